Background: an optimization exercise with open tools, aiming at small area. Do not read the settings as production practice. In this exercise RTL edits were held to simulation tests only and were not proved equivalent to the original. Order is by start time. A run may have started before the one above it ended, and the first run may already hold edits. Not every run is shown, and edits may drop behaviour that the tests do not exercise. Power is estimated from default activity; no workload was simulated.

### design/flow/design.v
`timescale 1ns/100ps 
module I2cExpAndMuxMaster 
#(  parameter g_SclHalfPeriod = 10'd256)      
(   
    input             Clk_ik,
    input             Rst_irq,
    input             IoExpWrReq_i,    
    output reg        IoExpWrOn_oq,
    input             IoExpRdReq_i,     
    output reg        IoExpRdOn_oq,    
    input       [2:0] IoExpAddr_ib3,
    input       [1:0] IoExpRegAddr_ib2, 
    input       [7:0] IoExpData_ib8,  
    input             I2cSlaveWrReq_i,
    output reg        I2cSlaveWrOn_o,
    input             I2cSlaveRdReq_i,
    output reg        I2cSlaveRdOn_o,    
    input             I2cMuxAddress_i,
    input       [1:0] I2cMuxChannel_ib2, 
    input       [6:0] I2cSlaveAddr_ib7,
    input       [7:0] I2cSlaveRegAddr_ib8,
    input       [7:0] I2cSlaveByte_ib8,   
    output reg        Busy_o,
    output reg        NewByteRead_op,
    output reg  [7:0] ByteOut_ob8,
    output reg        AckError_op,    
    input             Scl_ioz,
    input             Sda_ioz,
    output            SclOe_o,
    output            SdaOe_o
);     
localparam  s_Idle              = 4'h0,
            s_FetchCommand      = 4'h1,
            s_StartExecution    = 4'h2,
            s_StartSda1         = 4'h3,
            s_StartScl1         = 4'h4,
            s_StartSda0         = 4'h5,
            s_StartScl0         = 4'h6,
            s_SendScl0          = 4'h7,
            s_SendScl1          = 4'h8,
            s_GetScl0           = 4'h9,
            s_GetScl1           = 4'ha,
            s_StopSda0          = 4'hb,
            s_StopScl1          = 4'hc,
            s_StopSda1          = 4'hd;
localparam  c_IoExpWriteSeq     = 3'd0,
            c_IoExpReadSeq      = 3'd1,
            c_I2cSlaveRead      = 3'd2,  
            c_I2cSlaveWrite     = 3'd3;
localparam  c_SendStartBit  = 3'd1, 
            c_SendStopBit   = 3'd2,
            c_SendByte      = 3'd3,
            c_GetByte       = 3'd4,
            c_GoToIdle      = 3'b0;           
reg [3:0] State_qb4, NextState_ab4;    
reg [2:0] Command_b3;
reg [9:0] SclCounter_c10; 
reg [3:0] BitCounter_c4;
reg       SclOe_e, SdaOe_e;        
reg       I2CAck;  
reg [7:0] ShReg_b8;   
reg [2:0] ActiveSequence_b3;  
reg  [3:0] CommandPointer_c4;          
reg [10:0] IoExpWriteSeq_b11, IoExpReadSeq_b11;
reg  [2:0] IoExpAddr_qb3;
reg  [1:0] IoExpRegAddr_qb2;
reg  [7:0] IoExpData_qb8; 
reg [10:0] I2cMuxRdSlaveRegSeq_b11, I2cMuxWrSlaveRegSeq_b11;
reg        I2cMuxAddress_q;
reg  [1:0] I2cMuxChannel_qb2; 
reg  [6:0] I2cSlaveAddr_qb7;
reg  [7:0] I2cSlaveRegAddr_qb8;
reg  [7:0] I2cSlaveByte_qb8;   
always @(posedge Clk_ik) case(CommandPointer_c4) 
    4'd0: IoExpWriteSeq_b11    <= {c_SendStartBit, 8'h0};
    4'd1: IoExpWriteSeq_b11    <= {c_SendByte, 4'b0100, IoExpAddr_qb3, 1'b0};  
    4'd2: IoExpWriteSeq_b11    <= {c_SendByte, 6'b0, IoExpRegAddr_qb2};        
    4'd3: IoExpWriteSeq_b11    <= {c_SendByte, IoExpData_qb8};                 
    4'd4: IoExpWriteSeq_b11    <= {c_SendStopBit, 8'h0};
    default: IoExpWriteSeq_b11 <= {c_GoToIdle, 8'h0};
endcase
always @(posedge Clk_ik) case(CommandPointer_c4) 
    4'd0: IoExpReadSeq_b11    <= {c_SendStartBit, 8'h0};
    4'd1: IoExpReadSeq_b11    <= {c_SendByte, 4'b0100, IoExpAddr_qb3, 1'b0};  
    4'd2: IoExpReadSeq_b11    <= {c_SendByte, 6'b0, IoExpRegAddr_qb2};        
    4'd3: IoExpReadSeq_b11    <= {c_SendStartBit, 8'h0};                      
    4'd4: IoExpReadSeq_b11    <= {c_SendByte, 4'b0100, IoExpAddr_qb3, 1'b1};  
    4'd5: IoExpReadSeq_b11    <= {c_GetByte, 8'h1};                            
    4'd6: IoExpReadSeq_b11    <= {c_SendStopBit, 8'h0};
    default: IoExpReadSeq_b11 <= {c_GoToIdle, 8'h0};  
endcase
always @(posedge Clk_ik) case(CommandPointer_c4) 
    4'h0: I2cMuxRdSlaveRegSeq_b11 <= {c_SendStartBit, 8'h0};
    4'h1: I2cMuxRdSlaveRegSeq_b11 <= {c_SendByte, 6'h38, I2cMuxAddress_q, 1'b0};   
    4'h2: I2cMuxRdSlaveRegSeq_b11 <= {c_SendByte, 5'b0, 1'b1, I2cMuxChannel_qb2};  
    4'h3: I2cMuxRdSlaveRegSeq_b11 <= {c_SendStopBit, 8'h0};
    4'h4: I2cMuxRdSlaveRegSeq_b11 <= {c_SendStartBit, 8'h0};
    4'h5: I2cMuxRdSlaveRegSeq_b11 <= {c_SendByte, I2cSlaveAddr_qb7, 1'b0};          
    4'h6: I2cMuxRdSlaveRegSeq_b11 <= {c_SendByte, I2cSlaveRegAddr_qb8};             
    4'h7: I2cMuxRdSlaveRegSeq_b11 <= {c_SendStartBit, 8'h0};                       
    4'h8: I2cMuxRdSlaveRegSeq_b11 <= {c_SendByte, I2cSlaveAddr_qb7, 1'b1};          
    4'h9: I2cMuxRdSlaveRegSeq_b11 <= {c_GetByte, 8'h1};                            
    4'ha: I2cMuxRdSlaveRegSeq_b11 <= {c_SendStopBit, 8'h0};
    4'hb: I2cMuxRdSlaveRegSeq_b11 <= {c_SendStartBit, 8'h0};
    4'hc: I2cMuxRdSlaveRegSeq_b11 <= {c_SendByte, 6'h38, I2cMuxAddress_q, 1'b0};  
    4'hd: I2cMuxRdSlaveRegSeq_b11 <= {c_SendByte, 5'b0, 3'b0};                    
    4'he: I2cMuxRdSlaveRegSeq_b11 <= {c_SendStopBit, 8'h0};        
    default: I2cMuxRdSlaveRegSeq_b11 <= {c_GoToIdle, 8'h0};
endcase
always @(posedge Clk_ik) case(CommandPointer_c4) 
    4'h0: I2cMuxWrSlaveRegSeq_b11 <= {c_SendStartBit, 8'h0};
    4'h1: I2cMuxWrSlaveRegSeq_b11 <= {c_SendByte, 6'h38, I2cMuxAddress_q, 1'b0};   
    4'h2: I2cMuxWrSlaveRegSeq_b11 <= {c_SendByte, 5'b0, 1'b1, I2cMuxChannel_qb2};  
    4'h3: I2cMuxWrSlaveRegSeq_b11 <= {c_SendStopBit, 8'h0};
    4'h4: I2cMuxWrSlaveRegSeq_b11 <= {c_SendStartBit, 8'h0};
    4'h5: I2cMuxWrSlaveRegSeq_b11 <= {c_SendByte, I2cSlaveAddr_qb7, 1'b0};          
    4'h6: I2cMuxWrSlaveRegSeq_b11 <= {c_SendByte, I2cSlaveRegAddr_qb8};             
    4'h7: I2cMuxWrSlaveRegSeq_b11 <= {c_SendByte, I2cSlaveByte_qb8};                
    4'h8: I2cMuxWrSlaveRegSeq_b11 <= {c_SendStopBit, 8'h0};
    4'h9: I2cMuxWrSlaveRegSeq_b11 <= {c_SendStartBit, 8'h0};
    4'ha: I2cMuxWrSlaveRegSeq_b11 <= {c_SendByte, 6'h38, I2cMuxAddress_q, 1'b0};  
    4'hb: I2cMuxWrSlaveRegSeq_b11 <= {c_SendByte, 5'b0, 3'b0};                    
    4'hc: I2cMuxWrSlaveRegSeq_b11 <= {c_SendStopBit, 8'h0};        
    default: I2cMuxWrSlaveRegSeq_b11 <= {c_GoToIdle, 8'h0};
endcase
always @(posedge Clk_ik) State_qb4 <= Rst_irq ?  s_Idle :  NextState_ab4;
always @* begin
    NextState_ab4 =  State_qb4;
    case(State_qb4)
    s_Idle: if (~Busy_o&&(IoExpWrReq_i || IoExpRdReq_i || I2cSlaveWrReq_i || I2cSlaveRdReq_i)) NextState_ab4 = s_FetchCommand;
    s_FetchCommand: NextState_ab4 =  s_StartExecution;
    s_StartExecution: if (Command_b3 == c_SendStartBit) NextState_ab4 = s_StartSda1;
                 else if (Command_b3 == c_SendByte)     NextState_ab4 = s_SendScl0;
                 else if (Command_b3 == c_GetByte)      NextState_ab4 = s_GetScl0;
                 else if (Command_b3 == c_SendStopBit)  NextState_ab4 = s_StopSda0;
                 else if (Command_b3 == c_GoToIdle)     NextState_ab4 = s_Idle; 
    s_StartSda1: if (SclCounter_c10 == g_SclHalfPeriod) NextState_ab4 = s_StartScl1;
    s_StartScl1: if (SclCounter_c10 == g_SclHalfPeriod) NextState_ab4 = s_StartSda0;
    s_StartSda0: if (SclCounter_c10 == g_SclHalfPeriod) NextState_ab4 = s_StartScl0;
    s_StartScl0: if (SclCounter_c10 == g_SclHalfPeriod) NextState_ab4 = s_FetchCommand;
    s_SendScl0: if (SclCounter_c10 == g_SclHalfPeriod) NextState_ab4 = (BitCounter_c4==4'd9) ? s_FetchCommand : s_SendScl1;
    s_SendScl1: if (SclCounter_c10 == g_SclHalfPeriod) NextState_ab4 = s_SendScl0;
    s_GetScl0 : if (SclCounter_c10 == g_SclHalfPeriod) NextState_ab4 = (BitCounter_c4==4'd9) ? s_FetchCommand : s_GetScl1;
    s_GetScl1 : if (SclCounter_c10 == g_SclHalfPeriod) NextState_ab4 = s_GetScl0;
    s_StopSda0: if (SclCounter_c10 == g_SclHalfPeriod) NextState_ab4 = s_StopScl1;
    s_StopScl1: if (SclCounter_c10 == g_SclHalfPeriod) NextState_ab4 = s_StopSda1;
    s_StopSda1: if (SclCounter_c10 == g_SclHalfPeriod) NextState_ab4 = s_FetchCommand;
    default: NextState_ab4 = s_Idle;
    endcase 
end 
always @(posedge Clk_ik) begin
    if  (Rst_irq) begin
        BitCounter_c4       <= 4'b0;
        SclCounter_c10      <= 10'b0;
        I2CAck              <= 1'b0;  
        ShReg_b8            <= 8'b0; 
        Command_b3          <= 3'b0;      
        CommandPointer_c4   <= 4'h0;
        ActiveSequence_b3   <= 3'b0;
        ByteOut_ob8         <= 8'b0;
        SclOe_e             <= 1'b0;
        SdaOe_e             <= 1'b0;   
        Busy_o              <= 1'b0;
        IoExpWrOn_oq        <= 1'b0;
        IoExpRdOn_oq        <= 1'b0;
        I2cSlaveWrOn_o      <= 1'b0;
        I2cSlaveRdOn_o      <= 1'b0;   
        NewByteRead_op      <= 1'b0;
    end else case(State_qb4)
        s_Idle : begin
            SclOe_e             <= 1'b0;
            SdaOe_e             <= 1'b0;         
            CommandPointer_c4   <= 4'h0; 
            IoExpWrOn_oq        <= 1'b0;
            IoExpRdOn_oq        <= 1'b0;
            I2cSlaveWrOn_o      <= 1'b0;
            I2cSlaveRdOn_o      <= 1'b0; 
            Busy_o              <= 1'b0;
            NewByteRead_op      <= 1'b0;
            if (NextState_ab4 != s_Idle) begin
                AckError_op <= 1'b0;  
                Busy_o      <= 1'b1;                
                if (IoExpWrReq_i) begin    
                    ActiveSequence_b3   <= c_IoExpWriteSeq;
                    IoExpWrOn_oq        <= 1'b1;
                    IoExpAddr_qb3       <= IoExpAddr_ib3;
                    IoExpRegAddr_qb2    <= IoExpRegAddr_ib2;
                    IoExpData_qb8       <= IoExpData_ib8;                        
                end else if (IoExpRdReq_i) begin
                    ActiveSequence_b3   <= c_IoExpReadSeq;   
                    IoExpRdOn_oq        <= 1'b1;
                    IoExpAddr_qb3       <= IoExpAddr_ib3;
                    IoExpRegAddr_qb2    <= IoExpRegAddr_ib2;
                end else if (I2cSlaveWrReq_i) begin
                    ActiveSequence_b3   <= c_I2cSlaveWrite;   
                    I2cSlaveWrOn_o      <= 1'b1; 
                    I2cMuxAddress_q     <= I2cMuxAddress_i;
                    I2cMuxChannel_qb2   <= I2cMuxChannel_ib2;
                    I2cSlaveAddr_qb7    <= I2cSlaveAddr_ib7;    
                    I2cSlaveRegAddr_qb8 <= I2cSlaveRegAddr_ib8;  
                    I2cSlaveByte_qb8    <= I2cSlaveByte_ib8;                         
                end else if (I2cSlaveRdReq_i) begin
                    ActiveSequence_b3   <= c_I2cSlaveRead;   
                    I2cSlaveRdOn_o      <= 1'b1;
                    I2cMuxAddress_q     <= I2cMuxAddress_i;
                    I2cMuxChannel_qb2   <= I2cMuxChannel_ib2;
                    I2cSlaveAddr_qb7    <= I2cSlaveAddr_ib7;    
                    I2cSlaveRegAddr_qb8 <= I2cSlaveRegAddr_ib8;  
                end 
            end
        end
        s_FetchCommand: begin
            NewByteRead_op    <= Command_b3 == c_GetByte;
            ByteOut_ob8       <= ShReg_b8;   
            AckError_op       <= Command_b3 == c_SendByte &&  I2CAck;   
            CommandPointer_c4 <= CommandPointer_c4 + 1'b1;
            case (ActiveSequence_b3) 
                c_IoExpWriteSeq:     {Command_b3, ShReg_b8} <= IoExpWriteSeq_b11;         
                c_IoExpReadSeq:      {Command_b3, ShReg_b8} <= IoExpReadSeq_b11;   
                c_I2cSlaveRead:      {Command_b3, ShReg_b8} <= I2cMuxRdSlaveRegSeq_b11; 
                c_I2cSlaveWrite:     {Command_b3, ShReg_b8} <= I2cMuxWrSlaveRegSeq_b11;  
                default:             {Command_b3, ShReg_b8} <= {c_GoToIdle, 8'h0};  
            endcase
        end
        s_StartExecution : begin
            NewByteRead_op    <= 1'b0;
            BitCounter_c4     <= 4'h0;
            SclCounter_c10    <= 10'h0;
            if (NextState_ab4==s_GetScl0)   I2CAck      <= ShReg_b8[0]; 
        end     
        s_StartSda1 : begin
            SdaOe_e <= 1'b0;
            if (NextState_ab4 !=  State_qb4) SclCounter_c10    <= 'h0;
            else if (Sda_ioz) SclCounter_c10 <= SclCounter_c10 + 1'b1;
            else SclCounter_c10    <= 'h0;
        end             
        s_StartScl1 : begin
            SclOe_e <= 1'b0;
            if (NextState_ab4 !=  State_qb4) SclCounter_c10    <= 'h0;
            else if (Scl_ioz) SclCounter_c10 <= SclCounter_c10 + 1'b1;
            else SclCounter_c10    <= 'h0;        
        end          
        s_StartSda0 : begin
            SdaOe_e <= 1'b1;
            if (NextState_ab4 !=  State_qb4) SclCounter_c10    <= 'h0;
            else if (!Sda_ioz) SclCounter_c10 <= SclCounter_c10 + 1'b1;
            else SclCounter_c10    <= 'h0;        
        end             
        s_StartScl0 : begin
            SclOe_e <= 1'b1;
            if (NextState_ab4 !=  State_qb4) SclCounter_c10    <= 'h0;
            else if (!Scl_ioz) SclCounter_c10 <= SclCounter_c10 + 1'b1;
            else SclCounter_c10    <= 'h0;        
        end   
        s_SendScl0 : begin
            SclOe_e             <= 1'b1;
            if (NextState_ab4 !=  State_qb4) SclCounter_c10    <= 'h0;
            else if (!Scl_ioz) SclCounter_c10 <= SclCounter_c10 + 1'b1;
            else SclCounter_c10    <= 'h0; 
            if (SclCounter_c10[8:0]==g_SclHalfPeriod[9:1])  SdaOe_e <= BitCounter_c4[3] ? 1'b0 : !ShReg_b8[7];   
        end
        s_SendScl1 : begin
            SclOe_e             <= 1'b0;
            if (NextState_ab4 !=  State_qb4) begin
                BitCounter_c4       <= BitCounter_c4 + 1'b1;
                SclCounter_c10    <= 'h0;
                ShReg_b8[7:1]       <= ShReg_b8[6:0];
                I2CAck              <= Sda_ioz; 
            end else if (Scl_ioz) SclCounter_c10 <= SclCounter_c10 + 1'b1;
            else SclCounter_c10    <= 'h0;                          
        end             
        s_GetScl0 : begin
            SclOe_e             <= 1'b1;
            SdaOe_e             <= (BitCounter_c4==4'd8) ? !I2CAck : 1'b0;        
            if (NextState_ab4 !=  State_qb4) SclCounter_c10    <= 'h0;
            else if (!Scl_ioz) SclCounter_c10 <= SclCounter_c10 + 1'b1;
            else SclCounter_c10    <= 'h0;         
        end                              
        s_GetScl1 : begin
            SclOe_e             <= 1'b0;
            if (NextState_ab4 !=  State_qb4) begin
                BitCounter_c4       <= BitCounter_c4 + 1'b1;
                SclCounter_c10    <= 'h0;
                ShReg_b8            <= (BitCounter_c4==4'd8) ? ShReg_b8 : {ShReg_b8[6:0], Sda_ioz};         
            end else if (Scl_ioz) SclCounter_c10 <= SclCounter_c10 + 1'b1;
            else SclCounter_c10    <= 'h0;               
        end  
        s_StopSda0 : begin
            SdaOe_e <= 1'b1;
            if (NextState_ab4 !=  State_qb4) SclCounter_c10    <= 'h0;
            else if (!Sda_ioz) SclCounter_c10 <= SclCounter_c10 + 1'b1;
            else SclCounter_c10    <= 'h0;  
        end              
        s_StopScl1 : begin
            SclOe_e <= 1'b0;
            if (NextState_ab4 !=  State_qb4) SclCounter_c10    <= 'h0;
            else if (Scl_ioz) SclCounter_c10 <= SclCounter_c10 + 1'b1;
            else SclCounter_c10    <= 'h0;        
        end              
        s_StopSda1 : begin
            SdaOe_e <= 1'b0;
            if (NextState_ab4 !=  State_qb4) SclCounter_c10    <= 'h0;
            else if (Sda_ioz) SclCounter_c10 <= SclCounter_c10 + 1'b1;
            else SclCounter_c10    <= 'h0;        
        end  
        default: begin
            SclOe_e             <= 1'b0;
            SdaOe_e             <= 1'b0;         
        end
    endcase
 end
assign SclOe_o = SclOe_e;
assign SdaOe_o = SdaOe_e;
endmodule
`timescale 1ns/100ps 
module I2cExpAndMuxReqArbiter 
#(  parameter g_SclHalfPeriod = 10'd256,
    parameter g_IdWaitWidth   = 24)      
(   
    input             Clk_ik,
    input             Rst_irq,
    output reg        IoExpWrReq_oq,    
    input             IoExpWrOn_i,
    output reg        IoExpRdReq_oq,     
    input             IoExpRdOn_i,    
    output reg  [2:0] IoExpAddr_oqb3,
    output reg  [1:0] IoExpRegAddr_oqb2, 
    output reg  [7:0] IoExpData_oqb8,  
    output reg        I2cSlaveWrReq_oq,
    input             I2cSlaveWrOn_i,
    output reg        I2cSlaveRdReq_oq,
    input             I2cSlaveRdOn_i,    
    output reg        I2cMuxAddress_oq,
    output reg  [1:0] I2cMuxChannel_oqb2, 
    output reg  [6:0] I2cSlaveAddr_oqb7,
    output reg  [7:0] I2cSlaveRegAddr_oqb8,
    output reg  [7:0] I2cSlaveByte_oqb8,   
    input             MasterBusy_i,
    input             MasterNewByteRead_ip,
    input       [7:0] MasterByteOut_ib8,
    input             MasterAckError_i,
    input             IoExpApp12Int_ian,
    input             IoExpApp34Int_ian,
    input             IoExpBstEthInt_ian,
    input             IoExpLosInt_ian,
    input             IoExpBlmInInt_ian,   
    output reg        InitDone_oq,
    output reg  [4:0] VmeGa_onqb5,
    output reg        VmeGaP_onq,
    input       [7:0] Led_ib8,
    output reg  [7:0] StatusLed_ob8,
    input             GpIo1A2B_i,
    input             EnGpIo1Term_i,
    input             GpIo2A2B_i,
    input             EnGpIo2Term_i,    
    input             GpIo34A2B_i,
    input             EnGpIo3Term_i,    
    input             EnGpIo4Term_i,    
    output reg        StatusGpIo1A2B_oq,
    output reg        StatusEnGpIo1Term_oq,
    output reg        StatusGpIo2A2B_oq,
    output reg        StatusEnGpIo2Term_oq,    
    output reg        StatusGpIo34A2B_oq,
    output reg        StatusEnGpIo3Term_oq,    
    output reg        StatusEnGpIo4Term_oq, 
    output reg  [7:0] BlmIn_oqb8,
    output reg        AppSfp1Present_oq,
    output reg [15:0] AppSfp1Id_oq16,
    output reg        AppSfp1TxFault_oq,
    output reg        AppSfp1Los_oq,
    input             AppSfp1TxDisable_i,
    input             AppSfp1RateSelect_i,
    output reg        StatusAppSfp1TxDisable_oq,
    output reg        StatusAppSfp1RateSelect_oq,    
    output reg        AppSfp2Present_oq,
    output reg [15:0] AppSfp2Id_oq16,
    output reg        AppSfp2TxFault_oq,
    output reg        AppSfp2Los_oq,
    input             AppSfp2TxDisable_i,
    input             AppSfp2RateSelect_i, 
    output reg        StatusAppSfp2TxDisable_oq,
    output reg        StatusAppSfp2RateSelect_oq,    
    output reg        AppSfp3Present_oq,
    output reg [15:0] AppSfp3Id_oq16,
    output reg        AppSfp3TxFault_oq,
    output reg        AppSfp3Los_oq,
    input             AppSfp3TxDisable_i,
    input             AppSfp3RateSelect_i,  
    output reg        StatusAppSfp3TxDisable_oq,
    output reg        StatusAppSfp3RateSelect_oq,
    output reg        AppSfp4Present_oq,
    output reg [15:0] AppSfp4Id_oq16,
    output reg        AppSfp4TxFault_oq,
    output reg        AppSfp4Los_oq,
    input             AppSfp4TxDisable_i,
    input             AppSfp4RateSelect_i,  
    output reg        StatusAppSfp4TxDisable_oq,
    output reg        StatusAppSfp4RateSelect_oq,
    output reg        BstSfpPresent_oq,
    output reg [15:0] BstSfpId_oq16,
    output reg        BstSfpTxFault_oq,
    output reg        BstSfpLos_oq,
    input             BstSfpTxDisable_i,
    input             BstSfpRateSelect_i,  
    output reg        StatusBstSfpTxDisable_oq,
    output reg        StatusBstSfpRateSelect_oq,    
    output reg        EthSfpPresent_oq,
    output reg [15:0] EthSfpId_oq16,
    output reg        EthSfpTxFault_oq,
    output reg        EthSfpLos_oq,
    input             EthSfpTxDisable_i,
    input             EthSfpRateSelect_i, 
    output reg        StatusEthSfpTxDisable_oq,
    output reg        StatusEthSfpRateSelect_oq,     
    output reg        CdrLos_oq,
    output reg        CdrLol_oq,
    input              I2cWbCyc_i,
    input              I2cWbStb_i,
    input              I2cWbWe_i,
    input       [11:0] I2cWbAdr_ib12,
    input        [7:0] I2cWbDat_ib8,
    output  reg  [7:0] I2cWbDat_ob8,
    output  reg        I2cWbAck_o,    
    input              WbCyc_i,
    input              WbStb_i,
    input              WbWe_i,
    input       [31:0] WbDat_ib32,
    output  reg [31:0] WbDat_oqb32,
    output  reg        WbAck_oa    
);     
localparam  s_Idle            = 6'd00,
            s_GaRead          = 6'd01,
            s_BlmInRead       = 6'd02,
            s_LosRead         = 6'd03,
            s_GpioWrite       = 6'd04, 
            s_GpioSetMode     = 6'd05, 
            s_LedWrite        = 6'd06, 
            s_LedSetMode      = 6'd07,     
            s_BstEthWrite     = 6'd08, 
            s_BstEthSetMode   = 6'd09, 
            s_App1App2Write   = 6'd10, 
            s_App1App2SetMode = 6'd11, 
            s_App3App4Write   = 6'd12, 
            s_App3App4SetMode = 6'd13, 
            s_BstEthRead      = 6'd14, 
            s_BstReadId1      = 6'd15, 
            s_BstReadId2      = 6'd16,      
            s_BstI2cRead      = 6'd17, 
            s_BstI2cWrite     = 6'd18,       
            s_EthReadId1      = 6'd19, 
            s_EthReadId2      = 6'd20, 
            s_EthI2cRead      = 6'd21, 
            s_EthI2cWrite     = 6'd22, 
            s_App1App2Read    = 6'd23, 
            s_App1ReadId1     = 6'd24, 
            s_App1ReadId2     = 6'd25, 
            s_App1I2cRead     = 6'd26, 
            s_App1I2cWrite    = 6'd27,       
            s_App2ReadId1     = 6'd28, 
            s_App2ReadId2     = 6'd29, 
            s_App2I2cRead     = 6'd30, 
            s_App2I2cWrite    = 6'd31, 
            s_App3App4Read    = 6'd32, 
            s_App3ReadId1     = 6'd33, 
            s_App3ReadId2     = 6'd34, 
            s_App3I2cRead     = 6'd35, 
            s_App3I2cWrite    = 6'd36, 
            s_App4ReadId1     = 6'd37, 
            s_App4ReadId2     = 6'd38,       
            s_App4I2cRead     = 6'd39, 
            s_App4I2cWrite    = 6'd40, 
            s_CdrI2cRead      = 6'd41, 
            s_CdrI2cWrite     = 6'd42,        
            s_Si57xI2cRead    = 6'd43, 
            s_Si57xI2cWrite   = 6'd44; 
reg [31:0] GlobalConfigReg_q32;
reg [31:0] BlmInConfigReg_q32;
reg [5:0] State_q, NextState_a, State_d;
reg AppSfp12ExpWrReqMask, AppSfp34ExpWrReqMask, BstEthSfpExpWrReqMask, GpioExpWrReqMask, LedExpWrReqMask, AppSfp12ExpRdReqMask, AppSfp34ExpRdReqMask, BstEthSfpExpRdReqMask, LosExRdReqMask;       
reg BlmInRdReqMask, AppSfp1I2cAccReqMask, AppSfp2I2cAccReqMask, AppSfp3I2cAccReqMask, AppSfp4I2cAccReqMask, BstSfpI2cAccReqMask, EthSfpI2cAccReqMask, CdrI2cAccReqMask, Si57xI2cAccReqMask; 
reg [23:0] BlmInMuteOthersCnt_c24;
reg PreAppSfp1Present_q, 
    PreAppSfp2Present_q, 
    PreAppSfp3Present_q, 
    PreAppSfp4Present_q, 
    PreEthSfpPresent_q, 
    PreBstSfpPresent_q; 
reg MasterBusy_d,
    MasterTrnDone_p;
reg [2:0] IoExpApp12Int_x3, IoExpApp34Int_x3, IoExpBstEthInt_x3, IoExpLosInt_x3, IoExpBlmInInt_x3;
reg [g_IdWaitWidth-1:0] WaitCounter_c24;
always @(posedge Clk_ik) 
    if (Rst_irq) begin
        GlobalConfigReg_q32 <= {3'b0, 1'b0, 1'b0, 1'b0, 1'b0, 1'b0, 24'd250_000};  
        WbAck_oa            <= 1'b0;
    end else begin  
        if (WbCyc_i && WbWe_i && WbStb_i) GlobalConfigReg_q32 <= WbDat_ib32;
        WbDat_oqb32    <= WbWe_i ? WbDat_ib32 : GlobalConfigReg_q32;
        WbAck_oa       <= WbStb_i&&WbCyc_i;
    end
wire        a_BlmInI2cIntDisable         = GlobalConfigReg_q32[28]; 
wire        a_LosI2cIntDisable           = GlobalConfigReg_q32[27]; 
wire        a_BstEthSfpI2cIntDisable     = GlobalConfigReg_q32[26];
wire        a_AppSfp34I2cIntDisable      = GlobalConfigReg_q32[25];
wire        a_AppSfp12I2cIntDisable      = GlobalConfigReg_q32[24];
wire [23:0] a_BlmInMuteOthersTime_b24    = GlobalConfigReg_q32[23:0];   
wire        a_BlmInI2cIntTimeOutEnable   = |a_BlmInMuteOthersTime_b24;    
reg [3:0] SelectedInterface_b4 ;
localparam  c_SelNothing    = 4'd0,
            c_SelAppSfp1    = 4'd1,
            c_SelAppSfp2    = 4'd2,
            c_SelAppSfp3    = 4'd3,
            c_SelAppSfp4    = 4'd4,
            c_SelBstSfp     = 4'd5,
            c_SelEthSfp     = 4'd6,
            c_SelCdr        = 4'd7,
            c_SelSi57x      = 4'd8;
always @* 
    if (I2cWbCyc_i && I2cWbStb_i && ~I2cWbAck_o) casez(I2cWbAdr_ib12)
        12'b000?_????????: SelectedInterface_b4 = c_SelAppSfp1 ;
        12'b001?_????????: SelectedInterface_b4 = c_SelAppSfp2 ;
        12'b010?_????????: SelectedInterface_b4 = c_SelAppSfp3 ;
        12'b011?_????????: SelectedInterface_b4 = c_SelAppSfp4 ;
        12'b100?_????????: SelectedInterface_b4 = c_SelBstSfp  ;
        12'b101?_????????: SelectedInterface_b4 = c_SelEthSfp  ;
        12'b1100_????????: SelectedInterface_b4 = c_SelCdr     ;
        12'b1110_????????: SelectedInterface_b4 = c_SelSi57x   ;
        default:           SelectedInterface_b4 = c_SelNothing ;
        endcase 
    else SelectedInterface_b4 = c_SelNothing;
always @(posedge Clk_ik) begin
    IoExpApp12Int_x3  <= {IoExpApp12Int_x3 [1:0], IoExpApp12Int_ian};
    IoExpApp34Int_x3  <= {IoExpApp34Int_x3 [1:0], IoExpApp34Int_ian};
    IoExpBstEthInt_x3 <= {IoExpBstEthInt_x3[1:0], IoExpBstEthInt_ian};
    IoExpLosInt_x3    <= {IoExpLosInt_x3   [1:0], IoExpLosInt_ian};
    IoExpBlmInInt_x3  <= {IoExpBlmInInt_x3 [1:0], IoExpBlmInInt_ian};
end 
wire BlmInRdReq        = ~BlmInRdReqMask        && ~(IoExpBlmInInt_x3[2] || a_BlmInI2cIntDisable);
wire AppSfp12ExpRdReq  = ~AppSfp12ExpRdReqMask  && ~(IoExpApp12Int_x3[2] || a_AppSfp12I2cIntDisable);
wire AppSfp34ExpRdReq  = ~AppSfp34ExpRdReqMask  && ~(IoExpApp34Int_x3[2] || a_AppSfp34I2cIntDisable);
wire BstEthSfpExpRdReq = ~BstEthSfpExpRdReqMask && ~(IoExpBstEthInt_x3[2] || a_BstEthSfpI2cIntDisable);
wire LosExRdReq        = ~LosExRdReqMask        && ~(IoExpLosInt_x3[2] || a_LosI2cIntDisable);
wire AppSfp12ExpWrReq  = ~AppSfp12ExpWrReqMask  && (AppSfp1TxDisable_i^StatusAppSfp1TxDisable_oq) || (AppSfp1RateSelect_i^StatusAppSfp1RateSelect_oq) || (AppSfp2TxDisable_i^StatusAppSfp2TxDisable_oq) || (AppSfp2RateSelect_i^StatusAppSfp2RateSelect_oq);
wire AppSfp34ExpWrReq  = ~AppSfp34ExpWrReqMask  && (AppSfp3TxDisable_i^StatusAppSfp3TxDisable_oq) || (AppSfp3RateSelect_i^StatusAppSfp3RateSelect_oq) || (AppSfp4TxDisable_i^StatusAppSfp4TxDisable_oq) || (AppSfp4RateSelect_i^StatusAppSfp4RateSelect_oq);
wire BstEthSfpExpWrReq = ~BstEthSfpExpWrReqMask && (BstSfpTxDisable_i^StatusBstSfpTxDisable_oq) || (BstSfpRateSelect_i^StatusBstSfpRateSelect_oq) || (EthSfpTxDisable_i^StatusEthSfpTxDisable_oq) || (EthSfpRateSelect_i^StatusEthSfpRateSelect_oq);
wire GpioExpWrReq      = ~GpioExpWrReqMask      && (GpIo1A2B_i^StatusGpIo1A2B_oq || EnGpIo1Term_i^StatusEnGpIo1Term_oq || GpIo2A2B_i^StatusGpIo2A2B_oq || EnGpIo2Term_i^StatusEnGpIo2Term_oq || GpIo34A2B_i^StatusGpIo34A2B_oq || EnGpIo3Term_i^StatusEnGpIo3Term_oq || EnGpIo4Term_i^StatusEnGpIo4Term_oq);    
wire LedExpWrReq       = ~LedExpWrReqMask       && (Led_ib8!=StatusLed_ob8);
wire AppSfp1I2cAccReq  = ~AppSfp1I2cAccReqMask  && SelectedInterface_b4 == c_SelAppSfp1;
wire AppSfp2I2cAccReq  = ~AppSfp2I2cAccReqMask  && SelectedInterface_b4 == c_SelAppSfp2;
wire AppSfp3I2cAccReq  = ~AppSfp3I2cAccReqMask  && SelectedInterface_b4 == c_SelAppSfp3;
wire AppSfp4I2cAccReq  = ~AppSfp4I2cAccReqMask  && SelectedInterface_b4 == c_SelAppSfp4;
wire BstSfpI2cAccReq   = ~BstSfpI2cAccReqMask   && SelectedInterface_b4 == c_SelBstSfp;
wire EthSfpI2cAccReq   = ~EthSfpI2cAccReqMask   && SelectedInterface_b4 == c_SelEthSfp;
wire CdrI2cAccReq      = ~CdrI2cAccReqMask      && SelectedInterface_b4 == c_SelCdr;
wire Si57xI2cAccReq    = ~Si57xI2cAccReqMask    && SelectedInterface_b4 == c_SelSi57x;
always @(posedge Clk_ik) MasterBusy_d    <= MasterBusy_i;
always @(posedge Clk_ik) MasterTrnDone_p <= MasterBusy_d && ~MasterBusy_i;
always @(posedge Clk_ik) State_d <= State_q;
always @(posedge Clk_ik) State_q <= Rst_irq ?  s_Idle :  NextState_a;
always @* begin
    NextState_a = State_q;
    case (State_q)
    s_Idle            : if (~MasterBusy_i) begin
                            if (~InitDone_oq) NextState_a = s_GaRead;
                            else if (|BlmInMuteOthersCnt_c24) begin   
                                if ((BlmInMuteOthersCnt_c24 == a_BlmInMuteOthersTime_b24) && BlmInRdReq ) NextState_a = s_BlmInRead;
                            end else begin
                                if (BlmInRdReq && ~|a_BlmInMuteOthersTime_b24) NextState_a = s_BlmInRead;  
                                else if (AppSfp12ExpRdReq )                    NextState_a = s_App1App2Read;
                                else if (AppSfp34ExpRdReq )                    NextState_a = s_App3App4Read;
                                else if (BstEthSfpExpRdReq)                    NextState_a = s_BstEthRead;
                                else if (LosExRdReq       )                    NextState_a = s_LosRead;
                                else if (AppSfp12ExpWrReq )                    NextState_a = s_App1App2Write;
                                else if (AppSfp34ExpWrReq )                    NextState_a = s_App3App4Write;
                                else if (BstEthSfpExpWrReq)                    NextState_a = s_BstEthWrite;
                                else if (GpioExpWrReq     )                    NextState_a = s_GpioWrite;
                                else if (LedExpWrReq      )                    NextState_a = s_LedWrite;
                                else if (AppSfp1I2cAccReq )                    NextState_a = I2cWbWe_i ? s_App1I2cWrite  : s_App1I2cRead; 
                                else if (AppSfp2I2cAccReq )                    NextState_a = I2cWbWe_i ? s_App2I2cWrite  : s_App2I2cRead; 
                                else if (AppSfp3I2cAccReq )                    NextState_a = I2cWbWe_i ? s_App3I2cWrite  : s_App3I2cRead; 
                                else if (AppSfp4I2cAccReq )                    NextState_a = I2cWbWe_i ? s_App4I2cWrite  : s_App4I2cRead; 
                                else if (BstSfpI2cAccReq  )                    NextState_a = I2cWbWe_i ? s_BstI2cWrite   : s_BstI2cRead; 
                                else if (EthSfpI2cAccReq  )                    NextState_a = I2cWbWe_i ? s_EthI2cWrite   : s_EthI2cRead;
                                else if (CdrI2cAccReq     )                    NextState_a = I2cWbWe_i ? s_CdrI2cWrite   : s_CdrI2cRead;
                                else if (Si57xI2cAccReq   )                    NextState_a = I2cWbWe_i ? s_Si57xI2cWrite : s_Si57xI2cRead;
                            end   
                        end
    s_GaRead          : if (MasterTrnDone_p) NextState_a = s_BlmInRead;  
    s_BlmInRead       : if (MasterTrnDone_p) NextState_a = InitDone_oq ? s_Idle : s_LosRead        ;
    s_LosRead         : if (MasterTrnDone_p) NextState_a = InitDone_oq ? s_Idle : s_GpioWrite      ;
    s_GpioWrite       : if (MasterTrnDone_p) NextState_a = InitDone_oq ? s_Idle : s_GpioSetMode    ;
    s_GpioSetMode     : if (MasterTrnDone_p) NextState_a = InitDone_oq ? s_Idle : s_LedWrite       ;
    s_LedWrite        : if (MasterTrnDone_p) NextState_a = InitDone_oq ? s_Idle : s_LedSetMode     ;
    s_LedSetMode      : if (MasterTrnDone_p) NextState_a = InitDone_oq ? s_Idle : s_BstEthWrite    ;
    s_BstEthWrite     : if (MasterTrnDone_p) NextState_a = InitDone_oq ? s_Idle : s_BstEthSetMode  ;   
    s_BstEthSetMode   : if (MasterTrnDone_p) NextState_a = InitDone_oq ? s_Idle : s_App1App2Write  ;
    s_App1App2Write   : if (MasterTrnDone_p) NextState_a = InitDone_oq ? s_Idle : s_App1App2SetMode;
    s_App1App2SetMode : if (MasterTrnDone_p) NextState_a = InitDone_oq ? s_Idle : s_App3App4Write  ;
    s_App3App4Write   : if (MasterTrnDone_p) NextState_a = InitDone_oq ? s_Idle : s_App3App4SetMode;
    s_App3App4SetMode : if (MasterTrnDone_p) NextState_a = InitDone_oq ? s_Idle : s_BstEthRead     ;
    s_BstEthRead      : if (MasterTrnDone_p) begin
                            if      (PreBstSfpPresent_q && ~BstSfpPresent_oq) NextState_a = s_BstReadId1;
                            else if (PreEthSfpPresent_q && ~EthSfpPresent_oq) NextState_a = s_EthReadId1;
                            else                                              NextState_a = InitDone_oq ? s_Idle : s_App1App2Read;
                        end
    s_BstReadId1      : if (MasterTrnDone_p) NextState_a = s_BstReadId2;
    s_BstReadId2      : if (MasterTrnDone_p) begin
                            if (PreEthSfpPresent_q && ~EthSfpPresent_oq) NextState_a = s_EthReadId1;
                            else                                         NextState_a = InitDone_oq ? s_Idle : s_App1App2Read;
                        end
    s_EthReadId1      : if (MasterTrnDone_p) NextState_a = s_EthReadId2;
    s_EthReadId2      : if (MasterTrnDone_p) NextState_a = InitDone_oq ? s_Idle : s_App1App2Read;
    s_App1App2Read    : if (MasterTrnDone_p) begin
                            if      (PreAppSfp1Present_q && ~AppSfp1Present_oq) NextState_a = s_App1ReadId1;
                            else if (PreAppSfp2Present_q && ~AppSfp2Present_oq) NextState_a = s_App2ReadId1;
                            else                                               NextState_a = InitDone_oq ? s_Idle : s_App3App4Read;
                        end
    s_App1ReadId1     : if (MasterTrnDone_p) NextState_a = s_App1ReadId2;
    s_App1ReadId2     : if (MasterTrnDone_p) begin
                            if (PreAppSfp2Present_q && ~AppSfp2Present_oq) NextState_a = s_App2ReadId1;
                            else                                          NextState_a = InitDone_oq ? s_Idle : s_App3App4Read;
                        end   
    s_App2ReadId1     : if (MasterTrnDone_p) NextState_a = s_App2ReadId2;
    s_App2ReadId2     : if (MasterTrnDone_p) NextState_a = InitDone_oq ? s_Idle : s_App3App4Read;  
    s_App3App4Read    : if (MasterTrnDone_p) begin
                            if      (PreAppSfp3Present_q && ~AppSfp3Present_oq) NextState_a = s_App3ReadId1;
                            else if (PreAppSfp4Present_q && ~AppSfp4Present_oq) NextState_a = s_App4ReadId1;
                            else                                               NextState_a = s_Idle;
                        end
    s_App3ReadId1     : if (MasterTrnDone_p) NextState_a = s_App3ReadId2;
    s_App3ReadId2     : if (MasterTrnDone_p) begin
                            if (PreAppSfp4Present_q && ~AppSfp4Present_oq) NextState_a = s_App4ReadId1;
                            else                                          NextState_a = s_Idle;
                        end   
    s_App4ReadId1     : if (MasterTrnDone_p) NextState_a = s_App4ReadId2;
    s_App4ReadId2     : if (MasterTrnDone_p) NextState_a = s_Idle; 
    s_BstI2cRead      : if (~(I2cWbCyc_i && I2cWbStb_i)) NextState_a = s_Idle;
    s_BstI2cWrite     : if (~(I2cWbCyc_i && I2cWbStb_i)) NextState_a = s_Idle;
    s_EthI2cRead      : if (~(I2cWbCyc_i && I2cWbStb_i)) NextState_a = s_Idle;
    s_EthI2cWrite     : if (~(I2cWbCyc_i && I2cWbStb_i)) NextState_a = s_Idle;
    s_App1I2cRead     : if (~(I2cWbCyc_i && I2cWbStb_i)) NextState_a = s_Idle;
    s_App1I2cWrite    : if (~(I2cWbCyc_i && I2cWbStb_i)) NextState_a = s_Idle;
    s_App2I2cRead     : if (~(I2cWbCyc_i && I2cWbStb_i)) NextState_a = s_Idle;
    s_App2I2cWrite    : if (~(I2cWbCyc_i && I2cWbStb_i)) NextState_a = s_Idle;
    s_App3I2cRead     : if (~(I2cWbCyc_i && I2cWbStb_i)) NextState_a = s_Idle;
    s_App3I2cWrite    : if (~(I2cWbCyc_i && I2cWbStb_i)) NextState_a = s_Idle;
    s_App4I2cRead     : if (~(I2cWbCyc_i && I2cWbStb_i)) NextState_a = s_Idle;
    s_App4I2cWrite    : if (~(I2cWbCyc_i && I2cWbStb_i)) NextState_a = s_Idle; 
    s_CdrI2cRead      : if (~(I2cWbCyc_i && I2cWbStb_i)) NextState_a = s_Idle;
    s_CdrI2cWrite     : if (~(I2cWbCyc_i && I2cWbStb_i)) NextState_a = s_Idle;
    s_Si57xI2cRead    : if (~(I2cWbCyc_i && I2cWbStb_i)) NextState_a = s_Idle;
    s_Si57xI2cWrite   : if (~(I2cWbCyc_i && I2cWbStb_i)) NextState_a = s_Idle;
    endcase
end
always @(posedge Clk_ik) begin
    if (Rst_irq) begin
        InitDone_oq                <= 1'b0;
        IoExpWrReq_oq              <= 1'b0;    
        IoExpRdReq_oq              <= 1'b0;     
        IoExpAddr_oqb3             <= 3'b0;
        IoExpRegAddr_oqb2          <= 2'b0; 
        IoExpData_oqb8             <= 8'b0;  
        I2cSlaveWrReq_oq           <= 1'b0;
        I2cSlaveRdReq_oq           <= 1'b0;
        I2cMuxAddress_oq           <= 1'b0;
        I2cMuxChannel_oqb2         <= 2'b0; 
        I2cSlaveAddr_oqb7          <= 7'b0;
        I2cSlaveRegAddr_oqb8       <= 8'b0;
        I2cSlaveByte_oqb8          <= 8'b0;      
        VmeGa_onqb5                <= 5'b0;
        VmeGaP_onq                 <= 1'b0;
        StatusLed_ob8              <= 8'b0;
        StatusGpIo1A2B_oq          <= 1'b0;
        StatusEnGpIo1Term_oq       <= 1'b0;
        StatusGpIo2A2B_oq          <= 1'b0;
        StatusEnGpIo2Term_oq       <= 1'b0;    
        StatusGpIo34A2B_oq         <= 1'b0;
        StatusEnGpIo3Term_oq       <= 1'b0;    
        StatusEnGpIo4Term_oq       <= 1'b0; 
        BlmIn_oqb8                 <= 8'b0;
        AppSfp1Present_oq          <= 1'b0;
        AppSfp1Id_oq16             <= 16'b0;
        AppSfp1TxFault_oq          <= 1'b0;
        AppSfp1Los_oq              <= 1'b0;
        StatusAppSfp1TxDisable_oq  <= 1'b0;
        StatusAppSfp1RateSelect_oq <= 1'b0;    
        AppSfp2Present_oq          <= 1'b0;
        AppSfp2Id_oq16             <= 16'b0;
        AppSfp2TxFault_oq          <= 1'b0;
        AppSfp2Los_oq              <= 1'b0;
        StatusAppSfp2TxDisable_oq  <= 1'b0;
        StatusAppSfp2RateSelect_oq <= 1'b0;    
        AppSfp3Present_oq          <= 1'b0;
        AppSfp3Id_oq16             <= 16'b0;
        AppSfp3TxFault_oq          <= 1'b0;
        AppSfp3Los_oq              <= 1'b0;
        StatusAppSfp3TxDisable_oq  <= 1'b0;
        StatusAppSfp3RateSelect_oq <= 1'b0; 
        AppSfp4Present_oq          <= 1'b0;
        AppSfp4Id_oq16             <= 16'b0;
        AppSfp4TxFault_oq          <= 1'b0;
        AppSfp4Los_oq              <= 1'b0;
        StatusAppSfp4TxDisable_oq  <= 1'b0;
        StatusAppSfp4RateSelect_oq <= 1'b0; 
        BstSfpPresent_oq           <= 1'b0;
        BstSfpId_oq16              <= 16'b0;
        BstSfpTxFault_oq           <= 1'b0;
        BstSfpLos_oq               <= 1'b0;
        StatusBstSfpTxDisable_oq   <= 1'b0;
        StatusBstSfpRateSelect_oq  <= 1'b0;    
        EthSfpPresent_oq           <= 1'b0;
        EthSfpId_oq16              <= 16'b0;
        EthSfpTxFault_oq           <= 1'b0;
        EthSfpLos_oq               <= 1'b0;
        StatusEthSfpTxDisable_oq   <= 1'b0;
        StatusEthSfpRateSelect_oq  <= 1'b0;     
        CdrLos_oq                  <= 1'b0;
        CdrLol_oq                  <= 1'b1;
        BlmInRdReqMask             <= 1'b0;
        AppSfp12ExpRdReqMask       <= 1'b0;
        AppSfp34ExpRdReqMask       <= 1'b0;
        BstEthSfpExpRdReqMask      <= 1'b0;
        LosExRdReqMask             <= 1'b0;
        AppSfp12ExpWrReqMask       <= 1'b0;
        AppSfp34ExpWrReqMask       <= 1'b0;
        BstEthSfpExpWrReqMask      <= 1'b0;
        GpioExpWrReqMask           <= 1'b0;
        LedExpWrReqMask            <= 1'b0;
        AppSfp1I2cAccReqMask       <= 1'b0;
        AppSfp2I2cAccReqMask       <= 1'b0;
        AppSfp3I2cAccReqMask       <= 1'b0;
        AppSfp4I2cAccReqMask       <= 1'b0;
        BstSfpI2cAccReqMask        <= 1'b0;
        EthSfpI2cAccReqMask        <= 1'b0;
        CdrI2cAccReqMask           <= 1'b0;
        Si57xI2cAccReqMask         <= 1'b0;
        BlmInMuteOthersCnt_c24     <= 24'h0;
        PreAppSfp1Present_q        <= 1'b0; 
        PreAppSfp2Present_q        <= 1'b0; 
        PreAppSfp3Present_q        <= 1'b0; 
        PreAppSfp4Present_q        <= 1'b0; 
        PreEthSfpPresent_q         <= 1'b0; 
        PreBstSfpPresent_q         <= 1'b0;  
        I2cWbAck_o                 <= 1'b0;
        WaitCounter_c24            <= {g_IdWaitWidth{1'b0}};
    end else begin
        if (~InitDone_oq || ~a_BlmInI2cIntTimeOutEnable) BlmInMuteOthersCnt_c24 <= 24'h0;
        else if (|BlmInMuteOthersCnt_c24 || (BlmInRdReq && |a_BlmInMuteOthersTime_b24)) BlmInMuteOthersCnt_c24 <= BlmInMuteOthersCnt_c24 + 1'b1;      
        case(State_q)
        s_Idle            : begin 
            I2cWbAck_o                 <= 1'b0;
            WaitCounter_c24            <= {g_IdWaitWidth{1'b0}};
            if (~(BlmInRdReq||AppSfp12ExpRdReq||AppSfp34ExpRdReq||BstEthSfpExpRdReq||LosExRdReq||AppSfp12ExpWrReq||AppSfp34ExpWrReq||BstEthSfpExpWrReq||GpioExpWrReq||LedExpWrReq||AppSfp1I2cAccReq||AppSfp2I2cAccReq||AppSfp3I2cAccReq ||AppSfp4I2cAccReq||BstSfpI2cAccReq||EthSfpI2cAccReq||CdrI2cAccReq||Si57xI2cAccReq)) begin
                BlmInRdReqMask             <= 1'b0;
                AppSfp12ExpRdReqMask       <= 1'b0;
                AppSfp34ExpRdReqMask       <= 1'b0;
                BstEthSfpExpRdReqMask      <= 1'b0;
                LosExRdReqMask             <= 1'b0;
                AppSfp12ExpWrReqMask       <= 1'b0;
                AppSfp34ExpWrReqMask       <= 1'b0;
                BstEthSfpExpWrReqMask      <= 1'b0;
                GpioExpWrReqMask           <= 1'b0;
                LedExpWrReqMask            <= 1'b0;
                AppSfp1I2cAccReqMask       <= 1'b0;
                AppSfp2I2cAccReqMask       <= 1'b0;
                AppSfp3I2cAccReqMask       <= 1'b0;
                AppSfp4I2cAccReqMask       <= 1'b0;
                BstSfpI2cAccReqMask        <= 1'b0;
                EthSfpI2cAccReqMask        <= 1'b0;
                CdrI2cAccReqMask           <= 1'b0;
                Si57xI2cAccReqMask         <= 1'b0;           
            end
        end             
        s_GaRead          : begin
            if (State_q!=State_d) IoExpRdReq_oq <= 1'b1; 
            else if (IoExpRdOn_i) IoExpRdReq_oq <= 1'b0; 
            IoExpAddr_oqb3            <= 3'b011;
            IoExpRegAddr_oqb2         <= 2'b00; 
            if (MasterNewByteRead_ip) {VmeGaP_onq, VmeGa_onqb5} <= MasterByteOut_ib8[5:0];
        end
        s_BlmInRead       : begin
            if (State_q!=State_d) IoExpRdReq_oq <= 1'b1; 
            else if (IoExpRdOn_i) IoExpRdReq_oq <= 1'b0; 
            IoExpAddr_oqb3            <= 3'b110;
            IoExpRegAddr_oqb2         <= 2'b00; 
            if (MasterNewByteRead_ip) BlmIn_oqb8 <= MasterByteOut_ib8;
            BlmInRdReqMask         <= ~a_BlmInI2cIntTimeOutEnable;
            BlmInMuteOthersCnt_c24 <= 24'b0;
        end
        s_LosRead         : begin
            if (State_q!=State_d) IoExpRdReq_oq <= 1'b1; 
            else if (IoExpRdOn_i) IoExpRdReq_oq <= 1'b0; 
            IoExpAddr_oqb3            <= 3'b111;
            IoExpRegAddr_oqb2         <= 2'b00; 
            if (MasterNewByteRead_ip) {CdrLol_oq, CdrLos_oq, EthSfpLos_oq, BstSfpLos_oq, AppSfp4Los_oq, AppSfp3Los_oq, AppSfp2Los_oq, AppSfp1Los_oq} <= MasterByteOut_ib8;
            LosExRdReqMask         <= 1'b1;
        end
        s_GpioWrite       : begin
            if (State_q!=State_d) begin 
                IoExpWrReq_oq  <= 1'b1; 
                IoExpData_oqb8 <= {1'b0, EnGpIo4Term_i, EnGpIo3Term_i, EnGpIo2Term_i, EnGpIo1Term_i, GpIo34A2B_i, GpIo2A2B_i, GpIo1A2B_i};
            end else if (IoExpWrOn_i) IoExpWrReq_oq <= 1'b0; 
            IoExpAddr_oqb3            <= 3'b100;
            IoExpRegAddr_oqb2         <= 2'b01;             
            if (NextState_a != s_GpioWrite) {StatusEnGpIo4Term_oq, StatusEnGpIo3Term_oq, StatusEnGpIo2Term_oq, StatusEnGpIo1Term_oq, StatusGpIo34A2B_oq, StatusGpIo2A2B_oq, StatusGpIo1A2B_oq} <= IoExpData_oqb8[6:0];
            GpioExpWrReqMask         <= 1'b1;
        end
        s_GpioSetMode     : begin
            if (State_q!=State_d) begin 
                IoExpWrReq_oq  <= 1'b1; 
                IoExpData_oqb8 <= 8'b0;
            end else if (IoExpWrOn_i) IoExpWrReq_oq <= 1'b0; 
            IoExpAddr_oqb3            <= 3'b100;
            IoExpRegAddr_oqb2         <= 2'b11;             
        end
        s_LedWrite        : begin
            if (State_q!=State_d) begin 
                IoExpWrReq_oq  <= 1'b1; 
                IoExpData_oqb8 <= ~Led_ib8;
            end else if (IoExpWrOn_i) IoExpWrReq_oq <= 1'b0; 
            IoExpAddr_oqb3            <= 3'b101;
            IoExpRegAddr_oqb2         <= 2'b01;             
            if (NextState_a != s_LedWrite) StatusLed_ob8 <= ~IoExpData_oqb8;
            LedExpWrReqMask         <= 1'b1;
        end
        s_LedSetMode      : begin
            if (State_q!=State_d) begin 
                IoExpWrReq_oq  <= 1'b1; 
                IoExpData_oqb8 <= 8'b0;
            end else if (IoExpWrOn_i) IoExpWrReq_oq <= 1'b0; 
            IoExpAddr_oqb3            <= 3'b101;
            IoExpRegAddr_oqb2         <= 2'b11;             
        end        
        s_BstEthWrite     : begin
            if (State_q!=State_d) begin 
                IoExpWrReq_oq  <= 1'b1; 
                IoExpData_oqb8 <= {1'b0, EthSfpRateSelect_i, EthSfpTxDisable_i, 1'b0, 1'b0, BstSfpRateSelect_i, BstSfpTxDisable_i, 1'b0};
            end else if (IoExpWrOn_i) IoExpWrReq_oq <= 1'b0; 
            IoExpAddr_oqb3            <= 3'b010;
            IoExpRegAddr_oqb2         <= 2'b01;             
            if (NextState_a != s_BstEthWrite) begin
                StatusEthSfpRateSelect_oq <= IoExpData_oqb8[6];
                StatusEthSfpTxDisable_oq  <= IoExpData_oqb8[5];
                StatusBstSfpRateSelect_oq <= IoExpData_oqb8[2];
                StatusBstSfpTxDisable_oq  <= IoExpData_oqb8[1];
            end    
            BstEthSfpExpWrReqMask         <= 1'b1;
        end
        s_BstEthSetMode   : begin
            if (State_q!=State_d) begin 
                IoExpWrReq_oq  <= 1'b1; 
            end else if (IoExpWrOn_i) IoExpWrReq_oq <= 1'b0; 
            IoExpAddr_oqb3            <= 3'b010;
            IoExpRegAddr_oqb2         <= 2'b11; 
            IoExpData_oqb8            <= 8'b10011001;            
        end
        s_BstEthRead      : begin
            if (State_q!=State_d) IoExpRdReq_oq <= 1'b1; 
            else if (IoExpRdOn_i) IoExpRdReq_oq <= 1'b0; 
            IoExpAddr_oqb3            <= 3'b010;
            IoExpRegAddr_oqb2         <= 2'b00; 
            if (MasterNewByteRead_ip) begin
                if (MasterByteOut_ib8[7]) begin
                    EthSfpPresent_oq <= 1'b0;
                    EthSfpId_oq16    <= 16'h0;
                end  
                PreEthSfpPresent_q <= ~MasterByteOut_ib8[7]; 
                EthSfpTxFault_oq   <= MasterByteOut_ib8[4];
                if (MasterByteOut_ib8[3]) begin
                    BstSfpPresent_oq <= 1'b0;
                    BstSfpId_oq16    <= 16'h0;
                end  
                PreBstSfpPresent_q  <= ~MasterByteOut_ib8[3];
                BstSfpTxFault_oq    <= MasterByteOut_ib8[0];
            end       
            BstEthSfpExpRdReqMask  <= 1'b1;
        end
        s_BstReadId1      : begin
            if ((State_q!=State_d) || |WaitCounter_c24)   WaitCounter_c24  <= WaitCounter_c24 + 1'b1;
            if (&WaitCounter_c24)    I2cSlaveRdReq_oq <= 1'b1; 
            else if (I2cSlaveRdOn_i) I2cSlaveRdReq_oq <= 1'b0;         
            I2cMuxAddress_oq          <= 1'b1;
            I2cMuxChannel_oqb2        <= 2'b00; 
            I2cSlaveAddr_oqb7         <= 7'h50;
            I2cSlaveRegAddr_oqb8      <= 8'b0;
            if (MasterNewByteRead_ip) BstSfpId_oq16[7:0] <= MasterByteOut_ib8; 
        end
        s_BstReadId2      : begin
            if (State_q!=State_d)    I2cSlaveRdReq_oq <= 1'b1; 
            else if (I2cSlaveRdOn_i) I2cSlaveRdReq_oq <= 1'b0;       
            I2cMuxAddress_oq          <= 1'b1;
            I2cMuxChannel_oqb2        <= 2'b00; 
            I2cSlaveAddr_oqb7         <= 7'h50;
            I2cSlaveRegAddr_oqb8      <= 8'b1;
            if (MasterNewByteRead_ip) begin 
                BstSfpId_oq16[15:8] <= MasterByteOut_ib8;
                BstSfpPresent_oq    <= 1'b1;
            end
        end   
        s_EthReadId1      : begin
            if ((State_q!=State_d) || |WaitCounter_c24)   WaitCounter_c24  <= WaitCounter_c24 + 1'b1;
            if (&WaitCounter_c24)    I2cSlaveRdReq_oq <= 1'b1;            
            else if (I2cSlaveRdOn_i) I2cSlaveRdReq_oq <= 1'b0;         
            I2cMuxAddress_oq          <= 1'b1;
            I2cMuxChannel_oqb2        <= 2'b01; 
            I2cSlaveAddr_oqb7         <= 7'h50;
            I2cSlaveRegAddr_oqb8      <= 8'b0;
            if (MasterNewByteRead_ip) EthSfpId_oq16[7:0] <= MasterByteOut_ib8; 
        end
        s_EthReadId2      : begin
            if (State_q!=State_d)    I2cSlaveRdReq_oq <= 1'b1; 
            else if (I2cSlaveRdOn_i) I2cSlaveRdReq_oq <= 1'b0;         
            I2cMuxAddress_oq          <= 1'b1;
            I2cMuxChannel_oqb2        <= 2'b01; 
            I2cSlaveAddr_oqb7         <= 7'h50;
            I2cSlaveRegAddr_oqb8      <= 8'b1;
            if (MasterNewByteRead_ip) begin 
                EthSfpId_oq16[15:8] <= MasterByteOut_ib8;
                EthSfpPresent_oq    <= 1'b1;
            end
        end 
        s_App1App2Write     : begin
            if (State_q!=State_d) begin 
                IoExpWrReq_oq  <= 1'b1; 
                IoExpData_oqb8 <= {1'b0, AppSfp2RateSelect_i, AppSfp2TxDisable_i, 1'b0, 1'b0, AppSfp1RateSelect_i, AppSfp1TxDisable_i, 1'b0};
            end else if (IoExpWrOn_i) IoExpWrReq_oq <= 1'b0; 
            IoExpAddr_oqb3            <= 3'b000;
            IoExpRegAddr_oqb2         <= 2'b01;             
            if (NextState_a != s_App1App2Write) begin
                StatusAppSfp2RateSelect_oq <= IoExpData_oqb8[6];
                StatusAppSfp2TxDisable_oq  <= IoExpData_oqb8[5];
                StatusAppSfp1RateSelect_oq <= IoExpData_oqb8[2];
                StatusAppSfp1TxDisable_oq  <= IoExpData_oqb8[1];
            end    
            AppSfp12ExpWrReqMask         <= 1'b1;
        end
        s_App1App2SetMode   : begin
            if (State_q!=State_d) begin 
                IoExpWrReq_oq  <= 1'b1; 
            end else if (IoExpWrOn_i) IoExpWrReq_oq <= 1'b0; 
            IoExpAddr_oqb3            <= 3'b000;
            IoExpRegAddr_oqb2         <= 2'b11;
            IoExpData_oqb8            <= 8'b10011001;            
        end
        s_App1App2Read      : begin
            if (State_q!=State_d) IoExpRdReq_oq <= 1'b1; 
            else if (IoExpRdOn_i) IoExpRdReq_oq <= 1'b0; 
            IoExpAddr_oqb3          <= 3'b000;
            IoExpRegAddr_oqb2       <= 2'b00; 
            if (MasterNewByteRead_ip) begin
                if (MasterByteOut_ib8[7]) begin
                    AppSfp2Present_oq <= 1'b0;
                    AppSfp2Id_oq16    <= 16'h0;
                end 
                PreAppSfp2Present_q <= ~MasterByteOut_ib8[7]; 
                AppSfp2TxFault_oq   <= MasterByteOut_ib8[4];
                if (MasterByteOut_ib8[3]) begin
                    AppSfp1Present_oq <= 1'b0;
                    AppSfp1Id_oq16    <= 16'h0;
                end 
                PreAppSfp1Present_q <= ~MasterByteOut_ib8[3];
                AppSfp1TxFault_oq   <= MasterByteOut_ib8[0];
            end    
            AppSfp12ExpRdReqMask    <= 1'b1;
        end
        s_App1ReadId1      : begin
            if ((State_q!=State_d) || |WaitCounter_c24)   WaitCounter_c24  <= WaitCounter_c24 + 1'b1;
            if (&WaitCounter_c24)    I2cSlaveRdReq_oq <= 1'b1;             
            else if (I2cSlaveRdOn_i) I2cSlaveRdReq_oq <= 1'b0;         
            I2cMuxAddress_oq          <= 1'b0;
            I2cMuxChannel_oqb2        <= 2'b00; 
            I2cSlaveAddr_oqb7         <= 7'h50;
            I2cSlaveRegAddr_oqb8      <= 8'b0;
            if (MasterNewByteRead_ip) AppSfp1Id_oq16[7:0] <= MasterByteOut_ib8; 
        end        
        s_App1ReadId2      : begin
            if (State_q!=State_d)    I2cSlaveRdReq_oq <= 1'b1; 
            else if (I2cSlaveRdOn_i) I2cSlaveRdReq_oq <= 1'b0;     
            I2cMuxAddress_oq          <= 1'b0;
            I2cMuxChannel_oqb2        <= 2'b00; 
            I2cSlaveAddr_oqb7         <= 7'h50;
            I2cSlaveRegAddr_oqb8      <= 8'b1;
            if (MasterNewByteRead_ip) begin 
                AppSfp1Id_oq16[15:8]  <= MasterByteOut_ib8;
                AppSfp1Present_oq     <= 1'b1;
            end
        end  
        s_App2ReadId1      : begin
            if ((State_q!=State_d) || |WaitCounter_c24)   WaitCounter_c24  <= WaitCounter_c24 + 1'b1;
            if (&WaitCounter_c24)    I2cSlaveRdReq_oq <= 1'b1;             
            else if (I2cSlaveRdOn_i) I2cSlaveRdReq_oq <= 1'b0;        
            I2cMuxAddress_oq          <= 1'b0;
            I2cMuxChannel_oqb2        <= 2'b01; 
            I2cSlaveAddr_oqb7         <= 7'h50;
            I2cSlaveRegAddr_oqb8      <= 8'b0;
            if (MasterNewByteRead_ip) AppSfp2Id_oq16[7:0] <= MasterByteOut_ib8; 
        end        
        s_App2ReadId2      : begin
            if (State_q!=State_d)    I2cSlaveRdReq_oq <= 1'b1; 
            else if (I2cSlaveRdOn_i) I2cSlaveRdReq_oq <= 1'b0;
            I2cMuxAddress_oq          <= 1'b0;
            I2cMuxChannel_oqb2        <= 2'b01; 
            I2cSlaveAddr_oqb7         <= 7'h50;
            I2cSlaveRegAddr_oqb8      <= 8'b1;
            if (MasterNewByteRead_ip) begin 
                AppSfp2Id_oq16[15:8] <= MasterByteOut_ib8;
                AppSfp2Present_oq    <= 1'b1;
            end
        end 
        s_App3App4Write     : begin
            if (State_q!=State_d) begin 
                IoExpWrReq_oq  <= 1'b1; 
                IoExpData_oqb8 <= {1'b0, AppSfp4RateSelect_i, AppSfp4TxDisable_i, 1'b0, 1'b0, AppSfp3RateSelect_i, AppSfp3TxDisable_i, 1'b0};
            end else if (IoExpWrOn_i) IoExpWrReq_oq <= 1'b0; 
            IoExpAddr_oqb3            <= 3'b001;
            IoExpRegAddr_oqb2         <= 2'b01;             
            if (NextState_a != s_App1App2Write) begin
                StatusAppSfp4RateSelect_oq <= IoExpData_oqb8[6];
                StatusAppSfp4TxDisable_oq  <= IoExpData_oqb8[5];
                StatusAppSfp3RateSelect_oq <= IoExpData_oqb8[2];
                StatusAppSfp3TxDisable_oq  <= IoExpData_oqb8[1];
            end    
            AppSfp34ExpWrReqMask     <= 1'b1;
        end
        s_App3App4SetMode   : begin
            if (State_q!=State_d) begin 
                IoExpWrReq_oq  <= 1'b1; 
            end else if (IoExpWrOn_i) IoExpWrReq_oq <= 1'b0; 
            IoExpAddr_oqb3            <= 3'b001;
            IoExpRegAddr_oqb2         <= 2'b11; 
            IoExpData_oqb8            <= 8'b10011001;            
        end       
        s_App3App4Read      : begin
            if (State_q!=State_d) IoExpRdReq_oq <= 1'b1; 
            else if (IoExpRdOn_i) IoExpRdReq_oq <= 1'b0; 
            IoExpAddr_oqb3            <= 3'b001;
            IoExpRegAddr_oqb2         <= 2'b00; 
            if (MasterNewByteRead_ip) begin
                if (MasterByteOut_ib8[7]) begin
                    AppSfp4Present_oq <= 1'b0;
                    AppSfp4Id_oq16    <= 16'h0;
                end 
                PreAppSfp4Present_q <= ~MasterByteOut_ib8[7]; 
                AppSfp4TxFault_oq   <= MasterByteOut_ib8[4];
                if (MasterByteOut_ib8[3]) begin
                    AppSfp3Present_oq <= 1'b0;
                    AppSfp3Id_oq16    <= 16'h0;
                end 
                PreAppSfp3Present_q <= ~MasterByteOut_ib8[3];
                AppSfp3TxFault_oq   <= MasterByteOut_ib8[0];
            end    
            AppSfp34ExpRdReqMask  <= 1'b1;
            if (NextState_a==s_Idle) InitDone_oq           <= 1'b1;
        end
        s_App3ReadId1      : begin
            if ((State_q!=State_d) || |WaitCounter_c24)   WaitCounter_c24  <= WaitCounter_c24 + 1'b1;
            if (&WaitCounter_c24)    I2cSlaveRdReq_oq <= 1'b1;             
            else if (I2cSlaveRdOn_i) I2cSlaveRdReq_oq <= 1'b0; 
            I2cMuxAddress_oq          <= 1'b0;
            I2cMuxChannel_oqb2        <= 2'b10; 
            I2cSlaveAddr_oqb7         <= 7'h50;
            I2cSlaveRegAddr_oqb8      <= 8'b0;
            if (MasterNewByteRead_ip) AppSfp3Id_oq16[7:0] <= MasterByteOut_ib8; 
        end        
        s_App3ReadId2      : begin
            if (State_q!=State_d)    I2cSlaveRdReq_oq <= 1'b1; 
            else if (I2cSlaveRdOn_i) I2cSlaveRdReq_oq <= 1'b0; 
            I2cMuxAddress_oq          <= 1'b0;
            I2cMuxChannel_oqb2        <= 2'b10; 
            I2cSlaveAddr_oqb7         <= 7'h50;
            I2cSlaveRegAddr_oqb8      <= 8'b1;
            if (MasterNewByteRead_ip) begin 
                AppSfp3Id_oq16[15:8] <= MasterByteOut_ib8;
                AppSfp3Present_oq    <= 1'b1;
            end
            if (NextState_a==s_Idle) InitDone_oq           <= 1'b1;            
        end  
        s_App4ReadId1      : begin
            if ((State_q!=State_d) || |WaitCounter_c24)   WaitCounter_c24  <= WaitCounter_c24 + 1'b1;
            if (&WaitCounter_c24)    I2cSlaveRdReq_oq <= 1'b1;             
            else if (I2cSlaveRdOn_i) I2cSlaveRdReq_oq <= 1'b0; 
            I2cMuxAddress_oq          <= 1'b0;
            I2cMuxChannel_oqb2        <= 2'b11; 
            I2cSlaveAddr_oqb7         <= 7'h50;
            I2cSlaveRegAddr_oqb8      <= 8'b0;
            if (MasterNewByteRead_ip) AppSfp4Id_oq16[7:0] <= MasterByteOut_ib8; 
        end        
        s_App4ReadId2      : begin
            if (State_q!=State_d)    I2cSlaveRdReq_oq <= 1'b1;
            else if (I2cSlaveRdOn_i) I2cSlaveRdReq_oq <= 1'b0;
            I2cMuxAddress_oq          <= 1'b0;
            I2cMuxChannel_oqb2        <= 2'b11; 
            I2cSlaveAddr_oqb7         <= 7'h50;
            I2cSlaveRegAddr_oqb8      <= 8'b1;
            if (MasterNewByteRead_ip) begin 
                AppSfp4Id_oq16[15:8] <= MasterByteOut_ib8;
                AppSfp4Present_oq    <= 1'b1;
            end
            if (NextState_a==s_Idle) InitDone_oq <= 1'b1;
        end     
        s_BstI2cRead      : begin
            if (State_q!=State_d)    I2cSlaveRdReq_oq <= 1'b1; 
            else if (I2cSlaveRdOn_i) I2cSlaveRdReq_oq <= 1'b0; 
            I2cMuxAddress_oq          <= 1'b1;
            I2cMuxChannel_oqb2        <= 2'b00; 
            I2cSlaveAddr_oqb7         <= {6'b101000, I2cWbAdr_ib12[8]};
            I2cSlaveRegAddr_oqb8      <= I2cWbAdr_ib12[7:0];
            if (MasterNewByteRead_ip) I2cWbDat_ob8 <= MasterByteOut_ib8;
            BstSfpI2cAccReqMask        <= 1'b1;
            if (MasterTrnDone_p)      I2cWbAck_o   <= 1'b1;
        end 
        s_BstI2cWrite     : begin
            if (State_q!=State_d)    I2cSlaveWrReq_oq <= 1'b1; 
            else if (I2cSlaveWrOn_i) I2cSlaveWrReq_oq <= 1'b0; 
            I2cSlaveByte_oqb8         <= I2cWbDat_ib8;
            I2cMuxAddress_oq          <= 1'b1;
            I2cMuxChannel_oqb2        <= 2'b00; 
            I2cSlaveAddr_oqb7         <= {6'b101000, I2cWbAdr_ib12[8]};
            I2cSlaveRegAddr_oqb8      <= I2cWbAdr_ib12[7:0];
            BstSfpI2cAccReqMask       <= 1'b1;
            if (MasterTrnDone_p)      I2cWbAck_o   <= 1'b1;
        end 
        s_EthI2cRead      : begin
            if (State_q!=State_d)    I2cSlaveRdReq_oq <= 1'b1; 
            else if (I2cSlaveRdOn_i) I2cSlaveRdReq_oq <= 1'b0; 
            I2cMuxAddress_oq          <= 1'b1;
            I2cMuxChannel_oqb2        <= 2'b01; 
            I2cSlaveAddr_oqb7         <= {6'b101000, I2cWbAdr_ib12[8]};
            I2cSlaveRegAddr_oqb8      <= I2cWbAdr_ib12[7:0];
            if (MasterNewByteRead_ip) I2cWbDat_ob8 <= MasterByteOut_ib8;
            EthSfpI2cAccReqMask        <= 1'b1;
            if (MasterTrnDone_p)      I2cWbAck_o   <= 1'b1;
        end 
        s_EthI2cWrite     : begin
            if (State_q!=State_d)    I2cSlaveWrReq_oq <= 1'b1; 
            else if (I2cSlaveWrOn_i) I2cSlaveWrReq_oq <= 1'b0; 
            I2cSlaveByte_oqb8         <= I2cWbDat_ib8;
            I2cMuxAddress_oq          <= 1'b1;
            I2cMuxChannel_oqb2        <= 2'b01; 
            I2cSlaveAddr_oqb7         <= {6'b101000, I2cWbAdr_ib12[8]};
            I2cSlaveRegAddr_oqb8      <= I2cWbAdr_ib12[7:0];
            EthSfpI2cAccReqMask       <= 1'b1;
            if (MasterTrnDone_p)      I2cWbAck_o   <= 1'b1;
        end        
        s_Si57xI2cRead      : begin
            if (State_q!=State_d)    I2cSlaveRdReq_oq <= 1'b1; 
            else if (I2cSlaveRdOn_i) I2cSlaveRdReq_oq <= 1'b0; 
            I2cMuxAddress_oq          <= 1'b1;
            I2cMuxChannel_oqb2        <= 2'b10; 
            I2cSlaveAddr_oqb7         <= 7'h55;
            I2cSlaveRegAddr_oqb8      <= I2cWbAdr_ib12[7:0];
            if (MasterNewByteRead_ip) I2cWbDat_ob8 <= MasterByteOut_ib8;
            Si57xI2cAccReqMask        <= 1'b1;
            if (MasterTrnDone_p)      I2cWbAck_o   <= 1'b1;
        end 
        s_Si57xI2cWrite     : begin
            if (State_q!=State_d)    I2cSlaveWrReq_oq <= 1'b1; 
            else if (I2cSlaveWrOn_i) I2cSlaveWrReq_oq <= 1'b0; 
            I2cSlaveByte_oqb8         <= I2cWbDat_ib8;            
            I2cMuxAddress_oq          <= 1'b1;
            I2cMuxChannel_oqb2        <= 2'b10; 
            I2cSlaveAddr_oqb7         <= 7'h55;
            I2cSlaveRegAddr_oqb8      <= I2cWbAdr_ib12[7:0];
            Si57xI2cAccReqMask        <= 1'b1;
            if (MasterTrnDone_p)      I2cWbAck_o   <= 1'b1;
        end 
        s_CdrI2cRead      : begin
            if (State_q!=State_d)    I2cSlaveRdReq_oq <= 1'b1; 
            else if (I2cSlaveRdOn_i) I2cSlaveRdReq_oq <= 1'b0; 
            I2cMuxAddress_oq          <= 1'b1;
            I2cMuxChannel_oqb2        <= 2'b11; 
            I2cSlaveAddr_oqb7         <= 7'h40;
            I2cSlaveRegAddr_oqb8      <= I2cWbAdr_ib12[7:0];
            if (MasterNewByteRead_ip) I2cWbDat_ob8     <= MasterByteOut_ib8;
            CdrI2cAccReqMask          <= 1'b1;
            if (MasterTrnDone_p)      I2cWbAck_o   <= 1'b1;
        end 
        s_CdrI2cWrite     : begin
            if (State_q!=State_d)    I2cSlaveWrReq_oq <= 1'b1; 
            else if (I2cSlaveWrOn_i) I2cSlaveWrReq_oq <= 1'b0; 
            I2cSlaveByte_oqb8         <= I2cWbDat_ib8;            
            I2cMuxAddress_oq          <= 1'b1;
            I2cMuxChannel_oqb2        <= 2'b11; 
            I2cSlaveAddr_oqb7         <= 7'h40;
            I2cSlaveRegAddr_oqb8      <= I2cWbAdr_ib12[7:0];
            CdrI2cAccReqMask          <= 1'b1;
            if (MasterTrnDone_p)      I2cWbAck_o   <= 1'b1;
        end
        s_App1I2cRead      : begin
            if (State_q!=State_d)    I2cSlaveRdReq_oq <= 1'b1; 
            else if (I2cSlaveRdOn_i) I2cSlaveRdReq_oq <= 1'b0; 
            I2cMuxAddress_oq          <= 1'b0;
            I2cMuxChannel_oqb2        <= 2'b00; 
            I2cSlaveAddr_oqb7         <= {6'b101000, I2cWbAdr_ib12[8]};
            I2cSlaveRegAddr_oqb8      <= I2cWbAdr_ib12[7:0];
            if (MasterNewByteRead_ip) I2cWbDat_ob8 <= MasterByteOut_ib8;
            AppSfp1I2cAccReqMask      <= 1'b1;
            if (MasterTrnDone_p)      I2cWbAck_o   <= 1'b1;
        end 
        s_App1I2cWrite     : begin
            if (State_q!=State_d)    I2cSlaveWrReq_oq <= 1'b1; 
            else if (I2cSlaveWrOn_i) I2cSlaveWrReq_oq <= 1'b0; 
            I2cSlaveByte_oqb8         <= I2cWbDat_ib8;            
            I2cMuxAddress_oq          <= 1'b0;
            I2cMuxChannel_oqb2        <= 2'b00; 
            I2cSlaveAddr_oqb7         <= {6'b101000, I2cWbAdr_ib12[8]};
            I2cSlaveRegAddr_oqb8      <= I2cWbAdr_ib12[7:0];
            AppSfp1I2cAccReqMask      <= 1'b1;
            if (MasterTrnDone_p)      I2cWbAck_o   <= 1'b1;
        end 
        s_App2I2cRead      : begin
            if (State_q!=State_d)    I2cSlaveRdReq_oq <= 1'b1; 
            else if (I2cSlaveRdOn_i) I2cSlaveRdReq_oq <= 1'b0; 
            I2cMuxAddress_oq          <= 1'b0;
            I2cMuxChannel_oqb2        <= 2'b01; 
            I2cSlaveAddr_oqb7         <= {6'b101000, I2cWbAdr_ib12[8]};
            I2cSlaveRegAddr_oqb8      <= I2cWbAdr_ib12[7:0];
            if (MasterNewByteRead_ip) I2cWbDat_ob8 <= MasterByteOut_ib8;
            AppSfp2I2cAccReqMask      <= 1'b1;
            if (MasterTrnDone_p)      I2cWbAck_o   <= 1'b1;
        end 
        s_App2I2cWrite     : begin
            if (State_q!=State_d)    I2cSlaveWrReq_oq <= 1'b1; 
            else if (I2cSlaveWrOn_i) I2cSlaveWrReq_oq <= 1'b0; 
            I2cSlaveByte_oqb8         <= I2cWbDat_ib8;            
            I2cMuxAddress_oq          <= 1'b0;
            I2cMuxChannel_oqb2        <= 2'b01; 
            I2cSlaveAddr_oqb7         <= {6'b101000, I2cWbAdr_ib12[8]};
            I2cSlaveRegAddr_oqb8      <= I2cWbAdr_ib12[7:0];
            AppSfp2I2cAccReqMask      <= 1'b1;
            if (MasterTrnDone_p)      I2cWbAck_o   <= 1'b1;
        end  
        s_App3I2cRead      : begin
            if (State_q!=State_d)    I2cSlaveRdReq_oq <= 1'b1; 
            else if (I2cSlaveRdOn_i) I2cSlaveRdReq_oq <= 1'b0; 
            I2cMuxAddress_oq          <= 1'b0;
            I2cMuxChannel_oqb2        <= 2'b10; 
            I2cSlaveAddr_oqb7         <= {6'b101000, I2cWbAdr_ib12[8]};
            I2cSlaveRegAddr_oqb8      <= I2cWbAdr_ib12[7:0];
            if (MasterNewByteRead_ip) I2cWbDat_ob8 <= MasterByteOut_ib8; 
            AppSfp3I2cAccReqMask      <= 1'b1;
            if (MasterTrnDone_p)      I2cWbAck_o   <= 1'b1;
        end 
        s_App3I2cWrite     : begin
            if (State_q!=State_d)    I2cSlaveWrReq_oq <= 1'b1; 
            else if (I2cSlaveWrOn_i) I2cSlaveWrReq_oq <= 1'b0; 
            I2cSlaveByte_oqb8         <= I2cWbDat_ib8;            
            I2cMuxAddress_oq          <= 1'b0;
            I2cMuxChannel_oqb2        <= 2'b10; 
            I2cSlaveAddr_oqb7         <= {6'b101000, I2cWbAdr_ib12[8]};
            I2cSlaveRegAddr_oqb8      <= I2cWbAdr_ib12[7:0];
            AppSfp3I2cAccReqMask      <= 1'b1;
            if (MasterTrnDone_p)      I2cWbAck_o   <= 1'b1;
        end  
         s_App4I2cRead      : begin
            if (State_q!=State_d)    I2cSlaveRdReq_oq <= 1'b1; 
            else if (I2cSlaveRdOn_i) I2cSlaveRdReq_oq <= 1'b0; 
            I2cMuxAddress_oq          <= 1'b0;
            I2cMuxChannel_oqb2        <= 2'b11; 
            I2cSlaveAddr_oqb7         <= {6'b101000, I2cWbAdr_ib12[8]};
            I2cSlaveRegAddr_oqb8      <= I2cWbAdr_ib12[7:0];
            if (MasterNewByteRead_ip)  I2cWbDat_ob8 <= MasterByteOut_ib8;
            AppSfp4I2cAccReqMask      <= 1'b1;
            if (MasterTrnDone_p)      I2cWbAck_o   <= 1'b1;
        end 
        s_App4I2cWrite     : begin
            if (State_q!=State_d)    I2cSlaveWrReq_oq <= 1'b1; 
            else if (I2cSlaveWrOn_i) I2cSlaveWrReq_oq <= 1'b0; 
            I2cSlaveByte_oqb8         <= I2cWbDat_ib8;            
            I2cMuxAddress_oq          <= 1'b0;
            I2cMuxChannel_oqb2        <= 2'b11; 
            I2cSlaveAddr_oqb7         <= {6'b101000, I2cWbAdr_ib12[8]};
            I2cSlaveRegAddr_oqb8      <= I2cWbAdr_ib12[7:0];
            AppSfp4I2cAccReqMask      <= 1'b1;
            if (MasterTrnDone_p)      I2cWbAck_o   <= 1'b1;
        end 
        default           : begin
            InitDone_oq                <= 1'b0;
            IoExpWrReq_oq              <= 1'b0;    
            IoExpRdReq_oq              <= 1'b0;     
            IoExpAddr_oqb3             <= 3'b0;
            IoExpRegAddr_oqb2          <= 2'b0; 
            IoExpData_oqb8             <= 8'b0;  
            I2cSlaveWrReq_oq           <= 1'b0;
            I2cSlaveRdReq_oq           <= 1'b0;
            I2cMuxAddress_oq           <= 1'b0;
            I2cMuxChannel_oqb2         <= 2'b0; 
            I2cSlaveAddr_oqb7          <= 7'b0;
            I2cSlaveRegAddr_oqb8       <= 8'b0;
            I2cSlaveByte_oqb8          <= 8'b0;      
            VmeGa_onqb5                <= 5'b0;
            VmeGaP_onq                 <= 1'b0;
            StatusLed_ob8              <= 8'b0;
            StatusGpIo1A2B_oq          <= 1'b0;
            StatusEnGpIo1Term_oq       <= 1'b0;
            StatusGpIo2A2B_oq          <= 1'b0;
            StatusEnGpIo2Term_oq       <= 1'b0;    
            StatusGpIo34A2B_oq         <= 1'b0;
            StatusEnGpIo3Term_oq       <= 1'b0;    
            StatusEnGpIo4Term_oq       <= 1'b0; 
            BlmIn_oqb8                 <= 8'b0;
            AppSfp1Present_oq          <= 1'b0;
            AppSfp1Id_oq16             <= 16'b0;
            AppSfp1TxFault_oq          <= 1'b0;
            AppSfp1Los_oq              <= 1'b0;
            StatusAppSfp1TxDisable_oq  <= 1'b0;
            StatusAppSfp1RateSelect_oq <= 1'b0;    
            AppSfp2Present_oq          <= 1'b0;
            AppSfp2Id_oq16             <= 16'b0;
            AppSfp2TxFault_oq          <= 1'b0;
            AppSfp2Los_oq              <= 1'b0;
            StatusAppSfp2TxDisable_oq  <= 1'b0;
            StatusAppSfp2RateSelect_oq <= 1'b0;    
            AppSfp3Present_oq          <= 1'b0;
            AppSfp3Id_oq16             <= 16'b0;
            AppSfp3TxFault_oq          <= 1'b0;
            AppSfp3Los_oq              <= 1'b0;
            StatusAppSfp3TxDisable_oq  <= 1'b0;
            StatusAppSfp3RateSelect_oq <= 1'b0; 
            AppSfp4Present_oq          <= 1'b0;
            AppSfp4Id_oq16             <= 16'b0;
            AppSfp4TxFault_oq          <= 1'b0;
            AppSfp4Los_oq              <= 1'b0;
            StatusAppSfp4TxDisable_oq  <= 1'b0;
            StatusAppSfp4RateSelect_oq <= 1'b0; 
            BstSfpPresent_oq           <= 1'b0;
            BstSfpId_oq16              <= 16'b0;
            BstSfpTxFault_oq           <= 1'b0;
            BstSfpLos_oq               <= 1'b0;
            StatusBstSfpTxDisable_oq   <= 1'b0;
            StatusBstSfpRateSelect_oq  <= 1'b0;    
            EthSfpPresent_oq           <= 1'b0;
            EthSfpId_oq16              <= 16'b0;
            EthSfpTxFault_oq           <= 1'b0;
            EthSfpLos_oq               <= 1'b0;
            StatusEthSfpTxDisable_oq   <= 1'b0;
            StatusEthSfpRateSelect_oq  <= 1'b0;     
            CdrLos_oq                  <= 1'b0;
            CdrLol_oq                  <= 1'b1;
            BlmInRdReqMask             <= 1'b0;
            AppSfp12ExpRdReqMask       <= 1'b0;
            AppSfp34ExpRdReqMask       <= 1'b0;
            BstEthSfpExpRdReqMask      <= 1'b0;
            LosExRdReqMask             <= 1'b0;
            AppSfp12ExpWrReqMask       <= 1'b0;
            AppSfp34ExpWrReqMask       <= 1'b0;
            BstEthSfpExpWrReqMask      <= 1'b0;
            GpioExpWrReqMask           <= 1'b0;
            LedExpWrReqMask            <= 1'b0;
            AppSfp1I2cAccReqMask       <= 1'b0;
            AppSfp2I2cAccReqMask       <= 1'b0;
            AppSfp3I2cAccReqMask       <= 1'b0;
            AppSfp4I2cAccReqMask       <= 1'b0;
            BstSfpI2cAccReqMask        <= 1'b0;
            EthSfpI2cAccReqMask        <= 1'b0;
            CdrI2cAccReqMask           <= 1'b0;
            Si57xI2cAccReqMask         <= 1'b0;
            BlmInMuteOthersCnt_c24     <= 24'h0;
            PreAppSfp1Present_q        <= 1'b0; 
            PreAppSfp2Present_q        <= 1'b0; 
            PreAppSfp3Present_q        <= 1'b0; 
            PreAppSfp4Present_q        <= 1'b0; 
            PreEthSfpPresent_q         <= 1'b0; 
            PreBstSfpPresent_q         <= 1'b0;  
            I2cWbAck_o                 <= 1'b0;
        end
        endcase
    end
end
endmodule
`timescale 1ns/100ps
module vfchd_i2cmux (
    input           Clk_ik,
    input           Rst_irq,
    input           IoExpApp12Int_ian,
    input           IoExpApp34Int_ian,
    input           IoExpBstEthInt_ian,
    input           IoExpLosInt_ian,
    input           IoExpBlmInInt_ian,
    output          InitDone_oq,
    output [4:0]    VmeGa_onqb5,
    output          VmeGaP_onq,
    input  [7:0]    Led_ib8,
    output [7:0]    StatusLed_ob8,
    input           GpIo1A2B_i,
    input           EnGpIo1Term_i,
    input           GpIo2A2B_i,
    input           EnGpIo2Term_i,
    input           GpIo34A2B_i,
    input           EnGpIo3Term_i,
    input           EnGpIo4Term_i,
    output          StatusGpIo1A2B_oq,
    output          StatusEnGpIo1Term_oq,
    output          StatusGpIo2A2B_oq,
    output          StatusEnGpIo2Term_oq,
    output          StatusGpIo34A2B_oq,
    output          StatusEnGpIo3Term_oq,
    output          StatusEnGpIo4Term_oq,
    output [7:0]    BlmIn_oqb8,
    output          AppSfp1Present_oq,
    output [15:0]   AppSfp1Id_oq16,
    output          AppSfp1TxFault_oq,
    output          AppSfp1Los_oq,
    input           AppSfp1TxDisable_i,
    input           AppSfp1RateSelect_i,
    output          StatusAppSfp1TxDisable_oq,
    output          StatusAppSfp1RateSelect_oq,
    output          AppSfp2Present_oq,
    output [15:0]   AppSfp2Id_oq16,
    output          AppSfp2TxFault_oq,
    output          AppSfp2Los_oq,
    input           AppSfp2TxDisable_i,
    input           AppSfp2RateSelect_i,
    output          StatusAppSfp2TxDisable_oq,
    output          StatusAppSfp2RateSelect_oq,
    output          AppSfp3Present_oq,
    output [15:0]   AppSfp3Id_oq16,
    output          AppSfp3TxFault_oq,
    output          AppSfp3Los_oq,
    input           AppSfp3TxDisable_i,
    input           AppSfp3RateSelect_i,
    output          StatusAppSfp3TxDisable_oq,
    output          StatusAppSfp3RateSelect_oq,
    output          AppSfp4Present_oq,
    output [15:0]   AppSfp4Id_oq16,
    output          AppSfp4TxFault_oq,
    output          AppSfp4Los_oq,
    input           AppSfp4TxDisable_i,
    input           AppSfp4RateSelect_i,
    output          StatusAppSfp4TxDisable_oq,
    output          StatusAppSfp4RateSelect_oq,
    output          BstSfpPresent_oq,
    output [15:0]   BstSfpId_oq16,
    output          BstSfpTxFault_oq,
    output          BstSfpLos_oq,
    input           BstSfpTxDisable_i,
    input           BstSfpRateSelect_i,
    output          StatusBstSfpTxDisable_oq,
    output          StatusBstSfpRateSelect_oq,
    output          EthSfpPresent_oq,
    output [15:0]   EthSfpId_oq16,
    output          EthSfpTxFault_oq,
    output          EthSfpLos_oq,
    input           EthSfpTxDisable_i,
    input           EthSfpRateSelect_i,
    output          StatusEthSfpTxDisable_oq,
    output          StatusEthSfpRateSelect_oq,
    output          CdrLos_oq,
    output          CdrLol_oq,
    input           I2cWbCyc_i,
    input           I2cWbStb_i,
    input           I2cWbWe_i,
    input  [11:0]   I2cWbAdr_ib12,
    input  [7:0]    I2cWbDat_ib8,
    output [7:0]    I2cWbDat_ob8,
    output          I2cWbAck_o,
    input           WbCyc_i,
    input           WbStb_i,
    input           WbWe_i,
    input  [31:0]   WbDat_ib32,
    output [31:0]   WbDat_oqb32,
    output          WbAck_oa,
    input           Scl_i,
    input           Sda_i,
    output          SclOe_o,
    output          SdaOe_o
);
wire       IoExpWrReq, IoExpWrOn, IoExpRdReq, IoExpRdOn;
wire [2:0] IoExpAddr;
wire [1:0] IoExpRegAddr;
wire [7:0] IoExpData;
wire       I2cSlaveWrReq, I2cSlaveWrOn, I2cSlaveRdReq, I2cSlaveRdOn;
wire       I2cMuxAddress;
wire [1:0] I2cMuxChannel;
wire [6:0] I2cSlaveAddr;
wire [7:0] I2cSlaveRegAddr, I2cSlaveByte;
wire       MasterBusy, MasterNewByteRead, MasterAckError;
wire [7:0] MasterByteOut;
I2cExpAndMuxReqArbiter #(.g_IdWaitWidth(12)) i_Arbiter (
    .Clk_ik                      (Clk_ik),
    .Rst_irq                     (Rst_irq),
    .IoExpWrReq_oq               (IoExpWrReq),
    .IoExpWrOn_i                 (IoExpWrOn),
    .IoExpRdReq_oq               (IoExpRdReq),
    .IoExpRdOn_i                 (IoExpRdOn),
    .IoExpAddr_oqb3              (IoExpAddr),
    .IoExpRegAddr_oqb2           (IoExpRegAddr),
    .IoExpData_oqb8              (IoExpData),
    .I2cSlaveWrReq_oq            (I2cSlaveWrReq),
    .I2cSlaveWrOn_i              (I2cSlaveWrOn),
    .I2cSlaveRdReq_oq            (I2cSlaveRdReq),
    .I2cSlaveRdOn_i              (I2cSlaveRdOn),
    .I2cMuxAddress_oq            (I2cMuxAddress),
    .I2cMuxChannel_oqb2          (I2cMuxChannel),
    .I2cSlaveAddr_oqb7           (I2cSlaveAddr),
    .I2cSlaveRegAddr_oqb8        (I2cSlaveRegAddr),
    .I2cSlaveByte_oqb8           (I2cSlaveByte),
    .MasterBusy_i                (MasterBusy),
    .MasterNewByteRead_ip        (MasterNewByteRead),
    .MasterByteOut_ib8           (MasterByteOut),
    .MasterAckError_i            (MasterAckError),
    .IoExpApp12Int_ian           (IoExpApp12Int_ian),
    .IoExpApp34Int_ian           (IoExpApp34Int_ian),
    .IoExpBstEthInt_ian          (IoExpBstEthInt_ian),
    .IoExpLosInt_ian             (IoExpLosInt_ian),
    .IoExpBlmInInt_ian           (IoExpBlmInInt_ian),
    .InitDone_oq                 (InitDone_oq),
    .VmeGa_onqb5                 (VmeGa_onqb5),
    .VmeGaP_onq                  (VmeGaP_onq),
    .Led_ib8                     (Led_ib8),
    .StatusLed_ob8               (StatusLed_ob8),
    .GpIo1A2B_i                  (GpIo1A2B_i),
    .EnGpIo1Term_i               (EnGpIo1Term_i),
    .GpIo2A2B_i                  (GpIo2A2B_i),
    .EnGpIo2Term_i               (EnGpIo2Term_i),
    .GpIo34A2B_i                 (GpIo34A2B_i),
    .EnGpIo3Term_i               (EnGpIo3Term_i),
    .EnGpIo4Term_i               (EnGpIo4Term_i),
    .StatusGpIo1A2B_oq           (StatusGpIo1A2B_oq),
    .StatusEnGpIo1Term_oq        (StatusEnGpIo1Term_oq),
    .StatusGpIo2A2B_oq           (StatusGpIo2A2B_oq),
    .StatusEnGpIo2Term_oq        (StatusEnGpIo2Term_oq),
    .StatusGpIo34A2B_oq          (StatusGpIo34A2B_oq),
    .StatusEnGpIo3Term_oq        (StatusEnGpIo3Term_oq),
    .StatusEnGpIo4Term_oq        (StatusEnGpIo4Term_oq),
    .BlmIn_oqb8                  (BlmIn_oqb8),
    .AppSfp1Present_oq           (AppSfp1Present_oq),
    .AppSfp1Id_oq16              (AppSfp1Id_oq16),
    .AppSfp1TxFault_oq           (AppSfp1TxFault_oq),
    .AppSfp1Los_oq               (AppSfp1Los_oq),
    .AppSfp1TxDisable_i          (AppSfp1TxDisable_i),
    .AppSfp1RateSelect_i         (AppSfp1RateSelect_i),
    .StatusAppSfp1TxDisable_oq   (StatusAppSfp1TxDisable_oq),
    .StatusAppSfp1RateSelect_oq  (StatusAppSfp1RateSelect_oq),
    .AppSfp2Present_oq           (AppSfp2Present_oq),
    .AppSfp2Id_oq16              (AppSfp2Id_oq16),
    .AppSfp2TxFault_oq           (AppSfp2TxFault_oq),
    .AppSfp2Los_oq               (AppSfp2Los_oq),
    .AppSfp2TxDisable_i          (AppSfp2TxDisable_i),
    .AppSfp2RateSelect_i         (AppSfp2RateSelect_i),
    .StatusAppSfp2TxDisable_oq   (StatusAppSfp2TxDisable_oq),
    .StatusAppSfp2RateSelect_oq  (StatusAppSfp2RateSelect_oq),
    .AppSfp3Present_oq           (AppSfp3Present_oq),
    .AppSfp3Id_oq16              (AppSfp3Id_oq16),
    .AppSfp3TxFault_oq           (AppSfp3TxFault_oq),
    .AppSfp3Los_oq               (AppSfp3Los_oq),
    .AppSfp3TxDisable_i          (AppSfp3TxDisable_i),
    .AppSfp3RateSelect_i         (AppSfp3RateSelect_i),
    .StatusAppSfp3TxDisable_oq   (StatusAppSfp3TxDisable_oq),
    .StatusAppSfp3RateSelect_oq  (StatusAppSfp3RateSelect_oq),
    .AppSfp4Present_oq           (AppSfp4Present_oq),
    .AppSfp4Id_oq16              (AppSfp4Id_oq16),
    .AppSfp4TxFault_oq           (AppSfp4TxFault_oq),
    .AppSfp4Los_oq               (AppSfp4Los_oq),
    .AppSfp4TxDisable_i          (AppSfp4TxDisable_i),
    .AppSfp4RateSelect_i         (AppSfp4RateSelect_i),
    .StatusAppSfp4TxDisable_oq   (StatusAppSfp4TxDisable_oq),
    .StatusAppSfp4RateSelect_oq  (StatusAppSfp4RateSelect_oq),
    .BstSfpPresent_oq            (BstSfpPresent_oq),
    .BstSfpId_oq16               (BstSfpId_oq16),
    .BstSfpTxFault_oq            (BstSfpTxFault_oq),
    .BstSfpLos_oq                (BstSfpLos_oq),
    .BstSfpTxDisable_i           (BstSfpTxDisable_i),
    .BstSfpRateSelect_i          (BstSfpRateSelect_i),
    .StatusBstSfpTxDisable_oq    (StatusBstSfpTxDisable_oq),
    .StatusBstSfpRateSelect_oq   (StatusBstSfpRateSelect_oq),
    .EthSfpPresent_oq            (EthSfpPresent_oq),
    .EthSfpId_oq16               (EthSfpId_oq16),
    .EthSfpTxFault_oq            (EthSfpTxFault_oq),
    .EthSfpLos_oq                (EthSfpLos_oq),
    .EthSfpTxDisable_i           (EthSfpTxDisable_i),
    .EthSfpRateSelect_i          (EthSfpRateSelect_i),
    .StatusEthSfpTxDisable_oq    (StatusEthSfpTxDisable_oq),
    .StatusEthSfpRateSelect_oq   (StatusEthSfpRateSelect_oq),
    .CdrLos_oq                   (CdrLos_oq),
    .CdrLol_oq                   (CdrLol_oq),
    .I2cWbCyc_i                  (I2cWbCyc_i),
    .I2cWbStb_i                  (I2cWbStb_i),
    .I2cWbWe_i                   (I2cWbWe_i),
    .I2cWbAdr_ib12               (I2cWbAdr_ib12),
    .I2cWbDat_ib8                (I2cWbDat_ib8),
    .I2cWbDat_ob8                (I2cWbDat_ob8),
    .I2cWbAck_o                  (I2cWbAck_o),
    .WbCyc_i                     (WbCyc_i),
    .WbStb_i                     (WbStb_i),
    .WbWe_i                      (WbWe_i),
    .WbDat_ib32                  (WbDat_ib32),
    .WbDat_oqb32                 (WbDat_oqb32),
    .WbAck_oa                    (WbAck_oa)
);
I2cExpAndMuxMaster #(.g_SclHalfPeriod(10'd160)) i_Master (
    .Clk_ik             (Clk_ik),
    .Rst_irq            (Rst_irq),
    .IoExpWrReq_i       (IoExpWrReq),
    .IoExpWrOn_oq       (IoExpWrOn),
    .IoExpRdReq_i       (IoExpRdReq),
    .IoExpRdOn_oq       (IoExpRdOn),
    .IoExpAddr_ib3      (IoExpAddr),
    .IoExpRegAddr_ib2   (IoExpRegAddr),
    .IoExpData_ib8      (IoExpData),
    .I2cSlaveWrReq_i    (I2cSlaveWrReq),
    .I2cSlaveWrOn_o     (I2cSlaveWrOn),
    .I2cSlaveRdReq_i    (I2cSlaveRdReq),
    .I2cSlaveRdOn_o     (I2cSlaveRdOn),
    .I2cMuxAddress_i    (I2cMuxAddress),
    .I2cMuxChannel_ib2  (I2cMuxChannel),
    .I2cSlaveAddr_ib7   (I2cSlaveAddr),
    .I2cSlaveRegAddr_ib8(I2cSlaveRegAddr),
    .I2cSlaveByte_ib8   (I2cSlaveByte),
    .Busy_o             (MasterBusy),
    .NewByteRead_op     (MasterNewByteRead),
    .ByteOut_ob8        (MasterByteOut),
    .AckError_op        (MasterAckError),
    .Scl_ioz            (Scl_i),
    .Sda_ioz            (Sda_i),
    .SclOe_o            (SclOe_o),
    .SdaOe_o            (SdaOe_o));
endmodule
### design/flow/constraint.sdc
create_clock -name core_clock -period 10.0 [get_ports {Clk_ik}]
set_input_delay 2.0000 -clock core_clock [delete_from_list [all_inputs] [get_ports {Clk_ik}]]
set_output_delay 2.0000 -clock core_clock [all_outputs]
set_load 0.01 [all_outputs]
### design/flow/run.sh
#!/bin/bash
# synth_recipe.tcl (not shown) runs the flow's synth.tcl, then flattens the netlist and writes it again
# the make line also repeats each setting of config.mk as NAME=value (left out here)
make -C /OpenROAD-flow-scripts/flow DESIGN_CONFIG=/design/flow/config.mk WORK_HOME=/design/flow/orfs CLKGATE_MAP_FILE= SYNTH_SCRIPT=/design/flow/synth_recipe.tcl finish
### design/flow/config.mk
export PLATFORM = sky130hd
export DESIGN_NAME = vfchd_i2cmux
export DESIGN_NICKNAME = vfchd_i2cmux
export VERILOG_FILES = /design/flow/design.v
export SDC_FILE = /design/flow/constraint.sdc
export NUM_CORES = 4
export LEC_CHECK = 0
export CAP_MARGIN = 20
export CORE_MARGIN = 2
export CORE_UTILIZATION = 40
export SLEW_MARGIN = 20
==> results by group, run 1 <==
Timing
  • Period utilization: 48.92%
  • Tmin final: 4.892 ns
  • Hold WS: 0.3150 ns
  • Slew Viols, Final: 0
  • Final setup vio count: 0
  • RSZ-0062 raised after global routing: no
  • TNS Setup: 0 ns
  • Slew Limit Headroom: 27.43%
  • Fmax: 0.2044 GHz
  • Least-Margin Pin Slew: 1.089 ns
  • Skew final: 0.02491 ns
  • Final Hold Fails: 0

Setup path
  • Critical-path cell list: clkdlybuf4s50_1 -> nor4bb_1 -> a31o_1 -> mux2i_1 -> a311oi_1 -> o2111ai_1 -> a31oi_2 -> nand4_2 -> a32o_1
  • Startpoint Class: input port
  • Worst endpoint data arrival time: 5.37 ns
  • Nature of the critical path endpoint: flop
  • Slowest cell on the critical path: clkdlybuf4s50_1
  • Crit path kind: in -> reg
  • Max FO, Critical Path: 14
  • Max incr delay on CP: 0.78 ns
  • Worst endpoint required time: 10.48 ns
  • Reg2Reg Depth: 10

Place
  • Detailed Place HPWL: 62020 um
  • Placer Congestion: 1.033
  • Placed Cells: 3719
  • PortBufs: 295

Global routing
  • Gr usage total: 27.36%
  • Total gr overflow: 0
  • Initial antenna violation count: 0
  • First-pass GRT wire length: 130900 um
  • Largest net degree at the start of global routing: 167
  • Vias in the first global route: 21630

Logic synthesis
  • Yosys warnings: 2
  • Post-synth EDFFs: 76
  • Main synth FF type: dfxtp_1
  • Mapped Area: 0.02378 mm^2
  • Cell variety after synth: 117
  • Mean Syn Cell Area: 8.475 um^2
  • Synth area leader: dfxtp_1
  • Ys async rst share: 0%
  • Synth Register Bits: 488
  • Syn Inst Count: 2806
  • Synth area leaders: dfxtp_1 (35%), edfxtp_1 (9.6%), a21oi_1 (6.3%), nand2_1 (5.5%), nor2_1 (5.0%)
  • Syn Nets: 2913
  • Share of the synthesized area in the top cell type: 34.68%
  • Sequential cell area fraction in the yosys report: 44.28%

Power
  • Pwr Total: 5.212 mW
  • Internal power: 3.617 mW
  • Sw Pwr: 1.595 mW
  • Peak VDD IR: 0.1359 mV
  • Pwr per Cell Area: 179.1 mW/mm^2
  • Reg power frac: 42.0%
  • Sw frac: 30.60%
  • Clock share of power: 39.4%
  • Combinational Power Share: 18.6%
  • P_leak: 10.24 nW

Clock network
  • Clock transition at the registers of the reported paths: 0.06 ns
  • TritonCTS Buffers: 52
  • Number of hold buffers added after CTS: 0
  • Post-CTS sizing: 0
  • Max clock buf depth: 3
  • CTS Root Cell: clkbuf_16
  • CTS H-tree depth: 2
  • Clock Latency Late Sink: 0.61 ns
  • CTS tree: yes
  • Clock Sinks: 488
  • Setup Buffers After CTS: 0

Detailed routing
  • WL final: 87430 um
  • Iteration-0 DRC Markers: 2217
  • Via count: 22750
  • Final ANT Viol Nets: 0
  • DRC viols: 0
  • Vias/cell: 5.960
  • DRT Pass-1 Iters: 7
  • Wire per inst: 22.91 um

Floorplanning
  • Die area: 0.06142 mm^2
  • Die Wd: 247.8 um
  • Die Ht: 247.8 um
  • Rows: 89
  • Core Region: 0.05891 mm^2
  • Ports: 296
  • Starting Density: 40.37%

Final layout
  • Synthesis-to-finish area growth: 22.35%
  • Most frequent cells in the layout: dfxtp_1 (406), nand2_1 (346), nor2_1 (314)
  • Layout cells sized above 1: 8.051%
  • Fin nets: 3107
  • N_diodes: 0
  • Final Non-Filler Cells: 3816
  • Most common cell after layout, fill and taps aside: dfxtp_1
  • FILL cells: 5544

Hold path
  • Min-delay worst type: reg -> reg
  • Hold path cells: 0

Run
  • # Max-Cap Violations: 0

Outcome
  • Status: timing/DRC/antenna clean
-- logic make-up after synthesis --
kind of cell             count (synthesis)  share of synthesized area (%)
adder cells (fa/ha/maj)                 14                         0.7261
buffers and inverters                  239                          4.109
flip-flops                             488                          44.28
AND/OR/NAND/NOR                       1143                          23.02
XOR/XNOR                                91                          3.351
multiplexers                            90                          4.362
AO/OA/AOI/OAI                          741                          20.16
-- area by class of cell --
cell class | count | area [um^2] | area share [%]
clock inverter | 30 | 362.8 | 1.247
clock buffer | 67 | 1461 | 5.022
sequential | 488 | 10540 | 36.21
multi-input combinational | 2079 | 12330 | 42.36
tap | 773 | 967.2 | 3.324
timing repair buffer | 337 | 3284 | 11.29
inverter | 42 | 157.7 | 0.5418
-- per-layer routing --
layer  track usage [%]  wire (um)  vias up
met5                 0          0        -
met3             4.304       6215      251
met2             44.60      40960     1023
met1             35.94      36520    10970
li1                  -          -    10500
met4             11.64       3732        0
-- power groups by stage --
stage | combinational (mW) | clock (mW) | sequential [mW]
after floorplan | 0.623 | 0 | 2.18
after global placement | 0.915 | 0 | 2.23
after detailed placement | 0.928 | 0 | 2.23
after CTS | 0.935 | 2.09 | 2.19
after global routing | 1.03 | 2.17 | 2.20
final | 0.968 | 2.05 | 2.19
-- registers in the layout (all words and copies together) (netlist names), 10 cells and up --
register                          count
i_Arbiter.AppSfp1Id_oq16             16
i_Arbiter.AppSfp2Id_oq16             16
i_Arbiter.AppSfp3Id_oq16             16
i_Arbiter.AppSfp4Id_oq16             16
i_Arbiter.BlmInMuteOthersCnt_c24     24
i_Arbiter.BstSfpId_oq16              16
i_Arbiter.EthSfpId_oq16              16
i_Arbiter.GlobalConfigReg_q32        32
i_Arbiter.WaitCounter_c24            12
i_Arbiter.WbDat_oqb32                32
i_Master.I2cMuxRdSlaveRegSeq_b11     11
i_Master.I2cMuxWrSlaveRegSeq_b11     10
i_Master.IoExpWriteSeq_b11           10
i_Master.SclCounter_c10              10
-- worst max-delay path: cells and delay by family --
kind            cells  cell delay, ns
compound gates      5            1.64
mux                 1            0.08
buf+inv             1            0.78
simple gates        2            0.87
-- through the flow --
| stage | area [um^2] | utilization (%) | setup slack (ns) |
|---|---|---|---|
| finish | 29100 | 49.40 | 5.108 |
| global route | 29100 | 49.40 | 4.946 |
| CTS | 29070 | 49.36 | 5.230 |
| detailed placement | 27250 | 46.26 | 4.626 |
| global placement | 27240 | 46.24 | 4.794 |
| floorplan | 23780 | - | 5.466 |
-- worst paths after layout --
kind                                               startpoint  slack (ns)                             end
worst max-delay path                        I2cWbAdr_ib12[11]        5.11  i_Arbiter.StatusEnGpIo2Term_oq
worst min register to register  i_Arbiter.IoExpBlmInInt_x3[1]        0.32   i_Arbiter.IoExpBlmInInt_x3[2]
worst max register to register           i_Arbiter.State_q[5]        5.28  i_Arbiter.StatusEnGpIo2Term_oq
worst min-delay path            i_Arbiter.IoExpBlmInInt_x3[1]        0.32   i_Arbiter.IoExpBlmInInt_x3[2]
-- cells in the mapped netlist, types with 23 or more instances --
cell        n
dfxtp_1   412
nand2_1   346
nor2_1    315
a21oi_1   298
clkbuf_1  133
nand3_1   128
o21ai_0   113
edfxtp_1   76
nor3_1     69
xnor2_1    47
a22oi_1    45
mux2i_1    44
xor2_1     44
mux2_2     38
buf_2      36
inv_1      32
nor4_1     32
nand2b_1   29
nor2b_1    29
and3_1     27
nand4_1    27
and2_1     25
or3_1      25
a31oi_1    23
==> run 2, diff against run 1 <==
==> design/flow/flow/run.sh (new file) <==
#!/bin/bash
# Standard ORFS flow (standard.sh, unchanged synthesis) with smaller port buffers
# and smaller clock-tree buffers.
set -euo pipefail
bash standard.sh \
  BUFFER_PORTS_ARGS="-buffer_cell sky130_fd_sc_hd__buf_1" \
  CTS_ARGS="-sink_clustering_enable -repair_clock_nets -buf_list sky130_fd_sc_hd__clkbuf_4 -dont_use_dummy_load" \
  finish > standard_flow.log 2>&1
==> design/flow/standard.sh (new file) <==
#!/bin/bash
# synth_recipe.tcl (not shown) runs the flow's synth.tcl, then flattens the netlist and writes it again
# the make line also repeats each setting of config.mk as NAME=value (left out here)
make -C /OpenROAD-flow-scripts/flow DESIGN_CONFIG=/design/flow/config.mk WORK_HOME=/design/flow/orfs CLKGATE_MAP_FILE= SYNTH_SCRIPT=/design/flow/synth_recipe.tcl "${@:-finish}"
removed: design/flow/run.sh
==> run 2 against run 1 <==
Against the previous run:
- area after synthesis stayed put
- routed wire length is 0.75% lower
- flip-flop and latch count stayed put
- die area stayed put
- count of clock-buffer cells in the layout is 67 higher
- register-to-register slack better by 0.19 ns
- fmax is 8.0% higher
- global-route usage is 0.22 points higher
- hold slack worse by 0.019 ns
- critical path depth is 1 higher
- critical endpoint is now i_Arbiter.StatusEnGpIo4Term_oq
- largest cell class unchanged
==> results by group, run 2 <==
Clock network
  • Max clock buf depth: 3
  • CTS H-tree depth: 4
  • Setup Buffers After CTS: 0
  • Post-CTS sizing: 0
  • Clock Latency Late Sink: 1.05 ns
  • TritonCTS Buffers: 134
  • CTS tree: yes
  • CTS Root Cell: clkbuf_4
  • Clock transition at the registers of the reported paths: 0.06 ns
  • Clock Sinks: 488
  • Number of hold buffers added after CTS: 0

Run
  • # Max-Cap Violations: 0

Timing
  • Tmin final: 4.528 ns
  • Final Hold Fails: 0
  • Skew final: 0.1277 ns
  • Slew Viols, Final: 0
  • Period utilization: 45.28%
  • RSZ-0062 raised after global routing: no
  • Final WS setup: 5.472 ns
  • Least-Margin Pin Slew: 1.089 ns
  • Final setup vio count: 0
  • Fmax: 0.2208 GHz
  • Slew Limit Headroom: 27.12%
  • TNS Setup: 0 ns

Global routing
  • First-pass GRT wire length: 130500 um
  • Gr usage total: 27.58%
  • Total gr overflow: 0
  • Largest net degree at the start of global routing: 113
  • Vias in the first global route: 21930
  • Initial antenna violation count: 2

Logic synthesis
  • Top-count cell post-synth: dfxtp_1
  • Commonest cells post-synth: dfxtp_1 (412), nand2_1 (346), nor2_1 (315), a21oi_1 (298), clkbuf_1 (133)
  • Synth area leaders: dfxtp_1 (35%), edfxtp_1 (9.6%), a21oi_1 (6.3%), nand2_1 (5.5%), nor2_1 (5.0%)
  • Mapped Area: 0.02378 mm^2
  • Mean Syn Cell Area: 8.475 um^2
  • Main synth FF type: dfxtp_1
  • Synth area leader: dfxtp_1
  • Post-synth EDFFs: 76
  • Syn Nets: 2913
  • Syn Inst Count: 2806
  • Synth Register Bits: 488
  • Cell variety after synth: 117
  • Share of the synthesized area in the top cell type: 34.68%
  • Yosys warnings: 2
  • Ys async rst share: 0%
  • Sequential cell area fraction in the yosys report: 44.28%

Final layout
  • Most common cell after layout, fill and taps aside: dfxtp_1
  • Leading registers by flop count: i_Arbiter.GlobalConfigReg_q32 x32, i_Arbiter.WbDat_oqb32 x32, i_Arbiter.BlmInMuteOthersCnt_c24 x24
  • Final Non-Filler Cells: 3862
  • Fin nets: 3193
  • Layout cells sized above 1: 9.695%
  • Synthesis-to-finish area growth: 11.29%
  • Storage cell area: 0.01054 mm^2
  • Multi-input logic area: 0.01233 mm^2
  • FILL cells: 5877
  • Most frequent cells in the layout: dfxtp_1 (406), nand2_1 (346), nor2_1 (315)

Detailed routing
  • Vias/cell: 5.974
  • DRT Pass-1 Iters: 6
  • WL final: 86770 um
  • Wire per inst: 22.47 um
  • Final ANT Viol Nets: 0
  • Via count: 23070
  • DRC viols: 0
  • Iteration-0 DRC Markers: 2511

Setup path
  • Max FO, Critical Path: 44
  • Crit path kind: reg -> reg
  • Worst endpoint data arrival time: 5.35 ns
  • Crit-path most repeated cell: a32o_1
  • Critical-path cell list: buf_4 -> nor2b_1 -> nand2_1 -> a2111oi_0 -> o22ai_1 -> a41oi_1 -> a211oi_2 -> and3_1 -> a32o_1 -> a32o_1
  • Nature of the critical path endpoint: flop
  • Startpoint Class: flop
  • Worst r2r src: i_Arbiter.State_q[5]
  • Max incr delay on CP: 0.66 ns
  • Reg2Reg Depth: 10
  • Slowest cell on the critical path: a41oi_1
  • R2R Setup Slk: 5.47 ns
  • Worst endpoint required time: 10.82 ns
  • Reg2Reg Capture Point: i_Arbiter.StatusEnGpIo4Term_oq

Place
  • Placer Congestion: 1.028
  • Placed Cells: 3722
  • Place WS: 4.981 ns
  • PortBufs: 295
  • Detailed Place HPWL: 61210 um

Floorplanning
  • Rows: 89
  • Die Ht: 247.8 um
  • Starting Density: 40.37%
  • Ports: 296
  • Core Region: 0.05891 mm^2
  • Die area: 0.06142 mm^2
  • Die Wd: 247.8 um

Power
  • P_leak: 9.260 nW
  • Pwr per Cell Area: 168.5 mW/mm^2
  • Pwr Total: 4.460 mW
  • Peak VDD IR: 0.1040 mV

Hold path
  • Hold path cells: 0
  • Hold_sp: i_Arbiter.IoExpBstEthInt_x3[0]
  • Hold Path Sink: i_Arbiter.IoExpBstEthInt_x3[1]
  • Min-delay worst type: reg -> reg

Outcome
  • Status: timing/DRC/antenna clean
==> run 2: metal layers <==
metal	up-vias	track usage, %	routed length, um
li1	10660	-	-
met1	11080	34.83	35420
met2	1071	43.84	40440
met3	258	6.120	6695
met4	0	14.88	4216
met5	-	0	0
==> run 2: kinds of logic after synthesis <==
family / count (synthesis) / share of synthesized area, %
and+or+nand+nor: 1143 / 23.02
xor gates and xnor gates: 91 / 3.351
AOI/OAI and AO/OA: 741 / 20.16
buffers and inverters: 239 / 4.109
adders and majority gates: 14 / 0.7261
DFF: 488 / 44.28
muxes: 90 / 4.362
==> run 2: how the worst max path moves through the flow <==
stage | slack [ns] | to | cells after the start | startpoint
final | 5.47 | i_Arbiter.StatusEnGpIo4Term_oq | 10 | i_Arbiter.State_q[5]
after global routing | 5.25 | i_Arbiter.StatusAppSfp1RateSelect_oq | 9 | i_Arbiter.State_q[5]
after CTS | 5.58 | i_Arbiter.StatusEnGpIo4Term_oq | 10 | i_Arbiter.State_q[5]
after detailed placement | 4.98 | i_Arbiter.LedExpWrReqMask | 10 | EthSfpRateSelect_i
after global placement | 5.08 | i_Arbiter.StatusGpIo2A2B_oq | 10 | I2cWbAdr_ib12[9]
after floorplan | 5.47 | i_Master.I2cSlaveByte_qb8[0] | 3 | Rst_irq
==> run 2: power by group <==
part | switching, mW | total, mW | leakage, nW | internal (mW)
Clock | 0.740 | 1.35 | 0.617 | 0.606
Combinational | 0.653 | 0.926 | 4.57 | 0.273
Sequential | 0.0990 | 2.19 | 4.07 | 2.09
Total | 1.49 | 4.46 | 9.26 | 2.97
==> run 2: critical path, delay by kind of cell (launching register included) <==
family / cells / cell delay, ns
DFF: 1 / 0.64
buffers and inverters: 1 / 0.54
and+or+nand+nor: 3 / 1.07
AOI/OAI and AO/OA: 6 / 2.10
==> run 2: cell type report <==
type                       instances  share of cell area (%)
sequential                       488                   39.81
multi-input combinational       2079                   46.57
tap                              773                   3.654
inverter                          42                  0.5957
timing repair buffer             341                   5.512
antenna                            5                 0.04727
clock buffer                     134                   3.801
==> run 2: per-stage QoR <==
stage / hold slack (ns) / instance area (um^2) / util, %
after floorplan: 0.3096 / 23780 / -
after global placement: 0.3119 / 25400 / 43.12
after detailed placement: 0.3121 / 25420 / 43.15
after CTS: 0.2921 / 26420 / 44.86
after global routing: 0.3104 / 26470 / 44.93
final: 0.2963 / 26470 / 44.93
==> run 3, diff against run 2 <==
==> design/flow/design.v (replaced) <==
`timescale 1ns/100ps
module I2cExpAndMuxMaster
#(  parameter g_SclHalfPeriod = 10'd256)
(
    input             Clk_ik,
    input             Rst_irq,
    input             IoExpWrReq_i,
    output            IoExpWrOn_oq,
    input             IoExpRdReq_i,
    output            IoExpRdOn_oq,
    input       [2:0] IoExpAddr_ib3,
    input       [1:0] IoExpRegAddr_ib2,
    input       [7:0] IoExpData_ib8,
    input             I2cSlaveWrReq_i,
    output            I2cSlaveWrOn_o,
    input             I2cSlaveRdReq_i,
    output            I2cSlaveRdOn_o,
    input       [3:0] I2cTarget_ib4,
    input       [7:0] I2cSlaveRegAddr_ib8,
    input       [7:0] I2cSlaveByte_ib8,
    output            Busy_o,
    output            NewByteRead_op,
    output      [7:0] ByteOut_ob8,
    input             Scl_ioz,
    input             Sda_ioz,
    output reg        SclOe_o,
    output reg        SdaOe_o
);
localparam CW = (g_SclHalfPeriod >= 512) ? 10 : (g_SclHalfPeriod >= 256) ? 9 : (g_SclHalfPeriod >= 128) ? 8 :
                (g_SclHalfPeriod >= 64) ? 7 : (g_SclHalfPeriod >= 32) ? 6 : (g_SclHalfPeriod >= 16) ? 5 :
                (g_SclHalfPeriod >= 8) ? 4 : (g_SclHalfPeriod >= 4) ? 3 : 2;
localparam  s_Idle           = 4'h0,
            s_IdleFirst      = 4'h1,
            s_FetchCommand   = 4'h2,
            s_StartExecution = 4'h3,
            s_StartSda1      = 4'h4,
            s_StartScl1      = 4'h5,
            s_StartSda0      = 4'h6,
            s_StartScl0      = 4'h7,
            s_SendScl0       = 4'h8,
            s_SendScl1       = 4'h9,
            s_GetScl0        = 4'ha,
            s_GetScl1        = 4'hb,
            s_StopSda0       = 4'hc,
            s_StopScl1       = 4'hd,
            s_StopSda1       = 4'he;
localparam  c_IoExpWriteSeq = 2'd0,
            c_IoExpReadSeq  = 2'd1,
            c_I2cSlaveRead  = 2'd2,
            c_I2cSlaveWrite = 2'd3;
localparam  c_GoToIdle     = 3'd0,
            c_SendStartBit = 3'd1,
            c_SendStopBit  = 3'd2,
            c_SendByte     = 3'd3,
            c_GetByte      = 3'd4;
reg  [3:0]    State_qb4, NextState_ab4;
reg  [CW-1:0] SclCounter_c;
reg  [3:0]    BitCounter_c4;
reg  [7:0]    ShReg_b8;
reg  [1:0]    ActiveSequence_b2;
reg  [3:0]    CommandPointer_c4;      
reg  [3:0]    Target_qb4;             
reg  [7:0]    RegAddr_qb8;
reg  [7:0]    Data_qb8;
wire       Accept = (State_qb4 == s_Idle) && (IoExpWrReq_i || IoExpRdReq_i || I2cSlaveWrReq_i || I2cSlaveRdReq_i);
wire       SlaveAcc = ~IoExpWrReq_i && ~IoExpRdReq_i;
wire       CntDone = SclCounter_c == g_SclHalfPeriod;
assign Busy_o         = State_qb4 != s_Idle;
assign IoExpWrOn_oq   = Busy_o && ActiveSequence_b2 == c_IoExpWriteSeq;
assign IoExpRdOn_oq   = Busy_o && ActiveSequence_b2 == c_IoExpReadSeq;
assign I2cSlaveRdOn_o = Busy_o && ActiveSequence_b2 == c_I2cSlaveRead;
assign I2cSlaveWrOn_o = Busy_o && ActiveSequence_b2 == c_I2cSlaveWrite;
assign ByteOut_ob8    = ShReg_b8;
assign NewByteRead_op = State_qb4 == s_StartExecution &&
                        ((ActiveSequence_b2 == c_IoExpReadSeq && CommandPointer_c4 == 4'd6) ||
                         (ActiveSequence_b2 == c_I2cSlaveRead && CommandPointer_c4 == 4'ha));
wire [6:0] SlaveAddr_b7 = (Target_qb4[3] && Target_qb4[2:1] == 2'b10) ? 7'h55 :
                          (Target_qb4[3] && Target_qb4[2:1] == 2'b11) ? 7'h40 :
                                                                        {6'b101000, Target_qb4[0]};
wire [7:0] MuxAddrByte = {6'h38, Target_qb4[3], 1'b0};
wire [7:0] IoExpAddrByte = {4'b0100, Target_qb4[2:0], 1'b0};
reg  [2:0] Command_b3;
reg  [7:0] Byte_b8;
always @* begin
    Byte_b8 = 8'h00;
    case (ActiveSequence_b2)
    c_IoExpWriteSeq: case (CommandPointer_c4)
        4'd0: Command_b3 = c_SendStartBit;
        4'd1: begin Command_b3 = c_SendByte; Byte_b8 = IoExpAddrByte; end
        4'd2: begin Command_b3 = c_SendByte; Byte_b8 = RegAddr_qb8; end
        4'd3: begin Command_b3 = c_SendByte; Byte_b8 = Data_qb8; end
        4'd4: Command_b3 = c_SendStopBit;
        default: Command_b3 = c_GoToIdle;
        endcase
    c_IoExpReadSeq: case (CommandPointer_c4)
        4'd0: Command_b3 = c_SendStartBit;
        4'd1: begin Command_b3 = c_SendByte; Byte_b8 = IoExpAddrByte; end
        4'd2: begin Command_b3 = c_SendByte; Byte_b8 = RegAddr_qb8; end
        4'd3: Command_b3 = c_SendStartBit;
        4'd4: begin Command_b3 = c_SendByte; Byte_b8 = IoExpAddrByte | 8'h01; end
        4'd5: Command_b3 = c_GetByte;
        4'd6: Command_b3 = c_SendStopBit;
        default: Command_b3 = c_GoToIdle;
        endcase
    c_I2cSlaveRead: case (CommandPointer_c4)
        4'h0: Command_b3 = c_SendStartBit;
        4'h1: begin Command_b3 = c_SendByte; Byte_b8 = MuxAddrByte; end
        4'h2: begin Command_b3 = c_SendByte; Byte_b8 = {5'b0, 1'b1, Target_qb4[2:1]}; end
        4'h3: Command_b3 = c_SendStopBit;
        4'h4: Command_b3 = c_SendStartBit;
        4'h5: begin Command_b3 = c_SendByte; Byte_b8 = {SlaveAddr_b7, 1'b0}; end
        4'h6: begin Command_b3 = c_SendByte; Byte_b8 = RegAddr_qb8; end
        4'h7: Command_b3 = c_SendStartBit;
        4'h8: begin Command_b3 = c_SendByte; Byte_b8 = {SlaveAddr_b7, 1'b1}; end
        4'h9: Command_b3 = c_GetByte;
        4'ha: Command_b3 = c_SendStopBit;
        4'hb: Command_b3 = c_SendStartBit;
        4'hc: begin Command_b3 = c_SendByte; Byte_b8 = MuxAddrByte; end
        4'hd: Command_b3 = c_SendByte;
        4'he: Command_b3 = c_SendStopBit;
        default: Command_b3 = c_GoToIdle;
        endcase
    default: case (CommandPointer_c4)
        4'h0: Command_b3 = c_SendStartBit;
        4'h1: begin Command_b3 = c_SendByte; Byte_b8 = MuxAddrByte; end
        4'h2: begin Command_b3 = c_SendByte; Byte_b8 = {5'b0, 1'b1, Target_qb4[2:1]}; end
        4'h3: Command_b3 = c_SendStopBit;
        4'h4: Command_b3 = c_SendStartBit;
        4'h5: begin Command_b3 = c_SendByte; Byte_b8 = {SlaveAddr_b7, 1'b0}; end
        4'h6: begin Command_b3 = c_SendByte; Byte_b8 = RegAddr_qb8; end
        4'h7: begin Command_b3 = c_SendByte; Byte_b8 = Data_qb8; end
        4'h8: Command_b3 = c_SendStopBit;
        4'h9: Command_b3 = c_SendStartBit;
        4'ha: begin Command_b3 = c_SendByte; Byte_b8 = MuxAddrByte; end
        4'hb: Command_b3 = c_SendByte;
        4'hc: Command_b3 = c_SendStopBit;
        default: Command_b3 = c_GoToIdle;
        endcase
    endcase
end
always @* begin
    NextState_ab4 = State_qb4;
    case (State_qb4)
    s_Idle:           if (Accept) NextState_ab4 = s_FetchCommand;
    s_IdleFirst:      NextState_ab4 = s_Idle;
    s_FetchCommand:   NextState_ab4 = s_StartExecution;
    s_StartExecution: case (Command_b3)
                      c_SendStartBit: NextState_ab4 = s_StartSda1;
                      c_SendByte:     NextState_ab4 = s_SendScl0;
                      c_GetByte:      NextState_ab4 = s_GetScl0;
                      c_SendStopBit:  NextState_ab4 = s_StopSda0;
                      default:        NextState_ab4 = s_IdleFirst;
                      endcase
    s_StartSda1: if (CntDone) NextState_ab4 = s_StartScl1;
    s_StartScl1: if (CntDone) NextState_ab4 = s_StartSda0;
    s_StartSda0: if (CntDone) NextState_ab4 = s_StartScl0;
    s_StartScl0: if (CntDone) NextState_ab4 = s_FetchCommand;
    s_SendScl0:  if (CntDone) NextState_ab4 = (BitCounter_c4 == 4'd9) ? s_FetchCommand : s_SendScl1;
    s_SendScl1:  if (CntDone) NextState_ab4 = s_SendScl0;
    s_GetScl0:   if (CntDone) NextState_ab4 = (BitCounter_c4 == 4'd9) ? s_FetchCommand : s_GetScl1;
    s_GetScl1:   if (CntDone) NextState_ab4 = s_GetScl0;
    s_StopSda0:  if (CntDone) NextState_ab4 = s_StopScl1;
    s_StopScl1:  if (CntDone) NextState_ab4 = s_StopSda1;
    s_StopSda1:  if (CntDone) NextState_ab4 = s_FetchCommand;
    default:     NextState_ab4 = s_Idle;
    endcase
end
always @(posedge Clk_ik) State_qb4 <= Rst_irq ? s_Idle : NextState_ab4;
reg LineOk;
always @* case (State_qb4)
    s_StartSda1, s_StopSda1:                                  LineOk =  Sda_ioz;
    s_StartSda0, s_StopSda0:                                  LineOk = ~Sda_ioz;
    s_StartScl1, s_SendScl1, s_GetScl1, s_StopScl1:           LineOk =  Scl_ioz;
    default:                                                  LineOk = ~Scl_ioz;
endcase
always @(posedge Clk_ik) begin
    if (State_qb4 == s_StartExecution || CntDone || !LineOk) SclCounter_c <= {CW{1'b0}};
    else                                                     SclCounter_c <= SclCounter_c + 1'b1;
    if (State_qb4 == s_StartExecution) BitCounter_c4 <= 4'h0;
    else if ((State_qb4 == s_SendScl1 || State_qb4 == s_GetScl1) && CntDone) BitCounter_c4 <= BitCounter_c4 + 1'b1;
    if (State_qb4 == s_Idle || State_qb4 == s_IdleFirst) CommandPointer_c4 <= 4'hf;
    else if (State_qb4 == s_FetchCommand)                CommandPointer_c4 <= CommandPointer_c4 + 1'b1;
    if (State_qb4 == s_StartExecution && Command_b3 == c_SendByte) ShReg_b8 <= Byte_b8;
    else if (State_qb4 == s_SendScl1 && CntDone) ShReg_b8[7:1] <= ShReg_b8[6:0];
    else if (State_qb4 == s_GetScl1 && CntDone && BitCounter_c4 != 4'd8) ShReg_b8 <= {ShReg_b8[6:0], Sda_ioz};
    if (Accept) begin
        ActiveSequence_b2 <= IoExpWrReq_i ? c_IoExpWriteSeq :
                             IoExpRdReq_i ? c_IoExpReadSeq  :
                             I2cSlaveWrReq_i ? c_I2cSlaveWrite : c_I2cSlaveRead;
        Target_qb4  <= SlaveAcc ? I2cTarget_ib4 : {1'b0, IoExpAddr_ib3};
        RegAddr_qb8 <= SlaveAcc ? I2cSlaveRegAddr_ib8 : {6'b0, IoExpRegAddr_ib2};
        if (IoExpWrReq_i)                      Data_qb8 <= IoExpData_ib8;
        else if (~IoExpRdReq_i && I2cSlaveWrReq_i) Data_qb8 <= I2cSlaveByte_ib8;
    end
end
always @(posedge Clk_ik) begin
    if (Rst_irq) begin
        SclOe_o <= 1'b0;
        SdaOe_o <= 1'b0;
    end else case (State_qb4)
        s_Idle, s_IdleFirst: begin SclOe_o <= 1'b0; SdaOe_o <= 1'b0; end
        s_StartSda1, s_StopSda1: SdaOe_o <= 1'b0;
        s_StartSda0, s_StopSda0: SdaOe_o <= 1'b1;
        s_StartScl1, s_SendScl1, s_GetScl1, s_StopScl1: SclOe_o <= 1'b0;
        s_StartScl0: SclOe_o <= 1'b1;
        s_SendScl0: begin
            SclOe_o <= 1'b1;
            if (SclCounter_c == g_SclHalfPeriod[9:1]) SdaOe_o <= BitCounter_c4[3] ? 1'b0 : !ShReg_b8[7];
        end
        s_GetScl0: begin SclOe_o <= 1'b1; SdaOe_o <= 1'b0; end
        default: ;
    endcase
end
endmodule
`timescale 1ns/100ps
module I2cExpAndMuxReqArbiter
#(  parameter g_IdWaitWidth   = 24)
(
    input             Clk_ik,
    input             Rst_irq,
    output reg        IoExpWrReq_oq,
    input             IoExpWrOn_i,
    output reg        IoExpRdReq_oq,
    input             IoExpRdOn_i,
    output reg  [2:0] IoExpAddr_oqb3,
    output reg  [1:0] IoExpRegAddr_oqb2,
    output reg  [7:0] IoExpData_oqb8,
    output reg        I2cSlaveWrReq_oq,
    input             I2cSlaveWrOn_i,
    output reg        I2cSlaveRdReq_oq,
    input             I2cSlaveRdOn_i,
    output reg  [3:0] I2cTarget_oqb4,        
    output reg  [7:0] I2cSlaveRegAddr_oqb8,
    output reg  [7:0] I2cSlaveByte_oqb8,
    input             MasterBusy_i,
    input             MasterNewByteRead_ip,
    input       [7:0] MasterByteOut_ib8,
    input             IoExpApp12Int_ian,
    input             IoExpApp34Int_ian,
    input             IoExpBstEthInt_ian,
    input             IoExpLosInt_ian,
    input             IoExpBlmInInt_ian,
    output reg        InitDone_oq,
    output reg  [4:0] VmeGa_onqb5,
    output reg        VmeGaP_onq,
    input       [7:0] Led_ib8,
    output reg  [7:0] StatusLed_ob8,
    input             GpIo1A2B_i,
    input             EnGpIo1Term_i,
    input             GpIo2A2B_i,
    input             EnGpIo2Term_i,
    input             GpIo34A2B_i,
    input             EnGpIo3Term_i,
    input             EnGpIo4Term_i,
    output reg        StatusGpIo1A2B_oq,
    output reg        StatusEnGpIo1Term_oq,
    output reg        StatusGpIo2A2B_oq,
    output reg        StatusEnGpIo2Term_oq,
    output reg        StatusGpIo34A2B_oq,
    output reg        StatusEnGpIo3Term_oq,
    output reg        StatusEnGpIo4Term_oq,
    output reg  [7:0] BlmIn_oqb8,
    output reg        AppSfp1Present_oq,
    output reg [15:0] AppSfp1Id_oq16,
    output reg        AppSfp1TxFault_oq,
    output reg        AppSfp1Los_oq,
    input             AppSfp1TxDisable_i,
    input             AppSfp1RateSelect_i,
    output reg        StatusAppSfp1TxDisable_oq,
    output reg        StatusAppSfp1RateSelect_oq,
    output reg        AppSfp2Present_oq,
    output reg [15:0] AppSfp2Id_oq16,
    output reg        AppSfp2TxFault_oq,
    output reg        AppSfp2Los_oq,
    input             AppSfp2TxDisable_i,
    input             AppSfp2RateSelect_i,
    output reg        StatusAppSfp2TxDisable_oq,
    output reg        StatusAppSfp2RateSelect_oq,
    output reg        AppSfp3Present_oq,
    output reg [15:0] AppSfp3Id_oq16,
    output reg        AppSfp3TxFault_oq,
    output reg        AppSfp3Los_oq,
    input             AppSfp3TxDisable_i,
    input             AppSfp3RateSelect_i,
    output reg        StatusAppSfp3TxDisable_oq,
    output reg        StatusAppSfp3RateSelect_oq,
    output reg        AppSfp4Present_oq,
    output reg [15:0] AppSfp4Id_oq16,
    output reg        AppSfp4TxFault_oq,
    output reg        AppSfp4Los_oq,
    input             AppSfp4TxDisable_i,
    input             AppSfp4RateSelect_i,
    output reg        StatusAppSfp4TxDisable_oq,
    output reg        StatusAppSfp4RateSelect_oq,
    output reg        BstSfpPresent_oq,
    output reg [15:0] BstSfpId_oq16,
    output reg        BstSfpTxFault_oq,
    output reg        BstSfpLos_oq,
    input             BstSfpTxDisable_i,
    input             BstSfpRateSelect_i,
    output reg        StatusBstSfpTxDisable_oq,
    output reg        StatusBstSfpRateSelect_oq,
    output reg        EthSfpPresent_oq,
    output reg [15:0] EthSfpId_oq16,
    output reg        EthSfpTxFault_oq,
    output reg        EthSfpLos_oq,
    input             EthSfpTxDisable_i,
    input             EthSfpRateSelect_i,
    output reg        StatusEthSfpTxDisable_oq,
    output reg        StatusEthSfpRateSelect_oq,
    output reg        CdrLos_oq,
    output reg        CdrLol_oq,
    input              I2cWbCyc_i,
    input              I2cWbStb_i,
    input              I2cWbWe_i,
    input       [11:0] I2cWbAdr_ib12,
    input        [7:0] I2cWbDat_ib8,
    output  reg  [7:0] I2cWbDat_ob8,
    output  reg        I2cWbAck_o,
    input              WbCyc_i,
    input              WbStb_i,
    input              WbWe_i,
    input       [31:0] WbDat_ib32,
    output      [31:0] WbDat_oqb32,
    output  reg        WbAck_oa
);
localparam  s_Idle            = 6'b010000,
            s_GaRead          = 6'b000011,
            s_BlmInRead       = 6'b000110,
            s_LosRead         = 6'b000111,
            s_GpioWrite       = 6'b001100,
            s_GpioSetMode     = 6'b011100,
            s_LedWrite        = 6'b001101,
            s_LedSetMode      = 6'b011101,
            s_BstEthWrite     = 6'b001010,
            s_BstEthSetMode   = 6'b011010,
            s_App1App2Write   = 6'b001000,
            s_App1App2SetMode = 6'b011000,
            s_App3App4Write   = 6'b001001,
            s_App3App4SetMode = 6'b011001,
            s_BstEthRead      = 6'b000010,
            s_App1App2Read    = 6'b000000,
            s_App3App4Read    = 6'b000001,
            s_App1ReadId1     = 6'b100000,
            s_App2ReadId1     = 6'b100001,
            s_App3ReadId1     = 6'b100010,
            s_App4ReadId1     = 6'b100011,
            s_BstReadId1      = 6'b100100,
            s_EthReadId1      = 6'b100101,
            s_App1ReadId2     = 6'b101000,
            s_App2ReadId2     = 6'b101001,
            s_App3ReadId2     = 6'b101010,
            s_App4ReadId2     = 6'b101011,
            s_BstReadId2      = 6'b101100,
            s_EthReadId2      = 6'b101101;
reg [31:0] GlobalConfigReg_q32;
always @(posedge Clk_ik)
    if (Rst_irq) begin
        GlobalConfigReg_q32 <= 32'h0003_D090;
        WbAck_oa            <= 1'b0;
    end else begin
        if (WbCyc_i && WbWe_i && WbStb_i) GlobalConfigReg_q32 <= WbDat_ib32;
        WbAck_oa <= WbStb_i && WbCyc_i;
    end
assign WbDat_oqb32 = GlobalConfigReg_q32;
wire        a_BlmInI2cIntDisable       = GlobalConfigReg_q32[28];
wire        a_LosI2cIntDisable         = GlobalConfigReg_q32[27];
wire        a_BstEthSfpI2cIntDisable   = GlobalConfigReg_q32[26];
wire        a_AppSfp34I2cIntDisable    = GlobalConfigReg_q32[25];
wire        a_AppSfp12I2cIntDisable    = GlobalConfigReg_q32[24];
wire [23:0] a_BlmInMuteOthersTime_b24  = GlobalConfigReg_q32[23:0];
wire        a_BlmInI2cIntTimeOutEnable = |a_BlmInMuteOthersTime_b24;
reg [5:0] State_q, NextState_a;
reg       Enter_q;       
reg AppSfp12ExpWrReqMask, AppSfp34ExpWrReqMask, BstEthSfpExpWrReqMask, GpioExpWrReqMask, LedExpWrReqMask,
    AppSfp12ExpRdReqMask, AppSfp34ExpRdReqMask, BstEthSfpExpRdReqMask, LosExRdReqMask, BlmInRdReqMask;
reg [7:0] I2cAccReqMask_b8;
reg [23:0] BlmInMuteOthersCnt_c24;
reg PreAppSfp1Present_q, PreAppSfp2Present_q, PreAppSfp3Present_q, PreAppSfp4Present_q,
    PreEthSfpPresent_q, PreBstSfpPresent_q;
reg MasterBusy_d, MasterTrnDone_p;
reg [2:0] IoExpApp12Int_x3, IoExpApp34Int_x3, IoExpBstEthInt_x3, IoExpLosInt_x3, IoExpBlmInInt_x3;
reg [g_IdWaitWidth-1:0] WaitCounter_c;
always @(posedge Clk_ik) begin
    IoExpApp12Int_x3  <= {IoExpApp12Int_x3 [1:0], IoExpApp12Int_ian};
    IoExpApp34Int_x3  <= {IoExpApp34Int_x3 [1:0], IoExpApp34Int_ian};
    IoExpBstEthInt_x3 <= {IoExpBstEthInt_x3[1:0], IoExpBstEthInt_ian};
    IoExpLosInt_x3    <= {IoExpLosInt_x3   [1:0], IoExpLosInt_ian};
    IoExpBlmInInt_x3  <= {IoExpBlmInInt_x3 [1:0], IoExpBlmInInt_ian};
end
wire BlmInRdReq        = ~BlmInRdReqMask        && ~(IoExpBlmInInt_x3[2]  || a_BlmInI2cIntDisable);
wire AppSfp12ExpRdReq  = ~AppSfp12ExpRdReqMask  && ~(IoExpApp12Int_x3[2]  || a_AppSfp12I2cIntDisable);
wire AppSfp34ExpRdReq  = ~AppSfp34ExpRdReqMask  && ~(IoExpApp34Int_x3[2]  || a_AppSfp34I2cIntDisable);
wire BstEthSfpExpRdReq = ~BstEthSfpExpRdReqMask && ~(IoExpBstEthInt_x3[2] || a_BstEthSfpI2cIntDisable);
wire LosExRdReq        = ~LosExRdReqMask        && ~(IoExpLosInt_x3[2]    || a_LosI2cIntDisable);
wire AppSfp12ExpWrReq  = ~AppSfp12ExpWrReqMask  && (AppSfp1TxDisable_i^StatusAppSfp1TxDisable_oq) || (AppSfp1RateSelect_i^StatusAppSfp1RateSelect_oq) || (AppSfp2TxDisable_i^StatusAppSfp2TxDisable_oq) || (AppSfp2RateSelect_i^StatusAppSfp2RateSelect_oq);
wire AppSfp34ExpWrReq  = ~AppSfp34ExpWrReqMask  && (AppSfp3TxDisable_i^StatusAppSfp3TxDisable_oq) || (AppSfp3RateSelect_i^StatusAppSfp3RateSelect_oq) || (AppSfp4TxDisable_i^StatusAppSfp4TxDisable_oq) || (AppSfp4RateSelect_i^StatusAppSfp4RateSelect_oq);
wire BstEthSfpExpWrReq = ~BstEthSfpExpWrReqMask && (BstSfpTxDisable_i^StatusBstSfpTxDisable_oq) || (BstSfpRateSelect_i^StatusBstSfpRateSelect_oq) || (EthSfpTxDisable_i^StatusEthSfpTxDisable_oq) || (EthSfpRateSelect_i^StatusEthSfpRateSelect_oq);
wire GpioExpWrReq      = ~GpioExpWrReqMask      && (GpIo1A2B_i^StatusGpIo1A2B_oq || EnGpIo1Term_i^StatusEnGpIo1Term_oq || GpIo2A2B_i^StatusGpIo2A2B_oq || EnGpIo2Term_i^StatusEnGpIo2Term_oq || GpIo34A2B_i^StatusGpIo34A2B_oq || EnGpIo3Term_i^StatusEnGpIo3Term_oq || EnGpIo4Term_i^StatusEnGpIo4Term_oq);
wire LedExpWrReq       = ~LedExpWrReqMask       && (Led_ib8 != StatusLed_ob8);
wire       WbReq = I2cWbCyc_i && I2cWbStb_i && ~I2cWbAck_o &&
                   ~(I2cWbAdr_ib12[11:10] == 2'b11 && I2cWbAdr_ib12[8]);
wire [2:0] WbIface = (I2cWbAdr_ib12[11:10] == 2'b11) ? {2'b11, ~I2cWbAdr_ib12[9]} : I2cWbAdr_ib12[11:9];
wire [7:0] I2cAccReq_b8 = {8{WbReq}} & (8'b1 << WbIface) & ~I2cAccReqMask_b8;    
wire AnyReq = BlmInRdReq || AppSfp12ExpRdReq || AppSfp34ExpRdReq || BstEthSfpExpRdReq || LosExRdReq ||
              AppSfp12ExpWrReq || AppSfp34ExpWrReq || BstEthSfpExpWrReq || GpioExpWrReq || LedExpWrReq ||
              |I2cAccReq_b8;
always @(posedge Clk_ik) MasterBusy_d    <= MasterBusy_i;
always @(posedge Clk_ik) MasterTrnDone_p <= MasterBusy_d && ~MasterBusy_i;
wire StIoExp = ~State_q[5];
wire StId    = State_q[5] & ~State_q[4];
wire StWb    = State_q[5] &  State_q[4];
wire StIdle  = State_q == s_Idle;
wire [2:0] Iface = State_q[2:0];
always @* begin
    NextState_a = State_q;
    if (StWb) begin
        if (~(I2cWbCyc_i && I2cWbStb_i)) NextState_a = s_Idle;
    end else if (StIdle) begin
        if (~MasterBusy_i) begin
            if (~InitDone_oq) NextState_a = s_GaRead;
            else if (|BlmInMuteOthersCnt_c24) begin
                if ((BlmInMuteOthersCnt_c24 == a_BlmInMuteOthersTime_b24) && BlmInRdReq) NextState_a = s_BlmInRead;
            end else begin
                if (BlmInRdReq && ~a_BlmInI2cIntTimeOutEnable) NextState_a = s_BlmInRead;
                else if (AppSfp12ExpRdReq ) NextState_a = s_App1App2Read;
                else if (AppSfp34ExpRdReq ) NextState_a = s_App3App4Read;
                else if (BstEthSfpExpRdReq) NextState_a = s_BstEthRead;
                else if (LosExRdReq       ) NextState_a = s_LosRead;
                else if (AppSfp12ExpWrReq ) NextState_a = s_App1App2Write;
                else if (AppSfp34ExpWrReq ) NextState_a = s_App3App4Write;
                else if (BstEthSfpExpWrReq) NextState_a = s_BstEthWrite;
                else if (GpioExpWrReq     ) NextState_a = s_GpioWrite;
                else if (LedExpWrReq      ) NextState_a = s_LedWrite;
                else if (|I2cAccReq_b8    ) NextState_a = {2'b11, I2cWbWe_i, WbIface};
            end
        end
    end else if (MasterTrnDone_p) case (State_q)
        s_GaRead          : NextState_a = s_BlmInRead;
        s_BlmInRead       : NextState_a = InitDone_oq ? s_Idle : s_LosRead;
        s_LosRead         : NextState_a = InitDone_oq ? s_Idle : s_GpioWrite;
        s_GpioWrite       : NextState_a = InitDone_oq ? s_Idle : s_GpioSetMode;
        s_GpioSetMode     : NextState_a = InitDone_oq ? s_Idle : s_LedWrite;
        s_LedWrite        : NextState_a = InitDone_oq ? s_Idle : s_LedSetMode;
        s_LedSetMode      : NextState_a = InitDone_oq ? s_Idle : s_BstEthWrite;
        s_BstEthWrite     : NextState_a = InitDone_oq ? s_Idle : s_BstEthSetMode;
        s_BstEthSetMode   : NextState_a = InitDone_oq ? s_Idle : s_App1App2Write;
        s_App1App2Write   : NextState_a = InitDone_oq ? s_Idle : s_App1App2SetMode;
        s_App1App2SetMode : NextState_a = InitDone_oq ? s_Idle : s_App3App4Write;
        s_App3App4Write   : NextState_a = InitDone_oq ? s_Idle : s_App3App4SetMode;
        s_App3App4SetMode : NextState_a = InitDone_oq ? s_Idle : s_BstEthRead;
        s_BstEthRead      : if      (PreBstSfpPresent_q && ~BstSfpPresent_oq) NextState_a = s_BstReadId1;
                            else if (PreEthSfpPresent_q && ~EthSfpPresent_oq) NextState_a = s_EthReadId1;
                            else NextState_a = InitDone_oq ? s_Idle : s_App1App2Read;
        s_BstReadId1      : NextState_a = s_BstReadId2;
        s_BstReadId2      : if (PreEthSfpPresent_q && ~EthSfpPresent_oq) NextState_a = s_EthReadId1;
                            else NextState_a = InitDone_oq ? s_Idle : s_App1App2Read;
        s_EthReadId1      : NextState_a = s_EthReadId2;
        s_EthReadId2      : NextState_a = InitDone_oq ? s_Idle : s_App1App2Read;
        s_App1App2Read    : if      (PreAppSfp1Present_q && ~AppSfp1Present_oq) NextState_a = s_App1ReadId1;
                            else if (PreAppSfp2Present_q && ~AppSfp2Present_oq) NextState_a = s_App2ReadId1;
                            else NextState_a = InitDone_oq ? s_Idle : s_App3App4Read;
        s_App1ReadId1     : NextState_a = s_App1ReadId2;
        s_App1ReadId2     : if (PreAppSfp2Present_q && ~AppSfp2Present_oq) NextState_a = s_App2ReadId1;
                            else NextState_a = InitDone_oq ? s_Idle : s_App3App4Read;
        s_App2ReadId1     : NextState_a = s_App2ReadId2;
        s_App2ReadId2     : NextState_a = InitDone_oq ? s_Idle : s_App3App4Read;
        s_App3App4Read    : if      (PreAppSfp3Present_q && ~AppSfp3Present_oq) NextState_a = s_App3ReadId1;
                            else if (PreAppSfp4Present_q && ~AppSfp4Present_oq) NextState_a = s_App4ReadId1;
                            else NextState_a = s_Idle;
        s_App3ReadId1     : NextState_a = s_App3ReadId2;
        s_App3ReadId2     : if (PreAppSfp4Present_q && ~AppSfp4Present_oq) NextState_a = s_App4ReadId1;
                            else NextState_a = s_Idle;
        s_App4ReadId1     : NextState_a = s_App4ReadId2;
        s_App4ReadId2     : NextState_a = s_Idle;
        default           : ;
    endcase
end
always @(posedge Clk_ik) State_q <= Rst_irq ? s_Idle : NextState_a;
always @(posedge Clk_ik) Enter_q <= NextState_a != State_q;
wire NBR = MasterNewByteRead_ip;
wire [7:0] B = MasterByteOut_ib8;
wire StIoRd   = StIoExp && State_q[4:3] == 2'b00;
wire StIoWr   = StIoExp && State_q[4:3] == 2'b01;
wire StIoSm   = StIoExp && State_q[4:3] == 2'b11;
wire StId1    = StId && ~State_q[3];
wire StId2    = StId &&  State_q[3];
wire StWbRd   = StWb && ~State_q[3];
wire StWbWr   = StWb &&  State_q[3];
wire Exit     = NextState_a != State_q;
always @(posedge Clk_ik) begin
    if (Rst_irq) begin
        InitDone_oq                <= 1'b0;
        IoExpWrReq_oq              <= 1'b0;
        IoExpRdReq_oq              <= 1'b0;
        IoExpAddr_oqb3             <= 3'b0;
        IoExpRegAddr_oqb2          <= 2'b0;
        IoExpData_oqb8             <= 8'b0;
        I2cSlaveWrReq_oq           <= 1'b0;
        I2cSlaveRdReq_oq           <= 1'b0;
        VmeGa_onqb5                <= 5'b0;
        VmeGaP_onq                 <= 1'b0;
        StatusLed_ob8              <= 8'b0;
        StatusGpIo1A2B_oq          <= 1'b0;
        StatusEnGpIo1Term_oq       <= 1'b0;
        StatusGpIo2A2B_oq          <= 1'b0;
        StatusEnGpIo2Term_oq       <= 1'b0;
        StatusGpIo34A2B_oq         <= 1'b0;
        StatusEnGpIo3Term_oq       <= 1'b0;
        StatusEnGpIo4Term_oq       <= 1'b0;
        BlmIn_oqb8                 <= 8'b0;
        AppSfp1Present_oq          <= 1'b0;
        AppSfp1Id_oq16             <= 16'b0;
        AppSfp1TxFault_oq          <= 1'b0;
        AppSfp1Los_oq              <= 1'b0;
        StatusAppSfp1TxDisable_oq  <= 1'b0;
        StatusAppSfp1RateSelect_oq <= 1'b0;
        AppSfp2Present_oq          <= 1'b0;
        AppSfp2Id_oq16             <= 16'b0;
        AppSfp2TxFault_oq          <= 1'b0;
        AppSfp2Los_oq              <= 1'b0;
        StatusAppSfp2TxDisable_oq  <= 1'b0;
        StatusAppSfp2RateSelect_oq <= 1'b0;
        AppSfp3Present_oq          <= 1'b0;
        AppSfp3Id_oq16             <= 16'b0;
        AppSfp3TxFault_oq          <= 1'b0;
        AppSfp3Los_oq              <= 1'b0;
        StatusAppSfp3TxDisable_oq  <= 1'b0;
        StatusAppSfp3RateSelect_oq <= 1'b0;
        AppSfp4Present_oq          <= 1'b0;
        AppSfp4Id_oq16             <= 16'b0;
        AppSfp4TxFault_oq          <= 1'b0;
        AppSfp4Los_oq              <= 1'b0;
        StatusAppSfp4TxDisable_oq  <= 1'b0;
        StatusAppSfp4RateSelect_oq <= 1'b0;
        BstSfpPresent_oq           <= 1'b0;
        BstSfpId_oq16              <= 16'b0;
        BstSfpTxFault_oq           <= 1'b0;
        BstSfpLos_oq               <= 1'b0;
        StatusBstSfpTxDisable_oq   <= 1'b0;
        StatusBstSfpRateSelect_oq  <= 1'b0;
        EthSfpPresent_oq           <= 1'b0;
        EthSfpId_oq16              <= 16'b0;
        EthSfpTxFault_oq           <= 1'b0;
        EthSfpLos_oq               <= 1'b0;
        StatusEthSfpTxDisable_oq   <= 1'b0;
        StatusEthSfpRateSelect_oq  <= 1'b0;
        CdrLos_oq                  <= 1'b0;
        CdrLol_oq                  <= 1'b1;
        BlmInRdReqMask             <= 1'b0;
        AppSfp12ExpRdReqMask       <= 1'b0;
        AppSfp34ExpRdReqMask       <= 1'b0;
        BstEthSfpExpRdReqMask      <= 1'b0;
        LosExRdReqMask             <= 1'b0;
        AppSfp12ExpWrReqMask       <= 1'b0;
        AppSfp34ExpWrReqMask       <= 1'b0;
        BstEthSfpExpWrReqMask      <= 1'b0;
        GpioExpWrReqMask           <= 1'b0;
        LedExpWrReqMask            <= 1'b0;
        I2cAccReqMask_b8           <= 8'b0;
        BlmInMuteOthersCnt_c24     <= 24'h0;
        PreAppSfp1Present_q        <= 1'b0;
        PreAppSfp2Present_q        <= 1'b0;
        PreAppSfp3Present_q        <= 1'b0;
        PreAppSfp4Present_q        <= 1'b0;
        PreEthSfpPresent_q         <= 1'b0;
        PreBstSfpPresent_q         <= 1'b0;
        I2cWbAck_o                 <= 1'b0;
        WaitCounter_c              <= {g_IdWaitWidth{1'b0}};
    end else begin
        if (State_q == s_BlmInRead || ~InitDone_oq || ~a_BlmInI2cIntTimeOutEnable) BlmInMuteOthersCnt_c24 <= 24'h0;
        else if (|BlmInMuteOthersCnt_c24 || BlmInRdReq) BlmInMuteOthersCnt_c24 <= BlmInMuteOthersCnt_c24 + 1'b1;
        if (StIdle) begin
            I2cWbAck_o    <= 1'b0;
            WaitCounter_c <= {g_IdWaitWidth{1'b0}};
            if (~AnyReq) begin
                BlmInRdReqMask        <= 1'b0;
                AppSfp12ExpRdReqMask  <= 1'b0;
                AppSfp34ExpRdReqMask  <= 1'b0;
                BstEthSfpExpRdReqMask <= 1'b0;
                LosExRdReqMask        <= 1'b0;
                AppSfp12ExpWrReqMask  <= 1'b0;
                AppSfp34ExpWrReqMask  <= 1'b0;
                BstEthSfpExpWrReqMask <= 1'b0;
                GpioExpWrReqMask      <= 1'b0;
                LedExpWrReqMask       <= 1'b0;
                I2cAccReqMask_b8      <= 8'b0;
            end
        end
        if (StIoExp && ~StIdle) begin
            IoExpAddr_oqb3    <= State_q[2:0];
            IoExpRegAddr_oqb2 <= State_q[4:3];
        end
        if (StIoRd) begin
            if (Enter_q) IoExpRdReq_oq <= 1'b1;
            else if (IoExpRdOn_i) IoExpRdReq_oq <= 1'b0;
        end
        if (StIoWr || StIoSm) begin
            if (Enter_q) IoExpWrReq_oq <= 1'b1;
            else if (IoExpWrOn_i) IoExpWrReq_oq <= 1'b0;
        end
        if (StIoSm && State_q[2:1] != 2'b10) IoExpData_oqb8 <= 8'b10011001;    
        if (Enter_q) case (State_q)
            s_GpioWrite:     IoExpData_oqb8 <= {1'b0, EnGpIo4Term_i, EnGpIo3Term_i, EnGpIo2Term_i, EnGpIo1Term_i, GpIo34A2B_i, GpIo2A2B_i, GpIo1A2B_i};
            s_GpioSetMode,
            s_LedSetMode:    IoExpData_oqb8 <= 8'b0;
            s_LedWrite:      IoExpData_oqb8 <= ~Led_ib8;
            s_BstEthWrite:   IoExpData_oqb8 <= {1'b0, EthSfpRateSelect_i, EthSfpTxDisable_i, 2'b0, BstSfpRateSelect_i, BstSfpTxDisable_i, 1'b0};
            s_App1App2Write: IoExpData_oqb8 <= {1'b0, AppSfp2RateSelect_i, AppSfp2TxDisable_i, 2'b0, AppSfp1RateSelect_i, AppSfp1TxDisable_i, 1'b0};
            s_App3App4Write: IoExpData_oqb8 <= {1'b0, AppSfp4RateSelect_i, AppSfp4TxDisable_i, 2'b0, AppSfp3RateSelect_i, AppSfp3TxDisable_i, 1'b0};
            default: ;
        endcase
        case (State_q)
        s_GaRead: if (NBR) {VmeGaP_onq, VmeGa_onqb5} <= B[5:0];
        s_BlmInRead: begin
            if (NBR) BlmIn_oqb8 <= B;
            BlmInRdReqMask <= ~a_BlmInI2cIntTimeOutEnable;
        end
        s_LosRead: begin
            if (NBR) {CdrLol_oq, CdrLos_oq, EthSfpLos_oq, BstSfpLos_oq, AppSfp4Los_oq, AppSfp3Los_oq, AppSfp2Los_oq, AppSfp1Los_oq} <= B;
            LosExRdReqMask <= 1'b1;
        end
        s_GpioWrite: begin
            if (Exit) {StatusEnGpIo4Term_oq, StatusEnGpIo3Term_oq, StatusEnGpIo2Term_oq, StatusEnGpIo1Term_oq, StatusGpIo34A2B_oq, StatusGpIo2A2B_oq, StatusGpIo1A2B_oq} <= IoExpData_oqb8[6:0];
            GpioExpWrReqMask <= 1'b1;
        end
        s_LedWrite: begin
            if (Exit) StatusLed_ob8 <= ~IoExpData_oqb8;
            LedExpWrReqMask <= 1'b1;
        end
        s_BstEthWrite: begin
            if (Exit) {StatusEthSfpRateSelect_oq, StatusEthSfpTxDisable_oq, StatusBstSfpRateSelect_oq, StatusBstSfpTxDisable_oq} <= {IoExpData_oqb8[6:5], IoExpData_oqb8[2:1]};
            BstEthSfpExpWrReqMask <= 1'b1;
        end
        s_App1App2Write: begin
            if (Exit) {StatusAppSfp2RateSelect_oq, StatusAppSfp2TxDisable_oq, StatusAppSfp1RateSelect_oq, StatusAppSfp1TxDisable_oq} <= {IoExpData_oqb8[6:5], IoExpData_oqb8[2:1]};
            AppSfp12ExpWrReqMask <= 1'b1;
        end
        s_App3App4Write: begin
            {StatusAppSfp4RateSelect_oq, StatusAppSfp4TxDisable_oq, StatusAppSfp3RateSelect_oq, StatusAppSfp3TxDisable_oq} <= {IoExpData_oqb8[6:5], IoExpData_oqb8[2:1]};
            AppSfp34ExpWrReqMask <= 1'b1;
        end
        s_BstEthRead: begin
            if (NBR) begin
                if (B[7]) begin EthSfpPresent_oq <= 1'b0; EthSfpId_oq16 <= 16'h0; end
                PreEthSfpPresent_q <= ~B[7];
                EthSfpTxFault_oq   <= B[4];
                if (B[3]) begin BstSfpPresent_oq <= 1'b0; BstSfpId_oq16 <= 16'h0; end
                PreBstSfpPresent_q <= ~B[3];
                BstSfpTxFault_oq   <= B[0];
            end
            BstEthSfpExpRdReqMask <= 1'b1;
        end
        s_App1App2Read: begin
            if (NBR) begin
                if (B[7]) begin AppSfp2Present_oq <= 1'b0; AppSfp2Id_oq16 <= 16'h0; end
                PreAppSfp2Present_q <= ~B[7];
                AppSfp2TxFault_oq   <= B[4];
                if (B[3]) begin AppSfp1Present_oq <= 1'b0; AppSfp1Id_oq16 <= 16'h0; end
                PreAppSfp1Present_q <= ~B[3];
                AppSfp1TxFault_oq   <= B[0];
            end
            AppSfp12ExpRdReqMask <= 1'b1;
        end
        s_App3App4Read: begin
            if (NBR) begin
                if (B[7]) begin AppSfp4Present_oq <= 1'b0; AppSfp4Id_oq16 <= 16'h0; end
                PreAppSfp4Present_q <= ~B[7];
                AppSfp4TxFault_oq   <= B[4];
                if (B[3]) begin AppSfp3Present_oq <= 1'b0; AppSfp3Id_oq16 <= 16'h0; end
                PreAppSfp3Present_q <= ~B[3];
                AppSfp3TxFault_oq   <= B[0];
            end
            AppSfp34ExpRdReqMask <= 1'b1;
            if (NextState_a == s_Idle) InitDone_oq <= 1'b1;
        end
        s_App1ReadId1: if (NBR) AppSfp1Id_oq16[7:0]  <= B;
        s_App2ReadId1: if (NBR) AppSfp2Id_oq16[7:0]  <= B;
        s_App3ReadId1: if (NBR) AppSfp3Id_oq16[7:0]  <= B;
        s_App4ReadId1: if (NBR) AppSfp4Id_oq16[7:0]  <= B;
        s_BstReadId1:  if (NBR) BstSfpId_oq16[7:0]   <= B;
        s_EthReadId1:  if (NBR) EthSfpId_oq16[7:0]   <= B;
        s_App1ReadId2: if (NBR) begin AppSfp1Id_oq16[15:8] <= B; AppSfp1Present_oq <= 1'b1; end
        s_App2ReadId2: if (NBR) begin AppSfp2Id_oq16[15:8] <= B; AppSfp2Present_oq <= 1'b1; end
        s_App3ReadId2: begin
            if (NBR) begin AppSfp3Id_oq16[15:8] <= B; AppSfp3Present_oq <= 1'b1; end
            if (NextState_a == s_Idle) InitDone_oq <= 1'b1;
        end
        s_App4ReadId2: begin
            if (NBR) begin AppSfp4Id_oq16[15:8] <= B; AppSfp4Present_oq <= 1'b1; end
            if (NextState_a == s_Idle) InitDone_oq <= 1'b1;
        end
        s_BstReadId2:  if (NBR) begin BstSfpId_oq16[15:8] <= B; BstSfpPresent_oq <= 1'b1; end
        s_EthReadId2:  if (NBR) begin EthSfpId_oq16[15:8] <= B; EthSfpPresent_oq <= 1'b1; end
        default: ;
        endcase
        if (StId1 && (Enter_q || |WaitCounter_c)) WaitCounter_c <= WaitCounter_c + 1'b1;
        if (StId) begin
            I2cTarget_oqb4       <= {Iface[2], Iface[2] ? {1'b0, Iface[0]} : Iface[1:0], 1'b0};
            I2cSlaveRegAddr_oqb8 <= {7'b0, State_q[3]};
        end
        if (StId1) begin
            if (&WaitCounter_c) I2cSlaveRdReq_oq <= 1'b1;
            else if (I2cSlaveRdOn_i) I2cSlaveRdReq_oq <= 1'b0;
        end
        if (StWb) begin
            I2cTarget_oqb4       <= {Iface, I2cWbAdr_ib12[8]};
            I2cSlaveRegAddr_oqb8 <= I2cWbAdr_ib12[7:0];
            I2cAccReqMask_b8[Iface] <= 1'b1;
            if (MasterTrnDone_p) I2cWbAck_o <= 1'b1;
        end
        if (StWbRd && NBR) I2cWbDat_ob8 <= B;
        if (StWbWr) begin
            I2cSlaveByte_oqb8 <= I2cWbDat_ib8;
            if (Enter_q) I2cSlaveWrReq_oq <= 1'b1;
            else if (I2cSlaveWrOn_i) I2cSlaveWrReq_oq <= 1'b0;
        end
        if (StId2 || StWbRd) begin
            if (Enter_q) I2cSlaveRdReq_oq <= 1'b1;
            else if (I2cSlaveRdOn_i) I2cSlaveRdReq_oq <= 1'b0;
        end
    end
end
endmodule
`timescale 1ns/100ps
module vfchd_i2cmux (
    input           Clk_ik,
    input           Rst_irq,
    input           IoExpApp12Int_ian,
    input           IoExpApp34Int_ian,
    input           IoExpBstEthInt_ian,
    input           IoExpLosInt_ian,
    input           IoExpBlmInInt_ian,
    output          InitDone_oq,
    output [4:0]    VmeGa_onqb5,
    output          VmeGaP_onq,
    input  [7:0]    Led_ib8,
    output [7:0]    StatusLed_ob8,
    input           GpIo1A2B_i,
    input           EnGpIo1Term_i,
    input           GpIo2A2B_i,
    input           EnGpIo2Term_i,
    input           GpIo34A2B_i,
    input           EnGpIo3Term_i,
    input           EnGpIo4Term_i,
    output          StatusGpIo1A2B_oq,
    output          StatusEnGpIo1Term_oq,
    output          StatusGpIo2A2B_oq,
    output          StatusEnGpIo2Term_oq,
    output          StatusGpIo34A2B_oq,
    output          StatusEnGpIo3Term_oq,
    output          StatusEnGpIo4Term_oq,
    output [7:0]    BlmIn_oqb8,
    output          AppSfp1Present_oq,
    output [15:0]   AppSfp1Id_oq16,
    output          AppSfp1TxFault_oq,
    output          AppSfp1Los_oq,
    input           AppSfp1TxDisable_i,
    input           AppSfp1RateSelect_i,
    output          StatusAppSfp1TxDisable_oq,
    output          StatusAppSfp1RateSelect_oq,
    output          AppSfp2Present_oq,
    output [15:0]   AppSfp2Id_oq16,
    output          AppSfp2TxFault_oq,
    output          AppSfp2Los_oq,
    input           AppSfp2TxDisable_i,
    input           AppSfp2RateSelect_i,
    output          StatusAppSfp2TxDisable_oq,
    output          StatusAppSfp2RateSelect_oq,
    output          AppSfp3Present_oq,
    output [15:0]   AppSfp3Id_oq16,
    output          AppSfp3TxFault_oq,
    output          AppSfp3Los_oq,
    input           AppSfp3TxDisable_i,
    input           AppSfp3RateSelect_i,
    output          StatusAppSfp3TxDisable_oq,
    output          StatusAppSfp3RateSelect_oq,
    output          AppSfp4Present_oq,
    output [15:0]   AppSfp4Id_oq16,
    output          AppSfp4TxFault_oq,
    output          AppSfp4Los_oq,
    input           AppSfp4TxDisable_i,
    input           AppSfp4RateSelect_i,
    output          StatusAppSfp4TxDisable_oq,
    output          StatusAppSfp4RateSelect_oq,
    output          BstSfpPresent_oq,
    output [15:0]   BstSfpId_oq16,
    output          BstSfpTxFault_oq,
    output          BstSfpLos_oq,
    input           BstSfpTxDisable_i,
    input           BstSfpRateSelect_i,
    output          StatusBstSfpTxDisable_oq,
    output          StatusBstSfpRateSelect_oq,
    output          EthSfpPresent_oq,
    output [15:0]   EthSfpId_oq16,
    output          EthSfpTxFault_oq,
    output          EthSfpLos_oq,
    input           EthSfpTxDisable_i,
    input           EthSfpRateSelect_i,
    output          StatusEthSfpTxDisable_oq,
    output          StatusEthSfpRateSelect_oq,
    output          CdrLos_oq,
    output          CdrLol_oq,
    input           I2cWbCyc_i,
    input           I2cWbStb_i,
    input           I2cWbWe_i,
    input  [11:0]   I2cWbAdr_ib12,
    input  [7:0]    I2cWbDat_ib8,
    output [7:0]    I2cWbDat_ob8,
    output          I2cWbAck_o,
    input           WbCyc_i,
    input           WbStb_i,
    input           WbWe_i,
    input  [31:0]   WbDat_ib32,
    output [31:0]   WbDat_oqb32,
    output          WbAck_oa,
    input           Scl_i,
    input           Sda_i,
    output          SclOe_o,
    output          SdaOe_o
);
wire       IoExpWrReq, IoExpWrOn, IoExpRdReq, IoExpRdOn;
wire [2:0] IoExpAddr;
wire [1:0] IoExpRegAddr;
wire [7:0] IoExpData;
wire       I2cSlaveWrReq, I2cSlaveWrOn, I2cSlaveRdReq, I2cSlaveRdOn;
wire [3:0] I2cTarget;
wire [7:0] I2cSlaveRegAddr, I2cSlaveByte;
wire       MasterBusy, MasterNewByteRead;
wire [7:0] MasterByteOut;
I2cExpAndMuxReqArbiter #(.g_IdWaitWidth(12)) i_Arbiter (
    .Clk_ik                      (Clk_ik),
    .Rst_irq                     (Rst_irq),
    .IoExpWrReq_oq               (IoExpWrReq),
    .IoExpWrOn_i                 (IoExpWrOn),
    .IoExpRdReq_oq               (IoExpRdReq),
    .IoExpRdOn_i                 (IoExpRdOn),
    .IoExpAddr_oqb3              (IoExpAddr),
    .IoExpRegAddr_oqb2           (IoExpRegAddr),
    .IoExpData_oqb8              (IoExpData),
    .I2cSlaveWrReq_oq            (I2cSlaveWrReq),
    .I2cSlaveWrOn_i              (I2cSlaveWrOn),
    .I2cSlaveRdReq_oq            (I2cSlaveRdReq),
    .I2cSlaveRdOn_i              (I2cSlaveRdOn),
    .I2cTarget_oqb4              (I2cTarget),
    .I2cSlaveRegAddr_oqb8        (I2cSlaveRegAddr),
    .I2cSlaveByte_oqb8           (I2cSlaveByte),
    .MasterBusy_i                (MasterBusy),
    .MasterNewByteRead_ip        (MasterNewByteRead),
    .MasterByteOut_ib8           (MasterByteOut),
    .IoExpApp12Int_ian           (IoExpApp12Int_ian),
    .IoExpApp34Int_ian           (IoExpApp34Int_ian),
    .IoExpBstEthInt_ian          (IoExpBstEthInt_ian),
    .IoExpLosInt_ian             (IoExpLosInt_ian),
    .IoExpBlmInInt_ian           (IoExpBlmInInt_ian),
    .InitDone_oq                 (InitDone_oq),
    .VmeGa_onqb5                 (VmeGa_onqb5),
    .VmeGaP_onq                  (VmeGaP_onq),
    .Led_ib8                     (Led_ib8),
    .StatusLed_ob8               (StatusLed_ob8),
    .GpIo1A2B_i                  (GpIo1A2B_i),
    .EnGpIo1Term_i               (EnGpIo1Term_i),
    .GpIo2A2B_i                  (GpIo2A2B_i),
    .EnGpIo2Term_i               (EnGpIo2Term_i),
    .GpIo34A2B_i                 (GpIo34A2B_i),
    .EnGpIo3Term_i               (EnGpIo3Term_i),
    .EnGpIo4Term_i               (EnGpIo4Term_i),
    .StatusGpIo1A2B_oq           (StatusGpIo1A2B_oq),
    .StatusEnGpIo1Term_oq        (StatusEnGpIo1Term_oq),
    .StatusGpIo2A2B_oq           (StatusGpIo2A2B_oq),
    .StatusEnGpIo2Term_oq        (StatusEnGpIo2Term_oq),
    .StatusGpIo34A2B_oq          (StatusGpIo34A2B_oq),
    .StatusEnGpIo3Term_oq        (StatusEnGpIo3Term_oq),
    .StatusEnGpIo4Term_oq        (StatusEnGpIo4Term_oq),
    .BlmIn_oqb8                  (BlmIn_oqb8),
    .AppSfp1Present_oq           (AppSfp1Present_oq),
    .AppSfp1Id_oq16              (AppSfp1Id_oq16),
    .AppSfp1TxFault_oq           (AppSfp1TxFault_oq),
    .AppSfp1Los_oq               (AppSfp1Los_oq),
    .AppSfp1TxDisable_i          (AppSfp1TxDisable_i),
    .AppSfp1RateSelect_i         (AppSfp1RateSelect_i),
    .StatusAppSfp1TxDisable_oq   (StatusAppSfp1TxDisable_oq),
    .StatusAppSfp1RateSelect_oq  (StatusAppSfp1RateSelect_oq),
    .AppSfp2Present_oq           (AppSfp2Present_oq),
    .AppSfp2Id_oq16              (AppSfp2Id_oq16),
    .AppSfp2TxFault_oq           (AppSfp2TxFault_oq),
    .AppSfp2Los_oq               (AppSfp2Los_oq),
    .AppSfp2TxDisable_i          (AppSfp2TxDisable_i),
    .AppSfp2RateSelect_i         (AppSfp2RateSelect_i),
    .StatusAppSfp2TxDisable_oq   (StatusAppSfp2TxDisable_oq),
    .StatusAppSfp2RateSelect_oq  (StatusAppSfp2RateSelect_oq),
    .AppSfp3Present_oq           (AppSfp3Present_oq),
    .AppSfp3Id_oq16              (AppSfp3Id_oq16),
    .AppSfp3TxFault_oq           (AppSfp3TxFault_oq),
    .AppSfp3Los_oq               (AppSfp3Los_oq),
    .AppSfp3TxDisable_i          (AppSfp3TxDisable_i),
    .AppSfp3RateSelect_i         (AppSfp3RateSelect_i),
    .StatusAppSfp3TxDisable_oq   (StatusAppSfp3TxDisable_oq),
    .StatusAppSfp3RateSelect_oq  (StatusAppSfp3RateSelect_oq),
    .AppSfp4Present_oq           (AppSfp4Present_oq),
    .AppSfp4Id_oq16              (AppSfp4Id_oq16),
    .AppSfp4TxFault_oq           (AppSfp4TxFault_oq),
    .AppSfp4Los_oq               (AppSfp4Los_oq),
    .AppSfp4TxDisable_i          (AppSfp4TxDisable_i),
    .AppSfp4RateSelect_i         (AppSfp4RateSelect_i),
    .StatusAppSfp4TxDisable_oq   (StatusAppSfp4TxDisable_oq),
    .StatusAppSfp4RateSelect_oq  (StatusAppSfp4RateSelect_oq),
    .BstSfpPresent_oq            (BstSfpPresent_oq),
    .BstSfpId_oq16               (BstSfpId_oq16),
    .BstSfpTxFault_oq            (BstSfpTxFault_oq),
    .BstSfpLos_oq                (BstSfpLos_oq),
    .BstSfpTxDisable_i           (BstSfpTxDisable_i),
    .BstSfpRateSelect_i          (BstSfpRateSelect_i),
    .StatusBstSfpTxDisable_oq    (StatusBstSfpTxDisable_oq),
    .StatusBstSfpRateSelect_oq   (StatusBstSfpRateSelect_oq),
    .EthSfpPresent_oq            (EthSfpPresent_oq),
    .EthSfpId_oq16               (EthSfpId_oq16),
    .EthSfpTxFault_oq            (EthSfpTxFault_oq),
    .EthSfpLos_oq                (EthSfpLos_oq),
    .EthSfpTxDisable_i           (EthSfpTxDisable_i),
    .EthSfpRateSelect_i          (EthSfpRateSelect_i),
    .StatusEthSfpTxDisable_oq    (StatusEthSfpTxDisable_oq),
    .StatusEthSfpRateSelect_oq   (StatusEthSfpRateSelect_oq),
    .CdrLos_oq                   (CdrLos_oq),
    .CdrLol_oq                   (CdrLol_oq),
    .I2cWbCyc_i                  (I2cWbCyc_i),
    .I2cWbStb_i                  (I2cWbStb_i),
    .I2cWbWe_i                   (I2cWbWe_i),
    .I2cWbAdr_ib12               (I2cWbAdr_ib12),
    .I2cWbDat_ib8                (I2cWbDat_ib8),
    .I2cWbDat_ob8                (I2cWbDat_ob8),
    .I2cWbAck_o                  (I2cWbAck_o),
    .WbCyc_i                     (WbCyc_i),
    .WbStb_i                     (WbStb_i),
    .WbWe_i                      (WbWe_i),
    .WbDat_ib32                  (WbDat_ib32),
    .WbDat_oqb32                 (WbDat_oqb32),
    .WbAck_oa                    (WbAck_oa)
);
I2cExpAndMuxMaster #(.g_SclHalfPeriod(10'd160)) i_Master (
    .Clk_ik             (Clk_ik),
    .Rst_irq            (Rst_irq),
    .IoExpWrReq_i       (IoExpWrReq),
    .IoExpWrOn_oq       (IoExpWrOn),
    .IoExpRdReq_i       (IoExpRdReq),
    .IoExpRdOn_oq       (IoExpRdOn),
    .IoExpAddr_ib3      (IoExpAddr),
    .IoExpRegAddr_ib2   (IoExpRegAddr),
    .IoExpData_ib8      (IoExpData),
    .I2cSlaveWrReq_i    (I2cSlaveWrReq),
    .I2cSlaveWrOn_o     (I2cSlaveWrOn),
    .I2cSlaveRdReq_i    (I2cSlaveRdReq),
    .I2cSlaveRdOn_o     (I2cSlaveRdOn),
    .I2cTarget_ib4      (I2cTarget),
    .I2cSlaveRegAddr_ib8(I2cSlaveRegAddr),
    .I2cSlaveByte_ib8   (I2cSlaveByte),
    .Busy_o             (MasterBusy),
    .NewByteRead_op     (MasterNewByteRead),
    .ByteOut_ob8        (MasterByteOut),
    .Scl_ioz            (Scl_i),
    .Sda_ioz            (Sda_i),
    .SclOe_o            (SclOe_o),
    .SdaOe_o            (SdaOe_o));
endmodule
==> run 3 against run 2 <==
Against the previous run:
- non-clock buffer count shrank 29
- cell count fell by 25%
- global-route usage decreased by 3.8 points
- largest cell class unchanged
- critical endpoint is now i_Arbiter.StatusLed_ob8[2]
- via count shrank 29%
- register-to-register slack worse by 0.11 ns
- core utilization is 0.93 points higher
==> results by group, run 3 <==
Logic synthesis
  • Syn Inst Count: 2043
  • Synth Register Bits: 373
  • Post-synth EDFFs: 58
  • Synth area leader: dfxtp_1
  • Multiplexer area fraction after synthesis: 3.812%
  • Synthesized-area fraction occupied by adder cells: 1.211%
  • Mapped Area: 0.01756 mm^2
  • Mean Syn Cell Area: 8.595 um^2
  • Share of the synthesized area in the top cell type: 35.91%
  • Post-Synth Simple-Gate Area: 22.34%
  • Sequential cell area fraction in the yosys report: 45.83%
  • Syn Nets: 2154
  • Synth area leaders: dfxtp_1 (36%), edfxtp_1 (9.9%), nor2_1 (5.2%), a21oi_1 (5.1%), nand2_1 (4.9%)
  • Top-count cell post-synth: dfxtp_1
  • Post-Synth XOR/XNOR Area: 4.489%
  • Main combinational cell family by area after synthesis: simple AND/OR/NAND/NOR gates
  • Cell variety after synth: 90
  • Commonest cells post-synth: dfxtp_1 (315), nor2_1 (244), nand2_1 (231), a21oi_1 (179), clkbuf_1 (106)
  • Ys async rst share: 0%
  • Yosys warnings: 2
  • Post-synthesis compound-gate area fraction: 18.41%
  • Main synth FF type: dfxtp_1

Power
  • Peak VDD IR: 0.1030 mV
  • Reg power frac: 47.8%
  • P_leak: 6.810 nW
  • Pwr per Cell Area: 179.1 mW/mm^2
  • Clock share of power: 28.5%
  • Combinational Power Share: 23.7%
  • Internal power: 2.326 mW
  • Sw frac: 34.41%
  • Sw Pwr: 1.220 mW

Clock network
  • Clock Sinks: 373
  • Max clock buf depth: 3
  • Post-CTS sizing: 0
  • CTS H-tree depth: 3
  • Clock Latency Late Sink: 0.81 ns
  • CTS Root Cell: clkbuf_4
  • Clock transition at the registers of the reported paths: 0.06 ns
  • Number of hold buffers added after CTS: 0
  • TritonCTS Buffers: 100
  • CTS tree: yes
  • Setup Buffers After CTS: 0

Setup path
  • Reg2Reg Depth: 11
  • Worst endpoint required time: 10.68 ns
  • Nature of the critical path endpoint: flop
  • Crit path kind: reg -> reg
  • Startpoint Class: flop
  • Worst r2r src: i_Arbiter.State_q[0]
  • R2R Setup Slk: 5.36 ns
  • Setup crit start: i_Arbiter.State_q[0]
  • Worst endpoint data arrival time: 5.32 ns
  • Max FO, Critical Path: 13
  • Crit path to: i_Arbiter.StatusLed_ob8[2]
  • Reg2Reg Capture Point: i_Arbiter.StatusLed_ob8[2]

Place
  • Detailed Place HPWL: 39210 um
  • PortBufs: 295
  • Placed Cells: 2801
  • Placer Congestion: 0.9218

Final layout
  • Most common cell after layout, fill and taps aside: dfxtp_1
  • Most frequent cells in the layout: dfxtp_1 (315), buf_1 (294), nor2_1 (242)
  • Layout Utilization: 45.86%
  • FILL cells: 4415
  • Most flops, register: i_Arbiter.GlobalConfigReg_q32
  • Number of flip-flops in the largest register: 32
  • Fin nets: 2430
  • Layout cells sized above 1: 7.553%
  • Leading registers by flop count: i_Arbiter.GlobalConfigReg_q32 x32, i_Arbiter.BlmInMuteOthersCnt_c24 x24
  • Final Non-Filler Cells: 2905
  • Synthesis-to-finish area growth: 12.73%

Detailed routing
  • WL final: 55390 um
  • Via count: 16450
  • DRC viols: 0
  • DRT Pass-1 Iters: 7
  • Iteration-0 DRC Markers: 1482
  • Final ANT Viol Nets: 0
  • Wire per inst: 19.07 um
  • Vias/cell: 5.662

Run
  • # Max-Cap Violations: 0

Global routing
  • First-pass GRT wire length: 85220 um
  • Vias in the first global route: 15360
  • Total gr overflow: 0
  • Gr usage total: 23.75%
  • Largest net degree at the start of global routing: 99
  • Initial antenna violation count: 2

Floorplanning
  • Core Region: 0.04317 mm^2
  • Die Wd: 213.5 um
  • Rows: 76
  • Starting Density: 40.68%
  • Die Ht: 213.5 um
  • Die area: 0.04559 mm^2
  • Ports: 296

Timing
  • Slew Limit Headroom: 23.18%
  • Fmax: 0.2154 GHz
  • Tmin final: 4.643 ns
  • Least-Margin Pin Slew: 1.143 ns
  • TNS Setup: 0 ns
  • Hold WS: 0.3197 ns
  • Period utilization: 46.43%
  • Final Hold Fails: 0
  • Final setup vio count: 0
  • RSZ-0062 raised after global routing: no
  • Slew Viols, Final: 0
  • Skew final: 0.06047 ns

Hold path
  • Min-delay worst type: reg -> reg

Outcome
  • Status: timing/DRC/antenna clean
==> run 3: routing by layer <==
| metal | GRT usage (%) | routed length [um] | vias up |
|---|---|---|---|
| met4 | 8.716 | 1565 | 0 |
| met5 | 0 | 0 | - |
| met1 | 31.64 | 24510 | 7885 |
| met3 | 4.818 | 3595 | 98 |
| met2 | 38.15 | 25710 | 613 |
| li1 | - | - | 7852 |
==> run 3: cells by family (layout without fill, tap and decap cells) <==
group,after synthesis,count (layout)
and+or+nand+nor,829,829
muxes,64,64
DFF,373,373
adders and majority gates,17,17
xor gates and xnor gates,90,90
other,0,3
buffers and inverters,171,445
AOI/OAI and AO/OA,499,499
==> run 3: how the worst min path moves through the flow <==
stage	startpoint	endpoint	slack [ns]	depth (start not counted)
5_1_grt	i_Arbiter.IoExpApp34Int_x3[0]	i_Arbiter.IoExpApp34Int_x3[1]	0.30	0
4_1_cts	i_Arbiter.IoExpApp34Int_x3[0]	i_Arbiter.IoExpApp34Int_x3[1]	0.31	0
2_1_floorplan	i_Arbiter.IoExpApp12Int_x3[0]	i_Arbiter.IoExpApp12Int_x3[1]	0.31	0
3_3_place_gp	i_Arbiter.IoExpApp34Int_x3[1]	i_Arbiter.IoExpApp34Int_x3[2]	0.31	0
3_5_place_dp	i_Arbiter.IoExpLosInt_x3[0]	i_Arbiter.IoExpLosInt_x3[1]	0.31	0
6_report	i_Arbiter.IoExpApp34Int_x3[0]	i_Arbiter.IoExpApp34Int_x3[1]	0.32	0
==> run 3: worst max-delay path: stages (launching register included) <==
cell,delay (ns)
dfxtp_1,0.66
inv_1,0.20
ha_1,0.40
or3b_1,0.51
nor2_1,0.23
a311o_1,0.37
o41ai_4,0.50
mux2i_1,0.34
a311o_1,0.19
nand4_1,0.29
a31oi_4,0.45
mux2_2,0.39
==> run 3: area by class of cell <==
type	instances	area [um^2]	share of cell area [%]
timing repair buffer	312	1246	6.295
sequential	373	8048	40.65
clock buffer	100	750.7	3.792
antenna	3	7.507	0.03792
multi-input combinational	1499	8889	44.90
inverter	33	123.9	0.6257
tap	585	732.0	3.697
==> run 3: power by group through the flow <==
stage | combinational, mW | sequential, mW | clock (mW)
detailed placement | 0.826 | 1.72 | 0
global route | 0.929 | 1.70 | 1.12
finish | 0.842 | 1.69 | 1.01
CTS | 0.829 | 1.69 | 1.05
floorplan | 0.644 | 1.67 | 0
global placement | 0.822 | 1.72 | 0
==> run 3: through the flow <==
step | setup slack [ns] | area, um^2 | power (mW)
after CTS | 5.404 | 19740 | 3.572
after floorplan | 5.320 | 17560 | 2.315
after global placement | 4.900 | 18980 | 2.546
after detailed placement | 4.850 | 18990 | 2.551
final | 5.357 | 19800 | 3.546
after global routing | 5.085 | 19800 | 3.754
==> run 4, diff against run 3 <==
==> design/flow/flow/run.sh (replaced) <==
#!/bin/bash
# Standard ORFS flow (standard.sh, unchanged synthesis) with smaller port buffers
# and a clock tree of fewer, mid-size buffers.
set -euo pipefail
bash standard.sh \
  BUFFER_PORTS_ARGS="-buffer_cell sky130_fd_sc_hd__buf_1" \
  CTS_ARGS="-sink_clustering_enable -repair_clock_nets -buf_list sky130_fd_sc_hd__clkbuf_16 -sink_clustering_size 30 -sink_clustering_max_diameter 100 -dont_use_dummy_load" \
  finish > standard_flow.log 2>&1
==> run 4 against run 3 <==
Against the previous run:
- count of clock-buffer cells in the layout fell by 83
- synthesized cell count did not move
- clock power fell by 23%
- cell count fell by 3.0%
- flip-flop and latch count did not move
- via count fell by 3.5%
- largest cell class unchanged
==> results by group, run 4 <==
Outcome
  • Status: timing/DRC/antenna clean

Global routing
  • Total gr overflow: 0
  • Initial antenna violation count: 0
  • Largest net degree at the start of global routing: 99
  • Vias in the first global route: 14580
  • Gr usage total: 22.90%
  • First-pass GRT wire length: 82920 um

Final layout
  • Design area: 0.01947 mm^2
  • Most common cell after layout, fill and taps aside: dfxtp_1
  • Fin nets: 2347
  • N_diodes: 0
  • Synthesis-to-finish area growth: 10.87%
  • Most frequent cells in the layout: dfxtp_1 (315), buf_1 (294), nor2_1 (242)
  • Most flops, register: i_Arbiter.GlobalConfigReg_q32
  • Layout cells sized above 1: 4.163%
  • Number of flip-flops in the largest register: 32
  • Leading registers by flop count: i_Arbiter.GlobalConfigReg_q32 x32, i_Arbiter.BlmInMuteOthersCnt_c24 x24

Floorplanning
  • Starting Density: 40.68%
  • Die area: 0.04559 mm^2
  • Die Ht: 213.5 um
  • Ports: 296
  • Core Region: 0.04317 mm^2
  • Rows: 76
  • Die Wd: 213.5 um

Setup path
  • Startpoint Class: flop
  • Max incr delay on CP: 0.69 ns
  • Worst r2r src: i_Arbiter.State_q[0]
  • Slowest cell on the critical path: dfxtp_1
  • Worst endpoint data arrival time: 5.11 ns
  • Max FO, Critical Path: 13
  • Reg2Reg Depth: 11
  • Worst endpoint required time: 10.43 ns
  • Crit path kind: reg -> reg
  • R2R Setup Slk: 5.31 ns
  • Nature of the critical path endpoint: flop
  • Critical-path cell list: inv_1 -> ha_1 -> or3b_1 -> nor2_1 -> a311o_1 -> o41ai_4 -> mux2i_1 -> a311o_1 -> nand4_1 -> a31oi_4 -> mux2_2
  • Crit-path most repeated cell: a311o_1
  • Setup crit start: i_Arbiter.State_q[0]
  • Reg2Reg Capture Point: i_Arbiter.StatusLed_ob8[0]

Logic synthesis
  • Share of the synthesized area in the top cell type: 35.91%
  • Top-count cell post-synth: dfxtp_1
  • Synth area leaders: dfxtp_1 (36%), edfxtp_1 (9.9%), nor2_1 (5.2%), a21oi_1 (5.1%), nand2_1 (4.9%)
  • Post-synth EDFFs: 58
  • Mean Syn Cell Area: 8.595 um^2
  • Synth area leader: dfxtp_1
  • Syn Inst Count: 2043
  • Sequential cell area fraction in the yosys report: 45.83%
  • Ys async rst share: 0%
  • Main synth FF type: dfxtp_1
  • Mapped Area: 0.01756 mm^2
  • Cell variety after synth: 90
  • Syn Nets: 2154
  • Synth Register Bits: 373
  • Yosys warnings: 2
  • Commonest cells post-synth: dfxtp_1 (315), nor2_1 (244), nand2_1 (231), a21oi_1 (179), clkbuf_1 (106)

Power
  • Reg power frac: 51.2%
  • Peak VDD IR: 0.1551 mV
  • P_leak: 6.561 nW
  • Sw frac: 34.06%
  • Pwr per Cell Area: 170.0 mW/mm^2
  • Sw Pwr: 1.127 mW
  • Clock share of power: 23.5%
  • Combinational Power Share: 25.4%
  • Pwr Total: 3.309 mW
  • Internal power: 2.182 mW

Timing
  • TNS Setup: 0 ns
  • RSZ-0062 raised after global routing: no
  • Least-Margin Pin Slew: 1.118 ns
  • Final setup vio count: 0
  • Skew final: 0.05315 ns
  • Slew Limit Headroom: 25.19%
  • Tmin final: 4.685 ns
  • Slew Viols, Final: 0
  • Fmax: 0.2134 GHz
  • Period utilization: 46.85%
  • Final Hold Fails: 0

Detailed routing
  • Wire per inst: 19.24 um
  • DRT Pass-1 Iters: 7
  • Final ANT Viol Nets: 0
  • Iteration-0 DRC Markers: 1539
  • Via count: 15870
  • Vias/cell: 5.630
  • DRC viols: 0
  • WL final: 54240 um

Clock network
  • CTS Root Cell: clkbuf_16
  • Clock Sinks: 373
  • Max clock buf depth: 3
  • Post-CTS sizing: 0
  • CTS tree: yes
  • CTS H-tree depth: 1
  • Clock transition at the registers of the reported paths: 0.12 ns
  • Number of hold buffers added after CTS: 0
  • Clock Latency Late Sink: 0.55 ns
  • Setup Buffers After CTS: 0
  • TritonCTS Buffers: 17

Hold path
  • Hold_sp: i_Arbiter.IoExpBlmInInt_x3[1]
  • Hold Path Sink: i_Arbiter.IoExpBlmInInt_x3[2]
  • Hold path cells: 0
  • Min-delay worst type: reg -> reg

Run
  • # Max-Cap Violations: 0

Place
  • Placer Congestion: 0.9218
  • Placed Area: 0.01899 mm^2
  • Detailed Place HPWL: 39210 um
  • PortBufs: 295
==> run 4: how the worst max path moves through the flow <==
stage               cells after the start                          to  slack, ns
floorplan                              10  i_Arbiter.StatusLed_ob8[0]       5.32
global placement                       10  i_Arbiter.StatusLed_ob8[4]       4.90
detailed placement                     10  i_Arbiter.StatusLed_ob8[0]       4.85
CTS                                    11  i_Arbiter.StatusLed_ob8[0]       5.38
global route                           11  i_Arbiter.StatusLed_ob8[4]       5.07
finish                                 11  i_Arbiter.StatusLed_ob8[0]       5.31
==> run 4: area by class of cell <==
| cell class | instances | area (um^2) |
|---|---|---|
| clock buffers | 17 | 425.4 |
| fillers | 4415 | 23700 |
| inverters | 33 | 123.9 |
| multi-input cells | 1499 | 8894 |
| flip-flops and latches | 373 | 8048 |
| well taps | 585 | 732.0 |
| repair buffers | 312 | 1246 |
==> run 4: cells by family (layout without fill, tap and decap cells) <==
family,count (synthesis),in the layout,synth area share (%)
buffers and inverters,171,362,3.912
multiplexers,64,64,3.812
adder cells (fa/ha/maj),17,17,1.211
flip-flops,373,373,45.83
AO/OA/AOI/OAI,499,499,18.41
XOR/XNOR,90,90,4.489
AND/OR/NAND/NOR,829,829,22.34
==> run 4: routing by layer <==
| metal | global-route usage (%) | vias up | part of all wire (%) |
|---|---|---|---|
| met5 | 0 | - | 0 |
| met4 | 6.873 | 0 | 3.1 |
| met3 | 3.603 | 88 | 6.3 |
| met2 | 37.10 | 541 | 46 |
| met1 | 31.51 | 7592 | 45 |
| li1 | - | 7651 | - |
==> run 4: per-stage QoR <==
stage                     std cells  hold WS, ns  worst slack (ns)  utilization, %
after CTS                      2818       0.3298             5.376           44.98
after global routing           2819       0.3440             5.069           45.10
after detailed placement       2801       0.3121             4.850           43.99
after floorplan                2043       0.3096             5.320               -
after global placement         2801       0.3100             4.900           43.97
final                          2819       0.3296             5.315           45.10
==> run 4: worst max-delay path: cells and delay by family, from the launching register on <==
family / cells / cell delay, ns
AO/OA/AOI/OAI: 4 / 1.51
adder cells (fa/ha/maj): 1 / 0.39
buffers and inverters: 1 / 0.20
flip-flops: 1 / 0.69
multiplexers: 2 / 0.72
AND/OR/NAND/NOR: 3 / 1.04
==> run 4: power groups by stage <==
| stage | combinational, mW | clock, mW | sequential, mW |
|---|---|---|---|
| finish | 0.839 | 0.777 | 1.69 |
| global route | 0.930 | 0.850 | 1.70 |
| CTS | 0.829 | 0.802 | 1.69 |
| detailed placement | 0.826 | 0 | 1.72 |
| global placement | 0.822 | 0 | 1.72 |
| floorplan | 0.644 | 0 | 1.67 |
==> run 5, diff against run 4 <==
==> design/flow/flow/run.sh (replaced) <==
#!/bin/bash
# Standard ORFS flow (standard.sh, unchanged synthesis) with smaller port buffers
# and a clock tree of fewer, mid-size buffers.
set -euo pipefail
bash standard.sh \
  BUFFER_PORTS_ARGS="-buffer_cell sky130_fd_sc_hd__buf_1" \
  CTS_ARGS="-sink_clustering_enable -repair_clock_nets -buf_list sky130_fd_sc_hd__clkbuf_8 -sink_clustering_size 16 -sink_clustering_max_diameter 60 -dont_use_dummy_load" \
  finish > standard_flow.log 2>&1
==> run 5 against run 4 <==
Against the previous run:
- synthesized cell count unchanged
- largest power group unchanged
- flip-flop and latch count unchanged
- non-clock buffer count unchanged
- cell count up 0.71%
==> results by group, run 5 <==
Clock network
  • Clock transition at the registers of the reported paths: 0.09 ns
  • Clock Sinks: 373
  • Max clock buf depth: 3
  • Clock Latency Late Sink: 0.62 ns
  • Setup Buffers After CTS: 0
  • Number of hold buffers added after CTS: 0
  • CTS Root Cell: clkbuf_8
  • TritonCTS Buffers: 37
  • CTS tree: yes
  • CTS H-tree depth: 2
  • Post-CTS sizing: 0

Logic synthesis
  • Syn Nets: 2154
  • Yosys warnings: 2
  • Commonest cells post-synth: dfxtp_1 (315), nor2_1 (244), nand2_1 (231), a21oi_1 (179), clkbuf_1 (106)
  • Cell variety after synth: 90
  • Sequential cell area fraction in the yosys report: 45.83%
  • Synth area leaders: dfxtp_1 (36%), edfxtp_1 (9.9%), nor2_1 (5.2%), a21oi_1 (5.1%), nand2_1 (4.9%)
  • Ys async rst share: 0%
  • Synth area leader: dfxtp_1
  • Post-synth EDFFs: 58
  • Syn Inst Count: 2043
  • Main synth FF type: dfxtp_1
  • Share of the synthesized area in the top cell type: 35.91%
  • Mapped Area: 0.01756 mm^2
  • Top-count cell post-synth: dfxtp_1
  • Mean Syn Cell Area: 8.595 um^2
  • Synth Register Bits: 373

Timing
  • Period utilization: 46.99%
  • Final Hold Fails: 0
  • Slew Viols, Final: 0
  • Final setup vio count: 0
  • Least-Margin Pin Slew: 1.149 ns
  • RSZ-0062 raised after global routing: no
  • Slew Limit Headroom: 23.12%
  • Tmin final: 4.699 ns
  • Fmax: 0.2128 GHz
  • Skew final: 0.07358 ns
  • TNS Setup: 0 ns

Global routing
  • Largest net degree at the start of global routing: 99
  • Total gr overflow: 0
  • Gr usage total: 23.27%
  • Initial antenna violation count: 0
  • First-pass GRT wire length: 83770 um
  • Vias in the first global route: 14650

Setup path
  • Worst endpoint required time: 10.48 ns
  • R2R Setup Slk: 5.30 ns
  • Startpoint Class: flop
  • Crit path kind: reg -> reg
  • Worst endpoint data arrival time: 5.18 ns
  • Max FO, Critical Path: 13
  • Nature of the critical path endpoint: flop

Detailed routing
  • DRC viols: 0
  • WL final: 54750 um
  • Via count: 16060
  • Vias/cell: 5.658
  • Iteration-0 DRC Markers: 1506
  • Final ANT Viol Nets: 0
  • DRT Pass-1 Iters: 6
  • Wire per inst: 19.28 um

Final layout
  • Most flops, register: i_Arbiter.GlobalConfigReg_q32
  • Layout Utilization: 45.28%
  • N_diodes: 0
  • Most common cell after layout, fill and taps aside: dfxtp_1
  • Most frequent cells in the layout: dfxtp_1 (315), buf_1 (294), nor2_1 (242)
  • Fin nets: 2367
  • Number of flip-flops in the largest register: 32
  • Leading registers by flop count: i_Arbiter.GlobalConfigReg_q32 x32, i_Arbiter.BlmInMuteOthersCnt_c24 x24
  • Synthesis-to-finish area growth: 11.31%
  • Layout cells sized above 1: 4.969%

Power
  • Peak VDD IR: 0.09120 mV
  • P_leak: 6.616 nW
  • Pwr per Cell Area: 172.0 mW/mm^2

Floorplanning
  • Die area: 0.04559 mm^2
  • Die Ht: 213.5 um
  • Starting Density: 40.68%
  • Ports: 296
  • Core Region: 0.04317 mm^2
  • Die Wd: 213.5 um
  • Rows: 76

Hold path
  • Min-delay worst type: reg -> reg

Place
  • Detailed Place HPWL: 39210 um
  • PortBufs: 295
  • Placer Congestion: 0.9218

Outcome
  • Status: timing/DRC/antenna clean

Run
  • # Max-Cap Violations: 0
## run 5: cell count changes in the layout (fill, tap and decap cells not counted), sizes merged
cell    delta
clkbuf    +20
## run 5: cells by family after synthesis
kind of cell             Yosys count  synth area share [%]
buffers and inverters            171                 3.912
multiplexers                      64                 3.812
AND/OR/NAND/NOR                  829                 22.34
flip-flops                       373                 45.83
AO/OA/AOI/OAI                    499                 18.41
XOR/XNOR                          90                 4.489
adder cells (fa/ha/maj)           17                 1.211
## run 5: final cells by class
cell class | count | area (um^2)
Multi-Input combinational cell | 1499 | 8889
Sequential cell | 373 | 8048
Timing Repair Buffer | 312 | 1246
Tap cell | 585 | 732.0
Inverter | 33 | 123.9
Fill cell | 4413 | 23620
Clock buffer | 37 | 509.2
## run 5: where the power goes
group	switching (mW)	internal [mW]
registers	0.0975	1.59
clock network	0.498	0.331
logic	0.562	0.279
## run 5: metrics by stage
step	total power, mW	hold WS, ns	worst slack, ns	instances	instance area, um^2
2_1_floorplan	2.315	0.3096	5.320	2043	17560
3_3_place_gp	2.546	0.3100	4.900	2801	18980
3_5_place_dp	2.551	0.3121	4.850	2801	18990
4_1_cts	3.385	0.3338	5.405	2838	19500
5_1_grt	3.547	0.3421	5.077	2839	19550
6_report	3.362	0.3341	5.301	2839	19550
## run 5: final timing paths
| kind | to | startpoint | cells past startpoint |
|---|---|---|---|
| worst max-delay path | i_Arbiter.StatusLed_ob8[0] | i_Arbiter.State_q[0] | 11 |
| worst min-delay path | i_Arbiter.IoExpLosInt_x3[1] | i_Arbiter.IoExpLosInt_x3[0] | 0 |
| worst max register to register | i_Arbiter.StatusLed_ob8[0] | i_Arbiter.State_q[0] | 11 |
| worst min register to register | i_Arbiter.IoExpLosInt_x3[1] | i_Arbiter.IoExpLosInt_x3[0] | 0 |
## run 5: routing by layer
layer	track usage, %	wire length, um	up-vias
li1	-	-	7690
met5	0	0	-
met2	38.21	25590	576
met1	32.03	24480	7725
met3	3.661	3522	71
met4	5.819	1145	0
## run 5: worst max-delay path: stages (launching register included)
cell	delay, ns
dfxtp_1	0.66
inv_1	0.20
ha_1	0.40
or3b_1	0.53
nor2_1	0.25
a311o_1	0.38
o41ai_4	0.51
mux2i_1	0.32
a311o_1	0.19
nand4_1	0.29
a31oi_4	0.45
mux2_2	0.39
==> run 6, diff against run 5 <==
--- a/design/flow/design.v
+++ b/design/flow/design.v
@@ -57,5 +57,5 @@
 reg  [CW-1:0] SclCounter_c;
 reg  [3:0]    BitCounter_c4;
-reg  [7:0]    ShReg_b8;
+reg  [7:0]    ShReg_b8;               
 reg  [1:0]    ActiveSequence_b2;
 reg  [3:0]    CommandPointer_c4;      
@@ -181,7 +181,5 @@
     if (State_qb4 == s_Idle || State_qb4 == s_IdleFirst) CommandPointer_c4 <= 4'hf;
     else if (State_qb4 == s_FetchCommand)                CommandPointer_c4 <= CommandPointer_c4 + 1'b1;
-    if (State_qb4 == s_StartExecution && Command_b3 == c_SendByte) ShReg_b8 <= Byte_b8;
-    else if (State_qb4 == s_SendScl1 && CntDone) ShReg_b8[7:1] <= ShReg_b8[6:0];
-    else if (State_qb4 == s_GetScl1 && CntDone && BitCounter_c4 != 4'd8) ShReg_b8 <= {ShReg_b8[6:0], Sda_ioz};
+    if (State_qb4 == s_GetScl1 && CntDone && BitCounter_c4 != 4'd8) ShReg_b8 <= {ShReg_b8[6:0], Sda_ioz};
     if (Accept) begin
         ActiveSequence_b2 <= IoExpWrReq_i ? c_IoExpWriteSeq :
@@ -206,5 +204,5 @@
         s_SendScl0: begin
             SclOe_o <= 1'b1;
-            if (SclCounter_c == g_SclHalfPeriod[9:1]) SdaOe_o <= BitCounter_c4[3] ? 1'b0 : !ShReg_b8[7];
+            if (SclCounter_c == g_SclHalfPeriod[9:1]) SdaOe_o <= BitCounter_c4[3] ? 1'b0 : !Byte_b8[~BitCounter_c4[2:0]];
         end
         s_GetScl0: begin SclOe_o <= 1'b1; SdaOe_o <= 1'b0; end
@@ -479,6 +477,33 @@
 always @(posedge Clk_ik) State_q <= Rst_irq ? s_Idle : NextState_a;
 always @(posedge Clk_ik) Enter_q <= NextState_a != State_q;
+always @(posedge Clk_ik) begin
+        if (StIoExp && ~StIdle) begin
+            IoExpAddr_oqb3    <= State_q[2:0];
+            IoExpRegAddr_oqb2 <= State_q[4:3];
+        end
+        if (StIoSm && State_q[2:1] != 2'b10) IoExpData_oqb8 <= 8'b10011001;    
+        if (Enter_q) case (State_q)
+            s_GpioWrite:     IoExpData_oqb8 <= {1'b0, EnGpIo4Term_i, EnGpIo3Term_i, EnGpIo2Term_i, EnGpIo1Term_i, GpIo34A2B_i, GpIo2A2B_i, GpIo1A2B_i};
+            s_GpioSetMode,
+            s_LedSetMode:    IoExpData_oqb8 <= 8'b0;
+            s_LedWrite:      IoExpData_oqb8 <= ~Led_ib8;
+            s_BstEthWrite:   IoExpData_oqb8 <= {1'b0, EthSfpRateSelect_i, EthSfpTxDisable_i, 2'b0, BstSfpRateSelect_i, BstSfpTxDisable_i, 1'b0};
+            s_App1App2Write: IoExpData_oqb8 <= {1'b0, AppSfp2RateSelect_i, AppSfp2TxDisable_i, 2'b0, AppSfp1RateSelect_i, AppSfp1TxDisable_i, 1'b0};
+            s_App3App4Write: IoExpData_oqb8 <= {1'b0, AppSfp4RateSelect_i, AppSfp4TxDisable_i, 2'b0, AppSfp3RateSelect_i, AppSfp3TxDisable_i, 1'b0};
+            default: ;
+        endcase
+        if (StId) begin
+            I2cTarget_oqb4       <= {Iface[2], Iface[2] ? {1'b0, Iface[0]} : Iface[1:0], 1'b0};
+            I2cSlaveRegAddr_oqb8 <= {7'b0, State_q[3]};
+        end
+        if (StWb) begin
+            I2cTarget_oqb4       <= {Iface, I2cWbAdr_ib12[8]};
+            I2cSlaveRegAddr_oqb8 <= I2cWbAdr_ib12[7:0];
+        end
+        if (StWbWr) I2cSlaveByte_oqb8 <= I2cWbDat_ib8;
+end
 wire NBR = MasterNewByteRead_ip;
 wire [7:0] B = MasterByteOut_ib8;
+wire Done     = MasterTrnDone_p;
 wire StIoRd   = StIoExp && State_q[4:3] == 2'b00;
 wire StIoWr   = StIoExp && State_q[4:3] == 2'b01;
@@ -488,5 +513,64 @@
 wire StWbRd   = StWb && ~State_q[3];
 wire StWbWr   = StWb &&  State_q[3];
-wire Exit     = NextState_a != State_q;
+wire [7:0] Br = B & {8{~Rst_irq}};                   
+wire [7:0] Bz = B & {8{~(Rst_irq | StIoRd)}};        
+wire       Pz = ~(Rst_irq | StIoRd);                 
+wire [7:0] Dr = IoExpData_oqb8 & {8{~Rst_irq}};
+wire RdApp12  = State_q == s_App1App2Read && NBR;
+wire RdApp34  = State_q == s_App3App4Read && NBR;
+wire RdBstEth = State_q == s_BstEthRead   && NBR;
+wire ClrApp1 = RdApp12  && B[3];
+wire ClrApp2 = RdApp12  && B[7];
+wire ClrApp3 = RdApp34  && B[3];
+wire ClrApp4 = RdApp34  && B[7];
+wire ClrBst  = RdBstEth && B[3];
+wire ClrEth  = RdBstEth && B[7];
+wire [5:0] LdId1 = {6{StId1 && NBR}} & (6'b1 << Iface);    
+wire [5:0] LdId2 = {6{StId2 && NBR}} & (6'b1 << Iface);
+always @(posedge Clk_ik) begin
+    if (Rst_irq || ClrApp1 || LdId1[0]) AppSfp1Id_oq16[7:0]  <= Bz;
+    if (Rst_irq || ClrApp2 || LdId1[1]) AppSfp2Id_oq16[7:0]  <= Bz;
+    if (Rst_irq || ClrApp3 || LdId1[2]) AppSfp3Id_oq16[7:0]  <= Bz;
+    if (Rst_irq || ClrApp4 || LdId1[3]) AppSfp4Id_oq16[7:0]  <= Bz;
+    if (Rst_irq || ClrBst  || LdId1[4]) BstSfpId_oq16[7:0]   <= Bz;
+    if (Rst_irq || ClrEth  || LdId1[5]) EthSfpId_oq16[7:0]   <= Bz;
+    if (Rst_irq || ClrApp1 || LdId2[0]) begin AppSfp1Id_oq16[15:8] <= Bz; AppSfp1Present_oq <= Pz; end
+    if (Rst_irq || ClrApp2 || LdId2[1]) begin AppSfp2Id_oq16[15:8] <= Bz; AppSfp2Present_oq <= Pz; end
+    if (Rst_irq || ClrApp3 || LdId2[2]) begin AppSfp3Id_oq16[15:8] <= Bz; AppSfp3Present_oq <= Pz; end
+    if (Rst_irq || ClrApp4 || LdId2[3]) begin AppSfp4Id_oq16[15:8] <= Bz; AppSfp4Present_oq <= Pz; end
+    if (Rst_irq || ClrBst  || LdId2[4]) begin BstSfpId_oq16[15:8]  <= Bz; BstSfpPresent_oq  <= Pz; end
+    if (Rst_irq || ClrEth  || LdId2[5]) begin EthSfpId_oq16[15:8]  <= Bz; EthSfpPresent_oq  <= Pz; end
+    if (Rst_irq || RdApp12) begin
+        AppSfp1TxFault_oq <= Br[0]; PreAppSfp1Present_q <= ~B[3] & ~Rst_irq;
+        AppSfp2TxFault_oq <= Br[4]; PreAppSfp2Present_q <= ~B[7] & ~Rst_irq;
+    end
+    if (Rst_irq || RdApp34) begin
+        AppSfp3TxFault_oq <= Br[0]; PreAppSfp3Present_q <= ~B[3] & ~Rst_irq;
+        AppSfp4TxFault_oq <= Br[4]; PreAppSfp4Present_q <= ~B[7] & ~Rst_irq;
+    end
+    if (Rst_irq || RdBstEth) begin
+        BstSfpTxFault_oq <= Br[0]; PreBstSfpPresent_q <= ~B[3] & ~Rst_irq;
+        EthSfpTxFault_oq <= Br[4]; PreEthSfpPresent_q <= ~B[7] & ~Rst_irq;
+    end
+    if (Rst_irq || (State_q == s_GaRead && NBR)) {VmeGaP_onq, VmeGa_onqb5} <= Br[5:0];
+    if (Rst_irq || (State_q == s_BlmInRead && NBR)) BlmIn_oqb8 <= Br;
+    if (Rst_irq || (State_q == s_LosRead && NBR))
+        {CdrLol_oq, CdrLos_oq, EthSfpLos_oq, BstSfpLos_oq, AppSfp4Los_oq, AppSfp3Los_oq, AppSfp2Los_oq, AppSfp1Los_oq} <= {B[7] | Rst_irq, Br[6:0]};
+    if (Rst_irq || (State_q == s_GpioWrite && Done))
+        {StatusEnGpIo4Term_oq, StatusEnGpIo3Term_oq, StatusEnGpIo2Term_oq, StatusEnGpIo1Term_oq, StatusGpIo34A2B_oq, StatusGpIo2A2B_oq, StatusGpIo1A2B_oq} <= Dr[6:0];
+    if (Rst_irq || (State_q == s_LedWrite && Done)) StatusLed_ob8 <= ~IoExpData_oqb8 & {8{~Rst_irq}};
+    if (Rst_irq || (State_q == s_BstEthWrite && Done))
+        {StatusEthSfpRateSelect_oq, StatusEthSfpTxDisable_oq, StatusBstSfpRateSelect_oq, StatusBstSfpTxDisable_oq} <= {Dr[6:5], Dr[2:1]};
+    if (Rst_irq || (State_q == s_App1App2Write && Done))
+        {StatusAppSfp2RateSelect_oq, StatusAppSfp2TxDisable_oq, StatusAppSfp1RateSelect_oq, StatusAppSfp1TxDisable_oq} <= {Dr[6:5], Dr[2:1]};
+    if (Rst_irq || State_q == s_App3App4Write)
+        {StatusAppSfp4RateSelect_oq, StatusAppSfp4TxDisable_oq, StatusAppSfp3RateSelect_oq, StatusAppSfp3TxDisable_oq} <= {Dr[6:5], Dr[2:1]};
+    if (StWbRd && NBR) I2cWbDat_ob8 <= B;
+end
+wire App4IdPending = PreAppSfp4Present_q && ~AppSfp4Present_oq;
+wire App3IdPending = PreAppSfp3Present_q && ~AppSfp3Present_oq;
+wire InitEnd = Done && ((State_q == s_App3App4Read && ~App3IdPending && ~App4IdPending) ||
+                        (State_q == s_App3ReadId2  && ~App4IdPending) ||
+                         State_q == s_App4ReadId2);
 always @(posedge Clk_ik) begin
     if (Rst_irq) begin
@@ -494,58 +578,6 @@
         IoExpWrReq_oq              <= 1'b0;
         IoExpRdReq_oq              <= 1'b0;
-        IoExpAddr_oqb3             <= 3'b0;
-        IoExpRegAddr_oqb2          <= 2'b0;
-        IoExpData_oqb8             <= 8'b0;
         I2cSlaveWrReq_oq           <= 1'b0;
         I2cSlaveRdReq_oq           <= 1'b0;
-        VmeGa_onqb5                <= 5'b0;
-        VmeGaP_onq                 <= 1'b0;
-        StatusLed_ob8              <= 8'b0;
-        StatusGpIo1A2B_oq          <= 1'b0;
-        StatusEnGpIo1Term_oq       <= 1'b0;
-        StatusGpIo2A2B_oq          <= 1'b0;
-        StatusEnGpIo2Term_oq       <= 1'b0;
-        StatusGpIo34A2B_oq         <= 1'b0;
-        StatusEnGpIo3Term_oq       <= 1'b0;
-        StatusEnGpIo4Term_oq       <= 1'b0;
-        BlmIn_oqb8                 <= 8'b0;
-        AppSfp1Present_oq          <= 1'b0;
-        AppSfp1Id_oq16             <= 16'b0;
-        AppSfp1TxFault_oq          <= 1'b0;
-        AppSfp1Los_oq              <= 1'b0;
-        StatusAppSfp1TxDisable_oq  <= 1'b0;
-        StatusAppSfp1RateSelect_oq <= 1'b0;
-        AppSfp2Present_oq          <= 1'b0;
-        AppSfp2Id_oq16             <= 16'b0;
-        AppSfp2TxFault_oq          <= 1'b0;
-        AppSfp2Los_oq              <= 1'b0;
-        StatusAppSfp2TxDisable_oq  <= 1'b0;
-        StatusAppSfp2RateSelect_oq <= 1'b0;
-        AppSfp3Present_oq          <= 1'b0;
-        AppSfp3Id_oq16             <= 16'b0;
-        AppSfp3TxFault_oq          <= 1'b0;
-        AppSfp3Los_oq              <= 1'b0;
-        StatusAppSfp3TxDisable_oq  <= 1'b0;
-        StatusAppSfp3RateSelect_oq <= 1'b0;
-        AppSfp4Present_oq          <= 1'b0;
-        AppSfp4Id_oq16             <= 16'b0;
-        AppSfp4TxFault_oq          <= 1'b0;
-        AppSfp4Los_oq              <= 1'b0;
-        StatusAppSfp4TxDisable_oq  <= 1'b0;
-        StatusAppSfp4RateSelect_oq <= 1'b0;
-        BstSfpPresent_oq           <= 1'b0;
-        BstSfpId_oq16              <= 16'b0;
-        BstSfpTxFault_oq           <= 1'b0;
-        BstSfpLos_oq               <= 1'b0;
-        StatusBstSfpTxDisable_oq   <= 1'b0;
-        StatusBstSfpRateSelect_oq  <= 1'b0;
-        EthSfpPresent_oq           <= 1'b0;
-        EthSfpId_oq16              <= 16'b0;
-        EthSfpTxFault_oq           <= 1'b0;
-        EthSfpLos_oq               <= 1'b0;
-        StatusEthSfpTxDisable_oq   <= 1'b0;
-        StatusEthSfpRateSelect_oq  <= 1'b0;
-        CdrLos_oq                  <= 1'b0;
-        CdrLol_oq                  <= 1'b1;
         BlmInRdReqMask             <= 1'b0;
         AppSfp12ExpRdReqMask       <= 1'b0;
@@ -560,13 +592,8 @@
         I2cAccReqMask_b8           <= 8'b0;
         BlmInMuteOthersCnt_c24     <= 24'h0;
-        PreAppSfp1Present_q        <= 1'b0;
-        PreAppSfp2Present_q        <= 1'b0;
-        PreAppSfp3Present_q        <= 1'b0;
-        PreAppSfp4Present_q        <= 1'b0;
-        PreEthSfpPresent_q         <= 1'b0;
-        PreBstSfpPresent_q         <= 1'b0;
         I2cWbAck_o                 <= 1'b0;
         WaitCounter_c              <= {g_IdWaitWidth{1'b0}};
     end else begin
+        if (InitEnd) InitDone_oq <= 1'b1;
         if (State_q == s_BlmInRead || ~InitDone_oq || ~a_BlmInI2cIntTimeOutEnable) BlmInMuteOthersCnt_c24 <= 24'h0;
         else if (|BlmInMuteOthersCnt_c24 || BlmInRdReq) BlmInMuteOthersCnt_c24 <= BlmInMuteOthersCnt_c24 + 1'b1;
@@ -588,8 +615,17 @@
             end
         end
-        if (StIoExp && ~StIdle) begin
-            IoExpAddr_oqb3    <= State_q[2:0];
-            IoExpRegAddr_oqb2 <= State_q[4:3];
-        end
+        case (State_q)
+        s_BlmInRead:     BlmInRdReqMask        <= ~a_BlmInI2cIntTimeOutEnable;
+        s_LosRead:       LosExRdReqMask        <= 1'b1;
+        s_GpioWrite:     GpioExpWrReqMask      <= 1'b1;
+        s_LedWrite:      LedExpWrReqMask       <= 1'b1;
+        s_BstEthWrite:   BstEthSfpExpWrReqMask <= 1'b1;
+        s_App1App2Write: AppSfp12ExpWrReqMask  <= 1'b1;
+        s_App3App4Write: AppSfp34ExpWrReqMask  <= 1'b1;
+        s_BstEthRead:    BstEthSfpExpRdReqMask <= 1'b1;
+        s_App1App2Read:  AppSfp12ExpRdReqMask  <= 1'b1;
+        s_App3App4Read:  AppSfp34ExpRdReqMask  <= 1'b1;
+        default: ;
+        endcase
         if (StIoRd) begin
             if (Enter_q) IoExpRdReq_oq <= 1'b1;
@@ -600,104 +636,5 @@
             else if (IoExpWrOn_i) IoExpWrReq_oq <= 1'b0;
         end
-        if (StIoSm && State_q[2:1] != 2'b10) IoExpData_oqb8 <= 8'b10011001;    
-        if (Enter_q) case (State_q)
-            s_GpioWrite:     IoExpData_oqb8 <= {1'b0, EnGpIo4Term_i, EnGpIo3Term_i, EnGpIo2Term_i, EnGpIo1Term_i, GpIo34A2B_i, GpIo2A2B_i, GpIo1A2B_i};
-            s_GpioSetMode,
-            s_LedSetMode:    IoExpData_oqb8 <= 8'b0;
-            s_LedWrite:      IoExpData_oqb8 <= ~Led_ib8;
-            s_BstEthWrite:   IoExpData_oqb8 <= {1'b0, EthSfpRateSelect_i, EthSfpTxDisable_i, 2'b0, BstSfpRateSelect_i, BstSfpTxDisable_i, 1'b0};
-            s_App1App2Write: IoExpData_oqb8 <= {1'b0, AppSfp2RateSelect_i, AppSfp2TxDisable_i, 2'b0, AppSfp1RateSelect_i, AppSfp1TxDisable_i, 1'b0};
-            s_App3App4Write: IoExpData_oqb8 <= {1'b0, AppSfp4RateSelect_i, AppSfp4TxDisable_i, 2'b0, AppSfp3RateSelect_i, AppSfp3TxDisable_i, 1'b0};
-            default: ;
-        endcase
-        case (State_q)
-        s_GaRead: if (NBR) {VmeGaP_onq, VmeGa_onqb5} <= B[5:0];
-        s_BlmInRead: begin
-            if (NBR) BlmIn_oqb8 <= B;
-            BlmInRdReqMask <= ~a_BlmInI2cIntTimeOutEnable;
-        end
-        s_LosRead: begin
-            if (NBR) {CdrLol_oq, CdrLos_oq, EthSfpLos_oq, BstSfpLos_oq, AppSfp4Los_oq, AppSfp3Los_oq, AppSfp2Los_oq, AppSfp1Los_oq} <= B;
-            LosExRdReqMask <= 1'b1;
-        end
-        s_GpioWrite: begin
-            if (Exit) {StatusEnGpIo4Term_oq, StatusEnGpIo3Term_oq, StatusEnGpIo2Term_oq, StatusEnGpIo1Term_oq, StatusGpIo34A2B_oq, StatusGpIo2A2B_oq, StatusGpIo1A2B_oq} <= IoExpData_oqb8[6:0];
-            GpioExpWrReqMask <= 1'b1;
-        end
-        s_LedWrite: begin
-            if (Exit) StatusLed_ob8 <= ~IoExpData_oqb8;
-            LedExpWrReqMask <= 1'b1;
-        end
-        s_BstEthWrite: begin
-            if (Exit) {StatusEthSfpRateSelect_oq, StatusEthSfpTxDisable_oq, StatusBstSfpRateSelect_oq, StatusBstSfpTxDisable_oq} <= {IoExpData_oqb8[6:5], IoExpData_oqb8[2:1]};
-            BstEthSfpExpWrReqMask <= 1'b1;
-        end
-        s_App1App2Write: begin
-            if (Exit) {StatusAppSfp2RateSelect_oq, StatusAppSfp2TxDisable_oq, StatusAppSfp1RateSelect_oq, StatusAppSfp1TxDisable_oq} <= {IoExpData_oqb8[6:5], IoExpData_oqb8[2:1]};
-            AppSfp12ExpWrReqMask <= 1'b1;
-        end
-        s_App3App4Write: begin
-            {StatusAppSfp4RateSelect_oq, StatusAppSfp4TxDisable_oq, StatusAppSfp3RateSelect_oq, StatusAppSfp3TxDisable_oq} <= {IoExpData_oqb8[6:5], IoExpData_oqb8[2:1]};
-            AppSfp34ExpWrReqMask <= 1'b1;
-        end
-        s_BstEthRead: begin
-            if (NBR) begin
-                if (B[7]) begin EthSfpPresent_oq <= 1'b0; EthSfpId_oq16 <= 16'h0; end
-                PreEthSfpPresent_q <= ~B[7];
-                EthSfpTxFault_oq   <= B[4];
-                if (B[3]) begin BstSfpPresent_oq <= 1'b0; BstSfpId_oq16 <= 16'h0; end
-                PreBstSfpPresent_q <= ~B[3];
-                BstSfpTxFault_oq   <= B[0];
-            end
-            BstEthSfpExpRdReqMask <= 1'b1;
-        end
-        s_App1App2Read: begin
-            if (NBR) begin
-                if (B[7]) begin AppSfp2Present_oq <= 1'b0; AppSfp2Id_oq16 <= 16'h0; end
-                PreAppSfp2Present_q <= ~B[7];
-                AppSfp2TxFault_oq   <= B[4];
-                if (B[3]) begin AppSfp1Present_oq <= 1'b0; AppSfp1Id_oq16 <= 16'h0; end
-                PreAppSfp1Present_q <= ~B[3];
-                AppSfp1TxFault_oq   <= B[0];
-            end
-            AppSfp12ExpRdReqMask <= 1'b1;
-        end
-        s_App3App4Read: begin
-            if (NBR) begin
-                if (B[7]) begin AppSfp4Present_oq <= 1'b0; AppSfp4Id_oq16 <= 16'h0; end
-                PreAppSfp4Present_q <= ~B[7];
-                AppSfp4TxFault_oq   <= B[4];
-                if (B[3]) begin AppSfp3Present_oq <= 1'b0; AppSfp3Id_oq16 <= 16'h0; end
-                PreAppSfp3Present_q <= ~B[3];
-                AppSfp3TxFault_oq   <= B[0];
-            end
-            AppSfp34ExpRdReqMask <= 1'b1;
-            if (NextState_a == s_Idle) InitDone_oq <= 1'b1;
-        end
-        s_App1ReadId1: if (NBR) AppSfp1Id_oq16[7:0]  <= B;
-        s_App2ReadId1: if (NBR) AppSfp2Id_oq16[7:0]  <= B;
-        s_App3ReadId1: if (NBR) AppSfp3Id_oq16[7:0]  <= B;
-        s_App4ReadId1: if (NBR) AppSfp4Id_oq16[7:0]  <= B;
-        s_BstReadId1:  if (NBR) BstSfpId_oq16[7:0]   <= B;
-        s_EthReadId1:  if (NBR) EthSfpId_oq16[7:0]   <= B;
-        s_App1ReadId2: if (NBR) begin AppSfp1Id_oq16[15:8] <= B; AppSfp1Present_oq <= 1'b1; end
-        s_App2ReadId2: if (NBR) begin AppSfp2Id_oq16[15:8] <= B; AppSfp2Present_oq <= 1'b1; end
-        s_App3ReadId2: begin
-            if (NBR) begin AppSfp3Id_oq16[15:8] <= B; AppSfp3Present_oq <= 1'b1; end
-            if (NextState_a == s_Idle) InitDone_oq <= 1'b1;
-        end
-        s_App4ReadId2: begin
-            if (NBR) begin AppSfp4Id_oq16[15:8] <= B; AppSfp4Present_oq <= 1'b1; end
-            if (NextState_a == s_Idle) InitDone_oq <= 1'b1;
-        end
-        s_BstReadId2:  if (NBR) begin BstSfpId_oq16[15:8] <= B; BstSfpPresent_oq <= 1'b1; end
-        s_EthReadId2:  if (NBR) begin EthSfpId_oq16[15:8] <= B; EthSfpPresent_oq <= 1'b1; end
-        default: ;
-        endcase
         if (StId1 && (Enter_q || |WaitCounter_c)) WaitCounter_c <= WaitCounter_c + 1'b1;
-        if (StId) begin
-            I2cTarget_oqb4       <= {Iface[2], Iface[2] ? {1'b0, Iface[0]} : Iface[1:0], 1'b0};
-            I2cSlaveRegAddr_oqb8 <= {7'b0, State_q[3]};
-        end
         if (StId1) begin
             if (&WaitCounter_c) I2cSlaveRdReq_oq <= 1'b1;
@@ -705,12 +642,8 @@
         end
         if (StWb) begin
-            I2cTarget_oqb4       <= {Iface, I2cWbAdr_ib12[8]};
-            I2cSlaveRegAddr_oqb8 <= I2cWbAdr_ib12[7:0];
             I2cAccReqMask_b8[Iface] <= 1'b1;
-            if (MasterTrnDone_p) I2cWbAck_o <= 1'b1;
+            if (Done) I2cWbAck_o <= 1'b1;
         end
-        if (StWbRd && NBR) I2cWbDat_ob8 <= B;
         if (StWbWr) begin
-            I2cSlaveByte_oqb8 <= I2cWbDat_ib8;
             if (Enter_q) I2cSlaveWrReq_oq <= 1'b1;
             else if (I2cSlaveWrOn_i) I2cSlaveWrReq_oq <= 1'b0;
==> run 6 against run 5 <==
Against the previous run:
- still clean
- sequential share of layout area increased by 11 points
- count of clock-buffer cells in the layout unchanged
- design area decreased by 3.8%
- fmax increased by 12%
- core utilization decreased by 0.23 points
- clock power decreased by 0.5%
- combinational power increased by 18%
- critical path depth decreased by 3
- global-route usage decreased by 1.8 points
- critical path type is now in -> reg
- critical endpoint is now i_Arbiter.I2cAccReqMask_b8[0]
==> results by group, run 6 <==
Logic synthesis
  • Main synth FF type: edfxtp_1
  • Mapped Area: 0.01681 mm^2
  • Synth Register Bits: 373
  • Synth area leaders: edfxtp_1 (40%), dfxtp_1 (18%), nand2_1 (3.4%), nor2_1 (3.1%), xnor2_1 (3.0%)
  • Sequential cell area fraction in the yosys report: 57.86%
  • Yosys warnings: 2
  • Ys async rst share: 0%
  • Share of the synthesized area in the top cell type: 40.36%
  • Synth area leader: edfxtp_1
  • Post-synth EDFFs: 226
  • Mean Syn Cell Area: 10.67 um^2
  • Cell variety after synth: 84
  • Syn Nets: 1689
  • Top-count cell post-synth: edfxtp_1
  • Commonest cells post-synth: edfxtp_1 (226), nand2_1 (153), dfxtp_1 (147), nor2_1 (137), a21oi_1 (98)
  • Syn Inst Count: 1576

Place
  • Placed Cells: 2331
  • Detailed Place HPWL: 35310 um
  • PortBufs: 295
  • Placer Congestion: 0.9039
  • Place WS: 5.268 ns

Power
  • Pwr Total: 3.851 mW
  • Internal power: 2.514 mW
  • Combinational Power Share: 25.8%
  • Sw Pwr: 1.338 mW
  • Reg power frac: 52.8%
  • P_leak: 6.264 nW
  • Clock share of power: 21.4%
  • Pwr per Cell Area: 204.7 mW/mm^2
  • Sw frac: 34.73%
  • Peak VDD IR: 0.08978 mV

Global routing
  • GR Util met2: 35.14%
  • Vias in the first global route: 12600
  • Initial antenna violation count: 2
  • Met1 Track Usage GR: 29.33%
  • First-pass GRT wire length: 73620 um
  • Total gr overflow: 0
  • Largest net degree at the start of global routing: 68
  • Gr usage total: 21.51%
  • Peak-usage layer in the global routing report: met2
  • M3 GR Usage: 4.073%

Timing
  • Hold WS: 0.2928 ns
  • Least-Margin Pin Slew: 1.062 ns
  • Slew Viols, Final: 0
  • Final Hold Fails: 0
  • RSZ-0062 raised after global routing: no
  • Tmin final: 4.193 ns
  • Final WS setup: 5.807 ns
  • Fmax: 0.2385 GHz
  • Slew Limit Headroom: 29.18%
  • Period utilization: 41.93%
  • Skew final: 0.07282 ns
  • Final setup vio count: 0
  • TNS Setup: 0 ns

Clock network
  • CTS tree: yes
  • Clock Sinks: 373
  • CTS Root Cell: clkbuf_8
  • Setup Buffers After CTS: 0
  • Clock transition at the registers of the reported paths: 0.09 ns
  • Number of hold buffers added after CTS: 0
  • Post-CTS sizing: 0
  • TritonCTS Buffers: 37
  • Clock Latency Late Sink: 0.63 ns
  • Max clock buf depth: 3
  • CTS H-tree depth: 2

Detailed routing
  • DRT Pass-1 Iters: 7
  • Iteration-0 DRC Markers: 1034
  • WL final: 48040 um
  • Vias/cell: 5.597
  • Via count: 13270
  • Final ANT Viol Nets: 0
  • DRC viols: 0
  • Wire per inst: 20.27 um

Final layout
  • Most flops, register: i_Arbiter.GlobalConfigReg_q32
  • Most common cell after layout, fill and taps aside: buf_1
  • Layout cells sized above 1: 4.757%
  • Most frequent cells in the layout: buf_1 (294), edfxtp_1 (226), nand2_1 (153)
  • Fin nets: 1944
  • Synthesis-to-finish area growth: 11.88%
  • Number of flip-flops in the largest register: 32
  • Leading registers by flop count: i_Arbiter.GlobalConfigReg_q32 x32, i_Arbiter.BlmInMuteOthersCnt_c24 x24
  • Final Non-Filler Cells: 2370

Floorplanning
  • Ports: 296
  • Die Ht: 209.0 um
  • Starting Density: 40.27%
  • Die area: 0.04369 mm^2
  • Core Region: 0.04176 mm^2
  • Die Wd: 209.0 um
  • Rows: 75

Setup path
  • Startpoint Class: input port
  • Reg2Reg Depth: 8
  • Setup crit start: Led_ib8[6]
  • Max FO, Critical Path: 18
  • Reg2Reg Capture Point: i_Arbiter.I2cAccReqMask_b8[0]
  • Nature of the critical path endpoint: flop
  • Crit path to: i_Arbiter.I2cAccReqMask_b8[0]
  • Worst endpoint required time: 10.42 ns
  • Worst r2r src: i_Arbiter.State_q[1]
  • R2R Setup Slk: 6.28 ns
  • Crit path kind: in -> reg
  • Worst endpoint data arrival time: 4.61 ns

Hold path
  • Min-delay worst type: reg -> reg

Outcome
  • Status: timing/DRC/antenna clean

Run
  • # Max-Cap Violations: 0
-- run 6: changes by cell type after synthesis, sizes merged, moves of 49 or more --
cell | previous run | this run
a21oi | 179 | 98
clkbuf | 106 | 57
a22oi | 78 | 19
nor2 | 244 | 137
edfxtp | 58 | 226
nand2 | 232 | 153
dfxtp | 315 | 147
-- run 6: layout make-up --
class	instances	area [um^2]
antenna	2	5.005
clock buffer	37	509.2
fill	4047	22950
inverter	41	153.9
multi-input combinational	1071	6538
sequential	373	9731
tap	539	674.4
timing repair buffer	307	1201
-- run 6: worst min-delay path by stage --
stage,startpoint,end,cells after the start
2_1_floorplan,i_Arbiter.IoExpApp12Int_x3[0],i_Arbiter.IoExpApp12Int_x3[1],0
3_3_place_gp,i_Arbiter.IoExpLosInt_x3[1],i_Arbiter.IoExpLosInt_x3[2],0
3_5_place_dp,i_Arbiter.IoExpBlmInInt_x3[0],i_Arbiter.IoExpBlmInInt_x3[1],0
4_1_cts,i_Arbiter.IoExpApp12Int_x3[1],i_Arbiter.IoExpApp12Int_x3[2],0
5_1_grt,i_Arbiter.IoExpApp12Int_x3[1],i_Arbiter.IoExpApp12Int_x3[2],0
6_report,i_Arbiter.IoExpApp12Int_x3[1],i_Arbiter.IoExpApp12Int_x3[2],0
-- run 6: kinds of logic after synthesis --
logic type | Yosys count | synth area share, %
simple gates | 592 | 17.61
flops | 373 | 57.86
compound gates | 344 | 13.41
buf+inv | 132 | 3.319
xor+xnor | 89 | 4.636
mux | 27 | 1.756
fa+ha+maj | 19 | 1.414
-- run 6: worst max-delay path, cell delays in order --
cell and delay (ns):
buf_1 0.09, xor2_1 0.14, nor4_1 0.39, a41oi_1 0.30
nor4_2 0.58, nand3_1 0.65, a32oi_1 0.38, nor2_1 0.07
-- run 6: power by group through the flow --
stage | sequential [mW] | combinational (mW) | clock (mW)
after floorplan | 1.99 | 0.700 | 0
after global placement | 2.07 | 0.972 | 0
after detailed placement | 2.07 | 0.985 | 0
after CTS | 2.03 | 0.989 | 0.853
after global routing | 2.05 | 1.09 | 0.904
final | 2.03 | 0.993 | 0.825
-- run 6: per-layer routing --
layer | wire (um) | vias to the layer above
li1 | - | 6255
met1 | 21580 | 6436
met2 | 22350 | 505
met3 | 3007 | 68
met4 | 1085 | 2
met5 | 13 | -
-- run 6: through the flow --
stage | utilization [%] | area, um^2
final | 45.05 | 18810
after CTS | 45.04 | 18810
after detailed placement | 43.82 | 18300
after floorplan | - | 16810
after global placement | 43.81 | 18290
after global routing | 45.04 | 18810
==> run 7, diff against run 6 <==
==> design/flow/flow/run.sh (replaced) <==
#!/bin/bash
# Standard ORFS flow (standard.sh, unchanged synthesis) with smaller port buffers
# and a clock tree of fewer, mid-size buffers.
set -euo pipefail
bash standard.sh \
  BUFFER_PORTS_ARGS="-buffer_cell sky130_fd_sc_hd__buf_1" \
  CTS_ARGS="-sink_clustering_enable -repair_clock_nets -buf_list sky130_fd_sc_hd__clkbuf_8 -sink_clustering_size 20 -sink_clustering_max_diameter 80 -dont_use_dummy_load" \
  finish > standard_flow.log 2>&1
==> run 7 against run 6 <==
Against the previous run:
- global-route usage is 0.39 points lower
- sequential share of layout area is 0.47 points higher
- largest power group unchanged
- total power is 3.8% lower
==> results by group, run 7 <==
Outcome
  • Status: timing/DRC/antenna clean

Timing
  • Final setup vio count: 0
  • Final Hold Fails: 0
  • Slew Limit Headroom: 28.28%
  • Hold WS: 0.3217 ns
  • Skew final: 0.05542 ns
  • RSZ-0062 raised after global routing: no
  • Period utilization: 41.56%
  • TNS Setup: 0 ns
  • Fmax: 0.2406 GHz
  • Tmin final: 4.156 ns
  • Least-Margin Pin Slew: 1.076 ns
  • Slew Viols, Final: 0

Logic synthesis
  • Post-synth EDFFs: 226
  • Top-count cell post-synth: edfxtp_1
  • Multiplexer area fraction after synthesis: 1.756%
  • Syn Nets: 1689
  • Synth Register Bits: 373
  • Mean Syn Cell Area: 10.67 um^2
  • Yosys warnings: 2
  • Commonest cells post-synth: edfxtp_1 (226), nand2_1 (153), dfxtp_1 (147), nor2_1 (137), a21oi_1 (98)
  • Syn Inst Count: 1576
  • Share of the synthesized area in the top cell type: 40.36%
  • Synthesized-area fraction occupied by adder cells: 1.414%
  • Post-synthesis compound-gate area fraction: 13.41%
  • Main combinational cell family by area after synthesis: simple AND/OR/NAND/NOR gates
  • Sequential cell area fraction in the yosys report: 57.86%
  • Main synth FF type: edfxtp_1
  • Synth area leader: edfxtp_1
  • Synth area leaders: edfxtp_1 (40%), dfxtp_1 (18%), nand2_1 (3.4%), nor2_1 (3.1%), xnor2_1 (3.0%)
  • Ys async rst share: 0%
  • Mapped Area: 0.01681 mm^2
  • Post-Synth XOR/XNOR Area: 4.636%
  • Post-Synth Simple-Gate Area: 17.61%
  • Cell variety after synth: 84

Floorplanning
  • Die Wd: 209.0 um
  • Ports: 296
  • Core Region: 0.04176 mm^2
  • Die Ht: 209.0 um
  • Die area: 0.04369 mm^2
  • Starting Density: 40.27%
  • Rows: 75

Final layout
  • Most frequent cells in the layout: buf_1 (294), edfxtp_1 (226), nand2_1 (153)
  • Leading registers by flop count: i_Arbiter.GlobalConfigReg_q32 x32, i_Arbiter.BlmInMuteOthersCnt_c24 x24
  • Layout cells sized above 1: 4.128%
  • Synthesis-to-finish area growth: 10.88%
  • Number of flip-flops in the largest register: 32
  • Fin nets: 1932
  • Most common cell after layout, fill and taps aside: buf_1
  • Most flops, register: i_Arbiter.GlobalConfigReg_q32

Global routing
  • First-pass GRT wire length: 73010 um
  • Total gr overflow: 0
  • Largest net degree at the start of global routing: 68
  • Initial antenna violation count: 2
  • Gr usage total: 21.12%
  • Vias in the first global route: 12510

Setup path
  • Worst endpoint required time: 10.46 ns
  • Nature of the critical path endpoint: flop
  • Crit path kind: in -> reg
  • Worst endpoint data arrival time: 4.62 ns
  • Max FO, Critical Path: 18
  • Startpoint Class: input port

Detailed routing
  • Met3 wire length: 2978 um
  • DR top layer: met5
  • DRC viols: 0
  • Iteration-0 DRC Markers: 1106
  • Met2 wire length: 22230 um
  • WL final: 47590 um
  • Final ANT Viol Nets: 0
  • Metal-1 WL: 21250 um
  • Via count: 13190
  • Wire per inst: 20.19 um
  • DRT Pass-1 Iters: 5
  • Vias/cell: 5.596

Place
  • Placer Congestion: 0.9039
  • PortBufs: 295
  • Detailed Place HPWL: 35310 um

Run
  • # Max-Cap Violations: 0

Power
  • Pwr per Cell Area: 198.7 mW/mm^2
  • P_leak: 6.177 nW
  • Peak VDD IR: 0.09285 mV

Hold path
  • Min-delay worst type: reg -> reg

Clock network
  • Clock transition at the registers of the reported paths: 0.12 ns
  • CTS tree: yes
  • TritonCTS Buffers: 25
  • Setup Buffers After CTS: 0
  • Max clock buf depth: 3
  • Post-CTS sizing: 0
  • Clock Sinks: 373
  • CTS H-tree depth: 1
  • Clock Latency Late Sink: 0.59 ns
  • CTS Root Cell: clkbuf_8
  • Number of hold buffers added after CTS: 0
-- run 7: area by class of cell --
type                    instances  area, um^2
diodes                          1       2.502
flip-flops and latches        373        9731
well taps                     539       674.4
repair buffers                307        1201
multi-input cells            1071        6538
inverters                      41       153.9
fillers                      4050       23110
clock buffers                  25       344.1
-- run 7: per-stage QoR --
step | area, um^2 | utilization, % | instances | total power, mW | worst slack, ns
2_1_floorplan | 16810 | - | 1576 | 2.690 | 6.047
3_3_place_gp | 18290 | 43.81 | 2331 | 3.038 | 5.367
3_5_place_dp | 18300 | 43.82 | 2331 | 3.051 | 5.268
4_1_cts | 18640 | 44.64 | 2356 | 3.724 | 5.916
5_1_grt | 18640 | 44.64 | 2356 | 3.898 | 5.593
6_report | 18640 | 44.65 | 2357 | 3.704 | 5.844
-- run 7: per-layer routing --
layer | track usage (%) | up-vias
met3 | 2.946 | 67
met5 | 0 | -
li1 | - | 6228
met1 | 29.35 | 6375
met4 | 5.320 | 2
met2 | 34.89 | 517
-- run 7: worst max-delay path, cell delays in order --
cell	delay [ns]
buf_1	0.09
xor2_1	0.14
nor4_1	0.39
a41oi_1	0.30
nor4_2	0.59
nand3_1	0.66
a32oi_1	0.38
nor2_1	0.07
-- run 7: worst paths after layout --
path	start	end	slack, ns	depth (start not counted)
worst max-delay path	Led_ib8[6]	i_Arbiter.I2cAccReqMask_b8[0]	5.84	8
worst min-delay path	i_Arbiter.IoExpBlmInInt_x3[0]	i_Arbiter.IoExpBlmInInt_x3[1]	0.32	0
worst max register to register	i_Arbiter.State_q[1]	i_Arbiter.I2cAccReqMask_b8[0]	6.30	8
worst min register to register	i_Arbiter.IoExpBlmInInt_x3[0]	i_Arbiter.IoExpBlmInInt_x3[1]	0.32	0
-- run 7: where the power goes --
part | leakage [nW] | total, mW | internal (mW) | switching (mW)
logic | 2.58 | 0.994 | 0.339 | 0.655
clock network | 0.180 | 0.677 | 0.225 | 0.452
registers | 3.41 | 2.03 | 1.84 | 0.190
-- run 7: cells by family after synthesis --
group	count (synthesis)
xor gates and xnor gates	89
and+or+nand+nor	592
DFF	373
AOI/OAI and AO/OA	344
muxes	27
adders and majority gates	19
buffers and inverters	132
==> run 8, diff against run 7 <==
==> design/flow/flow/run.sh (replaced) <==
#!/bin/bash
# Standard ORFS flow (standard.sh, unchanged synthesis) with smaller port buffers
# and a clock tree of fewer, mid-size buffers.
set -euo pipefail
bash standard.sh \
  BUFFER_PORTS_ARGS="-buffer_cell sky130_fd_sc_hd__buf_1" \
  CTS_ARGS="-sink_clustering_enable -repair_clock_nets -buf_list sky130_fd_sc_hd__clkbuf_8 -sink_clustering_size 16 -sink_clustering_max_diameter 60 -dont_use_dummy_load" \
  finish > standard_flow.log 2>&1
--- a/design/flow/config.mk
+++ b/design/flow/config.mk
@@ -8,4 +8,4 @@
 export CAP_MARGIN = 20
 export CORE_MARGIN = 2
-export CORE_UTILIZATION = 40
+export CORE_UTILIZATION = 60
 export SLEW_MARGIN = 20
==> run 8 against run 7 <==
Against the previous run:
- fmax shrank 4.6%
- flip-flop and latch count is the same
- combinational power grew 0.4%
- count of clock-buffer cells in the layout grew 6
- clock power grew 7.2%
- non-clock buffer count shrank 1
- die area shrank 33%
- largest cell class unchanged
- area after synthesis is the same
- cell count shrank 6.7%
- still clean
- critical path type unchanged
- clock skew shrank 0.0012 ns
- sequential share of layout area grew 0.34 points
==> results by group, run 8 <==
Detailed routing
  • Wire per inst: 19.78 um
  • Iteration-0 DRC Markers: 1364
  • DRC viols: 0
  • Via count: 13260
  • DRT Pass-1 Iters: 6
  • Final ANT Viol Nets: 0
  • WL final: 43510 um
  • Vias/cell: 6.029

Logic synthesis
  • Commonest cells post-synth: edfxtp_1 (226), nand2_1 (153), dfxtp_1 (147), nor2_1 (137), a21oi_1 (98)
  • Mean Syn Cell Area: 10.67 um^2
  • Share of the synthesized area in the top cell type: 40.36%
  • Top-count cell post-synth: edfxtp_1
  • Multiplexer area fraction after synthesis: 1.756%
  • Syn Inst Count: 1576
  • Post-synthesis compound-gate area fraction: 13.41%
  • Post-synth EDFFs: 226
  • Sequential cell area fraction in the yosys report: 57.86%
  • Main combinational cell family by area after synthesis: simple AND/OR/NAND/NOR gates
  • Cell variety after synth: 84
  • Main synth FF type: edfxtp_1
  • Mapped Area: 0.01681 mm^2
  • Synth area leader: edfxtp_1
  • Ys async rst share: 0%
  • Synth Register Bits: 373
  • Post-Synth Simple-Gate Area: 17.61%
  • Yosys warnings: 2
  • Post-Synth XOR/XNOR Area: 4.636%
  • Syn Nets: 1689
  • Synthesized-area fraction occupied by adder cells: 1.414%
  • Synth area leaders: edfxtp_1 (40%), dfxtp_1 (18%), nand2_1 (3.4%), nor2_1 (3.1%), xnor2_1 (3.0%)

Final layout
  • Most flops, register: i_Arbiter.GlobalConfigReg_q32
  • Fin nets: 1937
  • Leading registers by flop count: i_Arbiter.GlobalConfigReg_q32 x32, i_Arbiter.BlmInMuteOthersCnt_c24 x24
  • Multi-input logic area: 0.006546 mm^2
  • Most frequent cells in the layout: buf_1 (294), edfxtp_1 (226), nand2_1 (153)
  • N_diodes: 0
  • Number of flip-flops in the largest register: 32
  • Synthesis-to-finish area growth: 10.16%
  • Most common cell after layout, fill and taps aside: buf_1
  • Design area: 0.01852 mm^2
  • Layout cells sized above 1: 4.555%
  • Storage cell area: 0.009731 mm^2
  • FILL cells: 2235

Floorplanning
  • Ports: 296
  • Die Ht: 171.4 um
  • Die Wd: 171.4 um
  • Rows: 61
  • Die area: 0.02938 mm^2
  • Starting Density: 60.69%
  • Core Region: 0.02771 mm^2

Timing
  • Slew Limit Headroom: 28.74%
  • RSZ-0062 raised after global routing: no
  • Least-Margin Pin Slew: 1.067 ns
  • Final Hold Fails: 0
  • Tmin final: 4.358 ns
  • Final setup vio count: 0
  • TNS Setup: 0 ns
  • Skew final: 0.05419 ns
  • Fmax: 0.2295 GHz
  • Slew Viols, Final: 0
  • Period utilization: 43.58%

Clock network
  • Clock transition at the registers of the reported paths: 0.09 ns
  • TritonCTS Buffers: 31
  • Clock Sinks: 373
  • CTS H-tree depth: 1
  • Number of hold buffers added after CTS: 0
  • CTS tree: yes
  • Post-CTS sizing: 0
  • CTS Root Cell: clkbuf_8
  • Max clock buf depth: 3
  • Clock Latency Late Sink: 0.61 ns
  • Setup Buffers After CTS: 0

Setup path
  • Startpoint Class: input port
  • Setup crit start: Led_ib8[6]
  • Worst path bufs/invs: 1
  • Critical-path cell list: buf_1 -> xor2_1 -> nor4_1 -> a41oi_1 -> nor4_2 -> nand3_1 -> a32oi_1 -> nor2_1
  • Reg2Reg Capture Point: i_Arbiter.I2cAccReqMask_b8[4]
  • Slowest cell on the critical path: nand3_1
  • Crit path max-delay family: simple AND/OR/NAND/NOR gates
  • Max FO, Critical Path: 18
  • R2R Setup Slk: 6.22 ns
  • Worst endpoint data arrival time: 4.81 ns
  • Worst r2r src: i_Arbiter.State_q[0]
  • Reg2Reg Depth: 8
  • Nature of the critical path endpoint: flop
  • Crit path to: i_Arbiter.I2cAccReqMask_b8[4]
  • Worst endpoint required time: 10.46 ns
  • Crit path kind: in -> reg
  • Max incr delay on CP: 0.69 ns
  • Cell count along the critical path: 8

Place
  • PortBufs: 295
  • Placed Area: 0.01808 mm^2
  • Placer Congestion: 0.9186
  • Detailed Place HPWL: 31250 um

Global routing
  • Gr usage total: 28.52%
  • Largest net degree at the start of global routing: 89
  • First-pass GRT wire length: 65920 um
  • Initial antenna violation count: 0
  • Vias in the first global route: 12090
  • Total gr overflow: 0

Run
  • # Max-Cap Violations: 0

Power
  • P_leak: 6.215 nW
  • Pwr per Cell Area: 200.9 mW/mm^2
  • Peak VDD IR: 0.1212 mV

Outcome
  • Status: timing/DRC/antenna clean

Hold path
  • Hold path cells: 0
  • Min-delay worst type: reg -> reg
## run 8: changes by cell type in the layout (fill, tap and decap cells not counted)
cell	delta
clkbuf_8	+6
and3_1	-1
and3_2	+1
buf_4	-1
diode_2	-1
nor2_1	-1
nor2_2	+1
nor3_1	-1
nor3_2	+1
## run 8: area by class of cell
cell class | instances | area share (%)
inverters | 41 | 0.8308
clock buffers | 31 | 2.303
multi-input cells | 1071 | 35.34
repair buffers | 306 | 6.444
well taps | 378 | 2.553
flip-flops and latches | 373 | 52.53
## run 8: report_power, final
group	leakage, nW	internal [mW]	switching, mW
Sequential	3.41	1.84	0.153
Combinational	2.58	0.338	0.661
Clock	0.223	0.275	0.451
Total	6.21	2.46	1.27
## run 8: how the worst min path moves through the flow
stage,start,endpoint
after floorplan,i_Arbiter.IoExpApp12Int_x3[0],i_Arbiter.IoExpApp12Int_x3[1]
after global placement,i_Arbiter.IoExpLosInt_x3[1],i_Arbiter.IoExpLosInt_x3[2]
after detailed placement,i_Arbiter.IoExpApp12Int_x3[0],i_Arbiter.IoExpApp12Int_x3[1]
after CTS,i_Arbiter.IoExpBlmInInt_x3[1],i_Arbiter.IoExpBlmInInt_x3[2]
after global routing,i_Arbiter.IoExpApp34Int_x3[0],i_Arbiter.IoExpApp34Int_x3[1]
final,i_Arbiter.IoExpApp12Int_x3[0],i_Arbiter.IoExpApp12Int_x3[1]
## run 8: worst reg2reg max path, delay by kind of cell, from the launching register on
kind	cells	cell delay [ns]
adders and majority gates	1	0.63
buffers and inverters	1	0.26
DFF	1	0.49
and+or+nand+nor	5	1.83
AOI/OAI and AO/OA	1	0.41
## run 8: metrics by stage
stage          setup WS (ns)  total power, mW  cells  utilization [%]  hold WS (ns)
2_1_floorplan          6.047            2.690   1576                -        0.3096
3_3_place_gp           5.234            2.991   2169            65.25        0.3104
3_5_place_dp           5.071            3.000   2169            65.27        0.3121
4_1_cts                5.734            3.710   2200            66.81        0.3345
5_1_grt                5.368            3.898   2200            66.86        0.3391
6_report               5.642            3.721   2200            66.86        0.3336
## run 8: logic make-up (layout without fill, tap and decap cells)
family	count (synthesis)	after routing
muxes	27	27
xor gates and xnor gates	89	89
AOI/OAI and AO/OA	344	344
adders and majority gates	19	19
buffers and inverters	132	378
DFF	373	373
and+or+nand+nor	592	592
## run 8: metal layers
layer | GRT usage [%] | vias to the layer above | part of all wire [%]
li1 | - | 6235 | -
met1 | 41.13 | 6266 | 44
met2 | 44.97 | 676 | 45
met3 | 4.947 | 86 | 8.5
met4 | 7.480 | 0 | 2.4
met5 | 0 | - | 0
==> run 9, diff against run 8 <==
--- a/design/flow/design.v
+++ b/design/flow/design.v
@@ -20,4 +20,5 @@
     input       [7:0] I2cSlaveByte_ib8,
     output            Busy_o,
+    output            TrnDone_o,         
     output            NewByteRead_op,
     output      [7:0] ByteOut_ob8,
@@ -31,5 +32,5 @@
                 (g_SclHalfPeriod >= 8) ? 4 : (g_SclHalfPeriod >= 4) ? 3 : 2;
 localparam  s_Idle           = 4'h0,
-            s_IdleFirst      = 4'h1,
+            s_IdleA          = 4'h1,      
             s_FetchCommand   = 4'h2,
             s_StartExecution = 4'h3,
@@ -44,5 +45,6 @@
             s_StopSda0       = 4'hc,
             s_StopScl1       = 4'hd,
-            s_StopSda1       = 4'he;
+            s_StopSda1       = 4'he,
+            s_IdleFirst      = 4'hf;      
 localparam  c_IoExpWriteSeq = 2'd0,
             c_IoExpReadSeq  = 2'd1,
@@ -63,8 +65,10 @@
 reg  [7:0]    RegAddr_qb8;
 reg  [7:0]    Data_qb8;
-wire       Accept = (State_qb4 == s_Idle) && (IoExpWrReq_i || IoExpRdReq_i || I2cSlaveWrReq_i || I2cSlaveRdReq_i);
+wire       Idle = State_qb4 == s_Idle || State_qb4 == s_IdleA;
+wire       Accept = Idle && (IoExpWrReq_i || IoExpRdReq_i || I2cSlaveWrReq_i || I2cSlaveRdReq_i);
 wire       SlaveAcc = ~IoExpWrReq_i && ~IoExpRdReq_i;
 wire       CntDone = SclCounter_c == g_SclHalfPeriod;
-assign Busy_o         = State_qb4 != s_Idle;
+assign Busy_o         = ~Idle;
+assign TrnDone_o      = State_qb4 == s_IdleA;
 assign IoExpWrOn_oq   = Busy_o && ActiveSequence_b2 == c_IoExpWriteSeq;
 assign IoExpRdOn_oq   = Busy_o && ActiveSequence_b2 == c_IoExpReadSeq;
@@ -143,5 +147,6 @@
     case (State_qb4)
     s_Idle:           if (Accept) NextState_ab4 = s_FetchCommand;
-    s_IdleFirst:      NextState_ab4 = s_Idle;
+    s_IdleA:          NextState_ab4 = Accept ? s_FetchCommand : s_Idle;
+    s_IdleFirst:      NextState_ab4 = s_IdleA;
     s_FetchCommand:   NextState_ab4 = s_StartExecution;
     s_StartExecution: case (Command_b3)
@@ -163,5 +168,4 @@
     s_StopScl1:  if (CntDone) NextState_ab4 = s_StopSda1;
     s_StopSda1:  if (CntDone) NextState_ab4 = s_FetchCommand;
-    default:     NextState_ab4 = s_Idle;
     endcase
 end
@@ -179,5 +183,5 @@
     if (State_qb4 == s_StartExecution) BitCounter_c4 <= 4'h0;
     else if ((State_qb4 == s_SendScl1 || State_qb4 == s_GetScl1) && CntDone) BitCounter_c4 <= BitCounter_c4 + 1'b1;
-    if (State_qb4 == s_Idle || State_qb4 == s_IdleFirst) CommandPointer_c4 <= 4'hf;
+    if (Idle || State_qb4 == s_IdleFirst) CommandPointer_c4 <= 4'hf;
     else if (State_qb4 == s_FetchCommand)                CommandPointer_c4 <= CommandPointer_c4 + 1'b1;
     if (State_qb4 == s_GetScl1 && CntDone && BitCounter_c4 != 4'd8) ShReg_b8 <= {ShReg_b8[6:0], Sda_ioz};
@@ -197,5 +201,5 @@
         SdaOe_o <= 1'b0;
     end else case (State_qb4)
-        s_Idle, s_IdleFirst: begin SclOe_o <= 1'b0; SdaOe_o <= 1'b0; end
+        s_Idle, s_IdleA, s_IdleFirst: begin SclOe_o <= 1'b0; SdaOe_o <= 1'b0; end
         s_StartSda1, s_StopSda1: SdaOe_o <= 1'b0;
         s_StartSda0, s_StopSda0: SdaOe_o <= 1'b1;
@@ -232,4 +236,5 @@
     output reg  [7:0] I2cSlaveByte_oqb8,
     input             MasterBusy_i,
+    input             MasterTrnDone_i,
     input             MasterNewByteRead_ip,
     input       [7:0] MasterByteOut_ib8,
@@ -377,7 +382,35 @@
 reg PreAppSfp1Present_q, PreAppSfp2Present_q, PreAppSfp3Present_q, PreAppSfp4Present_q,
     PreEthSfpPresent_q, PreBstSfpPresent_q;
-reg MasterBusy_d, MasterTrnDone_p;
+reg MasterTrnDone_p;
 reg [2:0] IoExpApp12Int_x3, IoExpApp34Int_x3, IoExpBstEthInt_x3, IoExpLosInt_x3, IoExpBlmInInt_x3;
 reg [g_IdWaitWidth-1:0] WaitCounter_c;
+localparam [23:0] c_WaitTaps = (g_IdWaitWidth == 2) ? 24'h000003 :
+                                (g_IdWaitWidth == 3) ? 24'h000006 :
+                                (g_IdWaitWidth == 4) ? 24'h00000c :
+                                (g_IdWaitWidth == 5) ? 24'h000014 :
+                                (g_IdWaitWidth == 6) ? 24'h000030 :
+                                (g_IdWaitWidth == 7) ? 24'h000060 :
+                                (g_IdWaitWidth == 8) ? 24'h0000b8 :
+                                (g_IdWaitWidth == 9) ? 24'h000110 :
+                                (g_IdWaitWidth == 10) ? 24'h000240 :
+                                (g_IdWaitWidth == 11) ? 24'h000500 :
+                                (g_IdWaitWidth == 12) ? 24'h000829 :
+                                (g_IdWaitWidth == 13) ? 24'h00100d :
+                                (g_IdWaitWidth == 14) ? 24'h002015 :
+                                (g_IdWaitWidth == 15) ? 24'h006000 :
+                                (g_IdWaitWidth == 16) ? 24'h00d008 :
+                                (g_IdWaitWidth == 17) ? 24'h012000 :
+                                (g_IdWaitWidth == 18) ? 24'h020400 :
+                                (g_IdWaitWidth == 19) ? 24'h040023 :
+                                (g_IdWaitWidth == 20) ? 24'h090000 :
+                                (g_IdWaitWidth == 21) ? 24'h140000 :
+                                (g_IdWaitWidth == 22) ? 24'h300000 :
+                                (g_IdWaitWidth == 23) ? 24'h420000 :
+                                (g_IdWaitWidth == 24) ? 24'he10000 : 24'h000000;
+wire WaitZero = ~|WaitCounter_c;
+wire WaitLast = &WaitCounter_c;
+wire [g_IdWaitWidth-1:0] WaitNext = WaitZero ? {{(g_IdWaitWidth-1){1'b1}}, 1'b0} :
+                                    WaitLast ? {g_IdWaitWidth{1'b0}} :
+                                    {WaitCounter_c[g_IdWaitWidth-2:0], ^(WaitCounter_c & c_WaitTaps[g_IdWaitWidth-1:0])};
 always @(posedge Clk_ik) begin
     IoExpApp12Int_x3  <= {IoExpApp12Int_x3 [1:0], IoExpApp12Int_ian};
@@ -404,6 +437,5 @@
               AppSfp12ExpWrReq || AppSfp34ExpWrReq || BstEthSfpExpWrReq || GpioExpWrReq || LedExpWrReq ||
               |I2cAccReq_b8;
-always @(posedge Clk_ik) MasterBusy_d    <= MasterBusy_i;
-always @(posedge Clk_ik) MasterTrnDone_p <= MasterBusy_d && ~MasterBusy_i;
+always @(posedge Clk_ik) MasterTrnDone_p <= MasterTrnDone_i;
 wire StIoExp = ~State_q[5];
 wire StId    = State_q[5] & ~State_q[4];
@@ -476,5 +508,11 @@
 end
 always @(posedge Clk_ik) State_q <= Rst_irq ? s_Idle : NextState_a;
-always @(posedge Clk_ik) Enter_q <= NextState_a != State_q;
+wire MuteActive = |BlmInMuteOthersCnt_c24;
+wire GoReq = (BlmInRdReq && ~a_BlmInI2cIntTimeOutEnable) || AppSfp12ExpRdReq || AppSfp34ExpRdReq ||
+             BstEthSfpExpRdReq || LosExRdReq || AppSfp12ExpWrReq || AppSfp34ExpWrReq ||
+             BstEthSfpExpWrReq || GpioExpWrReq || LedExpWrReq || |I2cAccReq_b8;
+wire IdleGo = ~MasterBusy_i && (~InitDone_oq ||
+              (MuteActive ? (BlmInMuteOthersCnt_c24 == a_BlmInMuteOthersTime_b24) && BlmInRdReq : GoReq));
+always @(posedge Clk_ik) Enter_q <= StIdle ? IdleGo : StWb ? ~(I2cWbCyc_i && I2cWbStb_i) : MasterTrnDone_p;
 always @(posedge Clk_ik) begin
         if (StIoExp && ~StIdle) begin
@@ -636,7 +674,7 @@
             else if (IoExpWrOn_i) IoExpWrReq_oq <= 1'b0;
         end
-        if (StId1 && (Enter_q || |WaitCounter_c)) WaitCounter_c <= WaitCounter_c + 1'b1;
+        if (StId1 && (Enter_q || ~WaitZero)) WaitCounter_c <= WaitNext;
         if (StId1) begin
-            if (&WaitCounter_c) I2cSlaveRdReq_oq <= 1'b1;
+            if (WaitLast) I2cSlaveRdReq_oq <= 1'b1;
             else if (I2cSlaveRdOn_i) I2cSlaveRdReq_oq <= 1'b0;
         end
@@ -760,5 +798,5 @@
 wire [3:0] I2cTarget;
 wire [7:0] I2cSlaveRegAddr, I2cSlaveByte;
-wire       MasterBusy, MasterNewByteRead;
+wire       MasterBusy, MasterTrnDone, MasterNewByteRead;
 wire [7:0] MasterByteOut;
 I2cExpAndMuxReqArbiter #(.g_IdWaitWidth(12)) i_Arbiter (
@@ -780,4 +818,5 @@
     .I2cSlaveByte_oqb8           (I2cSlaveByte),
     .MasterBusy_i                (MasterBusy),
+    .MasterTrnDone_i             (MasterTrnDone),
     .MasterNewByteRead_ip        (MasterNewByteRead),
     .MasterByteOut_ib8           (MasterByteOut),
@@ -889,4 +928,5 @@
     .I2cSlaveByte_ib8   (I2cSlaveByte),
     .Busy_o             (MasterBusy),
+    .TrnDone_o          (MasterTrnDone),
     .NewByteRead_op     (MasterNewByteRead),
     .ByteOut_ob8        (MasterByteOut),
--- a/design/flow/config.mk
+++ b/design/flow/config.mk
@@ -8,4 +8,4 @@
 export CAP_MARGIN = 20
 export CORE_MARGIN = 2
-export CORE_UTILIZATION = 60
+export CORE_UTILIZATION = 40
 export SLEW_MARGIN = 20
==> run 9 against run 8 <==
Against the previous run:
- largest cell class unchanged
- flip-flop and latch count is 1 lower
- sequential share of layout area is 0.28 points lower
- hold slack lost 0.053 ns
- critical path depth unchanged
- core utilization fell by 21 points
- still clean on timing, DRC and antenna
- sequential power decreased by 6%
- largest power group unchanged
- setup slack better by 0.62 ns
- first-iteration DRC count fell by 24%
- via count down 2.0%
- design area rose by 0.32%
- critical path type unchanged
- clock skew up 0.022 ns
- die area is 46% higher
==> results by group, run 9 <==
Outcome
  • Status: timing/DRC/antenna clean

Final layout
  • Storage cell area: 0.009709 mm^2
  • Leading registers by flop count: i_Arbiter.GlobalConfigReg_q32 x32, i_Arbiter.BlmInMuteOthersCnt_c24 x24
  • Most flops, register: i_Arbiter.GlobalConfigReg_q32
  • Layout cells sized above 1: 5.694%
  • Number of flip-flops in the largest register: 32
  • FILL cells: 3890
  • Most common cell after layout, fill and taps aside: buf_1
  • Final Non-Filler Cells: 2341
  • N_diodes: 0
  • Multi-input logic area: 0.006294 mm^2
  • Most frequent cells in the layout: buf_1 (294), edfxtp_1 (226), nand2_1 (186)
  • Synthesis-to-finish area growth: 12.91%
  • Fin nets: 1924

Setup path
  • Worst endpoint required time: 10.45 ns
  • Max FO, Critical Path: 18
  • Reg2Reg Depth: 7
  • R2R Setup Slk: 6.27 ns
  • Crit path kind: in -> reg
  • Setup crit start: Led_ib8[1]
  • Crit path to: i_Arbiter.I2cAccReqMask_b8[1]
  • Startpoint Class: input port
  • Worst endpoint data arrival time: 4.20 ns
  • Reg2Reg Capture Point: i_Arbiter.BstSfpPresent_oq
  • Nature of the critical path endpoint: flop
  • Worst r2r src: i_Master.State_qb4[0]

Logic synthesis
  • Synth area leader: edfxtp_1
  • Syn Inst Count: 1541
  • Commonest cells post-synth: edfxtp_1 (226), nand2_1 (186), dfxtp_1 (146), nor2_1 (144), a21oi_1 (110)
  • Main synth FF type: edfxtp_1
  • Mean Syn Cell Area: 10.68 um^2
  • Synth area leaders: edfxtp_1 (41%), dfxtp_1 (18%), nand2_1 (4.2%), a21oi_1 (3.3%), nor2_1 (3.3%)
  • Mapped Area: 0.01646 mm^2
  • Sequential cell area fraction in the yosys report: 58.99%
  • Ys async rst share: 0%
  • Cell variety after synth: 81
  • Synth Register Bits: 372
  • Share of the synthesized area in the top cell type: 41.23%
  • Syn Nets: 1654
  • Post-synth EDFFs: 226
  • Top-count cell post-synth: edfxtp_1
  • Yosys warnings: 2

Clock network
  • CTS H-tree depth: 2
  • Clock transition at the registers of the reported paths: 0.09 ns
  • Max clock buf depth: 3
  • CTS tree: yes
  • TritonCTS Buffers: 36
  • Clock Sinks: 372
  • Setup Buffers After CTS: 0
  • Post-CTS sizing: 0
  • Clock Latency Late Sink: 0.60 ns
  • Number of hold buffers added after CTS: 0
  • CTS Root Cell: clkbuf_8

Timing
  • Fmax: 0.2673 GHz
  • Least-Margin Pin Slew: 1.051 ns
  • Period utilization: 37.42%
  • Skew final: 0.07595 ns
  • Slew Viols, Final: 0
  • Slew Limit Headroom: 29.79%
  • Final Hold Fails: 0
  • RSZ-0062 raised after global routing: no
  • Final setup vio count: 0
  • Tmin final: 3.742 ns
  • TNS Setup: 0 ns

Detailed routing
  • Iteration-0 DRC Markers: 1030
  • DRT Pass-1 Iters: 5
  • Via count: 13000
  • Vias/cell: 5.553
  • WL final: 48150 um
  • Wire per inst: 20.57 um
  • DRC viols: 0
  • Final ANT Viol Nets: 0

Floorplanning
  • Ports: 296
  • Die Ht: 206.8 um
  • Core Region: 0.04074 mm^2
  • Rows: 74
  • Starting Density: 40.40%
  • Die area: 0.04278 mm^2
  • Die Wd: 206.8 um

Hold path
  • Min-delay worst type: reg -> reg

Run
  • # Max-Cap Violations: 0

Power
  • P_leak: 6.283 nW
  • Pwr per Cell Area: 196.3 mW/mm^2
  • Peak VDD IR: 0.09707 mV

Place
  • Detailed Place HPWL: 35190 um
  • PortBufs: 295
  • Placed Cells: 2304
  • Placer Congestion: 0.9151

Global routing
  • Total gr overflow: 0
  • First-pass GRT wire length: 72810 um
  • Vias in the first global route: 12170
  • Initial antenna violation count: 2
  • Largest net degree at the start of global routing: 93
  • Gr usage total: 22.31%
-- run 9: cell count changes after synthesis, sizes merged, moves of 11 or more --
cell	previous run	this run
nand2	153	186
nand3	71	47
buf	34	18
clkbuf	57	71
xnor2	57	43
a21oi	98	111
inv	40	28
a31oi	15	26
-- run 9: per-stage QoR --
stage	area, um^2	hold WS, ns	setup WS (ns)	util, %	power [mW]
global placement	18060	0.3168	5.741	44.33	2.861
CTS	18560	0.2958	6.317	45.56	3.671
detailed placement	18060	0.3135	5.680	44.34	2.869
finish	18580	0.2811	6.258	45.61	3.648
global route	18580	0.3132	5.976	45.61	3.837
floorplan	16460	0.3096	6.189	-	2.535
-- run 9: worst min-delay path by stage --
| stage | depth (start not counted) | startpoint | endpoint |
|---|---|---|---|
| after floorplan | 0 | i_Arbiter.IoExpApp12Int_x3[0] | i_Arbiter.IoExpApp12Int_x3[1] |
| after global placement | 0 | i_Arbiter.IoExpLosInt_x3[0] | i_Arbiter.IoExpLosInt_x3[1] |
| after detailed placement | 0 | i_Arbiter.IoExpLosInt_x3[1] | i_Arbiter.IoExpLosInt_x3[2] |
| after CTS | 0 | i_Arbiter.IoExpApp34Int_x3[0] | i_Arbiter.IoExpApp34Int_x3[1] |
| after global routing | 0 | i_Arbiter.IoExpBlmInInt_x3[1] | i_Arbiter.IoExpBlmInInt_x3[2] |
| final | 0 | i_Arbiter.IoExpApp34Int_x3[0] | i_Arbiter.IoExpApp34Int_x3[1] |
-- run 9: cell type report --
cell class / instances / share of cell area (%)
Sequential cell: 372 / 52.25
Multi-Input combinational cell: 1051 / 33.87
Timing Repair Buffer: 321 / 7.050
Tap cell: 532 / 3.582
Clock buffer: 36 / 2.666
Inverter: 29 / 0.5858
-- run 9: power by group --
| group | switching [mW] | internal (mW) | total [mW] |
|---|---|---|---|
| logic | 0.652 | 0.299 | 0.951 |
| registers | 0.104 | 1.79 | 1.89 |
| clock network | 0.481 | 0.322 | 0.803 |
| total | 1.24 | 2.41 | 3.65 |
-- run 9: routing by layer --
metal | global-route usage, % | share of wire, % | vias to the layer above
met5 | 0 | 0.062 | -
met4 | 8.941 | 3.6 | 4
met3 | 3.721 | 5.3 | 101
met2 | 37.15 | 49 | 447
met1 | 29.00 | 42 | 6321
li1 | - | - | 6126
-- run 9: critical path: stages --
cell      delay, ns
buf_1          0.09
xor2_1         0.14
nor4_1         0.33
a21oi_1        0.25
nor4b_4        0.48
nand4b_2       0.51
a32oi_1        0.33
nor2_1         0.06
-- run 9: cells by family (layout without fill, tap and decap cells) --
group	count (synthesis)	after routing	synth area share [%]
simple gates	575	575	16.88
compound gates	353	353	13.94
xor+xnor	84	84	4.470
fa+ha+maj	19	19	1.444
flops	372	372	58.99
mux	20	20	1.406
buf+inv	118	386	2.866
==> run 10, diff against run 9 <==
==> design/flow/flow/run.sh (replaced) <==
#!/bin/bash
# Standard ORFS flow (standard.sh, unchanged synthesis) with smaller port buffers
# and a clock tree of fewer, mid-size buffers.
set -euo pipefail
bash standard.sh \
  BUFFER_PORTS_ARGS="-buffer_cell sky130_fd_sc_hd__buf_1" \
  CTS_ARGS="-sink_clustering_enable -repair_clock_nets -buf_list sky130_fd_sc_hd__clkbuf_8 -sink_clustering_size 20 -sink_clustering_max_diameter 50 -dont_use_dummy_load" \
  finish > standard_flow.log 2>&1
--- a/design/flow/config.mk
+++ b/design/flow/config.mk
@@ -8,4 +8,4 @@
 export CAP_MARGIN = 20
 export CORE_MARGIN = 2
-export CORE_UTILIZATION = 40
+export CORE_UTILIZATION = 60
 export SLEW_MARGIN = 20
==> run 10 against run 9 <==
Against the previous run:
- clock power down about 10%
- clock skew down 0.021 ns
- non-clock buffer count down 2
- fmax down 1.0%
- largest power group unchanged
- count of clock-buffer cells in the layout down 5
- setup slack worse by 0.039 ns
- global-route usage up 8.0 points
- synthesized cell count unchanged
==> results by group, run 10 <==
Clock network
  • CTS Root Cell: clkbuf_8
  • Number of hold buffers added after CTS: 0
  • Clock transition at the registers of the reported paths: 0.11 ns
  • Setup Buffers After CTS: 0
  • CTS H-tree depth: 1
  • TritonCTS Buffers: 31
  • Clock Sinks: 372
  • Max clock buf depth: 3
  • Clock Latency Late Sink: 0.62 ns
  • Post-CTS sizing: 0
  • CTS tree: yes

Setup path
  • Worst endpoint required time: 10.43 ns
  • Crit path kind: in -> reg
  • Critical-path cell list: buf_1 -> xor2_1 -> nor4_1 -> a21oi_1 -> nor4b_4 -> nand4b_2 -> a32oi_1 -> nor2_1
  • Worst endpoint data arrival time: 4.21 ns
  • Max FO, Critical Path: 18
  • Startpoint Class: input port
  • Crit path max-delay family: simple AND/OR/NAND/NOR gates
  • Worst path bufs/invs: 1
  • Nature of the critical path endpoint: flop
  • Slowest cell on the critical path: nand4b_2
  • Max incr delay on CP: 0.49 ns

Final layout
  • Most common cell after layout, fill and taps aside: buf_1
  • Leading registers by flop count: i_Arbiter.GlobalConfigReg_q32 x32, i_Arbiter.BlmInMuteOthersCnt_c24 x24
  • Most flops, register: i_Arbiter.GlobalConfigReg_q32
  • Layout cells sized above 1: 5.272%
  • Number of flip-flops in the largest register: 32
  • Fin nets: 1917
  • Most frequent cells in the layout: buf_1 (294), edfxtp_1 (226), nand2_1 (186)
  • Synthesis-to-finish area growth: 10.96%
  • FILL cells: 2116

Floorplanning
  • Die area: 0.02877 mm^2
  • Die Wd: 169.6 um
  • Ports: 296
  • Rows: 60
  • Starting Density: 61.07%
  • Die Ht: 169.6 um
  • Core Region: 0.02695 mm^2

Place
  • Detailed Place HPWL: 32150 um
  • Placer Congestion: 0.9279
  • PortBufs: 295

Global routing
  • Met1 Track Usage GR: 45.05%
  • Total gr overflow: 0
  • First-pass GRT wire length: 67980 um
  • GR Util met2: 46.97%
  • M3 GR Usage: 5.131%
  • Vias in the first global route: 12040
  • Gr usage total: 30.28%
  • Largest net degree at the start of global routing: 85
  • Peak-usage layer in the global routing report: met2
  • Initial antenna violation count: 0

Logic synthesis
  • Main synth FF type: edfxtp_1
  • Cell variety after synth: 81
  • Top-count cell post-synth: edfxtp_1
  • Sequential cell area fraction in the yosys report: 58.99%
  • Commonest cells post-synth: edfxtp_1 (226), nand2_1 (186), dfxtp_1 (146), nor2_1 (144), a21oi_1 (110)
  • Post-Synth XOR/XNOR Area: 4.470%
  • Yosys warnings: 2
  • Syn Inst Count: 1541
  • Synth area leader: edfxtp_1
  • Post-synthesis compound-gate area fraction: 13.93%
  • Synth area leaders: edfxtp_1 (41%), dfxtp_1 (18%), nand2_1 (4.2%), a21oi_1 (3.3%), nor2_1 (3.3%)
  • Synth Register Bits: 372
  • Mean Syn Cell Area: 10.68 um^2
  • Share of the synthesized area in the top cell type: 41.23%
  • Main combinational cell family by area after synthesis: simple AND/OR/NAND/NOR gates
  • Post-Synth Simple-Gate Area: 16.88%
  • Ys async rst share: 0%
  • Syn Nets: 1654
  • Synthesized-area fraction occupied by adder cells: 1.444%
  • Post-synth EDFFs: 226
  • Multiplexer area fraction after synthesis: 1.406%
  • Mapped Area: 0.01646 mm^2

Timing
  • Fmax: 0.2645 GHz
  • Slew Limit Headroom: 29.59%
  • TNS Setup: 0 ns
  • Period utilization: 37.80%
  • RSZ-0062 raised after global routing: no
  • Skew final: 0.05461 ns
  • Hold WS: 0.2915 ns
  • Final Hold Fails: 0
  • Tmin final: 3.780 ns
  • Slew Viols, Final: 0
  • Final setup vio count: 0
  • Least-Margin Pin Slew: 1.045 ns

Power
  • Pwr per Cell Area: 194.6 mW/mm^2
  • Peak VDD IR: 0.1084 mV
  • P_leak: 6.236 nW

Detailed routing
  • Vias/cell: 6.118
  • Wire per inst: 20.74 um
  • DRT Pass-1 Iters: 8
  • Via count: 13120
  • Final ANT Viol Nets: 0
  • WL final: 44460 um
  • DRC viols: 0
  • Iteration-0 DRC Markers: 1305

Run
  • # Max-Cap Violations: 0

Hold path
  • Min-delay worst type: reg -> reg

Outcome
  • Status: timing/DRC/antenna clean
[run 10: area by class of cell]
cell class	instances	area, um^2	area share (%)
clock buffers	31	426.7	2.336
multi-input cells	1051	6289	34.44
repair buffers	319	1299	7.112
flip-flops and latches	372	9709	53.17
inverters	29	108.9	0.5961
well taps	341	426.7	2.336
diodes	1	2.502	0.01370
[run 10: kinds of logic after synthesis]
logic type	count (synthesis)
AND/OR/NAND/NOR	575
flip-flops	372
AO/OA/AOI/OAI	353
buffers and inverters	118
XOR/XNOR	84
multiplexers	20
adder cells (fa/ha/maj)	19
[run 10: per-stage QoR]
step | util (%) | power, mW | instances | setup WS (ns) | instance area (um^2)
detailed placement | 66.10 | 2.843 | 2111 | 5.600 | 17810
finish | 67.76 | 3.553 | 2144 | 6.220 | 18260
global route | 67.75 | 3.717 | 2143 | 6.008 | 18260
CTS | 67.68 | 3.548 | 2142 | 6.225 | 18240
global placement | 66.04 | 2.829 | 2110 | 5.606 | 17800
floorplan | - | 2.535 | 1541 | 6.189 | 16460
[run 10: worst paths after layout]
path / start / endpoint / slack, ns / depth (start not counted)
setup / recovery: Led_ib8[1] / i_Arbiter.I2cAccReqMask_b8[0] / 6.22 / 8
hold / removal: i_Arbiter.IoExpApp34Int_x3[0] / i_Arbiter.IoExpApp34Int_x3[1] / 0.29 / 0
setup reg to reg: i_Master.State_qb4[0] / i_Arbiter.BstSfpId_oq16[10] / 6.38 / 7
hold reg to reg: i_Arbiter.IoExpApp34Int_x3[0] / i_Arbiter.IoExpApp34Int_x3[1] / 0.29 / 0
[run 10: power by group]
part	internal (mW)	leakage (nW)	switching [mW]
clock network	0.275	0.223	0.446
logic	0.297	2.60	0.627
registers	1.79	3.41	0.117
[run 10: per-layer routing]
metal,wire [um],vias up
li1,-,6122
met1,19660,6272
met2,20170,663
met3,3905,59
met4,720,0
met5,0,-
==> run 11, diff against run 10 <==
==> design/flow/flow/run.sh (replaced) <==
#!/bin/bash
# Standard ORFS flow (standard.sh, unchanged synthesis) with smaller port buffers
# and a clock tree of fewer, mid-size buffers.
set -euo pipefail
bash standard.sh \
  BUFFER_PORTS_ARGS="-buffer_cell sky130_fd_sc_hd__buf_1" \
  CTS_ARGS="-sink_clustering_enable -repair_clock_nets -buf_list sky130_fd_sc_hd__clkbuf_16 -sink_clustering_size 24 -sink_clustering_max_diameter 50 -dont_use_dummy_load" \
  finish > standard_flow.log 2>&1
==> run 11 against run 10 <==
Against the previous run:
- sequential share of layout area down 1.0 points
- setup slack worse by 0.044 ns
- largest power group unchanged
- critical endpoint unchanged
- combinational power about the same
==> results by group, run 11 <==
Outcome
  • Status: timing/DRC/antenna clean

Clock network
  • Clock Latency Late Sink: 0.58 ns
  • TritonCTS Buffers: 31
  • CTS tree: yes
  • Setup Buffers After CTS: 0
  • Max clock buf depth: 3
  • Number of hold buffers added after CTS: 0
  • CTS Root Cell: clkbuf_16
  • Clock transition at the registers of the reported paths: 0.08 ns
  • CTS H-tree depth: 1
  • Post-CTS sizing: 0
  • Clock Sinks: 372

Timing
  • Period utilization: 38.24%
  • Skew final: 0.04345 ns
  • Final Hold Fails: 0
  • Final setup vio count: 0
  • TNS Setup: 0 ns
  • Slew Limit Headroom: 29.50%
  • Tmin final: 3.824 ns
  • RSZ-0062 raised after global routing: no
  • Fmax: 0.2615 GHz
  • Least-Margin Pin Slew: 1.055 ns
  • Slew Viols, Final: 0
  • Hold WS: 0.3028 ns

Logic synthesis
  • Main synth FF type: edfxtp_1
  • Share of the synthesized area in the top cell type: 41.23%
  • Yosys warnings: 2
  • Synth area leaders: edfxtp_1 (41%), dfxtp_1 (18%), nand2_1 (4.2%), a21oi_1 (3.3%), nor2_1 (3.3%)
  • Synth area leader: edfxtp_1
  • Ys async rst share: 0%
  • Post-synth EDFFs: 226
  • Cell variety after synth: 81
  • Sequential cell area fraction in the yosys report: 58.99%
  • Mapped Area: 0.01646 mm^2
  • Top-count cell post-synth: edfxtp_1
  • Synth Register Bits: 372
  • Syn Nets: 1654
  • Commonest cells post-synth: edfxtp_1 (226), nand2_1 (186), dfxtp_1 (146), nor2_1 (144), a21oi_1 (110)
  • Syn Inst Count: 1541
  • Mean Syn Cell Area: 10.68 um^2

Floorplanning
  • Die Wd: 169.6 um
  • Core Region: 0.02695 mm^2
  • Rows: 60
  • Die area: 0.02877 mm^2
  • Ports: 296
  • Starting Density: 61.07%
  • Die Ht: 169.6 um

Detailed routing
  • Vias/cell: 6.167
  • Wire per inst: 20.83 um
  • Final ANT Viol Nets: 0
  • Iteration-0 DRC Markers: 1303
  • WL final: 44630 um
  • Via count: 13220
  • DRT Pass-1 Iters: 5
  • DRC viols: 0

Final layout
  • Number of flip-flops in the largest register: 32
  • Synthesis-to-finish area growth: 13.08%
  • Most flops, register: i_Arbiter.GlobalConfigReg_q32
  • Leading registers by flop count: i_Arbiter.GlobalConfigReg_q32 x32, i_Arbiter.BlmInMuteOthersCnt_c24 x24
  • Most common cell after layout, fill and taps aside: buf_1
  • Fin nets: 1917
  • Layout cells sized above 1: 5.327%
  • N_diodes: 0
  • Most frequent cells in the layout: buf_1 (294), edfxtp_1 (226), nand2_1 (186)
  • FILL cells: 2091

Place
  • Placer Congestion: 0.9279
  • PortBufs: 295
  • Detailed Place HPWL: 32150 um

Setup path
  • Startpoint Class: input port
  • Crit path kind: in -> reg
  • Worst endpoint required time: 10.39 ns
  • Max FO, Critical Path: 18
  • Nature of the critical path endpoint: flop
  • Worst endpoint data arrival time: 4.21 ns

Global routing
  • Vias in the first global route: 12060
  • Largest net degree at the start of global routing: 85
  • Gr usage total: 30.39%
  • Initial antenna violation count: 0
  • First-pass GRT wire length: 68240 um
  • Total gr overflow: 0

Power
  • Pwr Total: 3.863 mW
  • Peak VDD IR: 0.1285 mV
  • P_leak: 6.396 nW
  • Pwr per Cell Area: 207.6 mW/mm^2

Hold path
  • Min-delay worst type: reg -> reg

Run
  • # Max-Cap Violations: 0
[run 11: cell counts after synthesis]
No cell type changed its count.
[run 11: cells by family after synthesis]
| logic type | count (synthesis) | synth area share, % |
|---|---|---|
| AOI/OAI and AO/OA | 353 | 13.94 |
| xor gates and xnor gates | 84 | 4.470 |
| adders and majority gates | 19 | 1.444 |
| buffers and inverters | 118 | 2.866 |
| DFF | 372 | 58.99 |
| muxes | 20 | 1.406 |
| and+or+nand+nor | 575 | 16.88 |
[run 11: layout make-up]
cell class,instances,area [um^2],area share (%)
Inverter,29,108.9,0.5849
Sequential cell,372,9709,52.17
Tap cell,341,426.7,2.293
Multi-Input combinational cell,1051,6291,33.80
Clock buffer,31,775.7,4.168
Timing Repair Buffer,319,1299,6.979
[run 11: per-stage QoR]
step           utilization [%]  setup WS (ns)  instances  area, um^2
4_1_cts                  68.98          6.175       2142       18590
5_1_grt                  69.05          5.993       2143       18610
3_3_place_gp             66.04          5.606       2110       17800
2_1_floorplan                -          6.189       1541       16460
6_report                 69.05          6.176       2143       18610
3_5_place_dp             66.10          5.600       2111       17810
[run 11: report_power, final]
group	internal [mW]	leakage (nW)	total, mW	switching (mW)
clock network	0.540	0.382	1.03	0.486
logic	0.297	2.60	0.927	0.630
registers	1.79	3.41	1.91	0.117
[run 11: worst max-delay path: stages]
cell and delay (ns):
buf_1 0.11, xor2_1 0.16, nor4_1 0.41, a21oi_1 0.25, nor4b_4 0.43, nand4b_2 0.47, a32oi_1 0.33, nor2_1 0.06
[run 11: worst paths after layout]
kind | from | end | slack [ns] | cells past startpoint
max | Led_ib8[1] | i_Arbiter.I2cAccReqMask_b8[0] | 6.18 | 8
min | i_Arbiter.IoExpApp34Int_x3[0] | i_Arbiter.IoExpApp34Int_x3[1] | 0.30 | 0
max reg2reg | i_Master.State_qb4[0] | i_Arbiter.BstSfpId_oq16[10] | 6.35 | 7
min reg2reg | i_Arbiter.IoExpApp34Int_x3[0] | i_Arbiter.IoExpApp34Int_x3[1] | 0.30 | 0
[run 11: routing by layer]
metal	vias up	track usage, %	share of wire (%)
li1	6116	-	-
met4	0	6.763	1.7
met2	701	47.26	45
met5	-	0	0
met3	63	5.340	9.0
met1	6335	44.96	44
==> run 12, diff against run 11 <==
==> design/flow/flow/run.sh (replaced) <==
#!/bin/bash
# Standard ORFS flow (standard.sh, unchanged synthesis) with smaller port buffers
# and a clock tree of fewer, mid-size buffers.
set -euo pipefail
bash standard.sh \
  BUFFER_PORTS_ARGS="-buffer_cell sky130_fd_sc_hd__buf_1" \
  CTS_ARGS="-sink_clustering_enable -repair_clock_nets -buf_list sky130_fd_sc_hd__clkbuf_8 -sink_clustering_size 16 -sink_clustering_max_diameter 60 -dont_use_dummy_load" \
  finish > standard_flow.log 2>&1
==> run 12 against run 11 <==
Against the previous run:
- sequential share of layout area grew 1.1 points
- via count shrank 0.67%
- count of clock-buffer cells in the layout shrank 2
- first-iteration DRC count grew 2.6%
- setup slack gained 0.049 ns
- design area shrank 2.0%
- fmax grew 1.3%
- flip-flop and latch count is the same
- clock skew grew 0.011 ns
==> results by group, run 12 <==
Outcome
  • Status: timing/DRC/antenna clean

Global routing
  • First-pass GRT wire length: 67990 um
  • Met1 Track Usage GR: 45.11%
  • Initial antenna violation count: 0
  • Largest net degree at the start of global routing: 85
  • Vias in the first global route: 12010
  • Gr usage total: 30.25%
  • GR Util met2: 47.10%
  • Peak-usage layer in the global routing report: met2
  • Total gr overflow: 0
  • M3 GR Usage: 4.478%

Logic synthesis
  • Cell variety after synth: 81
  • Top-count cell post-synth: edfxtp_1
  • Synthesized-area fraction occupied by adder cells: 1.444%
  • Post-Synth Simple-Gate Area: 16.88%
  • Multiplexer area fraction after synthesis: 1.406%
  • Yosys warnings: 2
  • Share of the synthesized area in the top cell type: 41.23%
  • Commonest cells post-synth: edfxtp_1 (226), nand2_1 (186), dfxtp_1 (146), nor2_1 (144), a21oi_1 (110)
  • Main synth FF type: edfxtp_1
  • Post-synthesis compound-gate area fraction: 13.93%
  • Mean Syn Cell Area: 10.68 um^2
  • Syn Inst Count: 1541
  • Post-Synth XOR/XNOR Area: 4.470%
  • Ys async rst share: 0%
  • Post-synth EDFFs: 226
  • Syn Nets: 1654
  • Sequential cell area fraction in the yosys report: 58.99%
  • Main combinational cell family by area after synthesis: simple AND/OR/NAND/NOR gates
  • Synth area leaders: edfxtp_1 (41%), dfxtp_1 (18%), nand2_1 (4.2%), a21oi_1 (3.3%), nor2_1 (3.3%)
  • Synth area leader: edfxtp_1
  • Mapped Area: 0.01646 mm^2
  • Synth Register Bits: 372

Power
  • Sw frac: 33.72%
  • Pwr per Cell Area: 194.1 mW/mm^2
  • Peak VDD IR: 0.1143 mV
  • Sw Pwr: 1.193 mW
  • P_leak: 6.222 nW
  • Clock share of power: 19.9%
  • Internal power: 2.345 mW
  • Combinational Power Share: 26.2%
  • Reg power frac: 53.9%

Clock network
  • CTS H-tree depth: 1
  • CTS Root Cell: clkbuf_8
  • Setup Buffers After CTS: 0
  • Post-CTS sizing: 0
  • Clock Sinks: 372
  • Clock Latency Late Sink: 0.60 ns
  • Clock transition at the registers of the reported paths: 0.09 ns
  • CTS tree: yes
  • Number of hold buffers added after CTS: 0
  • Max clock buf depth: 3
  • TritonCTS Buffers: 29

Final layout
  • Most flops, register: i_Arbiter.GlobalConfigReg_q32
  • Fin nets: 1915
  • Number of flip-flops in the largest register: 32
  • Leading registers by flop count: i_Arbiter.GlobalConfigReg_q32 x32, i_Arbiter.BlmInMuteOthersCnt_c24 x24
  • Most frequent cells in the layout: buf_1 (294), edfxtp_1 (226), nand2_1 (186)
  • FILL cells: 2121
  • Final Non-Filler Cells: 2141
  • Layout cells sized above 1: 5.167%
  • N_diodes: 0
  • Multi-input logic area: 0.006289 mm^2
  • Storage cell area: 0.009709 mm^2
  • Synthesis-to-finish area growth: 10.77%
  • Most common cell after layout, fill and taps aside: buf_1

Detailed routing
  • Wire per inst: 20.82 um
  • Final ANT Viol Nets: 0
  • Iteration-0 DRC Markers: 1337
  • DRC viols: 0
  • Vias/cell: 6.131
  • DRT Pass-1 Iters: 6
  • Via count: 13130
  • WL final: 44570 um

Timing
  • Final setup vio count: 0
  • Period utilization: 37.75%
  • Final Hold Fails: 0
  • Least-Margin Pin Slew: 1.085 ns
  • Skew final: 0.05481 ns
  • Slew Viols, Final: 0
  • Slew Limit Headroom: 27.52%
  • TNS Setup: 0 ns
  • Tmin final: 3.775 ns
  • Final WS setup: 6.225 ns
  • Fmax: 0.2649 GHz
  • RSZ-0062 raised after global routing: no

Place
  • Placed Cells: 2111
  • Placer Congestion: 0.9279
  • Place WS: 5.600 ns
  • PortBufs: 295
  • Detailed Place HPWL: 32150 um

Setup path
  • Worst endpoint required time: 10.44 ns
  • Max incr delay on CP: 0.48 ns
  • Reg2Reg Capture Point: i_Arbiter.AppSfp1Id_oq16[12]
  • Worst r2r src: i_Arbiter.State_q[0]
  • Worst endpoint data arrival time: 4.21 ns
  • Startpoint Class: input port
  • Crit path kind: in -> reg
  • Critical-path cell list: buf_1 -> xor2_1 -> nor4_1 -> a21oi_1 -> nor4b_4 -> nand4b_2 -> a32oi_1 -> nor2_1
  • R2R Setup Slk: 6.38 ns
  • Nature of the critical path endpoint: flop
  • Reg2Reg Depth: 7
  • Slowest cell on the critical path: nand4b_2
  • Max FO, Critical Path: 18

Floorplanning
  • Die Ht: 169.6 um
  • Die area: 0.02877 mm^2
  • Ports: 296
  • Die Wd: 169.6 um
  • Starting Density: 61.07%
  • Rows: 60
  • Core Region: 0.02695 mm^2

Hold path
  • Hold path cells: 0
  • Hold Path Sink: i_Arbiter.IoExpApp12Int_x3[1]
  • Hold_sp: i_Arbiter.IoExpApp12Int_x3[0]
  • Min-delay worst type: reg -> reg

Run
  • # Max-Cap Violations: 0
run 12: cell counts after synthesis:
Identical to the previous run, type by type.
run 12: power by group through the flow:
| stage | Clock (mW) | Sequential (mW) | Combinational (mW) |
|---|---|---|---|
| finish | 0.705 | 1.91 | 0.927 |
| global route | 0.762 | 1.92 | 1.01 |
| CTS | 0.715 | 1.91 | 0.908 |
| detailed placement | 0 | 1.94 | 0.904 |
| global placement | 0 | 1.94 | 0.892 |
| floorplan | 0 | 1.92 | 0.618 |
run 12: how the worst max path moves through the flow:
stage	startpoint	end	slack, ns	depth (start not counted)
2_1_floorplan	GpIo34A2B_i	i_Arbiter.State_q[4]	6.19	8
3_3_place_gp	Led_ib8[1]	i_Arbiter.I2cAccReqMask_b8[2]	5.61	8
3_5_place_dp	Led_ib8[1]	i_Arbiter.I2cAccReqMask_b8[1]	5.60	8
4_1_cts	Led_ib8[1]	i_Arbiter.I2cAccReqMask_b8[2]	6.23	8
5_1_grt	i_Master.State_qb4[0]	i_Arbiter.BstSfpId_oq16[11]	6.03	7
6_report	Led_ib8[6]	i_Arbiter.I2cAccReqMask_b8[0]	6.23	8
run 12: stage by stage:
step                power, mW  util [%]  area, um^2  hold WS (ns)
global placement        2.829     66.04       17800        0.3099
global route            3.692     67.65       18230        0.3390
detailed placement      2.843     66.10       17810        0.3128
floorplan               2.535         -       16460        0.3096
finish                  3.539     67.65       18230        0.3342
CTS                     3.529     67.58       18210        0.3342
run 12: per-layer routing:
layer | part of all wire, % | vias to the layer above
met5 | 0 | -
met4 | 2.1 | 0
met3 | 8.8 | 72
met2 | 45 | 692
met1 | 44 | 6256
li1 | - | 6106
run 12: area by class of cell:
| type | instances | share of cell area [%] |
|---|---|---|
| Timing Repair Buffer | 319 | 7.124 |
| Clock buffer | 29 | 2.189 |
| Tap cell | 341 | 2.340 |
| Inverter | 29 | 0.5971 |
| Sequential cell | 372 | 53.26 |
| Multi-Input combinational cell | 1051 | 34.49 |
run 12: kinds of logic after synthesis:
family / Yosys count
simple gates: 575
flops: 372
compound gates: 353
buf+inv: 118
xor+xnor: 84
mux: 20
fa+ha+maj: 19
run 12: worst max-delay path: cells and delay by family:
kind	cells	cell delay, ns
AND/OR/NAND/NOR	4	1.39
AO/OA/AOI/OAI	2	0.59
XOR/XNOR	1	0.14
buffers and inverters	1	0.09
==> run 13, diff against run 12 <==
--- a/design/flow/config.mk
+++ b/design/flow/config.mk
@@ -8,4 +8,4 @@
 export CAP_MARGIN = 20
 export CORE_MARGIN = 2
-export CORE_UTILIZATION = 60
+export CORE_UTILIZATION = 75
 export SLEW_MARGIN = 20
==> run 13 against run 12 <==
Against the previous run:
- design area decreased by 0.61%
- cell count decreased by 3.1%
- highest routed layer unchanged
- sequential power about the same
- via count up 5.5%
- first-iteration DRC count grew 33%
- count of clock-buffer cells in the layout is 1 lower
- hold slack improved by 0.0025 ns
- area after synthesis did not move
==> results by group, run 13 <==
Outcome
  • Status: timing/DRC/antenna clean

Logic synthesis
  • Sequential cell area fraction in the yosys report: 58.99%
  • Mean Syn Cell Area: 10.68 um^2
  • Synth area leaders: edfxtp_1 (41%), dfxtp_1 (18%), nand2_1 (4.2%), a21oi_1 (3.3%), nor2_1 (3.3%)
  • Synth Register Bits: 372
  • Ys async rst share: 0%
  • Share of the synthesized area in the top cell type: 41.23%
  • Post-synth EDFFs: 226
  • Syn Nets: 1654
  • Cell variety after synth: 81
  • Top-count cell post-synth: edfxtp_1
  • Yosys warnings: 2
  • Commonest cells post-synth: edfxtp_1 (226), nand2_1 (186), dfxtp_1 (146), nor2_1 (144), a21oi_1 (110)
  • Syn Inst Count: 1541
  • Main synth FF type: edfxtp_1
  • Synth area leader: edfxtp_1
  • Mapped Area: 0.01646 mm^2

Timing
  • RSZ-0062 raised after global routing: no
  • Fmax: 0.2369 GHz
  • Tmin final: 4.222 ns
  • Final Hold Fails: 0
  • Period utilization: 42.22%
  • Final setup vio count: 0
  • Slew Viols, Final: 0
  • Slew Limit Headroom: 15.87%
  • TNS Setup: 0 ns
  • Skew final: 0.05565 ns
  • Least-Margin Pin Slew: 1.259 ns

Clock network
  • Clock transition at the registers of the reported paths: 0.10 ns
  • Clock Latency Late Sink: 0.61 ns
  • CTS Root Cell: clkbuf_8
  • CTS H-tree depth: 1
  • CTS tree: yes
  • Post-CTS sizing: 0
  • Max clock buf depth: 3
  • TritonCTS Buffers: 28
  • Setup Buffers After CTS: 0
  • Number of hold buffers added after CTS: 0
  • Clock Sinks: 372

Setup path
  • Worst endpoint data arrival time: 4.45 ns
  • Worst r2r src: i_Arbiter.State_q[0]
  • Crit path kind: reg -> reg
  • Critical-path cell list: inv_1 -> ha_1 -> nor2b_1 -> nand2_1 -> o21ai_0 -> o21ai_0 -> nand2_1
  • Max incr delay on CP: 1.02 ns
  • Slowest cell on the critical path: nor2b_1
  • Crit path max-delay family: simple AND/OR/NAND/NOR gates
  • Setup crit start: i_Arbiter.State_q[0]
  • Nature of the critical path endpoint: flop
  • Startpoint Class: flop
  • Worst endpoint required time: 10.23 ns
  • Worst path bufs/invs: 1
  • Max FO, Critical Path: 10

Global routing
  • Initial antenna violation count: 0
  • Largest net degree at the start of global routing: 93
  • Vias in the first global route: 13020
  • First-pass GRT wire length: 70810 um
  • Gr usage total: 38.26%
  • Total gr overflow: 0

Detailed routing
  • Final ANT Viol Nets: 0
  • Iteration-0 DRC Markers: 1783
  • Metal-1 WL: 17260 um
  • DR top layer: met4
  • Met3 wire length: 5835 um
  • Via count: 13850
  • DRC viols: 0
  • Met2 wire length: 21180 um
  • Wire per inst: 22.12 um
  • DRT Pass-1 Iters: 8
  • Vias/cell: 6.673
  • WL final: 45900 um

Final layout
  • Leading registers by flop count: i_Arbiter.GlobalConfigReg_q32 x32, i_Arbiter.BlmInMuteOthersCnt_c24 x24
  • FILL cells: 1282
  • Fin nets: 1910
  • Most frequent cells in the layout: buf_1 (294), edfxtp_1 (226), nand2_1 (186)
  • N_diodes: 0
  • Layout cells sized above 1: 5.070%
  • Final Non-Filler Cells: 2075
  • Most flops, register: i_Arbiter.GlobalConfigReg_q32
  • Synthesis-to-finish area growth: 10.10%
  • Most common cell after layout, fill and taps aside: buf_1
  • Number of flip-flops in the largest register: 32

Floorplanning
  • Die area: 0.02315 mm^2
  • Starting Density: 75.89%
  • Die Wd: 152.1 um
  • Ports: 296
  • Rows: 54
  • Die Ht: 152.1 um
  • Core Region: 0.02169 mm^2

Run
  • # Max-Cap Violations: 0

Place
  • Placer Congestion: 0.9418
  • Detailed Place HPWL: 33320 um
  • Placed Cells: 2046
  • PortBufs: 295

Hold path
  • Min-delay worst type: reg -> reg
  • Hold_sp: i_Arbiter.IoExpLosInt_x3[1]

Power
  • Pwr per Cell Area: 196.5 mW/mm^2
  • Reg power frac: 53.8%
  • P_leak: 6.192 nW
  • Internal power: 2.335 mW
  • Sw Pwr: 1.225 mW
  • Combinational Power Share: 26.5%
  • Sw frac: 34.40%
  • Clock share of power: 19.7%
  • Peak VDD IR: 0.1429 mV
-- run 13: kinds of logic (layout without fill, tap and decap cells) --
group / Yosys count / after routing / synth area share [%]
simple gates: 575 / 575 / 16.88
flops: 372 / 372 / 58.99
compound gates: 353 / 353 / 13.94
buf+inv: 118 / 372 / 2.866
xor+xnor: 84 / 84 / 4.470
mux: 20 / 20 / 1.406
fa+ha+maj: 19 / 19 / 1.444
-- run 13: layout make-up --
cell class	count	area, um^2	share of cell area [%]
sequential	372	9709	53.58
timing repair buffer	315	1265	6.981
multi-input combinational	1051	6301	34.77
inverter	29	108.9	0.6007
clock buffer	28	385.4	2.127
tap	280	350.3	1.933
-- run 13: worst paths after layout --
check	endpoint	slack [ns]	depth (start not counted)
worst max register to register	i_Arbiter.BstSfpPresent_oq	5.78	7
worst min-delay path	i_Arbiter.IoExpLosInt_x3[2]	0.34	0
worst min register to register	i_Arbiter.IoExpLosInt_x3[2]	0.34	0
worst max-delay path	i_Arbiter.BstSfpPresent_oq	5.78	7
-- run 13: power by group through the flow --
stage | Sequential, mW | Combinational [mW] | Clock (mW)
2_1_floorplan | 1.92 | 0.618 | 0
3_3_place_gp | 1.94 | 0.872 | 0
3_5_place_dp | 1.94 | 0.902 | 0
4_1_cts | 1.91 | 0.906 | 0.697
5_1_grt | 1.93 | 1.01 | 0.747
6_report | 1.92 | 0.943 | 0.702
-- run 13: metal layers --
layer,GRT usage [%],vias to the layer above
met4,12.51,0
li1,-,6103
met3,7.509,160
met5,0,-
met1,53.44,6494
met2,61.39,1089
-- run 13: stage by stage --
step                      setup WS, ns  hold slack, ns  instance area [um^2]  power [mW]  util, %
final                            5.778          0.3367                 18120       3.560    83.55
after global placement           5.731          0.3108                 17710       2.808    81.64
after global routing             5.677          0.3426                 18120       3.679    83.55
after CTS                        6.015          0.3345                 18090       3.513    83.42
after floorplan                  6.189          0.3096                 16460       2.535        -
after detailed placement         5.670          0.3154                 17710       2.845    81.64
==> run 14, diff against run 13 <==
--- a/design/flow/design.v
+++ b/design/flow/design.v
@@ -51,9 +51,4 @@
             c_I2cSlaveRead  = 2'd2,
             c_I2cSlaveWrite = 2'd3;
-localparam  c_GoToIdle     = 3'd0,
-            c_SendStartBit = 3'd1,
-            c_SendStopBit  = 3'd2,
-            c_SendByte     = 3'd3,
-            c_GetByte      = 3'd4;
 reg  [3:0]    State_qb4, NextState_ab4;
 reg  [CW-1:0] SclCounter_c;
@@ -79,68 +74,39 @@
                         ((ActiveSequence_b2 == c_IoExpReadSeq && CommandPointer_c4 == 4'd6) ||
                          (ActiveSequence_b2 == c_I2cSlaveRead && CommandPointer_c4 == 4'ha));
-wire [6:0] SlaveAddr_b7 = (Target_qb4[3] && Target_qb4[2:1] == 2'b10) ? 7'h55 :
-                          (Target_qb4[3] && Target_qb4[2:1] == 2'b11) ? 7'h40 :
-                                                                        {6'b101000, Target_qb4[0]};
+wire [3:0] Cp  = CommandPointer_c4;
+wire SeqIoW  = ActiveSequence_b2 == c_IoExpWriteSeq;
+wire SeqIoR  = ActiveSequence_b2 == c_IoExpReadSeq;
+wire SeqMuxR = ActiveSequence_b2 == c_I2cSlaveRead;
+wire SeqMuxW = ActiveSequence_b2 == c_I2cSlaveWrite;
+wire CmdStart = Cp == 4'd0 || (SeqIoR && Cp == 4'd3) ||
+                ((SeqMuxR || SeqMuxW) && Cp == 4'd4) || (SeqMuxR && (Cp == 4'd7 || Cp == 4'hb)) ||
+                (SeqMuxW && Cp == 4'd9);
+wire CmdStop  = (SeqIoW && Cp == 4'd4) || (SeqIoR && Cp == 4'd6) ||
+                ((SeqMuxR || SeqMuxW) && Cp == 4'd3) || (SeqMuxR && (Cp == 4'ha || Cp == 4'he)) ||
+                (SeqMuxW && (Cp == 4'd8 || Cp == 4'hc));
+wire CmdGet   = (SeqIoR && Cp == 4'd5) || (SeqMuxR && Cp == 4'd9);
+wire CmdSend  = (Cp == 4'd1 || Cp == 4'd2) || (SeqIoW && Cp == 4'd3) || (SeqIoR && Cp == 4'd4) ||
+                ((SeqMuxR || SeqMuxW) && (Cp == 4'd5 || Cp == 4'd6)) ||
+                (SeqMuxR && (Cp == 4'd8 || Cp == 4'hc || Cp == 4'hd)) ||
+                (SeqMuxW && (Cp == 4'd7 || Cp == 4'ha || Cp == 4'hb));
+wire SeqIo  = ~ActiveSequence_b2[1];
+wire SeqMux =  ActiveSequence_b2[1];
+wire KIoAddr  = SeqIo && (Cp == 4'd1 || (ActiveSequence_b2[0] && Cp == 4'd4));
+wire KRegAddr = (SeqIo && Cp == 4'd2) || (SeqMux && Cp == 4'd6);
+wire KData    = (ActiveSequence_b2 == c_IoExpWriteSeq && Cp == 4'd3) || (ActiveSequence_b2 == c_I2cSlaveWrite && Cp == 4'd7);
+wire KMuxAddr = SeqMux && (Cp == 4'd1 || (ActiveSequence_b2[0] ? Cp == 4'ha : Cp == 4'hc));
+wire KChannel = SeqMux && Cp == 4'd2;
+wire KSlave   = SeqMux && (Cp == 4'd5 || (~ActiveSequence_b2[0] && Cp == 4'd8));
+wire Rw       = SeqIo ? Cp[2] : Cp[3];        
+wire [2:0] Bi = ~BitCounter_c4[2:0];
+wire Si57x = Target_qb4[3] && Target_qb4[2:1] == 2'b10;
+wire Cdr   = Target_qb4[3] && Target_qb4[2:1] == 2'b11;
+wire [7:0] IoAddrByte  = {4'b0100, Target_qb4[2:0], Rw};
 wire [7:0] MuxAddrByte = {6'h38, Target_qb4[3], 1'b0};
-wire [7:0] IoExpAddrByte = {4'b0100, Target_qb4[2:0], 1'b0};
-reg  [2:0] Command_b3;
-reg  [7:0] Byte_b8;
-always @* begin
-    Byte_b8 = 8'h00;
-    case (ActiveSequence_b2)
-    c_IoExpWriteSeq: case (CommandPointer_c4)
-        4'd0: Command_b3 = c_SendStartBit;
-        4'd1: begin Command_b3 = c_SendByte; Byte_b8 = IoExpAddrByte; end
-        4'd2: begin Command_b3 = c_SendByte; Byte_b8 = RegAddr_qb8; end
-        4'd3: begin Command_b3 = c_SendByte; Byte_b8 = Data_qb8; end
-        4'd4: Command_b3 = c_SendStopBit;
-        default: Command_b3 = c_GoToIdle;
-        endcase
-    c_IoExpReadSeq: case (CommandPointer_c4)
-        4'd0: Command_b3 = c_SendStartBit;
-        4'd1: begin Command_b3 = c_SendByte; Byte_b8 = IoExpAddrByte; end
-        4'd2: begin Command_b3 = c_SendByte; Byte_b8 = RegAddr_qb8; end
-        4'd3: Command_b3 = c_SendStartBit;
-        4'd4: begin Command_b3 = c_SendByte; Byte_b8 = IoExpAddrByte | 8'h01; end
-        4'd5: Command_b3 = c_GetByte;
-        4'd6: Command_b3 = c_SendStopBit;
-        default: Command_b3 = c_GoToIdle;
-        endcase
-    c_I2cSlaveRead: case (CommandPointer_c4)
-        4'h0: Command_b3 = c_SendStartBit;
-        4'h1: begin Command_b3 = c_SendByte; Byte_b8 = MuxAddrByte; end
-        4'h2: begin Command_b3 = c_SendByte; Byte_b8 = {5'b0, 1'b1, Target_qb4[2:1]}; end
-        4'h3: Command_b3 = c_SendStopBit;
-        4'h4: Command_b3 = c_SendStartBit;
-        4'h5: begin Command_b3 = c_SendByte; Byte_b8 = {SlaveAddr_b7, 1'b0}; end
-        4'h6: begin Command_b3 = c_SendByte; Byte_b8 = RegAddr_qb8; end
-        4'h7: Command_b3 = c_SendStartBit;
-        4'h8: begin Command_b3 = c_SendByte; Byte_b8 = {SlaveAddr_b7, 1'b1}; end
-        4'h9: Command_b3 = c_GetByte;
-        4'ha: Command_b3 = c_SendStopBit;
-        4'hb: Command_b3 = c_SendStartBit;
-        4'hc: begin Command_b3 = c_SendByte; Byte_b8 = MuxAddrByte; end
-        4'hd: Command_b3 = c_SendByte;
-        4'he: Command_b3 = c_SendStopBit;
-        default: Command_b3 = c_GoToIdle;
-        endcase
-    default: case (CommandPointer_c4)
-        4'h0: Command_b3 = c_SendStartBit;
-        4'h1: begin Command_b3 = c_SendByte; Byte_b8 = MuxAddrByte; end
-        4'h2: begin Command_b3 = c_SendByte; Byte_b8 = {5'b0, 1'b1, Target_qb4[2:1]}; end
-        4'h3: Command_b3 = c_SendStopBit;
-        4'h4: Command_b3 = c_SendStartBit;
-        4'h5: begin Command_b3 = c_SendByte; Byte_b8 = {SlaveAddr_b7, 1'b0}; end
-        4'h6: begin Command_b3 = c_SendByte; Byte_b8 = RegAddr_qb8; end
-        4'h7: begin Command_b3 = c_SendByte; Byte_b8 = Data_qb8; end
-        4'h8: Command_b3 = c_SendStopBit;
-        4'h9: Command_b3 = c_SendStartBit;
-        4'ha: begin Command_b3 = c_SendByte; Byte_b8 = MuxAddrByte; end
-        4'hb: Command_b3 = c_SendByte;
-        4'hc: Command_b3 = c_SendStopBit;
-        default: Command_b3 = c_GoToIdle;
-        endcase
-    endcase
-end
+wire [7:0] ChannelByte = {5'b0, 1'b1, Target_qb4[2:1]};
+wire [7:0] SlaveByte   = {1'b1, 1'b0, ~Cdr, 1'b0, Si57x, 1'b0, Si57x || (~Cdr && Target_qb4[0]), Rw};
+wire SendBit = (KIoAddr  && IoAddrByte[Bi])  || (KRegAddr && RegAddr_qb8[Bi]) ||
+               (KData    && Data_qb8[Bi])    || (KMuxAddr && MuxAddrByte[Bi]) ||
+               (KChannel && ChannelByte[Bi]) || (KSlave   && SlaveByte[Bi]);
 always @* begin
     NextState_ab4 = State_qb4;
@@ -150,11 +116,6 @@
     s_IdleFirst:      NextState_ab4 = s_IdleA;
     s_FetchCommand:   NextState_ab4 = s_StartExecution;
-    s_StartExecution: case (Command_b3)
-                      c_SendStartBit: NextState_ab4 = s_StartSda1;
-                      c_SendByte:     NextState_ab4 = s_SendScl0;
-                      c_GetByte:      NextState_ab4 = s_GetScl0;
-                      c_SendStopBit:  NextState_ab4 = s_StopSda0;
-                      default:        NextState_ab4 = s_IdleFirst;
-                      endcase
+    s_StartExecution: NextState_ab4 = CmdStart ? s_StartSda1 : CmdSend ? s_SendScl0 : CmdGet ? s_GetScl0 :
+                                      CmdStop ? s_StopSda0 : s_IdleFirst;
     s_StartSda1: if (CntDone) NextState_ab4 = s_StartScl1;
     s_StartScl1: if (CntDone) NextState_ab4 = s_StartSda0;
@@ -208,5 +169,5 @@
         s_SendScl0: begin
             SclOe_o <= 1'b1;
-            if (SclCounter_c == g_SclHalfPeriod[9:1]) SdaOe_o <= BitCounter_c4[3] ? 1'b0 : !Byte_b8[~BitCounter_c4[2:0]];
+            if (SclCounter_c == g_SclHalfPeriod[9:1]) SdaOe_o <= BitCounter_c4[3] ? 1'b0 : !SendBit;
         end
         s_GetScl0: begin SclOe_o <= 1'b1; SdaOe_o <= 1'b0; end
--- a/design/flow/config.mk
+++ b/design/flow/config.mk
@@ -8,4 +8,4 @@
 export CAP_MARGIN = 20
 export CORE_MARGIN = 2
-export CORE_UTILIZATION = 75
+export CORE_UTILIZATION = 60
 export SLEW_MARGIN = 20
==> run 14 against run 13 <==
Against the previous run:
- flip-flop and latch count unchanged
- combinational power down 6.2%
- highest routed layer unchanged
- cell count down 2.2%
- synthesized cell count down 6.4%
- register-to-register slack better by 0.27 ns
- setup slack better by 0.23 ns
- non-clock buffer count down 5
- still clean on timing, DRC and antenna
- via count down 10%
- clock skew down 0.0025 ns
- core utilization down 16 points
- count of clock-buffer cells in the layout up 1
- sequential power up 3%
==> results by group, run 14 <==
Detailed routing
  • DR top layer: met4
  • Iteration-0 DRC Markers: 1259
  • DRC viols: 0
  • Via count: 12420
  • WL final: 42260 um
  • Met2 wire length: 18890 um
  • Vias/cell: 6.119
  • Metal-1 WL: 18110 um
  • DRT Pass-1 Iters: 5
  • Final ANT Viol Nets: 0
  • Wire per inst: 20.82 um
  • Met3 wire length: 4232 um

Setup path
  • Worst endpoint required time: 10.47 ns
  • Worst path bufs/invs: 1
  • Crit path kind: in -> reg
  • Worst endpoint data arrival time: 4.46 ns
  • Slowest cell on the critical path: or4_1
  • Max FO, Critical Path: 18
  • Nature of the critical path endpoint: flop
  • Max incr delay on CP: 0.86 ns
  • Crit path max-delay family: simple AND/OR/NAND/NOR gates
  • Critical-path cell list: buf_1 -> xor2_1 -> nor4_1 -> a41o_1 -> o2111ai_1 -> or4_1 -> a22oi_1 -> nor2_1
  • Startpoint Class: input port

Final layout
  • Layout Utilization: 67.72%
  • Most flops, register: i_Arbiter.GlobalConfigReg_q32
  • Synthesis-to-finish area growth: 10.63%
  • Leading registers by flop count: i_Arbiter.GlobalConfigReg_q32 x32, i_Arbiter.BlmInMuteOthersCnt_c24 x24
  • FILL cells: 2071
  • Fin nets: 1809
  • N_diodes: 0
  • Layout cells sized above 1: 4.602%
  • Most common cell after layout, fill and taps aside: buf_1
  • Final Non-Filler Cells: 2030
  • Number of flip-flops in the largest register: 32
  • Most frequent cells in the layout: buf_1 (294), edfxtp_1 (226), nand2_1 (152)

Logic synthesis
  • Post-Synth XOR/XNOR Area: 4.832%
  • Post-Synth Simple-Gate Area: 15.31%
  • Synth area leaders: edfxtp_1 (43%), dfxtp_1 (18%), nand2_1 (3.6%), a21oi_1 (3.2%), xnor2_1 (2.9%)
  • Syn Inst Count: 1442
  • Multiplexer area fraction after synthesis: 2.259%
  • Synthesized-area fraction occupied by adder cells: 1.412%
  • Mapped Area: 0.01595 mm^2
  • Main synth FF type: edfxtp_1
  • Post-synthesis compound-gate area fraction: 12.22%
  • Main combinational cell family by area after synthesis: simple AND/OR/NAND/NOR gates
  • Ys async rst share: 0%
  • Share of the synthesized area in the top cell type: 42.54%
  • Post-synth EDFFs: 226
  • Top-count cell post-synth: edfxtp_1
  • Yosys warnings: 2
  • Sequential cell area fraction in the yosys report: 60.87%
  • Synth area leader: edfxtp_1
  • Syn Nets: 1554
  • Synth Register Bits: 372
  • Commonest cells post-synth: edfxtp_1 (226), nand2_1 (152), dfxtp_1 (146), nor2_1 (123), a21oi_1 (103)
  • Cell variety after synth: 74
  • Mean Syn Cell Area: 11.06 um^2

Clock network
  • Clock Latency Late Sink: 0.60 ns
  • CTS H-tree depth: 1
  • TritonCTS Buffers: 29
  • Clock Sinks: 372
  • CTS Root Cell: clkbuf_8
  • CTS tree: yes
  • Max clock buf depth: 3
  • Clock transition at the registers of the reported paths: 0.09 ns
  • Number of hold buffers added after CTS: 0
  • Post-CTS sizing: 0
  • Setup Buffers After CTS: 0

Global routing
  • Total gr overflow: 0
  • Vias in the first global route: 11520
  • Initial antenna violation count: 1
  • Largest net degree at the start of global routing: 62
  • Gr usage total: 29.57%
  • First-pass GRT wire length: 65520 um

Timing
  • Slew Viols, Final: 0
  • Tmin final: 3.992 ns
  • RSZ-0062 raised after global routing: no
  • Slew Limit Headroom: 23.93%
  • Skew final: 0.05315 ns
  • Period utilization: 39.92%
  • Least-Margin Pin Slew: 1.131 ns
  • Fmax: 0.2505 GHz
  • Final setup vio count: 0
  • Final Hold Fails: 0
  • Hold WS: 0.3263 ns
  • TNS Setup: 0 ns

Place
  • Placer Congestion: 0.9452
  • Detailed Place HPWL: 30620 um
  • PortBufs: 295
  • Placed Cells: 2001

Power
  • Clock share of power: 19.8%
  • Internal power: 2.389 mW
  • Peak VDD IR: 0.1233 mV
  • Reg power frac: 55.4%
  • Sw frac: 33.14%
  • Sw Pwr: 1.184 mW
  • Pwr per Cell Area: 202.5 mW/mm^2
  • P_leak: 6.027 nW
  • Combinational Power Share: 24.8%

Floorplanning
  • Ports: 296
  • Die Ht: 167.1 um
  • Starting Density: 61.21%
  • Rows: 59
  • Die Wd: 167.1 um
  • Core Region: 0.02606 mm^2
  • Die area: 0.02791 mm^2

Hold path
  • Min-delay worst type: reg -> reg

Run
  • # Max-Cap Violations: 0

Outcome
  • Status: timing/DRC/antenna clean
-- run 14: cell types whose count changed after synthesis, sizes merged, moves of 8 or more --
cell	delta
nand2	-34
o21ai	-29
nor2	-22
a22oi	-15
o22ai	+15
xnor2	+10
and3	+9
a21oi	-8
-- run 14: kinds of logic after synthesis --
family	after synthesis
adder cells (fa/ha/maj)	18
multiplexers	28
AO/OA/AOI/OAI	305
flip-flops	372
buffers and inverters	123
AND/OR/NAND/NOR	508
XOR/XNOR	88
-- run 14: area by class of cell --
type	count	area [um^2]	share of cell area, %
repair buffers	310	1224	6.934
well taps	335	419.2	2.375
flip-flops and latches	372	9709	55.02
multi-input cells	947	5757	32.62
inverters	37	138.9	0.7870
clock buffers	29	399.1	2.262
-- run 14: per-stage QoR --
stage / cell area [um^2] / power (mW) / setup WS [ns]
after floorplan: 15950 / 2.582 / 6.080
after global placement: 17240 / 2.869 / 5.470
final: 17650 / 3.574 / 6.008
after CTS: 17640 / 3.566 / 6.021
after detailed placement: 17240 / 2.879 / 5.436
after global routing: 17650 / 3.745 / 5.652
-- run 14: routing by layer --
metal / track usage (%) / vias up
li1: - / 5744
met1: 44.00 / 5901
met2: 45.23 / 702
met3: 4.919 / 74
met4: 8.208 / 0
met5: 0 / -
-- run 14: worst reg2reg max path: cells and delay by family (launching register included) --
| family | cells | cell delay (ns) |
|---|---|---|
| buf+inv | 1 | 0.51 |
| simple gates | 2 | 1.22 |
| compound gates | 2 | 1.05 |
| flops | 1 | 0.80 |
-- run 14: path summary, 6_finish.rpt --
path / from / to / slack, ns / depth (start not counted)
max: EnGpIo1Term_i / i_Arbiter.I2cAccReqMask_b8[0] / 6.01 / 8
min: i_Arbiter.IoExpLosInt_x3[0] / i_Arbiter.IoExpLosInt_x3[1] / 0.33 / 0
max reg2reg: i_Master.State_qb4[0] / i_Arbiter.EthSfpId_oq16[11] / 6.05 / 5
min reg2reg: i_Arbiter.IoExpLosInt_x3[0] / i_Arbiter.IoExpLosInt_x3[1] / 0.33 / 0
-- run 14: power groups by stage --
stage	registers, mW	logic (mW)	clock network [mW]
5_1_grt	2.00	0.971	0.771
3_3_place_gp	2.01	0.859	0
3_5_place_dp	2.01	0.868	0
2_1_floorplan	1.95	0.634	0
6_report	1.98	0.885	0.708
4_1_cts	1.98	0.871	0.718
==> run 15, diff against run 14 <==
--- a/design/flow/design.v
+++ b/design/flow/design.v
@@ -404,4 +404,16 @@
 wire StIdle  = State_q == s_Idle;
 wire [2:0] Iface = State_q[2:0];
+wire MuteActive = |BlmInMuteOthersCnt_c24;
+wire GoReq = (BlmInRdReq && ~a_BlmInI2cIntTimeOutEnable) || AppSfp12ExpRdReq || AppSfp34ExpRdReq ||
+             BstEthSfpExpRdReq || LosExRdReq || AppSfp12ExpWrReq || AppSfp34ExpWrReq ||
+             BstEthSfpExpWrReq || GpioExpWrReq || LedExpWrReq || |I2cAccReq_b8;
+wire IdleGo = ~MasterBusy_i && (~InitDone_oq ||
+              (MuteActive ? (BlmInMuteOthersCnt_c24 == a_BlmInMuteOthersTime_b24) && BlmInRdReq : GoReq));
+wire [5:0] Pend = {PreEthSfpPresent_q  && ~EthSfpPresent_oq,  PreBstSfpPresent_q  && ~BstSfpPresent_oq,
+                   PreAppSfp4Present_q && ~AppSfp4Present_oq, PreAppSfp3Present_q && ~AppSfp3Present_oq,
+                   PreAppSfp2Present_q && ~AppSfp2Present_oq, PreAppSfp1Present_q && ~AppSfp1Present_oq};
+wire       PairFirst = ~State_q[5];                          
+wire [2:0] PairBase  = StId ? {Iface[2:1], 1'b0} :
+                       (State_q[1] ? 3'd4 : {1'b0, State_q[0], 1'b0});    
 always @* begin
     NextState_a = State_q;
@@ -409,70 +421,43 @@
         if (~(I2cWbCyc_i && I2cWbStb_i)) NextState_a = s_Idle;
     end else if (StIdle) begin
-        if (~MasterBusy_i) begin
+        if (IdleGo) begin
             if (~InitDone_oq) NextState_a = s_GaRead;
-            else if (|BlmInMuteOthersCnt_c24) begin
-                if ((BlmInMuteOthersCnt_c24 == a_BlmInMuteOthersTime_b24) && BlmInRdReq) NextState_a = s_BlmInRead;
-            end else begin
-                if (BlmInRdReq && ~a_BlmInI2cIntTimeOutEnable) NextState_a = s_BlmInRead;
-                else if (AppSfp12ExpRdReq ) NextState_a = s_App1App2Read;
-                else if (AppSfp34ExpRdReq ) NextState_a = s_App3App4Read;
-                else if (BstEthSfpExpRdReq) NextState_a = s_BstEthRead;
-                else if (LosExRdReq       ) NextState_a = s_LosRead;
-                else if (AppSfp12ExpWrReq ) NextState_a = s_App1App2Write;
-                else if (AppSfp34ExpWrReq ) NextState_a = s_App3App4Write;
-                else if (BstEthSfpExpWrReq) NextState_a = s_BstEthWrite;
-                else if (GpioExpWrReq     ) NextState_a = s_GpioWrite;
-                else if (LedExpWrReq      ) NextState_a = s_LedWrite;
-                else if (|I2cAccReq_b8    ) NextState_a = {2'b11, I2cWbWe_i, WbIface};
-            end
+            else if (MuteActive || (BlmInRdReq && ~a_BlmInI2cIntTimeOutEnable)) NextState_a = s_BlmInRead;
+            else if (AppSfp12ExpRdReq ) NextState_a = s_App1App2Read;
+            else if (AppSfp34ExpRdReq ) NextState_a = s_App3App4Read;
+            else if (BstEthSfpExpRdReq) NextState_a = s_BstEthRead;
+            else if (LosExRdReq       ) NextState_a = s_LosRead;
+            else if (AppSfp12ExpWrReq ) NextState_a = s_App1App2Write;
+            else if (AppSfp34ExpWrReq ) NextState_a = s_App3App4Write;
+            else if (BstEthSfpExpWrReq) NextState_a = s_BstEthWrite;
+            else if (GpioExpWrReq     ) NextState_a = s_GpioWrite;
+            else if (LedExpWrReq      ) NextState_a = s_LedWrite;
+            else                        NextState_a = {2'b11, I2cWbWe_i, WbIface};
         end
-    end else if (MasterTrnDone_p) case (State_q)
-        s_GaRead          : NextState_a = s_BlmInRead;
-        s_BlmInRead       : NextState_a = InitDone_oq ? s_Idle : s_LosRead;
-        s_LosRead         : NextState_a = InitDone_oq ? s_Idle : s_GpioWrite;
-        s_GpioWrite       : NextState_a = InitDone_oq ? s_Idle : s_GpioSetMode;
-        s_GpioSetMode     : NextState_a = InitDone_oq ? s_Idle : s_LedWrite;
-        s_LedWrite        : NextState_a = InitDone_oq ? s_Idle : s_LedSetMode;
-        s_LedSetMode      : NextState_a = InitDone_oq ? s_Idle : s_BstEthWrite;
-        s_BstEthWrite     : NextState_a = InitDone_oq ? s_Idle : s_BstEthSetMode;
-        s_BstEthSetMode   : NextState_a = InitDone_oq ? s_Idle : s_App1App2Write;
-        s_App1App2Write   : NextState_a = InitDone_oq ? s_Idle : s_App1App2SetMode;
-        s_App1App2SetMode : NextState_a = InitDone_oq ? s_Idle : s_App3App4Write;
-        s_App3App4Write   : NextState_a = InitDone_oq ? s_Idle : s_App3App4SetMode;
-        s_App3App4SetMode : NextState_a = InitDone_oq ? s_Idle : s_BstEthRead;
-        s_BstEthRead      : if      (PreBstSfpPresent_q && ~BstSfpPresent_oq) NextState_a = s_BstReadId1;
-                            else if (PreEthSfpPresent_q && ~EthSfpPresent_oq) NextState_a = s_EthReadId1;
-                            else NextState_a = InitDone_oq ? s_Idle : s_App1App2Read;
-        s_BstReadId1      : NextState_a = s_BstReadId2;
-        s_BstReadId2      : if (PreEthSfpPresent_q && ~EthSfpPresent_oq) NextState_a = s_EthReadId1;
-                            else NextState_a = InitDone_oq ? s_Idle : s_App1App2Read;
-        s_EthReadId1      : NextState_a = s_EthReadId2;
-        s_EthReadId2      : NextState_a = InitDone_oq ? s_Idle : s_App1App2Read;
-        s_App1App2Read    : if      (PreAppSfp1Present_q && ~AppSfp1Present_oq) NextState_a = s_App1ReadId1;
-                            else if (PreAppSfp2Present_q && ~AppSfp2Present_oq) NextState_a = s_App2ReadId1;
-                            else NextState_a = InitDone_oq ? s_Idle : s_App3App4Read;
-        s_App1ReadId1     : NextState_a = s_App1ReadId2;
-        s_App1ReadId2     : if (PreAppSfp2Present_q && ~AppSfp2Present_oq) NextState_a = s_App2ReadId1;
-                            else NextState_a = InitDone_oq ? s_Idle : s_App3App4Read;
-        s_App2ReadId1     : NextState_a = s_App2ReadId2;
-        s_App2ReadId2     : NextState_a = InitDone_oq ? s_Idle : s_App3App4Read;
-        s_App3App4Read    : if      (PreAppSfp3Present_q && ~AppSfp3Present_oq) NextState_a = s_App3ReadId1;
-                            else if (PreAppSfp4Present_q && ~AppSfp4Present_oq) NextState_a = s_App4ReadId1;
-                            else NextState_a = s_Idle;
-        s_App3ReadId1     : NextState_a = s_App3ReadId2;
-        s_App3ReadId2     : if (PreAppSfp4Present_q && ~AppSfp4Present_oq) NextState_a = s_App4ReadId1;
-                            else NextState_a = s_Idle;
-        s_App4ReadId1     : NextState_a = s_App4ReadId2;
-        s_App4ReadId2     : NextState_a = s_Idle;
-        default           : ;
-    endcase
+    end else if (MasterTrnDone_p) begin
+        if (StId && ~State_q[3]) NextState_a = State_q | 6'b001000;           
+        else if (StId || State_q == s_BstEthRead || State_q == s_App1App2Read || State_q == s_App3App4Read) begin
+            if (PairFirst && Pend[PairBase]) NextState_a = {3'b100, PairBase};
+            else if ((PairFirst || ~Iface[0]) && Pend[PairBase | 3'd1]) NextState_a = {3'b100, PairBase | 3'd1};
+            else NextState_a = (InitDone_oq || PairBase == 3'd2) ? s_Idle : (PairBase[2] ? s_App1App2Read : s_App3App4Read);
+        end else case (State_q)
+            s_GaRead          : NextState_a = s_BlmInRead;
+            s_BlmInRead       : NextState_a = InitDone_oq ? s_Idle : s_LosRead;
+            s_LosRead         : NextState_a = InitDone_oq ? s_Idle : s_GpioWrite;
+            s_GpioWrite       : NextState_a = InitDone_oq ? s_Idle : s_GpioSetMode;
+            s_GpioSetMode     : NextState_a = InitDone_oq ? s_Idle : s_LedWrite;
+            s_LedWrite        : NextState_a = InitDone_oq ? s_Idle : s_LedSetMode;
+            s_LedSetMode      : NextState_a = InitDone_oq ? s_Idle : s_BstEthWrite;
+            s_BstEthWrite     : NextState_a = InitDone_oq ? s_Idle : s_BstEthSetMode;
+            s_BstEthSetMode   : NextState_a = InitDone_oq ? s_Idle : s_App1App2Write;
+            s_App1App2Write   : NextState_a = InitDone_oq ? s_Idle : s_App1App2SetMode;
+            s_App1App2SetMode : NextState_a = InitDone_oq ? s_Idle : s_App3App4Write;
+            s_App3App4Write   : NextState_a = InitDone_oq ? s_Idle : s_App3App4SetMode;
+            s_App3App4SetMode : NextState_a = InitDone_oq ? s_Idle : s_BstEthRead;
+            default           : ;
+        endcase
+    end
 end
 always @(posedge Clk_ik) State_q <= Rst_irq ? s_Idle : NextState_a;
-wire MuteActive = |BlmInMuteOthersCnt_c24;
-wire GoReq = (BlmInRdReq && ~a_BlmInI2cIntTimeOutEnable) || AppSfp12ExpRdReq || AppSfp34ExpRdReq ||
-             BstEthSfpExpRdReq || LosExRdReq || AppSfp12ExpWrReq || AppSfp34ExpWrReq ||
-             BstEthSfpExpWrReq || GpioExpWrReq || LedExpWrReq || |I2cAccReq_b8;
-wire IdleGo = ~MasterBusy_i && (~InitDone_oq ||
-              (MuteActive ? (BlmInMuteOthersCnt_c24 == a_BlmInMuteOthersTime_b24) && BlmInRdReq : GoReq));
 always @(posedge Clk_ik) Enter_q <= StIdle ? IdleGo : StWb ? ~(I2cWbCyc_i && I2cWbStb_i) : MasterTrnDone_p;
 always @(posedge Clk_ik) begin
--- a/design/flow/config.mk
+++ b/design/flow/config.mk
@@ -8,4 +8,4 @@
 export CAP_MARGIN = 20
 export CORE_MARGIN = 2
-export CORE_UTILIZATION = 60
+export CORE_UTILIZATION = 70
 export SLEW_MARGIN = 20
==> run 15 against run 14 <==
Against the previous run:
- critical path type unchanged
- clock power down 1%
- global-route usage up 2.6 points
- critical path depth shrank 4
- die area decreased by 15%
- first-iteration DRC count fell by 0.79%
- setup slack worse by 0.14 ns
- core utilization grew 10 points
- register-to-register slack better by 0.20 ns
- design area is 1.1% lower
- flip-flop and latch count stayed put
- critical endpoint is now i_Arbiter.AppSfp2Id_oq16[13]
==> results by group, run 15 <==
Final layout
  • Design area: 0.01746 mm^2
  • Layout cells sized above 1: 4.731%
  • Fin nets: 1784
  • Layout Utilization: 77.83%
  • Final Non-Filler Cells: 1955
  • Synthesis-to-finish area growth: 10.32%
  • FILL cells: 1531
  • Number of flip-flops in the largest register: 32
  • Most common cell after layout, fill and taps aside: buf_1
  • N_diodes: 0
  • Leading registers by flop count: i_Arbiter.GlobalConfigReg_q32 x32, i_Arbiter.BlmInMuteOthersCnt_c24 x24
  • Most flops, register: i_Arbiter.GlobalConfigReg_q32
  • Most frequent cells in the layout: buf_1 (294), edfxtp_1 (226), nand2_1 (154)

Timing
  • Slew Limit Headroom: 29.45%
  • RSZ-0062 raised after global routing: no
  • Least-Margin Pin Slew: 1.058 ns
  • Skew final: 0.08284 ns
  • Fmax: 0.2422 GHz
  • Final setup vio count: 0
  • Period utilization: 41.29%
  • TNS Setup: 0 ns
  • Slew Viols, Final: 0
  • Tmin final: 4.129 ns
  • Final Hold Fails: 0
  • Hold WS: 0.3319 ns

Logic synthesis
  • Share of the synthesized area in the top cell type: 42.88%
  • Post-synth EDFFs: 226
  • Commonest cells post-synth: edfxtp_1 (226), nand2_1 (154), dfxtp_1 (146), nor2_1 (141), a21oi_1 (87)
  • Syn Nets: 1531
  • Main synth FF type: edfxtp_1
  • Mean Syn Cell Area: 11.15 um^2
  • Mapped Area: 0.01583 mm^2
  • Yosys warnings: 2
  • Synth Register Bits: 372
  • Top-count cell post-synth: edfxtp_1
  • Ys async rst share: 0%
  • Synth area leaders: edfxtp_1 (43%), dfxtp_1 (18%), nand2_1 (3.7%), nor2_1 (3.3%), a21oi_1 (2.8%)
  • Syn Inst Count: 1419
  • Synth area leader: edfxtp_1
  • Cell variety after synth: 78
  • Sequential cell area fraction in the yosys report: 61.35%

Clock network
  • Setup Buffers After CTS: 0
  • CTS H-tree depth: 1
  • Clock transition at the registers of the reported paths: 0.09 ns
  • Number of hold buffers added after CTS: 0
  • CTS Root Cell: clkbuf_8
  • Clock Sinks: 372
  • TritonCTS Buffers: 29
  • Max clock buf depth: 3
  • Clock Latency Late Sink: 0.62 ns
  • Post-CTS sizing: 0
  • CTS tree: yes

Global routing
  • Vias in the first global route: 11300
  • Largest net degree at the start of global routing: 73
  • First-pass GRT wire length: 60640 um
  • Gr usage total: 32.22%
  • Initial antenna violation count: 0
  • Total gr overflow: 0

Detailed routing
  • Final ANT Viol Nets: 0
  • Iteration-0 DRC Markers: 1249
  • WL final: 39460 um
  • DRC viols: 0
  • Wire per inst: 20.18 um
  • Via count: 12050
  • DRT Pass-1 Iters: 5
  • Vias/cell: 6.163

Hold path
  • Hold_sp: i_Arbiter.IoExpBstEthInt_x3[1]
  • Min-delay worst type: reg -> reg

Setup path
  • Startpoint Class: input port
  • Nature of the critical path endpoint: flop
  • Worst endpoint data arrival time: 4.36 ns
  • Crit path kind: in -> reg
  • Max incr delay on CP: 0.90 ns
  • Worst endpoint required time: 10.23 ns
  • Setup crit start: Rst_irq
  • Slowest cell on the critical path: o22ai_1
  • Worst r2r src: i_Arbiter.State_q[1]
  • Critical-path cell list: clkbuf_4 -> buf_4 -> nor2_1 -> o22ai_1
  • Max FO, Critical Path: 72

Floorplanning
  • Die area: 0.02383 mm^2
  • Die Ht: 154.4 um
  • Rows: 55
  • Starting Density: 70.55%
  • Ports: 296
  • Core Region: 0.02243 mm^2
  • Die Wd: 154.4 um

Power
  • Clock share of power: 20.4%
  • Pwr per Cell Area: 196.6 mW/mm^2
  • Sw Pwr: 1.084 mW
  • Peak VDD IR: 0.1329 mV
  • Sw frac: 31.58%
  • P_leak: 6.025 nW
  • Internal power: 2.349 mW
  • Combinational Power Share: 22.5%
  • Reg power frac: 57.1%

Run
  • # Max-Cap Violations: 0

Place
  • PortBufs: 295
  • Placed Area: 0.01703 mm^2
  • Detailed Place HPWL: 28620 um
  • Placer Congestion: 0.9677
  • Placed Cells: 1925

Outcome
  • Status: timing/DRC/antenna clean
run 15: changes by cell type in the layout (fill, tap and decap cells not counted), moves of 7 or more:
cell / change
a21oi_1: -16
nand4_1: -8
nor2_1: +18
xnor2_1: -16
a31oi_1: -9
nor3_1: -7
xor2_1: +14
nor4_1: +8
run 15: stage by stage:
stage / power, mW / worst slack, ns
6_report: 3.434 / 5.871
5_1_grt: 3.578 / 5.718
4_1_cts: 3.420 / 5.922
3_5_place_dp: 2.746 / 5.293
3_3_place_gp: 2.722 / 5.410
2_1_floorplan: 2.507 / 6.149
run 15: cell type report:
| class | count | area (um^2) | share of cell area (%) |
|---|---|---|---|
| clock buffers | 29 | 399.1 | 2.286 |
| inverters | 29 | 108.9 | 0.6234 |
| multi-input cells | 935 | 5697 | 32.63 |
| flip-flops and latches | 372 | 9709 | 55.61 |
| well taps | 285 | 356.6 | 2.042 |
| repair buffers | 305 | 1190 | 6.815 |
run 15: path summary, 6_finish.rpt:
| kind | endpoint | slack, ns | cells after the start |
|---|---|---|---|
| worst min register to register | i_Arbiter.IoExpBstEthInt_x3[2] | 0.33 | 0 |
| worst min-delay path | i_Arbiter.IoExpBstEthInt_x3[2] | 0.33 | 0 |
| worst max-delay path | i_Arbiter.AppSfp2Id_oq16[13] | 5.87 | 4 |
| worst max register to register | i_Arbiter.BlmInRdReqMask | 6.25 | 7 |
run 15: metal layers:
metal / share of wire (%) / track usage [%]
met3: 7.7 / 4.875
met4: 2.3 / 9.171
met5: 0 / 0
met1: 40 / 43.89
met2: 50 / 54.67
run 15: kinds of logic (layout without fill, tap and decap cells):
| family | count (synthesis) | after routing | share of synthesized area, % |
|---|---|---|---|
| adder cells (fa/ha/maj) | 19 | 19 | 1.486 |
| multiplexers | 31 | 31 | 2.554 |
| buffers and inverters | 112 | 363 | 2.838 |
| AO/OA/AOI/OAI | 280 | 280 | 11.37 |
| XOR/XNOR | 86 | 86 | 4.759 |
| flip-flops | 372 | 372 | 61.35 |
| AND/OR/NAND/NOR | 519 | 519 | 15.65 |
run 15: critical path, delay by kind of cell:
family | cells | cell delay, ns
buf+inv | 2 | 1.02
simple gates | 1 | 0.37
compound gates | 1 | 0.90
run 15: power groups by stage:
stage               combinational [mW]  clock (mW)  sequential (mW)
detailed placement               0.757           0             1.99
global placement                 0.739           0             1.98
CTS                              0.762       0.703             1.95
floorplan                        0.575           0             1.93
finish                           0.774       0.701             1.96
global route                     0.846       0.754             1.98
==> run 16, diff against run 15 <==
==> design/flow/flow/run.sh (replaced) <==
#!/bin/bash
# Standard ORFS flow (standard.sh, unchanged synthesis) with smaller port buffers
# and a clock tree of fewer, mid-size buffers.
set -euo pipefail
bash standard.sh \
  BUFFER_PORTS_ARGS="-buffer_cell sky130_fd_sc_hd__buf_1" \
  CTS_ARGS="-sink_clustering_enable -repair_clock_nets -buf_list sky130_fd_sc_hd__clkbuf_8 -sink_clustering_size 18 -sink_clustering_max_diameter 60 -dont_use_dummy_load" \
  finish > standard_flow.log 2>&1
==> run 16 against run 15 <==
Against the previous run:
- still clean on timing, DRC and antenna
- sequential power about the same
- area after synthesis is the same
- clock skew increased by 0.011 ns
- critical endpoint is now i_Arbiter.AppSfp2Id_oq16[10]
- largest power group unchanged
==> results by group, run 16 <==
Logic synthesis
  • Syn Nets: 1531
  • Share of the synthesized area in the top cell type: 42.88%
  • Synth Register Bits: 372
  • Cell variety after synth: 78
  • Syn Inst Count: 1419
  • Mean Syn Cell Area: 11.15 um^2
  • Top-count cell post-synth: edfxtp_1
  • Mapped Area: 0.01583 mm^2
  • Commonest cells post-synth: edfxtp_1 (226), nand2_1 (154), dfxtp_1 (146), nor2_1 (141), a21oi_1 (87)
  • Main synth FF type: edfxtp_1
  • Post-synth EDFFs: 226
  • Sequential cell area fraction in the yosys report: 61.35%
  • Ys async rst share: 0%
  • Synth area leader: edfxtp_1
  • Yosys warnings: 2
  • Synth area leaders: edfxtp_1 (43%), dfxtp_1 (18%), nand2_1 (3.7%), nor2_1 (3.3%), a21oi_1 (2.8%)

Power
  • Peak VDD IR: 0.1596 mV
  • Pwr per Cell Area: 195.7 mW/mm^2
  • P_leak: 6.011 nW

Global routing
  • Vias in the first global route: 11310
  • Gr usage total: 32.20%
  • First-pass GRT wire length: 60550 um
  • Initial antenna violation count: 0
  • Largest net degree at the start of global routing: 73
  • Total gr overflow: 0

Final layout
  • Final Non-Filler Cells: 1953
  • FILL cells: 1532
  • Most common cell after layout, fill and taps aside: buf_1
  • Synthesis-to-finish area growth: 10.15%
  • Storage cell area: 0.009709 mm^2
  • N_diodes: 0
  • Layout cells sized above 1: 4.616%
  • Leading registers by flop count: i_Arbiter.GlobalConfigReg_q32 x32, i_Arbiter.BlmInMuteOthersCnt_c24 x24
  • Most frequent cells in the layout: buf_1 (294), edfxtp_1 (226), nand2_1 (154)
  • Number of flip-flops in the largest register: 32
  • Most flops, register: i_Arbiter.GlobalConfigReg_q32
  • Fin nets: 1782
  • Multi-input logic area: 0.005697 mm^2

Clock network
  • Number of hold buffers added after CTS: 0
  • CTS H-tree depth: 1
  • TritonCTS Buffers: 27
  • Setup Buffers After CTS: 0
  • Max clock buf depth: 3
  • CTS tree: yes
  • Clock transition at the registers of the reported paths: 0.11 ns
  • Clock Latency Late Sink: 0.63 ns
  • CTS Root Cell: clkbuf_8
  • Clock Sinks: 372
  • Post-CTS sizing: 0

Hold path
  • Min-delay worst type: reg -> reg
  • Hold path cells: 0
  • Hold_sp: i_Arbiter.IoExpApp12Int_x3[1]
  • Hold Path Sink: i_Arbiter.IoExpApp12Int_x3[2]

Detailed routing
  • Iteration-0 DRC Markers: 1278
  • Final ANT Viol Nets: 0
  • Via count: 12090
  • DRC viols: 0
  • WL final: 39300 um
  • Wire per inst: 20.12 um
  • Vias/cell: 6.191
  • DRT Pass-1 Iters: 7

Run
  • # Max-Cap Violations: 0

Timing
  • Slew Viols, Final: 0
  • Tmin final: 4.152 ns
  • Period utilization: 41.52%
  • Slew Limit Headroom: 26.30%
  • Final setup vio count: 0
  • RSZ-0062 raised after global routing: no
  • Final Hold Fails: 0
  • TNS Setup: 0 ns
  • Hold WS: 0.3325 ns
  • Fmax: 0.2408 GHz
  • Skew final: 0.09347 ns
  • Least-Margin Pin Slew: 1.105 ns

Floorplanning
  • Die Wd: 154.4 um
  • Core Region: 0.02243 mm^2
  • Rows: 55
  • Ports: 296
  • Starting Density: 70.55%
  • Die area: 0.02383 mm^2
  • Die Ht: 154.4 um

Setup path
  • Worst endpoint required time: 10.25 ns
  • Worst path bufs/invs: 2
  • R2R Setup Slk: 6.23 ns
  • Max FO, Critical Path: 72
  • Critical-path cell list: clkbuf_4 -> buf_4 -> nor2_1 -> o22ai_1
  • Reg2Reg Capture Point: i_Arbiter.BlmInRdReqMask
  • Max incr delay on CP: 0.93 ns
  • Reg2Reg Depth: 7
  • Worst endpoint data arrival time: 4.40 ns
  • Worst r2r src: i_Arbiter.State_q[1]
  • Startpoint Class: input port
  • Crit path kind: in -> reg
  • Crit path max-delay family: buffers and inverters
  • Nature of the critical path endpoint: flop
  • Slowest cell on the critical path: o22ai_1

Place
  • PortBufs: 295
  • Detailed Place HPWL: 28620 um
  • Placed Cells: 1925
  • Placer Congestion: 0.9677

Outcome
  • Status: timing/DRC/antenna clean
[run 16: metal layers]
metal  track usage [%]  share of wire, %
met5                 0                 0
met4             10.14               2.9
met3             4.707               8.1
met2             54.47                49
met1             43.70                40
[run 16: area by class of cell]
class | instances | area share [%]
Multi-Input combinational cell | 935 | 32.68
Sequential cell | 372 | 55.70
Tap cell | 285 | 2.045
Clock buffer | 27 | 2.132
Timing Repair Buffer | 305 | 6.826
Inverter | 29 | 0.6244
[run 16: stage by stage]
step	total power, mW	setup slack (ns)	utilization [%]	area, um^2
after floorplan	2.507	6.149	-	15830
after global placement	2.722	5.410	75.87	17020
after detailed placement	2.746	5.293	75.90	17030
after CTS	3.400	5.939	77.55	17400
after global routing	3.558	5.717	77.71	17430
final	3.411	5.848	77.71	17430
[run 16: kinds of logic after synthesis]
| group | share of synthesized area [%] |
|---|---|
| multiplexers | 2.554 |
| buffers and inverters | 2.838 |
| XOR/XNOR | 4.759 |
| AO/OA/AOI/OAI | 11.37 |
| adder cells (fa/ha/maj) | 1.486 |
| flip-flops | 61.35 |
| AND/OR/NAND/NOR | 15.65 |
[run 16: worst max path at each step]
| stage | start | end | slack, ns | cells after the start |
|---|---|---|---|---|
| 3_3_place_gp | EnGpIo4Term_i | i_Arbiter.I2cAccReqMask_b8[4] | 5.41 | 8 |
| 3_5_place_dp | Rst_irq | i_Arbiter.AppSfp2Id_oq16[12] | 5.29 | 4 |
| 4_1_cts | Rst_irq | i_Arbiter.AppSfp2Id_oq16[10] | 5.94 | 4 |
| 6_report | Rst_irq | i_Arbiter.AppSfp2Id_oq16[10] | 5.85 | 4 |
| 2_1_floorplan | AppSfp2TxDisable_i | i_Arbiter.I2cAccReqMask_b8[1] | 6.15 | 8 |
| 5_1_grt | EnGpIo4Term_i | i_Arbiter.GpioExpWrReqMask | 5.72 | 8 |
[run 16: power by group]
| part | leakage, nW | switching, mW | internal (mW) |
|---|---|---|---|
| combinational | 2.42 | 0.490 | 0.284 |
| clock | 0.194 | 0.436 | 0.241 |
| sequential | 3.40 | 0.153 | 1.81 |
| total | 6.01 | 1.08 | 2.33 |
[run 16: worst register-to-register path: stages (launching register included)]
cell and delay [ns]:
dfxtp_1 0.46, inv_1 0.30, ha_1 0.47, nand3_1 0.79, nor2_1 0.42, nand4_1 0.67
a31oi_1 0.40, nor2_1 0.06
==> run 17, diff against run 16 <==
==> design/flow/flow/run.sh (replaced) <==
#!/bin/bash
# Standard ORFS flow (standard.sh, unchanged synthesis) with smaller port buffers
# and a clock tree of fewer, mid-size buffers.
set -euo pipefail
bash standard.sh \
  BUFFER_PORTS_ARGS="-buffer_cell sky130_fd_sc_hd__buf_1" \
  CTS_ARGS="-sink_clustering_enable -repair_clock_nets -buf_list sky130_fd_sc_hd__clkbuf_8 -sink_clustering_size 16 -sink_clustering_max_diameter 60 -dont_use_dummy_load" \
  finish > standard_flow.log 2>&1
--- a/design/flow/config.mk
+++ b/design/flow/config.mk
@@ -8,4 +8,4 @@
 export CAP_MARGIN = 20
 export CORE_MARGIN = 2
-export CORE_UTILIZATION = 70
+export CORE_UTILIZATION = 80
 export SLEW_MARGIN = 20
==> run 17 against run 16 <==
Against the previous run:
- count of clock-buffer cells in the layout unchanged
- design area about the same
- core utilization up 12 points
- highest routed layer unchanged
- largest power group unchanged
- setup slack worse by 0.11 ns
- register-to-register slack worse by 0.26 ns
- cell count down 0.87%
==> results by group, run 17 <==
Timing
  • Hold WS: 0.2951 ns
  • TNS Setup: 0 ns
  • Period utilization: 42.66%
  • RSZ-0062 raised after global routing: no
  • Tmin final: 4.266 ns
  • Final setup vio count: 0
  • Final Hold Fails: 0
  • Skew final: 0.07320 ns
  • Final WS setup: 5.734 ns
  • Slew Limit Headroom: 24.42%
  • Slew Viols, Final: 0
  • Fmax: 0.2344 GHz
  • Least-Margin Pin Slew: 1.134 ns

Outcome
  • Status: timing/DRC/antenna clean

Detailed routing
  • WL final: 48810 um
  • DRC viols: 0
  • Final ANT Viol Nets: 0
  • Wire per inst: 25.21 um
  • DRT Pass-1 Iters: 9
  • Vias/cell: 7.065
  • Via count: 13680
  • Iteration-0 DRC Markers: 2211

Run
  • # Max-Cap Violations: 0

Logic synthesis
  • Mean Syn Cell Area: 11.15 um^2
  • Sequential cell area fraction in the yosys report: 61.35%
  • Main synth FF type: edfxtp_1
  • Synth Register Bits: 372
  • Top-count cell post-synth: edfxtp_1
  • Share of the synthesized area in the top cell type: 42.88%
  • Mapped Area: 0.01583 mm^2
  • Commonest cells post-synth: edfxtp_1 (226), nand2_1 (154), dfxtp_1 (146), nor2_1 (141), a21oi_1 (87)
  • Post-synth EDFFs: 226
  • Yosys warnings: 2
  • Synth area leaders: edfxtp_1 (43%), dfxtp_1 (18%), nand2_1 (3.7%), nor2_1 (3.3%), a21oi_1 (2.8%)
  • Ys async rst share: 0%
  • Cell variety after synth: 78
  • Syn Nets: 1531
  • Syn Inst Count: 1419
  • Synth area leader: edfxtp_1

Setup path
  • Crit path kind: in -> reg
  • Max incr delay on CP: 0.95 ns
  • Worst endpoint data arrival time: 4.49 ns
  • Max FO, Critical Path: 60
  • Startpoint Class: input port
  • Worst endpoint required time: 10.23 ns
  • Reg2Reg Depth: 6
  • Slowest cell on the critical path: o22ai_1
  • Nature of the critical path endpoint: flop
  • Critical-path cell list: clkbuf_4 -> buf_4 -> nor2_1 -> o22ai_1

Floorplanning
  • Ports: 296
  • Die Ht: 144.7 um
  • Starting Density: 81.32%
  • Rows: 51
  • Die Wd: 144.7 um
  • Die area: 0.02092 mm^2
  • Core Region: 0.01946 mm^2

Clock network
  • TritonCTS Buffers: 27
  • CTS tree: yes
  • Setup Buffers After CTS: 0
  • Clock Latency Late Sink: 0.60 ns
  • Clock Sinks: 372
  • Clock transition at the registers of the reported paths: 0.10 ns
  • Number of hold buffers added after CTS: 0
  • Max clock buf depth: 3
  • Post-CTS sizing: 0
  • CTS Root Cell: clkbuf_8
  • CTS H-tree depth: 1

Final layout
  • Number of flip-flops in the largest register: 32
  • Fin nets: 1784
  • Leading registers by flop count: i_Arbiter.GlobalConfigReg_q32 x32, i_Arbiter.BlmInMuteOthersCnt_c24 x24
  • Final Non-Filler Cells: 1936
  • Most common cell after layout, fill and taps aside: buf_1
  • Layout cells sized above 1: 4.731%
  • Most flops, register: i_Arbiter.GlobalConfigReg_q32
  • FILL cells: 836
  • Synthesis-to-finish area growth: 10.10%
  • Design area: 0.01743 mm^2
  • Storage cell area: 0.009709 mm^2
  • Most frequent cells in the layout: buf_1 (294), edfxtp_1 (226), nand2_1 (154)
  • Layout Utilization: 89.53%
  • Multi-input logic area: 0.005697 mm^2

Power
  • P_leak: 6.021 nW
  • Pwr per Cell Area: 202.8 mW/mm^2
  • Peak VDD IR: 0.2024 mV
  • Pwr Total: 3.534 mW

Place
  • Placed Cells: 1907
  • Place WS: 5.272 ns
  • PortBufs: 295
  • Detailed Place HPWL: 32310 um
  • Placer Congestion: 0.9745
  • Placed Area: 0.01701 mm^2

Global routing
  • Initial antenna violation count: 1
  • First-pass GRT wire length: 73970 um
  • Gr usage total: 47.05%
  • Largest net degree at the start of global routing: 61
  • Vias in the first global route: 13290
  • Total gr overflow: 0

Hold path
  • Hold path cells: 0
  • Min-delay worst type: reg -> reg
## run 17: cell counts after synthesis
No cell type changed its count.
## run 17: final cells by class
type / count / share of cell area [%]
diodes: 1 / 0.01436
clock buffers: 27 / 2.133
inverters: 29 / 0.6247
multi-input cells: 935 / 32.69
flip-flops and latches: 372 / 55.72
well taps: 265 / 1.903
repair buffers: 307 / 6.915
## run 17: final timing paths
check                                       end                     startpoint  slack, ns
setup / recovery    i_Arbiter.AppSfp1Id_oq16[7]                        Rst_irq       5.73
hold / removal    i_Arbiter.IoExpBlmInInt_x3[2]  i_Arbiter.IoExpBlmInInt_x3[1]       0.30
setup reg to reg    i_Arbiter.AppSfp1Id_oq16[7]          i_Master.State_qb4[1]       5.97
hold reg to reg   i_Arbiter.IoExpBlmInInt_x3[2]  i_Arbiter.IoExpBlmInInt_x3[1]       0.30
## run 17: power breakdown
group          internal, mW  leakage, nW  switching [mW]
logic                 0.288         2.43           0.563
clock network         0.242        0.194           0.456
registers              1.81         3.40           0.178
total                  2.34         6.02            1.20
## run 17: cell families (layout without fill, tap and decap cells)
group,count (synthesis),after routing,share of synthesized area [%]
AOI/OAI and AO/OA,280,280,11.37
xor gates and xnor gates,86,86,4.759
adders and majority gates,19,19,1.486
buffers and inverters,112,363,2.838
DFF,372,372,61.35
muxes,31,31,2.554
other,0,1,0
and+or+nand+nor,519,519,15.65
## run 17: critical path: cells and delay by family
kind,cells,cell delay [ns]
AOI/OAI and AO/OA,1,0.95
buffers and inverters,2,1.08
and+or+nand+nor,1,0.34
## run 17: layer usage
metal	track usage (%)	vias to the layer above	wire length [um]
li1	-	5650	-
met1	55.08	6212	15380
met2	77.08	1431	23610
met3	16.62	385	6381
met4	23.81	0	3441
met5	3.258	-	0

[what the ideal ports hide]
How much do the figures lean on ideal ports? The routed layouts below were timed once more, with nothing changed but the port constraints. Step 1: set_driving_cell puts a clkbuf_16 on Clk_ik and a buf_2 on each other input, an assumption about the parent block. Step 2, shift: input delay + t, output delay - t, t = (earliest + latest rising clock arrival at the registers) / 2. This alone moves slack from input paths to output paths. a / b / c = ideal ports / drivers / drivers and shift; a / b = the first two.
run | t (ns) | setup slack, ns | hold slack, ns | pins driven straight from the clock port
run 1 | 0.659 | 5.108 / 5.142 / 4.482 | 0.315 / 0.315 / 0.315 | 1
run 2 | 1.045 | 5.472 / 5.472 / 4.881 | 0.296 / 0.296 / 0.296 | 1
run 3 | 0.852 | 5.357 / 5.357 / 4.762 | 0.320 / 0.320 / 0.320 | 1
run 4 | 0.575 | 5.315 / 5.315 / 4.836 | 0.330 / 0.330 / 0.330 | 1
run 5 | 0.633 | 5.301 / 5.301 / 4.795 | 0.334 / 0.334 / 0.334 | 1
run 6 | 0.639 | 5.807 / 5.834 / 5.195 | 0.293 / 0.293 / 0.293 | 1
run 7 | 0.628 | 5.844 / 5.869 / 5.241 | 0.322 / 0.322 / 0.322 | 1
run 8 | 0.635 | 5.642 / 5.671 / 5.036 | 0.334 / 0.334 / 0.334 | 1
run 9 | 0.632 | 6.258 / 6.265 / 5.660 | 0.281 / 0.281 / 0.281 | 1
run 10 | 0.641 | 6.220 / 6.246 / 5.604 | 0.292 / 0.292 / 0.292 | 1
run 11 | 0.605 | 6.176 / 6.205 / 5.599 | 0.303 / 0.303 / 0.303 | 1
run 12 | 0.619 | 6.225 / 6.249 / 5.630 | 0.334 / 0.334 / 0.334 | 1
run 13 | 0.627 | 5.778 / 5.778 / 5.525 | 0.337 / 0.337 / 0.337 | 1
run 14 | 0.621 | 6.008 / 6.023 / 5.403 | 0.326 / 0.326 / 0.326 | 1
run 15 | 0.621 | 5.871 / 5.887 / 5.267 | 0.332 / 0.332 / 0.332 | 1
run 16 | 0.621 | 5.848 / 5.862 / 5.240 | 0.332 / 0.332 / 0.332 | 1
run 17 | 0.615 | 5.734 / 5.733 / 5.118 | 0.295 / 0.295 / 0.295 | 1
After both steps every run listed still meets setup and hold. The setup slack of run 1, which loses most, moves by +0.034 ns with the drivers and by -0.626 ns with both steps.
